Context: an optimization exercise on an open-source flow, tuned for small area, a short achievable clock period and few clock cycles. The choices shown serve that exercise and are no tape-out recipe.
RTL that was checked went through simulation tests only; none was proved equivalent to the original.
Order is by start time. A run may have started before the one above it ended, and the first run may already hold edits.
Not every run is shown, and edits may drop behaviour that the tests do not exercise.
No functional check of the RTL was part of runs 2 to 9 and 13 to 20.

--- design/flow/run.sh ---
#!/bin/bash
# synth_recipe.tcl (not shown) runs the flow's synth.tcl, then flattens the netlist and writes it again
# the make line also repeats each setting of config.mk as NAME=value (left out here)
make -C /OpenROAD-flow-scripts/flow DESIGN_CONFIG=/design/flow/config.mk WORK_HOME=/design/flow/orfs CLKGATE_MAP_FILE= SYNTH_SCRIPT=/design/flow/synth_recipe.tcl finish
--- design/flow/config.mk ---
export PLATFORM = sky130hd
export DESIGN_NAME = cordic
export DESIGN_NICKNAME = cordic
export VERILOG_FILES = /design/flow/design.v
export SDC_FILE = /design/flow/constraint.sdc
export NUM_CORES = 4
export LEC_CHECK = 0
export CAP_MARGIN = 20
export CORE_MARGIN = 2
export CORE_UTILIZATION = 40
export SLEW_MARGIN = 20
--- design/flow/constraint.sdc ---
create_clock -name core_clock -period 10.0 [get_ports {i_clk}]
set_input_delay 2.0000 -clock core_clock [delete_from_list [all_inputs] [get_ports {i_clk}]]
set_output_delay 2.0000 -clock core_clock [all_outputs]
set_load 0.01 [all_outputs]
--- design/flow/design.v ---
module fxp_smul
#( parameter QINT=8,
    parameter QFRAC=16)
(out, a, b);
    localparam BIT_WIDTH = QINT + QFRAC; 
    output signed [BIT_WIDTH-1:0] out;
    input signed [BIT_WIDTH-1:0] a;
    input signed [BIT_WIDTH-1:0] b;
    wire [BIT_WIDTH*2-1:0] mul_out;
    assign mul_out = a * b;
    assign out = {mul_out[BIT_WIDTH*2-1],mul_out[BIT_WIDTH*2-QINT-2:QFRAC]};
endmodule
module cordic(i_clk, i_rst, i_en, o_vld, o_cosine, o_sine, i_theta);
    localparam ITER = 16;
    localparam ITER_BITS = $clog2(ITER);
    localparam QFRAC = 16;
    localparam QINT = 8;
    localparam QBITS = QFRAC + QINT;
    localparam width = 16;
    localparam STEPS = 2*(ITER-1);
    input i_clk;
    input i_rst;
    input i_en;
    input signed [QBITS-1:0] i_theta;
    output signed [QBITS-1:0] o_cosine;
    output signed [QBITS-1:0] o_sine;
    output o_vld;
    wire signed [QBITS-1:0] cordic_angles [0:ITER-1];
    assign cordic_angles[00] = 'h00c90f;
    assign cordic_angles[01] = 'h0076b1;
    assign cordic_angles[02] = 'h003eb6;
    assign cordic_angles[03] = 'h001fd5;
    assign cordic_angles[04] = 'h000ffa;
    assign cordic_angles[05] = 'h0007ff;
    assign cordic_angles[06] = 'h0003ff;
    assign cordic_angles[07] = 'h0001ff;
    assign cordic_angles[08] = 'h0000ff;
    assign cordic_angles[09] = 'h00007f;
    assign cordic_angles[10] = 'h00003f;
    assign cordic_angles[11] = 'h00001f;
    assign cordic_angles[12] = 'h000010;
    assign cordic_angles[13] = 'h000008;
    assign cordic_angles[14] = 'h000004;
    assign cordic_angles[15] = 'h000002;
    wire signed [QBITS-1:0] cos_prod2;
    assign cos_prod2 = 'h5E66;
    reg signed [QBITS-1:0] x   [0:STEPS];
    reg signed [QBITS-1:0] y   [0:STEPS];
    reg signed [QBITS-1:0] phi [0:STEPS];
    reg           [STEPS:0] vld;   
    assign o_vld = vld[STEPS];
    always @(posedge i_clk) 
    begin 
        if (i_rst) begin
            vld <= 0;
        end
        else begin
            vld <= {vld[STEPS-1:0], i_en};
        end
        if (i_en == 1) begin
            x[0] <= 'h10000;
            y[0] <= 0;
            phi[0] <= i_theta;
        end
    end
    genvar i,k;
    generate 
    for (i = 0; i < ITER; i=i+1)
    begin: outer
        for(k = 0; k < 2; k=k+1)
        begin: corder_iter
            if (2*i + k + 1 <= STEPS) begin: step
            wire phi_cmp;
            wire signed [QBITS-1:0] x_shr, y_shr;
            assign x_shr = x[2*i + k] >>> i;
            assign y_shr = y[2*i + k] >>> i;
            assign phi_cmp = phi[2*i + k][23];
            always @(posedge i_clk)
            begin 
                  x[2*i + k + 1]  <= phi_cmp ?   x[2*i+k] + y_shr : x[2*i+k] - y_shr;
                  y[2*i + k + 1]  <= phi_cmp ?   y[2*i+k] - x_shr : y[2*i+k] + x_shr;
                phi[2*i + k + 1]  <= phi_cmp ? phi[2*i+k] + cordic_angles[i] : phi[2*i+k] - cordic_angles[i];
            end
            end
        end
    end
    endgenerate
    fxp_smul #(QINT, QFRAC) cosine_mul (.out(o_cosine), .a(x[STEPS]), .b(cos_prod2));
    fxp_smul #(QINT, QFRAC) sine_mul   (.out(o_sine),   .a(y[STEPS]), .b(cos_prod2));
endmodule
==> results of run 1 <==
-- cell usage after synthesis, types with 81 or more instances --
| cell type | n | area (sq um) |
|---|---|---|
| a21oi_1 | 1616 | 8090 |
| nor2b_1 | 253 | 1580 |
| a211oi_1 | 120 | 901 |
| nor3_1 | 434 | 2170 |
| mux2i_1 | 115 | 1150 |
| a31oi_1 | 175 | 1090 |
| nand2b_1 | 198 | 1240 |
| and3_1 | 115 | 719 |
| nor2_1 | 1313 | 4930 |
| nor4_1 | 81 | 507 |
| o21ai_0 | 602 | 3010 |
| dfxtp_1 | 1901 | 38100 |
| o21a_1 | 203 | 1520 |
| nand3_1 | 268 | 1340 |
| ha_1 | 2069 | 25900 |
| o21bai_1 | 248 | 1860 |
| clkbuf_1 | 154 | 578 |
| nand2_1 | 623 | 2340 |
| xnor2_1 | 1503 | 13200 |
| a21o_1 | 595 | 4470 |
| inv_1 | 1258 | 4720 |
| xor2_1 | 722 | 6320 |
| fa_1 | 405 | 8110 |
-- registers in the layout, indices dropped and copies added (netlist names) --
name	cells
phi	687
vld	31
x	602
y	605
-- per-layer routing --
metal | up-vias | share of wire (%)
li1 | 57400 | -
met1 | 51500 | 45
met2 | 1431 | 49
met3 | 491 | 2.8
met4 | 2 | 3.1
met5 | - | 0.0051
-- critical path, stage by stage, from the launching register on --
cell and delay [ns]:
dfxtp_2 0.46, ha_1 0.29, inv_1 0.08, fa_1 0.50, inv_1 0.05, fa_1 0.51, fa_1 0.45, fa_1 0.56
inv_1 0.06, fa_1 0.53, inv_1 0.04, ha_1 0.33, a21o_1 0.19, a21oi_1 0.13, nor2b_1 0.09, nor4_4 0.24
nand3_2 0.19, a31o_2 0.31, and3_1 0.19, o21a_1 0.20, o21a_1 0.21, or4b_1 0.46, o2111ai_1 0.12, clkdlybuf4s50_1 0.57
-- stage by stage --
| stage | hold slack (ns) | cells | cell area, sq um |
|---|---|---|---|
| 2_1_floorplan | 0.310 | 16200 | 144000 |
| 3_3_place_gp | 0.311 | 20900 | 151000 |
| 3_5_place_dp | 0.312 | 20900 | 151000 |
| 4_1_cts | 0.325 | 21300 | 158000 |
| 5_1_grt | 0.337 | 21300 | 158000 |
| 6_report | 0.325 | 21300 | 158000 |
-- final timing paths --
| kind | cells past startpoint | slack (ns) | endpoint |
|---|---|---|---|
| hold / removal | 0 | 0.33 | phi[10][0] |
| setup / recovery | 23 | 0.36 | o_sine[22] |
| hold reg to reg | 0 | 0.33 | phi[10][0] |
| setup reg to reg | 14 | 4.89 | x[20][18] |
-- final cells by class --
type / instances / area (sq um)
diodes: 2 / 5.00
inverters: 1261 / 4730
fillers: 35200 / 201000
clock inverters: 114 / 1580
repair buffers: 124 / 1110
multi-input cells: 12800 / 100000
clock buffers: 281 / 6030
flip-flops and latches: 1925 / 38800
well taps: 4773 / 5970
-- cell families after synthesis --
family | count (synthesis) | synth area share (%)
AO/OA/AOI/OAI | 4236 | 18.6
AND/OR/NAND/NOR | 3710 | 12.3
adder cells (fa/ha/maj) | 2474 | 23.6
XOR/XNOR | 2225 | 13.5
flip-flops | 1925 | 26.9
buffers and inverters | 1459 | 3.80
multiplexers | 185 | 1.34
-- repair_timing --
item / in CTS / in global routing
endpoints found under the setup margin: 1 / 1
hold buffers: 0 / 0
gates resized for setup: 6 / 16
setup buffers: 0 / 1
gates cloned: 0 / 0
==> metrics.yaml, run 1 <==
pre_cts_slack_ns: 0.847
hold_viol: 0
post-dp-hpwl_um: 273000
synth_seq_cells: 1925
grt_max_degree: 57
ys_warn_count: 7
slew_violations: 0
via_per_inst: 5.20
cp.required_ns: 8.00
cts_sinks: 1925
grt_pass1_vias: 108000
cts_root_buf: "clkbuf_16"
dr.pass1.iters: 7
synthFlopType: "dfxtp_1"
io_pins: 76
critPathLaunchType: "register"
drv_cap: 0
drive_above_1_share_pct: 3.94
grt.total_usage_pct: 18.0
drc: 0
worstMarginPinSlew_ns: 1.14
die_area_sq_mm: 0.366
start_util_pct: 40.2
core_area_sq_mm: 0.359
syn_inst: 16200
top_usage_layer: "met2"
cts_made_buffers: 215
grt_antenna_before_repair: 3
avgSynthCellArea_sq_um: 8.90
period_share_pct: 96.4
routed_wl_um: 335000
min_from: "phi[9][0]"
postRouteAntennaNets: 0
clkTransAtPathRegs_ns: 0.06
cp-startpoint: "y[30][13]"
slew_headroom_pct: 23.3
gp_congestion: 0.861
crit_arrival_ns: 7.64
final_util_pct: 44.1
fmax_ghz: 0.104
grt_remaining_overflow: 0
clock_path_buffers: 4
final_cell_mix: "ha_1, dfxtp_1, a21oi_1, xnor2_1, nor2_1"
skew_ns: 0.0756
drt_iter0_drc: 5410
wl_per_cell_um: 15.7
synth-async-reset-ratio_pct: 0
path_class: "register to output port"
synthToLayoutAreaGrowth_pct: 9.71
grt.met2_usage_pct: 33.0
setup_ws_ns: 0.359
grt_pass1_wl_um: 550000
setup_viol: 0
synth-edff-count: 24
setup_tns_ns: 0
die_h_um: 605
nNetsFinal: 18900
r2r-start: "y[19][15]"
final_common_cell: "ha_1"
finalWorstPathRequiredPeriod_ns: 9.64
via_count: 111000
port_buffers: 75
met3_usage_pct: 1.57
grtUsageMet1_pct: 22.1
cts-htree-levels: 4
tritoncts: "yes"
synth_area_sq_mm: 0.144
clk_latency_ns: 0.91
yosysSeqAreaShare_pct: 26.9
rows: 220
outcome: "complete, no violations"
hp-class: "register to register"
synth_cell_type_count: 95
cp_max_fo: 7
dieWidth_um: 605
cp-end-kind: "output port"
Testbench counts, summed over its fixed seeds: cycles 8,440.
Power of run 1 is not shown: default switching activity piles up to over one toggle a cycle in this logic, so the estimate is an artifact.
==> run 2: changes to the inputs <==
==> design/flow/design.v (replaced) <==
module fxp_smul
#( parameter QINT=8,
    parameter QFRAC=16)
(out, a, b);
    localparam BIT_WIDTH = QINT + QFRAC; 
    output signed [BIT_WIDTH-1:0] out;
    input signed [BIT_WIDTH-1:0] a;
    input signed [BIT_WIDTH-1:0] b;
    wire [BIT_WIDTH*2-1:0] mul_out;
    assign mul_out = a * b;
    assign out = {mul_out[BIT_WIDTH*2-1],mul_out[BIT_WIDTH*2-QINT-2:QFRAC]};
endmodule
module cordic(i_clk, i_rst, i_en, o_vld, o_cosine, o_sine, i_theta);
    input i_clk;
    input i_rst;
    input i_en;
    input signed [23:0] i_theta;
    output signed [23:0] o_cosine;
    output signed [23:0] o_sine;
    output o_vld;
    reg [29:0] vld;    
    assign o_vld = vld[29];
    always @(posedge i_clk)
        if (i_rst) vld <= 0;
        else vld <= {vld[28:0], i_en};
    wire signed [23:0] th;
    wire signed [18:0] phi0;
    wire sat0;
    wire sgn0;
    reg signed [18:0] phi0_q1;
    reg sat0_q1;
    reg sgn0_q1;
    wire n0;
    wire ltp0;
    wire ltn0;
    wire n1;
    wire signed [18:0] pn0;
    wire signed [17:0] phi1;
    wire sat1;
    wire sgn1;
    reg signed [17:0] phi1_q2;
    reg sat1_q2;
    reg sgn1_q2;
    wire n2;
    wire ltp1;
    wire ltn1;
    wire n3;
    wire signed [17:0] pn1;
    wire signed [16:0] phi2;
    wire sat2;
    wire sgn2;
    reg signed [16:0] phi2_q3;
    reg sat2_q3;
    reg sgn2_q3;
    wire n4;
    wire ltp2;
    wire ltn2;
    wire n5;
    wire signed [16:0] pn2;
    wire signed [15:0] phi3;
    wire sat3;
    wire sgn3;
    reg signed [15:0] phi3_q4;
    reg sat3_q4;
    reg sgn3_q4;
    wire n6;
    wire ltp3;
    wire ltn3;
    wire n7;
    wire signed [15:0] pn3;
    wire signed [14:0] phi4;
    wire sat4;
    wire sgn4;
    reg signed [14:0] phi4_q5;
    reg sat4_q5;
    reg sgn4_q5;
    wire n8;
    wire ltp4;
    wire ltn4;
    wire n9;
    wire signed [14:0] pn4;
    wire signed [13:0] phi5;
    wire sat5;
    wire sgn5;
    reg signed [13:0] phi5_q6;
    reg sat5_q6;
    reg sgn5_q6;
    wire n10;
    wire ltp5;
    wire ltn5;
    wire n11;
    wire signed [13:0] pn5;
    wire signed [12:0] phi6;
    wire sat6;
    wire sgn6;
    reg signed [12:0] phi6_q7;
    reg sat6_q7;
    reg sgn6_q7;
    wire n12;
    wire ltp6;
    wire ltn6;
    wire n13;
    wire signed [12:0] pn6;
    wire signed [11:0] phi7;
    wire sat7;
    wire sgn7;
    reg signed [11:0] phi7_q8;
    reg sat7_q8;
    reg sgn7_q8;
    wire n14;
    wire ltp7;
    wire ltn7;
    wire n15;
    wire signed [11:0] pn7;
    wire signed [10:0] phi8;
    wire sat8;
    wire sgn8;
    reg signed [10:0] phi8_q9;
    reg sat8_q9;
    reg sgn8_q9;
    wire n16;
    wire ltp8;
    wire ltn8;
    wire n17;
    wire signed [10:0] pn8;
    wire signed [9:0] phi9;
    wire sat9;
    wire sgn9;
    reg signed [9:0] phi9_q10;
    reg sat9_q10;
    reg sgn9_q10;
    wire n18;
    wire ltp9;
    wire ltn9;
    wire n19;
    wire signed [9:0] pn9;
    wire signed [8:0] phi10;
    wire sat10;
    wire sgn10;
    reg signed [8:0] phi10_q11;
    reg sat10_q11;
    reg sgn10_q11;
    wire n20;
    wire ltp10;
    wire ltn10;
    wire n21;
    wire signed [8:0] pn10;
    wire signed [7:0] phi11;
    wire sat11;
    wire sgn11;
    reg signed [7:0] phi11_q12;
    reg sat11_q12;
    reg sgn11_q12;
    wire n22;
    wire ltp11;
    wire ltn11;
    wire n23;
    wire signed [7:0] pn11;
    wire signed [6:0] phi12;
    wire sat12;
    wire sgn12;
    reg signed [6:0] phi12_q13;
    reg sat12_q13;
    reg sgn12_q13;
    wire n24;
    wire ltp12;
    wire ltn12;
    wire n25;
    wire signed [6:0] pn12;
    wire signed [5:0] phi13;
    wire sat13;
    wire sgn13;
    reg signed [5:0] phi13_q14;
    reg sat13_q14;
    reg sgn13_q14;
    wire n26;
    wire ltp13;
    wire ltn13;
    wire n27;
    wire signed [5:0] pn13;
    wire signed [3:0] phi14;
    wire sat14;
    wire sgn14;
    reg signed [3:0] phi14_q15;
    reg sat14_q15;
    reg sgn14_q15;
    wire n28;
    wire ltp14;
    wire ltn14;
    wire n29;
    reg n0_q2;
    reg n0_q3;
    reg n0_q4;
    reg n0_q5;
    reg n1_q2;
    reg n1_q3;
    reg n1_q4;
    reg n1_q5;
    reg n2_q3;
    reg n2_q4;
    reg n2_q5;
    reg n3_q3;
    reg n3_q4;
    reg n3_q5;
    reg n4_q4;
    reg n4_q5;
    reg n5_q4;
    reg n5_q5;
    reg n6_q5;
    reg n7_q5;
    wire [7:0] lutidx;
    reg signed [18:0] xl, yl;
    wire signed [18:0] x8;
    wire signed [18:0] y8;
    reg signed [18:0] x8_q6;
    reg signed [18:0] y8_q6;
    reg n8_q6;
    wire signed [18:0] xs8;
    wire signed [18:0] ys8;
    wire [19:0] x9_t;
    wire signed [18:0] x9;
    wire [19:0] y9_t;
    wire signed [18:0] y9;
    reg signed [18:0] x9_q7;
    reg signed [18:0] y9_q7;
    reg n9_q6;
    reg n9_q7;
    wire signed [18:0] xs9;
    wire signed [18:0] ys9;
    wire [19:0] x10_t;
    wire signed [18:0] x10;
    wire [19:0] y10_t;
    wire signed [18:0] y10;
    reg signed [18:0] x10_q8;
    reg signed [18:0] y10_q8;
    reg n10_q7;
    reg n10_q8;
    wire signed [18:0] xs10;
    wire signed [18:0] ys10;
    wire [19:0] x11_t;
    wire signed [18:0] x11;
    wire [19:0] y11_t;
    wire signed [18:0] y11;
    reg signed [18:0] x11_q9;
    reg signed [18:0] y11_q9;
    reg n11_q7;
    reg n11_q8;
    reg n11_q9;
    wire signed [18:0] xs11;
    wire signed [18:0] ys11;
    wire [19:0] x12_t;
    wire signed [18:0] x12;
    wire [19:0] y12_t;
    wire signed [18:0] y12;
    reg signed [18:0] x12_q10;
    reg signed [18:0] y12_q10;
    reg n12_q8;
    reg n12_q9;
    reg n12_q10;
    wire signed [18:0] xs12;
    wire signed [18:0] ys12;
    wire [19:0] x13_t;
    wire signed [18:0] x13;
    wire [19:0] y13_t;
    wire signed [18:0] y13;
    reg signed [18:0] x13_q11;
    reg signed [18:0] y13_q11;
    reg n13_q8;
    reg n13_q9;
    reg n13_q10;
    reg n13_q11;
    wire signed [18:0] xs13;
    wire signed [18:0] ys13;
    wire [19:0] x14_t;
    wire signed [18:0] x14;
    wire [19:0] y14_t;
    wire signed [18:0] y14;
    reg signed [18:0] x14_q12;
    reg signed [18:0] y14_q12;
    reg n14_q9;
    reg n14_q10;
    reg n14_q11;
    reg n14_q12;
    wire signed [18:0] xs14;
    wire signed [18:0] ys14;
    wire [19:0] x15_t;
    wire signed [18:0] x15;
    wire [19:0] y15_t;
    wire signed [18:0] y15;
    reg signed [18:0] x15_q13;
    reg signed [18:0] y15_q13;
    reg n15_q9;
    reg n15_q10;
    reg n15_q11;
    reg n15_q12;
    reg n15_q13;
    wire signed [18:0] xs15;
    wire signed [18:0] ys15;
    wire [19:0] x16_t;
    wire signed [18:0] x16;
    wire [19:0] y16_t;
    wire signed [18:0] y16;
    reg signed [18:0] x16_q14;
    reg signed [18:0] y16_q14;
    reg n16_q10;
    reg n16_q11;
    reg n16_q12;
    reg n16_q13;
    reg n16_q14;
    wire signed [18:0] xs16;
    wire signed [18:0] ys16;
    wire [19:0] x17_t;
    wire signed [18:0] x17;
    wire [19:0] y17_t;
    wire signed [18:0] y17;
    reg signed [18:0] x17_q15;
    reg signed [18:0] y17_q15;
    reg n17_q10;
    reg n17_q11;
    reg n17_q12;
    reg n17_q13;
    reg n17_q14;
    reg n17_q15;
    wire signed [18:0] xs17;
    wire signed [18:0] ys17;
    wire [19:0] x18_t;
    wire signed [18:0] x18;
    wire [19:0] y18_t;
    wire signed [18:0] y18;
    reg signed [18:0] x18_q16;
    reg signed [18:0] y18_q16;
    reg n18_q11;
    reg n18_q12;
    reg n18_q13;
    reg n18_q14;
    reg n18_q15;
    reg n18_q16;
    wire signed [18:0] xs18;
    wire signed [18:0] ys18;
    wire [19:0] x19_t;
    wire signed [18:0] x19;
    wire [19:0] y19_t;
    wire signed [18:0] y19;
    reg signed [18:0] x19_q17;
    reg signed [18:0] y19_q17;
    reg n19_q11;
    reg n19_q12;
    reg n19_q13;
    reg n19_q14;
    reg n19_q15;
    reg n19_q16;
    reg n19_q17;
    wire signed [18:0] xs19;
    wire signed [18:0] ys19;
    wire [19:0] x20_t;
    wire signed [18:0] x20;
    wire [19:0] y20_t;
    wire signed [18:0] y20;
    reg signed [18:0] x20_q18;
    reg signed [18:0] y20_q18;
    reg n20_q12;
    reg n20_q13;
    reg n20_q14;
    reg n20_q15;
    reg n20_q16;
    reg n20_q17;
    reg n20_q18;
    wire signed [18:0] xs20;
    wire signed [18:0] ys20;
    wire [19:0] x21_t;
    wire signed [18:0] x21;
    wire [19:0] y21_t;
    wire signed [18:0] y21;
    reg signed [18:0] x21_q19;
    reg signed [18:0] y21_q19;
    reg n21_q12;
    reg n21_q13;
    reg n21_q14;
    reg n21_q15;
    reg n21_q16;
    reg n21_q17;
    reg n21_q18;
    reg n21_q19;
    wire signed [18:0] xs21;
    wire signed [18:0] ys21;
    wire [19:0] x22_t;
    wire signed [18:0] x22;
    wire [19:0] y22_t;
    wire signed [18:0] y22;
    reg signed [18:0] x22_q20;
    reg signed [18:0] y22_q20;
    reg n22_q13;
    reg n22_q14;
    reg n22_q15;
    reg n22_q16;
    reg n22_q17;
    reg n22_q18;
    reg n22_q19;
    reg n22_q20;
    wire signed [18:0] xs22;
    wire signed [18:0] ys22;
    wire [19:0] x23_t;
    wire signed [18:0] x23;
    wire [19:0] y23_t;
    wire signed [18:0] y23;
    reg signed [18:0] x23_q21;
    reg signed [18:0] y23_q21;
    reg n23_q13;
    reg n23_q14;
    reg n23_q15;
    reg n23_q16;
    reg n23_q17;
    reg n23_q18;
    reg n23_q19;
    reg n23_q20;
    reg n23_q21;
    wire signed [18:0] xs23;
    wire signed [18:0] ys23;
    wire [19:0] x24_t;
    wire signed [18:0] x24;
    wire [19:0] y24_t;
    wire signed [18:0] y24;
    reg signed [18:0] x24_q22;
    reg signed [18:0] y24_q22;
    reg n24_q14;
    reg n24_q15;
    reg n24_q16;
    reg n24_q17;
    reg n24_q18;
    reg n24_q19;
    reg n24_q20;
    reg n24_q21;
    reg n24_q22;
    wire signed [18:0] xs24;
    wire signed [18:0] ys24;
    wire [19:0] x25_t;
    wire signed [18:0] x25;
    wire [19:0] y25_t;
    wire signed [18:0] y25;
    reg signed [18:0] x25_q23;
    reg signed [18:0] y25_q23;
    reg n25_q14;
    reg n25_q15;
    reg n25_q16;
    reg n25_q17;
    reg n25_q18;
    reg n25_q19;
    reg n25_q20;
    reg n25_q21;
    reg n25_q22;
    reg n25_q23;
    wire signed [18:0] xs25;
    wire signed [18:0] ys25;
    wire [19:0] x26_t;
    wire signed [18:0] x26;
    wire [19:0] y26_t;
    wire signed [18:0] y26;
    reg signed [18:0] x26_q24;
    reg signed [18:0] y26_q24;
    reg n26_q15;
    reg n26_q16;
    reg n26_q17;
    reg n26_q18;
    reg n26_q19;
    reg n26_q20;
    reg n26_q21;
    reg n26_q22;
    reg n26_q23;
    reg n26_q24;
    wire signed [18:0] xs26;
    wire signed [18:0] ys26;
    wire [19:0] x27_t;
    wire signed [18:0] x27;
    wire [19:0] y27_t;
    wire signed [18:0] y27;
    reg signed [18:0] x27_q25;
    reg signed [18:0] y27_q25;
    reg n27_q15;
    reg n27_q16;
    reg n27_q17;
    reg n27_q18;
    reg n27_q19;
    reg n27_q20;
    reg n27_q21;
    reg n27_q22;
    reg n27_q23;
    reg n27_q24;
    reg n27_q25;
    wire signed [18:0] xs27;
    wire signed [18:0] ys27;
    wire [19:0] x28_t;
    wire signed [18:0] x28;
    wire [19:0] y28_t;
    wire signed [18:0] y28;
    reg signed [18:0] x28_q26;
    reg signed [18:0] y28_q26;
    reg n28_q16;
    reg n28_q17;
    reg n28_q18;
    reg n28_q19;
    reg n28_q20;
    reg n28_q21;
    reg n28_q22;
    reg n28_q23;
    reg n28_q24;
    reg n28_q25;
    reg n28_q26;
    wire signed [18:0] xs28;
    wire signed [18:0] ys28;
    wire [19:0] x29_t;
    wire signed [18:0] x29;
    wire [19:0] y29_t;
    wire signed [18:0] y29;
    reg signed [18:0] x29_q27;
    reg signed [18:0] y29_q27;
    reg n29_q16;
    reg n29_q17;
    reg n29_q18;
    reg n29_q19;
    reg n29_q20;
    reg n29_q21;
    reg n29_q22;
    reg n29_q23;
    reg n29_q24;
    reg n29_q25;
    reg n29_q26;
    reg n29_q27;
    wire signed [18:0] xs29;
    wire signed [18:0] ys29;
    wire [19:0] x30_t;
    wire signed [18:0] x30;
    wire [19:0] y30_t;
    wire signed [18:0] y30;
    reg signed [18:0] x30_q28;
    wire signed [20:0] tx;
    reg signed [20:0] tx_q29;
    reg signed [18:0] x30_q29;
    wire signed [32:0] qx;
    reg signed [18:0] y30_q28;
    wire signed [20:0] ty;
    reg signed [20:0] ty_q29;
    reg signed [18:0] y30_q29;
    wire signed [32:0] qy;
    reg signed [32:0] qx_q30;
    reg signed [32:0] qy_q30;
    assign th = i_theta;
    assign phi0 = th[18:0];
    assign sat0 = ~((&th[23:18]) | ~(|th[23:18]));
    assign sgn0 = th[23];
    assign n0 = sat0_q1 ? sgn0_q1 : phi0_q1[18];
    assign ltp0 = phi0_q1 < 19'sd51471;
    assign ltn0 = phi0_q1 < -19'sd51471;
    assign n1 = sat0_q1 ? sgn0_q1 : (n0 ? ltn0 : ltp0);
    assign pn0 = (n0 == n1) ? (n0 ? phi0_q1 + 19'sd102942 : phi0_q1 - 19'sd102942) : phi0_q1;
    assign phi1 = pn0[17:0];
    assign sat1 = sat0_q1 | ~((&pn0[18:17]) | ~(|pn0[18:17]));
    assign sgn1 = sat0_q1 ? sgn0_q1 : pn0[18];
    assign n2 = sat1_q2 ? sgn1_q2 : phi1_q2[17];
    assign ltp1 = phi1_q2 < 18'sd30385;
    assign ltn1 = phi1_q2 < -18'sd30385;
    assign n3 = sat1_q2 ? sgn1_q2 : (n2 ? ltn1 : ltp1);
    assign pn1 = (n2 == n3) ? (n2 ? phi1_q2 + 18'sd60770 : phi1_q2 - 18'sd60770) : phi1_q2;
    assign phi2 = pn1[16:0];
    assign sat2 = sat1_q2 | ~((&pn1[17:16]) | ~(|pn1[17:16]));
    assign sgn2 = sat1_q2 ? sgn1_q2 : pn1[17];
    assign n4 = sat2_q3 ? sgn2_q3 : phi2_q3[16];
    assign ltp2 = phi2_q3 < 17'sd16054;
    assign ltn2 = phi2_q3 < -17'sd16054;
    assign n5 = sat2_q3 ? sgn2_q3 : (n4 ? ltn2 : ltp2);
    assign pn2 = (n4 == n5) ? (n4 ? phi2_q3 + 17'sd32108 : phi2_q3 - 17'sd32108) : phi2_q3;
    assign phi3 = pn2[15:0];
    assign sat3 = sat2_q3 | ~((&pn2[16:15]) | ~(|pn2[16:15]));
    assign sgn3 = sat2_q3 ? sgn2_q3 : pn2[16];
    assign n6 = sat3_q4 ? sgn3_q4 : phi3_q4[15];
    assign ltp3 = phi3_q4 < 16'sd8149;
    assign ltn3 = phi3_q4 < -16'sd8149;
    assign n7 = sat3_q4 ? sgn3_q4 : (n6 ? ltn3 : ltp3);
    assign pn3 = (n6 == n7) ? (n6 ? phi3_q4 + 16'sd16298 : phi3_q4 - 16'sd16298) : phi3_q4;
    assign phi4 = pn3[14:0];
    assign sat4 = sat3_q4 | ~((&pn3[15:14]) | ~(|pn3[15:14]));
    assign sgn4 = sat3_q4 ? sgn3_q4 : pn3[15];
    assign n8 = sat4_q5 ? sgn4_q5 : phi4_q5[14];
    assign ltp4 = phi4_q5 < 15'sd4090;
    assign ltn4 = phi4_q5 < -15'sd4090;
    assign n9 = sat4_q5 ? sgn4_q5 : (n8 ? ltn4 : ltp4);
    assign pn4 = (n8 == n9) ? (n8 ? phi4_q5 + 15'sd8180 : phi4_q5 - 15'sd8180) : phi4_q5;
    assign phi5 = pn4[13:0];
    assign sat5 = sat4_q5 | ~((&pn4[14:13]) | ~(|pn4[14:13]));
    assign sgn5 = sat4_q5 ? sgn4_q5 : pn4[14];
    assign n10 = sat5_q6 ? sgn5_q6 : phi5_q6[13];
    assign ltp5 = phi5_q6 < 14'sd2047;
    assign ltn5 = phi5_q6 < -14'sd2047;
    assign n11 = sat5_q6 ? sgn5_q6 : (n10 ? ltn5 : ltp5);
    assign pn5 = (n10 == n11) ? (n10 ? phi5_q6 + 14'sd4094 : phi5_q6 - 14'sd4094) : phi5_q6;
    assign phi6 = pn5[12:0];
    assign sat6 = sat5_q6 | ~((&pn5[13:12]) | ~(|pn5[13:12]));
    assign sgn6 = sat5_q6 ? sgn5_q6 : pn5[13];
    assign n12 = sat6_q7 ? sgn6_q7 : phi6_q7[12];
    assign ltp6 = phi6_q7 < 13'sd1023;
    assign ltn6 = phi6_q7 < -13'sd1023;
    assign n13 = sat6_q7 ? sgn6_q7 : (n12 ? ltn6 : ltp6);
    assign pn6 = (n12 == n13) ? (n12 ? phi6_q7 + 13'sd2046 : phi6_q7 - 13'sd2046) : phi6_q7;
    assign phi7 = pn6[11:0];
    assign sat7 = sat6_q7 | ~((&pn6[12:11]) | ~(|pn6[12:11]));
    assign sgn7 = sat6_q7 ? sgn6_q7 : pn6[12];
    assign n14 = sat7_q8 ? sgn7_q8 : phi7_q8[11];
    assign ltp7 = phi7_q8 < 12'sd511;
    assign ltn7 = phi7_q8 < -12'sd511;
    assign n15 = sat7_q8 ? sgn7_q8 : (n14 ? ltn7 : ltp7);
    assign pn7 = (n14 == n15) ? (n14 ? phi7_q8 + 12'sd1022 : phi7_q8 - 12'sd1022) : phi7_q8;
    assign phi8 = pn7[10:0];
    assign sat8 = sat7_q8 | ~((&pn7[11:10]) | ~(|pn7[11:10]));
    assign sgn8 = sat7_q8 ? sgn7_q8 : pn7[11];
    assign n16 = sat8_q9 ? sgn8_q9 : phi8_q9[10];
    assign ltp8 = phi8_q9 < 11'sd255;
    assign ltn8 = phi8_q9 < -11'sd255;
    assign n17 = sat8_q9 ? sgn8_q9 : (n16 ? ltn8 : ltp8);
    assign pn8 = (n16 == n17) ? (n16 ? phi8_q9 + 11'sd510 : phi8_q9 - 11'sd510) : phi8_q9;
    assign phi9 = pn8[9:0];
    assign sat9 = sat8_q9 | ~((&pn8[10:9]) | ~(|pn8[10:9]));
    assign sgn9 = sat8_q9 ? sgn8_q9 : pn8[10];
    assign n18 = sat9_q10 ? sgn9_q10 : phi9_q10[9];
    assign ltp9 = phi9_q10 < 10'sd127;
    assign ltn9 = phi9_q10 < -10'sd127;
    assign n19 = sat9_q10 ? sgn9_q10 : (n18 ? ltn9 : ltp9);
    assign pn9 = (n18 == n19) ? (n18 ? phi9_q10 + 10'sd254 : phi9_q10 - 10'sd254) : phi9_q10;
    assign phi10 = pn9[8:0];
    assign sat10 = sat9_q10 | ~((&pn9[9:8]) | ~(|pn9[9:8]));
    assign sgn10 = sat9_q10 ? sgn9_q10 : pn9[9];
    assign n20 = sat10_q11 ? sgn10_q11 : phi10_q11[8];
    assign ltp10 = phi10_q11 < 9'sd63;
    assign ltn10 = phi10_q11 < -9'sd63;
    assign n21 = sat10_q11 ? sgn10_q11 : (n20 ? ltn10 : ltp10);
    assign pn10 = (n20 == n21) ? (n20 ? phi10_q11 + 9'sd126 : phi10_q11 - 9'sd126) : phi10_q11;
    assign phi11 = pn10[7:0];
    assign sat11 = sat10_q11 | ~((&pn10[8:7]) | ~(|pn10[8:7]));
    assign sgn11 = sat10_q11 ? sgn10_q11 : pn10[8];
    assign n22 = sat11_q12 ? sgn11_q12 : phi11_q12[7];
    assign ltp11 = phi11_q12 < 8'sd31;
    assign ltn11 = phi11_q12 < -8'sd31;
    assign n23 = sat11_q12 ? sgn11_q12 : (n22 ? ltn11 : ltp11);
    assign pn11 = (n22 == n23) ? (n22 ? phi11_q12 + 8'sd62 : phi11_q12 - 8'sd62) : phi11_q12;
    assign phi12 = pn11[6:0];
    assign sat12 = sat11_q12 | ~((&pn11[7:6]) | ~(|pn11[7:6]));
    assign sgn12 = sat11_q12 ? sgn11_q12 : pn11[7];
    assign n24 = sat12_q13 ? sgn12_q13 : phi12_q13[6];
    assign ltp12 = phi12_q13 < 7'sd16;
    assign ltn12 = phi12_q13 < -7'sd16;
    assign n25 = sat12_q13 ? sgn12_q13 : (n24 ? ltn12 : ltp12);
    assign pn12 = (n24 == n25) ? (n24 ? phi12_q13 + 7'sd32 : phi12_q13 - 7'sd32) : phi12_q13;
    assign phi13 = pn12[5:0];
    assign sat13 = sat12_q13 | ~((&pn12[6:5]) | ~(|pn12[6:5]));
    assign sgn13 = sat12_q13 ? sgn12_q13 : pn12[6];
    assign n26 = sat13_q14 ? sgn13_q14 : phi13_q14[5];
    assign ltp13 = phi13_q14 < 6'sd8;
    assign ltn13 = phi13_q14 < -6'sd8;
    assign n27 = sat13_q14 ? sgn13_q14 : (n26 ? ltn13 : ltp13);
    assign pn13 = (n26 == n27) ? (n26 ? phi13_q14 + 6'sd16 : phi13_q14 - 6'sd16) : phi13_q14;
    assign phi14 = pn13[3:0];
    assign sat14 = sat13_q14 | ~((&pn13[5:3]) | ~(|pn13[5:3]));
    assign sgn14 = sat13_q14 ? sgn13_q14 : pn13[5];
    assign n28 = sat14_q15 ? sgn14_q15 : phi14_q15[3];
    assign ltp14 = phi14_q15 < 4'sd4;
    assign ltn14 = phi14_q15 < -4'sd4;
    assign n29 = sat14_q15 ? sgn14_q15 : (n28 ? ltn14 : ltp14);
    assign lutidx = {n7_q5,n6_q5,n5_q5,n4_q5,n3_q5,n2_q5,n1_q5,n0_q5};
    always @* begin
        case (lutidx)
            8'd0: begin xl = -19'sd176000; yl = -19'sd16800; end
            8'd1: begin xl = -19'sd16800; yl = 19'sd176000; end
            8'd2: begin xl = -19'sd16800; yl = 19'sd176000; end
            8'd3: begin xl = 19'sd176000; yl = 19'sd16800; end
            8'd4: begin xl = -19'sd119040; yl = 19'sd130720; end
            8'd5: begin xl = 19'sd130720; yl = 19'sd119040; end
            8'd6: begin xl = 19'sd130720; yl = 19'sd119040; end
            8'd7: begin xl = 19'sd119040; yl = -19'sd130720; end
            8'd8: begin xl = -19'sd119040; yl = 19'sd130720; end
            8'd9: begin xl = 19'sd130720; yl = 19'sd119040; end
            8'd10: begin xl = 19'sd130720; yl = 19'sd119040; end
            8'd11: begin xl = 19'sd119040; yl = -19'sd130720; end
            8'd12: begin xl = 19'sd33152; yl = 19'sd173664; end
            8'd13: begin xl = 19'sd173664; yl = -19'sd33152; end
            8'd14: begin xl = 19'sd173664; yl = -19'sd33152; end
            8'd15: begin xl = -19'sd33152; yl = -19'sd173664; end
            8'd16: begin xl = -19'sd163200; yl = 19'sd68000; end
            8'd17: begin xl = 19'sd68000; yl = 19'sd163200; end
            8'd18: begin xl = 19'sd68000; yl = 19'sd163200; end
            8'd19: begin xl = 19'sd163200; yl = -19'sd68000; end
            8'd20: begin xl = -19'sd43520; yl = 19'sd171360; end
            8'd21: begin xl = 19'sd171360; yl = 19'sd43520; end
            8'd22: begin xl = 19'sd171360; yl = 19'sd43520; end
            8'd23: begin xl = 19'sd43520; yl = -19'sd171360; end
            8'd24: begin xl = -19'sd43520; yl = 19'sd171360; end
            8'd25: begin xl = 19'sd171360; yl = 19'sd43520; end
            8'd26: begin xl = 19'sd171360; yl = 19'sd43520; end
            8'd27: begin xl = 19'sd43520; yl = -19'sd171360; end
            8'd28: begin xl = 19'sd110976; yl = 19'sd137632; end
            8'd29: begin xl = 19'sd137632; yl = -19'sd110976; end
            8'd30: begin xl = 19'sd137632; yl = -19'sd110976; end
            8'd31: begin xl = -19'sd110976; yl = -19'sd137632; end
            8'd32: begin xl = -19'sd163200; yl = 19'sd68000; end
            8'd33: begin xl = 19'sd68000; yl = 19'sd163200; end
            8'd34: begin xl = 19'sd68000; yl = 19'sd163200; end
            8'd35: begin xl = 19'sd163200; yl = -19'sd68000; end
            8'd36: begin xl = -19'sd43520; yl = 19'sd171360; end
            8'd37: begin xl = 19'sd171360; yl = 19'sd43520; end
            8'd38: begin xl = 19'sd171360; yl = 19'sd43520; end
            8'd39: begin xl = 19'sd43520; yl = -19'sd171360; end
            8'd40: begin xl = -19'sd43520; yl = 19'sd171360; end
            8'd41: begin xl = 19'sd171360; yl = 19'sd43520; end
            8'd42: begin xl = 19'sd171360; yl = 19'sd43520; end
            8'd43: begin xl = 19'sd43520; yl = -19'sd171360; end
            8'd44: begin xl = 19'sd110976; yl = 19'sd137632; end
            8'd45: begin xl = 19'sd137632; yl = -19'sd110976; end
            8'd46: begin xl = 19'sd137632; yl = -19'sd110976; end
            8'd47: begin xl = -19'sd110976; yl = -19'sd137632; end
            8'd48: begin xl = -19'sd112000; yl = 19'sd136800; end
            8'd49: begin xl = 19'sd136800; yl = 19'sd112000; end
            8'd50: begin xl = 19'sd136800; yl = 19'sd112000; end
            8'd51: begin xl = 19'sd112000; yl = -19'sd136800; end
            8'd52: begin xl = 19'sd42240; yl = 19'sd171680; end
            8'd53: begin xl = 19'sd171680; yl = -19'sd42240; end
            8'd54: begin xl = 19'sd171680; yl = -19'sd42240; end
            8'd55: begin xl = -19'sd42240; yl = -19'sd171680; end
            8'd56: begin xl = 19'sd42240; yl = 19'sd171680; end
            8'd57: begin xl = 19'sd171680; yl = -19'sd42240; end
            8'd58: begin xl = 19'sd171680; yl = -19'sd42240; end
            8'd59: begin xl = -19'sd42240; yl = -19'sd171680; end
            8'd60: begin xl = 19'sd162688; yl = 19'sd69216; end
            8'd61: begin xl = 19'sd69216; yl = -19'sd162688; end
            8'd62: begin xl = 19'sd69216; yl = -19'sd162688; end
            8'd63: begin xl = -19'sd162688; yl = -19'sd69216; end
            8'd64: begin xl = -19'sd174720; yl = 19'sd27040; end
            8'd65: begin xl = 19'sd27040; yl = 19'sd174720; end
            8'd66: begin xl = 19'sd27040; yl = 19'sd174720; end
            8'd67: begin xl = 19'sd174720; yl = -19'sd27040; end
            8'd68: begin xl = -19'sd83200; yl = 19'sd156000; end
            8'd69: begin xl = 19'sd156000; yl = 19'sd83200; end
            8'd70: begin xl = 19'sd156000; yl = 19'sd83200; end
            8'd71: begin xl = 19'sd83200; yl = -19'sd156000; end
            8'd72: begin xl = -19'sd83200; yl = 19'sd156000; end
            8'd73: begin xl = 19'sd156000; yl = 19'sd83200; end
            8'd74: begin xl = 19'sd156000; yl = 19'sd83200; end
            8'd75: begin xl = 19'sd83200; yl = -19'sd156000; end
            8'd76: begin xl = 19'sd74880; yl = 19'sd160160; end
            8'd77: begin xl = 19'sd160160; yl = -19'sd74880; end
            8'd78: begin xl = 19'sd160160; yl = -19'sd74880; end
            8'd79: begin xl = -19'sd74880; yl = -19'sd160160; end
            8'd80: begin xl = -19'sd141440; yl = 19'sd106080; end
            8'd81: begin xl = 19'sd106080; yl = 19'sd141440; end
            8'd82: begin xl = 19'sd106080; yl = 19'sd141440; end
            8'd83: begin xl = 19'sd141440; yl = -19'sd106080; end
            8'd84: begin xl = 19'sd0; yl = 19'sd176800; end
            8'd85: begin xl = 19'sd176800; yl = 19'sd0; end
            8'd86: begin xl = 19'sd176800; yl = 19'sd0; end
            8'd87: begin xl = 19'sd0; yl = -19'sd176800; end
            8'd88: begin xl = 19'sd0; yl = 19'sd176800; end
            8'd89: begin xl = 19'sd176800; yl = 19'sd0; end
            8'd90: begin xl = 19'sd176800; yl = 19'sd0; end
            8'd91: begin xl = 19'sd0; yl = -19'sd176800; end
            8'd92: begin xl = 19'sd141440; yl = 19'sd106080; end
            8'd93: begin xl = 19'sd106080; yl = -19'sd141440; end
            8'd94: begin xl = 19'sd106080; yl = -19'sd141440; end
            8'd95: begin xl = -19'sd141440; yl = -19'sd106080; end
            8'd96: begin xl = -19'sd141440; yl = 19'sd106080; end
            8'd97: begin xl = 19'sd106080; yl = 19'sd141440; end
            8'd98: begin xl = 19'sd106080; yl = 19'sd141440; end
            8'd99: begin xl = 19'sd141440; yl = -19'sd106080; end
            8'd100: begin xl = 19'sd0; yl = 19'sd176800; end
            8'd101: begin xl = 19'sd176800; yl = 19'sd0; end
            8'd102: begin xl = 19'sd176800; yl = 19'sd0; end
            8'd103: begin xl = 19'sd0; yl = -19'sd176800; end
            8'd104: begin xl = 19'sd0; yl = 19'sd176800; end
            8'd105: begin xl = 19'sd176800; yl = 19'sd0; end
            8'd106: begin xl = 19'sd176800; yl = 19'sd0; end
            8'd107: begin xl = 19'sd0; yl = -19'sd176800; end
            8'd108: begin xl = 19'sd141440; yl = 19'sd106080; end
            8'd109: begin xl = 19'sd106080; yl = -19'sd141440; end
            8'd110: begin xl = 19'sd106080; yl = -19'sd141440; end
            8'd111: begin xl = -19'sd141440; yl = -19'sd106080; end
            8'd112: begin xl = -19'sd74880; yl = 19'sd160160; end
            8'd113: begin xl = 19'sd160160; yl = 19'sd74880; end
            8'd114: begin xl = 19'sd160160; yl = 19'sd74880; end
            8'd115: begin xl = 19'sd74880; yl = -19'sd160160; end
            8'd116: begin xl = 19'sd83200; yl = 19'sd156000; end
            8'd117: begin xl = 19'sd156000; yl = -19'sd83200; end
            8'd118: begin xl = 19'sd156000; yl = -19'sd83200; end
            8'd119: begin xl = -19'sd83200; yl = -19'sd156000; end
            8'd120: begin xl = 19'sd83200; yl = 19'sd156000; end
            8'd121: begin xl = 19'sd156000; yl = -19'sd83200; end
            8'd122: begin xl = 19'sd156000; yl = -19'sd83200; end
            8'd123: begin xl = -19'sd83200; yl = -19'sd156000; end
            8'd124: begin xl = 19'sd174720; yl = 19'sd27040; end
            8'd125: begin xl = 19'sd27040; yl = -19'sd174720; end
            8'd126: begin xl = 19'sd27040; yl = -19'sd174720; end
            8'd127: begin xl = -19'sd174720; yl = -19'sd27040; end
            8'd128: begin xl = -19'sd174720; yl = 19'sd27040; end
            8'd129: begin xl = 19'sd27040; yl = 19'sd174720; end
            8'd130: begin xl = 19'sd27040; yl = 19'sd174720; end
            8'd131: begin xl = 19'sd174720; yl = -19'sd27040; end
            8'd132: begin xl = -19'sd83200; yl = 19'sd156000; end
            8'd133: begin xl = 19'sd156000; yl = 19'sd83200; end
            8'd134: begin xl = 19'sd156000; yl = 19'sd83200; end
            8'd135: begin xl = 19'sd83200; yl = -19'sd156000; end
            8'd136: begin xl = -19'sd83200; yl = 19'sd156000; end
            8'd137: begin xl = 19'sd156000; yl = 19'sd83200; end
            8'd138: begin xl = 19'sd156000; yl = 19'sd83200; end
            8'd139: begin xl = 19'sd83200; yl = -19'sd156000; end
            8'd140: begin xl = 19'sd74880; yl = 19'sd160160; end
            8'd141: begin xl = 19'sd160160; yl = -19'sd74880; end
            8'd142: begin xl = 19'sd160160; yl = -19'sd74880; end
            8'd143: begin xl = -19'sd74880; yl = -19'sd160160; end
            8'd144: begin xl = -19'sd141440; yl = 19'sd106080; end
            8'd145: begin xl = 19'sd106080; yl = 19'sd141440; end
            8'd146: begin xl = 19'sd106080; yl = 19'sd141440; end
            8'd147: begin xl = 19'sd141440; yl = -19'sd106080; end
            8'd148: begin xl = 19'sd0; yl = 19'sd176800; end
            8'd149: begin xl = 19'sd176800; yl = 19'sd0; end
            8'd150: begin xl = 19'sd176800; yl = 19'sd0; end
            8'd151: begin xl = 19'sd0; yl = -19'sd176800; end
            8'd152: begin xl = 19'sd0; yl = 19'sd176800; end
            8'd153: begin xl = 19'sd176800; yl = 19'sd0; end
            8'd154: begin xl = 19'sd176800; yl = 19'sd0; end
            8'd155: begin xl = 19'sd0; yl = -19'sd176800; end
            8'd156: begin xl = 19'sd141440; yl = 19'sd106080; end
            8'd157: begin xl = 19'sd106080; yl = -19'sd141440; end
            8'd158: begin xl = 19'sd106080; yl = -19'sd141440; end
            8'd159: begin xl = -19'sd141440; yl = -19'sd106080; end
            8'd160: begin xl = -19'sd141440; yl = 19'sd106080; end
            8'd161: begin xl = 19'sd106080; yl = 19'sd141440; end
            8'd162: begin xl = 19'sd106080; yl = 19'sd141440; end
            8'd163: begin xl = 19'sd141440; yl = -19'sd106080; end
            8'd164: begin xl = 19'sd0; yl = 19'sd176800; end
            8'd165: begin xl = 19'sd176800; yl = 19'sd0; end
            8'd166: begin xl = 19'sd176800; yl = 19'sd0; end
            8'd167: begin xl = 19'sd0; yl = -19'sd176800; end
            8'd168: begin xl = 19'sd0; yl = 19'sd176800; end
            8'd169: begin xl = 19'sd176800; yl = 19'sd0; end
            8'd170: begin xl = 19'sd176800; yl = 19'sd0; end
            8'd171: begin xl = 19'sd0; yl = -19'sd176800; end
            8'd172: begin xl = 19'sd141440; yl = 19'sd106080; end
            8'd173: begin xl = 19'sd106080; yl = -19'sd141440; end
            8'd174: begin xl = 19'sd106080; yl = -19'sd141440; end
            8'd175: begin xl = -19'sd141440; yl = -19'sd106080; end
            8'd176: begin xl = -19'sd74880; yl = 19'sd160160; end
            8'd177: begin xl = 19'sd160160; yl = 19'sd74880; end
            8'd178: begin xl = 19'sd160160; yl = 19'sd74880; end
            8'd179: begin xl = 19'sd74880; yl = -19'sd160160; end
            8'd180: begin xl = 19'sd83200; yl = 19'sd156000; end
            8'd181: begin xl = 19'sd156000; yl = -19'sd83200; end
            8'd182: begin xl = 19'sd156000; yl = -19'sd83200; end
            8'd183: begin xl = -19'sd83200; yl = -19'sd156000; end
            8'd184: begin xl = 19'sd83200; yl = 19'sd156000; end
            8'd185: begin xl = 19'sd156000; yl = -19'sd83200; end
            8'd186: begin xl = 19'sd156000; yl = -19'sd83200; end
            8'd187: begin xl = -19'sd83200; yl = -19'sd156000; end
            8'd188: begin xl = 19'sd174720; yl = 19'sd27040; end
            8'd189: begin xl = 19'sd27040; yl = -19'sd174720; end
            8'd190: begin xl = 19'sd27040; yl = -19'sd174720; end
            8'd191: begin xl = -19'sd174720; yl = -19'sd27040; end
            8'd192: begin xl = -19'sd162688; yl = 19'sd69216; end
            8'd193: begin xl = 19'sd69216; yl = 19'sd162688; end
            8'd194: begin xl = 19'sd69216; yl = 19'sd162688; end
            8'd195: begin xl = 19'sd162688; yl = -19'sd69216; end
            8'd196: begin xl = -19'sd42240; yl = 19'sd171680; end
            8'd197: begin xl = 19'sd171680; yl = 19'sd42240; end
            8'd198: begin xl = 19'sd171680; yl = 19'sd42240; end
            8'd199: begin xl = 19'sd42240; yl = -19'sd171680; end
            8'd200: begin xl = -19'sd42240; yl = 19'sd171680; end
            8'd201: begin xl = 19'sd171680; yl = 19'sd42240; end
            8'd202: begin xl = 19'sd171680; yl = 19'sd42240; end
            8'd203: begin xl = 19'sd42240; yl = -19'sd171680; end
            8'd204: begin xl = 19'sd112000; yl = 19'sd136800; end
            8'd205: begin xl = 19'sd136800; yl = -19'sd112000; end
            8'd206: begin xl = 19'sd136800; yl = -19'sd112000; end
            8'd207: begin xl = -19'sd112000; yl = -19'sd136800; end
            8'd208: begin xl = -19'sd110976; yl = 19'sd137632; end
            8'd209: begin xl = 19'sd137632; yl = 19'sd110976; end
            8'd210: begin xl = 19'sd137632; yl = 19'sd110976; end
            8'd211: begin xl = 19'sd110976; yl = -19'sd137632; end
            8'd212: begin xl = 19'sd43520; yl = 19'sd171360; end
            8'd213: begin xl = 19'sd171360; yl = -19'sd43520; end
            8'd214: begin xl = 19'sd171360; yl = -19'sd43520; end
            8'd215: begin xl = -19'sd43520; yl = -19'sd171360; end
            8'd216: begin xl = 19'sd43520; yl = 19'sd171360; end
            8'd217: begin xl = 19'sd171360; yl = -19'sd43520; end
            8'd218: begin xl = 19'sd171360; yl = -19'sd43520; end
            8'd219: begin xl = -19'sd43520; yl = -19'sd171360; end
            8'd220: begin xl = 19'sd163200; yl = 19'sd68000; end
            8'd221: begin xl = 19'sd68000; yl = -19'sd163200; end
            8'd222: begin xl = 19'sd68000; yl = -19'sd163200; end
            8'd223: begin xl = -19'sd163200; yl = -19'sd68000; end
            8'd224: begin xl = -19'sd110976; yl = 19'sd137632; end
            8'd225: begin xl = 19'sd137632; yl = 19'sd110976; end
            8'd226: begin xl = 19'sd137632; yl = 19'sd110976; end
            8'd227: begin xl = 19'sd110976; yl = -19'sd137632; end
            8'd228: begin xl = 19'sd43520; yl = 19'sd171360; end
            8'd229: begin xl = 19'sd171360; yl = -19'sd43520; end
            8'd230: begin xl = 19'sd171360; yl = -19'sd43520; end
            8'd231: begin xl = -19'sd43520; yl = -19'sd171360; end
            8'd232: begin xl = 19'sd43520; yl = 19'sd171360; end
            8'd233: begin xl = 19'sd171360; yl = -19'sd43520; end
            8'd234: begin xl = 19'sd171360; yl = -19'sd43520; end
            8'd235: begin xl = -19'sd43520; yl = -19'sd171360; end
            8'd236: begin xl = 19'sd163200; yl = 19'sd68000; end
            8'd237: begin xl = 19'sd68000; yl = -19'sd163200; end
            8'd238: begin xl = 19'sd68000; yl = -19'sd163200; end
            8'd239: begin xl = -19'sd163200; yl = -19'sd68000; end
            8'd240: begin xl = -19'sd33152; yl = 19'sd173664; end
            8'd241: begin xl = 19'sd173664; yl = 19'sd33152; end
            8'd242: begin xl = 19'sd173664; yl = 19'sd33152; end
            8'd243: begin xl = 19'sd33152; yl = -19'sd173664; end
            8'd244: begin xl = 19'sd119040; yl = 19'sd130720; end
            8'd245: begin xl = 19'sd130720; yl = -19'sd119040; end
            8'd246: begin xl = 19'sd130720; yl = -19'sd119040; end
            8'd247: begin xl = -19'sd119040; yl = -19'sd130720; end
            8'd248: begin xl = 19'sd119040; yl = 19'sd130720; end
            8'd249: begin xl = 19'sd130720; yl = -19'sd119040; end
            8'd250: begin xl = 19'sd130720; yl = -19'sd119040; end
            8'd251: begin xl = -19'sd119040; yl = -19'sd130720; end
            8'd252: begin xl = 19'sd176000; yl = -19'sd16800; end
            8'd253: begin xl = -19'sd16800; yl = -19'sd176000; end
            8'd254: begin xl = -19'sd16800; yl = -19'sd176000; end
            8'd255: begin xl = -19'sd176000; yl = 19'sd16800; end
            default: begin xl = 19'sd0; yl = 19'sd0; end
        endcase
    end
    assign x8 = xl;
    assign y8 = yl;
    assign xs8 = x8_q6 >>> 4;
    assign ys8 = y8_q6 >>> 4;
    assign x9_t = {x8_q6, 1'b1} + {ys8 ^ {19{~n8_q6}}, ~n8_q6};
    assign x9 = x9_t[19:1];
    assign y9_t = {y8_q6, 1'b1} + {xs8 ^ {19{n8_q6}}, n8_q6};
    assign y9 = y9_t[19:1];
    assign xs9 = x9_q7 >>> 4;
    assign ys9 = y9_q7 >>> 4;
    assign x10_t = {x9_q7, 1'b1} + {ys9 ^ {19{~n9_q7}}, ~n9_q7};
    assign x10 = x10_t[19:1];
    assign y10_t = {y9_q7, 1'b1} + {xs9 ^ {19{n9_q7}}, n9_q7};
    assign y10 = y10_t[19:1];
    assign xs10 = x10_q8 >>> 5;
    assign ys10 = y10_q8 >>> 5;
    assign x11_t = {x10_q8, 1'b1} + {ys10 ^ {19{~n10_q8}}, ~n10_q8};
    assign x11 = x11_t[19:1];
    assign y11_t = {y10_q8, 1'b1} + {xs10 ^ {19{n10_q8}}, n10_q8};
    assign y11 = y11_t[19:1];
    assign xs11 = x11_q9 >>> 5;
    assign ys11 = y11_q9 >>> 5;
    assign x12_t = {x11_q9, 1'b1} + {ys11 ^ {19{~n11_q9}}, ~n11_q9};
    assign x12 = x12_t[19:1];
    assign y12_t = {y11_q9, 1'b1} + {xs11 ^ {19{n11_q9}}, n11_q9};
    assign y12 = y12_t[19:1];
    assign xs12 = x12_q10 >>> 6;
    assign ys12 = y12_q10 >>> 6;
    assign x13_t = {x12_q10, 1'b1} + {ys12 ^ {19{~n12_q10}}, ~n12_q10};
    assign x13 = x13_t[19:1];
    assign y13_t = {y12_q10, 1'b1} + {xs12 ^ {19{n12_q10}}, n12_q10};
    assign y13 = y13_t[19:1];
    assign xs13 = x13_q11 >>> 6;
    assign ys13 = y13_q11 >>> 6;
    assign x14_t = {x13_q11, 1'b1} + {ys13 ^ {19{~n13_q11}}, ~n13_q11};
    assign x14 = x14_t[19:1];
    assign y14_t = {y13_q11, 1'b1} + {xs13 ^ {19{n13_q11}}, n13_q11};
    assign y14 = y14_t[19:1];
    assign xs14 = x14_q12 >>> 7;
    assign ys14 = y14_q12 >>> 7;
    assign x15_t = {x14_q12, 1'b1} + {ys14 ^ {19{~n14_q12}}, ~n14_q12};
    assign x15 = x15_t[19:1];
    assign y15_t = {y14_q12, 1'b1} + {xs14 ^ {19{n14_q12}}, n14_q12};
    assign y15 = y15_t[19:1];
    assign xs15 = x15_q13 >>> 7;
    assign ys15 = y15_q13 >>> 7;
    assign x16_t = {x15_q13, 1'b1} + {ys15 ^ {19{~n15_q13}}, ~n15_q13};
    assign x16 = x16_t[19:1];
    assign y16_t = {y15_q13, 1'b1} + {xs15 ^ {19{n15_q13}}, n15_q13};
    assign y16 = y16_t[19:1];
    assign xs16 = x16_q14 >>> 8;
    assign ys16 = y16_q14 >>> 8;
    assign x17_t = {x16_q14, 1'b1} + {ys16 ^ {19{~n16_q14}}, ~n16_q14};
    assign x17 = x17_t[19:1];
    assign y17_t = {y16_q14, 1'b1} + {xs16 ^ {19{n16_q14}}, n16_q14};
    assign y17 = y17_t[19:1];
    assign xs17 = x17_q15 >>> 8;
    assign ys17 = y17_q15 >>> 8;
    assign x18_t = {x17_q15, 1'b1} + {ys17 ^ {19{~n17_q15}}, ~n17_q15};
    assign x18 = x18_t[19:1];
    assign y18_t = {y17_q15, 1'b1} + {xs17 ^ {19{n17_q15}}, n17_q15};
    assign y18 = y18_t[19:1];
    assign xs18 = x18_q16 >>> 9;
    assign ys18 = y18_q16 >>> 9;
    assign x19_t = {x18_q16, 1'b1} + {ys18 ^ {19{~n18_q16}}, ~n18_q16};
    assign x19 = x19_t[19:1];
    assign y19_t = {y18_q16, 1'b1} + {xs18 ^ {19{n18_q16}}, n18_q16};
    assign y19 = y19_t[19:1];
    assign xs19 = x19_q17 >>> 9;
    assign ys19 = y19_q17 >>> 9;
    assign x20_t = {x19_q17, 1'b1} + {ys19 ^ {19{~n19_q17}}, ~n19_q17};
    assign x20 = x20_t[19:1];
    assign y20_t = {y19_q17, 1'b1} + {xs19 ^ {19{n19_q17}}, n19_q17};
    assign y20 = y20_t[19:1];
    assign xs20 = x20_q18 >>> 10;
    assign ys20 = y20_q18 >>> 10;
    assign x21_t = {x20_q18, 1'b1} + {ys20 ^ {19{~n20_q18}}, ~n20_q18};
    assign x21 = x21_t[19:1];
    assign y21_t = {y20_q18, 1'b1} + {xs20 ^ {19{n20_q18}}, n20_q18};
    assign y21 = y21_t[19:1];
    assign xs21 = x21_q19 >>> 10;
    assign ys21 = y21_q19 >>> 10;
    assign x22_t = {x21_q19, 1'b1} + {ys21 ^ {19{~n21_q19}}, ~n21_q19};
    assign x22 = x22_t[19:1];
    assign y22_t = {y21_q19, 1'b1} + {xs21 ^ {19{n21_q19}}, n21_q19};
    assign y22 = y22_t[19:1];
    assign xs22 = x22_q20 >>> 11;
    assign ys22 = y22_q20 >>> 11;
    assign x23_t = {x22_q20, 1'b1} + {ys22 ^ {19{~n22_q20}}, ~n22_q20};
    assign x23 = x23_t[19:1];
    assign y23_t = {y22_q20, 1'b1} + {xs22 ^ {19{n22_q20}}, n22_q20};
    assign y23 = y23_t[19:1];
    assign xs23 = x23_q21 >>> 11;
    assign ys23 = y23_q21 >>> 11;
    assign x24_t = {x23_q21, 1'b1} + {ys23 ^ {19{~n23_q21}}, ~n23_q21};
    assign x24 = x24_t[19:1];
    assign y24_t = {y23_q21, 1'b1} + {xs23 ^ {19{n23_q21}}, n23_q21};
    assign y24 = y24_t[19:1];
    assign xs24 = x24_q22 >>> 12;
    assign ys24 = y24_q22 >>> 12;
    assign x25_t = {x24_q22, 1'b1} + {ys24 ^ {19{~n24_q22}}, ~n24_q22};
    assign x25 = x25_t[19:1];
    assign y25_t = {y24_q22, 1'b1} + {xs24 ^ {19{n24_q22}}, n24_q22};
    assign y25 = y25_t[19:1];
    assign xs25 = x25_q23 >>> 12;
    assign ys25 = y25_q23 >>> 12;
    assign x26_t = {x25_q23, 1'b1} + {ys25 ^ {19{~n25_q23}}, ~n25_q23};
    assign x26 = x26_t[19:1];
    assign y26_t = {y25_q23, 1'b1} + {xs25 ^ {19{n25_q23}}, n25_q23};
    assign y26 = y26_t[19:1];
    assign xs26 = x26_q24 >>> 13;
    assign ys26 = y26_q24 >>> 13;
    assign x27_t = {x26_q24, 1'b1} + {ys26 ^ {19{~n26_q24}}, ~n26_q24};
    assign x27 = x27_t[19:1];
    assign y27_t = {y26_q24, 1'b1} + {xs26 ^ {19{n26_q24}}, n26_q24};
    assign y27 = y27_t[19:1];
    assign xs27 = x27_q25 >>> 13;
    assign ys27 = y27_q25 >>> 13;
    assign x28_t = {x27_q25, 1'b1} + {ys27 ^ {19{~n27_q25}}, ~n27_q25};
    assign x28 = x28_t[19:1];
    assign y28_t = {y27_q25, 1'b1} + {xs27 ^ {19{n27_q25}}, n27_q25};
    assign y28 = y28_t[19:1];
    assign xs28 = x28_q26 >>> 14;
    assign ys28 = y28_q26 >>> 14;
    assign x29_t = {x28_q26, 1'b1} + {ys28 ^ {19{~n28_q26}}, ~n28_q26};
    assign x29 = x29_t[19:1];
    assign y29_t = {y28_q26, 1'b1} + {xs28 ^ {19{n28_q26}}, n28_q26};
    assign y29 = y29_t[19:1];
    assign xs29 = x29_q27 >>> 14;
    assign ys29 = y29_q27 >>> 14;
    assign x30_t = {x29_q27, 1'b1} + {ys29 ^ {19{~n29_q27}}, ~n29_q27};
    assign x30 = x30_t[19:1];
    assign y30_t = {y29_q27, 1'b1} + {xs29 ^ {19{n29_q27}}, n29_q27};
    assign y30 = y30_t[19:1];
    assign tx = {{2{x30_q28[18]}}, x30_q28} + {x30_q28[18], x30_q28, 1'b0};
    assign qx = ({{12{tx_q29[20]}}, tx_q29} <<< 12) + ({{12{tx_q29[20]}}, tx_q29} <<< 4) + {{12{tx_q29[20]}}, tx_q29} - ({{14{x30_q29[18]}}, x30_q29} <<< 8);
    assign ty = {{2{y30_q28[18]}}, y30_q28} + {y30_q28[18], y30_q28, 1'b0};
    assign qy = ({{12{ty_q29[20]}}, ty_q29} <<< 12) + ({{12{ty_q29[20]}}, ty_q29} <<< 4) + {{12{ty_q29[20]}}, ty_q29} - ({{14{y30_q29[18]}}, y30_q29} <<< 8);
    always @(posedge i_clk) begin
        phi0_q1 <= phi0;
        sat0_q1 <= sat0;
        sgn0_q1 <= sgn0;
        phi1_q2 <= phi1;
        sat1_q2 <= sat1;
        sgn1_q2 <= sgn1;
        phi2_q3 <= phi2;
        sat2_q3 <= sat2;
        sgn2_q3 <= sgn2;
        phi3_q4 <= phi3;
        sat3_q4 <= sat3;
        sgn3_q4 <= sgn3;
        phi4_q5 <= phi4;
        sat4_q5 <= sat4;
        sgn4_q5 <= sgn4;
        phi5_q6 <= phi5;
        sat5_q6 <= sat5;
        sgn5_q6 <= sgn5;
        phi6_q7 <= phi6;
        sat6_q7 <= sat6;
        sgn6_q7 <= sgn6;
        phi7_q8 <= phi7;
        sat7_q8 <= sat7;
        sgn7_q8 <= sgn7;
        phi8_q9 <= phi8;
        sat8_q9 <= sat8;
        sgn8_q9 <= sgn8;
        phi9_q10 <= phi9;
        sat9_q10 <= sat9;
        sgn9_q10 <= sgn9;
        phi10_q11 <= phi10;
        sat10_q11 <= sat10;
        sgn10_q11 <= sgn10;
        phi11_q12 <= phi11;
        sat11_q12 <= sat11;
        sgn11_q12 <= sgn11;
        phi12_q13 <= phi12;
        sat12_q13 <= sat12;
        sgn12_q13 <= sgn12;
        phi13_q14 <= phi13;
        sat13_q14 <= sat13;
        sgn13_q14 <= sgn13;
        phi14_q15 <= phi14;
        sat14_q15 <= sat14;
        sgn14_q15 <= sgn14;
        n0_q2 <= n0;
        n0_q3 <= n0_q2;
        n0_q4 <= n0_q3;
        n0_q5 <= n0_q4;
        n1_q2 <= n1;
        n1_q3 <= n1_q2;
        n1_q4 <= n1_q3;
        n1_q5 <= n1_q4;
        n2_q3 <= n2;
        n2_q4 <= n2_q3;
        n2_q5 <= n2_q4;
        n3_q3 <= n3;
        n3_q4 <= n3_q3;
        n3_q5 <= n3_q4;
        n4_q4 <= n4;
        n4_q5 <= n4_q4;
        n5_q4 <= n5;
        n5_q5 <= n5_q4;
        n6_q5 <= n6;
        n7_q5 <= n7;
        x8_q6 <= x8;
        y8_q6 <= y8;
        n8_q6 <= n8;
        x9_q7 <= x9;
        y9_q7 <= y9;
        n9_q6 <= n9;
        n9_q7 <= n9_q6;
        x10_q8 <= x10;
        y10_q8 <= y10;
        n10_q7 <= n10;
        n10_q8 <= n10_q7;
        x11_q9 <= x11;
        y11_q9 <= y11;
        n11_q7 <= n11;
        n11_q8 <= n11_q7;
        n11_q9 <= n11_q8;
        x12_q10 <= x12;
        y12_q10 <= y12;
        n12_q8 <= n12;
        n12_q9 <= n12_q8;
        n12_q10 <= n12_q9;
        x13_q11 <= x13;
        y13_q11 <= y13;
        n13_q8 <= n13;
        n13_q9 <= n13_q8;
        n13_q10 <= n13_q9;
        n13_q11 <= n13_q10;
        x14_q12 <= x14;
        y14_q12 <= y14;
        n14_q9 <= n14;
        n14_q10 <= n14_q9;
        n14_q11 <= n14_q10;
        n14_q12 <= n14_q11;
        x15_q13 <= x15;
        y15_q13 <= y15;
        n15_q9 <= n15;
        n15_q10 <= n15_q9;
        n15_q11 <= n15_q10;
        n15_q12 <= n15_q11;
        n15_q13 <= n15_q12;
        x16_q14 <= x16;
        y16_q14 <= y16;
        n16_q10 <= n16;
        n16_q11 <= n16_q10;
        n16_q12 <= n16_q11;
        n16_q13 <= n16_q12;
        n16_q14 <= n16_q13;
        x17_q15 <= x17;
        y17_q15 <= y17;
        n17_q10 <= n17;
        n17_q11 <= n17_q10;
        n17_q12 <= n17_q11;
        n17_q13 <= n17_q12;
        n17_q14 <= n17_q13;
        n17_q15 <= n17_q14;
        x18_q16 <= x18;
        y18_q16 <= y18;
        n18_q11 <= n18;
        n18_q12 <= n18_q11;
        n18_q13 <= n18_q12;
        n18_q14 <= n18_q13;
        n18_q15 <= n18_q14;
        n18_q16 <= n18_q15;
        x19_q17 <= x19;
        y19_q17 <= y19;
        n19_q11 <= n19;
        n19_q12 <= n19_q11;
        n19_q13 <= n19_q12;
        n19_q14 <= n19_q13;
        n19_q15 <= n19_q14;
        n19_q16 <= n19_q15;
        n19_q17 <= n19_q16;
        x20_q18 <= x20;
        y20_q18 <= y20;
        n20_q12 <= n20;
        n20_q13 <= n20_q12;
        n20_q14 <= n20_q13;
        n20_q15 <= n20_q14;
        n20_q16 <= n20_q15;
        n20_q17 <= n20_q16;
        n20_q18 <= n20_q17;
        x21_q19 <= x21;
        y21_q19 <= y21;
        n21_q12 <= n21;
        n21_q13 <= n21_q12;
        n21_q14 <= n21_q13;
        n21_q15 <= n21_q14;
        n21_q16 <= n21_q15;
        n21_q17 <= n21_q16;
        n21_q18 <= n21_q17;
        n21_q19 <= n21_q18;
        x22_q20 <= x22;
        y22_q20 <= y22;
        n22_q13 <= n22;
        n22_q14 <= n22_q13;
        n22_q15 <= n22_q14;
        n22_q16 <= n22_q15;
        n22_q17 <= n22_q16;
        n22_q18 <= n22_q17;
        n22_q19 <= n22_q18;
        n22_q20 <= n22_q19;
        x23_q21 <= x23;
        y23_q21 <= y23;
        n23_q13 <= n23;
        n23_q14 <= n23_q13;
        n23_q15 <= n23_q14;
        n23_q16 <= n23_q15;
        n23_q17 <= n23_q16;
        n23_q18 <= n23_q17;
        n23_q19 <= n23_q18;
        n23_q20 <= n23_q19;
        n23_q21 <= n23_q20;
        x24_q22 <= x24;
        y24_q22 <= y24;
        n24_q14 <= n24;
        n24_q15 <= n24_q14;
        n24_q16 <= n24_q15;
        n24_q17 <= n24_q16;
        n24_q18 <= n24_q17;
        n24_q19 <= n24_q18;
        n24_q20 <= n24_q19;
        n24_q21 <= n24_q20;
        n24_q22 <= n24_q21;
        x25_q23 <= x25;
        y25_q23 <= y25;
        n25_q14 <= n25;
        n25_q15 <= n25_q14;
        n25_q16 <= n25_q15;
        n25_q17 <= n25_q16;
        n25_q18 <= n25_q17;
        n25_q19 <= n25_q18;
        n25_q20 <= n25_q19;
        n25_q21 <= n25_q20;
        n25_q22 <= n25_q21;
        n25_q23 <= n25_q22;
        x26_q24 <= x26;
        y26_q24 <= y26;
        n26_q15 <= n26;
        n26_q16 <= n26_q15;
        n26_q17 <= n26_q16;
        n26_q18 <= n26_q17;
        n26_q19 <= n26_q18;
        n26_q20 <= n26_q19;
        n26_q21 <= n26_q20;
        n26_q22 <= n26_q21;
        n26_q23 <= n26_q22;
        n26_q24 <= n26_q23;
        x27_q25 <= x27;
        y27_q25 <= y27;
        n27_q15 <= n27;
        n27_q16 <= n27_q15;
        n27_q17 <= n27_q16;
        n27_q18 <= n27_q17;
        n27_q19 <= n27_q18;
        n27_q20 <= n27_q19;
        n27_q21 <= n27_q20;
        n27_q22 <= n27_q21;
        n27_q23 <= n27_q22;
        n27_q24 <= n27_q23;
        n27_q25 <= n27_q24;
        x28_q26 <= x28;
        y28_q26 <= y28;
        n28_q16 <= n28;
        n28_q17 <= n28_q16;
        n28_q18 <= n28_q17;
        n28_q19 <= n28_q18;
        n28_q20 <= n28_q19;
        n28_q21 <= n28_q20;
        n28_q22 <= n28_q21;
        n28_q23 <= n28_q22;
        n28_q24 <= n28_q23;
        n28_q25 <= n28_q24;
        n28_q26 <= n28_q25;
        x29_q27 <= x29;
        y29_q27 <= y29;
        n29_q16 <= n29;
        n29_q17 <= n29_q16;
        n29_q18 <= n29_q17;
        n29_q19 <= n29_q18;
        n29_q20 <= n29_q19;
        n29_q21 <= n29_q20;
        n29_q22 <= n29_q21;
        n29_q23 <= n29_q22;
        n29_q24 <= n29_q23;
        n29_q25 <= n29_q24;
        n29_q26 <= n29_q25;
        n29_q27 <= n29_q26;
        x30_q28 <= x30;
        tx_q29 <= tx;
        x30_q29 <= x30_q28;
        y30_q28 <= y30;
        ty_q29 <= ty;
        y30_q29 <= y30_q28;
        qx_q30 <= qx;
        qy_q30 <= qy;
    end
    assign o_cosine = {{7{qx_q30[32]}}, qx_q30[31:15]};
    assign o_sine   = {{7{qy_q30[32]}}, qy_q30[31:15]};
endmodule
--- a/design/flow/config.mk
+++ b/design/flow/config.mk
@@ -9,3 +9,4 @@
 export CORE_MARGIN = 2
 export CORE_UTILIZATION = 40
 export SLEW_MARGIN = 20
+export SYNTH_MEMORY_MAX_BITS = 16384
==> run 2 against run 1 <==
Critical endpoint is now sat5_q6. Register-to-register slack improved by 1.2 ns. Non-clock buffer count increased by 4. Clock-buffer cell count decreased by 76. Flip-flop and latch count decreased by 555. Critical path depth decreased by 10. First-iteration DRC count decreased by 34%.
==> metrics.yaml, run 2 <==
syn_inst: 9418
rows: 169
avgSynthCellArea_sq_um: 9.03
path_class: "register to register"
skew_ns: 0.0420
grt.total_usage_pct: 17.8
cts-htree-levels: 4
die_area_sq_mm: 0.216
routed_wl_um: 197000
yosysTopAreaCellShare_pct: 32.3
synthMuxAreaShare_pct: 0.918
cpLargestDelayFamily: "compound AO/OA/AOI/OAI gates"
wl_per_cell_um: 15.8
cp-end-kind: "register"
cts_resized: 0
grt.met2_usage_pct: 31.5
crit_slowest_cell: "a21boi_0"
largest_register_ffs: 30
synthTopCellsByArea: "dfxtp_1, ha_1, xnor2_1"
synthMostInstantiatedCell: "dfxtp_1"
synthTopCellsByCount: "dfxtp_1, ha_1, xnor2_1, a21oi_1, nor2_1"
final_cell_mix: "dfxtp_1, ha_1, xnor2_1, a21oi_1, nor2_1"
synth_top_family_by_area: "compound AO/OA/AOI/OAI gates"
grt_antenna_before_repair: 2
grt_pass1_wl_um: 323000
synth_cell_type_count: 97
drt_iter0_drc: 3547
synthFlopType: "dfxtp_1"
top_register: "vld"
reg_top3: "vld x30, tx_q29 x20, ty_q29 x20"
die_h_um: 465
cts_made_buffers: 162
gp_congestion: 0.871
setup_tns_ns: 0
fmax_ghz: 0.257
period_share_pct: 38.9
synthToLayoutAreaGrowth_pct: 11.4
synth_area_sq_mm: 0.0850
synth-async-reset-ratio_pct: 0
met3_usage_pct: 2.37
post-dp-hpwl_um: 154000
clkTransAtPathRegs_ns: 0.06
grt_pass1_vias: 64800
slew_headroom_pct: 30.6
synth_seq_cells: 1370
cpMostUsedCell: "inv_1"
via_count: 65600
cts_sinks: 1370
finalWorstPathRequiredPeriod_ns: 3.89
start_util_pct: 40.2
drive_above_1_share_pct: 5.45
drv_cap: 0
cp.required_ns: 10.69
port_buffers: 75
critPathBufInv: 2
outcome: "complete, no violations"
grtUsageMet1_pct: 22.2
hp-class: "register to register"
synth-edff-count: 0
postRouteAntennaNets: 0
setup_viol: 0
cp_max_fo: 11
via_per_inst: 5.25
ctsHoldBuffers: 0
synth_fa_ha_area_share_pct: 17.4
grt_remaining_overflow: 0
critPathLaunchType: "register"
clk_latency_ns: 0.81
tritoncts: "yes"
clock_path_buffers: 3
grt_max_degree: 72
crit_arrival_ns: 4.58
drc: 0
dr.pass1.iters: 5
crit_chain: "inv_1 -> a21boi_0 -> inv_1 -> ha_1 -> a211oi_1 -> o21bai_1 -> a31oi_1 -> o21ai_0 -> o41ai_1 -> mux2i_1 -> xnor2_1 -> xor2_1 -> nand2_1"
synth_compound_area_share_pct: 19.6
rsz0062_at_grt: "no"
final_common_cell: "dfxtp_1"
slew_violations: 0
ys_warn_count: 1
hold_viol: 0
cts_setup_buffers: 0
top_usage_layer: "met2"
dieWidth_um: 465
synth-simple-area-share_pct: 12.2
worstMarginPinSlew_ns: 1.03
cts_root_buf: "clkbuf_16"
io_pins: 76
max_stage_delay_ns: 0.58
core_area_sq_mm: 0.212
nNetsFinal: 10700
yosysSeqAreaShare_pct: 32.3
yosys.area.top_type: "dfxtp_1"
yosys.area_share.xor_xnor_pct: 14.6
## run 2: cell types whose count changed in the layout (fill, tap and decap cells not counted), sizes merged, moves of 338 or more
cell / previous run / this run
dfxtp: 1901 / 1370
ha: 2069 / 1064
nor2: 1313 / 627
inv: 1268 / 515
xnor2: 1503 / 912
a21oi: 1617 / 785
a21o: 595 / 257
## run 2: cell families (layout without fill, tap and decap cells)
logic type,count (synthesis),after routing
AOI/OAI and AO/OA,2590,2590
xor gates and xnor gates,1413,1413
other,0,4
buffers and inverters,674,926
and+or+nand+nor,2158,2158
adders and majority gates,1142,1142
muxes,71,71
DFF,1370,1370
## run 2: metrics by stage
step | utilization [%] | hold slack, ns | cells | cell area (sq um) | setup WS (ns)
detailed placement | 42.0 | 0.312 | 12200 | 89000 | 6.09
global route | 44.7 | 0.309 | 12500 | 94700 | 5.69
global placement | 42.0 | 0.311 | 12200 | 89000 | 6.23
CTS | 44.7 | 0.300 | 12500 | 94700 | 5.99
finish | 44.7 | 0.302 | 12500 | 94700 | 6.11
floorplan | - | 0.310 | 9418 | 85000 | 6.09
## run 2: layout make-up
class / count / area, sq um
repair buffers: 128 / 1150
diodes: 4 / 10.0
clock buffers: 205 / 4540
flip-flops and latches: 1370 / 27400
inverters: 502 / 1880
well taps: 2821 / 3530
fillers: 20300 / 117000
multi-input cells: 7374 / 55000
clock inverters: 91 / 1120
## run 2: worst register-to-register path: cells and delay by family (launching register included)
kind                     cells  cell delay [ns]
flip-flops                   1             0.36
adder cells (fa/ha/maj)      1             0.45
AND/OR/NAND/NOR              1             0.06
XOR/XNOR                     2             0.35
multiplexers                 1             0.28
AO/OA/AOI/OAI                6             1.79
buffers and inverters        2             0.50
## run 2: final timing paths
path	to	slack, ns	cells after the start	startpoint
setup / recovery	sat5_q6	6.11	13	sat4_q5
hold / removal	n29_q22	0.30	0	n29_q21
setup reg to reg	sat5_q6	6.11	13	sat4_q5
hold reg to reg	n29_q22	0.30	0	n29_q21
## run 2: layer usage
layer  vias up  wire length, um  part of all wire (%)
met5         -               13                0.0066
met4         2             6030                   3.1
met3       328             6890                   3.5
met2      1166            94000                    48
met1     30400            89900                    46
li1      33700                -                     -
Power of run 2 is left out for the same reason.
--- run 3: outline of the changes from run 2 ---
design/flow/design.v: 1330 -> 4234 lines; modules unchanged: 1
  cordic: edited, 1318 -> 4222 lines, shown in part
==> module cordic, changes in run 3, first 70 of 3393 lines <==
@@ -205,9 +205,11 @@
     reg n8_q6;
     wire signed [18:0] xs8;
     wire signed [18:0] ys8;
-    wire [19:0] x9_t;
+    wire [18:0] x9_b;
+    wire [18:0] x9_s;
     wire signed [18:0] x9;
-    wire [19:0] y9_t;
+    wire [18:0] y9_b;
+    wire [18:0] y9_s;
     wire signed [18:0] y9;
     reg signed [18:0] x9_q7;
     reg signed [18:0] y9_q7;
@@ -215,9 +217,11 @@
     reg n9_q7;
     wire signed [18:0] xs9;
     wire signed [18:0] ys9;
-    wire [19:0] x10_t;
+    wire [18:0] x10_b;
+    wire [18:0] x10_s;
     wire signed [18:0] x10;
-    wire [19:0] y10_t;
+    wire [18:0] y10_b;
+    wire [18:0] y10_s;
     wire signed [18:0] y10;
     reg signed [18:0] x10_q8;
     reg signed [18:0] y10_q8;
@@ -225,9 +229,11 @@
     reg n10_q8;
     wire signed [18:0] xs10;
     wire signed [18:0] ys10;
-    wire [19:0] x11_t;
+    wire [18:0] x11_b;
+    wire [18:0] x11_s;
     wire signed [18:0] x11;
-    wire [19:0] y11_t;
+    wire [18:0] y11_b;
+    wire [18:0] y11_s;
     wire signed [18:0] y11;
     reg signed [18:0] x11_q9;
     reg signed [18:0] y11_q9;
@@ -236,9 +242,11 @@
     reg n11_q9;
     wire signed [18:0] xs11;
     wire signed [18:0] ys11;
-    wire [19:0] x12_t;
+    wire [18:0] x12_b;
+    wire [18:0] x12_s;
     wire signed [18:0] x12;
-    wire [19:0] y12_t;
+    wire [18:0] y12_b;
+    wire [18:0] y12_s;
     wire signed [18:0] y12;
     reg signed [18:0] x12_q10;
     reg signed [18:0] y12_q10;
@@ -247,9 +255,11 @@
     reg n12_q10;
     wire signed [18:0] xs12;
     wire signed [18:0] ys12;
-    wire [19:0] x13_t;
+    wire [18:0] x13_b;
+    wire [18:0] x13_s;
     wire signed [18:0] x13;
-    wire [19:0] y13_t;
+    wire [18:0] y13_b;
+    wire [18:0] y13_s;
     wire signed [18:0] y13;
     reg signed [18:0] x13_q11;
     reg signed [18:0] y13_q11;
==> run 3 against run 2 <==
Still clean. Via count fell by 14%. Routed wire length fell by 15%. Utilization rose by 0.31 points. Clock-buffer cell count rose by 9. Synthesized cell count fell by 10%. Cell count fell by 9.3%. Global-route usage fell by 1.2 points. Worst setup slack got worse by 0.49 ns. Critical endpoint is now x23_q21[15].
==> metrics.yaml, run 3 <==
outcome: "complete, no violations"
final_common_cell: "dfxtp_1"
gp_congestion: 0.864
synth-edff-count: 0
clk_latency_ns: 0.78
final_cell_mix: "dfxtp_1, ha_1, inv_1, xnor2_1, nor2_1"
worstMarginPinSlew_ns: 1.05
min_from: "n26_q22"
holdPathStages: 0
cts_setup_buffers: 0
ctsHoldBuffers: 0
yosys.area.top_type: "dfxtp_1"
largest_register_ffs: 30
rows: 163
slew_violations: 0
rsz0062_at_grt: "no"
critPathLaunchType: "register"
synthFlopType: "dfxtp_1"
syn_inst: 8433
postRouteAntennaNets: 0
cp-startpoint: "n22_q20"
tritoncts: "yes"
core_area_sq_mm: 0.198
grt.total_usage_pct: 16.6
ys_warn_count: 1
top_register: "vld"
post-dp-hpwl_um: 132000
synthToLayoutAreaGrowth_pct: 11.6
io_pins: 76
cts_made_buffers: 157
synth-async-reset-ratio_pct: 0
via_per_inst: 4.97
synthTopCellsByCount: "dfxtp_1, ha_1, inv_1, xnor2_1, nor2_1"
r2r-start: "n22_q20"
slew_headroom_pct: 29.5
hold_viol: 0
crit_arrival_ns: 5.10
cts_root_buf: "clkbuf_16"
setup_tns_ns: 0
setup_viol: 0
die_h_um: 451
clkTransAtPathRegs_ns: 0.06
fmax_ghz: 0.228
start_util_pct: 40.4
hp-class: "register to register"
clock_path_buffers: 3
finalWorstPathRequiredPeriod_ns: 4.38
grt_pass1_wl_um: 283000
die_area_sq_mm: 0.203
dieWidth_um: 451
cts_sinks: 1370
via_count: 56300
avgSynthCellArea_sq_um: 9.47
cts_resized: 0
drt_iter0_drc: 2478
wl_per_cell_um: 14.8
r2r_cells: 11
reg_top3: "vld x30, tx_q29 x20, ty_q29 x20"
skew_ns: 0.0237
cp-end-kind: "register"
cp_max_fo: 16
drive_above_1_share_pct: 4.89
synthTopCellsByArea: "dfxtp_1, ha_1, xnor2_1"
port_buffers: 75
drc: 0
yosysTopAreaCellShare_pct: 34.3
synthMostInstantiatedCell: "dfxtp_1"
grt_pass1_vias: 57500
routed_wl_um: 168000
period_share_pct: 43.8
synth_cell_type_count: 88
drv_cap: 0
grt_remaining_overflow: 0
cp.required_ns: 10.71
dr.pass1.iters: 6
synth_area_sq_mm: 0.0798
synth_seq_cells: 1370
grt_antenna_before_repair: 2
yosysSeqAreaShare_pct: 34.3
path_class: "register to register"
cts-htree-levels: 4
nNetsFinal: 9862
grt_max_degree: 89
run 3: cells by family after synthesis:
group | share of synthesized area, %
compound gates | 13.9
xor+xnor | 12.3
fa+ha+maj | 22.3
buf+inv | 4.97
flops | 34.3
mux | 0.804
simple gates | 11.3
run 3: stage by stage:
step,instance area [sq um],std cells,util [%],setup WS [ns],hold WS [ns]
after global placement,83600,11000,42.2,5.37,0.310
after CTS,89100,11300,45.0,5.45,0.312
after global routing,89100,11300,45.1,5.18,0.322
after detailed placement,83600,11000,42.2,5.48,0.312
final,89100,11300,45.1,5.62,0.313
after floorplan,79800,8433,-,5.82,0.310
run 3: layout make-up:
class / count / area [sq um]
well taps: 2640 / 3300
inverters: 887 / 3330
fillers: 18700 / 109000
clock inverters: 71 / 900
clock buffers: 214 / 4600
multi-input cells: 6028 / 48500
flip-flops and latches: 1370 / 27400
diodes: 3 / 7.51
repair buffers: 115 / 1050
run 3: worst paths after layout:
path                               endpoint  slack, ns
worst max-delay path            x23_q21[15]       5.62
worst min-delay path                n26_q23       0.31
worst max register to register  x23_q21[15]       5.62
worst min register to register      n26_q23       0.31
run 3: routing by layer:
layer / share of wire (%) / GRT usage [%] / up-vias
met4: 2.5 / 4.92 / 0
li1: - / - / 29100
met5: 0 / 0 / -
met1: 46 / 21.0 / 26200
met3: 3.2 / 2.37 / 284
met2: 48 / 29.0 / 770
run 3: worst max-delay path, cell delays in order (launching register included):
cell and delay, ns:
dfxtp_1 0.95, xnor2_1 0.54, ha_1 0.38, or4_1 0.53, o221ai_1 0.38, o21ai_1 0.21, o21a_1 0.23, o21a_1 0.18
or2_1 0.23, a21oi_1 0.20, fa_1 0.43, inv_1 0.06
Power of run 3 is left out for the same reason.
==> run 4: changes to the inputs <==
==> design/flow/design.v: back to that of run 2 <==
==> design/flow/flow/run.sh (new file) <==
#!/bin/bash
# Standard layout, with timing repair aiming for extra setup slack.
set -euo pipefail
export SETUP_SLACK_MARGIN=6.5
bash standard.sh > standard.log 2>&1
==> design/flow/standard.sh (new file) <==
#!/bin/bash
# synth_recipe.tcl (not shown) runs the flow's synth.tcl, then flattens the netlist and writes it again
# the make line also repeats each setting of config.mk as NAME=value (left out here)
make -C /OpenROAD-flow-scripts/flow DESIGN_CONFIG=/design/flow/config.mk WORK_HOME=/design/flow/orfs CLKGATE_MAP_FILE= SYNTH_SCRIPT=/design/flow/synth_recipe.tcl "${@:-finish}"
removed: design/flow/run.sh
==> run 4 against run 3 <==
Clock-buffer cell count fell by 10. Worst hold slack got worse by 0.0057 ns. Worst setup slack better by 0.89 ns. Utilization rose by 0.26 points. Critical path depth down 8.
==> metrics.yaml, run 4 <==
synth-edff-count: 0
fmax_ghz: 0.287
final_cell_mix: "dfxtp_1, ha_1, xnor2_1, a21oi_1, nor2_1"
yosysTopAreaCellShare_pct: 32.3
synthMostInstantiatedCell: "dfxtp_1"
start_util_pct: 40.2
nFillCells: 20100
syn_inst: 9418
seq_area_sq_mm: 0.0275
grt_pass1_wl_um: 322000
hold_viol: 0
cts_made_buffers: 160
rrSetupSlack_ns: 6.59
wl_per_cell_um: 15.8
dr.pass1.iters: 6
skew_ns: 0.0396
synthMuxAreaShare_pct: 0.918
synth_compound_area_share_pct: 19.6
synth_seq_cells: 1370
pre_cts_slack_ns: 5.84
drive_above_1_share_pct: 7.15
hold_slack_ns: 0.307
grt_max_degree: 66
clkTransAtPathRegs_ns: 0.06
grt_remaining_overflow: 0
cpMostUsedCell: "buf_6"
post-dp-hpwl_um: 154000
synthFlopType: "dfxtp_1"
final_util_pct: 45.3
rsz0062_at_grt: "yes"
routed_wl_um: 198000
clock_path_buffers: 3
yosys.area_share.xor_xnor_pct: 14.6
rows: 169
synth_top_family_by_area: "compound AO/OA/AOI/OAI gates"
top_register: "vld"
period_share_pct: 34.9
drc: 0
cp.required_ns: 8.00
cts_root_buf: "clkbuf_16"
setup_tns_ns: 0
path_class: "register to output port"
worstMarginPinSlew_ns: 0.973
grt_antenna_before_repair: 1
largest_register_ffs: 30
drv_cap: 0
gp_congestion: 0.901
grt_pass1_vias: 64200
hp-class: "register to register"
max_stage_delay_ns: 0.37
port_buffers: 75
cpLargestDelayFamily: "flip-flops"
slew_headroom_pct: 34.9
tritoncts: "yes"
synthTopCellsByCount: "dfxtp_1, ha_1, xnor2_1, a21oi_1, nor2_1"
multiInputGateArea_sq_mm: 0.0557
dieWidth_um: 465
nNetsFinal: 10700
postRouteAntennaNets: 0
ys_warn_count: 1
reg_top3: "vld x30, tx_q29 x20, ty_q29 x20"
synth-simple-area-share_pct: 12.2
crit_slowest_cell: "dfxtp_4"
cts_sinks: 1370
outcome: "complete, no violations"
core_area_sq_mm: 0.212
via_count: 65800
grt.total_usage_pct: 17.7
via_per_inst: 5.25
io_pins: 76
finalWorstPathRequiredPeriod_ns: 3.49
setup_ws_ns: 6.51
yosys.area.top_type: "dfxtp_1"
drt_iter0_drc: 3445
critPathBufInv: 3
slew_violations: 0
avgSynthCellArea_sq_um: 9.03
setup_viol: 0
synthToLayoutAreaGrowth_pct: 12.8
cts-htree-levels: 4
clk_latency_ns: 0.81
synth_cell_type_count: 97
crit_chain: "buf_6 -> buf_6 -> buf_6"
synth_area_sq_mm: 0.0850
final_common_cell: "dfxtp_1"
crit_arrival_ns: 1.49
cp-end-kind: "output port"
synth-async-reset-ratio_pct: 0
ctsHoldBuffers: 0
die_area_sq_mm: 0.216
cp_max_fo: 6
synthTopCellsByArea: "dfxtp_1, ha_1, xnor2_1"
synth_fa_ha_area_share_pct: 17.4
yosysSeqAreaShare_pct: 32.3
die_h_um: 465
critPathLaunchType: "register"
==> run 4: timing repair <==
item	CTS	global route
gates cloned	0	1
gates resized for setup	159	124
setup buffers	2	43
pin swaps	7	21
setup endpoints to repair	140	91
==> run 4: layer usage <==
metal	global-route usage, %	part of all wire, %	routed length [um]	vias to the layer above
met4	5.49	2.8	5500	0
met5	0	0	0	-
met3	2.32	3.4	6640	329
met1	22.4	46	90900	30500
met2	31.1	48	94500	1108
li1	-	-	-	33800
==> run 4: metrics by stage <==
| stage | area, sq um | cells |
|---|---|---|
| 2_1_floorplan | 85100 | 9418 |
| 3_3_place_gp | 88900 | 12200 |
| 3_5_place_dp | 88900 | 12200 |
| 4_1_cts | 95000 | 12500 |
| 5_1_grt | 95900 | 12500 |
| 6_report | 95900 | 12500 |
==> run 4: cells by family (layout without fill, tap and decap cells) <==
group	after synthesis	after routing
AOI/OAI and AO/OA	2590	2590
and+or+nand+nor	2158	2158
xor gates and xnor gates	1413	1413
DFF	1370	1370
adders and majority gates	1142	1142
buffers and inverters	674	953
muxes	71	71
other	0	1
==> run 4: final cells by class <==
class / instances / area share, %
flip-flops and latches: 1370 / 28.7
clock inverters: 86 / 1.40
clock buffers: 204 / 4.66
well taps: 2821 / 3.68
inverters: 502 / 1.98
repair buffers: 160 / 1.52
repair inverters: 1 / 0.00522
diodes: 1 / 0.00261
multi-input cells: 7374 / 58.1
==> run 4: path summary, 6_finish.rpt <==
check        startpoint          to  cells past startpoint
min reg2reg     n25_q15     n25_q16                      0
min             n25_q15     n25_q16                      0
max reg2reg  y30_q29[0]  qy_q30[29]                     12
max          qy_q30[32]  o_sine[23]                      3
==> run 4: worst register-to-register path: stages, from the launching register on <==
cell     delay (ns)
dfxtp_2        0.33
fa_1           0.55
fa_1           0.45
ha_4           0.27
a21o_1         0.16
a21o_1         0.17
a21o_1         0.16
nor2b_1        0.13
or3_4          0.33
a41o_1         0.24
a41oi_2        0.26
o21ai_2        0.08
xor2_1         0.16
Power of run 4 is left out for the same reason.
==> run 5: changes to the inputs <==
==> design/flow/flow/run.sh (replaced) <==
#!/bin/bash
# Standard layout, with timing repair aiming for extra setup slack.
set -euo pipefail
export SETUP_SLACK_MARGIN=7.0
bash standard.sh > standard.log 2>&1
==> run 5 against run 4 <==
Largest cell class unchanged. Clock-buffer cell count shrank 5. Utilization increased by 2.5 points. Flip-flop and latch count unchanged. Worst setup slack gained 0.12 ns. Cell count grew 2.3%. Routed wire length is 7.3% higher. Still clean. Sequential share of layout area is 1.4 points lower. Critical path type is now register to register. Critical endpoint is now qy_q30[31]. Fmax increased by 3.6%. Synthesized cell count did not move. First-iteration DRC count fell by 2.9%.
==> metrics.yaml, run 5 <==
outcome: "complete, no violations"
grt_antenna_before_repair: 2
core_area_sq_mm: 0.212
synth-async-reset-ratio_pct: 0
yosysSeqAreaShare_pct: 32.3
slew_violations: 0
clkTransAtPathRegs_ns: 0.06
synthFlopType: "dfxtp_1"
final_area_sq_mm: 0.101
yosys.area.top_type: "dfxtp_1"
hp-class: "register to register"
avgSynthCellArea_sq_um: 9.03
tritoncts: "yes"
drv_cap: 0
setup_tns_ns: 0
post-dp-hpwl_um: 156000
cp-end-kind: "register"
cts_root_buf: "clkbuf_16"
syn_inst: 9418
synthTopCellsByArea: "dfxtp_1, ha_1, xnor2_1"
drc: 0
final_cell_mix: "dfxtp_1, ha_1, xnor2_1, a21oi_1, nor2_1"
die_h_um: 465
crit_arrival_ns: 4.09
dieWidth_um: 465
yosysTopAreaCellShare_pct: 32.3
synth_area_sq_mm: 0.0850
cts-htree-levels: 4
synthToLayoutAreaGrowth_pct: 19.1
top_register: "vld"
grt_pass1_vias: 66200
synth-edff-count: 0
path_class: "register to register"
synthTopCellsByCount: "dfxtp_1, ha_1, xnor2_1, a21oi_1, nor2_1"
via_per_inst: 5.30
wl_per_cell_um: 16.6
drive_above_1_share_pct: 14.7
fmax_ghz: 0.297
holdPathStages: 0
synth_seq_cells: 1370
critPathLaunchType: "register"
rows: 169
postRouteAntennaNets: 0
routed_wl_um: 212000
die_area_sq_mm: 0.216
rrSetupSlack_ns: 6.63
final_common_cell: "dfxtp_1"
r2r_cells: 12
clock_path_buffers: 3
period_share_pct: 33.7
cts_sinks: 1370
grt_remaining_overflow: 0
grt_max_degree: 64
drt_iter0_drc: 3345
hold_viol: 0
dpl_cell_area_sq_mm: 0.0893
cp_max_fo: 4
via_count: 67900
clk_latency_ns: 0.83
nNetsFinal: 11000
synth_cell_type_count: 97
slew_headroom_pct: 37.1
grt_pass1_wl_um: 335000
cts_made_buffers: 157
port_buffers: 75
grt.total_usage_pct: 18.5
ys_warn_count: 1
nFillCells: 19600
rsz0062_at_grt: "yes"
setup_viol: 0
worstMarginPinSlew_ns: 0.938
synthMostInstantiatedCell: "dfxtp_1"
io_pins: 76
gp_congestion: 0.908
dr.pass1.iters: 6
skew_ns: 0.0600
finalWorstPathRequiredPeriod_ns: 3.37
reg_top3: "vld x30, tx_q29 x20, ty_q29 x20"
largest_register_ffs: 30
cp.required_ns: 10.72
start_util_pct: 40.2
run 5: cell type report:
type,count,area [sq um],share of cell area [%]
Multi-Input combinational cell,7375,58600,57.9
Sequential cell,1370,27700,27.3
Clock buffer,199,4340,4.28
Timing Repair Buffer,458,4090,4.04
Tap cell,2821,3530,3.48
Inverter,502,1910,1.89
Clock inverter,83,1150,1.14
Antenna cell,3,7.51,0.00741
run 5: per-layer routing:
metal | global-route usage, % | vias to the layer above | wire [um]
met3 | 2.32 | 401 | 7600
met1 | 23.0 | 31800 | 94800
li1 | - | 34400 | -
met5 | 0 | - | 0
met4 | 6.24 | 0 | 6740
met2 | 32.7 | 1277 | 103000
run 5: cells by family (layout without fill, tap and decap cells):
kind of cell,after synthesis,in the layout,share of synthesized area (%)
adders and majority gates,1142,1142,17.4
buffers and inverters,674,1242,3.07
other,0,3,0
xor gates and xnor gates,1413,1414,14.6
and+or+nand+nor,2158,2158,12.2
DFF,1370,1370,32.3
AOI/OAI and AO/OA,2590,2590,19.6
muxes,71,71,0.918
run 5: through the flow:
stage               setup slack [ns]  utilization (%)  hold slack [ns]  cells
floorplan                       6.73                -            0.310   9418
global placement                6.22             42.2            0.310  12200
detailed placement              6.12             42.2            0.312  12200
CTS                             6.59             45.9            0.313  12600
global route                    6.55             47.9            0.322  12800
finish                          6.63             47.9            0.309  12800
run 5: worst paths after layout:
kind / startpoint / endpoint
setup / recovery: ty_q29[8] / qy_q30[31]
hold / removal: n29_q26 / n29_q27
setup reg to reg: ty_q29[8] / qy_q30[31]
hold reg to reg: n29_q26 / n29_q27
run 5: timing repair:
item                                   in CTS  in global routing
buffers inserted                          114                227
endpoints found under the hold margin       0                  0
setup endpoints to repair                 408                248
gates resized for setup                   581                470
pin swaps                                 110                276
hold buffers                                0                  0
cloned                                      1                 12
run 5: critical path, cell delays in order (launching register included):
cell and delay, ns:
dfxtp_4 0.35, fa_1 0.49, fa_1 0.58, ha_4 0.22, a21o_1 0.15, a21o_1 0.15, a21o_1 0.16, nor2b_4 0.12
or3_4 0.34, a41o_4 0.24, and2_4 0.15, o31ai_4 0.19, xnor2_1 0.15
Power of run 5 is left out for the same reason.
--- run 6: outline of the changes from run 5 ---
design/flow/design.v: 1330 -> 4150 lines; modules unchanged: 1
  cordic: edited, 1318 -> 4138 lines, shown in part
==> module cordic, changes in run 6, first 83 of 4202 lines <==
@@ -22,7 +22,8 @@
     wire ltp0;
     wire ltn0;
     wire n1;
-    wire signed [18:0] pn0;
+    wire signed [18:0] cs0;
+    wire signed [18:0] ca0;
     wire signed [17:0] phi1;
     wire sat1;
     wire sgn1;
@@ -33,7 +34,8 @@
     wire ltp1;
     wire ltn1;
     wire n3;
-    wire signed [17:0] pn1;
+    wire signed [17:0] cs1;
+    wire signed [17:0] ca1;
     wire signed [16:0] phi2;
     wire sat2;
     wire sgn2;
@@ -44,7 +46,8 @@
     wire ltp2;
     wire ltn2;
     wire n5;
-    wire signed [16:0] pn2;
+    wire signed [16:0] cs2;
+    wire signed [16:0] ca2;
     wire signed [15:0] phi3;
     wire sat3;
     wire sgn3;
@@ -55,7 +58,8 @@
     wire ltp3;
     wire ltn3;
     wire n7;
-    wire signed [15:0] pn3;
+    wire signed [15:0] cs3;
+    wire signed [15:0] ca3;
     wire signed [14:0] phi4;
     wire sat4;
     wire sgn4;
@@ -66,112 +70,134 @@
     wire ltp4;
     wire ltn4;
     wire n9;
-    wire signed [14:0] pn4;
+    wire signed [14:0] cs4;
+    wire signed [14:0] ca4;
     wire signed [13:0] phi5;
     wire sat5;
     wire sgn5;
     reg signed [13:0] phi5_q6;
+    reg signed [13:0] phi5_q7;
     reg sat5_q6;
+    reg sat5_q7;
     reg sgn5_q6;
+    reg sgn5_q7;
     wire n10;
     wire ltp5;
     wire ltn5;
     wire n11;
-    wire signed [13:0] pn5;
+    wire signed [13:0] cs5;
+    wire signed [13:0] ca5;
     wire signed [12:0] phi6;
     wire sat6;
     wire sgn6;
-    reg signed [12:0] phi6_q7;
-    reg sat6_q7;
-    reg sgn6_q7;
+    reg signed [12:0] phi6_q8;
+    reg signed [12:0] phi6_q9;
+    reg sat6_q8;
+    reg sat6_q9;
+    reg sgn6_q8;
+    reg sgn6_q9;
     wire n12;
     wire ltp6;
     wire ltn6;
     wire n13;
-    wire signed [12:0] pn6;
+    wire signed [12:0] cs6;
+    wire signed [12:0] ca6;
     wire signed [11:0] phi7;
==> design/flow/flow/run.sh (replaced) <==
#!/bin/bash
# The standard layout (standard.sh), with timing repair aiming for extra setup slack.
set -euo pipefail
export SETUP_SLACK_MARGIN=6.6
bash standard.sh > standard.log 2>&1
--- a/design/flow/config.mk
+++ b/design/flow/config.mk
@@ -8,5 +8,7 @@
 export CAP_MARGIN = 20
 export CORE_MARGIN = 2
 export CORE_UTILIZATION = 40
+export CTS_BUF_LIST = sky130_fd_sc_hd__clkbuf_8
+export CTS_CLUSTER_SIZE = 25
 export SLEW_MARGIN = 20
 export SYNTH_MEMORY_MAX_BITS = 16384
==> run 6 against run 5 <==
Cell count decreased by 9.2%. Fmax decreased by 5.0%. Global-route usage decreased by 1.4 points. Still clean. Critical path type unchanged. Flip-flop and latch count decreased by 10. Routed wire length decreased by 17%. Clock-buffer cell count increased by 92.
==> metrics.yaml, run 6 <==
reg_top3: "vld x30, tx_q29 x20, ty_q29 x20"
slew_headroom_pct: 30.0
cts-htree-levels: 4
largest_register_ffs: 30
drc: 0
port_buffers: 75
synth_seq_cells: 1360
synthTopCellsByArea: "dfxtp_1, ha_1, xnor2_1"
drt_iter0_drc: 2858
yosysSeqAreaShare_pct: 34.0
final_common_cell: "dfxtp_1"
clock_path_buffers: 3
crit_arrival_ns: 4.39
cts_sinks: 1360
grt_remaining_overflow: 0
period_share_pct: 35.4
cp_max_fo: 5
synth-async-reset-ratio_pct: 0
synthFlopType: "dfxtp_1"
cts_made_buffers: 231
avgSynthCellArea_sq_um: 9.37
synth-edff-count: 0
fmax_ghz: 0.282
synthToLayoutAreaGrowth_pct: 13.2
yosys.area.top_type: "dfxtp_1"
grt_antenna_before_repair: 3
gp_congestion: 0.868
synth_area_sq_mm: 0.0801
drive_above_1_share_pct: 9.82
synthTopCellsByCount: "dfxtp_1, ha_1, inv_1, xnor2_1, a21oi_1"
r2r-start: "tx_q29[2]"
synth_cell_type_count: 91
die_area_sq_mm: 0.204
r2r_cells: 12
rrSetupSlack_ns: 6.46
clk_latency_ns: 0.95
worstMarginPinSlew_ns: 1.05
syn_inst: 8555
postRouteAntennaNets: 0
hp-class: "register to register"
die_h_um: 452
outcome: "complete, no violations"
holdPathStages: 0
via_per_inst: 5.01
slew_violations: 0
hold_slack_ns: 0.306
grt_pass1_wl_um: 293000
min_from: "phi7_q10[0]"
synthMostInstantiatedCell: "dfxtp_1"
r2r_end: "qx_q30[31]"
ctsHoldBuffers: 0
grt_pass1_vias: 58800
yosysTopAreaCellShare_pct: 34.0
cp.required_ns: 10.85
wl_per_cell_um: 15.1
setup_tns_ns: 0
routed_wl_um: 176000
ys_warn_count: 1
clkTransAtPathRegs_ns: 0.07
rsz0062_at_grt: "yes"
path_class: "register to register"
tritoncts: "yes"
drv_cap: 0
post-dp-hpwl_um: 135000
core_area_sq_mm: 0.199
final_cells: 11600
final_cell_mix: "dfxtp_1, ha_1, inv_1, xnor2_1, a21oi_1"
hold_viol: 0
setup_viol: 0
skew_ns: 0.0448
hold_end: "phi7_q11[0]"
cp-end-kind: "register"
dieWidth_um: 452
top_register: "vld"
grt.total_usage_pct: 17.1
cts_root_buf: "clkbuf_8"
dpl_cell_area_sq_mm: 0.0838
dr.pass1.iters: 8
rows: 164
final_area_sq_mm: 0.0907
finalWorstPathRequiredPeriod_ns: 3.55
nNetsFinal: 9983
grt_max_degree: 86
io_pins: 76
via_count: 58300
critPathLaunchType: "register"
dp.cells: 11100
nFillCells: 19100
start_util_pct: 40.2
[run 6: cell count changes in the layout (fill, tap and decap cells not counted), moves of 70 or more]
cell / before / now
inv_1: 477 / 922
clkbuf_8: 23 / 291
buf_4: 329 / 112
a21oi_1: 694 / 495
clkbuf_16: 169 / 0
fa_1: 67 / 232
xnor2_1: 881 / 742
nor2_1: 616 / 479
o21ai_0: 419 / 293
o21bai_1: 129 / 51
a21oi_2: 84 / 12
nand2_1: 498 / 427
ha_1: 1002 / 932
[run 6: through the flow]
| step | setup WS, ns | util (%) |
|---|---|---|
| CTS | 6.36 | 45.0 |
| floorplan | 6.61 | - |
| detailed placement | 5.72 | 42.0 |
| global route | 6.32 | 45.5 |
| finish | 6.46 | 45.5 |
| global placement | 5.79 | 42.0 |
[run 6: critical path, stage by stage, from the launching register on]
cell and delay, ns:
dfxtp_2 0.35, fa_1 0.56, fa_1 0.46, ha_4 0.28, a21oi_4 0.19, o211ai_1 0.12
buf_4 0.16, nor4b_2 0.35, o21ai_2 0.12, a311oi_2 0.30, o21ai_0 0.15, a31o_2 0.26
xor2_1 0.14
[run 6: cell type report]
| cell class | instances | area [sq um] | area share, % |
|---|---|---|---|
| Inverter | 873 | 3280 | 3.62 |
| Antenna cell | 4 | 10.0 | 0.0110 |
| Timing Repair Buffer | 200 | 1710 | 1.88 |
| Clock buffer | 291 | 4010 | 4.41 |
| Tap cell | 2656 | 3320 | 3.66 |
| Multi-Input combinational cell | 6113 | 49800 | 54.8 |
| Clock inverter | 141 | 1310 | 1.44 |
| Sequential cell | 1360 | 27300 | 30.1 |
[run 6: cell families after synthesis]
group                      share of synthesized area, %
DFF                                                34.0
buffers and inverters                              5.17
adders and majority gates                          20.6
AOI/OAI and AO/OA                                  15.3
muxes                                             0.717
and+or+nand+nor                                    10.8
xor gates and xnor gates                           13.5
[run 6: per-layer routing]
| metal | global-route usage [%] | vias to the layer above | part of all wire [%] |
|---|---|---|---|
| li1 | - | 29800 | - |
| met1 | 22.3 | 27300 | 47 |
| met2 | 29.2 | 883 | 47 |
| met3 | 2.48 | 305 | 3.5 |
| met4 | 5.11 | 0 | 2.3 |
| met5 | 0 | - | 0 |
[run 6: timing repair]
| item | CTS | global route |
|---|---|---|
| pin swaps | 28 | 42 |
| resized for setup | 344 | 135 |
| setup buffers | 21 | 70 |
| endpoints found under the setup margin | 194 | 146 |
[run 6: how the worst max path moves through the flow]
stage               slack (ns)  startpoint           end
finish                    6.46   tx_q29[2]    qx_q30[31]
detailed placement        5.72     n19_q17   y20_q18[15]
CTS                       6.36  qx_q30[32]  o_cosine[21]
global placement          5.79     n19_q17   y20_q18[15]
floorplan                 6.61     n19_q17   y20_q18[15]
global route              6.32  tx_q29[17]    qx_q30[31]
Power of run 6 is left out for the same reason.
==> run 7: changes to the inputs <==
==> design/flow/design.v (replaced) <==
module fxp_smul
#( parameter QINT=8,
    parameter QFRAC=16)
(out, a, b);
    localparam BIT_WIDTH = QINT + QFRAC; 
    output signed [BIT_WIDTH-1:0] out;
    input signed [BIT_WIDTH-1:0] a;
    input signed [BIT_WIDTH-1:0] b;
    wire [BIT_WIDTH*2-1:0] mul_out;
    assign mul_out = a * b;
    assign out = {mul_out[BIT_WIDTH*2-1],mul_out[BIT_WIDTH*2-QINT-2:QFRAC]};
endmodule
module cordic(i_clk, i_rst, i_en, o_vld, o_cosine, o_sine, i_theta);
    input i_clk;
    input i_rst;
    input i_en;
    input signed [23:0] i_theta;
    output signed [23:0] o_cosine;
    output signed [23:0] o_sine;
    output o_vld;
    reg [29:0] vld;    
    assign o_vld = vld[29];
    always @(posedge i_clk)
        if (i_rst) vld <= 0;
        else vld <= {vld[28:0], i_en};
    wire signed [23:0] th;
    wire signed [18:0] phi0;
    wire sat0;
    wire sgn0;
    reg signed [18:0] phi0_q1;
    reg sat0_q1;
    reg sgn0_q1;
    wire n0;
    wire ltp0;
    wire ltn0;
    wire n1;
    wire signed [18:0] cs0;
    wire signed [18:0] ca0;
    wire signed [17:0] phi1;
    wire sat1;
    wire sgn1;
    reg signed [17:0] phi1_q2;
    reg sat1_q2;
    reg sgn1_q2;
    wire n2;
    wire ltp1;
    wire ltn1;
    wire n3;
    wire signed [17:0] cs1;
    wire signed [17:0] ca1;
    wire signed [16:0] phi2;
    wire sat2;
    wire sgn2;
    reg signed [16:0] phi2_q3;
    reg sat2_q3;
    reg sgn2_q3;
    wire n4;
    wire ltp2;
    wire ltn2;
    wire n5;
    wire signed [16:0] cs2;
    wire signed [16:0] ca2;
    wire signed [15:0] phi3;
    wire sat3;
    wire sgn3;
    reg signed [15:0] phi3_q4;
    reg sat3_q4;
    reg sgn3_q4;
    wire n6;
    wire ltp3;
    wire ltn3;
    wire n7;
    wire signed [15:0] cs3;
    wire signed [15:0] ca3;
    wire signed [14:0] phi4;
    wire sat4;
    wire sgn4;
    reg signed [14:0] phi4_q5;
    reg sat4_q5;
    reg sgn4_q5;
    wire n8;
    wire ltp4;
    wire ltn4;
    wire n9;
    wire signed [14:0] cs4;
    wire signed [14:0] ca4;
    wire signed [13:0] phi5;
    wire sat5;
    wire sgn5;
    reg signed [13:0] phi5_q6;
    reg signed [13:0] phi5_q7;
    reg sat5_q6;
    reg sat5_q7;
    reg sgn5_q6;
    reg sgn5_q7;
    wire n10;
    wire ltp5;
    wire ltn5;
    wire n11;
    wire signed [13:0] cs5;
    wire signed [13:0] ca5;
    wire signed [12:0] phi6;
    wire sat6;
    wire sgn6;
    reg signed [12:0] phi6_q8;
    reg signed [12:0] phi6_q9;
    reg sat6_q8;
    reg sat6_q9;
    reg sgn6_q8;
    reg sgn6_q9;
    wire n12;
    wire ltp6;
    wire ltn6;
    wire n13;
    wire signed [12:0] cs6;
    wire signed [12:0] ca6;
    wire signed [11:0] phi7;
    wire sat7;
    wire sgn7;
    reg signed [11:0] phi7_q10;
    reg signed [11:0] phi7_q11;
    reg sat7_q10;
    reg sat7_q11;
    reg sgn7_q10;
    reg sgn7_q11;
    wire n14;
    wire ltp7;
    wire ltn7;
    wire n15;
    wire signed [11:0] cs7;
    wire signed [11:0] ca7;
    wire signed [10:0] phi8;
    wire sat8;
    wire sgn8;
    reg signed [10:0] phi8_q12;
    reg signed [10:0] phi8_q13;
    reg sat8_q12;
    reg sat8_q13;
    reg sgn8_q12;
    reg sgn8_q13;
    wire n16;
    wire ltp8;
    wire ltn8;
    wire n17;
    wire signed [10:0] cs8;
    wire signed [10:0] ca8;
    wire signed [9:0] phi9;
    wire sat9;
    wire sgn9;
    reg signed [9:0] phi9_q14;
    reg sat9_q14;
    reg sgn9_q14;
    wire n18;
    wire ltp9;
    wire ltn9;
    wire n19;
    wire signed [9:0] cs9;
    wire signed [9:0] ca9;
    wire signed [8:0] phi10;
    wire sat10;
    wire sgn10;
    reg signed [8:0] phi10_q15;
    reg sat10_q15;
    reg sgn10_q15;
    wire n20;
    wire ltp10;
    wire ltn10;
    wire n21;
    wire signed [8:0] cs10;
    wire signed [8:0] ca10;
    wire signed [7:0] phi11;
    wire sat11;
    wire sgn11;
    reg signed [7:0] phi11_q16;
    reg sat11_q16;
    reg sgn11_q16;
    wire n22;
    wire ltp11;
    wire ltn11;
    wire n23;
    wire signed [7:0] cs11;
    wire signed [7:0] ca11;
    wire signed [6:0] phi12;
    wire sat12;
    wire sgn12;
    reg signed [6:0] phi12_q17;
    reg sat12_q17;
    reg sgn12_q17;
    wire n24;
    wire ltp12;
    wire ltn12;
    wire n25;
    wire signed [6:0] cs12;
    wire signed [6:0] ca12;
    wire signed [5:0] phi13;
    wire sat13;
    wire sgn13;
    reg signed [5:0] phi13_q18;
    reg sat13_q18;
    reg sgn13_q18;
    wire n26;
    wire ltp13;
    wire ltn13;
    wire n27;
    wire signed [5:0] cs13;
    wire signed [5:0] ca13;
    wire signed [3:0] phi14;
    wire sat14;
    wire sgn14;
    reg signed [3:0] phi14_q19;
    reg sat14_q19;
    reg sgn14_q19;
    wire n28;
    wire ltp14;
    wire ltn14;
    wire n29;
    reg n0_q2;
    reg n0_q3;
    reg n0_q4;
    reg n0_q5;
    reg n1_q2;
    reg n1_q3;
    reg n1_q4;
    reg n1_q5;
    reg n2_q3;
    reg n2_q4;
    reg n2_q5;
    reg n3_q3;
    reg n3_q4;
    reg n3_q5;
    reg n4_q4;
    reg n4_q5;
    reg n5_q4;
    reg n5_q5;
    reg n6_q5;
    reg n7_q5;
    wire [7:0] lutidx;
    reg signed [18:0] xl, yl;
    wire signed [18:0] x8;
    wire signed [18:0] y8;
    reg signed [18:0] x8_q6;
    reg signed [18:0] y8_q6;
    reg n8_q6;
    wire signed [18:0] xs8;
    wire signed [18:0] ys8;
    wire [19:0] x9_t;
    wire signed [18:0] x9;
    wire [19:0] y9_t;
    wire signed [18:0] y9;
    reg signed [18:0] x9_q7;
    reg signed [18:0] y9_q7;
    reg n9_q6;
    reg n9_q7;
    wire signed [18:0] xs9;
    wire signed [18:0] ys9;
    wire [19:0] x10_t;
    wire signed [18:0] x10;
    wire [19:0] y10_t;
    wire signed [18:0] y10;
    reg signed [18:0] x10_q8;
    reg signed [18:0] y10_q8;
    reg n10_q8;
    wire signed [18:0] xs10;
    wire signed [18:0] ys10;
    wire [19:0] x11_t;
    wire signed [18:0] x11;
    wire [19:0] y11_t;
    wire signed [18:0] y11;
    reg signed [18:0] x11_q9;
    reg signed [18:0] y11_q9;
    reg n11_q8;
    reg n11_q9;
    wire signed [18:0] xs11;
    wire signed [18:0] ys11;
    wire [19:0] x12_t;
    wire signed [18:0] x12;
    wire [19:0] y12_t;
    wire signed [18:0] y12;
    reg signed [18:0] x12_q10;
    reg signed [18:0] y12_q10;
    reg n12_q10;
    wire signed [18:0] xs12;
    wire signed [18:0] ys12;
    wire [19:0] x13_t;
    wire signed [18:0] x13;
    wire [19:0] y13_t;
    wire signed [18:0] y13;
    reg signed [18:0] x13_q11;
    reg signed [18:0] y13_q11;
    reg n13_q10;
    reg n13_q11;
    wire signed [18:0] xs13;
    wire signed [18:0] ys13;
    wire [19:0] x14_t;
    wire signed [18:0] x14;
    wire [19:0] y14_t;
    wire signed [18:0] y14;
    reg signed [18:0] x14_q12;
    reg signed [18:0] y14_q12;
    reg n14_q12;
    wire signed [18:0] xs14;
    wire signed [18:0] ys14;
    wire [19:0] x15_t;
    wire signed [18:0] x15;
    wire [19:0] y15_t;
    wire signed [18:0] y15;
    reg signed [18:0] x15_q13;
    reg signed [18:0] y15_q13;
    reg n15_q12;
    reg n15_q13;
    wire signed [18:0] xs15;
    wire signed [18:0] ys15;
    wire [19:0] x16_t;
    wire signed [18:0] x16;
    wire [19:0] y16_t;
    wire signed [18:0] y16;
    reg signed [18:0] x16_q14;
    reg signed [18:0] y16_q14;
    reg n16_q14;
    wire signed [18:0] xs16;
    wire signed [18:0] ys16;
    wire [19:0] x17_t;
    wire signed [18:0] x17;
    wire [19:0] y17_t;
    wire signed [18:0] y17;
    reg signed [18:0] x17_q15;
    reg signed [18:0] y17_q15;
    reg n17_q14;
    reg n17_q15;
    wire signed [18:0] xs17;
    wire signed [18:0] ys17;
    wire [19:0] x18_t;
    wire signed [18:0] x18;
    wire [19:0] y18_t;
    wire signed [18:0] y18;
    reg signed [18:0] x18_q16;
    reg signed [18:0] y18_q16;
    reg n18_q15;
    reg n18_q16;
    wire signed [18:0] xs18;
    wire signed [18:0] ys18;
    wire [19:0] x19_t;
    wire signed [18:0] x19;
    wire [19:0] y19_t;
    wire signed [18:0] y19;
    reg signed [18:0] x19_q17;
    reg signed [18:0] y19_q17;
    reg n19_q15;
    reg n19_q16;
    reg n19_q17;
    wire signed [18:0] xs19;
    wire signed [18:0] ys19;
    wire [19:0] x20_t;
    wire signed [18:0] x20;
    wire [19:0] y20_t;
    wire signed [18:0] y20;
    reg signed [18:0] x20_q18;
    reg signed [18:0] y20_q18;
    reg n20_q16;
    reg n20_q17;
    reg n20_q18;
    wire signed [18:0] xs20;
    wire signed [18:0] ys20;
    wire [19:0] x21_t;
    wire signed [18:0] x21;
    wire [19:0] y21_t;
    wire signed [18:0] y21;
    reg signed [18:0] x21_q19;
    reg signed [18:0] y21_q19;
    reg n21_q16;
    reg n21_q17;
    reg n21_q18;
    reg n21_q19;
    wire signed [18:0] xs21;
    wire signed [18:0] ys21;
    wire [19:0] x22_t;
    wire signed [18:0] x22;
    wire [19:0] y22_t;
    wire signed [18:0] y22;
    reg signed [18:0] x22_q20;
    reg signed [18:0] y22_q20;
    reg n22_q17;
    reg n22_q18;
    reg n22_q19;
    reg n22_q20;
    wire signed [18:0] xs22;
    wire signed [18:0] ys22;
    wire [19:0] x23_t;
    wire signed [18:0] x23;
    wire [19:0] y23_t;
    wire signed [18:0] y23;
    reg signed [18:0] x23_q21;
    reg signed [18:0] y23_q21;
    reg n23_q17;
    reg n23_q18;
    reg n23_q19;
    reg n23_q20;
    reg n23_q21;
    wire signed [18:0] xs23;
    wire signed [18:0] ys23;
    wire [19:0] x24_t;
    wire signed [18:0] x24;
    wire [19:0] y24_t;
    wire signed [18:0] y24;
    reg signed [18:0] x24_q22;
    reg signed [18:0] y24_q22;
    reg n24_q18;
    reg n24_q19;
    reg n24_q20;
    reg n24_q21;
    reg n24_q22;
    wire signed [18:0] xs24;
    wire signed [18:0] ys24;
    wire [19:0] x25_t;
    wire signed [18:0] x25;
    wire [19:0] y25_t;
    wire signed [18:0] y25;
    reg signed [18:0] x25_q23;
    reg signed [18:0] y25_q23;
    reg n25_q18;
    reg n25_q19;
    reg n25_q20;
    reg n25_q21;
    reg n25_q22;
    reg n25_q23;
    wire signed [18:0] xs25;
    wire signed [18:0] ys25;
    wire [19:0] x26_t;
    wire signed [18:0] x26;
    wire [19:0] y26_t;
    wire signed [18:0] y26;
    reg signed [18:0] x26_q24;
    reg signed [18:0] y26_q24;
    reg n26_q19;
    reg n26_q20;
    reg n26_q21;
    reg n26_q22;
    reg n26_q23;
    reg n26_q24;
    wire signed [18:0] xs26;
    wire signed [18:0] ys26;
    wire [19:0] x27_t;
    wire signed [18:0] x27;
    wire [19:0] y27_t;
    wire signed [18:0] y27;
    reg signed [18:0] x27_q25;
    reg signed [18:0] y27_q25;
    reg n27_q19;
    reg n27_q20;
    reg n27_q21;
    reg n27_q22;
    reg n27_q23;
    reg n27_q24;
    reg n27_q25;
    wire signed [18:0] xs27;
    wire signed [18:0] ys27;
    wire [19:0] x28_t;
    wire signed [18:0] x28;
    wire [19:0] y28_t;
    wire signed [18:0] y28;
    reg signed [18:0] x28_q26;
    reg signed [18:0] y28_q26;
    reg n28_q20;
    reg n28_q21;
    reg n28_q22;
    reg n28_q23;
    reg n28_q24;
    reg n28_q25;
    reg n28_q26;
    wire signed [18:0] xs28;
    wire signed [18:0] ys28;
    wire [19:0] x29_t;
    wire signed [18:0] x29;
    wire [19:0] y29_t;
    wire signed [18:0] y29;
    reg signed [18:0] x29_q27;
    reg signed [18:0] y29_q27;
    reg n29_q20;
    reg n29_q21;
    reg n29_q22;
    reg n29_q23;
    reg n29_q24;
    reg n29_q25;
    reg n29_q26;
    reg n29_q27;
    wire signed [18:0] xs29;
    wire signed [18:0] ys29;
    wire [19:0] x30_t;
    wire signed [18:0] x30;
    wire [19:0] y30_t;
    wire signed [18:0] y30;
    reg signed [18:0] x30_q28;
    wire signed [20:0] tx;
    reg signed [20:0] tx_q29;
    reg signed [18:0] x30_q29;
    wire signed [32:0] qx;
    reg signed [18:0] y30_q28;
    wire signed [20:0] ty;
    reg signed [20:0] ty_q29;
    reg signed [18:0] y30_q29;
    wire signed [32:0] qy;
    reg signed [32:0] qx_q30;
    reg signed [32:0] qy_q30;
    assign th = i_theta;
    assign phi0 = th[18:0];
    assign sat0 = ~((&th[23:18]) | ~(|th[23:18]));
    assign sgn0 = th[23];
    assign n0 = sat0_q1 ? sgn0_q1 : phi0_q1[18];
    assign ltp0 = phi0_q1 < 19'sd51471;
    assign ltn0 = phi0_q1 < -19'sd51471;
    assign n1 = sat0_q1 ? sgn0_q1 : (phi0_q1[18] ? ltn0 : ltp0);
    assign cs0 = phi0_q1 - 19'sd102942;
    assign ca0 = phi0_q1 + 19'sd102942;
    assign phi1 = ~ltp0 ? cs0[17:0] : ltn0 ? ca0[17:0] : phi0_q1[17:0];
    assign sat1 = sat0_q1 | (~ltp0 ? ~((&cs0[18:17]) | ~(|cs0[18:17])) : ltn0 ? ~((&ca0[18:17]) | ~(|ca0[18:17])) : 1'b0);
    assign sgn1 = sat0_q1 ? sgn0_q1 : ~ltp0 ? cs0[18] : ltn0 ? ca0[18] : phi0_q1[18];
    assign n2 = sat1_q2 ? sgn1_q2 : phi1_q2[17];
    assign ltp1 = phi1_q2 < 18'sd30385;
    assign ltn1 = phi1_q2 < -18'sd30385;
    assign n3 = sat1_q2 ? sgn1_q2 : (phi1_q2[17] ? ltn1 : ltp1);
    assign cs1 = phi1_q2 - 18'sd60770;
    assign ca1 = phi1_q2 + 18'sd60770;
    assign phi2 = ~ltp1 ? cs1[16:0] : ltn1 ? ca1[16:0] : phi1_q2[16:0];
    assign sat2 = sat1_q2 | (~ltp1 ? ~((&cs1[17:16]) | ~(|cs1[17:16])) : ltn1 ? ~((&ca1[17:16]) | ~(|ca1[17:16])) : 1'b0);
    assign sgn2 = sat1_q2 ? sgn1_q2 : ~ltp1 ? cs1[17] : ltn1 ? ca1[17] : phi1_q2[17];
    assign n4 = sat2_q3 ? sgn2_q3 : phi2_q3[16];
    assign ltp2 = phi2_q3 < 17'sd16054;
    assign ltn2 = phi2_q3 < -17'sd16054;
    assign n5 = sat2_q3 ? sgn2_q3 : (phi2_q3[16] ? ltn2 : ltp2);
    assign cs2 = phi2_q3 - 17'sd32108;
    assign ca2 = phi2_q3 + 17'sd32108;
    assign phi3 = ~ltp2 ? cs2[15:0] : ltn2 ? ca2[15:0] : phi2_q3[15:0];
    assign sat3 = sat2_q3 | (~ltp2 ? ~((&cs2[16:15]) | ~(|cs2[16:15])) : ltn2 ? ~((&ca2[16:15]) | ~(|ca2[16:15])) : 1'b0);
    assign sgn3 = sat2_q3 ? sgn2_q3 : ~ltp2 ? cs2[16] : ltn2 ? ca2[16] : phi2_q3[16];
    assign n6 = sat3_q4 ? sgn3_q4 : phi3_q4[15];
    assign ltp3 = phi3_q4 < 16'sd8149;
    assign ltn3 = phi3_q4 < -16'sd8149;
    assign n7 = sat3_q4 ? sgn3_q4 : (phi3_q4[15] ? ltn3 : ltp3);
    assign cs3 = phi3_q4 - 16'sd16298;
    assign ca3 = phi3_q4 + 16'sd16298;
    assign phi4 = ~ltp3 ? cs3[14:0] : ltn3 ? ca3[14:0] : phi3_q4[14:0];
    assign sat4 = sat3_q4 | (~ltp3 ? ~((&cs3[15:14]) | ~(|cs3[15:14])) : ltn3 ? ~((&ca3[15:14]) | ~(|ca3[15:14])) : 1'b0);
    assign sgn4 = sat3_q4 ? sgn3_q4 : ~ltp3 ? cs3[15] : ltn3 ? ca3[15] : phi3_q4[15];
    assign n8 = sat4_q5 ? sgn4_q5 : phi4_q5[14];
    assign ltp4 = phi4_q5 < 15'sd4090;
    assign ltn4 = phi4_q5 < -15'sd4090;
    assign n9 = sat4_q5 ? sgn4_q5 : (phi4_q5[14] ? ltn4 : ltp4);
    assign cs4 = phi4_q5 - 15'sd8180;
    assign ca4 = phi4_q5 + 15'sd8180;
    assign phi5 = ~ltp4 ? cs4[13:0] : ltn4 ? ca4[13:0] : phi4_q5[13:0];
    assign sat5 = sat4_q5 | (~ltp4 ? ~((&cs4[14:13]) | ~(|cs4[14:13])) : ltn4 ? ~((&ca4[14:13]) | ~(|ca4[14:13])) : 1'b0);
    assign sgn5 = sat4_q5 ? sgn4_q5 : ~ltp4 ? cs4[14] : ltn4 ? ca4[14] : phi4_q5[14];
    assign n10 = sat5_q7 ? sgn5_q7 : phi5_q7[13];
    assign ltp5 = phi5_q7 < 14'sd2047;
    assign ltn5 = phi5_q7 < -14'sd2047;
    assign n11 = sat5_q7 ? sgn5_q7 : (phi5_q7[13] ? ltn5 : ltp5);
    assign cs5 = phi5_q7 - 14'sd4094;
    assign ca5 = phi5_q7 + 14'sd4094;
    assign phi6 = ~ltp5 ? cs5[12:0] : ltn5 ? ca5[12:0] : phi5_q7[12:0];
    assign sat6 = sat5_q7 | (~ltp5 ? ~((&cs5[13:12]) | ~(|cs5[13:12])) : ltn5 ? ~((&ca5[13:12]) | ~(|ca5[13:12])) : 1'b0);
    assign sgn6 = sat5_q7 ? sgn5_q7 : ~ltp5 ? cs5[13] : ltn5 ? ca5[13] : phi5_q7[13];
    assign n12 = sat6_q9 ? sgn6_q9 : phi6_q9[12];
    assign ltp6 = phi6_q9 < 13'sd1023;
    assign ltn6 = phi6_q9 < -13'sd1023;
    assign n13 = sat6_q9 ? sgn6_q9 : (phi6_q9[12] ? ltn6 : ltp6);
    assign cs6 = phi6_q9 - 13'sd2046;
    assign ca6 = phi6_q9 + 13'sd2046;
    assign phi7 = ~ltp6 ? cs6[11:0] : ltn6 ? ca6[11:0] : phi6_q9[11:0];
    assign sat7 = sat6_q9 | (~ltp6 ? ~((&cs6[12:11]) | ~(|cs6[12:11])) : ltn6 ? ~((&ca6[12:11]) | ~(|ca6[12:11])) : 1'b0);
    assign sgn7 = sat6_q9 ? sgn6_q9 : ~ltp6 ? cs6[12] : ltn6 ? ca6[12] : phi6_q9[12];
    assign n14 = sat7_q11 ? sgn7_q11 : phi7_q11[11];
    assign ltp7 = phi7_q11 < 12'sd511;
    assign ltn7 = phi7_q11 < -12'sd511;
    assign n15 = sat7_q11 ? sgn7_q11 : (phi7_q11[11] ? ltn7 : ltp7);
    assign cs7 = phi7_q11 - 12'sd1022;
    assign ca7 = phi7_q11 + 12'sd1022;
    assign phi8 = ~ltp7 ? cs7[10:0] : ltn7 ? ca7[10:0] : phi7_q11[10:0];
    assign sat8 = sat7_q11 | (~ltp7 ? ~((&cs7[11:10]) | ~(|cs7[11:10])) : ltn7 ? ~((&ca7[11:10]) | ~(|ca7[11:10])) : 1'b0);
    assign sgn8 = sat7_q11 ? sgn7_q11 : ~ltp7 ? cs7[11] : ltn7 ? ca7[11] : phi7_q11[11];
    assign n16 = sat8_q13 ? sgn8_q13 : phi8_q13[10];
    assign ltp8 = phi8_q13 < 11'sd255;
    assign ltn8 = phi8_q13 < -11'sd255;
    assign n17 = sat8_q13 ? sgn8_q13 : (phi8_q13[10] ? ltn8 : ltp8);
    assign cs8 = phi8_q13 - 11'sd510;
    assign ca8 = phi8_q13 + 11'sd510;
    assign phi9 = ~ltp8 ? cs8[9:0] : ltn8 ? ca8[9:0] : phi8_q13[9:0];
    assign sat9 = sat8_q13 | (~ltp8 ? ~((&cs8[10:9]) | ~(|cs8[10:9])) : ltn8 ? ~((&ca8[10:9]) | ~(|ca8[10:9])) : 1'b0);
    assign sgn9 = sat8_q13 ? sgn8_q13 : ~ltp8 ? cs8[10] : ltn8 ? ca8[10] : phi8_q13[10];
    assign n18 = sat9_q14 ? sgn9_q14 : phi9_q14[9];
    assign ltp9 = phi9_q14 < 10'sd127;
    assign ltn9 = phi9_q14 < -10'sd127;
    assign n19 = sat9_q14 ? sgn9_q14 : (phi9_q14[9] ? ltn9 : ltp9);
    assign cs9 = phi9_q14 - 10'sd254;
    assign ca9 = phi9_q14 + 10'sd254;
    assign phi10 = ~ltp9 ? cs9[8:0] : ltn9 ? ca9[8:0] : phi9_q14[8:0];
    assign sat10 = sat9_q14 | (~ltp9 ? ~((&cs9[9:8]) | ~(|cs9[9:8])) : ltn9 ? ~((&ca9[9:8]) | ~(|ca9[9:8])) : 1'b0);
    assign sgn10 = sat9_q14 ? sgn9_q14 : ~ltp9 ? cs9[9] : ltn9 ? ca9[9] : phi9_q14[9];
    assign n20 = sat10_q15 ? sgn10_q15 : phi10_q15[8];
    assign ltp10 = phi10_q15 < 9'sd63;
    assign ltn10 = phi10_q15 < -9'sd63;
    assign n21 = sat10_q15 ? sgn10_q15 : (phi10_q15[8] ? ltn10 : ltp10);
    assign cs10 = phi10_q15 - 9'sd126;
    assign ca10 = phi10_q15 + 9'sd126;
    assign phi11 = ~ltp10 ? cs10[7:0] : ltn10 ? ca10[7:0] : phi10_q15[7:0];
    assign sat11 = sat10_q15 | (~ltp10 ? ~((&cs10[8:7]) | ~(|cs10[8:7])) : ltn10 ? ~((&ca10[8:7]) | ~(|ca10[8:7])) : 1'b0);
    assign sgn11 = sat10_q15 ? sgn10_q15 : ~ltp10 ? cs10[8] : ltn10 ? ca10[8] : phi10_q15[8];
    assign n22 = sat11_q16 ? sgn11_q16 : phi11_q16[7];
    assign ltp11 = phi11_q16 < 8'sd31;
    assign ltn11 = phi11_q16 < -8'sd31;
    assign n23 = sat11_q16 ? sgn11_q16 : (phi11_q16[7] ? ltn11 : ltp11);
    assign cs11 = phi11_q16 - 8'sd62;
    assign ca11 = phi11_q16 + 8'sd62;
    assign phi12 = ~ltp11 ? cs11[6:0] : ltn11 ? ca11[6:0] : phi11_q16[6:0];
    assign sat12 = sat11_q16 | (~ltp11 ? ~((&cs11[7:6]) | ~(|cs11[7:6])) : ltn11 ? ~((&ca11[7:6]) | ~(|ca11[7:6])) : 1'b0);
    assign sgn12 = sat11_q16 ? sgn11_q16 : ~ltp11 ? cs11[7] : ltn11 ? ca11[7] : phi11_q16[7];
    assign n24 = sat12_q17 ? sgn12_q17 : phi12_q17[6];
    assign ltp12 = phi12_q17 < 7'sd16;
    assign ltn12 = phi12_q17 < -7'sd16;
    assign n25 = sat12_q17 ? sgn12_q17 : (phi12_q17[6] ? ltn12 : ltp12);
    assign cs12 = phi12_q17 - 7'sd32;
    assign ca12 = phi12_q17 + 7'sd32;
    assign phi13 = ~ltp12 ? cs12[5:0] : ltn12 ? ca12[5:0] : phi12_q17[5:0];
    assign sat13 = sat12_q17 | (~ltp12 ? ~((&cs12[6:5]) | ~(|cs12[6:5])) : ltn12 ? ~((&ca12[6:5]) | ~(|ca12[6:5])) : 1'b0);
    assign sgn13 = sat12_q17 ? sgn12_q17 : ~ltp12 ? cs12[6] : ltn12 ? ca12[6] : phi12_q17[6];
    assign n26 = sat13_q18 ? sgn13_q18 : phi13_q18[5];
    assign ltp13 = phi13_q18 < 6'sd8;
    assign ltn13 = phi13_q18 < -6'sd8;
    assign n27 = sat13_q18 ? sgn13_q18 : (phi13_q18[5] ? ltn13 : ltp13);
    assign cs13 = phi13_q18 - 6'sd16;
    assign ca13 = phi13_q18 + 6'sd16;
    assign phi14 = ~ltp13 ? cs13[3:0] : ltn13 ? ca13[3:0] : phi13_q18[3:0];
    assign sat14 = sat13_q18 | (~ltp13 ? ~((&cs13[5:3]) | ~(|cs13[5:3])) : ltn13 ? ~((&ca13[5:3]) | ~(|ca13[5:3])) : 1'b0);
    assign sgn14 = sat13_q18 ? sgn13_q18 : ~ltp13 ? cs13[5] : ltn13 ? ca13[5] : phi13_q18[5];
    assign n28 = sat14_q19 ? sgn14_q19 : phi14_q19[3];
    assign ltp14 = phi14_q19 < 4'sd4;
    assign ltn14 = phi14_q19 < -4'sd4;
    assign n29 = sat14_q19 ? sgn14_q19 : (phi14_q19[3] ? ltn14 : ltp14);
    assign lutidx = {n7_q5,n6_q5,n5_q5,n4_q5,n3_q5,n2_q5,n1_q5,n0_q5};
    always @* begin
        case (lutidx)
            8'd0: begin xl = -19'sd176000; yl = -19'sd16800; end
            8'd1: begin xl = -19'sd16800; yl = 19'sd176000; end
            8'd2: begin xl = -19'sd16800; yl = 19'sd176000; end
            8'd3: begin xl = 19'sd176000; yl = 19'sd16800; end
            8'd4: begin xl = -19'sd119040; yl = 19'sd130720; end
            8'd5: begin xl = 19'sd130720; yl = 19'sd119040; end
            8'd6: begin xl = 19'sd130720; yl = 19'sd119040; end
            8'd7: begin xl = 19'sd119040; yl = -19'sd130720; end
            8'd8: begin xl = -19'sd119040; yl = 19'sd130720; end
            8'd9: begin xl = 19'sd130720; yl = 19'sd119040; end
            8'd10: begin xl = 19'sd130720; yl = 19'sd119040; end
            8'd11: begin xl = 19'sd119040; yl = -19'sd130720; end
            8'd12: begin xl = 19'sd33152; yl = 19'sd173664; end
            8'd13: begin xl = 19'sd173664; yl = -19'sd33152; end
            8'd14: begin xl = 19'sd173664; yl = -19'sd33152; end
            8'd15: begin xl = -19'sd33152; yl = -19'sd173664; end
            8'd16: begin xl = -19'sd163200; yl = 19'sd68000; end
            8'd17: begin xl = 19'sd68000; yl = 19'sd163200; end
            8'd18: begin xl = 19'sd68000; yl = 19'sd163200; end
            8'd19: begin xl = 19'sd163200; yl = -19'sd68000; end
            8'd20: begin xl = -19'sd43520; yl = 19'sd171360; end
            8'd21: begin xl = 19'sd171360; yl = 19'sd43520; end
            8'd22: begin xl = 19'sd171360; yl = 19'sd43520; end
            8'd23: begin xl = 19'sd43520; yl = -19'sd171360; end
            8'd24: begin xl = -19'sd43520; yl = 19'sd171360; end
            8'd25: begin xl = 19'sd171360; yl = 19'sd43520; end
            8'd26: begin xl = 19'sd171360; yl = 19'sd43520; end
            8'd27: begin xl = 19'sd43520; yl = -19'sd171360; end
            8'd28: begin xl = 19'sd110976; yl = 19'sd137632; end
            8'd29: begin xl = 19'sd137632; yl = -19'sd110976; end
            8'd30: begin xl = 19'sd137632; yl = -19'sd110976; end
            8'd31: begin xl = -19'sd110976; yl = -19'sd137632; end
            8'd32: begin xl = -19'sd163200; yl = 19'sd68000; end
            8'd33: begin xl = 19'sd68000; yl = 19'sd163200; end
            8'd34: begin xl = 19'sd68000; yl = 19'sd163200; end
            8'd35: begin xl = 19'sd163200; yl = -19'sd68000; end
            8'd36: begin xl = -19'sd43520; yl = 19'sd171360; end
            8'd37: begin xl = 19'sd171360; yl = 19'sd43520; end
            8'd38: begin xl = 19'sd171360; yl = 19'sd43520; end
            8'd39: begin xl = 19'sd43520; yl = -19'sd171360; end
            8'd40: begin xl = -19'sd43520; yl = 19'sd171360; end
            8'd41: begin xl = 19'sd171360; yl = 19'sd43520; end
            8'd42: begin xl = 19'sd171360; yl = 19'sd43520; end
            8'd43: begin xl = 19'sd43520; yl = -19'sd171360; end
            8'd44: begin xl = 19'sd110976; yl = 19'sd137632; end
            8'd45: begin xl = 19'sd137632; yl = -19'sd110976; end
            8'd46: begin xl = 19'sd137632; yl = -19'sd110976; end
            8'd47: begin xl = -19'sd110976; yl = -19'sd137632; end
            8'd48: begin xl = -19'sd112000; yl = 19'sd136800; end
            8'd49: begin xl = 19'sd136800; yl = 19'sd112000; end
            8'd50: begin xl = 19'sd136800; yl = 19'sd112000; end
            8'd51: begin xl = 19'sd112000; yl = -19'sd136800; end
            8'd52: begin xl = 19'sd42240; yl = 19'sd171680; end
            8'd53: begin xl = 19'sd171680; yl = -19'sd42240; end
            8'd54: begin xl = 19'sd171680; yl = -19'sd42240; end
            8'd55: begin xl = -19'sd42240; yl = -19'sd171680; end
            8'd56: begin xl = 19'sd42240; yl = 19'sd171680; end
            8'd57: begin xl = 19'sd171680; yl = -19'sd42240; end
            8'd58: begin xl = 19'sd171680; yl = -19'sd42240; end
            8'd59: begin xl = -19'sd42240; yl = -19'sd171680; end
            8'd60: begin xl = 19'sd162688; yl = 19'sd69216; end
            8'd61: begin xl = 19'sd69216; yl = -19'sd162688; end
            8'd62: begin xl = 19'sd69216; yl = -19'sd162688; end
            8'd63: begin xl = -19'sd162688; yl = -19'sd69216; end
            8'd64: begin xl = -19'sd174720; yl = 19'sd27040; end
            8'd65: begin xl = 19'sd27040; yl = 19'sd174720; end
            8'd66: begin xl = 19'sd27040; yl = 19'sd174720; end
            8'd67: begin xl = 19'sd174720; yl = -19'sd27040; end
            8'd68: begin xl = -19'sd83200; yl = 19'sd156000; end
            8'd69: begin xl = 19'sd156000; yl = 19'sd83200; end
            8'd70: begin xl = 19'sd156000; yl = 19'sd83200; end
            8'd71: begin xl = 19'sd83200; yl = -19'sd156000; end
            8'd72: begin xl = -19'sd83200; yl = 19'sd156000; end
            8'd73: begin xl = 19'sd156000; yl = 19'sd83200; end
            8'd74: begin xl = 19'sd156000; yl = 19'sd83200; end
            8'd75: begin xl = 19'sd83200; yl = -19'sd156000; end
            8'd76: begin xl = 19'sd74880; yl = 19'sd160160; end
            8'd77: begin xl = 19'sd160160; yl = -19'sd74880; end
            8'd78: begin xl = 19'sd160160; yl = -19'sd74880; end
            8'd79: begin xl = -19'sd74880; yl = -19'sd160160; end
            8'd80: begin xl = -19'sd141440; yl = 19'sd106080; end
            8'd81: begin xl = 19'sd106080; yl = 19'sd141440; end
            8'd82: begin xl = 19'sd106080; yl = 19'sd141440; end
            8'd83: begin xl = 19'sd141440; yl = -19'sd106080; end
            8'd84: begin xl = 19'sd0; yl = 19'sd176800; end
            8'd85: begin xl = 19'sd176800; yl = 19'sd0; end
            8'd86: begin xl = 19'sd176800; yl = 19'sd0; end
            8'd87: begin xl = 19'sd0; yl = -19'sd176800; end
            8'd88: begin xl = 19'sd0; yl = 19'sd176800; end
            8'd89: begin xl = 19'sd176800; yl = 19'sd0; end
            8'd90: begin xl = 19'sd176800; yl = 19'sd0; end
            8'd91: begin xl = 19'sd0; yl = -19'sd176800; end
            8'd92: begin xl = 19'sd141440; yl = 19'sd106080; end
            8'd93: begin xl = 19'sd106080; yl = -19'sd141440; end
            8'd94: begin xl = 19'sd106080; yl = -19'sd141440; end
            8'd95: begin xl = -19'sd141440; yl = -19'sd106080; end
            8'd96: begin xl = -19'sd141440; yl = 19'sd106080; end
            8'd97: begin xl = 19'sd106080; yl = 19'sd141440; end
            8'd98: begin xl = 19'sd106080; yl = 19'sd141440; end
            8'd99: begin xl = 19'sd141440; yl = -19'sd106080; end
            8'd100: begin xl = 19'sd0; yl = 19'sd176800; end
            8'd101: begin xl = 19'sd176800; yl = 19'sd0; end
            8'd102: begin xl = 19'sd176800; yl = 19'sd0; end
            8'd103: begin xl = 19'sd0; yl = -19'sd176800; end
            8'd104: begin xl = 19'sd0; yl = 19'sd176800; end
            8'd105: begin xl = 19'sd176800; yl = 19'sd0; end
            8'd106: begin xl = 19'sd176800; yl = 19'sd0; end
            8'd107: begin xl = 19'sd0; yl = -19'sd176800; end
            8'd108: begin xl = 19'sd141440; yl = 19'sd106080; end
            8'd109: begin xl = 19'sd106080; yl = -19'sd141440; end
            8'd110: begin xl = 19'sd106080; yl = -19'sd141440; end
            8'd111: begin xl = -19'sd141440; yl = -19'sd106080; end
            8'd112: begin xl = -19'sd74880; yl = 19'sd160160; end
            8'd113: begin xl = 19'sd160160; yl = 19'sd74880; end
            8'd114: begin xl = 19'sd160160; yl = 19'sd74880; end
            8'd115: begin xl = 19'sd74880; yl = -19'sd160160; end
            8'd116: begin xl = 19'sd83200; yl = 19'sd156000; end
            8'd117: begin xl = 19'sd156000; yl = -19'sd83200; end
            8'd118: begin xl = 19'sd156000; yl = -19'sd83200; end
            8'd119: begin xl = -19'sd83200; yl = -19'sd156000; end
            8'd120: begin xl = 19'sd83200; yl = 19'sd156000; end
            8'd121: begin xl = 19'sd156000; yl = -19'sd83200; end
            8'd122: begin xl = 19'sd156000; yl = -19'sd83200; end
            8'd123: begin xl = -19'sd83200; yl = -19'sd156000; end
            8'd124: begin xl = 19'sd174720; yl = 19'sd27040; end
            8'd125: begin xl = 19'sd27040; yl = -19'sd174720; end
            8'd126: begin xl = 19'sd27040; yl = -19'sd174720; end
            8'd127: begin xl = -19'sd174720; yl = -19'sd27040; end
            8'd128: begin xl = -19'sd174720; yl = 19'sd27040; end
            8'd129: begin xl = 19'sd27040; yl = 19'sd174720; end
            8'd130: begin xl = 19'sd27040; yl = 19'sd174720; end
            8'd131: begin xl = 19'sd174720; yl = -19'sd27040; end
            8'd132: begin xl = -19'sd83200; yl = 19'sd156000; end
            8'd133: begin xl = 19'sd156000; yl = 19'sd83200; end
            8'd134: begin xl = 19'sd156000; yl = 19'sd83200; end
            8'd135: begin xl = 19'sd83200; yl = -19'sd156000; end
            8'd136: begin xl = -19'sd83200; yl = 19'sd156000; end
            8'd137: begin xl = 19'sd156000; yl = 19'sd83200; end
            8'd138: begin xl = 19'sd156000; yl = 19'sd83200; end
            8'd139: begin xl = 19'sd83200; yl = -19'sd156000; end
            8'd140: begin xl = 19'sd74880; yl = 19'sd160160; end
            8'd141: begin xl = 19'sd160160; yl = -19'sd74880; end
            8'd142: begin xl = 19'sd160160; yl = -19'sd74880; end
            8'd143: begin xl = -19'sd74880; yl = -19'sd160160; end
            8'd144: begin xl = -19'sd141440; yl = 19'sd106080; end
            8'd145: begin xl = 19'sd106080; yl = 19'sd141440; end
            8'd146: begin xl = 19'sd106080; yl = 19'sd141440; end
            8'd147: begin xl = 19'sd141440; yl = -19'sd106080; end
            8'd148: begin xl = 19'sd0; yl = 19'sd176800; end
            8'd149: begin xl = 19'sd176800; yl = 19'sd0; end
            8'd150: begin xl = 19'sd176800; yl = 19'sd0; end
            8'd151: begin xl = 19'sd0; yl = -19'sd176800; end
            8'd152: begin xl = 19'sd0; yl = 19'sd176800; end
            8'd153: begin xl = 19'sd176800; yl = 19'sd0; end
            8'd154: begin xl = 19'sd176800; yl = 19'sd0; end
            8'd155: begin xl = 19'sd0; yl = -19'sd176800; end
            8'd156: begin xl = 19'sd141440; yl = 19'sd106080; end
            8'd157: begin xl = 19'sd106080; yl = -19'sd141440; end
            8'd158: begin xl = 19'sd106080; yl = -19'sd141440; end
            8'd159: begin xl = -19'sd141440; yl = -19'sd106080; end
            8'd160: begin xl = -19'sd141440; yl = 19'sd106080; end
            8'd161: begin xl = 19'sd106080; yl = 19'sd141440; end
            8'd162: begin xl = 19'sd106080; yl = 19'sd141440; end
            8'd163: begin xl = 19'sd141440; yl = -19'sd106080; end
            8'd164: begin xl = 19'sd0; yl = 19'sd176800; end
            8'd165: begin xl = 19'sd176800; yl = 19'sd0; end
            8'd166: begin xl = 19'sd176800; yl = 19'sd0; end
            8'd167: begin xl = 19'sd0; yl = -19'sd176800; end
            8'd168: begin xl = 19'sd0; yl = 19'sd176800; end
            8'd169: begin xl = 19'sd176800; yl = 19'sd0; end
            8'd170: begin xl = 19'sd176800; yl = 19'sd0; end
            8'd171: begin xl = 19'sd0; yl = -19'sd176800; end
            8'd172: begin xl = 19'sd141440; yl = 19'sd106080; end
            8'd173: begin xl = 19'sd106080; yl = -19'sd141440; end
            8'd174: begin xl = 19'sd106080; yl = -19'sd141440; end
            8'd175: begin xl = -19'sd141440; yl = -19'sd106080; end
            8'd176: begin xl = -19'sd74880; yl = 19'sd160160; end
            8'd177: begin xl = 19'sd160160; yl = 19'sd74880; end
            8'd178: begin xl = 19'sd160160; yl = 19'sd74880; end
            8'd179: begin xl = 19'sd74880; yl = -19'sd160160; end
            8'd180: begin xl = 19'sd83200; yl = 19'sd156000; end
            8'd181: begin xl = 19'sd156000; yl = -19'sd83200; end
            8'd182: begin xl = 19'sd156000; yl = -19'sd83200; end
            8'd183: begin xl = -19'sd83200; yl = -19'sd156000; end
            8'd184: begin xl = 19'sd83200; yl = 19'sd156000; end
            8'd185: begin xl = 19'sd156000; yl = -19'sd83200; end
            8'd186: begin xl = 19'sd156000; yl = -19'sd83200; end
            8'd187: begin xl = -19'sd83200; yl = -19'sd156000; end
            8'd188: begin xl = 19'sd174720; yl = 19'sd27040; end
            8'd189: begin xl = 19'sd27040; yl = -19'sd174720; end
            8'd190: begin xl = 19'sd27040; yl = -19'sd174720; end
            8'd191: begin xl = -19'sd174720; yl = -19'sd27040; end
            8'd192: begin xl = -19'sd162688; yl = 19'sd69216; end
            8'd193: begin xl = 19'sd69216; yl = 19'sd162688; end
            8'd194: begin xl = 19'sd69216; yl = 19'sd162688; end
            8'd195: begin xl = 19'sd162688; yl = -19'sd69216; end
            8'd196: begin xl = -19'sd42240; yl = 19'sd171680; end
            8'd197: begin xl = 19'sd171680; yl = 19'sd42240; end
            8'd198: begin xl = 19'sd171680; yl = 19'sd42240; end
            8'd199: begin xl = 19'sd42240; yl = -19'sd171680; end
            8'd200: begin xl = -19'sd42240; yl = 19'sd171680; end
            8'd201: begin xl = 19'sd171680; yl = 19'sd42240; end
            8'd202: begin xl = 19'sd171680; yl = 19'sd42240; end
            8'd203: begin xl = 19'sd42240; yl = -19'sd171680; end
            8'd204: begin xl = 19'sd112000; yl = 19'sd136800; end
            8'd205: begin xl = 19'sd136800; yl = -19'sd112000; end
            8'd206: begin xl = 19'sd136800; yl = -19'sd112000; end
            8'd207: begin xl = -19'sd112000; yl = -19'sd136800; end
            8'd208: begin xl = -19'sd110976; yl = 19'sd137632; end
            8'd209: begin xl = 19'sd137632; yl = 19'sd110976; end
            8'd210: begin xl = 19'sd137632; yl = 19'sd110976; end
            8'd211: begin xl = 19'sd110976; yl = -19'sd137632; end
            8'd212: begin xl = 19'sd43520; yl = 19'sd171360; end
            8'd213: begin xl = 19'sd171360; yl = -19'sd43520; end
            8'd214: begin xl = 19'sd171360; yl = -19'sd43520; end
            8'd215: begin xl = -19'sd43520; yl = -19'sd171360; end
            8'd216: begin xl = 19'sd43520; yl = 19'sd171360; end
            8'd217: begin xl = 19'sd171360; yl = -19'sd43520; end
            8'd218: begin xl = 19'sd171360; yl = -19'sd43520; end
            8'd219: begin xl = -19'sd43520; yl = -19'sd171360; end
            8'd220: begin xl = 19'sd163200; yl = 19'sd68000; end
            8'd221: begin xl = 19'sd68000; yl = -19'sd163200; end
            8'd222: begin xl = 19'sd68000; yl = -19'sd163200; end
            8'd223: begin xl = -19'sd163200; yl = -19'sd68000; end
            8'd224: begin xl = -19'sd110976; yl = 19'sd137632; end
            8'd225: begin xl = 19'sd137632; yl = 19'sd110976; end
            8'd226: begin xl = 19'sd137632; yl = 19'sd110976; end
            8'd227: begin xl = 19'sd110976; yl = -19'sd137632; end
            8'd228: begin xl = 19'sd43520; yl = 19'sd171360; end
            8'd229: begin xl = 19'sd171360; yl = -19'sd43520; end
            8'd230: begin xl = 19'sd171360; yl = -19'sd43520; end
            8'd231: begin xl = -19'sd43520; yl = -19'sd171360; end
            8'd232: begin xl = 19'sd43520; yl = 19'sd171360; end
            8'd233: begin xl = 19'sd171360; yl = -19'sd43520; end
            8'd234: begin xl = 19'sd171360; yl = -19'sd43520; end
            8'd235: begin xl = -19'sd43520; yl = -19'sd171360; end
            8'd236: begin xl = 19'sd163200; yl = 19'sd68000; end
            8'd237: begin xl = 19'sd68000; yl = -19'sd163200; end
            8'd238: begin xl = 19'sd68000; yl = -19'sd163200; end
            8'd239: begin xl = -19'sd163200; yl = -19'sd68000; end
            8'd240: begin xl = -19'sd33152; yl = 19'sd173664; end
            8'd241: begin xl = 19'sd173664; yl = 19'sd33152; end
            8'd242: begin xl = 19'sd173664; yl = 19'sd33152; end
            8'd243: begin xl = 19'sd33152; yl = -19'sd173664; end
            8'd244: begin xl = 19'sd119040; yl = 19'sd130720; end
            8'd245: begin xl = 19'sd130720; yl = -19'sd119040; end
            8'd246: begin xl = 19'sd130720; yl = -19'sd119040; end
            8'd247: begin xl = -19'sd119040; yl = -19'sd130720; end
            8'd248: begin xl = 19'sd119040; yl = 19'sd130720; end
            8'd249: begin xl = 19'sd130720; yl = -19'sd119040; end
            8'd250: begin xl = 19'sd130720; yl = -19'sd119040; end
            8'd251: begin xl = -19'sd119040; yl = -19'sd130720; end
            8'd252: begin xl = 19'sd176000; yl = -19'sd16800; end
            8'd253: begin xl = -19'sd16800; yl = -19'sd176000; end
            8'd254: begin xl = -19'sd16800; yl = -19'sd176000; end
            8'd255: begin xl = -19'sd176000; yl = 19'sd16800; end
            default: begin xl = 19'sd0; yl = 19'sd0; end
        endcase
    end
    assign x8 = xl;
    assign y8 = yl;
    assign xs8 = x8_q6 >>> 4;
    assign ys8 = y8_q6 >>> 4;
    assign x9_t = {x8_q6, 1'b1} + {ys8 ^ {19{~n8_q6}}, ~n8_q6};
    assign x9 = x9_t[19:1];
    assign y9_t = {y8_q6, 1'b1} + {xs8 ^ {19{n8_q6}}, n8_q6};
    assign y9 = y9_t[19:1];
    assign xs9 = x9_q7 >>> 4;
    assign ys9 = y9_q7 >>> 4;
    assign x10_t = {x9_q7, 1'b1} + {ys9 ^ {19{~n9_q7}}, ~n9_q7};
    assign x10 = x10_t[19:1];
    assign y10_t = {y9_q7, 1'b1} + {xs9 ^ {19{n9_q7}}, n9_q7};
    assign y10 = y10_t[19:1];
    assign xs10 = x10_q8 >>> 5;
    assign ys10 = y10_q8 >>> 5;
    assign x11_t = {x10_q8, 1'b1} + {ys10 ^ {19{~n10_q8}}, ~n10_q8};
    assign x11 = x11_t[19:1];
    assign y11_t = {y10_q8, 1'b1} + {xs10 ^ {19{n10_q8}}, n10_q8};
    assign y11 = y11_t[19:1];
    assign xs11 = x11_q9 >>> 5;
    assign ys11 = y11_q9 >>> 5;
    assign x12_t = {x11_q9, 1'b1} + {ys11 ^ {19{~n11_q9}}, ~n11_q9};
    assign x12 = x12_t[19:1];
    assign y12_t = {y11_q9, 1'b1} + {xs11 ^ {19{n11_q9}}, n11_q9};
    assign y12 = y12_t[19:1];
    assign xs12 = x12_q10 >>> 6;
    assign ys12 = y12_q10 >>> 6;
    assign x13_t = {x12_q10, 1'b1} + {ys12 ^ {19{~n12_q10}}, ~n12_q10};
    assign x13 = x13_t[19:1];
    assign y13_t = {y12_q10, 1'b1} + {xs12 ^ {19{n12_q10}}, n12_q10};
    assign y13 = y13_t[19:1];
    assign xs13 = x13_q11 >>> 6;
    assign ys13 = y13_q11 >>> 6;
    assign x14_t = {x13_q11, 1'b1} + {ys13 ^ {19{~n13_q11}}, ~n13_q11};
    assign x14 = x14_t[19:1];
    assign y14_t = {y13_q11, 1'b1} + {xs13 ^ {19{n13_q11}}, n13_q11};
    assign y14 = y14_t[19:1];
    assign xs14 = x14_q12 >>> 7;
    assign ys14 = y14_q12 >>> 7;
    assign x15_t = {x14_q12, 1'b1} + {ys14 ^ {19{~n14_q12}}, ~n14_q12};
    assign x15 = x15_t[19:1];
    assign y15_t = {y14_q12, 1'b1} + {xs14 ^ {19{n14_q12}}, n14_q12};
    assign y15 = y15_t[19:1];
    assign xs15 = x15_q13 >>> 7;
    assign ys15 = y15_q13 >>> 7;
    assign x16_t = {x15_q13, 1'b1} + {ys15 ^ {19{~n15_q13}}, ~n15_q13};
    assign x16 = x16_t[19:1];
    assign y16_t = {y15_q13, 1'b1} + {xs15 ^ {19{n15_q13}}, n15_q13};
    assign y16 = y16_t[19:1];
    assign xs16 = x16_q14 >>> 8;
    assign ys16 = y16_q14 >>> 8;
    assign x17_t = {x16_q14, 1'b1} + {ys16 ^ {19{~n16_q14}}, ~n16_q14};
    assign x17 = x17_t[19:1];
    assign y17_t = {y16_q14, 1'b1} + {xs16 ^ {19{n16_q14}}, n16_q14};
    assign y17 = y17_t[19:1];
    assign xs17 = x17_q15 >>> 8;
    assign ys17 = y17_q15 >>> 8;
    assign x18_t = {x17_q15, 1'b1} + {ys17 ^ {19{~n17_q15}}, ~n17_q15};
    assign x18 = x18_t[19:1];
    assign y18_t = {y17_q15, 1'b1} + {xs17 ^ {19{n17_q15}}, n17_q15};
    assign y18 = y18_t[19:1];
    assign xs18 = x18_q16 >>> 9;
    assign ys18 = y18_q16 >>> 9;
    assign x19_t = {x18_q16, 1'b1} + {ys18 ^ {19{~n18_q16}}, ~n18_q16};
    assign x19 = x19_t[19:1];
    assign y19_t = {y18_q16, 1'b1} + {xs18 ^ {19{n18_q16}}, n18_q16};
    assign y19 = y19_t[19:1];
    assign xs19 = x19_q17 >>> 9;
    assign ys19 = y19_q17 >>> 9;
    assign x20_t = {x19_q17, 1'b1} + {ys19 ^ {19{~n19_q17}}, ~n19_q17};
    assign x20 = x20_t[19:1];
    assign y20_t = {y19_q17, 1'b1} + {xs19 ^ {19{n19_q17}}, n19_q17};
    assign y20 = y20_t[19:1];
    assign xs20 = x20_q18 >>> 10;
    assign ys20 = y20_q18 >>> 10;
    assign x21_t = {x20_q18, 1'b1} + {ys20 ^ {19{~n20_q18}}, ~n20_q18};
    assign x21 = x21_t[19:1];
    assign y21_t = {y20_q18, 1'b1} + {xs20 ^ {19{n20_q18}}, n20_q18};
    assign y21 = y21_t[19:1];
    assign xs21 = x21_q19 >>> 10;
    assign ys21 = y21_q19 >>> 10;
    assign x22_t = {x21_q19, 1'b1} + {ys21 ^ {19{~n21_q19}}, ~n21_q19};
    assign x22 = x22_t[19:1];
    assign y22_t = {y21_q19, 1'b1} + {xs21 ^ {19{n21_q19}}, n21_q19};
    assign y22 = y22_t[19:1];
    assign xs22 = x22_q20 >>> 11;
    assign ys22 = y22_q20 >>> 11;
    assign x23_t = {x22_q20, 1'b1} + {ys22 ^ {19{~n22_q20}}, ~n22_q20};
    assign x23 = x23_t[19:1];
    assign y23_t = {y22_q20, 1'b1} + {xs22 ^ {19{n22_q20}}, n22_q20};
    assign y23 = y23_t[19:1];
    assign xs23 = x23_q21 >>> 11;
    assign ys23 = y23_q21 >>> 11;
    assign x24_t = {x23_q21, 1'b1} + {ys23 ^ {19{~n23_q21}}, ~n23_q21};
    assign x24 = x24_t[19:1];
    assign y24_t = {y23_q21, 1'b1} + {xs23 ^ {19{n23_q21}}, n23_q21};
    assign y24 = y24_t[19:1];
    assign xs24 = x24_q22 >>> 12;
    assign ys24 = y24_q22 >>> 12;
    assign x25_t = {x24_q22, 1'b1} + {ys24 ^ {19{~n24_q22}}, ~n24_q22};
    assign x25 = x25_t[19:1];
    assign y25_t = {y24_q22, 1'b1} + {xs24 ^ {19{n24_q22}}, n24_q22};
    assign y25 = y25_t[19:1];
    assign xs25 = x25_q23 >>> 12;
    assign ys25 = y25_q23 >>> 12;
    assign x26_t = {x25_q23, 1'b1} + {ys25 ^ {19{~n25_q23}}, ~n25_q23};
    assign x26 = x26_t[19:1];
    assign y26_t = {y25_q23, 1'b1} + {xs25 ^ {19{n25_q23}}, n25_q23};
    assign y26 = y26_t[19:1];
    assign xs26 = x26_q24 >>> 13;
    assign ys26 = y26_q24 >>> 13;
    assign x27_t = {x26_q24, 1'b1} + {ys26 ^ {19{~n26_q24}}, ~n26_q24};
    assign x27 = x27_t[19:1];
    assign y27_t = {y26_q24, 1'b1} + {xs26 ^ {19{n26_q24}}, n26_q24};
    assign y27 = y27_t[19:1];
    assign xs27 = x27_q25 >>> 13;
    assign ys27 = y27_q25 >>> 13;
    assign x28_t = {x27_q25, 1'b1} + {ys27 ^ {19{~n27_q25}}, ~n27_q25};
    assign x28 = x28_t[19:1];
    assign y28_t = {y27_q25, 1'b1} + {xs27 ^ {19{n27_q25}}, n27_q25};
    assign y28 = y28_t[19:1];
    assign xs28 = x28_q26 >>> 14;
    assign ys28 = y28_q26 >>> 14;
    assign x29_t = {x28_q26, 1'b1} + {ys28 ^ {19{~n28_q26}}, ~n28_q26};
    assign x29 = x29_t[19:1];
    assign y29_t = {y28_q26, 1'b1} + {xs28 ^ {19{n28_q26}}, n28_q26};
    assign y29 = y29_t[19:1];
    assign xs29 = x29_q27 >>> 14;
    assign ys29 = y29_q27 >>> 14;
    assign x30_t = {x29_q27, 1'b1} + {ys29 ^ {19{~n29_q27}}, ~n29_q27};
    assign x30 = x30_t[19:1];
    assign y30_t = {y29_q27, 1'b1} + {xs29 ^ {19{n29_q27}}, n29_q27};
    assign y30 = y30_t[19:1];
    assign tx = {{2{x30_q28[18]}}, x30_q28} + {x30_q28[18], x30_q28, 1'b0};
    assign qx = ({{12{tx_q29[20]}}, tx_q29} <<< 12) + ({{12{tx_q29[20]}}, tx_q29} <<< 4) + {{12{tx_q29[20]}}, tx_q29} - ({{14{x30_q29[18]}}, x30_q29} <<< 8);
    assign ty = {{2{y30_q28[18]}}, y30_q28} + {y30_q28[18], y30_q28, 1'b0};
    assign qy = ({{12{ty_q29[20]}}, ty_q29} <<< 12) + ({{12{ty_q29[20]}}, ty_q29} <<< 4) + {{12{ty_q29[20]}}, ty_q29} - ({{14{y30_q29[18]}}, y30_q29} <<< 8);
    always @(posedge i_clk) begin
        phi0_q1 <= phi0;
        sat0_q1 <= sat0;
        sgn0_q1 <= sgn0;
        phi1_q2 <= phi1;
        sat1_q2 <= sat1;
        sgn1_q2 <= sgn1;
        phi2_q3 <= phi2;
        sat2_q3 <= sat2;
        sgn2_q3 <= sgn2;
        phi3_q4 <= phi3;
        sat3_q4 <= sat3;
        sgn3_q4 <= sgn3;
        phi4_q5 <= phi4;
        sat4_q5 <= sat4;
        sgn4_q5 <= sgn4;
        phi5_q6 <= phi5;
        phi5_q7 <= phi5_q6;
        sat5_q6 <= sat5;
        sat5_q7 <= sat5_q6;
        sgn5_q6 <= sgn5;
        sgn5_q7 <= sgn5_q6;
        phi6_q8 <= phi6;
        phi6_q9 <= phi6_q8;
        sat6_q8 <= sat6;
        sat6_q9 <= sat6_q8;
        sgn6_q8 <= sgn6;
        sgn6_q9 <= sgn6_q8;
        phi7_q10 <= phi7;
        phi7_q11 <= phi7_q10;
        sat7_q10 <= sat7;
        sat7_q11 <= sat7_q10;
        sgn7_q10 <= sgn7;
        sgn7_q11 <= sgn7_q10;
        phi8_q12 <= phi8;
        phi8_q13 <= phi8_q12;
        sat8_q12 <= sat8;
        sat8_q13 <= sat8_q12;
        sgn8_q12 <= sgn8;
        sgn8_q13 <= sgn8_q12;
        phi9_q14 <= phi9;
        sat9_q14 <= sat9;
        sgn9_q14 <= sgn9;
        phi10_q15 <= phi10;
        sat10_q15 <= sat10;
        sgn10_q15 <= sgn10;
        phi11_q16 <= phi11;
        sat11_q16 <= sat11;
        sgn11_q16 <= sgn11;
        phi12_q17 <= phi12;
        sat12_q17 <= sat12;
        sgn12_q17 <= sgn12;
        phi13_q18 <= phi13;
        sat13_q18 <= sat13;
        sgn13_q18 <= sgn13;
        phi14_q19 <= phi14;
        sat14_q19 <= sat14;
        sgn14_q19 <= sgn14;
        n0_q2 <= n0;
        n0_q3 <= n0_q2;
        n0_q4 <= n0_q3;
        n0_q5 <= n0_q4;
        n1_q2 <= n1;
        n1_q3 <= n1_q2;
        n1_q4 <= n1_q3;
        n1_q5 <= n1_q4;
        n2_q3 <= n2;
        n2_q4 <= n2_q3;
        n2_q5 <= n2_q4;
        n3_q3 <= n3;
        n3_q4 <= n3_q3;
        n3_q5 <= n3_q4;
        n4_q4 <= n4;
        n4_q5 <= n4_q4;
        n5_q4 <= n5;
        n5_q5 <= n5_q4;
        n6_q5 <= n6;
        n7_q5 <= n7;
        x8_q6 <= x8;
        y8_q6 <= y8;
        n8_q6 <= n8;
        x9_q7 <= x9;
        y9_q7 <= y9;
        n9_q6 <= n9;
        n9_q7 <= n9_q6;
        x10_q8 <= x10;
        y10_q8 <= y10;
        n10_q8 <= n10;
        x11_q9 <= x11;
        y11_q9 <= y11;
        n11_q8 <= n11;
        n11_q9 <= n11_q8;
        x12_q10 <= x12;
        y12_q10 <= y12;
        n12_q10 <= n12;
        x13_q11 <= x13;
        y13_q11 <= y13;
        n13_q10 <= n13;
        n13_q11 <= n13_q10;
        x14_q12 <= x14;
        y14_q12 <= y14;
        n14_q12 <= n14;
        x15_q13 <= x15;
        y15_q13 <= y15;
        n15_q12 <= n15;
        n15_q13 <= n15_q12;
        x16_q14 <= x16;
        y16_q14 <= y16;
        n16_q14 <= n16;
        x17_q15 <= x17;
        y17_q15 <= y17;
        n17_q14 <= n17;
        n17_q15 <= n17_q14;
        x18_q16 <= x18;
        y18_q16 <= y18;
        n18_q15 <= n18;
        n18_q16 <= n18_q15;
        x19_q17 <= x19;
        y19_q17 <= y19;
        n19_q15 <= n19;
        n19_q16 <= n19_q15;
        n19_q17 <= n19_q16;
        x20_q18 <= x20;
        y20_q18 <= y20;
        n20_q16 <= n20;
        n20_q17 <= n20_q16;
        n20_q18 <= n20_q17;
        x21_q19 <= x21;
        y21_q19 <= y21;
        n21_q16 <= n21;
        n21_q17 <= n21_q16;
        n21_q18 <= n21_q17;
        n21_q19 <= n21_q18;
        x22_q20 <= x22;
        y22_q20 <= y22;
        n22_q17 <= n22;
        n22_q18 <= n22_q17;
        n22_q19 <= n22_q18;
        n22_q20 <= n22_q19;
        x23_q21 <= x23;
        y23_q21 <= y23;
        n23_q17 <= n23;
        n23_q18 <= n23_q17;
        n23_q19 <= n23_q18;
        n23_q20 <= n23_q19;
        n23_q21 <= n23_q20;
        x24_q22 <= x24;
        y24_q22 <= y24;
        n24_q18 <= n24;
        n24_q19 <= n24_q18;
        n24_q20 <= n24_q19;
        n24_q21 <= n24_q20;
        n24_q22 <= n24_q21;
        x25_q23 <= x25;
        y25_q23 <= y25;
        n25_q18 <= n25;
        n25_q19 <= n25_q18;
        n25_q20 <= n25_q19;
        n25_q21 <= n25_q20;
        n25_q22 <= n25_q21;
        n25_q23 <= n25_q22;
        x26_q24 <= x26;
        y26_q24 <= y26;
        n26_q19 <= n26;
        n26_q20 <= n26_q19;
        n26_q21 <= n26_q20;
        n26_q22 <= n26_q21;
        n26_q23 <= n26_q22;
        n26_q24 <= n26_q23;
        x27_q25 <= x27;
        y27_q25 <= y27;
        n27_q19 <= n27;
        n27_q20 <= n27_q19;
        n27_q21 <= n27_q20;
        n27_q22 <= n27_q21;
        n27_q23 <= n27_q22;
        n27_q24 <= n27_q23;
        n27_q25 <= n27_q24;
        x28_q26 <= x28;
        y28_q26 <= y28;
        n28_q20 <= n28;
        n28_q21 <= n28_q20;
        n28_q22 <= n28_q21;
        n28_q23 <= n28_q22;
        n28_q24 <= n28_q23;
        n28_q25 <= n28_q24;
        n28_q26 <= n28_q25;
        x29_q27 <= x29;
        y29_q27 <= y29;
        n29_q20 <= n29;
        n29_q21 <= n29_q20;
        n29_q22 <= n29_q21;
        n29_q23 <= n29_q22;
        n29_q24 <= n29_q23;
        n29_q25 <= n29_q24;
        n29_q26 <= n29_q25;
        n29_q27 <= n29_q26;
        x30_q28 <= x30;
        tx_q29 <= tx;
        x30_q29 <= x30_q28;
        y30_q28 <= y30;
        ty_q29 <= ty;
        y30_q29 <= y30_q28;
        qx_q30 <= qx;
        qy_q30 <= qy;
    end
    assign o_cosine = {{7{qx_q30[32]}}, qx_q30[31:15]};
    assign o_sine   = {{7{qy_q30[32]}}, qy_q30[31:15]};
endmodule
==> design/flow/flow/run.sh (replaced) <==
#!/bin/bash
# The standard layout (standard.sh), with timing repair aiming for extra setup slack.
set -euo pipefail
export SETUP_SLACK_MARGIN=6.5
bash standard.sh > standard.log 2>&1
--- a/design/flow/config.mk
+++ b/design/flow/config.mk
@@ -8,7 +8,5 @@
 export CAP_MARGIN = 20
 export CORE_MARGIN = 2
 export CORE_UTILIZATION = 40
-export CTS_BUF_LIST = sky130_fd_sc_hd__clkbuf_8
-export CTS_CLUSTER_SIZE = 25
 export SLEW_MARGIN = 20
 export SYNTH_MEMORY_MAX_BITS = 16384
==> run 7 against run 6 <==
Flip-flop and latch count is the same. Still clean. Worst hold slack gained 0.0019 ns. Sequential share of layout area shrank 1.4 points. Clock-buffer cell count shrank 76. Fmax shrank 0.60%. Critical path depth grew 1. Design area grew 4.8%. Critical path type unchanged. Synthesized cell count grew 12%. Via count grew 16%. Global-route usage grew 0.86 points.
==> metrics.yaml, run 7 <==
synthFlopType: "dfxtp_1"
yosys.area.top_type: "dfxtp_1"
post-dp-hpwl_um: 157000
io_pins: 76
port_buffers: 75
final_util_pct: 44.9
grt.total_usage_pct: 18.0
path_class: "register to register"
routed_wl_um: 201000
via_per_inst: 5.34
finalWorstPathRequiredPeriod_ns: 3.57
cts_root_buf: "clkbuf_16"
avgSynthCellArea_sq_um: 8.86
ctsHoldBuffers: 0
nNetsFinal: 10700
critPathLaunchType: "register"
yosysSeqAreaShare_pct: 31.9
cp-end-kind: "register"
dr.pass1.iters: 6
ys_warn_count: 1
grt_antenna_before_repair: 0
grt_pass1_vias: 65300
die_area_sq_mm: 0.217
setup_viol: 0
dpl_cell_area_sq_mm: 0.0888
synth_top_family_by_area: "compound AO/OA/AOI/OAI gates"
synth_seq_cells: 1360
synth_area_sq_mm: 0.0853
clock_path_buffers: 3
rows: 169
synth-async-reset-ratio_pct: 0
grt_pass1_wl_um: 328000
final_area_sq_mm: 0.0951
top_register: "vld"
synth_cell_type_count: 99
cp_max_fo: 6
synthTopCellsByCount: "dfxtp_1, ha_1, xnor2_1, a21oi_1, nor2_1"
slew_violations: 0
drc: 0
drive_above_1_share_pct: 5.81
clkTransAtPathRegs_ns: 0.06
antenna_cells: 0
setup_tns_ns: 0
clk_latency_ns: 0.81
via_count: 67400
die_h_um: 466
postRouteAntennaNets: 0
outcome: "complete, no violations"
fmax_ghz: 0.280
synth-edff-count: 0
synth_fa_ha_area_share_pct: 15.9
start_util_pct: 40.2
final_common_cell: "dfxtp_1"
skew_ns: 0.0363
yosysTopAreaCellShare_pct: 31.9
synth_compound_area_share_pct: 20.0
synthMuxAreaShare_pct: 0.696
core_area_sq_mm: 0.212
cts_sinks: 1360
period_share_pct: 35.7
hp-class: "register to register"
synthTopCellsByArea: "dfxtp_1, ha_1, xnor2_1"
worstMarginPinSlew_ns: 1.11
cts-htree-levels: 4
final_cell_mix: "dfxtp_1, ha_1, xnor2_1, a21oi_1, nor2_1"
yosys.area_share.xor_xnor_pct: 14.3
gp_congestion: 0.888
slew_headroom_pct: 25.5
drt_iter0_drc: 4029
hold_viol: 0
cp.required_ns: 10.68
tritoncts: "yes"
syn_inst: 9620
synth-simple-area-share_pct: 13.8
largest_register_ffs: 30
drv_cap: 0
synthToLayoutAreaGrowth_pct: 11.5
crit_arrival_ns: 4.25
reg_top3: "vld x30, tx_q29 x20, ty_q29 x20"
hold_slack_ns: 0.308
wl_per_cell_um: 15.9
rsz0062_at_grt: "yes"
cts_made_buffers: 159
grt_remaining_overflow: 0
dieWidth_um: 466
synthMostInstantiatedCell: "dfxtp_1"
grt_max_degree: 94
[run 7: changes by cell type after synthesis, sizes merged, moves of 132 or more]
cell and delta:
a21oi +235, fa -172, inv -368, nand3 +132, nor2 +193, o21ai +170, xnor2 +139
[run 7: repair_timing]
action	CTS	global route
buffers inserted	12	12
gates cloned	0	0
setup endpoints to repair	89	125
gates resized for setup	88	104
pin swaps	12	22
[run 7: cell type report]
type                       instances  area (sq um)
timing repair buffer             131          1140
tap                             2821          3530
clock inverter                    77          1010
clock buffer                     215          4560
multi-input combinational       7518         55700
sequential                      1360         27300
fill                           20400        117000
inverter                         503          1900
[run 7: worst paths after layout]
check / from / to / slack, ns / cells after the start
worst max register to register: ty_q29[9] / qy_q30[32] / 6.43 / 13
worst max-delay path: ty_q29[9] / qy_q30[32] / 6.43 / 13
worst min register to register: phi6_q8[5] / phi6_q9[5] / 0.31 / 0
worst min-delay path: phi6_q8[5] / phi6_q9[5] / 0.31 / 0
[run 7: metal layers]
| metal | global-route usage, % | wire, um |
|---|---|---|
| met5 | 0 | 0 |
| met4 | 5.61 | 5530 |
| met3 | 2.25 | 6830 |
| met2 | 31.5 | 96600 |
| met1 | 22.8 | 92100 |
[run 7: worst max-delay path: stages, from the launching register on]
cell and delay [ns]:
dfxtp_4 0.36, fa_1 0.53, inv_1 0.06, fa_1 0.50, inv_1 0.04, ha_2 0.33
a21oi_2 0.18, nand2_1 0.10, nor4b_4 0.32, a21oi_4 0.12, a21oi_2 0.16, a21oi_2 0.07
or4_1 0.51, and3_1 0.17
[run 7: logic make-up after synthesis]
kind of cell | after synthesis
AO/OA/AOI/OAI | 2592
AND/OR/NAND/NOR | 2432
XOR/XNOR | 1391
flip-flops | 1360
adder cells (fa/ha/maj) | 1047
buffers and inverters | 742
multiplexers | 56
[run 7: metrics by stage]
stage,cells,worst slack (ns)
2_1_floorplan,9620,6.53
3_3_place_gp,12300,5.97
3_5_place_dp,12300,5.88
4_1_cts,12600,6.47
5_1_grt,12600,6.28
6_report,12600,6.43
Power of run 7 is left out for the same reason.
--- run 8: outline of the changes from run 7 ---
design/flow/design.v: 1246 -> 4154 lines; modules unchanged: 1
  cordic: edited, 1234 -> 4142 lines, shown in part
==> module cordic, changes in run 8, first 70 of 3433 lines <==
@@ -231,9 +231,11 @@
     reg n8_q6;
     wire signed [18:0] xs8;
     wire signed [18:0] ys8;
-    wire [19:0] x9_t;
+    wire [18:0] x9_b;
+    wire [18:0] x9_s;
     wire signed [18:0] x9;
-    wire [19:0] y9_t;
+    wire [18:0] y9_b;
+    wire [18:0] y9_s;
     wire signed [18:0] y9;
     reg signed [18:0] x9_q7;
     reg signed [18:0] y9_q7;
@@ -241,18 +243,22 @@
     reg n9_q7;
     wire signed [18:0] xs9;
     wire signed [18:0] ys9;
-    wire [19:0] x10_t;
+    wire [18:0] x10_b;
+    wire [18:0] x10_s;
     wire signed [18:0] x10;
-    wire [19:0] y10_t;
+    wire [18:0] y10_b;
+    wire [18:0] y10_s;
     wire signed [18:0] y10;
     reg signed [18:0] x10_q8;
     reg signed [18:0] y10_q8;
     reg n10_q8;
     wire signed [18:0] xs10;
     wire signed [18:0] ys10;
-    wire [19:0] x11_t;
+    wire [18:0] x11_b;
+    wire [18:0] x11_s;
     wire signed [18:0] x11;
-    wire [19:0] y11_t;
+    wire [18:0] y11_b;
+    wire [18:0] y11_s;
     wire signed [18:0] y11;
     reg signed [18:0] x11_q9;
     reg signed [18:0] y11_q9;
@@ -260,18 +266,22 @@
     reg n11_q9;
     wire signed [18:0] xs11;
     wire signed [18:0] ys11;
-    wire [19:0] x12_t;
+    wire [18:0] x12_b;
+    wire [18:0] x12_s;
     wire signed [18:0] x12;
-    wire [19:0] y12_t;
+    wire [18:0] y12_b;
+    wire [18:0] y12_s;
     wire signed [18:0] y12;
     reg signed [18:0] x12_q10;
     reg signed [18:0] y12_q10;
     reg n12_q10;
     wire signed [18:0] xs12;
     wire signed [18:0] ys12;
-    wire [19:0] x13_t;
+    wire [18:0] x13_b;
+    wire [18:0] x13_s;
     wire signed [18:0] x13;
-    wire [19:0] y13_t;
+    wire [18:0] y13_b;
+    wire [18:0] y13_s;
     wire signed [18:0] y13;
     reg signed [18:0] x13_q11;
     reg signed [18:0] y13_q11;
@@ -279,18 +289,22 @@
     reg n13_q11;
==> design/flow/flow/run.sh (replaced) <==
#!/bin/bash
# The standard layout (standard.sh), with timing repair aiming for extra setup slack.
set -euo pipefail
export SETUP_SLACK_MARGIN=6.6
bash standard.sh > standard.log 2>&1
--- a/design/flow/config.mk
+++ b/design/flow/config.mk
@@ -8,5 +8,8 @@
 export CAP_MARGIN = 20
 export CORE_MARGIN = 2
 export CORE_UTILIZATION = 40
+export CTS_BUF_LIST = sky130_fd_sc_hd__clkbuf_16
+export CTS_CLUSTER_DIAMETER = 100
+export CTS_CLUSTER_SIZE = 25
 export SLEW_MARGIN = 20
 export SYNTH_MEMORY_MAX_BITS = 16384
==> run 8 against run 7 <==
Synthesized cell count down 9.7%. Sequential share of layout area grew 2.5 points. Synthesized area is 3.9% lower. Fmax rose by 7.0%. Register-to-register slack better by 0.28 ns. Critical path depth down 12. Flip-flop and latch count grew 10. Global-route usage is 0.72 points lower. Critical endpoint is now o_sine[23]. Largest cell class unchanged. Highest routed layer unchanged.
==> metrics.yaml, run 8 <==
rows: 166
r2r_end: "x12_q10[15]"
routed_wl_um: 183000
synthFlopType: "dfxtp_1"
drt_iter0_drc: 3097
rrSetupSlack_ns: 6.71
cts_sinks: 1370
synth-edff-count: 0
synth_cell_type_count: 96
final_common_cell: "dfxtp_1"
yosysTopAreaCellShare_pct: 33.5
yosysSeqAreaShare_pct: 33.5
yosys.area.top_type: "dfxtp_1"
finalWorstPathRequiredPeriod_ns: 3.33
dr.pass1.iters: 6
cpLargestDelayFamily: "flip-flops"
setup_viol: 0
grt_pass1_wl_um: 301000
grt_pass1_vias: 59100
period_share_pct: 33.3
pre_cts_slack_ns: 6.18
fmax_ghz: 0.300
dieWidth_um: 457
cp.required_ns: 8.00
clock_path_buffers: 3
holdPathStages: 0
setup_tns_ns: 0
hold_end: "n29_q24"
drc: 0
wl_per_cell_um: 16.1
path_class: "register to output port"
avgSynthCellArea_sq_um: 9.43
largest_register_ffs: 30
ys_warn_count: 1
cts_made_buffers: 71
grt_remaining_overflow: 0
synthTopCellsByArea: "dfxtp_1, ha_1, xnor2_1"
clk_latency_ns: 0.74
tritoncts: "yes"
synth_seq_cells: 1370
crit_chain: "clkdlybuf4s15_2"
dpl_cell_area_sq_mm: 0.0856
synth_area_sq_mm: 0.0820
post-dp-hpwl_um: 147000
hold_slack_ns: 0.297
critPathBufInv: 1
hold_viol: 0
crit_arrival_ns: 1.33
hp-class: "register to register"
syn_inst: 8689
grt_antenna_before_repair: 2
max_stage_delay_ns: 0.39
worstMarginPinSlew_ns: 0.998
core_area_sq_mm: 0.204
synthTopCellsByCount: "dfxtp_1, ha_1, inv_1, xnor2_1, nor2_1"
grt_max_degree: 63
final_area_sq_mm: 0.0881
cts_root_buf: "clkbuf_16"
via_count: 59000
ctsHoldBuffers: 0
crit_slowest_cell: "dfxtp_4"
synthToLayoutAreaGrowth_pct: 7.42
cp-end-kind: "output port"
synthMostInstantiatedCell: "dfxtp_1"
die_area_sq_mm: 0.209
via_per_inst: 5.17
outcome: "complete, no violations"
rsz0062_at_grt: "yes"
gp_congestion: 0.873
nFillCells: 19800
slew_violations: 0
die_h_um: 457
nNetsFinal: 9892
drv_cap: 0
drive_above_1_share_pct: 3.09
r2r_cells: 12
r2r-start: "n11_q9"
io_pins: 76
start_util_pct: 40.1
cts-htree-levels: 3
final_cell_mix: "dfxtp_1, ha_1, inv_1, xnor2_1, nor2_1"
setup_ws_ns: 6.67
skew_ns: 0.0470
slew_headroom_pct: 33.1
reg_top3: "vld x30, bx_q29 x24, by_q29 x24"
critPathLaunchType: "register"
postRouteAntennaNets: 0
clkTransAtPathRegs_ns: 0.09
synth-async-reset-ratio_pct: 0
grt.total_usage_pct: 17.3
min_from: "n29_q23"
port_buffers: 75
top_register: "vld"
cp_max_fo: 5
==> run 8: changes by cell type after synthesis, sizes merged, moves of 48 or more <==
| cell | previous run | this run |
|---|---|---|
| inv | 502 | 777 |
| a21oi | 743 | 503 |
| nand2 | 554 | 337 |
| xnor2 | 891 | 692 |
| fa | 60 | 246 |
| nand3 | 256 | 80 |
| o21ai | 481 | 323 |
| nor2 | 675 | 567 |
| o21a | 101 | 175 |
| and3 | 137 | 65 |
| a211oi | 95 | 41 |
| or3 | 75 | 24 |
| o21bai | 114 | 66 |
==> run 8: metrics by stage <==
step / std cells / utilization, %
final: 11400 / 43.1
after global routing: 11400 / 43.1
after detailed placement: 11300 / 41.9
after floorplan: 8689 / -
after global placement: 11300 / 41.9
after CTS: 11400 / 43.0
==> run 8: final cells by class <==
class                           instances  area, sq um  share of cell area [%]
Antenna cell                            3         7.51                 0.00853
Clock buffer                           72         1800                    2.05
Clock inverter                         29          328                   0.372
Inverter                              779         2920                    3.32
Multi-Input combinational cell       6348        51100                    58.1
Sequential cell                      1370        27500                    31.2
Tap cell                             2688         3360                    3.82
Timing Repair Buffer                  111         1040                    1.18
==> run 8: layer usage <==
metal	global-route usage (%)	vias up	share of wire (%)
li1	-	30200	-
met1	22.1	27700	46
met2	30.8	847	49
met3	1.71	239	2.7
met4	4.46	0	2.5
met5	0	-	0
==> run 8: cells by family (layout without fill, tap and decap cells) <==
kind of cell,count (synthesis),after routing,share of synthesized area [%]
other,0,3,0
multiplexers,70,70,0.917
XOR/XNOR,1217,1217,13.0
AO/OA/AOI/OAI,2045,2045,16.7
adder cells (fa/ha/maj),1185,1185,20.3
flip-flops,1370,1370,33.5
buffers and inverters,971,991,4.52
AND/OR/NAND/NOR,1831,1831,11.1
==> run 8: timing repair <==
item                                    4_1_cts  5_1_grt
gates resized for setup                     114       60
endpoints found under the setup margin       93       84
pin swaps                                     0        2
buffers inserted                              3        0
==> run 8: worst max path at each step <==
stage	cells after the start	slack, ns	end	start
floorplan	11	6.57	x9_q7[18]	n8_q6
global placement	10	6.37	y27_q25[15]	n26_q24
detailed placement	10	6.18	y27_q25[16]	n26_q24
CTS	2	6.57	o_cosine[17]	qx_q30[32]
global route	11	6.58	by_q29[26]	y30_q28[4]
finish	1	6.67	o_sine[23]	qy_q30[32]
==> run 8: worst reg2reg max path: stages (launching register included) <==
cell,delay (ns)
dfxtp_1,0.34
buf_6,0.29
xnor2_1,0.19
ha_1,0.29
a21o_1,0.18
a41oi_1,0.37
a21oi_1,0.17
o21ai_1,0.37
o21ai_1,0.17
a21o_1,0.22
a21oi_1,0.19
fa_1,0.43
inv_1,0.06
Power of run 8 is left out for the same reason.
==> run 9: changes to the inputs <==
==> design/flow/design.v: back to that of run 6 <==
==> run 9 against run 8 <==
Still clean on timing, DRC and antenna. Clock-buffer cell count is 2 higher. Synthesized area is 2.2% lower. Die area is 2.2% lower. Routed wire length is 5.8% lower. Non-clock buffer count is 88 higher. Critical path type is now register to register. Highest routed layer unchanged.
==> metrics.yaml, run 9 <==
cp.required_ns: 10.61
yosysTopAreaCellShare_pct: 34.0
setup_tns_ns: 0
clkTransAtPathRegs_ns: 0.09
start_util_pct: 40.2
cp-end-kind: "register"
pre_cts_slack_ns: 5.72
synth-edff-count: 0
post-dp-hpwl_um: 135000
rsz0062_at_grt: "yes"
die_area_sq_mm: 0.204
dieWidth_um: 452
cp_max_fo: 5
holdPathStages: 0
hp-class: "register to register"
syn_inst: 8555
drv_cap: 0
r2r_cells: 14
path_class: "register to register"
grt_pass1_wl_um: 287000
skew_ns: 0.0357
avgSynthCellArea_sq_um: 9.37
finalWorstPathRequiredPeriod_ns: 3.58
postRouteAntennaNets: 0
final_common_cell: "dfxtp_1"
tritoncts: "yes"
yosysSeqAreaShare_pct: 34.0
reg_top3: "vld x30, tx_q29 x20, ty_q29 x20"
drt_iter0_drc: 2931
top_register: "vld"
ys_warn_count: 1
synthFlopType: "dfxtp_1"
slew_headroom_pct: 31.2
wl_per_cell_um: 15.2
grt_pass1_vias: 57400
final_cell_mix: "dfxtp_1, ha_1, inv_1, xnor2_1, a21oi_1"
gp_congestion: 0.868
crit_arrival_ns: 4.19
cts-htree-levels: 3
synthMostInstantiatedCell: "dfxtp_1"
hold_viol: 0
slew_violations: 0
drive_above_1_share_pct: 6.46
cts_sinks: 1360
cts_root_buf: "clkbuf_16"
synth_cell_type_count: 91
synth_seq_cells: 1360
min_from: "n29_q25"
yosys.area.top_type: "dfxtp_1"
r2r-start: "tx_q29[4]"
core_area_sq_mm: 0.199
die_h_um: 452
ctsHoldBuffers: 0
critPathLaunchType: "register"
cts_made_buffers: 73
io_pins: 76
grt.total_usage_pct: 16.7
synthTopCellsByCount: "dfxtp_1, ha_1, inv_1, xnor2_1, a21oi_1"
synthTopCellsByArea: "dfxtp_1, ha_1, xnor2_1"
grt_remaining_overflow: 0
grt_antenna_before_repair: 2
port_buffers: 75
drc: 0
clk_latency_ns: 0.74
rows: 164
fmax_ghz: 0.279
largest_register_ffs: 30
outcome: "complete, no violations"
period_share_pct: 35.8
nFillCells: 19200
synth-async-reset-ratio_pct: 0
clock_path_buffers: 3
via_count: 57300
synthToLayoutAreaGrowth_pct: 9.38
setup_viol: 0
worstMarginPinSlew_ns: 1.03
routed_wl_um: 172000
dr.pass1.iters: 6
cp-startpoint: "tx_q29[4]"
synth_area_sq_mm: 0.0801
via_per_inst: 5.06
grt_max_degree: 86
setup_ws_ns: 6.42
nNetsFinal: 9825
## run 9: cell count changes in the layout (fill, tap and decap cells not counted), sizes merged, moves of 60 or more
cell | before | now
buf | 45 | 132
nand2 | 337 | 430
inv | 791 | 883
nor2 | 567 | 482
o21a | 175 | 72
xnor2 | 692 | 752
a31o | 5 | 69
nand4 | 90 | 27
and3 | 65 | 136
## run 9: metal layers
metal / routed length (um) / share of wire (%) / GRT usage, % / up-vias
met1: 82100 / 48 / 22.3 / 27000
li1: - / - / - / 29400
met4: 3410 / 2.0 / 4.15 / 0
met3: 4830 / 2.8 / 1.53 / 202
met2: 82100 / 48 / 29.0 / 719
met5: 0 / 0 / 0 / -
## run 9: cell type report
| cell class | instances | area (sq um) | share of cell area [%] |
|---|---|---|---|
| diodes | 2 | 5.00 | 0.00571 |
| multi-input cells | 6114 | 49700 | 56.7 |
| repair buffers | 199 | 1710 | 1.96 |
| clock inverters | 36 | 420 | 0.480 |
| clock buffers | 74 | 1850 | 2.11 |
| well taps | 2656 | 3320 | 3.79 |
| inverters | 873 | 3280 | 3.75 |
| flip-flops and latches | 1360 | 27300 | 31.2 |
## run 9: final timing paths
| kind | endpoint | slack [ns] |
|---|---|---|
| min reg2reg | n29_q26 | 0.31 |
| max reg2reg | qx_q30[31] | 6.42 |
| min | n29_q26 | 0.31 |
| max | qx_q30[31] | 6.42 |
## run 9: critical path: stages (launching register included)
cell and delay [ns]:
dfxtp_2 0.36, fa_1 0.53, inv_1 0.05, fa_1 0.49
inv_1 0.07, ha_4 0.30, nand2_1 0.06, o211ai_1 0.16
buf_4 0.15, o311ai_2 0.12, o21ai_2 0.21, a311oi_2 0.15
or4_1 0.41, a31o_2 0.26, xor2_1 0.14
## run 9: through the flow
step / std cells / hold WS [ns] / utilization (%) / instance area, sq um
finish: 11300 / 0.313 / 43.9 / 87600
detailed placement: 11100 / 0.312 / 42.0 / 83800
floorplan: 8555 / 0.310 / - / 80300
global placement: 11100 / 0.310 / 42.0 / 83800
global route: 11300 / 0.312 / 43.9 / 87600
CTS: 11200 / 0.316 / 43.5 / 86700
## run 9: logic make-up after synthesis
group,count (synthesis),share of synthesized area (%)
compound gates,1865,15.3
simple gates,1780,10.8
flops,1360,34.0
xor+xnor,1239,13.5
fa+ha+maj,1177,20.6
buf+inv,1082,5.17
mux,52,0.717
## run 9: what timing repair did
| item | in CTS | in global routing |
|---|---|---|
| cloned | 0 | 1 |
| setup endpoints to repair | 193 | 98 |
| resized for setup | 216 | 109 |
| setup buffers | 22 | 68 |
| pin swaps | 26 | 26 |
| endpoints found under the hold margin | 0 | 0 |
Power of run 9 is left out for the same reason.
--- run 10: outline of the changes from run 9 ---
design/flow/design.v: 4150 -> 3334 lines; modules unchanged: 1
  cordic: edited, 4138 -> 3322 lines, shown in part
==> module cordic, changes in run 10, first 50 of 5085 lines <==
@@ -522,14 +522,16 @@
     wire [18:0] y30_s;
     wire signed [18:0] y30;
     reg signed [18:0] x30_q28;
-    wire signed [20:0] tx;
-    reg signed [20:0] tx_q29;
-    reg signed [18:0] x30_q29;
+    wire signed [20:0] ax;
+    wire signed [27:0] bx;
+    reg signed [20:0] ax_q29;
+    reg signed [27:0] bx_q29;
     wire signed [32:0] qx;
     reg signed [18:0] y30_q28;
-    wire signed [20:0] ty;
-    reg signed [20:0] ty_q29;
-    reg signed [18:0] y30_q29;
+    wire signed [20:0] ay;
+    wire signed [27:0] by;
+    reg signed [20:0] ay_q29;
+    reg signed [27:0] by_q29;
     wire signed [32:0] qy;
     reg signed [32:0] qx_q30;
     reg signed [32:0] qy_q30;
@@ -934,2999 +936,2181 @@
     assign xs8 = x8_q6 >>> 4;
     assign ys8 = y8_q6 >>> 4;
     assign x9_b = ys8 ^ {19{~n8_q6}};
-wire [18:0] x9_p0 = x8_q6 ^ x9_b;
-wire [18:0] x9_g0 = x8_q6 & x9_b;
-wire x9_G0 = x9_g0[0] | (x9_p0[0] & ~n8_q6);
-wire x9_G1 = x9_g0[2] | (x9_p0[2] & x9_g0[1]);
-wire x9_P1 = x9_p0[2] & x9_p0[1];
-wire x9_G2 = x9_g0[4] | (x9_p0[4] & x9_g0[3]);
-wire x9_P2 = x9_p0[4] & x9_p0[3];
-wire x9_G3 = x9_g0[6] | (x9_p0[6] & x9_g0[5]);
-wire x9_P3 = x9_p0[6] & x9_p0[5];
-wire x9_G4 = x9_g0[8] | (x9_p0[8] & x9_g0[7]);
-wire x9_P4 = x9_p0[8] & x9_p0[7];
-wire x9_G5 = x9_g0[10] | (x9_p0[10] & x9_g0[9]);
-wire x9_P5 = x9_p0[10] & x9_p0[9];
-wire x9_G6 = x9_g0[12] | (x9_p0[12] & x9_g0[11]);
-wire x9_P6 = x9_p0[12] & x9_p0[11];
-wire x9_G7 = x9_g0[14] | (x9_p0[14] & x9_g0[13]);
-wire x9_P7 = x9_p0[14] & x9_p0[13];
-wire x9_G8 = x9_g0[16] | (x9_p0[16] & x9_g0[15]);
-wire x9_P8 = x9_p0[16] & x9_p0[15];
-wire x9_G9 = x9_g0[18] | (x9_p0[18] & x9_g0[17]);
-wire x9_P9 = x9_p0[18] & x9_p0[17];
-wire x9_G10 = x9_g0[1] | (x9_p0[1] & x9_G0);
-wire x9_G11 = x9_G1 | (x9_P1 & x9_G0);
==> run 10 against run 9 <==
Worst hold slack worse by 0.014 ns. Cell count down 8.0%. Utilization about the same. Clock-buffer cell count down 3. Register-to-register slack better by 0.097 ns. Clock skew up 0.0060 ns. Synthesized area down 7.2%. First-iteration DRC count down 6.2%. Global-route usage down 0.30 points. Worst setup slack better by 0.097 ns. Highest routed layer unchanged. Still clean. Design area down 7.3%.
==> metrics.yaml, run 10 <==
nFillCells: 17800
grt_antenna_before_repair: 2
synthFlopType: "dfxtp_1"
nNetsFinal: 8661
start_util_pct: 40.2
skew_ns: 0.0417
synthTopCellsByArea: "dfxtp_1, xnor2_1, ha_1"
cp_max_fo: 6
grt_pass1_vias: 52200
holdPathStages: 0
port_buffers: 75
dpl_cell_area_sq_mm: 0.0775
cpMostUsedCell: "a21o_1"
ctsHoldBuffers: 0
post-dp-hpwl_um: 123000
cts_root_buf: "clkbuf_16"
final_area_sq_mm: 0.0813
synth-async-reset-ratio_pct: 0
dr.pass1.iters: 6
drc: 0
multiInputGateArea_sq_mm: 0.0452
synth_seq_cells: 1370
clkTransAtPathRegs_ns: 0.10
postRouteAntennaNets: 0
crit_chain: "buf_12 -> xor2_4 -> ha_4 -> a21o_1 -> a21oi_2 -> o21bai_1 -> a21oi_2 -> nor2b_2 -> o21a_1 -> nor2_2 -> fa_2 -> nand2_2 -> or3_4 -> nor3_4 -> a31oi_2 -> a21o_1 -> a21o_1 -> nor2_1 -> xor2_1"
cp-startpoint: "n20_q18"
setup_viol: 0
period_share_pct: 34.8
routed_wl_um: 160000
r2r_cells: 19
clock_path_buffers: 3
r2r-start: "n20_q18"
avgSynthCellArea_sq_um: 9.39
clk_latency_ns: 0.72
yosysSeqAreaShare_pct: 36.9
io_pins: 76
die_area_sq_mm: 0.189
synthToLayoutAreaGrowth_pct: 9.30
grt.total_usage_pct: 16.4
cts_sinks: 1370
cp.required_ns: 10.63
largest_register_ffs: 30
seq_area_sq_mm: 0.0275
drt_iter0_drc: 2748
synthMostInstantiatedCell: "dfxtp_1"
yosysTopAreaCellShare_pct: 36.9
outcome: "complete, no violations"
final_cell_mix: "dfxtp_1, xnor2_1, xor2_1, nor2_1, ha_1"
synth-edff-count: 0
dp.cells: 10200
ys_warn_count: 1
max_stage_delay_ns: 0.37
min_from: "n25_q19"
slew_violations: 0
synth_cell_type_count: 104
rsz0062_at_grt: "yes"
grt_max_degree: 74
tritoncts: "yes"
critPathBufInv: 1
critPathLaunchType: "register"
drv_cap: 0
setup_tns_ns: 0
hold_viol: 0
final_common_cell: "dfxtp_1"
rrSetupSlack_ns: 6.52
crit_slowest_cell: "or3_4"
fmax_ghz: 0.287
reg_top3: "vld x30, bx_q29 x24, by_q29 x24"
hp-class: "register to register"
wl_per_cell_um: 15.4
cts-htree-levels: 3
path_class: "register to register"
crit_cells: 19
synthTopCellsByCount: "dfxtp_1, xnor2_1, xor2_1, nor2_1, ha_1"
top_register: "vld"
hold_slack_ns: 0.298
die_h_um: 435
yosys.area.top_type: "dfxtp_1"
gp_congestion: 0.873
core_area_sq_mm: 0.185
antenna_cells: 0
cp-end-kind: "register"
cts_made_buffers: 67
drive_above_1_share_pct: 6.97
via_count: 53100
cpLargestDelayFamily: "compound AO/OA/AOI/OAI gates"
synth_area_sq_mm: 0.0744
final_cells: 10400
crit_arrival_ns: 4.11
dieWidth_um: 435
slew_headroom_pct: 28.4
rows: 158
grt_pass1_wl_um: 262000
via_per_inst: 5.10
finalWorstPathRequiredPeriod_ns: 3.48
syn_inst: 7921
grt_remaining_overflow: 0
worstMarginPinSlew_ns: 1.07
-- run 10: cell types whose count changed in the layout (fill, tap and decap cells not counted), moves of 52 or more --
cell     change
inv_1      -418
ha_1       -409
a21o_1     -158
xor2_1     +154
a21oi_1    -144
nor3_1      +72
nor2_1      +63
xnor2_1     +54
fa_1        -52
-- run 10: layout make-up --
type                    count  area share [%]
clock buffers              71            2.19
clock inverters            16           0.271
inverters                 452            2.09
multi-input cells        5835            55.6
flip-flops and latches   1370            33.8
well taps                2480            3.82
repair buffers            189            2.16
-- run 10: worst reg2reg max path, delay by kind of cell, from the launching register on --
family | cells | cell delay [ns]
flops | 1 | 0.34
compound gates | 8 | 1.30
fa+ha+maj | 2 | 0.45
simple gates | 6 | 0.85
buf+inv | 1 | 0.13
xor+xnor | 2 | 0.35
-- run 10: cell families after synthesis --
logic type      after synthesis  synth area share [%]
fa+ha+maj                   720                  14.0
mux                         135                  1.92
simple gates               2110                  14.1
flops                      1370                  36.9
buf+inv                     716                  3.73
xor+xnor                   1447                  17.0
compound gates             1423                  12.4
-- run 10: path summary, 6_finish.rpt --
kind	endpoint
setup / recovery	y21_q19[17]
hold / removal	n25_q20
setup reg to reg	y21_q19[17]
hold reg to reg	n25_q20
-- run 10: metal layers --
layer | vias to the layer above | share of wire, % | track usage (%)
met1 | 25100 | 46 | 21.0
met5 | - | 0 | 0
li1 | 27000 | - | -
met4 | 0 | 2.6 | 4.44
met2 | 783 | 49 | 29.2
met3 | 191 | 2.8 | 1.72
-- run 10: timing repair --
action / CTS / global route
setup buffers: 35 / 43
setup endpoints to repair: 181 / 193
pin swaps: 16 / 53
gates resized for setup: 182 / 184
gates cloned: 0 / 2
-- run 10: stage by stage --
step	setup WS (ns)	util, %
detailed placement	5.99	41.9
finish	6.52	43.9
CTS	6.44	43.3
global route	6.35	43.9
floorplan	6.48	-
global placement	5.99	41.9
Testbench counts for the RTL of run 10, summed over its fixed seeds: cycles 8,432.
Power of run 10 is left out for the same reason.
==> run 11: changes to the inputs <==
==> design/flow/flow/run.sh (replaced) <==
#!/bin/bash
# The standard layout (standard.sh), with timing repair aiming for extra setup slack.
set -euo pipefail
export SETUP_SLACK_MARGIN=6.8
bash standard.sh > standard.log 2>&1
==> run 11 against run 10 <==
Critical path type unchanged. Flip-flop and latch count unchanged. Synthesized cell count stayed put. Clock skew is essentially flat. Fmax decreased by 2.2%. Highest routed layer unchanged. Via count up 0.69%.
==> metrics.yaml, run 11 <==
outcome: "complete, no violations"
ctsHoldBuffers: 0
drt_iter0_drc: 2586
wl_per_cell_um: 15.5
nNetsFinal: 8766
cp.required_ns: 10.60
synthToLayoutAreaGrowth_pct: 11.6
pre_cts_slack_ns: 5.64
drive_above_1_share_pct: 10.4
path_class: "register to register"
grt_antenna_before_repair: 1
yosysSeqAreaShare_pct: 36.9
crit_chain: "xor2_2 -> ha_1 -> a21o_1 -> a21oi_2 -> o21bai_1 -> a21oi_2 -> nor2b_1 -> buf_4 -> buf_4 -> buf_4 -> buf_6 -> buf_6 -> buf_6 -> buf_4 -> buf_4 -> buf_4 -> buf_6 -> buf_6 -> buf_6 -> buf_6 -> buf_6 -> buf_6 -> nor3_2 -> nor2_1"
dr.pass1.iters: 6
final_cell_mix: "dfxtp_1, xnor2_1, xor2_1, nor2_1, ha_1"
critPathBufInv: 15
grt_pass1_vias: 52400
yosysTopAreaCellShare_pct: 36.9
grt.total_usage_pct: 16.6
reg_top3: "vld x30, bx_q29 x24, by_q29 x24"
slew_violations: 0
r2r-start: "n20_q18"
cts_root_buf: "clkbuf_16"
hold_viol: 0
clkTransAtPathRegs_ns: 0.10
post-dp-hpwl_um: 123000
postRouteAntennaNets: 0
grt_max_degree: 80
avgSynthCellArea_sq_um: 9.39
dieWidth_um: 435
synth_seq_cells: 1370
clock_path_buffers: 3
via_count: 53500
rows: 158
yosys.area.top_type: "dfxtp_1"
cp_max_fo: 2
port_buffers: 75
final_common_cell: "dfxtp_1"
hp-class: "register to register"
via_per_inst: 5.08
cts_sinks: 1370
min_from: "phi7_q10[4]"
cp-end-kind: "register"
core_area_sq_mm: 0.185
setup_tns_ns: 0
rsz0062_at_grt: "yes"
grt_remaining_overflow: 0
largest_register_ffs: 30
gp_congestion: 0.881
crit_slowest_cell: "dfxtp_4"
skew_ns: 0.0416
finalWorstPathRequiredPeriod_ns: 3.56
setup_ws_ns: 6.44
drc: 0
drv_cap: 0
antenna_cells: 0
tritoncts: "yes"
io_pins: 76
synthMostInstantiatedCell: "dfxtp_1"
cpLargestDelayFamily: "buffers and inverters"
worstMarginPinSlew_ns: 1.09
grt_pass1_wl_um: 263000
synth-edff-count: 0
start_util_pct: 40.2
ys_warn_count: 1
cts-htree-levels: 3
fmax_ghz: 0.281
top_register: "vld"
synth-async-reset-ratio_pct: 0
crit_arrival_ns: 4.16
die_h_um: 435
synthTopCellsByArea: "dfxtp_1, xnor2_1, ha_1"
max_stage_delay_ns: 0.37
syn_inst: 7921
critPathLaunchType: "register"
cts_made_buffers: 69
synthTopCellsByCount: "dfxtp_1, xnor2_1, xor2_1, nor2_1, ha_1"
routed_wl_um: 163000
clk_latency_ns: 0.72
die_area_sq_mm: 0.189
setup_viol: 0
synthFlopType: "dfxtp_1"
cp-startpoint: "n20_q18"
slew_headroom_pct: 26.9
synth_area_sq_mm: 0.0744
synth_cell_type_count: 104
cpMostUsedCell: "buf_6"
period_share_pct: 35.6
## run 11: kinds of logic after synthesis
family / after synthesis / synth area share (%)
xor+xnor: 1447 / 17.0
mux: 135 / 1.92
compound gates: 1423 / 12.4
simple gates: 2110 / 14.1
buf+inv: 716 / 3.73
fa+ha+maj: 720 / 14.0
flops: 1370 / 36.9
## run 11: per-layer routing
layer	vias up	routed length, um	part of all wire [%]	track usage, %
met5	-	0	0	0
met4	0	4530	2.8	4.75
met3	212	5060	3.1	1.85
met2	829	79700	49	29.5
met1	25200	73400	45	20.9
li1	27200	-	-	-
## run 11: timing repair
item | 4_1_cts | 5_1_grt
hold endpoints to repair | 0 | 0
endpoints found under the setup margin | 315 | 280
gates cloned | 1 | 3
pin swaps | 61 | 88
buffers inserted | 104 | 76
resized for setup | 444 | 248
## run 11: cell type report
cell class                 instances  area, sq um
fill                           17600       102000
multi-input combinational       5835        46000
sequential                      1370        27600
tap                             2480         3100
timing repair buffer             292         2660
clock buffer                      69         1730
inverter                         452         1700
clock inverter                    19          239
## run 11: per-stage QoR
stage	util (%)	instances	hold slack [ns]	cell area, sq um
floorplan	-	7921	0.310	74600
global placement	41.9	10200	0.311	77600
detailed placement	41.9	10200	0.312	77600
CTS	43.9	10400	0.319	81100
global route	44.8	10500	0.328	83000
finish	44.8	10500	0.315	83000
## run 11: worst paths after layout
kind / end / slack (ns) / depth (start not counted)
setup reg to reg: y21_q19[6] / 6.44 / 24
hold / removal: phi7_q11[4] / 0.32 / 0
hold reg to reg: phi7_q11[4] / 0.32 / 0
setup / recovery: y21_q19[6] / 6.44 / 24
Power of run 11 is left out for the same reason.
==> run 12: changes to the inputs <==
==> design/flow/flow/run.sh (replaced) <==
#!/bin/bash
# The standard layout (standard.sh), with timing repair aiming for extra setup slack.
set -euo pipefail
export SETUP_SLACK_MARGIN=6.6
bash standard.sh > standard.log 2>&1
--- a/design/flow/config.mk
+++ b/design/flow/config.mk
@@ -7,9 +7,10 @@
 export LEC_CHECK = 0
 export CAP_MARGIN = 20
 export CORE_MARGIN = 2
-export CORE_UTILIZATION = 40
+export CORE_UTILIZATION = 60
 export CTS_BUF_LIST = sky130_fd_sc_hd__clkbuf_16
 export CTS_CLUSTER_DIAMETER = 100
 export CTS_CLUSTER_SIZE = 25
+export PLACE_DENSITY = 0.72
 export SLEW_MARGIN = 20
 export SYNTH_MEMORY_MAX_BITS = 16384
==> run 12 against run 11 <==
Still clean on timing, DRC and antenna. Flip-flop and latch count is the same. Global-route usage is 7.6 points higher. Sequential share of layout area increased by 1.3 points. Clock-buffer cell count fell by 8. Synthesized area is the same. Register-to-register slack worse by 0.09 ns. Fmax down 2.4%. Routed wire length shrank 3.6%. Via count down 0.11%. Utilization increased by 20 points. First-iteration DRC count is 19% higher. Synthesized cell count unchanged. Critical endpoint is now y21_q19[15]. Largest cell class unchanged.
==> metrics.yaml, run 12 <==
grt.total_usage_pct: 24.1
synth_cell_type_count: 104
yosysSeqAreaShare_pct: 36.9
avgSynthCellArea_sq_um: 9.39
fmax_ghz: 0.274
drt_iter0_drc: 3090
post-dp-hpwl_um: 120000
cts_made_buffers: 61
yosysTopAreaCellShare_pct: 36.9
slew_violations: 0
synthMostInstantiatedCell: "dfxtp_1"
synthTopCellsByArea: "dfxtp_1, xnor2_1, ha_1"
cts_root_buf: "clkbuf_16"
slew_headroom_pct: 30.5
synthFlopType: "dfxtp_1"
hold_viol: 0
cp.required_ns: 10.63
dpl_cell_area_sq_mm: 0.0764
clk_latency_ns: 0.72
drive_above_1_share_pct: 6.79
critPathLaunchType: "register"
dr.pass1.iters: 7
path_class: "register to register"
drv_cap: 0
start_util_pct: 60.3
largest_register_ffs: 30
setup_tns_ns: 0
postRouteAntennaNets: 0
rsz0062_at_grt: "yes"
hp-class: "register to register"
finalWorstPathRequiredPeriod_ns: 3.65
clock_path_buffers: 3
top_register: "vld"
period_share_pct: 36.5
skew_ns: 0.0253
die_area_sq_mm: 0.127
synth_top_family_by_area: "XOR/XNOR gates"
synth-async-reset-ratio_pct: 0
grt_pass1_vias: 51500
gp_congestion: 0.893
routed_wl_um: 157000
yosys.area.top_type: "dfxtp_1"
synthTopCellsByCount: "dfxtp_1, xnor2_1, xor2_1, nor2_1, ha_1"
synth_fa_ha_area_share_pct: 14.0
yosys.area_share.xor_xnor_pct: 17.0
final_common_cell: "dfxtp_1"
final_area_sq_mm: 0.0798
cp_max_fo: 4
wl_per_cell_um: 16.4
grt_antenna_before_repair: 0
ys_warn_count: 1
antenna_cells: 0
io_pins: 76
drc: 0
cp-end-kind: "register"
grt_pass1_wl_um: 256000
dieWidth_um: 356
cts_sinks: 1370
tritoncts: "yes"
port_buffers: 75
grt_max_degree: 80
syn_inst: 7921
synth_area_sq_mm: 0.0744
rows: 129
outcome: "complete, no violations"
via_per_inst: 5.59
final_cell_mix: "dfxtp_1, xnor2_1, xor2_1, nor2_1, ha_1"
clkTransAtPathRegs_ns: 0.10
worstMarginPinSlew_ns: 1.03
core_area_sq_mm: 0.123
synthToLayoutAreaGrowth_pct: 7.29
die_h_um: 356
final_util_pct: 64.7
grt_remaining_overflow: 0
via_count: 53400
nNetsFinal: 8656
cts-htree-levels: 2
synth-simple-area-share_pct: 14.1
synth-edff-count: 0
synth_seq_cells: 1370
reg_top3: "vld x30, bx_q29 x24, by_q29 x24"
synthMuxAreaShare_pct: 1.92
setup_viol: 0
synth_compound_area_share_pct: 12.4
crit_arrival_ns: 4.28
==> run 12: cell counts after synthesis <==
Identical to the previous run, type by type.
==> run 12: kinds of logic after synthesis <==
logic type / after synthesis
mux: 135
flops: 1370
fa+ha+maj: 720
buf+inv: 716
compound gates: 1423
xor+xnor: 1447
simple gates: 2110
==> run 12: worst max-delay path, stage by stage (launching register included) <==
cell	delay (ns)
dfxtp_4	0.38
buf_6	0.14
xor2_1	0.15
ha_1	0.31
a21oi_2	0.18
o21bai_1	0.12
a21oi_2	0.17
nor2b_2	0.07
o21a_1	0.22
nor2_2	0.14
fa_2	0.26
nand2_2	0.06
or3_4	0.41
nor3_4	0.18
a31oi_2	0.06
a21o_1	0.21
buf_6	0.12
buf_6	0.11
nor2_4	0.08
xor2_1	0.20
==> run 12: area by class of cell <==
cell class,instances,area [sq um]
Multi-Input combinational cell,5835,45200
Sequential cell,1370,27500
Inverter,452,1700
Timing Repair Buffer,190,1720
Clock inverter,11,106
Clock buffer,61,1530
Tap cell,1637,2050
Fill cell,10000,43500
==> run 12: what timing repair did <==
action / CTS / global route
pin swaps: 18 / 59
endpoints found under the setup margin: 189 / 174
gates cloned: 0 / 1
gates resized for setup: 160 / 182
setup buffers: 27 / 56
hold buffers: 0 / 0
==> run 12: final timing paths <==
check / startpoint / to / slack, ns / depth (start not counted)
setup reg to reg: n20_q18 / y21_q19[15] / 6.35 / 19
hold reg to reg: n24_q21 / n24_q22 / 0.32 / 0
hold / removal: n24_q21 / n24_q22 / 0.32 / 0
setup / recovery: n20_q18 / y21_q19[15] / 6.35 / 19
==> run 12: routing by layer <==
layer	vias up	global-route usage (%)	part of all wire, %
li1	26900	-	-
met1	25300	30.4	44
met2	914	43.7	50
met3	269	1.79	2.9
met4	0	7.65	3.2
met5	-	0	0
==> run 12: stage by stage <==
stage | instances | worst slack, ns | hold slack, ns
2_1_floorplan | 7921 | 6.48 | 0.310
3_3_place_gp | 9400 | 5.88 | 0.310
3_5_place_dp | 9400 | 5.77 | 0.312
4_1_cts | 9499 | 6.51 | 0.315
5_1_grt | 9556 | 6.20 | 0.327
6_report | 9556 | 6.35 | 0.316
Power of run 12 is left out for the same reason.
==> run 13: changes to the inputs <==
--- a/design/flow/design.v
+++ b/design/flow/design.v
@@ -1000,10 +1000,9 @@
 wire x9_l_G29 = x9_l_G21 | (x9_l_P21 & x9_l_G19);
 wire x9_l_G30 = x9_l_G22 | (x9_l_P22 & x9_l_G19);
 wire x9_l_G31 = x9_l_G23 | (x9_l_P23 & x9_l_G19);
+wire x9_co = x9_l_G31;
 wire [14:0] x9_l_c = {x9_l_G30,x9_l_G29,x9_l_G28,x9_l_G27,x9_l_G26,x9_l_G25,x9_l_G24,x9_l_G19,x9_l_G18,x9_l_G17,x9_l_G16,x9_l_G9,x9_l_G8,x9_l_G0,~n8_q6};
 assign x9_lo[14:0] = x9_l_p0 ^ x9_l_c;
-wire x9_cl = x9_lo[14] ^ x8_q6[14] ^ x9_b[14];
-wire x9_co = (x8_q6[14] & x9_b[14]) | (x9_cl & (x8_q6[14] ^ x9_b[14]));
 wire x9_en = x9_co ^ x9_b[14];
 wire [3:0] x9_y = x8_q6[18:15] ^ {4{x9_b[14]}};
 wire [3:0] x9_t;
@@ -1066,10 +1065,9 @@
 wire y9_l_G29 = y9_l_G21 | (y9_l_P21 & y9_l_G19);
 wire y9_l_G30 = y9_l_G22 | (y9_l_P22 & y9_l_G19);
 wire y9_l_G31 = y9_l_G23 | (y9_l_P23 & y9_l_G19);
+wire y9_co = y9_l_G31;
 wire [14:0] y9_l_c = {y9_l_G30,y9_l_G29,y9_l_G28,y9_l_G27,y9_l_G26,y9_l_G25,y9_l_G24,y9_l_G19,y9_l_G18,y9_l_G17,y9_l_G16,y9_l_G9,y9_l_G8,y9_l_G0,n8_q6};
 assign y9_lo[14:0] = y9_l_p0 ^ y9_l_c;
-wire y9_cl = y9_lo[14] ^ y8_q6[14] ^ y9_b[14];
-wire y9_co = (y8_q6[14] & y9_b[14]) | (y9_cl & (y8_q6[14] ^ y9_b[14]));
 wire y9_en = y9_co ^ y9_b[14];
 wire [3:0] y9_y = y8_q6[18:15] ^ {4{y9_b[14]}};
 wire [3:0] y9_t;
@@ -1134,10 +1132,9 @@
 wire x10_l_G29 = x10_l_G21 | (x10_l_P21 & x10_l_G19);
 wire x10_l_G30 = x10_l_G22 | (x10_l_P22 & x10_l_G19);
 wire x10_l_G31 = x10_l_G23 | (x10_l_P23 & x10_l_G19);
+wire x10_co = x10_l_G31;
 wire [14:0] x10_l_c = {x10_l_G30,x10_l_G29,x10_l_G28,x10_l_G27,x10_l_G26,x10_l_G25,x10_l_G24,x10_l_G19,x10_l_G18,x10_l_G17,x10_l_G16,x10_l_G9,x10_l_G8,x10_l_G0,~n9_q7};
 assign x10_lo[14:0] = x10_l_p0 ^ x10_l_c;
-wire x10_cl = x10_lo[14] ^ x9_q7[14] ^ x10_b[14];
-wire x10_co = (x9_q7[14] & x10_b[14]) | (x10_cl & (x9_q7[14] ^ x10_b[14]));
 wire x10_en = x10_co ^ x10_b[14];
 wire [3:0] x10_y = x9_q7[18:15] ^ {4{x10_b[14]}};
 wire [3:0] x10_t;
@@ -1200,10 +1197,9 @@
 wire y10_l_G29 = y10_l_G21 | (y10_l_P21 & y10_l_G19);
 wire y10_l_G30 = y10_l_G22 | (y10_l_P22 & y10_l_G19);
 wire y10_l_G31 = y10_l_G23 | (y10_l_P23 & y10_l_G19);
+wire y10_co = y10_l_G31;
 wire [14:0] y10_l_c = {y10_l_G30,y10_l_G29,y10_l_G28,y10_l_G27,y10_l_G26,y10_l_G25,y10_l_G24,y10_l_G19,y10_l_G18,y10_l_G17,y10_l_G16,y10_l_G9,y10_l_G8,y10_l_G0,n9_q7};
 assign y10_lo[14:0] = y10_l_p0 ^ y10_l_c;
-wire y10_cl = y10_lo[14] ^ y9_q7[14] ^ y10_b[14];
-wire y10_co = (y9_q7[14] & y10_b[14]) | (y10_cl & (y9_q7[14] ^ y10_b[14]));
 wire y10_en = y10_co ^ y10_b[14];
 wire [3:0] y10_y = y9_q7[18:15] ^ {4{y10_b[14]}};
 wire [3:0] y10_t;
@@ -1261,10 +1257,9 @@
 wire x11_l_G25 = x11_l_G18 | (x11_l_P18 & x11_l_G17);
 wire x11_l_G26 = x11_l_G19 | (x11_l_P19 & x11_l_G17);
 wire x11_l_G27 = x11_l_G20 | (x11_l_P20 & x11_l_G17);
+wire x11_co = x11_l_G27;
 wire [13:0] x11_l_c = {x11_l_G26,x11_l_G25,x11_l_G24,x11_l_G23,x11_l_G22,x11_l_G21,x11_l_G17,x11_l_G16,x11_l_G15,x11_l_G14,x11_l_G8,x11_l_G7,x11_l_G0,~n10_q8};
 assign x11_lo[13:0] = x11_l_p0 ^ x11_l_c;
-wire x11_cl = x11_lo[13] ^ x10_q8[13] ^ x11_b[13];
-wire x11_co = (x10_q8[13] & x11_b[13]) | (x11_cl & (x10_q8[13] ^ x11_b[13]));
 wire x11_en = x11_co ^ x11_b[13];
 wire [4:0] x11_y = x10_q8[18:14] ^ {5{x11_b[13]}};
 wire [4:0] x11_t;
@@ -1321,10 +1316,9 @@
 wire y11_l_G25 = y11_l_G18 | (y11_l_P18 & y11_l_G17);
 wire y11_l_G26 = y11_l_G19 | (y11_l_P19 & y11_l_G17);
 wire y11_l_G27 = y11_l_G20 | (y11_l_P20 & y11_l_G17);
+wire y11_co = y11_l_G27;
 wire [13:0] y11_l_c = {y11_l_G26,y11_l_G25,y11_l_G24,y11_l_G23,y11_l_G22,y11_l_G21,y11_l_G17,y11_l_G16,y11_l_G15,y11_l_G14,y11_l_G8,y11_l_G7,y11_l_G0,n10_q8};
 assign y11_lo[13:0] = y11_l_p0 ^ y11_l_c;
-wire y11_cl = y11_lo[13] ^ y10_q8[13] ^ y11_b[13];
-wire y11_co = (y10_q8[13] & y11_b[13]) | (y11_cl & (y10_q8[13] ^ y11_b[13]));
 wire y11_en = y11_co ^ y11_b[13];
 wire [4:0] y11_y = y10_q8[18:14] ^ {5{y11_b[13]}};
 wire [4:0] y11_t;
@@ -1383,10 +1377,9 @@
 wire x12_l_G25 = x12_l_G18 | (x12_l_P18 & x12_l_G17);
 wire x12_l_G26 = x12_l_G19 | (x12_l_P19 & x12_l_G17);
 wire x12_l_G27 = x12_l_G20 | (x12_l_P20 & x12_l_G17);
+wire x12_co = x12_l_G27;
 wire [13:0] x12_l_c = {x12_l_G26,x12_l_G25,x12_l_G24,x12_l_G23,x12_l_G22,x12_l_G21,x12_l_G17,x12_l_G16,x12_l_G15,x12_l_G14,x12_l_G8,x12_l_G7,x12_l_G0,~n11_q9};
 assign x12_lo[13:0] = x12_l_p0 ^ x12_l_c;
-wire x12_cl = x12_lo[13] ^ x11_q9[13] ^ x12_b[13];
-wire x12_co = (x11_q9[13] & x12_b[13]) | (x12_cl & (x11_q9[13] ^ x12_b[13]));
 wire x12_en = x12_co ^ x12_b[13];
 wire [4:0] x12_y = x11_q9[18:14] ^ {5{x12_b[13]}};
 wire [4:0] x12_t;
@@ -1443,10 +1436,9 @@
 wire y12_l_G25 = y12_l_G18 | (y12_l_P18 & y12_l_G17);
 wire y12_l_G26 = y12_l_G19 | (y12_l_P19 & y12_l_G17);
 wire y12_l_G27 = y12_l_G20 | (y12_l_P20 & y12_l_G17);
+wire y12_co = y12_l_G27;
 wire [13:0] y12_l_c = {y12_l_G26,y12_l_G25,y12_l_G24,y12_l_G23,y12_l_G22,y12_l_G21,y12_l_G17,y12_l_G16,y12_l_G15,y12_l_G14,y12_l_G8,y12_l_G7,y12_l_G0,n11_q9};
 assign y12_lo[13:0] = y12_l_p0 ^ y12_l_c;
-wire y12_cl = y12_lo[13] ^ y11_q9[13] ^ y12_b[13];
-wire y12_co = (y11_q9[13] & y12_b[13]) | (y12_cl & (y11_q9[13] ^ y12_b[13]));
 wire y12_en = y12_co ^ y12_b[13];
 wire [4:0] y12_y = y11_q9[18:14] ^ {5{y12_b[13]}};
 wire [4:0] y12_t;
@@ -1500,10 +1492,9 @@
 wire x13_l_G22 = x13_l_G12 | (x13_l_P12 & x13_l_G16);
 wire x13_l_G23 = x13_l_G17 | (x13_l_P17 & x13_l_G16);
 wire x13_l_G24 = x13_l_G18 | (x13_l_P18 & x13_l_G16);
+wire x13_co = x13_l_G24;
 wire [12:0] x13_l_c = {x13_l_G23,x13_l_G22,x13_l_G21,x13_l_G20,x13_l_G19,x13_l_G16,x13_l_G15,x13_l_G14,x13_l_G13,x13_l_G8,x13_l_G7,x13_l_G0,~n12_q10};
 assign x13_lo[12:0] = x13_l_p0 ^ x13_l_c;
-wire x13_cl = x13_lo[12] ^ x12_q10[12] ^ x13_b[12];
-wire x13_co = (x12_q10[12] & x13_b[12]) | (x13_cl & (x12_q10[12] ^ x13_b[12]));
 wire x13_en = x13_co ^ x13_b[12];
 wire [5:0] x13_y = x12_q10[18:13] ^ {6{x13_b[12]}};
 wire [5:0] x13_t;
@@ -1556,10 +1547,9 @@
 wire y13_l_G22 = y13_l_G12 | (y13_l_P12 & y13_l_G16);
 wire y13_l_G23 = y13_l_G17 | (y13_l_P17 & y13_l_G16);
 wire y13_l_G24 = y13_l_G18 | (y13_l_P18 & y13_l_G16);
+wire y13_co = y13_l_G24;
 wire [12:0] y13_l_c = {y13_l_G23,y13_l_G22,y13_l_G21,y13_l_G20,y13_l_G19,y13_l_G16,y13_l_G15,y13_l_G14,y13_l_G13,y13_l_G8,y13_l_G7,y13_l_G0,n12_q10};
 assign y13_lo[12:0] = y13_l_p0 ^ y13_l_c;
-wire y13_cl = y13_lo[12] ^ y12_q10[12] ^ y13_b[12];
-wire y13_co = (y12_q10[12] & y13_b[12]) | (y13_cl & (y12_q10[12] ^ y13_b[12]));
 wire y13_en = y13_co ^ y13_b[12];
 wire [5:0] y13_y = y12_q10[18:13] ^ {6{y13_b[12]}};
 wire [5:0] y13_t;
@@ -1614,10 +1604,9 @@
 wire x14_l_G22 = x14_l_G12 | (x14_l_P12 & x14_l_G16);
 wire x14_l_G23 = x14_l_G17 | (x14_l_P17 & x14_l_G16);
 wire x14_l_G24 = x14_l_G18 | (x14_l_P18 & x14_l_G16);
+wire x14_co = x14_l_G24;
 wire [12:0] x14_l_c = {x14_l_G23,x14_l_G22,x14_l_G21,x14_l_G20,x14_l_G19,x14_l_G16,x14_l_G15,x14_l_G14,x14_l_G13,x14_l_G8,x14_l_G7,x14_l_G0,~n13_q11};
 assign x14_lo[12:0] = x14_l_p0 ^ x14_l_c;
-wire x14_cl = x14_lo[12] ^ x13_q11[12] ^ x14_b[12];
-wire x14_co = (x13_q11[12] & x14_b[12]) | (x14_cl & (x13_q11[12] ^ x14_b[12]));
 wire x14_en = x14_co ^ x14_b[12];
 wire [5:0] x14_y = x13_q11[18:13] ^ {6{x14_b[12]}};
 wire [5:0] x14_t;
@@ -1670,10 +1659,9 @@
 wire y14_l_G22 = y14_l_G12 | (y14_l_P12 & y14_l_G16);
 wire y14_l_G23 = y14_l_G17 | (y14_l_P17 & y14_l_G16);
 wire y14_l_G24 = y14_l_G18 | (y14_l_P18 & y14_l_G16);
+wire y14_co = y14_l_G24;
 wire [12:0] y14_l_c = {y14_l_G23,y14_l_G22,y14_l_G21,y14_l_G20,y14_l_G19,y14_l_G16,y14_l_G15,y14_l_G14,y14_l_G13,y14_l_G8,y14_l_G7,y14_l_G0,n13_q11};
 assign y14_lo[12:0] = y14_l_p0 ^ y14_l_c;
-wire y14_cl = y14_lo[12] ^ y13_q11[12] ^ y14_b[12];
-wire y14_co = (y13_q11[12] & y14_b[12]) | (y14_cl & (y13_q11[12] ^ y14_b[12]));
 wire y14_en = y14_co ^ y14_b[12];
 wire [5:0] y14_y = y13_q11[18:13] ^ {6{y14_b[12]}};
 wire [5:0] y14_t;
@@ -1723,10 +1711,9 @@
 wire x15_l_G19 = x15_l_G10 | (x15_l_P10 & x15_l_G15);
 wire x15_l_G20 = x15_l_G11 | (x15_l_P11 & x15_l_G15);
 wire x15_l_G21 = x15_l_G16 | (x15_l_P16 & x15_l_G15);
+wire x15_co = x15_l_G21;
 wire [11:0] x15_l_c = {x15_l_G20,x15_l_G19,x15_l_G18,x15_l_G17,x15_l_G15,x15_l_G14,x15_l_G13,x15_l_G12,x15_l_G7,x15_l_G6,x15_l_G0,~n14_q12};
 assign x15_lo[11:0] = x15_l_p0 ^ x15_l_c;
-wire x15_cl = x15_lo[11] ^ x14_q12[11] ^ x15_b[11];
-wire x15_co = (x14_q12[11] & x15_b[11]) | (x15_cl & (x14_q12[11] ^ x15_b[11]));
 wire x15_en = x15_co ^ x15_b[11];
 wire [6:0] x15_y = x14_q12[18:12] ^ {7{x15_b[11]}};
 wire [6:0] x15_t;
@@ -1775,10 +1762,9 @@
 wire y15_l_G19 = y15_l_G10 | (y15_l_P10 & y15_l_G15);
 wire y15_l_G20 = y15_l_G11 | (y15_l_P11 & y15_l_G15);
 wire y15_l_G21 = y15_l_G16 | (y15_l_P16 & y15_l_G15);
+wire y15_co = y15_l_G21;
 wire [11:0] y15_l_c = {y15_l_G20,y15_l_G19,y15_l_G18,y15_l_G17,y15_l_G15,y15_l_G14,y15_l_G13,y15_l_G12,y15_l_G7,y15_l_G6,y15_l_G0,n14_q12};
 assign y15_lo[11:0] = y15_l_p0 ^ y15_l_c;
-wire y15_cl = y15_lo[11] ^ y14_q12[11] ^ y15_b[11];
-wire y15_co = (y14_q12[11] & y15_b[11]) | (y15_cl & (y14_q12[11] ^ y15_b[11]));
 wire y15_en = y15_co ^ y15_b[11];
 wire [6:0] y15_y = y14_q12[18:12] ^ {7{y15_b[11]}};
 wire [6:0] y15_t;
@@ -1829,10 +1815,9 @@
 wire x16_l_G19 = x16_l_G10 | (x16_l_P10 & x16_l_G15);
 wire x16_l_G20 = x16_l_G11 | (x16_l_P11 & x16_l_G15);
 wire x16_l_G21 = x16_l_G16 | (x16_l_P16 & x16_l_G15);
+wire x16_co = x16_l_G21;
 wire [11:0] x16_l_c = {x16_l_G20,x16_l_G19,x16_l_G18,x16_l_G17,x16_l_G15,x16_l_G14,x16_l_G13,x16_l_G12,x16_l_G7,x16_l_G6,x16_l_G0,~n15_q13};
 assign x16_lo[11:0] = x16_l_p0 ^ x16_l_c;
-wire x16_cl = x16_lo[11] ^ x15_q13[11] ^ x16_b[11];
-wire x16_co = (x15_q13[11] & x16_b[11]) | (x16_cl & (x15_q13[11] ^ x16_b[11]));
 wire x16_en = x16_co ^ x16_b[11];
 wire [6:0] x16_y = x15_q13[18:12] ^ {7{x16_b[11]}};
 wire [6:0] x16_t;
@@ -1881,10 +1866,9 @@
 wire y16_l_G19 = y16_l_G10 | (y16_l_P10 & y16_l_G15);
 wire y16_l_G20 = y16_l_G11 | (y16_l_P11 & y16_l_G15);
 wire y16_l_G21 = y16_l_G16 | (y16_l_P16 & y16_l_G15);
+wire y16_co = y16_l_G21;
 wire [11:0] y16_l_c = {y16_l_G20,y16_l_G19,y16_l_G18,y16_l_G17,y16_l_G15,y16_l_G14,y16_l_G13,y16_l_G12,y16_l_G7,y16_l_G6,y16_l_G0,n15_q13};
 assign y16_lo[11:0] = y16_l_p0 ^ y16_l_c;
-wire y16_cl = y16_lo[11] ^ y15_q13[11] ^ y16_b[11];
-wire y16_co = (y15_q13[11] & y16_b[11]) | (y16_cl & (y15_q13[11] ^ y16_b[11]));
 wire y16_en = y16_co ^ y16_b[11];
 wire [6:0] y16_y = y15_q13[18:12] ^ {7{y16_b[11]}};
 wire [6:0] y16_t;
@@ -1932,10 +1916,9 @@
 wire x17_l_G17 = x17_l_G4 | (x17_l_P4 & x17_l_G15);
 wire x17_l_G18 = x17_l_G10 | (x17_l_P10 & x17_l_G15);
 wire x17_l_G19 = x17_l_G11 | (x17_l_P11 & x17_l_G15);
+wire x17_co = x17_l_G19;
 wire [10:0] x17_l_c = {x17_l_G18,x17_l_G17,x17_l_G16,x17_l_G15,x17_l_G14,x17_l_G13,x17_l_G12,x17_l_G7,x17_l_G6,x17_l_G0,~n16_q14};
 assign x17_lo[10:0] = x17_l_p0 ^ x17_l_c;
-wire x17_cl = x17_lo[10] ^ x16_q14[10] ^ x17_b[10];
-wire x17_co = (x16_q14[10] & x17_b[10]) | (x17_cl & (x16_q14[10] ^ x17_b[10]));
 wire x17_en = x17_co ^ x17_b[10];
 wire [7:0] x17_y = x16_q14[18:11] ^ {8{x17_b[10]}};
 wire [7:0] x17_t;
@@ -1982,10 +1965,9 @@
 wire y17_l_G17 = y17_l_G4 | (y17_l_P4 & y17_l_G15);
 wire y17_l_G18 = y17_l_G10 | (y17_l_P10 & y17_l_G15);
 wire y17_l_G19 = y17_l_G11 | (y17_l_P11 & y17_l_G15);
+wire y17_co = y17_l_G19;
 wire [10:0] y17_l_c = {y17_l_G18,y17_l_G17,y17_l_G16,y17_l_G15,y17_l_G14,y17_l_G13,y17_l_G12,y17_l_G7,y17_l_G6,y17_l_G0,n16_q14};
 assign y17_lo[10:0] = y17_l_p0 ^ y17_l_c;
-wire y17_cl = y17_lo[10] ^ y16_q14[10] ^ y17_b[10];
-wire y17_co = (y16_q14[10] & y17_b[10]) | (y17_cl & (y16_q14[10] ^ y17_b[10]));
 wire y17_en = y17_co ^ y17_b[10];
 wire [7:0] y17_y = y16_q14[18:11] ^ {8{y17_b[10]}};
 wire [7:0] y17_t;
@@ -2034,10 +2016,9 @@
 wire x18_l_G17 = x18_l_G4 | (x18_l_P4 & x18_l_G15);
 wire x18_l_G18 = x18_l_G10 | (x18_l_P10 & x18_l_G15);
 wire x18_l_G19 = x18_l_G11 | (x18_l_P11 & x18_l_G15);
+wire x18_co = x18_l_G19;
 wire [10:0] x18_l_c = {x18_l_G18,x18_l_G17,x18_l_G16,x18_l_G15,x18_l_G14,x18_l_G13,x18_l_G12,x18_l_G7,x18_l_G6,x18_l_G0,~n17_q15};
 assign x18_lo[10:0] = x18_l_p0 ^ x18_l_c;
-wire x18_cl = x18_lo[10] ^ x17_q15[10] ^ x18_b[10];
-wire x18_co = (x17_q15[10] & x18_b[10]) | (x18_cl & (x17_q15[10] ^ x18_b[10]));
 wire x18_en = x18_co ^ x18_b[10];
 wire [7:0] x18_y = x17_q15[18:11] ^ {8{x18_b[10]}};
 wire [7:0] x18_t;
@@ -2084,10 +2065,9 @@
 wire y18_l_G17 = y18_l_G4 | (y18_l_P4 & y18_l_G15);
 wire y18_l_G18 = y18_l_G10 | (y18_l_P10 & y18_l_G15);
 wire y18_l_G19 = y18_l_G11 | (y18_l_P11 & y18_l_G15);
+wire y18_co = y18_l_G19;
 wire [10:0] y18_l_c = {y18_l_G18,y18_l_G17,y18_l_G16,y18_l_G15,y18_l_G14,y18_l_G13,y18_l_G12,y18_l_G7,y18_l_G6,y18_l_G0,n17_q15};
 assign y18_lo[10:0] = y18_l_p0 ^ y18_l_c;
-wire y18_cl = y18_lo[10] ^ y17_q15[10] ^ y18_b[10];
-wire y18_co = (y17_q15[10] & y18_b[10]) | (y18_cl & (y17_q15[10] ^ y18_b[10]));
 wire y18_en = y18_co ^ y18_b[10];
 wire [7:0] y18_y = y17_q15[18:11] ^ {8{y18_b[10]}};
 wire [7:0] y18_t;
@@ -2131,10 +2111,9 @@
 wire x19_l_G14 = x19_l_g0[7] | (x19_l_p0[7] & x19_l_G13);
 wire x19_l_G15 = x19_l_G4 | (x19_l_P4 & x19_l_G13);
 wire x19_l_G16 = x19_l_G9 | (x19_l_P9 & x19_l_G13);
+wire x19_co = x19_l_G16;
 wire [9:0] x19_l_c = {x19_l_G15,x19_l_G14,x19_l_G13,x19_l_G12,x19_l_G11,x19_l_G10,x19_l_G6,x19_l_G5,x19_l_G0,~n18_q16};
 assign x19_lo[9:0] = x19_l_p0 ^ x19_l_c;
-wire x19_cl = x19_lo[9] ^ x18_q16[9] ^ x19_b[9];
-wire x19_co = (x18_q16[9] & x19_b[9]) | (x19_cl & (x18_q16[9] ^ x19_b[9]));
 wire x19_en = x19_co ^ x19_b[9];
 wire [8:0] x19_y = x18_q16[18:10] ^ {9{x19_b[9]}};
 wire [8:0] x19_t;
@@ -2177,10 +2156,9 @@
 wire y19_l_G14 = y19_l_g0[7] | (y19_l_p0[7] & y19_l_G13);
 wire y19_l_G15 = y19_l_G4 | (y19_l_P4 & y19_l_G13);
 wire y19_l_G16 = y19_l_G9 | (y19_l_P9 & y19_l_G13);
+wire y19_co = y19_l_G16;
 wire [9:0] y19_l_c = {y19_l_G15,y19_l_G14,y19_l_G13,y19_l_G12,y19_l_G11,y19_l_G10,y19_l_G6,y19_l_G5,y19_l_G0,n18_q16};
 assign y19_lo[9:0] = y19_l_p0 ^ y19_l_c;
-wire y19_cl = y19_lo[9] ^ y18_q16[9] ^ y19_b[9];
-wire y19_co = (y18_q16[9] & y19_b[9]) | (y19_cl & (y18_q16[9] ^ y19_b[9]));
 wire y19_en = y19_co ^ y19_b[9];
 wire [8:0] y19_y = y18_q16[18:10] ^ {9{y19_b[9]}};
 wire [8:0] y19_t;
@@ -2225,10 +2203,9 @@
 wire x20_l_G14 = x20_l_g0[7] | (x20_l_p0[7] & x20_l_G13);
 wire x20_l_G15 = x20_l_G4 | (x20_l_P4 & x20_l_G13);
 wire x20_l_G16 = x20_l_G9 | (x20_l_P9 & x20_l_G13);
+wire x20_co = x20_l_G16;
 wire [9:0] x20_l_c = {x20_l_G15,x20_l_G14,x20_l_G13,x20_l_G12,x20_l_G11,x20_l_G10,x20_l_G6,x20_l_G5,x20_l_G0,~n19_q17};
 assign x20_lo[9:0] = x20_l_p0 ^ x20_l_c;
-wire x20_cl = x20_lo[9] ^ x19_q17[9] ^ x20_b[9];
-wire x20_co = (x19_q17[9] & x20_b[9]) | (x20_cl & (x19_q17[9] ^ x20_b[9]));
 wire x20_en = x20_co ^ x20_b[9];
 wire [8:0] x20_y = x19_q17[18:10] ^ {9{x20_b[9]}};
 wire [8:0] x20_t;
@@ -2271,10 +2248,9 @@
 wire y20_l_G14 = y20_l_g0[7] | (y20_l_p0[7] & y20_l_G13);
 wire y20_l_G15 = y20_l_G4 | (y20_l_P4 & y20_l_G13);
 wire y20_l_G16 = y20_l_G9 | (y20_l_P9 & y20_l_G13);
+wire y20_co = y20_l_G16;
 wire [9:0] y20_l_c = {y20_l_G15,y20_l_G14,y20_l_G13,y20_l_G12,y20_l_G11,y20_l_G10,y20_l_G6,y20_l_G5,y20_l_G0,n19_q17};
 assign y20_lo[9:0] = y20_l_p0 ^ y20_l_c;
-wire y20_cl = y20_lo[9] ^ y19_q17[9] ^ y20_b[9];
-wire y20_co = (y19_q17[9] & y20_b[9]) | (y20_cl & (y19_q17[9] ^ y20_b[9]));
 wire y20_en = y20_co ^ y20_b[9];
 wire [8:0] y20_y = y19_q17[18:10] ^ {9{y20_b[9]}};
 wire [8:0] y20_t;
@@ -2316,10 +2292,9 @@
 wire x21_l_G12 = x21_l_G8 | (x21_l_P8 & x21_l_G6);
 wire x21_l_G13 = x21_l_g0[7] | (x21_l_p0[7] & x21_l_G12);
 wire x21_l_G14 = x21_l_G4 | (x21_l_P4 & x21_l_G12);
+wire x21_co = x21_l_G14;
 wire [8:0] x21_l_c = {x21_l_G13,x21_l_G12,x21_l_G11,x21_l_G10,x21_l_G9,x21_l_G6,x21_l_G5,x21_l_G0,~n20_q18};
 assign x21_lo[8:0] = x21_l_p0 ^ x21_l_c;
-wire x21_cl = x21_lo[8] ^ x20_q18[8] ^ x21_b[8];
-wire x21_co = (x20_q18[8] & x21_b[8]) | (x21_cl & (x20_q18[8] ^ x21_b[8]));
 wire x21_en = x21_co ^ x21_b[8];
 wire [9:0] x21_y = x20_q18[18:9] ^ {10{x21_b[8]}};
 wire [9:0] x21_t;
@@ -2360,10 +2335,9 @@
 wire y21_l_G12 = y21_l_G8 | (y21_l_P8 & y21_l_G6);
 wire y21_l_G13 = y21_l_g0[7] | (y21_l_p0[7] & y21_l_G12);
 wire y21_l_G14 = y21_l_G4 | (y21_l_P4 & y21_l_G12);
+wire y21_co = y21_l_G14;
 wire [8:0] y21_l_c = {y21_l_G13,y21_l_G12,y21_l_G11,y21_l_G10,y21_l_G9,y21_l_G6,y21_l_G5,y21_l_G0,n20_q18};
 assign y21_lo[8:0] = y21_l_p0 ^ y21_l_c;
-wire y21_cl = y21_lo[8] ^ y20_q18[8] ^ y21_b[8];
-wire y21_co = (y20_q18[8] & y21_b[8]) | (y21_cl & (y20_q18[8] ^ y21_b[8]));
 wire y21_en = y21_co ^ y21_b[8];
 wire [9:0] y21_y = y20_q18[18:9] ^ {10{y21_b[8]}};
 wire [9:0] y21_t;
@@ -2406,10 +2380,9 @@
 wire x22_l_G12 = x22_l_G8 | (x22_l_P8 & x22_l_G6);
 wire x22_l_G13 = x22_l_g0[7] | (x22_l_p0[7] & x22_l_G12);
 wire x22_l_G14 = x22_l_G4 | (x22_l_P4 & x22_l_G12);
+wire x22_co = x22_l_G14;
 wire [8:0] x22_l_c = {x22_l_G13,x22_l_G12,x22_l_G11,x22_l_G10,x22_l_G9,x22_l_G6,x22_l_G5,x22_l_G0,~n21_q19};
 assign x22_lo[8:0] = x22_l_p0 ^ x22_l_c;
-wire x22_cl = x22_lo[8] ^ x21_q19[8] ^ x22_b[8];
-wire x22_co = (x21_q19[8] & x22_b[8]) | (x22_cl & (x21_q19[8] ^ x22_b[8]));
 wire x22_en = x22_co ^ x22_b[8];
 wire [9:0] x22_y = x21_q19[18:9] ^ {10{x22_b[8]}};
 wire [9:0] x22_t;
@@ -2450,10 +2423,9 @@
 wire y22_l_G12 = y22_l_G8 | (y22_l_P8 & y22_l_G6);
 wire y22_l_G13 = y22_l_g0[7] | (y22_l_p0[7] & y22_l_G12);
 wire y22_l_G14 = y22_l_G4 | (y22_l_P4 & y22_l_G12);
+wire y22_co = y22_l_G14;
 wire [8:0] y22_l_c = {y22_l_G13,y22_l_G12,y22_l_G11,y22_l_G10,y22_l_G9,y22_l_G6,y22_l_G5,y22_l_G0,n21_q19};
 assign y22_lo[8:0] = y22_l_p0 ^ y22_l_c;
-wire y22_cl = y22_lo[8] ^ y21_q19[8] ^ y22_b[8];
-wire y22_co = (y21_q19[8] & y22_b[8]) | (y22_cl & (y21_q19[8] ^ y22_b[8]));
 wire y22_en = y22_co ^ y22_b[8];
 wire [9:0] y22_y = y21_q19[18:9] ^ {10{y22_b[8]}};
 wire [9:0] y22_t;
@@ -2493,10 +2465,9 @@
 wire x23_l_G10 = x23_l_G6 | (x23_l_P6 & x23_l_G5);
 wire x23_l_G11 = x23_l_G7 | (x23_l_P7 & x23_l_G5);
 wire x23_l_G12 = x23_l_g0[7] | (x23_l_p0[7] & x23_l_G11);
+wire x23_co = x23_l_G12;
 wire [7:0] x23_l_c = {x23_l_G11,x23_l_G10,x23_l_G9,x23_l_G8,x23_l_G5,x23_l_G4,x23_l_G0,~n22_q20};
 assign x23_lo[7:0] = x23_l_p0 ^ x23_l_c;
-wire x23_cl = x23_lo[7] ^ x22_q20[7] ^ x23_b[7];
-wire x23_co = (x22_q20[7] & x23_b[7]) | (x23_cl & (x22_q20[7] ^ x23_b[7]));
 wire x23_en = x23_co ^ x23_b[7];
 wire [10:0] x23_y = x22_q20[18:8] ^ {11{x23_b[7]}};
 wire [10:0] x23_t;
@@ -2535,10 +2506,9 @@
 wire y23_l_G10 = y23_l_G6 | (y23_l_P6 & y23_l_G5);
 wire y23_l_G11 = y23_l_G7 | (y23_l_P7 & y23_l_G5);
 wire y23_l_G12 = y23_l_g0[7] | (y23_l_p0[7] & y23_l_G11);
+wire y23_co = y23_l_G12;
 wire [7:0] y23_l_c = {y23_l_G11,y23_l_G10,y23_l_G9,y23_l_G8,y23_l_G5,y23_l_G4,y23_l_G0,n22_q20};
 assign y23_lo[7:0] = y23_l_p0 ^ y23_l_c;
-wire y23_cl = y23_lo[7] ^ y22_q20[7] ^ y23_b[7];
-wire y23_co = (y22_q20[7] & y23_b[7]) | (y23_cl & (y22_q20[7] ^ y23_b[7]));
 wire y23_en = y23_co ^ y23_b[7];
 wire [10:0] y23_y = y22_q20[18:8] ^ {11{y23_b[7]}};
 wire [10:0] y23_t;
@@ -2579,10 +2549,9 @@
 wire x24_l_G10 = x24_l_G6 | (x24_l_P6 & x24_l_G5);
 wire x24_l_G11 = x24_l_G7 | (x24_l_P7 & x24_l_G5);
 wire x24_l_G12 = x24_l_g0[7] | (x24_l_p0[7] & x24_l_G11);
+wire x24_co = x24_l_G12;
 wire [7:0] x24_l_c = {x24_l_G11,x24_l_G10,x24_l_G9,x24_l_G8,x24_l_G5,x24_l_G4,x24_l_G0,~n23_q21};
 assign x24_lo[7:0] = x24_l_p0 ^ x24_l_c;
-wire x24_cl = x24_lo[7] ^ x23_q21[7] ^ x24_b[7];
-wire x24_co = (x23_q21[7] & x24_b[7]) | (x24_cl & (x23_q21[7] ^ x24_b[7]));
 wire x24_en = x24_co ^ x24_b[7];
 wire [10:0] x24_y = x23_q21[18:8] ^ {11{x24_b[7]}};
 wire [10:0] x24_t;
@@ -2621,10 +2590,9 @@
 wire y24_l_G10 = y24_l_G6 | (y24_l_P6 & y24_l_G5);
 wire y24_l_G11 = y24_l_G7 | (y24_l_P7 & y24_l_G5);
 wire y24_l_G12 = y24_l_g0[7] | (y24_l_p0[7] & y24_l_G11);
+wire y24_co = y24_l_G12;
 wire [7:0] y24_l_c = {y24_l_G11,y24_l_G10,y24_l_G9,y24_l_G8,y24_l_G5,y24_l_G4,y24_l_G0,n23_q21};
 assign y24_lo[7:0] = y24_l_p0 ^ y24_l_c;
-wire y24_cl = y24_lo[7] ^ y23_q21[7] ^ y24_b[7];
-wire y24_co = (y23_q21[7] & y24_b[7]) | (y24_cl & (y23_q21[7] ^ y24_b[7]));
 wire y24_en = y24_co ^ y24_b[7];
 wire [10:0] y24_y = y23_q21[18:8] ^ {11{y24_b[7]}};
 wire [10:0] y24_t;
@@ -2664,10 +2632,9 @@
 wire x25_l_G9 = x25_l_G2 | (x25_l_P2 & x25_l_G5);
 wire x25_l_G10 = x25_l_G6 | (x25_l_P6 & x25_l_G5);
 wire x25_l_G11 = x25_l_G7 | (x25_l_P7 & x25_l_G5);
+wire x25_co = x25_l_G11;
 wire [6:0] x25_l_c = {x25_l_G10,x25_l_G9,x25_l_G8,x25_l_G5,x25_l_G4,x25_l_G0,~n24_q22};
 assign x25_lo[6:0] = x25_l_p0 ^ x25_l_c;
-wire x25_cl = x25_lo[6] ^ x24_q22[6] ^ x25_b[6];
-wire x25_co = (x24_q22[6] & x25_b[6]) | (x25_cl & (x24_q22[6] ^ x25_b[6]));
 wire x25_en = x25_co ^ x25_b[6];
 wire [11:0] x25_y = x24_q22[18:7] ^ {12{x25_b[6]}};
 wire [11:0] x25_t;
@@ -2706,10 +2673,9 @@
 wire y25_l_G9 = y25_l_G2 | (y25_l_P2 & y25_l_G5);
 wire y25_l_G10 = y25_l_G6 | (y25_l_P6 & y25_l_G5);
 wire y25_l_G11 = y25_l_G7 | (y25_l_P7 & y25_l_G5);
+wire y25_co = y25_l_G11;
 wire [6:0] y25_l_c = {y25_l_G10,y25_l_G9,y25_l_G8,y25_l_G5,y25_l_G4,y25_l_G0,n24_q22};
 assign y25_lo[6:0] = y25_l_p0 ^ y25_l_c;
-wire y25_cl = y25_lo[6] ^ y24_q22[6] ^ y25_b[6];
-wire y25_co = (y24_q22[6] & y25_b[6]) | (y25_cl & (y24_q22[6] ^ y25_b[6]));
 wire y25_en = y25_co ^ y25_b[6];
 wire [11:0] y25_y = y24_q22[18:7] ^ {12{y25_b[6]}};
 wire [11:0] y25_t;
@@ -2750,10 +2716,9 @@
 wire x26_l_G9 = x26_l_G2 | (x26_l_P2 & x26_l_G5);
 wire x26_l_G10 = x26_l_G6 | (x26_l_P6 & x26_l_G5);
 wire x26_l_G11 = x26_l_G7 | (x26_l_P7 & x26_l_G5);
+wire x26_co = x26_l_G11;
 wire [6:0] x26_l_c = {x26_l_G10,x26_l_G9,x26_l_G8,x26_l_G5,x26_l_G4,x26_l_G0,~n25_q23};
 assign x26_lo[6:0] = x26_l_p0 ^ x26_l_c;
-wire x26_cl = x26_lo[6] ^ x25_q23[6] ^ x26_b[6];
-wire x26_co = (x25_q23[6] & x26_b[6]) | (x26_cl & (x25_q23[6] ^ x26_b[6]));
 wire x26_en = x26_co ^ x26_b[6];
 wire [11:0] x26_y = x25_q23[18:7] ^ {12{x26_b[6]}};
 wire [11:0] x26_t;
@@ -2792,10 +2757,9 @@
 wire y26_l_G9 = y26_l_G2 | (y26_l_P2 & y26_l_G5);
 wire y26_l_G10 = y26_l_G6 | (y26_l_P6 & y26_l_G5);
 wire y26_l_G11 = y26_l_G7 | (y26_l_P7 & y26_l_G5);
+wire y26_co = y26_l_G11;
 wire [6:0] y26_l_c = {y26_l_G10,y26_l_G9,y26_l_G8,y26_l_G5,y26_l_G4,y26_l_G0,n25_q23};
 assign y26_lo[6:0] = y26_l_p0 ^ y26_l_c;
-wire y26_cl = y26_lo[6] ^ y25_q23[6] ^ y26_b[6];
-wire y26_co = (y25_q23[6] & y26_b[6]) | (y26_cl & (y25_q23[6] ^ y26_b[6]));
 wire y26_en = y26_co ^ y26_b[6];
 wire [11:0] y26_y = y25_q23[18:7] ^ {12{y26_b[6]}};
 wire [11:0] y26_t;
@@ -2831,10 +2795,9 @@
 wire x27_l_G6 = x27_l_g0[3] | (x27_l_p0[3] & x27_l_G4);
 wire x27_l_G7 = x27_l_G2 | (x27_l_P2 & x27_l_G4);
 wire x27_l_G8 = x27_l_G5 | (x27_l_P5 & x27_l_G4);
+wire x27_co = x27_l_G8;
 wire [5:0] x27_l_c = {x27_l_G7,x27_l_G6,x27_l_G4,x27_l_G3,x27_l_G0,~n26_q24};
 assign x27_lo[5:0] = x27_l_p0 ^ x27_l_c;
-wire x27_cl = x27_lo[5] ^ x26_q24[5] ^ x27_b[5];
-wire x27_co = (x26_q24[5] & x27_b[5]) | (x27_cl & (x26_q24[5] ^ x27_b[5]));
 wire x27_en = x27_co ^ x27_b[5];
 wire [12:0] x27_y = x26_q24[18:6] ^ {13{x27_b[5]}};
 wire [12:0] x27_t;
@@ -2869,10 +2832,9 @@
 wire y27_l_G6 = y27_l_g0[3] | (y27_l_p0[3] & y27_l_G4);
 wire y27_l_G7 = y27_l_G2 | (y27_l_P2 & y27_l_G4);
 wire y27_l_G8 = y27_l_G5 | (y27_l_P5 & y27_l_G4);
+wire y27_co = y27_l_G8;
 wire [5:0] y27_l_c = {y27_l_G7,y27_l_G6,y27_l_G4,y27_l_G3,y27_l_G0,n26_q24};
 assign y27_lo[5:0] = y27_l_p0 ^ y27_l_c;
-wire y27_cl = y27_lo[5] ^ y26_q24[5] ^ y27_b[5];
-wire y27_co = (y26_q24[5] & y27_b[5]) | (y27_cl & (y26_q24[5] ^ y27_b[5]));
 wire y27_en = y27_co ^ y27_b[5];
 wire [12:0] y27_y = y26_q24[18:6] ^ {13{y27_b[5]}};
 wire [12:0] y27_t;
@@ -2909,10 +2871,9 @@
 wire x28_l_G6 = x28_l_g0[3] | (x28_l_p0[3] & x28_l_G4);
 wire x28_l_G7 = x28_l_G2 | (x28_l_P2 & x28_l_G4);
 wire x28_l_G8 = x28_l_G5 | (x28_l_P5 & x28_l_G4);
+wire x28_co = x28_l_G8;
 wire [5:0] x28_l_c = {x28_l_G7,x28_l_G6,x28_l_G4,x28_l_G3,x28_l_G0,~n27_q25};
 assign x28_lo[5:0] = x28_l_p0 ^ x28_l_c;
-wire x28_cl = x28_lo[5] ^ x27_q25[5] ^ x28_b[5];
-wire x28_co = (x27_q25[5] & x28_b[5]) | (x28_cl & (x27_q25[5] ^ x28_b[5]));
 wire x28_en = x28_co ^ x28_b[5];
 wire [12:0] x28_y = x27_q25[18:6] ^ {13{x28_b[5]}};
 wire [12:0] x28_t;
@@ -2947,10 +2908,9 @@
 wire y28_l_G6 = y28_l_g0[3] | (y28_l_p0[3] & y28_l_G4);
 wire y28_l_G7 = y28_l_G2 | (y28_l_P2 & y28_l_G4);
 wire y28_l_G8 = y28_l_G5 | (y28_l_P5 & y28_l_G4);
+wire y28_co = y28_l_G8;
 wire [5:0] y28_l_c = {y28_l_G7,y28_l_G6,y28_l_G4,y28_l_G3,y28_l_G0,n27_q25};
 assign y28_lo[5:0] = y28_l_p0 ^ y28_l_c;
-wire y28_cl = y28_lo[5] ^ y27_q25[5] ^ y28_b[5];
-wire y28_co = (y27_q25[5] & y28_b[5]) | (y28_cl & (y27_q25[5] ^ y28_b[5]));
 wire y28_en = y28_co ^ y28_b[5];
 wire [12:0] y28_y = y27_q25[18:6] ^ {13{y28_b[5]}};
 wire [12:0] y28_t;
@@ -2984,10 +2944,9 @@
 wire x29_l_G4 = x29_l_G1 | (x29_l_P1 & x29_l_G0);
 wire x29_l_G5 = x29_l_g0[3] | (x29_l_p0[3] & x29_l_G4);
 wire x29_l_G6 = x29_l_G2 | (x29_l_P2 & x29_l_G4);
+wire x29_co = x29_l_G6;
 wire [4:0] x29_l_c = {x29_l_G5,x29_l_G4,x29_l_G3,x29_l_G0,~n28_q26};
 assign x29_lo[4:0] = x29_l_p0 ^ x29_l_c;
-wire x29_cl = x29_lo[4] ^ x28_q26[4] ^ x29_b[4];
-wire x29_co = (x28_q26[4] & x29_b[4]) | (x29_cl & (x28_q26[4] ^ x29_b[4]));
 wire x29_en = x29_co ^ x29_b[4];
 wire [13:0] x29_y = x28_q26[18:5] ^ {14{x29_b[4]}};
 wire [13:0] x29_t;
@@ -3020,10 +2979,9 @@
 wire y29_l_G4 = y29_l_G1 | (y29_l_P1 & y29_l_G0);
 wire y29_l_G5 = y29_l_g0[3] | (y29_l_p0[3] & y29_l_G4);
 wire y29_l_G6 = y29_l_G2 | (y29_l_P2 & y29_l_G4);
+wire y29_co = y29_l_G6;
 wire [4:0] y29_l_c = {y29_l_G5,y29_l_G4,y29_l_G3,y29_l_G0,n28_q26};
 assign y29_lo[4:0] = y29_l_p0 ^ y29_l_c;
-wire y29_cl = y29_lo[4] ^ y28_q26[4] ^ y29_b[4];
-wire y29_co = (y28_q26[4] & y29_b[4]) | (y29_cl & (y28_q26[4] ^ y29_b[4]));
 wire y29_en = y29_co ^ y29_b[4];
 wire [13:0] y29_y = y28_q26[18:5] ^ {14{y29_b[4]}};
 wire [13:0] y29_t;
@@ -3058,10 +3016,9 @@
 wire x30_l_G4 = x30_l_G1 | (x30_l_P1 & x30_l_G0);
 wire x30_l_G5 = x30_l_g0[3] | (x30_l_p0[3] & x30_l_G4);
 wire x30_l_G6 = x30_l_G2 | (x30_l_P2 & x30_l_G4);
+wire x30_co = x30_l_G6;
 wire [4:0] x30_l_c = {x30_l_G5,x30_l_G4,x30_l_G3,x30_l_G0,~n29_q27};
 assign x30_lo[4:0] = x30_l_p0 ^ x30_l_c;
-wire x30_cl = x30_lo[4] ^ x29_q27[4] ^ x30_b[4];
-wire x30_co = (x29_q27[4] & x30_b[4]) | (x30_cl & (x29_q27[4] ^ x30_b[4]));
 wire x30_en = x30_co ^ x30_b[4];
 wire [13:0] x30_y = x29_q27[18:5] ^ {14{x30_b[4]}};
 wire [13:0] x30_t;
@@ -3094,10 +3051,9 @@
 wire y30_l_G4 = y30_l_G1 | (y30_l_P1 & y30_l_G0);
 wire y30_l_G5 = y30_l_g0[3] | (y30_l_p0[3] & y30_l_G4);
 wire y30_l_G6 = y30_l_G2 | (y30_l_P2 & y30_l_G4);
+wire y30_co = y30_l_G6;
 wire [4:0] y30_l_c = {y30_l_G5,y30_l_G4,y30_l_G3,y30_l_G0,n29_q27};
 assign y30_lo[4:0] = y30_l_p0 ^ y30_l_c;
-wire y30_cl = y30_lo[4] ^ y29_q27[4] ^ y30_b[4];
-wire y30_co = (y29_q27[4] & y30_b[4]) | (y30_cl & (y29_q27[4] ^ y30_b[4]));
 wire y30_en = y30_co ^ y30_b[4];
 wire [13:0] y30_y = y29_q27[18:5] ^ {14{y30_b[4]}};
 wire [13:0] y30_t;
==> run 13 against run 12 <==
Clock skew increased by 0.00089 ns. Synthesized area increased by 0.91%. Global-route usage increased by 0.26 points. Clock-buffer cell count increased by 10. Cell count increased by 1.7%. Utilization increased by 0.56 points. Flip-flop and latch count unchanged. Via count increased by 2.2%. Register-to-register slack improved by 0.22 ns. Routed wire length increased by 2.0%. Worst setup slack improved by 0.22 ns. Critical path type unchanged.
==> metrics.yaml, run 13 <==
outcome: "complete, no violations"
grt_pass1_vias: 52200
core_area_sq_mm: 0.124
setup_viol: 0
period_share_pct: 34.2
grt_antenna_before_repair: 1
drc: 0
yosys.area.top_type: "dfxtp_1"
grt.total_usage_pct: 24.4
drt_iter0_drc: 3314
rsz0062_at_grt: "yes"
die_h_um: 358
clkTransAtPathRegs_ns: 0.09
cts_made_buffers: 66
wl_per_cell_um: 16.5
synthFlopType: "dfxtp_1"
cp_max_fo: 4
dieWidth_um: 358
synthToLayoutAreaGrowth_pct: 7.80
top_usage_layer: "met2"
drv_cap: 0
ys_warn_count: 1
port_buffers: 75
setup_tns_ns: 0
io_pins: 76
post-dp-hpwl_um: 123000
synth-edff-count: 0
reg_top3: "vld x30, bx_q29 x24, by_q29 x24"
avgSynthCellArea_sq_um: 9.28
nNetsFinal: 8865
synth_seq_cells: 1370
routed_wl_um: 160000
final_cell_mix: "dfxtp_1, xnor2_1, xor2_1, nor2_1, ha_1"
start_util_pct: 60.5
crit_arrival_ns: 3.97
antenna_cells: 0
via_count: 54600
grt_pass1_wl_um: 259000
synthMostInstantiatedCell: "dfxtp_1"
slew_violations: 0
fmax_ghz: 0.292
ctsHoldBuffers: 0
synth-async-reset-ratio_pct: 0
cts_root_buf: "clkbuf_16"
grt_max_degree: 74
tritoncts: "yes"
gp_congestion: 0.915
nFillCells: 10100
met3_usage_pct: 2.30
finalWorstPathRequiredPeriod_ns: 3.42
synthTopCellsByArea: "dfxtp_1, ha_1, xnor2_1"
hold_viol: 0
final_common_cell: "dfxtp_1"
synthTopCellsByCount: "dfxtp_1, xnor2_1, xor2_1, nor2_1, ha_1"
final_cells: 9716
syn_inst: 8086
grt_remaining_overflow: 0
rrSetupSlack_ns: 6.58
path_class: "register to register"
largest_register_ffs: 30
synth_cell_type_count: 88
cts-htree-levels: 3
setup_ws_ns: 6.58
rows: 129
skew_ns: 0.0262
yosysTopAreaCellShare_pct: 36.5
final_util_pct: 65.3
postRouteAntennaNets: 0
worstMarginPinSlew_ns: 1.15
grtUsageMet1_pct: 32.7
pre_cts_slack_ns: 5.92
top_register: "vld"
cp.required_ns: 10.54
yosysSeqAreaShare_pct: 36.5
grt.met2_usage_pct: 41.9
slew_headroom_pct: 23.2
via_per_inst: 5.62
die_area_sq_mm: 0.128
drive_above_1_share_pct: 5.56
cts_sinks: 1370
dp.cells: 9561
synth_area_sq_mm: 0.0750
cp-end-kind: "register"
hp-class: "register to register"
clock_path_buffers: 3
dr.pass1.iters: 5
clk_latency_ns: 0.66
critPathLaunchType: "register"
-- run 13: cell count changes after synthesis, sizes merged, moves of 31 or more --
cell   change
inv       +50
nand2     +37
ha        +47
nor2      +32
a21oi     +38
xor2      -36
o21a      -31
-- run 13: what timing repair did --
action                                 in CTS  in global routing
setup endpoints to repair                 235                210
buffers inserted                           21                 51
resized for setup                         122                180
gates cloned                                1                  3
endpoints found under the hold margin       0                  0
pin swaps                                  12                 73
-- run 13: path summary, 6_finish.rpt --
kind / start / to / cells past startpoint
hold reg to reg: n4_q4 / n4_q5 / 0
setup / recovery: n15_q13 / y16_q14[15] / 12
setup reg to reg: n15_q13 / y16_q14[15] / 12
hold / removal: n4_q4 / n4_q5 / 0
-- run 13: area by class of cell --
class / instances / area [sq um] / area share, %
clock inverters: 8 / 85.1 / 0.105
well taps: 1637 / 2050 / 2.53
clock buffers: 71 / 1780 / 2.20
flip-flops and latches: 1370 / 27500 / 34.0
repair buffers: 182 / 1710 / 2.12
inverters: 503 / 1890 / 2.33
multi-input cells: 5945 / 45900 / 56.7
-- run 13: per-layer routing --
layer / share of wire (%) / wire [um] / up-vias
li1: - / - / 27500
met1: 46 / 73700 / 25800
met2: 48 / 76100 / 1100
met3: 3.7 / 5970 / 236
met4: 2.6 / 4090 / 2
met5: 0.0081 / 13 / -
-- run 13: stage by stage --
step,hold WS [ns],area (sq um)
2_1_floorplan,0.310,75300
3_3_place_gp,0.311,77200
3_5_place_dp,0.312,77200
4_1_cts,0.325,79500
5_1_grt,0.327,80900
6_report,0.327,80900
-- run 13: cell families after synthesis --
| logic type | Yosys count | synth area share [%] |
|---|---|---|
| simple gates | 2151 | 13.9 |
| compound gates | 1489 | 12.6 |
| xor+xnor | 1397 | 16.3 |
| flops | 1370 | 36.5 |
| buf+inv | 771 | 3.94 |
| fa+ha+maj | 771 | 14.8 |
| mux | 137 | 1.89 |
-- run 13: critical path, cell delays in order, from the launching register on --
cell     delay (ns)
dfxtp_4        0.36
buf_12         0.14
xor2_1         0.15
ha_1           0.31
and3_1         0.20
a221o_1        0.35
o311a_1        0.32
o31a_1         0.28
or4_4          0.45
a31oi_4        0.28
nor3b_2        0.22
o21ai_1        0.09
xnor2_1        0.16
Power of run 13 is left out for the same reason.
==> run 14: changes to the inputs <==
--- a/design/flow/config.mk
+++ b/design/flow/config.mk
@@ -7,10 +7,9 @@
 export LEC_CHECK = 0
 export CAP_MARGIN = 20
 export CORE_MARGIN = 2
-export CORE_UTILIZATION = 60
+export CORE_UTILIZATION = 40
 export CTS_BUF_LIST = sky130_fd_sc_hd__clkbuf_16
 export CTS_CLUSTER_DIAMETER = 100
 export CTS_CLUSTER_SIZE = 25
-export PLACE_DENSITY = 0.72
 export SLEW_MARGIN = 20
 export SYNTH_MEMORY_MAX_BITS = 16384
==> run 14 against run 13 <==
Synthesized cell count unchanged. Design area grew 1.6%. Via count fell by 1.1%. Clock-buffer cell count down 2. Flip-flop and latch count stayed put. Die area up 49%. Critical path type unchanged.
==> metrics.yaml, run 14 <==
top_register: "vld"
drt_iter0_drc: 2671
setup_tns_ns: 0
cp-end-kind: "register"
worstMarginPinSlew_ns: 1.13
synthMostInstantiatedCell: "dfxtp_1"
yosysSeqAreaShare_pct: 36.5
core_area_sq_mm: 0.186
crit_arrival_ns: 4.02
yosysTopAreaCellShare_pct: 36.5
gp_congestion: 0.870
port_buffers: 75
cts_made_buffers: 67
rows: 158
avgSynthCellArea_sq_um: 9.28
min_from: "n23_q18"
routed_wl_um: 163000
drive_above_1_share_pct: 6.06
r2r_cells: 12
synthTopCellsByCount: "dfxtp_1, xnor2_1, xor2_1, nor2_1, ha_1"
cp.required_ns: 10.61
ys_warn_count: 1
rsz0062_at_grt: "yes"
grt.met2_usage_pct: 29.4
synth_seq_cells: 1370
io_pins: 76
grtUsageMet1_pct: 21.4
antenna_cells: 0
period_share_pct: 34.1
grt_pass1_wl_um: 266000
top_usage_layer: "met2"
synthTopCellsByArea: "dfxtp_1, ha_1, xnor2_1"
synthFlopType: "dfxtp_1"
grt.total_usage_pct: 16.6
synth-async-reset-ratio_pct: 0
start_util_pct: 40.4
outcome: "complete, no violations"
via_per_inst: 5.10
post-dp-hpwl_um: 125000
grt_max_degree: 74
cp_max_fo: 6
synth_cell_type_count: 88
hold_viol: 0
grt_antenna_before_repair: 3
final_common_cell: "dfxtp_1"
reg_top3: "vld x30, bx_q29 x24, by_q29 x24"
hold_end: "n23_q19"
holdPathStages: 0
setup_viol: 0
clk_latency_ns: 0.71
grt_remaining_overflow: 0
slew_violations: 0
die_area_sq_mm: 0.191
cts-htree-levels: 3
yosys.area.top_type: "dfxtp_1"
tritoncts: "yes"
cts_root_buf: "clkbuf_16"
dr.pass1.iters: 5
via_count: 54000
synthToLayoutAreaGrowth_pct: 9.57
slew_headroom_pct: 24.3
met3_usage_pct: 1.85
drc: 0
synth-edff-count: 0
dieWidth_um: 437
grt_pass1_vias: 52700
clock_path_buffers: 3
finalWorstPathRequiredPeriod_ns: 3.41
largest_register_ffs: 30
drv_cap: 0
wl_per_cell_um: 15.4
final_cell_mix: "dfxtp_1, xnor2_1, xor2_1, nor2_1, ha_1"
nNetsFinal: 8884
die_h_um: 437
postRouteAntennaNets: 0
ctsHoldBuffers: 0
syn_inst: 8086
critPathLaunchType: "register"
clkTransAtPathRegs_ns: 0.10
r2r_end: "y16_q14[14]"
r2r-start: "n15_q13"
hp-class: "register to register"
rrSetupSlack_ns: 6.59
synth_area_sq_mm: 0.0750
skew_ns: 0.0256
fmax_ghz: 0.293
path_class: "register to register"
cts_sinks: 1370
==> run 14: cell count changes in the layout (fill, tap and decap cells not counted), sizes merged <==
cell,previous run,this run
a31oi,83,84
buf,101,120
bufinv,0,1
clkbuf,76,74
clkdlybuf4s15,0,13
clkinv,6,8
dlygate4sd2,49,34
inv,505,511
==> run 14: cell type report <==
cell class | count | area (sq um)
clock buffers | 69 | 1730
clock inverters | 17 | 190
fillers | 17900 | 104000
inverters | 503 | 1890
multi-input cells | 5946 | 45900
flip-flops and latches | 1370 | 27500
well taps | 2480 | 3100
repair buffers | 199 | 1900
==> run 14: metrics by stage <==
stage / hold WS [ns] / cells / setup slack [ns] / util, % / cell area (sq um)
finish: 0.317 / 10600 / 6.59 / 44.2 / 82200
global route: 0.327 / 10600 / 6.41 / 44.2 / 82200
CTS: 0.307 / 10500 / 6.50 / 43.5 / 80800
detailed placement: 0.312 / 10400 / 5.81 / 42.1 / 78200
global placement: 0.310 / 10400 / 5.78 / 42.1 / 78200
floorplan: 0.310 / 8086 / 6.50 / - / 75300
==> run 14: worst max path at each step <==
| stage | to | from | slack [ns] |
|---|---|---|---|
| after floorplan | y16_q14[14] | n15_q13 | 6.50 |
| after global placement | x24_q22[17] | n23_q21 | 5.78 |
| after detailed placement | x24_q22[17] | n23_q21 | 5.81 |
| after CTS | y16_q14[18] | n15_q13 | 6.50 |
| after global routing | x23_q21[15] | n22_q20 | 6.41 |
| final | y16_q14[14] | n15_q13 | 6.59 |
==> run 14: worst max-delay path: stages, from the launching register on <==
cell      delay, ns
dfxtp_4        0.36
buf_12         0.14
xor2_2         0.14
ha_1           0.33
and3_4         0.19
a221o_1        0.36
o311a_4        0.35
o31a_1         0.27
or4_4          0.45
a31oi_4        0.26
xnor2_2        0.14
nand2b_4       0.19
xnor2_2        0.14
==> run 14: logic make-up after synthesis <==
family / Yosys count / share of synthesized area, %
compound gates: 1489 / 12.6
mux: 137 / 1.89
simple gates: 2151 / 13.9
fa+ha+maj: 771 / 14.8
buf+inv: 771 / 3.94
xor+xnor: 1397 / 16.3
flops: 1370 / 36.5
==> run 14: routing by layer <==
metal	vias up	part of all wire [%]
li1	27500	-
met1	25500	46
met2	754	49
met3	203	2.9
met4	0	2.3
met5	-	0
==> run 14: what timing repair did <==
| item | in CTS | in global routing |
|---|---|---|
| gates cloned | 2 | 4 |
| resized for setup | 162 | 171 |
| setup buffers | 24 | 64 |
| endpoints found under the setup margin | 246 | 209 |
| pin swaps | 16 | 70 |
Power of run 14 is left out for the same reason.
==> run 15: changes to the inputs <==
--- a/design/flow/design.v
+++ b/design/flow/design.v
@@ -234,6 +234,14 @@
     reg n5_q5;
     reg n6_q5;
     reg n7_q5;
+    wire le0;
+    wire ls0;
+    wire le1;
+    wire ls1;
+    wire le2;
+    wire ls2;
+    wire le3;
+    wire ls3;
     wire [7:0] lutidx;
     reg signed [18:0] xl, yl;
     wire signed [18:0] x8;
@@ -681,265 +689,273 @@
     assign ltp14 = phi14_q19 < 4'sd4;
     assign ltn14 = phi14_q19 < -4'sd4;
     assign n29 = sat14_q19 ? sgn14_q19 : (phi14_q19[3] ? ltn14 : ltp14);
-    assign lutidx = {n7_q5,n6_q5,n5_q5,n4_q5,n3_q5,n2_q5,n1_q5,n0_q5};
+    assign le0 = n0_q5 ^ n1_q5;
+    assign ls0 = n0_q5 & ~le0;
+    assign le1 = n2_q5 ^ n3_q5;
+    assign ls1 = n2_q5 & ~le1;
+    assign le2 = n4_q5 ^ n5_q5;
+    assign ls2 = n4_q5 & ~le2;
+    assign le3 = n6_q5 ^ n7_q5;
+    assign ls3 = n6_q5 & ~le3;
+    assign lutidx = {ls3,le3,ls2,le2,ls1,le1,ls0,le0};
     always @* begin
         case (lutidx)
             8'd0: begin xl = -19'sd176000; yl = -19'sd16800; end
             8'd1: begin xl = -19'sd16800; yl = 19'sd176000; end
-            8'd2: begin xl = -19'sd16800; yl = 19'sd176000; end
-            8'd3: begin xl = 19'sd176000; yl = 19'sd16800; end
+            8'd2: begin xl = 19'sd176000; yl = 19'sd16800; end
+            8'd3: begin xl = -19'sd16800; yl = 19'sd176000; end
             8'd4: begin xl = -19'sd119040; yl = 19'sd130720; end
             8'd5: begin xl = 19'sd130720; yl = 19'sd119040; end
-            8'd6: begin xl = 19'sd130720; yl = 19'sd119040; end
-            8'd7: begin xl = 19'sd119040; yl = -19'sd130720; end
-            8'd8: begin xl = -19'sd119040; yl = 19'sd130720; end
-            8'd9: begin xl = 19'sd130720; yl = 19'sd119040; end
-            8'd10: begin xl = 19'sd130720; yl = 19'sd119040; end
-            8'd11: begin xl = 19'sd119040; yl = -19'sd130720; end
-            8'd12: begin xl = 19'sd33152; yl = 19'sd173664; end
-            8'd13: begin xl = 19'sd173664; yl = -19'sd33152; end
-            8'd14: begin xl = 19'sd173664; yl = -19'sd33152; end
-            8'd15: begin xl = -19'sd33152; yl = -19'sd173664; end
+            8'd6: begin xl = 19'sd119040; yl = -19'sd130720; end
+            8'd7: begin xl = 19'sd130720; yl = 19'sd119040; end
+            8'd8: begin xl = 19'sd33152; yl = 19'sd173664; end
+            8'd9: begin xl = 19'sd173664; yl = -19'sd33152; end
+            8'd10: begin xl = -19'sd33152; yl = -19'sd173664; end
+            8'd11: begin xl = 19'sd173664; yl = -19'sd33152; end
+            8'd12: begin xl = -19'sd119040; yl = 19'sd130720; end
+            8'd13: begin xl = 19'sd130720; yl = 19'sd119040; end
+            8'd14: begin xl = 19'sd119040; yl = -19'sd130720; end
+            8'd15: begin xl = 19'sd130720; yl = 19'sd119040; end
             8'd16: begin xl = -19'sd163200; yl = 19'sd68000; end
             8'd17: begin xl = 19'sd68000; yl = 19'sd163200; end
-            8'd18: begin xl = 19'sd68000; yl = 19'sd163200; end
-            8'd19: begin xl = 19'sd163200; yl = -19'sd68000; end
+            8'd18: begin xl = 19'sd163200; yl = -19'sd68000; end
+            8'd19: begin xl = 19'sd68000; yl = 19'sd163200; end
             8'd20: begin xl = -19'sd43520; yl = 19'sd171360; end
             8'd21: begin xl = 19'sd171360; yl = 19'sd43520; end
-            8'd22: begin xl = 19'sd171360; yl = 19'sd43520; end
-            8'd23: begin xl = 19'sd43520; yl = -19'sd171360; end
-            8'd24: begin xl = -19'sd43520; yl = 19'sd171360; end
-            8'd25: begin xl = 19'sd171360; yl = 19'sd43520; end
-            8'd26: begin xl = 19'sd171360; yl = 19'sd43520; end
-            8'd27: begin xl = 19'sd43520; yl = -19'sd171360; end
-            8'd28: begin xl = 19'sd110976; yl = 19'sd137632; end
-            8'd29: begin xl = 19'sd137632; yl = -19'sd110976; end
-            8'd30: begin xl = 19'sd137632; yl = -19'sd110976; end
-            8'd31: begin xl = -19'sd110976; yl = -19'sd137632; end
-            8'd32: begin xl = -19'sd163200; yl = 19'sd68000; end
-            8'd33: begin xl = 19'sd68000; yl = 19'sd163200; end
-            8'd34: begin xl = 19'sd68000; yl = 19'sd163200; end
-            8'd35: begin xl = 19'sd163200; yl = -19'sd68000; end
-            8'd36: begin xl = -19'sd43520; yl = 19'sd171360; end
-            8'd37: begin xl = 19'sd171360; yl = 19'sd43520; end
-            8'd38: begin xl = 19'sd171360; yl = 19'sd43520; end
-            8'd39: begin xl = 19'sd43520; yl = -19'sd171360; end
-            8'd40: begin xl = -19'sd43520; yl = 19'sd171360; end
-            8'd41: begin xl = 19'sd171360; yl = 19'sd43520; end
-            8'd42: begin xl = 19'sd171360; yl = 19'sd43520; end
-            8'd43: begin xl = 19'sd43520; yl = -19'sd171360; end
-            8'd44: begin xl = 19'sd110976; yl = 19'sd137632; end
-            8'd45: begin xl = 19'sd137632; yl = -19'sd110976; end
-            8'd46: begin xl = 19'sd137632; yl = -19'sd110976; end
-            8'd47: begin xl = -19'sd110976; yl = -19'sd137632; end
-            8'd48: begin xl = -19'sd112000; yl = 19'sd136800; end
-            8'd49: begin xl = 19'sd136800; yl = 19'sd112000; end
-            8'd50: begin xl = 19'sd136800; yl = 19'sd112000; end
-            8'd51: begin xl = 19'sd112000; yl = -19'sd136800; end
-            8'd52: begin xl = 19'sd42240; yl = 19'sd171680; end
-            8'd53: begin xl = 19'sd171680; yl = -19'sd42240; end
-            8'd54: begin xl = 19'sd171680; yl = -19'sd42240; end
-            8'd55: begin xl = -19'sd42240; yl = -19'sd171680; end
-            8'd56: begin xl = 19'sd42240; yl = 19'sd171680; end
-            8'd57: begin xl = 19'sd171680; yl = -19'sd42240; end
-            8'd58: begin xl = 19'sd171680; yl = -19'sd42240; end
-            8'd59: begin xl = -19'sd42240; yl = -19'sd171680; end
-            8'd60: begin xl = 19'sd162688; yl = 19'sd69216; end
-            8'd61: begin xl = 19'sd69216; yl = -19'sd162688; end
-            8'd62: begin xl = 19'sd69216; yl = -19'sd162688; end
-            8'd63: begin xl = -19'sd162688; yl = -19'sd69216; end
+            8'd22: begin xl = 19'sd43520; yl = -19'sd171360; end
+            8'd23: begin xl = 19'sd171360; yl = 19'sd43520; end
+            8'd24: begin xl = 19'sd110976; yl = 19'sd137632; end
+            8'd25: begin xl = 19'sd137632; yl = -19'sd110976; end
+            8'd26: begin xl = -19'sd110976; yl = -19'sd137632; end
+            8'd27: begin xl = 19'sd137632; yl = -19'sd110976; end
+            8'd28: begin xl = -19'sd43520; yl = 19'sd171360; end
+            8'd29: begin xl = 19'sd171360; yl = 19'sd43520; end
+            8'd30: begin xl = 19'sd43520; yl = -19'sd171360; end
+            8'd31: begin xl = 19'sd171360; yl = 19'sd43520; end
+            8'd32: begin xl = -19'sd112000; yl = 19'sd136800; end
+            8'd33: begin xl = 19'sd136800; yl = 19'sd112000; end
+            8'd34: begin xl = 19'sd112000; yl = -19'sd136800; end
+            8'd35: begin xl = 19'sd136800; yl = 19'sd112000; end
+            8'd36: begin xl = 19'sd42240; yl = 19'sd171680; end
+            8'd37: begin xl = 19'sd171680; yl = -19'sd42240; end
+            8'd38: begin xl = -19'sd42240; yl = -19'sd171680; end
+            8'd39: begin xl = 19'sd171680; yl = -19'sd42240; end
+            8'd40: begin xl = 19'sd162688; yl = 19'sd69216; end
+            8'd41: begin xl = 19'sd69216; yl = -19'sd162688; end
+            8'd42: begin xl = -19'sd162688; yl = -19'sd69216; end
+            8'd43: begin xl = 19'sd69216; yl = -19'sd162688; end
+            8'd44: begin xl = 19'sd42240; yl = 19'sd171680; end
+            8'd45: begin xl = 19'sd171680; yl = -19'sd42240; end
+            8'd46: begin xl = -19'sd42240; yl = -19'sd171680; end
+            8'd47: begin xl = 19'sd171680; yl = -19'sd42240; end
+            8'd48: begin xl = -19'sd163200; yl = 19'sd68000; end
+            8'd49: begin xl = 19'sd68000; yl = 19'sd163200; end
+            8'd50: begin xl = 19'sd163200; yl = -19'sd68000; end
+            8'd51: begin xl = 19'sd68000; yl = 19'sd163200; end
+            8'd52: begin xl = -19'sd43520; yl = 19'sd171360; end
+            8'd53: begin xl = 19'sd171360; yl = 19'sd43520; end
+            8'd54: begin xl = 19'sd43520; yl = -19'sd171360; end
+            8'd55: begin xl = 19'sd171360; yl = 19'sd43520; end
+            8'd56: begin xl = 19'sd110976; yl = 19'sd137632; end
+            8'd57: begin xl = 19'sd137632; yl = -19'sd110976; end
+            8'd58: begin xl = -19'sd110976; yl = -19'sd137632; end
+            8'd59: begin xl = 19'sd137632; yl = -19'sd110976; end
+            8'd60: begin xl = -19'sd43520; yl = 19'sd171360; end
+            8'd61: begin xl = 19'sd171360; yl = 19'sd43520; end
+            8'd62: begin xl = 19'sd43520; yl = -19'sd171360; end
+            8'd63: begin xl = 19'sd171360; yl = 19'sd43520; end
             8'd64: begin xl = -19'sd174720; yl = 19'sd27040; end
             8'd65: begin xl = 19'sd27040; yl = 19'sd174720; end
-            8'd66: begin xl = 19'sd27040; yl = 19'sd174720; end
-            8'd67: begin xl = 19'sd174720; yl = -19'sd27040; end
+            8'd66: begin xl = 19'sd174720; yl = -19'sd27040; end
+            8'd67: begin xl = 19'sd27040; yl = 19'sd174720; end
             8'd68: begin xl = -19'sd83200; yl = 19'sd156000; end
             8'd69: begin xl = 19'sd156000; yl = 19'sd83200; end
-            8'd70: begin xl = 19'sd156000; yl = 19'sd83200; end
-            8'd71: begin xl = 19'sd83200; yl = -19'sd156000; end
-            8'd72: begin xl = -19'sd83200; yl = 19'sd156000; end
-            8'd73: begin xl = 19'sd156000; yl = 19'sd83200; end
-            8'd74: begin xl = 19'sd156000; yl = 19'sd83200; end
-            8'd75: begin xl = 19'sd83200; yl = -19'sd156000; end
-            8'd76: begin xl = 19'sd74880; yl = 19'sd160160; end
-            8'd77: begin xl = 19'sd160160; yl = -19'sd74880; end
-            8'd78: begin xl = 19'sd160160; yl = -19'sd74880; end
-            8'd79: begin xl = -19'sd74880; yl = -19'sd160160; end
+            8'd70: begin xl = 19'sd83200; yl = -19'sd156000; end
+            8'd71: begin xl = 19'sd156000; yl = 19'sd83200; end
+            8'd72: begin xl = 19'sd74880; yl = 19'sd160160; end
+            8'd73: begin xl = 19'sd160160; yl = -19'sd74880; end
+            8'd74: begin xl = -19'sd74880; yl = -19'sd160160; end
+            8'd75: begin xl = 19'sd160160; yl = -19'sd74880; end
+            8'd76: begin xl = -19'sd83200; yl = 19'sd156000; end
+            8'd77: begin xl = 19'sd156000; yl = 19'sd83200; end
+            8'd78: begin xl = 19'sd83200; yl = -19'sd156000; end
+            8'd79: begin xl = 19'sd156000; yl = 19'sd83200; end
             8'd80: begin xl = -19'sd141440; yl = 19'sd106080; end
             8'd81: begin xl = 19'sd106080; yl = 19'sd141440; end
-            8'd82: begin xl = 19'sd106080; yl = 19'sd141440; end
-            8'd83: begin xl = 19'sd141440; yl = -19'sd106080; end
+            8'd82: begin xl = 19'sd141440; yl = -19'sd106080; end
+            8'd83: begin xl = 19'sd106080; yl = 19'sd141440; end
             8'd84: begin xl = 19'sd0; yl = 19'sd176800; end
             8'd85: begin xl = 19'sd176800; yl = 19'sd0; end
-            8'd86: begin xl = 19'sd176800; yl = 19'sd0; end
-            8'd87: begin xl = 19'sd0; yl = -19'sd176800; end
-            8'd88: begin xl = 19'sd0; yl = 19'sd176800; end
-            8'd89: begin xl = 19'sd176800; yl = 19'sd0; end
-            8'd90: begin xl = 19'sd176800; yl = 19'sd0; end
-            8'd91: begin xl = 19'sd0; yl = -19'sd176800; end
-            8'd92: begin xl = 19'sd141440; yl = 19'sd106080; end
-            8'd93: begin xl = 19'sd106080; yl = -19'sd141440; end
-            8'd94: begin xl = 19'sd106080; yl = -19'sd141440; end
-            8'd95: begin xl = -19'sd141440; yl = -19'sd106080; end
-            8'd96: begin xl = -19'sd141440; yl = 19'sd106080; end
-            8'd97: begin xl = 19'sd106080; yl = 19'sd141440; end
-            8'd98: begin xl = 19'sd106080; yl = 19'sd141440; end
-            8'd99: begin xl = 19'sd141440; yl = -19'sd106080; end
-            8'd100: begin xl = 19'sd0; yl = 19'sd176800; end
-            8'd101: begin xl = 19'sd176800; yl = 19'sd0; end
-            8'd102: begin xl = 19'sd176800; yl = 19'sd0; end
-            8'd103: begin xl = 19'sd0; yl = -19'sd176800; end
-            8'd104: begin xl = 19'sd0; yl = 19'sd176800; end
-            8'd105: begin xl = 19'sd176800; yl = 19'sd0; end
-            8'd106: begin xl = 19'sd176800; yl = 19'sd0; end
-            8'd107: begin xl = 19'sd0; yl = -19'sd176800; end
-            8'd108: begin xl = 19'sd141440; yl = 19'sd106080; end
-            8'd109: begin xl = 19'sd106080; yl = -19'sd141440; end
-            8'd110: begin xl = 19'sd106080; yl = -19'sd141440; end
-            8'd111: begin xl = -19'sd141440; yl = -19'sd106080; end
-            8'd112: begin xl = -19'sd74880; yl = 19'sd160160; end
-            8'd113: begin xl = 19'sd160160; yl = 19'sd74880; end
-            8'd114: begin xl = 19'sd160160; yl = 19'sd74880; end
-            8'd115: begin xl = 19'sd74880; yl = -19'sd160160; end
-            8'd116: begin xl = 19'sd83200; yl = 19'sd156000; end
-            8'd117: begin xl = 19'sd156000; yl = -19'sd83200; end
-            8'd118: begin xl = 19'sd156000; yl = -19'sd83200; end
-            8'd119: begin xl = -19'sd83200; yl = -19'sd156000; end
-            8'd120: begin xl = 19'sd83200; yl = 19'sd156000; end
-            8'd121: begin xl = 19'sd156000; yl = -19'sd83200; end
-            8'd122: begin xl = 19'sd156000; yl = -19'sd83200; end
-            8'd123: begin xl = -19'sd83200; yl = -19'sd156000; end
-            8'd124: begin xl = 19'sd174720; yl = 19'sd27040; end
-            8'd125: begin xl = 19'sd27040; yl = -19'sd174720; end
-            8'd126: begin xl = 19'sd27040; yl = -19'sd174720; end
-            8'd127: begin xl = -19'sd174720; yl = -19'sd27040; end
-            8'd128: begin xl = -19'sd174720; yl = 19'sd27040; end
-            8'd129: begin xl = 19'sd27040; yl = 19'sd174720; end
-            8'd130: begin xl = 19'sd27040; yl = 19'sd174720; end
-            8'd131: begin xl = 19'sd174720; yl = -19'sd27040; end
-            8'd132: begin xl = -19'sd83200; yl = 19'sd156000; end
-            8'd133: begin xl = 19'sd156000; yl = 19'sd83200; end
-            8'd134: begin xl = 19'sd156000; yl = 19'sd83200; end
-            8'd135: begin xl = 19'sd83200; yl = -19'sd156000; end
-            8'd136: begin xl = -19'sd83200; yl = 19'sd156000; end
-            8'd137: begin xl = 19'sd156000; yl = 19'sd83200; end
-            8'd138: begin xl = 19'sd156000; yl = 19'sd83200; end
-            8'd139: begin xl = 19'sd83200; yl = -19'sd156000; end
-            8'd140: begin xl = 19'sd74880; yl = 19'sd160160; end
-            8'd141: begin xl = 19'sd160160; yl = -19'sd74880; end
-            8'd142: begin xl = 19'sd160160; yl = -19'sd74880; end
-            8'd143: begin xl = -19'sd74880; yl = -19'sd160160; end
-            8'd144: begin xl = -19'sd141440; yl = 19'sd106080; end
-            8'd145: begin xl = 19'sd106080; yl = 19'sd141440; end
-            8'd146: begin xl = 19'sd106080; yl = 19'sd141440; end
-            8'd147: begin xl = 19'sd141440; yl = -19'sd106080; end
-            8'd148: begin xl = 19'sd0; yl = 19'sd176800; end
-            8'd149: begin xl = 19'sd176800; yl = 19'sd0; end
-            8'd150: begin xl = 19'sd176800; yl = 19'sd0; end
-            8'd151: begin xl = 19'sd0; yl = -19'sd176800; end
-            8'd152: begin xl = 19'sd0; yl = 19'sd176800; end
-            8'd153: begin xl = 19'sd176800; yl = 19'sd0; end
-            8'd154: begin xl = 19'sd176800; yl = 19'sd0; end
-            8'd155: begin xl = 19'sd0; yl = -19'sd176800; end
-            8'd156: begin xl = 19'sd141440; yl = 19'sd106080; end
-            8'd157: begin xl = 19'sd106080; yl = -19'sd141440; end
-            8'd158: begin xl = 19'sd106080; yl = -19'sd141440; end
-            8'd159: begin xl = -19'sd141440; yl = -19'sd106080; end
-            8'd160: begin xl = -19'sd141440; yl = 19'sd106080; end
-            8'd161: begin xl = 19'sd106080; yl = 19'sd141440; end
-            8'd162: begin xl = 19'sd106080; yl = 19'sd141440; end
-            8'd163: begin xl = 19'sd141440; yl = -19'sd106080; end
-            8'd164: begin xl = 19'sd0; yl = 19'sd176800; end
-            8'd165: begin xl = 19'sd176800; yl = 19'sd0; end
-            8'd166: begin xl = 19'sd176800; yl = 19'sd0; end
-            8'd167: begin xl = 19'sd0; yl = -19'sd176800; end
-            8'd168: begin xl = 19'sd0; yl = 19'sd176800; end
-            8'd169: begin xl = 19'sd176800; yl = 19'sd0; end
-            8'd170: begin xl = 19'sd176800; yl = 19'sd0; end
-            8'd171: begin xl = 19'sd0; yl = -19'sd176800; end
-            8'd172: begin xl = 19'sd141440; yl = 19'sd106080; end
-            8'd173: begin xl = 19'sd106080; yl = -19'sd141440; end
-            8'd174: begin xl = 19'sd106080; yl = -19'sd141440; end
-            8'd175: begin xl = -19'sd141440; yl = -19'sd106080; end
-            8'd176: begin xl = -19'sd74880; yl = 19'sd160160; end
-            8'd177: begin xl = 19'sd160160; yl = 19'sd74880; end
-            8'd178: begin xl = 19'sd160160; yl = 19'sd74880; end
-            8'd179: begin xl = 19'sd74880; yl = -19'sd160160; end
-            8'd180: begin xl = 19'sd83200; yl = 19'sd156000; end
-            8'd181: begin xl = 19'sd156000; yl = -19'sd83200; end
-            8'd182: begin xl = 19'sd156000; yl = -19'sd83200; end
-            8'd183: begin xl = -19'sd83200; yl = -19'sd156000; end
-            8'd184: begin xl = 19'sd83200; yl = 19'sd156000; end
-            8'd185: begin xl = 19'sd156000; yl = -19'sd83200; end
-            8'd186: begin xl = 19'sd156000; yl = -19'sd83200; end
-            8'd187: begin xl = -19'sd83200; yl = -19'sd156000; end
-            8'd188: begin xl = 19'sd174720; yl = 19'sd27040; end
-            8'd189: begin xl = 19'sd27040; yl = -19'sd174720; end
-            8'd190: begin xl = 19'sd27040; yl = -19'sd174720; end
-            8'd191: begin xl = -19'sd174720; yl = -19'sd27040; end
-            8'd192: begin xl = -19'sd162688; yl = 19'sd69216; end
-            8'd193: begin xl = 19'sd69216; yl = 19'sd162688; end
-            8'd194: begin xl = 19'sd69216; yl = 19'sd162688; end
-            8'd195: begin xl = 19'sd162688; yl = -19'sd69216; end
-            8'd196: begin xl = -19'sd42240; yl = 19'sd171680; end
-            8'd197: begin xl = 19'sd171680; yl = 19'sd42240; end
-            8'd198: begin xl = 19'sd171680; yl = 19'sd42240; end
-            8'd199: begin xl = 19'sd42240; yl = -19'sd171680; end
-            8'd200: begin xl = -19'sd42240; yl = 19'sd171680; end
-            8'd201: begin xl = 19'sd171680; yl = 19'sd42240; end
-            8'd202: begin xl = 19'sd171680; yl = 19'sd42240; end
-            8'd203: begin xl = 19'sd42240; yl = -19'sd171680; end
-            8'd204: begin xl = 19'sd112000; yl = 19'sd136800; end
-            8'd205: begin xl = 19'sd136800; yl = -19'sd112000; end
-            8'd206: begin xl = 19'sd136800; yl = -19'sd112000; end
-            8'd207: begin xl = -19'sd112000; yl = -19'sd136800; end
-            8'd208: begin xl = -19'sd110976; yl = 19'sd137632; end
-            8'd209: begin xl = 19'sd137632; yl = 19'sd110976; end
-            8'd210: begin xl = 19'sd137632; yl = 19'sd110976; end
-            8'd211: begin xl = 19'sd110976; yl = -19'sd137632; end
-            8'd212: begin xl = 19'sd43520; yl = 19'sd171360; end
-            8'd213: begin xl = 19'sd171360; yl = -19'sd43520; end
-            8'd214: begin xl = 19'sd171360; yl = -19'sd43520; end
-            8'd215: begin xl = -19'sd43520; yl = -19'sd171360; end
-            8'd216: begin xl = 19'sd43520; yl = 19'sd171360; end
-            8'd217: begin xl = 19'sd171360; yl = -19'sd43520; end
-            8'd218: begin xl = 19'sd171360; yl = -19'sd43520; end
-            8'd219: begin xl = -19'sd43520; yl = -19'sd171360; end
-            8'd220: begin xl = 19'sd163200; yl = 19'sd68000; end
-            8'd221: begin xl = 19'sd68000; yl = -19'sd163200; end
-            8'd222: begin xl = 19'sd68000; yl = -19'sd163200; end
-            8'd223: begin xl = -19'sd163200; yl = -19'sd68000; end
-            8'd224: begin xl = -19'sd110976; yl = 19'sd137632; end
-            8'd225: begin xl = 19'sd137632; yl = 19'sd110976; end
-            8'd226: begin xl = 19'sd137632; yl = 19'sd110976; end
-            8'd227: begin xl = 19'sd110976; yl = -19'sd137632; end
-            8'd228: begin xl = 19'sd43520; yl = 19'sd171360; end
-            8'd229: begin xl = 19'sd171360; yl = -19'sd43520; end
-            8'd230: begin xl = 19'sd171360; yl = -19'sd43520; end
-            8'd231: begin xl = -19'sd43520; yl = -19'sd171360; end
-            8'd232: begin xl = 19'sd43520; yl = 19'sd171360; end
-            8'd233: begin xl = 19'sd171360; yl = -19'sd43520; end
-            8'd234: begin xl = 19'sd171360; yl = -19'sd43520; end
-            8'd235: begin xl = -19'sd43520; yl = -19'sd171360; end
-            8'd236: begin xl = 19'sd163200; yl = 19'sd68000; end
-            8'd237: begin xl = 19'sd68000; yl = -19'sd163200; end
-            8'd238: begin xl = 19'sd68000; yl = -19'sd163200; end
-            8'd239: begin xl = -19'sd163200; yl = -19'sd68000; end
-            8'd240: begin xl = -19'sd33152; yl = 19'sd173664; end
-            8'd241: begin xl = 19'sd173664; yl = 19'sd33152; end
-            8'd242: begin xl = 19'sd173664; yl = 19'sd33152; end
-            8'd243: begin xl = 19'sd33152; yl = -19'sd173664; end
-            8'd244: begin xl = 19'sd119040; yl = 19'sd130720; end
-            8'd245: begin xl = 19'sd130720; yl = -19'sd119040; end
-            8'd246: begin xl = 19'sd130720; yl = -19'sd119040; end
-            8'd247: begin xl = -19'sd119040; yl = -19'sd130720; end
-            8'd248: begin xl = 19'sd119040; yl = 19'sd130720; end
-            8'd249: begin xl = 19'sd130720; yl = -19'sd119040; end
-            8'd250: begin xl = 19'sd130720; yl = -19'sd119040; end
-            8'd251: begin xl = -19'sd119040; yl = -19'sd130720; end
-            8'd252: begin xl = 19'sd176000; yl = -19'sd16800; end
-            8'd253: begin xl = -19'sd16800; yl = -19'sd176000; end
-            8'd254: begin xl = -19'sd16800; yl = -19'sd176000; end
-            8'd255: begin xl = -19'sd176000; yl = 19'sd16800; end
+            8'd86: begin xl = 19'sd0; yl = -19'sd176800; end
+            8'd87: begin xl = 19'sd176800; yl = 19'sd0; end
+            8'd88: begin xl = 19'sd141440; yl = 19'sd106080; end
+            8'd89: begin xl = 19'sd106080; yl = -19'sd141440; end
+            8'd90: begin xl = -19'sd141440; yl = -19'sd106080; end
+            8'd91: begin xl = 19'sd106080; yl = -19'sd141440; end
+            8'd92: begin xl = 19'sd0; yl = 19'sd176800; end
+            8'd93: begin xl = 19'sd176800; yl = 19'sd0; end
+            8'd94: begin xl = 19'sd0; yl = -19'sd176800; end
+            8'd95: begin xl = 19'sd176800; yl = 19'sd0; end
+            8'd96: begin xl = -19'sd74880; yl = 19'sd160160; end
+            8'd97: begin xl = 19'sd160160; yl = 19'sd74880; end
+            8'd98: begin xl = 19'sd74880; yl = -19'sd160160; end
+            8'd99: begin xl = 19'sd160160; yl = 19'sd74880; end
+            8'd100: begin xl = 19'sd83200; yl = 19'sd156000; end
+            8'd101: begin xl = 19'sd156000; yl = -19'sd83200; end
+            8'd102: begin xl = -19'sd83200; yl = -19'sd156000; end
+            8'd103: begin xl = 19'sd156000; yl = -19'sd83200; end
+            8'd104: begin xl = 19'sd174720; yl = 19'sd27040; end
+            8'd105: begin xl = 19'sd27040; yl = -19'sd174720; end
+            8'd106: begin xl = -19'sd174720; yl = -19'sd27040; end
+            8'd107: begin xl = 19'sd27040; yl = -19'sd174720; end
+            8'd108: begin xl = 19'sd83200; yl = 19'sd156000; end
+            8'd109: begin xl = 19'sd156000; yl = -19'sd83200; end
+            8'd110: begin xl = -19'sd83200; yl = -19'sd156000; end
+            8'd111: begin xl = 19'sd156000; yl = -19'sd83200; end
+            8'd112: begin xl = -19'sd141440; yl = 19'sd106080; end
+            8'd113: begin xl = 19'sd106080; yl = 19'sd141440; end
+            8'd114: begin xl = 19'sd141440; yl = -19'sd106080; end
+            8'd115: begin xl = 19'sd106080; yl = 19'sd141440; end
+            8'd116: begin xl = 19'sd0; yl = 19'sd176800; end
+            8'd117: begin xl = 19'sd176800; yl = 19'sd0; end
+            8'd118: begin xl = 19'sd0; yl = -19'sd176800; end
+            8'd119: begin xl = 19'sd176800; yl = 19'sd0; end
+            8'd120: begin xl = 19'sd141440; yl = 19'sd106080; end
+            8'd121: begin xl = 19'sd106080; yl = -19'sd141440; end
+            8'd122: begin xl = -19'sd141440; yl = -19'sd106080; end
+            8'd123: begin xl = 19'sd106080; yl = -19'sd141440; end
+            8'd124: begin xl = 19'sd0; yl = 19'sd176800; end
+            8'd125: begin xl = 19'sd176800; yl = 19'sd0; end
+            8'd126: begin xl = 19'sd0; yl = -19'sd176800; end
+            8'd127: begin xl = 19'sd176800; yl = 19'sd0; end
+            8'd128: begin xl = -19'sd162688; yl = 19'sd69216; end
+            8'd129: begin xl = 19'sd69216; yl = 19'sd162688; end
+            8'd130: begin xl = 19'sd162688; yl = -19'sd69216; end
+            8'd131: begin xl = 19'sd69216; yl = 19'sd162688; end
+            8'd132: begin xl = -19'sd42240; yl = 19'sd171680; end
+            8'd133: begin xl = 19'sd171680; yl = 19'sd42240; end
+            8'd134: begin xl = 19'sd42240; yl = -19'sd171680; end
+            8'd135: begin xl = 19'sd171680; yl = 19'sd42240; end
+            8'd136: begin xl = 19'sd112000; yl = 19'sd136800; end
+            8'd137: begin xl = 19'sd136800; yl = -19'sd112000; end
+            8'd138: begin xl = -19'sd112000; yl = -19'sd136800; end
+            8'd139: begin xl = 19'sd136800; yl = -19'sd112000; end
+            8'd140: begin xl = -19'sd42240; yl = 19'sd171680; end
+            8'd141: begin xl = 19'sd171680; yl = 19'sd42240; end
+            8'd142: begin xl = 19'sd42240; yl = -19'sd171680; end
+            8'd143: begin xl = 19'sd171680; yl = 19'sd42240; end
+            8'd144: begin xl = -19'sd110976; yl = 19'sd137632; end
+            8'd145: begin xl = 19'sd137632; yl = 19'sd110976; end
+            8'd146: begin xl = 19'sd110976; yl = -19'sd137632; end
+            8'd147: begin xl = 19'sd137632; yl = 19'sd110976; end
+            8'd148: begin xl = 19'sd43520; yl = 19'sd171360; end
+            8'd149: begin xl = 19'sd171360; yl = -19'sd43520; end
+            8'd150: begin xl = -19'sd43520; yl = -19'sd171360; end
+            8'd151: begin xl = 19'sd171360; yl = -19'sd43520; end
+            8'd152: begin xl = 19'sd163200; yl = 19'sd68000; end
+            8'd153: begin xl = 19'sd68000; yl = -19'sd163200; end
+            8'd154: begin xl = -19'sd163200; yl = -19'sd68000; end
+            8'd155: begin xl = 19'sd68000; yl = -19'sd163200; end
+            8'd156: begin xl = 19'sd43520; yl = 19'sd171360; end
+            8'd157: begin xl = 19'sd171360; yl = -19'sd43520; end
+            8'd158: begin xl = -19'sd43520; yl = -19'sd171360; end
+            8'd159: begin xl = 19'sd171360; yl = -19'sd43520; end
+            8'd160: begin xl = -19'sd33152; yl = 19'sd173664; end
+            8'd161: begin xl = 19'sd173664; yl = 19'sd33152; end
+            8'd162: begin xl = 19'sd33152; yl = -19'sd173664; end
+            8'd163: begin xl = 19'sd173664; yl = 19'sd33152; end
+            8'd164: begin xl = 19'sd119040; yl = 19'sd130720; end
+            8'd165: begin xl = 19'sd130720; yl = -19'sd119040; end
+            8'd166: begin xl = -19'sd119040; yl = -19'sd130720; end
+            8'd167: begin xl = 19'sd130720; yl = -19'sd119040; end
+            8'd168: begin xl = 19'sd176000; yl = -19'sd16800; end
+            8'd169: begin xl = -19'sd16800; yl = -19'sd176000; end
+            8'd170: begin xl = -19'sd176000; yl = 19'sd16800; end
+            8'd171: begin xl = -19'sd16800; yl = -19'sd176000; end
+            8'd172: begin xl = 19'sd119040; yl = 19'sd130720; end
+            8'd173: begin xl = 19'sd130720; yl = -19'sd119040; end
+            8'd174: begin xl = -19'sd119040; yl = -19'sd130720; end
+            8'd175: begin xl = 19'sd130720; yl = -19'sd119040; end
+            8'd176: begin xl = -19'sd110976; yl = 19'sd137632; end
+            8'd177: begin xl = 19'sd137632; yl = 19'sd110976; end
+            8'd178: begin xl = 19'sd110976; yl = -19'sd137632; end
+            8'd179: begin xl = 19'sd137632; yl = 19'sd110976; end
+            8'd180: begin xl = 19'sd43520; yl = 19'sd171360; end
+            8'd181: begin xl = 19'sd171360; yl = -19'sd43520; end
+            8'd182: begin xl = -19'sd43520; yl = -19'sd171360; end
+            8'd183: begin xl = 19'sd171360; yl = -19'sd43520; end
+            8'd184: begin xl = 19'sd163200; yl = 19'sd68000; end
+            8'd185: begin xl = 19'sd68000; yl = -19'sd163200; end
+            8'd186: begin xl = -19'sd163200; yl = -19'sd68000; end
+            8'd187: begin xl = 19'sd68000; yl = -19'sd163200; end
+            8'd188: begin xl = 19'sd43520; yl = 19'sd171360; end
+            8'd189: begin xl = 19'sd171360; yl = -19'sd43520; end
+            8'd190: begin xl = -19'sd43520; yl = -19'sd171360; end
+            8'd191: begin xl = 19'sd171360; yl = -19'sd43520; end
+            8'd192: begin xl = -19'sd174720; yl = 19'sd27040; end
+            8'd193: begin xl = 19'sd27040; yl = 19'sd174720; end
+            8'd194: begin xl = 19'sd174720; yl = -19'sd27040; end
+            8'd195: begin xl = 19'sd27040; yl = 19'sd174720; end
+            8'd196: begin xl = -19'sd83200; yl = 19'sd156000; end
+            8'd197: begin xl = 19'sd156000; yl = 19'sd83200; end
+            8'd198: begin xl = 19'sd83200; yl = -19'sd156000; end
+            8'd199: begin xl = 19'sd156000; yl = 19'sd83200; end
+            8'd200: begin xl = 19'sd74880; yl = 19'sd160160; end
+            8'd201: begin xl = 19'sd160160; yl = -19'sd74880; end
+            8'd202: begin xl = -19'sd74880; yl = -19'sd160160; end
+            8'd203: begin xl = 19'sd160160; yl = -19'sd74880; end
+            8'd204: begin xl = -19'sd83200; yl = 19'sd156000; end
+            8'd205: begin xl = 19'sd156000; yl = 19'sd83200; end
+            8'd206: begin xl = 19'sd83200; yl = -19'sd156000; end
+            8'd207: begin xl = 19'sd156000; yl = 19'sd83200; end
+            8'd208: begin xl = -19'sd141440; yl = 19'sd106080; end
+            8'd209: begin xl = 19'sd106080; yl = 19'sd141440; end
+            8'd210: begin xl = 19'sd141440; yl = -19'sd106080; end
+            8'd211: begin xl = 19'sd106080; yl = 19'sd141440; end
+            8'd212: begin xl = 19'sd0; yl = 19'sd176800; end
+            8'd213: begin xl = 19'sd176800; yl = 19'sd0; end
+            8'd214: begin xl = 19'sd0; yl = -19'sd176800; end
+            8'd215: begin xl = 19'sd176800; yl = 19'sd0; end
+            8'd216: begin xl = 19'sd141440; yl = 19'sd106080; end
+            8'd217: begin xl = 19'sd106080; yl = -19'sd141440; end
+            8'd218: begin xl = -19'sd141440; yl = -19'sd106080; end
+            8'd219: begin xl = 19'sd106080; yl = -19'sd141440; end
+            8'd220: begin xl = 19'sd0; yl = 19'sd176800; end
+            8'd221: begin xl = 19'sd176800; yl = 19'sd0; end
+            8'd222: begin xl = 19'sd0; yl = -19'sd176800; end
+            8'd223: begin xl = 19'sd176800; yl = 19'sd0; end
+            8'd224: begin xl = -19'sd74880; yl = 19'sd160160; end
+            8'd225: begin xl = 19'sd160160; yl = 19'sd74880; end
+            8'd226: begin xl = 19'sd74880; yl = -19'sd160160; end
+            8'd227: begin xl = 19'sd160160; yl = 19'sd74880; end
+            8'd228: begin xl = 19'sd83200; yl = 19'sd156000; end
+            8'd229: begin xl = 19'sd156000; yl = -19'sd83200; end
+            8'd230: begin xl = -19'sd83200; yl = -19'sd156000; end
+            8'd231: begin xl = 19'sd156000; yl = -19'sd83200; end
+            8'd232: begin xl = 19'sd174720; yl = 19'sd27040; end
+            8'd233: begin xl = 19'sd27040; yl = -19'sd174720; end
+            8'd234: begin xl = -19'sd174720; yl = -19'sd27040; end
+            8'd235: begin xl = 19'sd27040; yl = -19'sd174720; end
+            8'd236: begin xl = 19'sd83200; yl = 19'sd156000; end
+            8'd237: begin xl = 19'sd156000; yl = -19'sd83200; end
+            8'd238: begin xl = -19'sd83200; yl = -19'sd156000; end
+            8'd239: begin xl = 19'sd156000; yl = -19'sd83200; end
+            8'd240: begin xl = -19'sd141440; yl = 19'sd106080; end
+            8'd241: begin xl = 19'sd106080; yl = 19'sd141440; end
+            8'd242: begin xl = 19'sd141440; yl = -19'sd106080; end
+            8'd243: begin xl = 19'sd106080; yl = 19'sd141440; end
+            8'd244: begin xl = 19'sd0; yl = 19'sd176800; end
+            8'd245: begin xl = 19'sd176800; yl = 19'sd0; end
+            8'd246: begin xl = 19'sd0; yl = -19'sd176800; end
+            8'd247: begin xl = 19'sd176800; yl = 19'sd0; end
+            8'd248: begin xl = 19'sd141440; yl = 19'sd106080; end
+            8'd249: begin xl = 19'sd106080; yl = -19'sd141440; end
+            8'd250: begin xl = -19'sd141440; yl = -19'sd106080; end
+            8'd251: begin xl = 19'sd106080; yl = -19'sd141440; end
+            8'd252: begin xl = 19'sd0; yl = 19'sd176800; end
+            8'd253: begin xl = 19'sd176800; yl = 19'sd0; end
+            8'd254: begin xl = 19'sd0; yl = -19'sd176800; end
+            8'd255: begin xl = 19'sd176800; yl = 19'sd0; end
             default: begin xl = 19'sd0; yl = 19'sd0; end
         endcase
     end
==> run 15 against run 14 <==
Still clean on timing, DRC and antenna. Sequential share of layout area is 0.087 points lower. Design area increased by 0.30%. Clock-buffer cell count increased by 3. Register-to-register slack worse by 0.05 ns. Clock skew is 0.012 ns higher. Die area decreased by 0.49%. Via count fell by 0.80%. Non-clock buffer count increased by 19. Critical path depth fell by 1. First-iteration DRC count grew 3.7%. Highest routed layer unchanged.
==> metrics.yaml, run 15 <==
start_util_pct: 40.3
ys_warn_count: 1
synth_area_sq_mm: 0.0747
tritoncts: "yes"
grt_pass1_wl_um: 262000
die_h_um: 436
via_count: 53500
grt.total_usage_pct: 16.3
wl_per_cell_um: 15.2
cts-htree-levels: 3
dr.pass1.iters: 5
io_pins: 76
max_stage_delay_ns: 0.53
final_util_pct: 44.5
synth_cell_type_count: 92
drt_iter0_drc: 2771
hp-class: "register to register"
finalWorstPathRequiredPeriod_ns: 3.47
dieWidth_um: 436
yosysTopAreaCellShare_pct: 36.7
final_common_cell: "dfxtp_1"
avgSynthCellArea_sq_um: 9.35
r2r-start: "x14_q12[8]"
die_area_sq_mm: 0.190
cp-startpoint: "x14_q12[8]"
grt_antenna_before_repair: 3
rsz0062_at_grt: "yes"
clock_path_buffers: 3
critPathBufInv: 0
rows: 158
crit_arrival_ns: 4.07
cts_sinks: 1370
worstMarginPinSlew_ns: 0.963
hold_viol: 0
drive_above_1_share_pct: 7.21
cts_root_buf: "clkbuf_16"
outcome: "complete, no violations"
post-dp-hpwl_um: 123000
dp.cells: 10300
via_per_inst: 5.08
clk_latency_ns: 0.72
yosys.area.top_type: "dfxtp_1"
synth-async-reset-ratio_pct: 0
antenna_cells: 0
synthFlopType: "dfxtp_1"
port_buffers: 75
drc: 0
synthMostInstantiatedCell: "dfxtp_1"
setup_ws_ns: 6.53
grt_pass1_vias: 52800
routed_wl_um: 160000
slew_headroom_pct: 35.6
grt_remaining_overflow: 0
cts_made_buffers: 70
ctsHoldBuffers: 0
drv_cap: 0
slew_violations: 0
cpLargestDelayFamily: "compound AO/OA/AOI/OAI gates"
fmax_ghz: 0.289
cp-end-kind: "register"
core_area_sq_mm: 0.185
syn_inst: 7983
synthTopCellsByArea: "dfxtp_1, ha_1, xnor2_1"
final_cells: 10500
clkTransAtPathRegs_ns: 0.09
final_cell_mix: "dfxtp_1, xnor2_1, nor2_1, ha_1, xor2_1"
crit_slowest_cell: "dfxtp_1"
path_class: "register to register"
min_from: "phi7_q10[10]"
yosysSeqAreaShare_pct: 36.7
grt_max_degree: 53
nNetsFinal: 8836
postRouteAntennaNets: 0
skew_ns: 0.0373
gp_congestion: 0.879
synthToLayoutAreaGrowth_pct: 10.4
reg_top3: "vld x30, bx_q29 x24, by_q29 x24"
setup_viol: 0
synth-edff-count: 0
largest_register_ffs: 30
critPathLaunchType: "register"
period_share_pct: 34.7
crit_chain: "xor2_4 -> ha_4 -> and3_4 -> a2111o_1 -> o311a_1 -> o31a_1 -> or4_4 -> a31oi_4 -> xnor2_4 -> o211ai_2 -> xnor2_1"
synth_seq_cells: 1370
cp_max_fo: 5
top_register: "vld"
cp.required_ns: 10.60
setup_tns_ns: 0
pre_cts_slack_ns: 5.84
synthTopCellsByCount: "dfxtp_1, xnor2_1, xor2_1, nor2_1, ha_1"
==> run 15: cell count changes after synthesis, moves of 17 or more <==
cell / before / now
or2_2: 11 / 35
nand2b_1: 111 / 84
o21ai_1: 233 / 2
a21boi_0: 0 / 23
o21ai_0: 119 / 295
o22ai_1: 47 / 29
clkbuf_1: 204 / 182
nor2b_1: 94 / 117
mux2i_1: 102 / 83
a21o_1: 138 / 121
or2_1: 33 / 0
a21oi_1: 419 / 401
==> run 15: kinds of logic after synthesis <==
group           Yosys count  share of synthesized area [%]
flops                  1370                           36.7
xor+xnor               1402                           16.5
fa+ha+maj               776                           14.9
buf+inv                 739                           3.80
compound gates         1422                           12.4
simple gates           2153                           14.0
mux                     121                           1.75
==> run 15: final cells by class <==
| cell class | count | area [sq um] |
|---|---|---|
| multi-input cells | 5875 | 45900 |
| flip-flops and latches | 1370 | 27500 |
| clock inverters | 26 | 270 |
| repair buffers | 218 | 2050 |
| clock buffers | 72 | 1800 |
| well taps | 2480 | 3100 |
| inverters | 498 | 1870 |
| fillers | 17800 | 103000 |
==> run 15: final timing paths <==
check | end | slack, ns | cells past startpoint
max | y15_q13[18] | 6.53 | 11
min | phi7_q11[10] | 0.32 | 0
max reg2reg | y15_q13[18] | 6.53 | 11
min reg2reg | phi7_q11[10] | 0.32 | 0
==> run 15: repair_timing <==
item                       CTS  global route
resized for setup          196           210
cloned                       3             3
setup endpoints to repair  263           208
pin swaps                   18            56
buffers inserted            32            81
==> run 15: layer usage <==
metal / track usage (%) / vias up / part of all wire (%)
li1: - / 27300 / -
met4: 5.23 / 0 / 2.8
met5: 0 / - / 0
met1: 20.5 / 25200 / 45
met2: 29.0 / 788 / 49
met3: 1.75 / 247 / 2.9
==> run 15: through the flow <==
step | hold WS [ns] | area [sq um]
floorplan | 0.310 | 74900
global placement | 0.310 | 77900
detailed placement | 0.312 | 77900
CTS | 0.316 | 80700
global route | 0.321 | 82500
finish | 0.319 | 82500
Power of run 15 is left out for the same reason.
==> run 16: changes to the inputs <==
==> design/flow/flow/run.sh (replaced) <==
#!/bin/bash
# The standard layout (standard.sh), with timing repair aiming for extra setup slack.
set -euo pipefail
export SETUP_SLACK_MARGIN=6.7
bash standard.sh > standard.log 2>&1
==> run 16 against run 15 <==
Still clean. Die area unchanged. Via count is 0.43% higher. Clock skew rose by 0.0087 ns. First-iteration DRC count down 0.43%. Synthesized cell count stayed put. Design area grew 0.81%. Cell count increased by 0.11%. Utilization grew 0.36 points. Non-clock buffer count grew 18. Sequential share of layout area shrank 0.24 points. Highest routed layer unchanged.
==> metrics.yaml, run 16 <==
outcome: "complete, no violations"
rows: 158
largest_register_ffs: 30
synth-edff-count: 0
grt_remaining_overflow: 0
drv_cap: 0
met3_usage_pct: 1.85
hp-class: "register to register"
yosys.area.top_type: "dfxtp_1"
via_per_inst: 5.10
avgSynthCellArea_sq_um: 9.35
slew_violations: 0
crit_arrival_ns: 4.10
crit_chain: "buf_12 -> xor2_2 -> ha_1 -> and3_1 -> a2111o_1 -> o311a_1 -> o31a_1 -> or4_4 -> a31oi_4 -> xnor2_4 -> o211ai_2 -> xnor2_1"
top_usage_layer: "met2"
finalWorstPathRequiredPeriod_ns: 3.49
path_class: "register to register"
final_common_cell: "dfxtp_1"
cts_made_buffers: 70
grt_antenna_before_repair: 1
ys_warn_count: 1
wl_per_cell_um: 15.3
setup_viol: 0
clock_path_buffers: 3
cts-htree-levels: 3
cp_max_fo: 6
worstMarginPinSlew_ns: 0.955
skew_ns: 0.0461
drt_iter0_drc: 2759
slew_headroom_pct: 35.5
synth_seq_cells: 1370
post-dp-hpwl_um: 123000
final_util_pct: 44.8
synth_cell_type_count: 92
grt.met2_usage_pct: 29.3
max_stage_delay_ns: 0.44
yosysTopAreaCellShare_pct: 36.7
drive_above_1_share_pct: 8.77
crit_slowest_cell: "or4_4"
synth-async-reset-ratio_pct: 0
io_pins: 76
tritoncts: "yes"
grtUsageMet1_pct: 20.9
period_share_pct: 34.9
synthToLayoutAreaGrowth_pct: 11.3
gp_congestion: 0.879
top_register: "vld"
dp.cells: 10300
yosysSeqAreaShare_pct: 36.7
nNetsFinal: 8853
cts_sinks: 1370
synthMostInstantiatedCell: "dfxtp_1"
cp-end-kind: "register"
routed_wl_um: 162000
grt_pass1_vias: 52900
fmax_ghz: 0.287
start_util_pct: 40.3
nFillCells: 17700
synth_area_sq_mm: 0.0747
reg_top3: "vld x30, bx_q29 x24, by_q29 x24"
grt_pass1_wl_um: 264000
postRouteAntennaNets: 0
clk_latency_ns: 0.72
core_area_sq_mm: 0.185
synthFlopType: "dfxtp_1"
syn_inst: 7983
die_h_um: 436
port_buffers: 75
final_cell_mix: "dfxtp_1, xnor2_1, nor2_1, xor2_1, ha_1"
die_area_sq_mm: 0.190
dieWidth_um: 436
grt.total_usage_pct: 16.5
drc: 0
clkTransAtPathRegs_ns: 0.10
via_count: 53800
hold_viol: 0
critPathLaunchType: "register"
rsz0062_at_grt: "yes"
grt_max_degree: 53
ctsHoldBuffers: 0
cp.required_ns: 10.62
synthTopCellsByArea: "dfxtp_1, ha_1, xnor2_1"
final_cells: 10600
synthTopCellsByCount: "dfxtp_1, xnor2_1, xor2_1, nor2_1, ha_1"
dr.pass1.iters: 6
cts_root_buf: "clkbuf_16"
setup_tns_ns: 0
-- run 16: cell counts after synthesis --
No cell type changed its count.
-- run 16: critical path, delay by kind of cell, from the launching register on --
| kind | cells | cell delay (ns) |
|---|---|---|
| AO/OA/AOI/OAI | 5 | 1.44 |
| AND/OR/NAND/NOR | 2 | 0.62 |
| XOR/XNOR | 3 | 0.52 |
| flip-flops | 1 | 0.36 |
| adder cells (fa/ha/maj) | 1 | 0.31 |
| buffers and inverters | 1 | 0.14 |
-- run 16: stage by stage --
stage / setup WS [ns] / hold WS (ns) / instance area (sq um)
6_report: 6.51 / 0.305 / 83100
5_1_grt: 6.42 / 0.322 / 83100
4_1_cts: 6.52 / 0.310 / 81200
3_5_place_dp: 5.90 / 0.312 / 78000
3_3_place_gp: 5.95 / 0.310 / 78000
2_1_floorplan: 6.44 / 0.310 / 75100
-- run 16: kinds of logic (layout without fill, tap and decap cells) --
logic type,Yosys count,count (layout),share of synthesized area [%]
adders and majority gates,776,776,14.9
AOI/OAI and AO/OA,1422,1422,12.4
muxes,121,121,1.75
and+or+nand+nor,2153,2153,14.0
other,0,1,0
xor gates and xnor gates,1402,1402,16.5
DFF,1370,1370,36.7
buffers and inverters,739,826,3.80
-- run 16: path summary, 6_finish.rpt --
check | slack (ns) | cells after the start | to | from
worst min register to register | 0.31 | 0 | n23_q20 | n23_q19
worst max-delay path | 6.51 | 12 | y15_q13[18] | n14_q12
worst min-delay path | 0.31 | 0 | n23_q20 | n23_q19
worst max register to register | 6.51 | 12 | y15_q13[18] | n14_q12
-- run 16: area by class of cell --
cell class / instances / area (sq um) / area share (%)
Tap cell: 2480 / 3100 / 3.73
Multi-Input combinational cell: 5874 / 46400 / 55.8
Clock buffer: 71 / 1780 / 2.14
Antenna cell: 1 / 2.50 / 0.00301
Clock inverter: 21 / 315 / 0.379
Sequential cell: 1370 / 27500 / 33.1
Inverter: 498 / 1870 / 2.25
Timing Repair Buffer: 236 / 2170 / 2.61
-- run 16: metal layers --
metal	wire [um]	vias to the layer above	share of wire (%)
met5	0	-	0
met4	4540	0	2.8
met3	5120	251	3.2
met2	79300	841	49
met1	73000	25400	45
li1	-	27300	-
-- run 16: timing repair --
item / in CTS / in global routing
endpoints found under the hold margin: 0 / 0
pin swaps: 43 / 98
resized for setup: 348 / 251
setup buffers: 58 / 69
setup endpoints to repair: 325 / 233
gates cloned: 4 / 3
Power of run 16 is left out for the same reason.
==> run 17: too many edits to list; what changed since run 16 <==
design/flow/design.v: 3306 -> 1831 lines; modules unchanged: 1
  cordic: edited, 3294 -> 1254 lines, shown in part
  cordic_add_s10: new, 47 lines, not shown
  cordic_add_s11: new, 45 lines, not shown
  cordic_add_s12: new, 45 lines, not shown
  cordic_add_s13: new, 41 lines, not shown
  cordic_add_s14: new, 39 lines, not shown
  cordic_add_s4: new, 69 lines, not shown
  cordic_add_s5: new, 63 lines, not shown
  cordic_add_s6: new, 59 lines, not shown
  cordic_add_s7: new, 55 lines, not shown
  cordic_add_s8: new, 53 lines, not shown
  cordic_add_s9: new, 49 lines, not shown
==> module cordic as of run 17, first 84 of 1254 lines <==
module cordic(i_clk, i_rst, i_en, o_vld, o_cosine, o_sine, i_theta);
    input i_clk;
    input i_rst;
    input i_en;
    input signed [23:0] i_theta;
    output signed [23:0] o_cosine;
    output signed [23:0] o_sine;
    output o_vld;
    reg [29:0] vld;    
    assign o_vld = vld[29];
    always @(posedge i_clk)
        if (i_rst) vld <= 0;
        else vld <= {vld[28:0], i_en};
    wire signed [23:0] th;
    wire signed [18:0] phi0;
    wire sat0;
    wire sgn0;
    reg signed [18:0] phi0_q1;
    reg sat0_q1;
    reg sgn0_q1;
    wire n0;
    wire ltp0;
    wire ltn0;
    wire n1;
    wire signed [18:0] cs0;
    wire signed [18:0] ca0;
    wire signed [17:0] phi1;
    wire sat1;
    wire sgn1;
    reg signed [17:0] phi1_q2;
    reg sat1_q2;
    reg sgn1_q2;
    wire n2;
    wire ltp1;
    wire ltn1;
    wire n3;
    wire signed [17:0] cs1;
    wire signed [17:0] ca1;
    wire signed [16:0] phi2;
    wire sat2;
    wire sgn2;
    reg signed [16:0] phi2_q3;
    reg sat2_q3;
    reg sgn2_q3;
    wire n4;
    wire ltp2;
    wire ltn2;
    wire n5;
    wire signed [16:0] cs2;
    wire signed [16:0] ca2;
    wire signed [15:0] phi3;
    wire sat3;
    wire sgn3;
    reg signed [15:0] phi3_q4;
    reg sat3_q4;
    reg sgn3_q4;
    wire n6;
    wire ltp3;
    wire ltn3;
    wire n7;
    wire signed [15:0] cs3;
    wire signed [15:0] ca3;
    wire signed [14:0] phi4;
    wire sat4;
    wire sgn4;
    reg signed [14:0] phi4_q5;
    reg sat4_q5;
    reg sgn4_q5;
    wire n8;
    wire ltp4;
    wire ltn4;
    wire n9;
    wire signed [14:0] cs4;
    wire signed [14:0] ca4;
    wire signed [13:0] phi5;
    wire sat5;
    wire sgn5;
    reg signed [13:0] phi5_q6;
    reg signed [13:0] phi5_q7;
    reg sat5_q6;
    reg sat5_q7;
    reg sgn5_q6;
    reg sgn5_q7;
    wire n10;
==> design/flow/flow/run.sh (replaced) <==
#!/bin/bash
# The standard layout (standard.sh), with timing repair aiming for extra setup slack.
set -euo pipefail
export SETUP_SLACK_MARGIN=6.6
bash standard.sh > standard.log 2>&1
--- a/design/flow/config.mk
+++ b/design/flow/config.mk
@@ -12,4 +12,5 @@
 export CTS_CLUSTER_DIAMETER = 100
 export CTS_CLUSTER_SIZE = 25
 export SLEW_MARGIN = 20
+export SYNTH_HIERARCHICAL = 1
 export SYNTH_MEMORY_MAX_BITS = 16384
==> run 17 against run 16 <==
First-iteration DRC count up 19%. Fmax rose by 4.4%. Flip-flop and latch count increased by 2. Non-clock buffer count is 94 lower. Critical endpoint is now o_cosine[21]. Highest routed layer unchanged.
==> metrics.yaml, run 17 <==
io_pins: 76
synthToLayoutAreaGrowth_pct: 7.52
ys_warn_count: 35
critPathLaunchType: "register"
holdPathStages: 0
postRouteAntennaNets: 0
synth_area_sq_mm: 0.0810
wl_per_cell_um: 16.3
die_area_sq_mm: 0.206
via_per_inst: 5.30
skew_ns: 0.0565
drive_above_1_share_pct: 7.89
path_class: "register to output port"
port_buffers: 75
grt_antenna_before_repair: 2
grt_max_degree: 65
grt.total_usage_pct: 17.4
grt_remaining_overflow: 0
slew_violations: 0
finalWorstPathRequiredPeriod_ns: 3.34
synthMostInstantiatedCell: "dfxtp_1"
drv_cap: 0
cts_root_buf: "clkbuf_16"
synth_seq_cells: 1372
reg_top3: "vld x30, bx_q29 x24, by_q29 x24"
fmax_ghz: 0.299
nNetsFinal: 9334
routed_wl_um: 183000
avgSynthCellArea_sq_um: 9.49
synthTopCellsByArea: "dfxtp_1, ha_1, xor2_1"
cts_sinks: 1372
clkTransAtPathRegs_ns: 0.09
clk_latency_ns: 0.73
gp_congestion: 0.908
cts-htree-levels: 3
ctsHoldBuffers: 0
cp.required_ns: 8.00
final_area_sq_mm: 0.0871
largest_register_ffs: 30
slew_headroom_pct: 32.7
worstMarginPinSlew_ns: 1.01
dieWidth_um: 454
rows: 165
hold_viol: 0
drt_iter0_drc: 3281
dpl_cell_area_sq_mm: 0.0839
hp-class: "register to register"
nFillCells: 19400
synth-edff-count: 0
final_common_cell: "dfxtp_1"
grt_pass1_wl_um: 298000
die_h_um: 454
rsz0062_at_grt: "yes"
drc: 0
cp-end-kind: "output port"
grt_pass1_vias: 57700
top_register: "vld"
dr.pass1.iters: 5
yosysTopAreaCellShare_pct: 33.9
via_count: 59500
cp_max_fo: 6
final_cell_mix: "dfxtp_1, xor2_1, ha_1, xnor2_1, nor2_1"
yosysSeqAreaShare_pct: 33.9
setup_tns_ns: 0
clock_path_buffers: 3
outcome: "complete, no violations"
synth_cell_type_count: 130
synthFlopType: "dfxtp_1"
core_area_sq_mm: 0.202
synthTopCellsByCount: "dfxtp_1, xor2_1, ha_1, xnor2_1, nor2_1"
start_util_pct: 40.2
setup_viol: 0
syn_inst: 8537
cts_made_buffers: 74
period_share_pct: 33.4
post-dp-hpwl_um: 144000
tritoncts: "yes"
r2r_cells: 12
synth-async-reset-ratio_pct: 0
crit_arrival_ns: 1.34
yosys.area.top_type: "dfxtp_1"
run 17: worst paths after layout:
kind	slack (ns)	startpoint	endpoint
worst max-delay path	6.66	qx_q30[32]	o_cosine[21]
worst max register to register	6.70	n22_q20	x23_q21[18]
worst min-delay path	0.31	n29_q23	n29_q24
worst min register to register	0.31	n29_q23	n29_q24
run 17: what timing repair did:
item,4_1_cts,5_1_grt
resized for setup,135,88
pin swaps,3,18
endpoints found under the setup margin,193,156
setup buffers,18,33
run 17: area by class of cell:
class	count	area (sq um)	area share, %
multi-input combinational	6410	50700	58.2
sequential	1372	27500	31.6
tap	2672	3340	3.84
inverter	524	2000	2.30
clock buffer	77	1930	2.21
timing repair buffer	142	1210	1.39
clock inverter	33	418	0.480
antenna	1	2.50	0.00287
run 17: kinds of logic (layout without fill, tap and decap cells):
| logic type | count (synthesis) | after routing | share of synthesized area, % |
|---|---|---|---|
| flops | 1372 | 1372 | 33.9 |
| buf+inv | 774 | 776 | 4.17 |
| fa+ha+maj | 783 | 783 | 13.9 |
| mux | 217 | 217 | 3.15 |
| other cells | 1 | 21 | 0.00463 |
| compound gates | 1858 | 1858 | 16.0 |
| simple gates | 2240 | 2240 | 14.5 |
| xor+xnor | 1292 | 1292 | 14.4 |
run 17: modules after synthesis, one instance, submodules excluded, excerpt:
| module | cells inside | area, sq um | flip-flops and latches |
|---|---|---|---|
| cordic | 3997 | 44800 | 1372 |
| cordic_add_s11 | 87 | 736 | 0 |
| cordic_add_s12 | 94 | 737 | 0 |
| cordic_add_s13 | 95 | 754 | 0 |
| cordic_add_s5 | 124 | 953 | 0 |
| cordic_add_s8 | 99 | 801 | 0 |
| cordic_add_s9 | 100 | 835 | 0 |
run 17: worst max-delay path, stage by stage, from the launching register on:
cell,delay (ns)
dfxtp_4,0.36
buf_6,0.12
buf_2,0.13
run 17: routing by layer:
| metal | vias to the layer above | part of all wire [%] | global-route usage, % | wire length (um) |
|---|---|---|---|---|
| met5 | - | 0 | 0 | 0 |
| met2 | 975 | 50 | 31.6 | 91600 |
| met1 | 28300 | 44 | 21.1 | 80000 |
| li1 | 29900 | - | - | - |
| met3 | 288 | 2.7 | 1.84 | 4900 |
| met4 | 0 | 3.7 | 5.99 | 6710 |
run 17: metrics by stage:
step	setup WS (ns)	hold WS [ns]	instances	utilization, %
after floorplan	6.82	0.310	8556	-
after global placement	6.10	0.310	11100	41.6
after detailed placement	5.97	0.312	11100	41.6
after CTS	6.52	0.314	11200	42.9
after global routing	6.56	0.310	11200	43.2
final	6.66	0.312	11200	43.2
Power of run 17 is left out for the same reason.
==> run 18: changes to the inputs <==
==> design/flow/flow/run.sh (replaced) <==
#!/bin/bash
# The standard layout (standard.sh), with timing repair aiming for extra setup slack.
set -euo pipefail
export SETUP_SLACK_MARGIN=6.8
bash standard.sh > standard.log 2>&1
==> run 18 against run 17 <==
Cell count increased by 0.64%. Clock skew increased by 0.0011 ns. Worst setup slack got worse by 0.0078 ns. Utilization rose by 0.62 points. Flip-flop and latch count unchanged. Synthesized cell count is the same. Routed wire length rose by 0.90%.
==> metrics.yaml, run 18 <==
outcome: "complete, no violations"
cpLargestDelayFamily: "flip-flops"
reg_top3: "vld x30, bx_q29 x24, by_q29 x24"
critPathLaunchType: "register"
hold_end: "n29_q24"
yosysSeqAreaShare_pct: 33.9
slew_headroom_pct: 34.0
grt.met2_usage_pct: 31.8
critPathBufInv: 2
post-dp-hpwl_um: 144000
avgSynthCellArea_sq_um: 9.49
tritoncts: "yes"
path_class: "register to output port"
nNetsFinal: 9407
dieWidth_um: 454
drt_iter0_drc: 3116
ys_warn_count: 35
rrSetupSlack_ns: 6.78
hold_viol: 0
nFillCells: 19300
grt_antenna_before_repair: 1
io_pins: 76
cts_made_buffers: 74
holdPathStages: 0
drc: 0
rows: 165
worstMarginPinSlew_ns: 0.986
dr.pass1.iters: 6
hp-class: "register to register"
drv_cap: 0
routed_wl_um: 185000
cp_max_fo: 6
grt.total_usage_pct: 17.4
min_from: "n29_q23"
met3_usage_pct: 1.82
grt_pass1_vias: 58000
start_util_pct: 40.2
final_common_cell: "dfxtp_1"
die_h_um: 454
largest_register_ffs: 30
r2r_end: "x23_q21[14]"
synth_cell_type_count: 130
r2r_cells: 12
synth_seq_cells: 1372
clkTransAtPathRegs_ns: 0.09
synthTopCellsByArea: "dfxtp_1, ha_1, xor2_1"
crit_chain: "buf_6 -> buf_6"
clk_latency_ns: 0.73
cts_sinks: 1372
syn_inst: 8537
final_util_pct: 43.8
grt_max_degree: 65
final_cells: 11300
dpl_cell_area_sq_mm: 0.0839
r2r-start: "n22_q20"
die_area_sq_mm: 0.206
period_share_pct: 33.5
crit_slowest_cell: "dfxtp_4"
yosys.area.top_type: "dfxtp_1"
final_cell_mix: "dfxtp_1, xor2_1, ha_1, xnor2_1"
cts-htree-levels: 3
antenna_cells: 0
top_register: "vld"
dp.cells: 11100
finalWorstPathRequiredPeriod_ns: 3.35
postRouteAntennaNets: 0
crit_arrival_ns: 1.35
grt_pass1_wl_um: 299000
gp_congestion: 0.908
synthMostInstantiatedCell: "dfxtp_1"
synthFlopType: "dfxtp_1"
wl_per_cell_um: 16.4
cts_root_buf: "clkbuf_16"
synth_area_sq_mm: 0.0810
core_area_sq_mm: 0.202
max_stage_delay_ns: 0.39
rsz0062_at_grt: "yes"
top_usage_layer: "met2"
grtUsageMet1_pct: 21.1
drive_above_1_share_pct: 10.5
skew_ns: 0.0576
synth-async-reset-ratio_pct: 0
final_area_sq_mm: 0.0884
synthToLayoutAreaGrowth_pct: 9.05
grt_remaining_overflow: 0
synthTopCellsByCount: "dfxtp_1, xor2_1, ha_1, xnor2_1, nor2_1"
cp-end-kind: "output port"
cpMostUsedCell: "buf_6"
setup_tns_ns: 0
cp.required_ns: 8.00
fmax_ghz: 0.299
via_per_inst: 5.30
synth-edff-count: 0
via_count: 59900
clock_path_buffers: 3
slew_violations: 0
port_buffers: 75
yosysTopAreaCellShare_pct: 33.9
setup_viol: 0
==> run 18: cell counts after synthesis <==
Identical to the previous run, type by type.
==> run 18: layer usage <==
metal,part of all wire (%),vias to the layer above
li1,-,30100
met1,44,28500
met2,50,994
met3,2.7,283
met4,3.6,0
met5,0,-
==> run 18: what timing repair did <==
action / CTS / global route
setup buffers: 42 / 81
gates resized for setup: 340 / 196
pin swaps: 18 / 64
hold buffers: 0 / 0
endpoints found under the setup margin: 271 / 278
cloned: 0 / 1
==> run 18: kinds of logic (layout without fill, tap and decap cells) <==
group / after synthesis / after routing / synth area share (%)
multiplexers: 217 / 217 / 3.15
adder cells (fa/ha/maj): 783 / 783 / 13.9
AND/OR/NAND/NOR: 2240 / 2240 / 14.5
XOR/XNOR: 1292 / 1292 / 14.4
buffers and inverters: 774 / 849 / 4.17
other: 1 / 20 / 0.00463
AO/OA/AOI/OAI: 1858 / 1858 / 16.0
flip-flops: 1372 / 1372 / 33.9
==> run 18: per-stage QoR <==
step	setup slack [ns]	hold slack, ns
final	6.65	0.313
after global routing	6.58	0.310
after CTS	6.56	0.314
after detailed placement	5.97	0.312
after global placement	6.10	0.310
after floorplan	6.82	0.310
==> run 18: worst register-to-register path, cell delays in order (launching register included) <==
cell        delay [ns]
dfxtp_4           0.43
clkinvlp_4        0.17
xor2_1            0.32
ha_1              0.32
a31oi_4           0.21
o221ai_2          0.15
a21oi_2           0.19
fa_2              0.24
buf_6             0.12
or2b_4            0.28
nor4b_4           0.39
o22ai_1           0.15
xnor2_1           0.14
==> run 18: area by class of cell <==
cell class	count	area (sq um)	share of cell area (%)
timing repair inverter	1	5.00	0.00566
tap	2672	3340	3.78
sequential	1372	27600	31.3
clock inverter	33	418	0.473
multi-input combinational	6410	51200	57.9
inverter	524	2030	2.30
clock buffer	77	1930	2.18
timing repair buffer	214	1820	2.05
==> run 18: worst max-delay path by stage <==
stage                    start      endpoint  slack [ns]  cells after the start
finish              qx_q30[32]  o_cosine[23]        6.65                      2
global route        qx_q30[32]  o_cosine[23]        6.58                      2
CTS                 qx_q30[32]  o_cosine[23]        6.56                      2
detailed placement     n23_q21   x24_q22[18]        5.97                     12
global placement       n23_q21   x24_q22[18]        6.10                     12
floorplan           ax_q29[20]    qx_q30[32]        6.82                     11
==> run 18: modules after synthesis (local to each module, per instance) <==
module	cell area, sq um	copies in the design	flops+latches	cells inside
cordic_add_s7	1030	4	0	141
cordic_add_s4	846	4	0	100
cordic_add_s9	835	4	0	100
cordic_add_s8	801	4	0	99
cordic_add_s6	831	4	0	109
cordic	44800	1	1372	3997
cordic_add_s13	754	4	0	95
cordic_add_s12	737	4	0	94
cordic_add_s5	953	4	0	124
cordic_add_s10	826	4	0	94
cordic_add_s14	713	4	0	92
cordic_add_s11	736	4	0	87
Power of run 18 is left out for the same reason.
==> run 19: too many edits to list; what changed since run 18 <==
design/flow/design.v: 1831 -> 3308 lines; modules unchanged: 1
  cordic: edited, 1254 -> 3296 lines, shown in part
  removed: cordic_add_s10, cordic_add_s11, cordic_add_s12, cordic_add_s13, cordic_add_s14, cordic_add_s4, cordic_add_s5, cordic_add_s6, cordic_add_s7, cordic_add_s8, cordic_add_s9
==> module cordic, changes in run 19, first 69 of 2757 lines <==
@@ -234,243 +234,280 @@
     reg signed [18:0] xl, yl;
     wire signed [18:0] x8;
     wire signed [18:0] y8;
+    wire signed [18:0] yh8;
     reg signed [18:0] x8_q6;
-    reg signed [18:0] y8_q6;
+    reg signed [18:0] yh8_q6;
     reg n8_q6;
     wire signed [18:0] xs8;
     wire signed [18:0] ys8;
     wire [18:0] x9_s;
     wire signed [18:0] x9;
+    reg n9_q6;
+    wire m8;
+    wire [18:0] xn8;
     wire [18:0] y9_s;
-    wire signed [18:0] y9;
+    wire signed [18:0] yh9;
     reg signed [18:0] x9_q7;
-    reg signed [18:0] y9_q7;
-    reg n9_q6;
+    reg signed [18:0] yh9_q7;
     reg n9_q7;
     wire signed [18:0] xs9;
     wire signed [18:0] ys9;
     wire [18:0] x10_s;
     wire signed [18:0] x10;
+    wire m9;
+    wire [18:0] xn9;
     wire [18:0] y10_s;
-    wire signed [18:0] y10;
+    wire signed [18:0] yh10;
     reg signed [18:0] x10_q8;
-    reg signed [18:0] y10_q8;
+    reg signed [18:0] yh10_q8;
     reg n10_q8;
     wire signed [18:0] xs10;
     wire signed [18:0] ys10;
     wire [18:0] x11_s;
     wire signed [18:0] x11;
+    reg n11_q8;
+    wire m10;
+    wire [18:0] xn10;
     wire [18:0] y11_s;
-    wire signed [18:0] y11;
+    wire signed [18:0] yh11;
     reg signed [18:0] x11_q9;
-    reg signed [18:0] y11_q9;
-    reg n11_q8;
+    reg signed [18:0] yh11_q9;
     reg n11_q9;
     wire signed [18:0] xs11;
     wire signed [18:0] ys11;
     wire [18:0] x12_s;
     wire signed [18:0] x12;
+    wire m11;
+    wire [18:0] xn11;
     wire [18:0] y12_s;
-    wire signed [18:0] y12;
+    wire signed [18:0] yh12;
     reg signed [18:0] x12_q10;
-    reg signed [18:0] y12_q10;
+    reg signed [18:0] yh12_q10;
     reg n12_q10;
     wire signed [18:0] xs12;
     wire signed [18:0] ys12;
     wire [18:0] x13_s;
     wire signed [18:0] x13;
==> design/flow/flow/run.sh (replaced) <==
#!/bin/bash
# The standard layout (standard.sh), with timing repair aiming for extra setup slack.
set -euo pipefail
export SETUP_SLACK_MARGIN=6.6
bash standard.sh > standard.log 2>&1
--- a/design/flow/config.mk
+++ b/design/flow/config.mk
@@ -12,5 +12,4 @@
 export CTS_CLUSTER_DIAMETER = 100
 export CTS_CLUSTER_SIZE = 25
 export SLEW_MARGIN = 20
-export SYNTH_HIERARCHICAL = 1
 export SYNTH_MEMORY_MAX_BITS = 16384
==> run 19 against run 18 <==
Via count fell by 12%. Synthesized cell count fell by 6.5%. Critical path depth did not move. Clock-buffer cell count fell by 6. Largest cell class unchanged. Highest routed layer unchanged.
==> metrics.yaml, run 19 <==
cts_root_buf: "clkbuf_16"
rrSetupSlack_ns: 6.74
largest_register_ffs: 30
synthFlopType: "dfxtp_1"
drt_iter0_drc: 2595
setup_tns_ns: 0
synthTopCellsByArea: "dfxtp_1, xnor2_1, ha_1"
drive_above_1_share_pct: 4.03
grt_remaining_overflow: 0
yosysSeqAreaShare_pct: 36.9
hold_slack_ns: 0.319
seq_area_sq_mm: 0.0275
clock_path_buffers: 3
drv_cap: 0
avgSynthCellArea_sq_um: 9.34
slew_headroom_pct: 33.8
path_class: "register to output port"
via_per_inst: 5.05
routed_wl_um: 156000
cpLargestDelayFamily: "flip-flops"
clkTransAtPathRegs_ns: 0.09
cts_made_buffers: 68
max_stage_delay_ns: 0.37
nNetsFinal: 8751
dieWidth_um: 436
cp-end-kind: "output port"
synth-edff-count: 0
synthTopCellsByCount: "dfxtp_1, xnor2_1, ha_1, inv_1, nor2_1"
grt_max_degree: 70
skew_ns: 0.0482
yosys.area.top_type: "dfxtp_1"
grt_antenna_before_repair: 1
outcome: "complete, no violations"
grt.total_usage_pct: 16.1
worstMarginPinSlew_ns: 0.993
final_cell_mix: "dfxtp_1, xnor2_1, ha_1, inv_1, nor2_1"
nFillCells: 18100
rsz0062_at_grt: "yes"
tritoncts: "yes"
dp.cells: 10400
crit_arrival_ns: 1.32
synthToLayoutAreaGrowth_pct: 7.69
via_count: 52800
dpl_cell_area_sq_mm: 0.0779
cpMostUsedCell: "buf_6"
final_common_cell: "dfxtp_1"
synth_area_sq_mm: 0.0746
multiInputGateArea_sq_mm: 0.0446
io_pins: 76
synth_seq_cells: 1373
grt_pass1_vias: 52000
setup_viol: 0
die_area_sq_mm: 0.190
reg_top3: "vld x30, bx_q29 x24, by_q29 x24"
cts_sinks: 1373
core_area_sq_mm: 0.185
syn_inst: 7984
cp_max_fo: 5
finalWorstPathRequiredPeriod_ns: 3.32
critPathLaunchType: "register"
wl_per_cell_um: 14.9
gp_congestion: 0.865
drc: 0
final_area_sq_mm: 0.0803
ys_warn_count: 1
hold_viol: 0
cp.required_ns: 8.00
synth_cell_type_count: 99
rows: 158
postRouteAntennaNets: 0
crit_chain: "buf_6 -> buf_6"
hp-class: "register to register"
die_h_um: 436
fmax_ghz: 0.301
post-dp-hpwl_um: 123000
port_buffers: 75
crit_slowest_cell: "dfxtp_4"
start_util_pct: 40.2
top_register: "vld"
grt_pass1_wl_um: 257000
yosysTopAreaCellShare_pct: 36.9
synth-async-reset-ratio_pct: 0
cts-htree-levels: 3
slew_violations: 0
dr.pass1.iters: 9
final_cells: 10500
period_share_pct: 33.2
critPathBufInv: 2
synthMostInstantiatedCell: "dfxtp_1"
clk_latency_ns: 0.72
==> run 19: cell count changes in the layout (fill, tap and decap cells not counted), sizes merged, moves of 43 or more <==
cell / previous run / this run
a31oi: 119 / 70
a21oi: 454 / 405
inv: 523 / 569
o22ai: 78 / 32
mux2i: 153 / 78
nand2: 526 / 466
buf: 188 / 56
xnor2: 598 / 1093
and2: 91 / 47
xor2: 694 / 394
o21ai: 401 / 353
and4: 60 / 17
nor3: 194 / 238
==> run 19: timing repair <==
action	CTS	global route
setup endpoints to repair	75	88
cloned	0	1
resized for setup	109	72
hold buffers	0	0
hold endpoints to repair	0	0
buffers inserted	5	11
pin swaps	4	13
==> run 19: per-layer routing <==
metal / vias up / GRT usage [%] / share of wire, %
met3: 226 / 1.72 / 3.0
met2: 798 / 29.0 / 49
met1: 24700 / 20.0 / 45
met5: - / 0 / 0
met4: 0 / 4.98 / 2.7
li1: 27100 / - / -
==> run 19: path summary, 6_finish.rpt <==
path / start / endpoint / depth (start not counted)
max: qy_q30[32] / o_sine[23] / 2
min: n29_q22 / n29_q23 / 0
max reg2reg: n22_q20 / x23_q21[17] / 16
min reg2reg: n29_q22 / n29_q23 / 0
==> run 19: area by class of cell <==
class | instances | share of cell area, %
Timing Repair Buffer | 121 | 1.28
Clock buffer | 71 | 2.21
Clock inverter | 21 | 0.235
Tap cell | 2480 | 3.86
Sequential cell | 1373 | 34.3
Timing Repair inverter | 1 | 0.00623
Antenna cell | 1 | 0.00312
Multi-Input combinational cell | 5836 | 55.5
Inverter | 561 | 2.63
==> run 19: cells by family (layout without fill, tap and decap cells) <==
family	count (synthesis)	after routing	synth area share, %
AOI/OAI and AO/OA	1443	1443	12.5
xor gates and xnor gates	1487	1487	17.5
adders and majority gates	762	762	14.3
buffers and inverters	775	775	3.99
DFF	1373	1373	36.9
muxes	99	99	1.39
other	0	1	0
and+or+nand+nor	2045	2045	13.5
==> run 19: metrics by stage <==
stage | setup slack [ns] | util [%]
2_1_floorplan | 6.64 | -
3_5_place_dp | 6.15 | 42.0
3_3_place_gp | 6.22 | 42.0
6_report | 6.68 | 43.3
4_1_cts | 6.54 | 43.1
5_1_grt | 6.55 | 43.3
Power of run 19 is left out for the same reason.
==> run 20: changes to the inputs <==
==> design/flow/flow/run.sh (replaced) <==
#!/bin/bash
# The standard layout (standard.sh), with timing repair aiming for extra setup slack.
set -euo pipefail
export SETUP_SLACK_MARGIN=6.8
bash standard.sh > standard.log 2>&1
==> run 20 against run 19 <==
Still clean on timing, DRC and antenna. Clock skew down 0.012 ns. Worst setup slack lost 0.0061 ns. Cell count is 0.39% higher. Die area is the same.
==> metrics.yaml, run 20 <==
outcome: "complete, no violations"
die_h_um: 436
path_class: "register to output port"
cts_root_buf: "clkbuf_16"
wl_per_cell_um: 15.0
worstMarginPinSlew_ns: 0.937
cp.required_ns: 8.00
grt.total_usage_pct: 16.2
cpLargestDelayFamily: "flip-flops"
nFillCells: 18000
synthToLayoutAreaGrowth_pct: 9.09
grt.met2_usage_pct: 29.5
grt_remaining_overflow: 0
synth-edff-count: 0
synth_seq_cells: 1373
postRouteAntennaNets: 0
drv_cap: 0
avgSynthCellArea_sq_um: 9.34
drive_above_1_share_pct: 6.29
setup_tns_ns: 0
yosysTopAreaCellShare_pct: 36.9
rsz0062_at_grt: "yes"
grt_pass1_wl_um: 260000
crit_chain: "buf_6 -> buf_6"
clock_path_buffers: 3
critPathBufInv: 2
clk_latency_ns: 0.73
drt_iter0_drc: 2646
rows: 158
cts_made_buffers: 69
hp-class: "register to register"
yosys.area.top_type: "dfxtp_1"
rrSetupSlack_ns: 6.76
final_cell_mix: "dfxtp_1, xnor2_1, ha_1, inv_1, nor2_1"
max_stage_delay_ns: 0.39
ctsHoldBuffers: 0
routed_wl_um: 158000
r2r-start: "x22_q20[0]"
hold_end: "n29_q22"
hold_viol: 0
synth_cell_type_count: 99
grt_pass1_vias: 52000
drc: 0
io_pins: 76
r2r_end: "x23_q21[17]"
via_count: 53000
r2r_cells: 14
synth-async-reset-ratio_pct: 0
tritoncts: "yes"
synthFlopType: "dfxtp_1"
core_area_sq_mm: 0.185
synthTopCellsByCount: "dfxtp_1, xnor2_1, ha_1, inv_1, nor2_1"
cp-end-kind: "output port"
largest_register_ffs: 30
final_common_cell: "dfxtp_1"
finalWorstPathRequiredPeriod_ns: 3.33
via_per_inst: 5.04
critPathLaunchType: "register"
reg_top3: "vld x30, bx_q29 x24, by_q29 x24"
nNetsFinal: 8791
holdPathStages: 0
cpMostUsedCell: "buf_6"
crit_slowest_cell: "dfxtp_4"
syn_inst: 7984
clkTransAtPathRegs_ns: 0.09
min_from: "n29_q21"
met3_usage_pct: 1.71
port_buffers: 75
cp_max_fo: 6
fmax_ghz: 0.301
period_share_pct: 33.3
grt_antenna_before_repair: 2
cts-htree-levels: 3
die_area_sq_mm: 0.190
synth_area_sq_mm: 0.0746
start_util_pct: 40.2
ys_warn_count: 1
gp_congestion: 0.854
top_register: "vld"
crit_arrival_ns: 1.33
slew_headroom_pct: 37.3
slew_violations: 0
cts_sinks: 1373
skew_ns: 0.0360
dieWidth_um: 436
top_usage_layer: "met2"
final_util_pct: 43.9
synthTopCellsByArea: "dfxtp_1, xnor2_1, ha_1"
dr.pass1.iters: 5
hold_slack_ns: 0.313
post-dp-hpwl_um: 123000
setup_viol: 0
yosysSeqAreaShare_pct: 36.9
grt_max_degree: 70
synthMostInstantiatedCell: "dfxtp_1"
grtUsageMet1_pct: 20.3
run 20: cell types whose count changed in the layout (fill, tap and decap cells not counted), moves of 5 or more:
| cell | before | now |
|---|---|---|
| buf_6 | 5 | 33 |
| a21oi_1 | 395 | 383 |
| dfxtp_4 | 4 | 12 |
| buf_4 | 44 | 80 |
| ha_1 | 608 | 600 |
| dfxtp_2 | 12 | 48 |
| a21oi_2 | 8 | 16 |
| buf_2 | 7 | 22 |
| o21ai_0 | 338 | 328 |
| o21ai_2 | 1 | 7 |
| dfxtp_1 | 1357 | 1313 |
| ha_4 | 1 | 6 |
| dlygate4sd2_1 | 32 | 0 |
| nor4_1 | 60 | 55 |
run 20: per-layer routing:
layer  part of all wire [%]  up-vias
met3                    2.6      200
li1                       -    27200
met5                      0        -
met4                    2.5        0
met2                     50      727
met1                     45    24900
run 20: how the worst max path moves through the flow:
stage	cells after the start	slack (ns)	end	start
2_1_floorplan	15	6.80	x23_q21[18]	n22_q20
3_5_place_dp	11	6.18	x30_q28[18]	n29_q27
6_report	2	6.67	o_sine[19]	qy_q30[32]
3_3_place_gp	11	6.25	x30_q28[18]	n29_q27
5_1_grt	14	6.55	x23_q21[18]	x22_q20[0]
4_1_cts	1	6.55	o_cosine[22]	qx_q30[32]
run 20: kinds of logic after synthesis:
logic type | Yosys count | synth area share [%]
flip-flops | 1373 | 36.9
XOR/XNOR | 1487 | 17.5
adder cells (fa/ha/maj) | 762 | 14.3
AND/OR/NAND/NOR | 2045 | 13.5
AO/OA/AOI/OAI | 1443 | 12.5
multiplexers | 99 | 1.39
buffers and inverters | 775 | 3.99
run 20: layout make-up:
cell class                      count  area [sq um]  area share, %
Sequential cell                  1373         27600           33.9
Clock inverter                     24           367          0.451
Timing Repair Buffer              161          1340           1.65
Inverter                          561          2110           2.59
Multi-Input combinational cell   5836         45100           55.4
Tap cell                         2480          3100           3.81
Antenna cell                        1          2.50        0.00308
Clock buffer                       70          1750           2.15
run 20: metrics by stage:
stage                     instances  worst slack, ns  area (sq um)
final                         10500             6.67         81400
after CTS                     10500             6.55         80400
after floorplan                7984             6.80         74600
after global routing          10500             6.55         81400
after global placement        10400             6.25         78000
after detailed placement      10400             6.18         78000
run 20: repair_timing:
| item | CTS | global route |
|---|---|---|
| pin swaps | 15 | 44 |
| gates resized for setup | 257 | 200 |
| setup endpoints to repair | 116 | 250 |
| buffers inserted | 25 | 28 |
Power of run 20 is left out for the same reason.
==> run 21: changes to the inputs <==
--- a/design/flow/design.v
+++ b/design/flow/design.v
@@ -556,6 +556,16 @@
     wire signed [32:0] qy;
     reg signed [32:0] qx_q30;
     reg signed [32:0] qy_q30;
+    wire sax;
+    wire sxx;
+    reg sax_q30;
+    reg sxx_q29;
+    reg sxx_q30;
+    wire say;
+    wire sxy;
+    reg say_q30;
+    reg sxy_q29;
+    reg sxy_q30;
     assign th = i_theta;
     assign phi0 = th[18:0];
     assign sat0 = ~((&th[23:18]) | ~(|th[23:18]));
@@ -3097,6 +3107,10 @@
     assign ay = {{2{y30_q28[18]}}, y30_q28} + {y30_q28[18], y30_q28, 1'b0};
     assign by = (({{14{y30_q28[18]}}, y30_q28} <<< 5) + ({{14{y30_q28[18]}}, y30_q28} <<< 4) - ({{14{y30_q28[18]}}, y30_q28} <<< 8));
     assign qy = ({{12{ay_q29[20]}}, ay_q29} <<< 12) + {{12{ay_q29[20]}}, ay_q29} + {{5{by_q29[27]}}, by_q29};
+    assign sax = ax_q29[20];
+    assign sxx = x30_q28[18];
+    assign say = ay_q29[20];
+    assign sxy = y30_q28[18];
     always @(posedge i_clk) begin
         phi0_q1 <= phi0;
         sat0_q1 <= sat0;
@@ -3302,7 +3316,13 @@
         by_q29 <= by;
         qx_q30 <= qx;
         qy_q30 <= qy;
+        sax_q30 <= sax;
+        sxx_q29 <= sxx;
+        sxx_q30 <= sxx_q29;
+        say_q30 <= say;
+        sxy_q29 <= sxy;
+        sxy_q30 <= sxy_q29;
     end
-    assign o_cosine = {{7{qx_q30[32]}}, qx_q30[31:15]};
-    assign o_sine   = {{7{qy_q30[32]}}, qy_q30[31:15]};
+    assign o_cosine = {sxx_q30, sxx_q30, sax_q30, sax_q30, qx_q30[32], qx_q30[32], qx_q30[32], qx_q30[31:15]};
+    assign o_sine = {sxy_q30, sxy_q30, say_q30, say_q30, qy_q30[32], qy_q30[32], qy_q30[32], qy_q30[31:15]};
 endmodule
==> design/flow/flow/run.sh (replaced) <==
#!/bin/bash
# The standard layout (standard.sh), with timing repair aiming for extra setup slack.
# make's full output goes to standard.log; ORFS's own per-step logs are under orfs/logs.
set -euo pipefail
export SETUP_SLACK_MARGIN=6.6
bash standard.sh > standard.log 2>&1
==> run 21 against run 20 <==
Still clean. Utilization is 0.37 points lower. Synthesized cell count increased by 0.11%. Non-clock buffer count decreased by 25. Worst setup slack gained 0.025 ns.
==> metrics.yaml, run 21 <==
drv_cap: 0
synth_cell_type_count: 94
avgSynthCellArea_sq_um: 9.36
ys_warn_count: 1
grt.total_usage_pct: 16.1
die_area_sq_mm: 0.191
post-dp-hpwl_um: 122000
port_buffers: 75
synthTopCellsByArea: "dfxtp_1, xnor2_1, ha_1"
setup_tns_ns: 0
max_stage_delay_ns: 0.35
tritoncts: "yes"
syn_inst: 7993
antenna_cells: 0
reg_top3: "vld x30, bx_q29 x24, by_q29 x24"
worstMarginPinSlew_ns: 0.985
final_common_cell: "dfxtp_1"
outcome: "complete, no violations"
cp_max_fo: 3
ctsHoldBuffers: 0
cp-end-kind: "output port"
cts_made_buffers: 68
slew_violations: 0
grt_antenna_before_repair: 2
critPathBufInv: 1
drc: 0
hp-class: "register to register"
crit_arrival_ns: 1.30
yosysTopAreaCellShare_pct: 36.8
cp-startpoint: "qy_q30[32]"
synth-edff-count: 0
yosys.area.top_type: "dfxtp_1"
nFillCells: 17800
synthToLayoutAreaGrowth_pct: 7.90
grt_pass1_vias: 52500
routed_wl_um: 156000
die_h_um: 437
seq_area_sq_mm: 0.0276
clkTransAtPathRegs_ns: 0.10
grt_max_degree: 82
setup_viol: 0
crit_slowest_cell: "dfxtp_1"
skew_ns: 0.0472
cp.required_ns: 8.00
drt_iter0_drc: 2844
path_class: "register to output port"
via_count: 52800
synthMostInstantiatedCell: "dfxtp_1"
synthFlopType: "dfxtp_1"
io_pins: 76
cpLargestDelayFamily: "flip-flops"
dieWidth_um: 437
rows: 158
via_per_inst: 5.04
start_util_pct: 40.3
finalWorstPathRequiredPeriod_ns: 3.30
cts-htree-levels: 3
cts_root_buf: "clkbuf_16"
crit_chain: "clkdlybuf4s15_1"
critPathLaunchType: "register"
drive_above_1_share_pct: 4.53
largest_register_ffs: 30
core_area_sq_mm: 0.186
final_cell_mix: "dfxtp_1, xnor2_1, inv_1, ha_1, nand2_1"
synth_area_sq_mm: 0.0748
slew_headroom_pct: 34.3
period_share_pct: 33.0
top_register: "vld"
grt_remaining_overflow: 0
synthTopCellsByCount: "dfxtp_1, xnor2_1, ha_1, inv_1, nand2_1"
grt_pass1_wl_um: 259000
rsz0062_at_grt: "yes"
synth_seq_cells: 1375
cts_sinks: 1375
postRouteAntennaNets: 0
yosysSeqAreaShare_pct: 36.8
synth-async-reset-ratio_pct: 0
multiInputGateArea_sq_mm: 0.0447
fmax_ghz: 0.303
r2r-start: "ax_q29[12]"
min_from: "n29_q20"
clk_latency_ns: 0.72
dr.pass1.iters: 6
gp_congestion: 0.866
hold_viol: 0
clock_path_buffers: 3
wl_per_cell_um: 14.8
nNetsFinal: 8778
==> run 21: changes by cell type after synthesis, sizes merged, moves of 15 or more <==
cell,before,now
a21boi,17,34
a21oi,405,355
inv,560,607
nand3,151,168
nor2,525,454
nor3,238,213
o21bai,27,45
or2,30,50
xnor2,1093,1078
==> run 21: worst paths after layout <==
check / slack (ns) / endpoint / depth (start not counted)
worst max register to register: 6.76 / qx_q30[30] / 13
worst min register to register: 0.31 / n29_q21 / 0
worst min-delay path: 0.31 / n29_q21 / 0
worst max-delay path: 6.70 / o_sine[18] / 1
==> run 21: what timing repair did <==
action,CTS,global route
setup buffers,3,24
endpoints found under the setup margin,94,121
pin swaps,6,35
gates resized for setup,97,85
==> run 21: area by class of cell <==
type	instances	share of cell area [%]
clock inverters	18	0.259
clock buffers	70	2.17
repair buffers	136	1.43
multi-input cells	5801	55.3
well taps	2480	3.84
flip-flops and latches	1375	34.1
inverters	607	2.82
==> run 21: per-layer routing <==
layer  track usage [%]  part of all wire, %  vias to the layer above
li1                  -                    -                    27100
met5                 0               0.0084                        -
met4              4.41                  2.7                        2
met3              1.77                  2.7                      205
met2              29.7                   50                      697
met1              19.7                   45                    24800
==> run 21: kinds of logic after synthesis <==
family          after synthesis  share of synthesized area, %
flops                      1375                          36.8
simple gates               1976                          13.0
mux                         110                          1.58
xor+xnor                   1470                          17.2
compound gates             1483                          12.9
fa+ha+maj                   762                          14.3
buf+inv                     817                          4.26
==> run 21: per-stage QoR <==
stage	instance area, sq um	instances	worst slack [ns]	utilization (%)	hold slack (ns)
floorplan	74800	7993	6.65	-	0.310
finish	80800	10500	6.70	43.5	0.314
global placement	78200	10400	6.05	42.1	0.310
global route	80800	10500	6.55	43.5	0.317
CTS	80300	10500	6.53	43.2	0.313
detailed placement	78200	10400	5.99	42.1	0.312
Testbench counts for the RTL of run 21, summed over its fixed seeds: cycles 8,432.
Power of run 21 is left out for the same reason.
==> run 22: changes to the inputs <==
==> design/flow/flow/run.sh (replaced) <==
#!/bin/bash
# The standard layout (standard.sh), with timing repair aiming for extra setup slack.
# make's full output goes to standard.log; ORFS's own per-step logs are under orfs/logs.
set -euo pipefail
export SETUP_SLACK_MARGIN=6.8
bash standard.sh > standard.log 2>&1
==> run 22 against run 21 <==
Critical path depth increased by 1. Worst hold slack lost 0.00076 ns. Sequential share of layout area decreased by 0.45 points.
==> metrics.yaml, run 22 <==
reg_top3: "vld x30, bx_q29 x24, by_q29 x24"
drive_above_1_share_pct: 7.40
cp-end-kind: "output port"
yosysTopAreaCellShare_pct: 36.8
seq_area_sq_mm: 0.0276
synthMostInstantiatedCell: "dfxtp_1"
cp.required_ns: 8.00
routed_wl_um: 157000
dr.pass1.iters: 6
grt_max_degree: 82
hp-class: "register to register"
dieWidth_um: 437
rsz0062_at_grt: "yes"
fmax_ghz: 0.302
met3_usage_pct: 1.78
die_h_um: 437
worstMarginPinSlew_ns: 0.976
cts_made_buffers: 69
final_common_cell: "dfxtp_1"
synthToLayoutAreaGrowth_pct: 9.61
synth-edff-count: 0
start_util_pct: 40.3
synth_seq_cells: 1375
hold_slack_ns: 0.313
synthFlopType: "dfxtp_1"
synth_cell_type_count: 94
drc: 0
cts-htree-levels: 3
slew_violations: 0
antenna_cells: 0
cpLargestDelayFamily: "flip-flops"
finalWorstPathRequiredPeriod_ns: 3.31
crit_arrival_ns: 1.31
hold_viol: 0
synthTopCellsByArea: "dfxtp_1, xnor2_1, ha_1"
clk_latency_ns: 0.73
die_area_sq_mm: 0.191
core_area_sq_mm: 0.186
multiInputGateArea_sq_mm: 0.0455
yosysSeqAreaShare_pct: 36.8
cp_max_fo: 4
grt_pass1_vias: 52500
crit_chain: "buf_4 -> buf_6"
io_pins: 76
setup_tns_ns: 0
nFillCells: 17900
drv_cap: 0
cts_sinks: 1375
critPathBufInv: 2
period_share_pct: 33.1
grt_antenna_before_repair: 1
post-dp-hpwl_um: 122000
holdPathStages: 0
nNetsFinal: 8837
cp-startpoint: "say_q30"
r2r_cells: 11
final_area_sq_mm: 0.0820
via_per_inst: 5.05
path_class: "register to output port"
grt_pass1_wl_um: 260000
slew_headroom_pct: 34.9
top_usage_layer: "met2"
final_util_pct: 44.2
max_stage_delay_ns: 0.35
ys_warn_count: 1
final_cell_mix: "dfxtp_1, xnor2_1, inv_1, ha_1, nand2_1"
outcome: "complete, no violations"
synthTopCellsByCount: "dfxtp_1, xnor2_1, ha_1, inv_1, nand2_1"
crit_slowest_cell: "dfxtp_2"
via_count: 53300
tritoncts: "yes"
min_from: "phi8_q12[2]"
clkTransAtPathRegs_ns: 0.10
clock_path_buffers: 3
skew_ns: 0.0427
wl_per_cell_um: 14.9
setup_viol: 0
r2r_end: "x10_q8[17]"
rrSetupSlack_ns: 6.75
critPathLaunchType: "register"
port_buffers: 75
cts_root_buf: "clkbuf_16"
drt_iter0_drc: 2529
grt.met2_usage_pct: 30.0
syn_inst: 7993
grtUsageMet1_pct: 19.5
dpl_cell_area_sq_mm: 0.0782
synth_area_sq_mm: 0.0748
hold_end: "phi8_q13[2]"
grt.total_usage_pct: 16.2
yosys.area.top_type: "dfxtp_1"
synth-async-reset-ratio_pct: 0
ctsHoldBuffers: 0
avgSynthCellArea_sq_um: 9.36
grt_remaining_overflow: 0
top_register: "vld"
postRouteAntennaNets: 0
rows: 158
gp_congestion: 0.855
r2r-start: "n9_q7"
largest_register_ffs: 30
## run 22: repair_timing
| action | CTS | global route |
|---|---|---|
| gates cloned | 0 | 1 |
| resized for setup | 286 | 232 |
| buffers inserted | 28 | 57 |
| pin swaps | 24 | 80 |
| endpoints found under the setup margin | 183 | 259 |
## run 22: logic make-up after synthesis
| family | count (synthesis) | synth area share (%) |
|---|---|---|
| simple gates | 1976 | 13.0 |
| compound gates | 1483 | 12.9 |
| xor+xnor | 1470 | 17.2 |
| flops | 1375 | 36.8 |
| buf+inv | 817 | 4.26 |
| fa+ha+maj | 762 | 14.3 |
| mux | 110 | 1.58 |
## run 22: worst max-delay path by stage
stage | to | slack [ns] | cells after the start
after global routing | o_sine[21] | 6.60 | 2
after global placement | x30_q28[18] | 6.00 | 11
after floorplan | x23_q21[14] | 6.81 | 14
after detailed placement | x30_q28[18] | 5.98 | 11
after CTS | o_cosine[23] | 6.60 | 1
final | o_sine[20] | 6.69 | 2
## run 22: worst register-to-register path: stages, from the launching register on
cell,delay [ns]
dfxtp_2,0.35
inv_4,0.04
fa_2,0.41
a211o_1,0.32
a2111oi_4,0.42
nor3_4,0.10
o31a_1,0.30
o41a_1,0.43
a211oi_2,0.32
and2_4,0.23
a31oi_1,0.10
xnor2_1,0.15
## run 22: stage by stage
step / worst slack (ns) / cells
2_1_floorplan: 6.81 / 7993
3_3_place_gp: 6.00 / 10400
3_5_place_dp: 5.98 / 10400
4_1_cts: 6.60 / 10500
5_1_grt: 6.60 / 10500
6_report: 6.69 / 10500
## run 22: metal layers
layer  vias to the layer above  wire length (um)
li1                      27300                 -
met1                     25000             69400
met2                       753             79700
met3                       233              3940
met4                         0              4380
met5                         -                 0
## run 22: cell type report
class | instances | area share (%)
Clock buffer | 70 | 2.14
Clock inverter | 22 | 0.313
Inverter | 607 | 2.78
Multi-Input combinational cell | 5801 | 55.4
Sequential cell | 1375 | 33.7
Tap cell | 2480 | 3.78
Timing Repair Buffer | 194 | 1.89
Power of run 22 is left out for the same reason.
==> run 23: changes to the inputs <==
==> design/flow/flow/run.sh (replaced) <==
#!/bin/bash
# The standard layout (standard.sh), with timing repair aiming for extra setup slack.
# make's full output goes to standard.log; ORFS's own per-step logs are under orfs/logs.
set -euo pipefail
export SETUP_SLACK_MARGIN=6.6
bash standard.sh > standard.log 2>&1
--- a/design/flow/config.mk
+++ b/design/flow/config.mk
@@ -7,9 +7,10 @@
 export LEC_CHECK = 0
 export CAP_MARGIN = 20
 export CORE_MARGIN = 2
-export CORE_UTILIZATION = 40
+export CORE_UTILIZATION = 55
 export CTS_BUF_LIST = sky130_fd_sc_hd__clkbuf_16
 export CTS_CLUSTER_DIAMETER = 100
 export CTS_CLUSTER_SIZE = 25
+export PLACE_DENSITY = 0.68
 export SLEW_MARGIN = 20
 export SYNTH_MEMORY_MAX_BITS = 16384
==> run 23 against run 22 <==
Worst hold slack better by 0.0015 ns. Via count about the same. Non-clock buffer count down 55. Critical path type is now register to register.
==> metrics.yaml, run 23 <==
nFillCells: 11600
hold_slack_ns: 0.315
synthFlopType: "dfxtp_1"
final_area_sq_mm: 0.0800
synth_seq_cells: 1375
rows: 135
cpMostUsedCell: "a31oi_2"
largest_register_ffs: 30
ctsHoldBuffers: 0
clkTransAtPathRegs_ns: 0.10
synthTopCellsByArea: "dfxtp_1, xnor2_1, ha_1"
synthTopCellsByCount: "dfxtp_1, xnor2_1, ha_1, inv_1, nand2_1"
synth_area_sq_mm: 0.0748
io_pins: 76
r2r_end: "qy_q30[31]"
drt_iter0_drc: 2846
period_share_pct: 33.5
crit_chain: "fa_1 -> ha_1 -> o21ai_0 -> inv_1 -> a31oi_1 -> a31oi_2 -> o211ai_1 -> a31oi_2 -> a221o_1 -> a21o_1 -> xor2_1"
grt_max_degree: 82
synthMostInstantiatedCell: "dfxtp_1"
final_common_cell: "dfxtp_1"
hp-class: "register to register"
holdPathStages: 0
yosysSeqAreaShare_pct: 36.8
max_stage_delay_ns: 0.47
post-dp-hpwl_um: 120000
via_per_inst: 5.44
wl_per_cell_um: 15.7
cts_root_buf: "clkbuf_16"
yosys.area.top_type: "dfxtp_1"
critPathLaunchType: "register"
ys_warn_count: 1
multiInputGateArea_sq_mm: 0.0447
r2r-start: "ay_q29[17]"
cts-htree-levels: 3
min_from: "n1_q2"
port_buffers: 75
routed_wl_um: 154000
setup_viol: 0
yosysTopAreaCellShare_pct: 36.8
path_class: "register to register"
synth-edff-count: 0
worstMarginPinSlew_ns: 1.02
cpLargestDelayFamily: "compound AO/OA/AOI/OAI gates"
tritoncts: "yes"
synth-async-reset-ratio_pct: 0
nNetsFinal: 8780
clock_path_buffers: 3
grt_antenna_before_repair: 0
rsz0062_at_grt: "yes"
slew_headroom_pct: 31.7
drv_cap: 0
cp-end-kind: "register"
clk_latency_ns: 0.69
r2r_cells: 11
slew_violations: 0
cp.required_ns: 10.58
drc: 0
grt_pass1_vias: 52500
syn_inst: 7993
hold_viol: 0
via_count: 53300
dpl_cell_area_sq_mm: 0.0774
dr.pass1.iters: 5
grt_remaining_overflow: 0
finalWorstPathRequiredPeriod_ns: 3.35
setup_tns_ns: 0
cts_sinks: 1375
drive_above_1_share_pct: 4.48
cts_made_buffers: 67
final_util_pct: 59.1
rrSetupSlack_ns: 6.65
crit_slowest_cell: "dfxtp_1"
reg_top3: "vld x30, bx_q29 x24, by_q29 x24"
grt.total_usage_pct: 21.9
cp_max_fo: 4
avgSynthCellArea_sq_um: 9.36
core_area_sq_mm: 0.135
die_h_um: 373
gp_congestion: 0.896
seq_area_sq_mm: 0.0276
outcome: "complete, no violations"
synth_cell_type_count: 94
skew_ns: 0.0239
dieWidth_um: 373
hold_end: "n1_q3"
grt_pass1_wl_um: 257000
top_register: "vld"
postRouteAntennaNets: 0
synthToLayoutAreaGrowth_pct: 6.87
start_util_pct: 55.3
fmax_ghz: 0.298
critPathBufInv: 1
final_cell_mix: "dfxtp_1, xnor2_1, inv_1, ha_1, nand2_1"
die_area_sq_mm: 0.139
crit_arrival_ns: 3.93
-- run 23: stage by stage --
| stage | setup WS (ns) | std cells |
|---|---|---|
| 2_1_floorplan | 6.65 | 7993 |
| 3_3_place_gp | 6.27 | 9674 |
| 3_5_place_dp | 6.30 | 9674 |
| 4_1_cts | 6.60 | 9763 |
| 5_1_grt | 6.40 | 9786 |
| 6_report | 6.65 | 9787 |
-- run 23: cells by family (layout without fill, tap and decap cells) --
family | Yosys count | after routing | synth area share (%)
compound gates | 1483 | 1483 | 12.9
xor+xnor | 1470 | 1470 | 17.2
fa+ha+maj | 762 | 762 | 14.3
buf+inv | 817 | 829 | 4.26
flops | 1375 | 1375 | 36.8
mux | 110 | 110 | 1.58
other cells | 0 | 1 | 0
simple gates | 1976 | 1976 | 13.0
-- run 23: worst max-delay path by stage --
stage,startpoint,endpoint,cells past startpoint
6_report,ay_q29[17],qy_q30[31],11
5_1_grt,ay_q29[17],qy_q30[31],11
4_1_cts,say_q30,o_sine[22],1
3_5_place_dp,n22_q20,x23_q21[14],13
3_3_place_gp,n22_q20,x23_q21[14],13
2_1_floorplan,n22_q20,x23_q21[14],14
-- run 23: final cells by class --
type,count,share of cell area (%)
Antenna cell,1,0.00313
Clock buffer,73,2.28
Clock inverter,10,0.217
Inverter,607,2.85
Multi-Input combinational cell,5801,55.9
Sequential cell,1375,34.5
Tap cell,1781,2.79
Timing Repair Buffer,139,1.47
-- run 23: timing repair --
item,in CTS,in global routing
setup buffers,6,23
pin swaps,6,34
gates resized for setup,79,91
setup endpoints to repair,88,127
-- run 23: layer usage --
metal | GRT usage [%] | wire length (um)
met1 | 26.4 | 66900
met2 | 40.9 | 78700
met5 | 0 | 0
met3 | 2.33 | 4160
met4 | 6.41 | 4330
Power of run 23 is left out for the same reason.
==> run 24: changes to the inputs <==
==> design/flow/config.mk (replaced) <==
export PLATFORM = sky130hd
export DESIGN_NAME = cordic
export DESIGN_NICKNAME = cordic
export VERILOG_FILES = /design/flow/design.v
export SDC_FILE = /design/flow/constraint.sdc
export NUM_CORES = 4
export LEC_CHECK = 0
export CAP_MARGIN = 20
export CORE_MARGIN = 2
export CORE_UTILIZATION = 40
export CTS_BUF_LIST = sky130_fd_sc_hd__clkbuf_16
export CTS_CLUSTER_DIAMETER = 120
export CTS_CLUSTER_SIZE = 30
export SLEW_MARGIN = 20
export SYNTH_MEMORY_MAX_BITS = 16384
==> run 24 against run 23 <==
First-iteration DRC count decreased by 5.8%. Clock skew increased by 0.025 ns. Critical path depth decreased by 10. Worst setup slack improved by 0.034 ns. Critical path type is now register to output port.
==> metrics.yaml, run 24 <==
drt_iter0_drc: 2682
pre_cts_slack_ns: 5.99
cts_root_buf: "clkbuf_16"
postRouteAntennaNets: 0
fmax_ghz: 0.302
synthTopCellsByCount: "dfxtp_1, xnor2_1, ha_1, inv_1, nand2_1"
period_share_pct: 33.2
via_count: 52600
top_register: "vld"
drc: 0
synth_seq_cells: 1375
slew_violations: 0
largest_register_ffs: 30
synth-edff-count: 0
outcome: "complete, no violations"
critPathBufInv: 1
grt_max_degree: 82
via_per_inst: 5.03
cts-htree-levels: 2
final_cell_mix: "dfxtp_1, xnor2_1, inv_1, ha_1, nand2_1"
cts_sinks: 1375
cp-end-kind: "output port"
setup_viol: 0
multiInputGateArea_sq_mm: 0.0447
slew_headroom_pct: 33.8
start_util_pct: 40.3
grt_antenna_before_repair: 2
die_h_um: 437
yosys.area.top_type: "dfxtp_1"
synth_area_sq_mm: 0.0748
core_area_sq_mm: 0.186
avgSynthCellArea_sq_um: 9.36
crit_arrival_ns: 1.32
grt_remaining_overflow: 0
clkTransAtPathRegs_ns: 0.11
cp_max_fo: 3
crit_chain: "clkdlybuf4s15_1"
setup_ws_ns: 6.68
cpLargestDelayFamily: "flip-flops"
wl_per_cell_um: 14.8
grt_pass1_vias: 52300
io_pins: 76
port_buffers: 75
dr.pass1.iters: 8
synthMostInstantiatedCell: "dfxtp_1"
die_area_sq_mm: 0.191
critPathLaunchType: "register"
cts_made_buffers: 54
max_stage_delay_ns: 0.36
yosysTopAreaCellShare_pct: 36.8
skew_ns: 0.0492
drive_above_1_share_pct: 4.33
drv_cap: 0
rsz0062_at_grt: "yes"
grt_pass1_wl_um: 258000
synth_cell_type_count: 94
gp_congestion: 0.866
seq_area_sq_mm: 0.0276
syn_inst: 7993
nFillCells: 17900
tritoncts: "yes"
cp.required_ns: 8.00
nNetsFinal: 8762
final_common_cell: "dfxtp_1"
ctsHoldBuffers: 0
worstMarginPinSlew_ns: 0.993
path_class: "register to output port"
synth-async-reset-ratio_pct: 0
hold_viol: 0
crit_slowest_cell: "dfxtp_1"
grt.total_usage_pct: 16.0
setup_tns_ns: 0
synthFlopType: "dfxtp_1"
clk_latency_ns: 0.74
clock_path_buffers: 3
synthTopCellsByArea: "dfxtp_1, xnor2_1, ha_1"
finalWorstPathRequiredPeriod_ns: 3.32
dieWidth_um: 437
synthToLayoutAreaGrowth_pct: 7.38
rows: 158
ys_warn_count: 1
reg_top3: "vld x30, bx_q29 x24, by_q29 x24"
hp-class: "register to register"
routed_wl_um: 155000
post-dp-hpwl_um: 122000
yosysSeqAreaShare_pct: 36.8
run 24: changes by cell type in the layout (fill, tap and decap cells not counted), sizes merged:
cell and change:
buf -5, clkbuf -12, clkdlybuf4s15 +9, clkinv +1, dlygate4sd2 -15, inv +3
run 24: cell type report:
cell class	instances	area share, %
clock inverter	14	0.280
tap	2480	3.86
antenna	1	0.00311
sequential	1375	34.3
multi-input combinational	5801	55.6
clock buffer	55	1.71
timing repair buffer	134	1.41
inverter	607	2.83
run 24: routing by layer:
metal | vias to the layer above | GRT usage, % | wire length [um]
li1 | 27100 | - | -
met1 | 24700 | 19.7 | 69500
met2 | 660 | 29.7 | 78000
met3 | 173 | 1.53 | 3770
met4 | 2 | 3.85 | 3780
met5 | - | 0 | 13
run 24: what timing repair did:
item | in CTS | in global routing
pin swaps | 6 | 35
endpoints found under the hold margin | 0 | 0
endpoints found under the setup margin | 97 | 127
buffers inserted | 3 | 22
gates resized for setup | 102 | 90
run 24: stage by stage:
step | instances | util, % | area (sq um) | hold WS [ns]
floorplan | 7993 | - | 74800 | 0.310
detailed placement | 10400 | 42.1 | 78200 | 0.312
global route | 10500 | 43.3 | 80400 | 0.336
global placement | 10400 | 42.1 | 78200 | 0.310
finish | 10500 | 43.3 | 80400 | 0.315
CTS | 10400 | 43.1 | 79900 | 0.324
run 24: cell families after synthesis:
family	share of synthesized area, %
XOR/XNOR	17.2
flip-flops	36.8
adder cells (fa/ha/maj)	14.3
buffers and inverters	4.26
AND/OR/NAND/NOR	13.0
AO/OA/AOI/OAI	12.9
multiplexers	1.58
run 24: worst paths after layout:
path,slack (ns),cells after the start,end,from
worst max-delay path,6.68,1,o_sine[19],qy_q30[32]
worst max register to register,6.73,13,bx_q29[26],x30_q28[4]
worst min-delay path,0.32,0,n24_q20,n24_q19
worst min register to register,0.32,0,n24_q20,n24_q19
Power of run 24 is left out for the same reason.
==> run 25: changes to the inputs <==
--- a/design/flow/design.v
+++ b/design/flow/design.v
@@ -243,7 +243,7 @@
     wire le3;
     wire ls3;
     wire [7:0] lutidx;
-    reg signed [18:0] xl, yl;
+    wire signed [18:0] xl, yl;
     wire signed [18:0] x8;
     wire signed [18:0] y8;
     wire signed [18:0] yh8;
@@ -709,267 +709,355 @@
     assign le3 = n6_q5 ^ n7_q5;
     assign ls3 = n6_q5 & ~le3;
     assign lutidx = {ls3,le3,ls2,le2,ls1,le1,ls0,le0};
-    always @* begin
-        case (lutidx)
-            8'd0: begin xl = -19'sd176000; yl = -19'sd16800; end
-            8'd1: begin xl = -19'sd16800; yl = 19'sd176000; end
-            8'd2: begin xl = 19'sd176000; yl = 19'sd16800; end
-            8'd3: begin xl = -19'sd16800; yl = 19'sd176000; end
-            8'd4: begin xl = -19'sd119040; yl = 19'sd130720; end
-            8'd5: begin xl = 19'sd130720; yl = 19'sd119040; end
-            8'd6: begin xl = 19'sd119040; yl = -19'sd130720; end
-            8'd7: begin xl = 19'sd130720; yl = 19'sd119040; end
-            8'd8: begin xl = 19'sd33152; yl = 19'sd173664; end
-            8'd9: begin xl = 19'sd173664; yl = -19'sd33152; end
-            8'd10: begin xl = -19'sd33152; yl = -19'sd173664; end
-            8'd11: begin xl = 19'sd173664; yl = -19'sd33152; end
-            8'd12: begin xl = -19'sd119040; yl = 19'sd130720; end
-            8'd13: begin xl = 19'sd130720; yl = 19'sd119040; end
-            8'd14: begin xl = 19'sd119040; yl = -19'sd130720; end
-            8'd15: begin xl = 19'sd130720; yl = 19'sd119040; end
-            8'd16: begin xl = -19'sd163200; yl = 19'sd68000; end
-            8'd17: begin xl = 19'sd68000; yl = 19'sd163200; end
-            8'd18: begin xl = 19'sd163200; yl = -19'sd68000; end
-            8'd19: begin xl = 19'sd68000; yl = 19'sd163200; end
-            8'd20: begin xl = -19'sd43520; yl = 19'sd171360; end
-            8'd21: begin xl = 19'sd171360; yl = 19'sd43520; end
-            8'd22: begin xl = 19'sd43520; yl = -19'sd171360; end
-            8'd23: begin xl = 19'sd171360; yl = 19'sd43520; end
-            8'd24: begin xl = 19'sd110976; yl = 19'sd137632; end
-            8'd25: begin xl = 19'sd137632; yl = -19'sd110976; end
-            8'd26: begin xl = -19'sd110976; yl = -19'sd137632; end
-            8'd27: begin xl = 19'sd137632; yl = -19'sd110976; end
-            8'd28: begin xl = -19'sd43520; yl = 19'sd171360; end
-            8'd29: begin xl = 19'sd171360; yl = 19'sd43520; end
-            8'd30: begin xl = 19'sd43520; yl = -19'sd171360; end
-            8'd31: begin xl = 19'sd171360; yl = 19'sd43520; end
-            8'd32: begin xl = -19'sd112000; yl = 19'sd136800; end
-            8'd33: begin xl = 19'sd136800; yl = 19'sd112000; end
-            8'd34: begin xl = 19'sd112000; yl = -19'sd136800; end
-            8'd35: begin xl = 19'sd136800; yl = 19'sd112000; end
-            8'd36: begin xl = 19'sd42240; yl = 19'sd171680; end
-            8'd37: begin xl = 19'sd171680; yl = -19'sd42240; end
-            8'd38: begin xl = -19'sd42240; yl = -19'sd171680; end
-            8'd39: begin xl = 19'sd171680; yl = -19'sd42240; end
-            8'd40: begin xl = 19'sd162688; yl = 19'sd69216; end
-            8'd41: begin xl = 19'sd69216; yl = -19'sd162688; end
-            8'd42: begin xl = -19'sd162688; yl = -19'sd69216; end
-            8'd43: begin xl = 19'sd69216; yl = -19'sd162688; end
-            8'd44: begin xl = 19'sd42240; yl = 19'sd171680; end
-            8'd45: begin xl = 19'sd171680; yl = -19'sd42240; end
-            8'd46: begin xl = -19'sd42240; yl = -19'sd171680; end
-            8'd47: begin xl = 19'sd171680; yl = -19'sd42240; end
-            8'd48: begin xl = -19'sd163200; yl = 19'sd68000; end
-            8'd49: begin xl = 19'sd68000; yl = 19'sd163200; end
-            8'd50: begin xl = 19'sd163200; yl = -19'sd68000; end
-            8'd51: begin xl = 19'sd68000; yl = 19'sd163200; end
-            8'd52: begin xl = -19'sd43520; yl = 19'sd171360; end
-            8'd53: begin xl = 19'sd171360; yl = 19'sd43520; end
-            8'd54: begin xl = 19'sd43520; yl = -19'sd171360; end
-            8'd55: begin xl = 19'sd171360; yl = 19'sd43520; end
-            8'd56: begin xl = 19'sd110976; yl = 19'sd137632; end
-            8'd57: begin xl = 19'sd137632; yl = -19'sd110976; end
-            8'd58: begin xl = -19'sd110976; yl = -19'sd137632; end
-            8'd59: begin xl = 19'sd137632; yl = -19'sd110976; end
-            8'd60: begin xl = -19'sd43520; yl = 19'sd171360; end
-            8'd61: begin xl = 19'sd171360; yl = 19'sd43520; end
-            8'd62: begin xl = 19'sd43520; yl = -19'sd171360; end
-            8'd63: begin xl = 19'sd171360; yl = 19'sd43520; end
-            8'd64: begin xl = -19'sd174720; yl = 19'sd27040; end
-            8'd65: begin xl = 19'sd27040; yl = 19'sd174720; end
-            8'd66: begin xl = 19'sd174720; yl = -19'sd27040; end
-            8'd67: begin xl = 19'sd27040; yl = 19'sd174720; end
-            8'd68: begin xl = -19'sd83200; yl = 19'sd156000; end
-            8'd69: begin xl = 19'sd156000; yl = 19'sd83200; end
-            8'd70: begin xl = 19'sd83200; yl = -19'sd156000; end
-            8'd71: begin xl = 19'sd156000; yl = 19'sd83200; end
-            8'd72: begin xl = 19'sd74880; yl = 19'sd160160; end
-            8'd73: begin xl = 19'sd160160; yl = -19'sd74880; end
-            8'd74: begin xl = -19'sd74880; yl = -19'sd160160; end
-            8'd75: begin xl = 19'sd160160; yl = -19'sd74880; end
-            8'd76: begin xl = -19'sd83200; yl = 19'sd156000; end
-            8'd77: begin xl = 19'sd156000; yl = 19'sd83200; end
-            8'd78: begin xl = 19'sd83200; yl = -19'sd156000; end
-            8'd79: begin xl = 19'sd156000; yl = 19'sd83200; end
-            8'd80: begin xl = -19'sd141440; yl = 19'sd106080; end
-            8'd81: begin xl = 19'sd106080; yl = 19'sd141440; end
-            8'd82: begin xl = 19'sd141440; yl = -19'sd106080; end
-            8'd83: begin xl = 19'sd106080; yl = 19'sd141440; end
-            8'd84: begin xl = 19'sd0; yl = 19'sd176800; end
-            8'd85: begin xl = 19'sd176800; yl = 19'sd0; end
-            8'd86: begin xl = 19'sd0; yl = -19'sd176800; end
-            8'd87: begin xl = 19'sd176800; yl = 19'sd0; end
-            8'd88: begin xl = 19'sd141440; yl = 19'sd106080; end
-            8'd89: begin xl = 19'sd106080; yl = -19'sd141440; end
-            8'd90: begin xl = -19'sd141440; yl = -19'sd106080; end
-            8'd91: begin xl = 19'sd106080; yl = -19'sd141440; end
-            8'd92: begin xl = 19'sd0; yl = 19'sd176800; end
-            8'd93: begin xl = 19'sd176800; yl = 19'sd0; end
-            8'd94: begin xl = 19'sd0; yl = -19'sd176800; end
-            8'd95: begin xl = 19'sd176800; yl = 19'sd0; end
-            8'd96: begin xl = -19'sd74880; yl = 19'sd160160; end
-            8'd97: begin xl = 19'sd160160; yl = 19'sd74880; end
-            8'd98: begin xl = 19'sd74880; yl = -19'sd160160; end
-            8'd99: begin xl = 19'sd160160; yl = 19'sd74880; end
-            8'd100: begin xl = 19'sd83200; yl = 19'sd156000; end
-            8'd101: begin xl = 19'sd156000; yl = -19'sd83200; end
-            8'd102: begin xl = -19'sd83200; yl = -19'sd156000; end
-            8'd103: begin xl = 19'sd156000; yl = -19'sd83200; end
-            8'd104: begin xl = 19'sd174720; yl = 19'sd27040; end
-            8'd105: begin xl = 19'sd27040; yl = -19'sd174720; end
-            8'd106: begin xl = -19'sd174720; yl = -19'sd27040; end
-            8'd107: begin xl = 19'sd27040; yl = -19'sd174720; end
-            8'd108: begin xl = 19'sd83200; yl = 19'sd156000; end
-            8'd109: begin xl = 19'sd156000; yl = -19'sd83200; end
-            8'd110: begin xl = -19'sd83200; yl = -19'sd156000; end
-            8'd111: begin xl = 19'sd156000; yl = -19'sd83200; end
-            8'd112: begin xl = -19'sd141440; yl = 19'sd106080; end
-            8'd113: begin xl = 19'sd106080; yl = 19'sd141440; end
-            8'd114: begin xl = 19'sd141440; yl = -19'sd106080; end
-            8'd115: begin xl = 19'sd106080; yl = 19'sd141440; end
-            8'd116: begin xl = 19'sd0; yl = 19'sd176800; end
-            8'd117: begin xl = 19'sd176800; yl = 19'sd0; end
-            8'd118: begin xl = 19'sd0; yl = -19'sd176800; end
-            8'd119: begin xl = 19'sd176800; yl = 19'sd0; end
-            8'd120: begin xl = 19'sd141440; yl = 19'sd106080; end
-            8'd121: begin xl = 19'sd106080; yl = -19'sd141440; end
-            8'd122: begin xl = -19'sd141440; yl = -19'sd106080; end
-            8'd123: begin xl = 19'sd106080; yl = -19'sd141440; end
-            8'd124: begin xl = 19'sd0; yl = 19'sd176800; end
-            8'd125: begin xl = 19'sd176800; yl = 19'sd0; end
-            8'd126: begin xl = 19'sd0; yl = -19'sd176800; end
-            8'd127: begin xl = 19'sd176800; yl = 19'sd0; end
-            8'd128: begin xl = -19'sd162688; yl = 19'sd69216; end
-            8'd129: begin xl = 19'sd69216; yl = 19'sd162688; end
-            8'd130: begin xl = 19'sd162688; yl = -19'sd69216; end
-            8'd131: begin xl = 19'sd69216; yl = 19'sd162688; end
-            8'd132: begin xl = -19'sd42240; yl = 19'sd171680; end
-            8'd133: begin xl = 19'sd171680; yl = 19'sd42240; end
-            8'd134: begin xl = 19'sd42240; yl = -19'sd171680; end
-            8'd135: begin xl = 19'sd171680; yl = 19'sd42240; end
-            8'd136: begin xl = 19'sd112000; yl = 19'sd136800; end
-            8'd137: begin xl = 19'sd136800; yl = -19'sd112000; end
-            8'd138: begin xl = -19'sd112000; yl = -19'sd136800; end
-            8'd139: begin xl = 19'sd136800; yl = -19'sd112000; end
-            8'd140: begin xl = -19'sd42240; yl = 19'sd171680; end
-            8'd141: begin xl = 19'sd171680; yl = 19'sd42240; end
-            8'd142: begin xl = 19'sd42240; yl = -19'sd171680; end
-            8'd143: begin xl = 19'sd171680; yl = 19'sd42240; end
-            8'd144: begin xl = -19'sd110976; yl = 19'sd137632; end
-            8'd145: begin xl = 19'sd137632; yl = 19'sd110976; end
-            8'd146: begin xl = 19'sd110976; yl = -19'sd137632; end
-            8'd147: begin xl = 19'sd137632; yl = 19'sd110976; end
-            8'd148: begin xl = 19'sd43520; yl = 19'sd171360; end
-            8'd149: begin xl = 19'sd171360; yl = -19'sd43520; end
-            8'd150: begin xl = -19'sd43520; yl = -19'sd171360; end
-            8'd151: begin xl = 19'sd171360; yl = -19'sd43520; end
-            8'd152: begin xl = 19'sd163200; yl = 19'sd68000; end
-            8'd153: begin xl = 19'sd68000; yl = -19'sd163200; end
-            8'd154: begin xl = -19'sd163200; yl = -19'sd68000; end
-            8'd155: begin xl = 19'sd68000; yl = -19'sd163200; end
-            8'd156: begin xl = 19'sd43520; yl = 19'sd171360; end
-            8'd157: begin xl = 19'sd171360; yl = -19'sd43520; end
-            8'd158: begin xl = -19'sd43520; yl = -19'sd171360; end
-            8'd159: begin xl = 19'sd171360; yl = -19'sd43520; end
-            8'd160: begin xl = -19'sd33152; yl = 19'sd173664; end
-            8'd161: begin xl = 19'sd173664; yl = 19'sd33152; end
-            8'd162: begin xl = 19'sd33152; yl = -19'sd173664; end
-            8'd163: begin xl = 19'sd173664; yl = 19'sd33152; end
-            8'd164: begin xl = 19'sd119040; yl = 19'sd130720; end
-            8'd165: begin xl = 19'sd130720; yl = -19'sd119040; end
-            8'd166: begin xl = -19'sd119040; yl = -19'sd130720; end
-            8'd167: begin xl = 19'sd130720; yl = -19'sd119040; end
-            8'd168: begin xl = 19'sd176000; yl = -19'sd16800; end
-            8'd169: begin xl = -19'sd16800; yl = -19'sd176000; end
-            8'd170: begin xl = -19'sd176000; yl = 19'sd16800; end
-            8'd171: begin xl = -19'sd16800; yl = -19'sd176000; end
-            8'd172: begin xl = 19'sd119040; yl = 19'sd130720; end
-            8'd173: begin xl = 19'sd130720; yl = -19'sd119040; end
-            8'd174: begin xl = -19'sd119040; yl = -19'sd130720; end
-            8'd175: begin xl = 19'sd130720; yl = -19'sd119040; end
-            8'd176: begin xl = -19'sd110976; yl = 19'sd137632; end
-            8'd177: begin xl = 19'sd137632; yl = 19'sd110976; end
-            8'd178: begin xl = 19'sd110976; yl = -19'sd137632; end
-            8'd179: begin xl = 19'sd137632; yl = 19'sd110976; end
-            8'd180: begin xl = 19'sd43520; yl = 19'sd171360; end
-            8'd181: begin xl = 19'sd171360; yl = -19'sd43520; end
-            8'd182: begin xl = -19'sd43520; yl = -19'sd171360; end
-            8'd183: begin xl = 19'sd171360; yl = -19'sd43520; end
-            8'd184: begin xl = 19'sd163200; yl = 19'sd68000; end
-            8'd185: begin xl = 19'sd68000; yl = -19'sd163200; end
-            8'd186: begin xl = -19'sd163200; yl = -19'sd68000; end
-            8'd187: begin xl = 19'sd68000; yl = -19'sd163200; end
-            8'd188: begin xl = 19'sd43520; yl = 19'sd171360; end
-            8'd189: begin xl = 19'sd171360; yl = -19'sd43520; end
-            8'd190: begin xl = -19'sd43520; yl = -19'sd171360; end
-            8'd191: begin xl = 19'sd171360; yl = -19'sd43520; end
-            8'd192: begin xl = -19'sd174720; yl = 19'sd27040; end
-            8'd193: begin xl = 19'sd27040; yl = 19'sd174720; end
-            8'd194: begin xl = 19'sd174720; yl = -19'sd27040; end
-            8'd195: begin xl = 19'sd27040; yl = 19'sd174720; end
-            8'd196: begin xl = -19'sd83200; yl = 19'sd156000; end
-            8'd197: begin xl = 19'sd156000; yl = 19'sd83200; end
-            8'd198: begin xl = 19'sd83200; yl = -19'sd156000; end
-            8'd199: begin xl = 19'sd156000; yl = 19'sd83200; end
-            8'd200: begin xl = 19'sd74880; yl = 19'sd160160; end
-            8'd201: begin xl = 19'sd160160; yl = -19'sd74880; end
-            8'd202: begin xl = -19'sd74880; yl = -19'sd160160; end
-            8'd203: begin xl = 19'sd160160; yl = -19'sd74880; end
-            8'd204: begin xl = -19'sd83200; yl = 19'sd156000; end
-            8'd205: begin xl = 19'sd156000; yl = 19'sd83200; end
-            8'd206: begin xl = 19'sd83200; yl = -19'sd156000; end
-            8'd207: begin xl = 19'sd156000; yl = 19'sd83200; end
-            8'd208: begin xl = -19'sd141440; yl = 19'sd106080; end
-            8'd209: begin xl = 19'sd106080; yl = 19'sd141440; end
-            8'd210: begin xl = 19'sd141440; yl = -19'sd106080; end
-            8'd211: begin xl = 19'sd106080; yl = 19'sd141440; end
-            8'd212: begin xl = 19'sd0; yl = 19'sd176800; end
-            8'd213: begin xl = 19'sd176800; yl = 19'sd0; end
-            8'd214: begin xl = 19'sd0; yl = -19'sd176800; end
-            8'd215: begin xl = 19'sd176800; yl = 19'sd0; end
-            8'd216: begin xl = 19'sd141440; yl = 19'sd106080; end
-            8'd217: begin xl = 19'sd106080; yl = -19'sd141440; end
-            8'd218: begin xl = -19'sd141440; yl = -19'sd106080; end
-            8'd219: begin xl = 19'sd106080; yl = -19'sd141440; end
-            8'd220: begin xl = 19'sd0; yl = 19'sd176800; end
-            8'd221: begin xl = 19'sd176800; yl = 19'sd0; end
-            8'd222: begin xl = 19'sd0; yl = -19'sd176800; end
-            8'd223: begin xl = 19'sd176800; yl = 19'sd0; end
-            8'd224: begin xl = -19'sd74880; yl = 19'sd160160; end
-            8'd225: begin xl = 19'sd160160; yl = 19'sd74880; end
-            8'd226: begin xl = 19'sd74880; yl = -19'sd160160; end
-            8'd227: begin xl = 19'sd160160; yl = 19'sd74880; end
-            8'd228: begin xl = 19'sd83200; yl = 19'sd156000; end
-            8'd229: begin xl = 19'sd156000; yl = -19'sd83200; end
-            8'd230: begin xl = -19'sd83200; yl = -19'sd156000; end
-            8'd231: begin xl = 19'sd156000; yl = -19'sd83200; end
-            8'd232: begin xl = 19'sd174720; yl = 19'sd27040; end
-            8'd233: begin xl = 19'sd27040; yl = -19'sd174720; end
-            8'd234: begin xl = -19'sd174720; yl = -19'sd27040; end
-            8'd235: begin xl = 19'sd27040; yl = -19'sd174720; end
-            8'd236: begin xl = 19'sd83200; yl = 19'sd156000; end
-            8'd237: begin xl = 19'sd156000; yl = -19'sd83200; end
-            8'd238: begin xl = -19'sd83200; yl = -19'sd156000; end
-            8'd239: begin xl = 19'sd156000; yl = -19'sd83200; end
-            8'd240: begin xl = -19'sd141440; yl = 19'sd106080; end
-            8'd241: begin xl = 19'sd106080; yl = 19'sd141440; end
-            8'd242: begin xl = 19'sd141440; yl = -19'sd106080; end
-            8'd243: begin xl = 19'sd106080; yl = 19'sd141440; end
-            8'd244: begin xl = 19'sd0; yl = 19'sd176800; end
-            8'd245: begin xl = 19'sd176800; yl = 19'sd0; end
-            8'd246: begin xl = 19'sd0; yl = -19'sd176800; end
-            8'd247: begin xl = 19'sd176800; yl = 19'sd0; end
-            8'd248: begin xl = 19'sd141440; yl = 19'sd106080; end
-            8'd249: begin xl = 19'sd106080; yl = -19'sd141440; end
-            8'd250: begin xl = -19'sd141440; yl = -19'sd106080; end
-            8'd251: begin xl = 19'sd106080; yl = -19'sd141440; end
-            8'd252: begin xl = 19'sd0; yl = 19'sd176800; end
-            8'd253: begin xl = 19'sd176800; yl = 19'sd0; end
-            8'd254: begin xl = 19'sd0; yl = -19'sd176800; end
-            8'd255: begin xl = 19'sd176800; yl = 19'sd0; end
-            default: begin xl = 19'sd0; yl = 19'sd0; end
-        endcase
-    end
+    wire lut_n0 = lutidx[0] ? 1'b1 : 1'b0;
+    wire lut_n1 = lutidx[2] ? 1'b0 : lut_n0;
+    wire lut_n2 = lutidx[2] ? lut_n0 : 1'b0;
+    wire lut_n3 = lutidx[4] ? lut_n2 : lut_n1;
+    wire lut_n4 = lutidx[4] ? lut_n1 : lut_n2;
+    wire lut_n5 = lutidx[6] ? lut_n4 : lut_n3;
+    wire lut_n6 = lutidx[0] ? 1'b0 : 1'b1;
+    wire lut_n7 = lutidx[2] ? lut_n0 : lut_n6;
+    wire lut_n8 = lutidx[2] ? 1'b0 : 1'b1;
+    wire lut_n9 = lutidx[4] ? lut_n8 : lut_n7;
+    wire lut_n10 = lutidx[4] ? lut_n7 : lut_n8;
+    wire lut_n11 = lutidx[6] ? lut_n10 : lut_n9;
+    wire lut_n12 = lutidx[1] ? lut_n6 : 1'b0;
+    wire lut_n13 = lutidx[2] ? lut_n6 : lut_n12;
+    wire lut_n14 = lutidx[1] ? 1'b0 : lut_n6;
+    wire lut_n15 = lutidx[2] ? lut_n6 : lut_n14;
+    wire lut_n16 = lutidx[3] ? lut_n15 : lut_n13;
+    wire lut_n17 = lutidx[1] ? 1'b1 : lut_n0;
+    wire lut_n18 = lutidx[2] ? lut_n0 : lut_n17;
+    wire lut_n19 = lutidx[1] ? lut_n0 : 1'b1;
+    wire lut_n20 = lutidx[2] ? lut_n0 : lut_n19;
+    wire lut_n21 = lutidx[3] ? lut_n20 : lut_n18;
+    wire lut_n22 = lutidx[4] ? lut_n21 : lut_n16;
+    wire lut_n23 = lutidx[2] ? 1'b1 : lut_n19;
+    wire lut_n24 = lutidx[2] ? 1'b1 : lut_n17;
+    wire lut_n25 = lutidx[3] ? lut_n24 : lut_n23;
+    wire lut_n26 = lutidx[2] ? 1'b0 : lut_n14;
+    wire lut_n27 = lutidx[2] ? 1'b0 : lut_n12;
+    wire lut_n28 = lutidx[3] ? lut_n27 : lut_n26;
+    wire lut_n29 = lutidx[4] ? lut_n28 : lut_n25;
+    wire lut_n30 = lutidx[6] ? lut_n29 : lut_n22;
+    wire lut_n31 = lutidx[2] ? lut_n19 : lut_n17;
+    wire lut_n32 = lutidx[3] ? lut_n13 : lut_n15;
+    wire lut_n33 = lutidx[4] ? lut_n32 : lut_n31;
+    wire lut_n34 = lutidx[2] ? lut_n17 : lut_n19;
+    wire lut_n35 = lutidx[4] ? lut_n32 : lut_n34;
+    wire lut_n36 = lutidx[5] ? lut_n35 : lut_n33;
+    wire lut_n37 = lutidx[2] ? lut_n14 : lut_n12;
+    wire lut_n38 = lutidx[3] ? lut_n18 : lut_n20;
+    wire lut_n39 = lutidx[4] ? lut_n38 : lut_n37;
+    wire lut_n40 = lutidx[2] ? lut_n12 : lut_n14;
+    wire lut_n41 = lutidx[4] ? lut_n38 : lut_n40;
+    wire lut_n42 = lutidx[5] ? lut_n41 : lut_n39;
+    wire lut_n43 = lutidx[6] ? lut_n42 : lut_n36;
+    wire lut_n44 = lutidx[2] ? lut_n19 : lut_n12;
+    wire lut_n45 = lutidx[4] ? lut_n44 : lut_n31;
+    wire lut_n46 = lutidx[2] ? 1'b0 : lut_n19;
+    wire lut_n47 = lutidx[2] ? 1'b0 : lut_n17;
+    wire lut_n48 = lutidx[3] ? lut_n47 : lut_n46;
+    wire lut_n49 = lutidx[4] ? lut_n48 : lut_n40;
+    wire lut_n50 = lutidx[4] ? lut_n48 : lut_n37;
+    wire lut_n51 = lutidx[5] ? lut_n50 : lut_n49;
+    wire lut_n52 = lutidx[6] ? lut_n51 : lut_n45;
+    wire lut_n53 = lutidx[2] ? lut_n17 : lut_n14;
+    wire lut_n54 = lutidx[4] ? lut_n53 : lut_n34;
+    wire lut_n55 = lutidx[6] ? lut_n51 : lut_n54;
+    wire lut_n56 = lutidx[7] ? lut_n55 : lut_n52;
+    wire lut_n57 = lutidx[3] ? lut_n44 : lut_n31;
+    wire lut_n58 = lutidx[4] ? lut_n17 : lut_n57;
+    wire lut_n59 = lutidx[3] ? lut_n34 : lut_n53;
+    wire lut_n60 = lutidx[4] ? lut_n17 : lut_n59;
+    wire lut_n61 = lutidx[5] ? lut_n60 : lut_n58;
+    wire lut_n62 = lutidx[2] ? lut_n14 : lut_n17;
+    wire lut_n63 = lutidx[3] ? lut_n37 : lut_n62;
+    wire lut_n64 = lutidx[3] ? lut_n46 : lut_n47;
+    wire lut_n65 = lutidx[4] ? lut_n64 : lut_n63;
+    wire lut_n66 = lutidx[2] ? lut_n12 : lut_n19;
+    wire lut_n67 = lutidx[3] ? lut_n66 : lut_n40;
+    wire lut_n68 = lutidx[4] ? lut_n64 : lut_n67;
+    wire lut_n69 = lutidx[5] ? lut_n68 : lut_n65;
+    wire lut_n70 = lutidx[6] ? lut_n69 : lut_n61;
+    wire lut_n71 = lutidx[4] ? lut_n19 : lut_n57;
+    wire lut_n72 = lutidx[4] ? lut_n19 : lut_n59;
+    wire lut_n73 = lutidx[5] ? lut_n72 : lut_n71;
+    wire lut_n74 = lutidx[6] ? lut_n69 : lut_n73;
+    wire lut_n75 = lutidx[7] ? lut_n74 : lut_n70;
+    wire lut_n76 = lutidx[2] ? lut_n17 : lut_n12;
+    wire lut_n77 = lutidx[3] ? lut_n76 : lut_n34;
+    wire lut_n78 = lutidx[3] ? lut_n19 : lut_n44;
+    wire lut_n79 = lutidx[4] ? lut_n78 : lut_n77;
+    wire lut_n80 = lutidx[3] ? lut_n53 : lut_n17;
+    wire lut_n81 = lutidx[4] ? lut_n78 : lut_n80;
+    wire lut_n82 = lutidx[5] ? lut_n81 : lut_n79;
+    wire lut_n83 = lutidx[3] ? lut_n62 : lut_n14;
+    wire lut_n84 = lutidx[4] ? lut_n38 : lut_n83;
+    wire lut_n85 = lutidx[3] ? lut_n12 : lut_n66;
+    wire lut_n86 = lutidx[4] ? lut_n38 : lut_n85;
+    wire lut_n87 = lutidx[5] ? lut_n86 : lut_n84;
+    wire lut_n88 = lutidx[6] ? lut_n87 : lut_n82;
+    wire lut_n89 = lutidx[4] ? lut_n80 : lut_n78;
+    wire lut_n90 = lutidx[2] ? lut_n19 : lut_n14;
+    wire lut_n91 = lutidx[3] ? lut_n31 : lut_n90;
+    wire lut_n92 = lutidx[4] ? lut_n80 : lut_n91;
+    wire lut_n93 = lutidx[5] ? lut_n92 : lut_n89;
+    wire lut_n94 = lutidx[6] ? lut_n87 : lut_n93;
+    wire lut_n95 = lutidx[7] ? lut_n94 : lut_n88;
+    wire lut_n96 = lutidx[3] ? lut_n40 : lut_n12;
+    wire lut_n97 = lutidx[4] ? lut_n96 : lut_n31;
+    wire lut_n98 = lutidx[3] ? lut_n14 : lut_n37;
+    wire lut_n99 = lutidx[4] ? lut_n96 : lut_n98;
+    wire lut_n100 = lutidx[5] ? lut_n99 : lut_n97;
+    wire lut_n101 = lutidx[3] ? lut_n19 : lut_n31;
+    wire lut_n102 = lutidx[2] ? lut_n0 : lut_n12;
+    wire lut_n103 = lutidx[2] ? lut_n0 : lut_n14;
+    wire lut_n104 = lutidx[3] ? lut_n103 : lut_n102;
+    wire lut_n105 = lutidx[4] ? lut_n104 : lut_n101;
+    wire lut_n106 = lutidx[3] ? lut_n34 : lut_n17;
+    wire lut_n107 = lutidx[4] ? lut_n104 : lut_n106;
+    wire lut_n108 = lutidx[5] ? lut_n107 : lut_n105;
+    wire lut_n109 = lutidx[6] ? lut_n108 : lut_n100;
+    wire lut_n110 = lutidx[4] ? lut_n98 : lut_n96;
+    wire lut_n111 = lutidx[4] ? lut_n98 : lut_n34;
+    wire lut_n112 = lutidx[5] ? lut_n111 : lut_n110;
+    wire lut_n113 = lutidx[6] ? lut_n108 : lut_n112;
+    wire lut_n114 = lutidx[7] ? lut_n113 : lut_n109;
+    wire lut_n115 = lutidx[3] ? lut_n76 : lut_n53;
+    wire lut_n116 = lutidx[4] ? lut_n37 : lut_n115;
+    wire lut_n117 = lutidx[4] ? lut_n37 : lut_n40;
+    wire lut_n118 = lutidx[5] ? lut_n117 : lut_n116;
+    wire lut_n119 = lutidx[3] ? lut_n17 : lut_n34;
+    wire lut_n120 = lutidx[4] ? lut_n28 : lut_n119;
+    wire lut_n121 = lutidx[3] ? lut_n31 : lut_n19;
+    wire lut_n122 = lutidx[4] ? lut_n28 : lut_n121;
+    wire lut_n123 = lutidx[5] ? lut_n122 : lut_n120;
+    wire lut_n124 = lutidx[6] ? lut_n123 : lut_n118;
+    wire lut_n125 = lutidx[4] ? lut_n40 : lut_n37;
+    wire lut_n126 = lutidx[3] ? lut_n44 : lut_n90;
+    wire lut_n127 = lutidx[4] ? lut_n40 : lut_n126;
+    wire lut_n128 = lutidx[5] ? lut_n127 : lut_n125;
+    wire lut_n129 = lutidx[6] ? lut_n123 : lut_n128;
+    wire lut_n130 = lutidx[7] ? lut_n129 : lut_n124;
+    wire lut_n131 = lutidx[4] ? lut_n53 : lut_n106;
+    wire lut_n132 = lutidx[4] ? lut_n53 : lut_n44;
+    wire lut_n133 = lutidx[5] ? lut_n132 : lut_n131;
+    wire lut_n134 = lutidx[6] ? lut_n42 : lut_n133;
+    wire lut_n135 = lutidx[4] ? lut_n44 : lut_n53;
+    wire lut_n136 = lutidx[4] ? lut_n44 : lut_n101;
+    wire lut_n137 = lutidx[5] ? lut_n136 : lut_n135;
+    wire lut_n138 = lutidx[6] ? lut_n42 : lut_n137;
+    wire lut_n139 = lutidx[7] ? lut_n138 : lut_n134;
+    wire lut_n140 = lutidx[2] ? lut_n14 : lut_n19;
+    wire lut_n141 = lutidx[3] ? lut_n14 : lut_n140;
+    wire lut_n142 = lutidx[4] ? lut_n141 : lut_n77;
+    wire lut_n143 = lutidx[2] ? lut_n12 : lut_n17;
+    wire lut_n144 = lutidx[3] ? lut_n143 : lut_n12;
+    wire lut_n145 = lutidx[4] ? lut_n141 : lut_n144;
+    wire lut_n146 = lutidx[5] ? lut_n145 : lut_n142;
+    wire lut_n147 = lutidx[6] ? lut_n51 : lut_n146;
+    wire lut_n148 = lutidx[4] ? lut_n144 : lut_n141;
+    wire lut_n149 = lutidx[4] ? lut_n144 : lut_n91;
+    wire lut_n150 = lutidx[5] ? lut_n149 : lut_n148;
+    wire lut_n151 = lutidx[6] ? lut_n51 : lut_n150;
+    wire lut_n152 = lutidx[7] ? lut_n151 : lut_n147;
+    wire lut_n153 = lutidx[3] ? lut_n31 : lut_n44;
+    wire lut_n154 = lutidx[4] ? lut_n153 : lut_n62;
+    wire lut_n155 = lutidx[3] ? lut_n53 : lut_n34;
+    wire lut_n156 = lutidx[4] ? lut_n153 : lut_n155;
+    wire lut_n157 = lutidx[5] ? lut_n156 : lut_n154;
+    wire lut_n158 = lutidx[4] ? lut_n104 : lut_n153;
+    wire lut_n159 = lutidx[4] ? lut_n104 : lut_n155;
+    wire lut_n160 = lutidx[5] ? lut_n159 : lut_n158;
+    wire lut_n161 = lutidx[6] ? lut_n160 : lut_n157;
+    wire lut_n162 = lutidx[4] ? lut_n155 : lut_n153;
+    wire lut_n163 = lutidx[4] ? lut_n155 : lut_n66;
+    wire lut_n164 = lutidx[5] ? lut_n163 : lut_n162;
+    wire lut_n165 = lutidx[6] ? lut_n160 : lut_n164;
+    wire lut_n166 = lutidx[7] ? lut_n165 : lut_n161;
+    wire lut_n167 = lutidx[3] ? lut_n37 : lut_n140;
+    wire lut_n168 = lutidx[3] ? lut_n37 : lut_n14;
+    wire lut_n169 = lutidx[4] ? lut_n168 : lut_n167;
+    wire lut_n170 = lutidx[3] ? lut_n12 : lut_n40;
+    wire lut_n171 = lutidx[4] ? lut_n168 : lut_n170;
+    wire lut_n172 = lutidx[5] ? lut_n171 : lut_n169;
+    wire lut_n173 = lutidx[4] ? lut_n28 : lut_n168;
+    wire lut_n174 = lutidx[4] ? lut_n28 : lut_n170;
+    wire lut_n175 = lutidx[5] ? lut_n174 : lut_n173;
+    wire lut_n176 = lutidx[6] ? lut_n175 : lut_n172;
+    wire lut_n177 = lutidx[4] ? lut_n170 : lut_n168;
+    wire lut_n178 = lutidx[3] ? lut_n143 : lut_n40;
+    wire lut_n179 = lutidx[4] ? lut_n170 : lut_n178;
+    wire lut_n180 = lutidx[5] ? lut_n179 : lut_n177;
+    wire lut_n181 = lutidx[6] ? lut_n175 : lut_n180;
+    wire lut_n182 = lutidx[7] ? lut_n181 : lut_n176;
+    wire lut_n183 = lutidx[6] ? lut_n125 : lut_n117;
+    wire lut_n184 = lutidx[4] ? lut_n66 : lut_n62;
+    wire lut_n185 = lutidx[4] ? lut_n62 : lut_n66;
+    wire lut_n186 = lutidx[6] ? lut_n185 : lut_n184;
+    wire lut_n187 = lutidx[3] ? lut_n76 : lut_n17;
+    wire lut_n188 = lutidx[4] ? lut_n141 : lut_n187;
+    wire lut_n189 = lutidx[3] ? lut_n19 : lut_n90;
+    wire lut_n190 = lutidx[4] ? lut_n144 : lut_n189;
+    wire lut_n191 = lutidx[6] ? lut_n190 : lut_n188;
+    wire lut_n192 = lutidx[3] ? lut_n17 : lut_n76;
+    wire lut_n193 = lutidx[4] ? lut_n192 : lut_n140;
+    wire lut_n194 = lutidx[4] ? lut_n192 : lut_n90;
+    wire lut_n195 = lutidx[5] ? lut_n194 : lut_n193;
+    wire lut_n196 = lutidx[3] ? lut_n140 : lut_n14;
+    wire lut_n197 = lutidx[4] ? lut_n196 : lut_n143;
+    wire lut_n198 = lutidx[4] ? lut_n196 : lut_n76;
+    wire lut_n199 = lutidx[5] ? lut_n198 : lut_n197;
+    wire lut_n200 = lutidx[6] ? lut_n199 : lut_n195;
+    wire lut_n201 = lutidx[4] ? lut_n62 : lut_n140;
+    wire lut_n202 = lutidx[4] ? lut_n67 : lut_n76;
+    wire lut_n203 = lutidx[4] ? lut_n67 : lut_n143;
+    wire lut_n204 = lutidx[5] ? lut_n203 : lut_n202;
+    wire lut_n205 = lutidx[6] ? lut_n204 : lut_n201;
+    wire lut_n206 = lutidx[4] ? lut_n44 : lut_n90;
+    wire lut_n207 = lutidx[6] ? lut_n204 : lut_n206;
+    wire lut_n208 = lutidx[7] ? lut_n207 : lut_n205;
+    wire lut_n209 = lutidx[3] ? lut_n62 : lut_n140;
+    wire lut_n210 = lutidx[4] ? lut_n19 : lut_n209;
+    wire lut_n211 = lutidx[3] ? lut_n90 : lut_n44;
+    wire lut_n212 = lutidx[4] ? lut_n19 : lut_n211;
+    wire lut_n213 = lutidx[5] ? lut_n212 : lut_n210;
+    wire lut_n214 = lutidx[3] ? lut_n143 : lut_n66;
+    wire lut_n215 = lutidx[3] ? lut_n40 : lut_n66;
+    wire lut_n216 = lutidx[4] ? lut_n215 : lut_n214;
+    wire lut_n217 = lutidx[3] ? lut_n53 : lut_n76;
+    wire lut_n218 = lutidx[4] ? lut_n215 : lut_n217;
+    wire lut_n219 = lutidx[5] ? lut_n218 : lut_n216;
+    wire lut_n220 = lutidx[6] ? lut_n219 : lut_n213;
+    wire lut_n221 = lutidx[4] ? lut_n14 : lut_n209;
+    wire lut_n222 = lutidx[4] ? lut_n14 : lut_n211;
+    wire lut_n223 = lutidx[5] ? lut_n222 : lut_n221;
+    wire lut_n224 = lutidx[6] ? lut_n219 : lut_n223;
+    wire lut_n225 = lutidx[7] ? lut_n224 : lut_n220;
+    wire lut_n226 = lutidx[3] ? lut_n14 : lut_n62;
+    wire lut_n227 = lutidx[4] ? lut_n226 : lut_n91;
+    wire lut_n228 = lutidx[3] ? lut_n44 : lut_n19;
+    wire lut_n229 = lutidx[4] ? lut_n226 : lut_n228;
+    wire lut_n230 = lutidx[5] ? lut_n229 : lut_n227;
+    wire lut_n231 = lutidx[3] ? lut_n66 : lut_n12;
+    wire lut_n232 = lutidx[4] ? lut_n196 : lut_n231;
+    wire lut_n233 = lutidx[3] ? lut_n17 : lut_n53;
+    wire lut_n234 = lutidx[4] ? lut_n196 : lut_n233;
+    wire lut_n235 = lutidx[5] ? lut_n234 : lut_n232;
+    wire lut_n236 = lutidx[6] ? lut_n235 : lut_n230;
+    wire lut_n237 = lutidx[4] ? lut_n228 : lut_n226;
+    wire lut_n238 = lutidx[3] ? lut_n140 : lut_n37;
+    wire lut_n239 = lutidx[4] ? lut_n228 : lut_n238;
+    wire lut_n240 = lutidx[5] ? lut_n239 : lut_n237;
+    wire lut_n241 = lutidx[6] ? lut_n235 : lut_n240;
+    wire lut_n242 = lutidx[7] ? lut_n241 : lut_n236;
+    wire lut_n243 = lutidx[4] ? lut_n187 : lut_n140;
+    wire lut_n244 = lutidx[3] ? lut_n12 : lut_n143;
+    wire lut_n245 = lutidx[4] ? lut_n187 : lut_n244;
+    wire lut_n246 = lutidx[5] ? lut_n245 : lut_n243;
+    wire lut_n247 = lutidx[4] ? lut_n63 : lut_n141;
+    wire lut_n248 = lutidx[3] ? lut_n90 : lut_n19;
+    wire lut_n249 = lutidx[4] ? lut_n63 : lut_n248;
+    wire lut_n250 = lutidx[5] ? lut_n249 : lut_n247;
+    wire lut_n251 = lutidx[6] ? lut_n250 : lut_n246;
+    wire lut_n252 = lutidx[4] ? lut_n244 : lut_n187;
+    wire lut_n253 = lutidx[4] ? lut_n244 : lut_n90;
+    wire lut_n254 = lutidx[5] ? lut_n253 : lut_n252;
+    wire lut_n255 = lutidx[6] ? lut_n250 : lut_n254;
+    wire lut_n256 = lutidx[7] ? lut_n255 : lut_n251;
+    wire lut_n257 = lutidx[4] ? lut_n143 : lut_n153;
+    wire lut_n258 = lutidx[4] ? lut_n143 : lut_n76;
+    wire lut_n259 = lutidx[5] ? lut_n258 : lut_n257;
+    wire lut_n260 = lutidx[4] ? lut_n144 : lut_n196;
+    wire lut_n261 = lutidx[5] ? lut_n260 : lut_n190;
+    wire lut_n262 = lutidx[6] ? lut_n261 : lut_n259;
+    wire lut_n263 = lutidx[4] ? lut_n76 : lut_n143;
+    wire lut_n264 = lutidx[3] ? lut_n62 : lut_n37;
+    wire lut_n265 = lutidx[4] ? lut_n76 : lut_n264;
+    wire lut_n266 = lutidx[5] ? lut_n265 : lut_n263;
+    wire lut_n267 = lutidx[6] ? lut_n261 : lut_n266;
+    wire lut_n268 = lutidx[7] ? lut_n267 : lut_n262;
+    wire lut_n269 = lutidx[4] ? lut_n44 : lut_n248;
+    wire lut_n270 = lutidx[4] ? lut_n44 : lut_n62;
+    wire lut_n271 = lutidx[5] ? lut_n270 : lut_n269;
+    wire lut_n272 = lutidx[6] ? lut_n199 : lut_n271;
+    wire lut_n273 = lutidx[4] ? lut_n62 : lut_n44;
+    wire lut_n274 = lutidx[4] ? lut_n62 : lut_n141;
+    wire lut_n275 = lutidx[5] ? lut_n274 : lut_n273;
+    wire lut_n276 = lutidx[6] ? lut_n199 : lut_n275;
+    wire lut_n277 = lutidx[7] ? lut_n276 : lut_n272;
+    wire lut_n278 = lutidx[4] ? lut_n170 : lut_n91;
+    wire lut_n279 = lutidx[4] ? lut_n170 : lut_n106;
+    wire lut_n280 = lutidx[5] ? lut_n279 : lut_n278;
+    wire lut_n281 = lutidx[6] ? lut_n204 : lut_n280;
+    wire lut_n282 = lutidx[4] ? lut_n106 : lut_n170;
+    wire lut_n283 = lutidx[4] ? lut_n106 : lut_n238;
+    wire lut_n284 = lutidx[5] ? lut_n283 : lut_n282;
+    wire lut_n285 = lutidx[6] ? lut_n204 : lut_n284;
+    wire lut_n286 = lutidx[7] ? lut_n285 : lut_n281;
+    wire lut_n287 = lutidx[3] ? lut_n140 : lut_n62;
+    wire lut_n288 = lutidx[4] ? lut_n287 : lut_n66;
+    wire lut_n289 = lutidx[4] ? lut_n287 : lut_n126;
+    wire lut_n290 = lutidx[5] ? lut_n289 : lut_n288;
+    wire lut_n291 = lutidx[4] ? lut_n63 : lut_n287;
+    wire lut_n292 = lutidx[4] ? lut_n63 : lut_n126;
+    wire lut_n293 = lutidx[5] ? lut_n292 : lut_n291;
+    wire lut_n294 = lutidx[6] ? lut_n293 : lut_n290;
+    wire lut_n295 = lutidx[4] ? lut_n126 : lut_n287;
+    wire lut_n296 = lutidx[4] ? lut_n126 : lut_n53;
+    wire lut_n297 = lutidx[5] ? lut_n296 : lut_n295;
+    wire lut_n298 = lutidx[6] ? lut_n293 : lut_n297;
+    wire lut_n299 = lutidx[7] ? lut_n298 : lut_n294;
+    wire lut_n300 = lutidx[4] ? lut_n144 : lut_n178;
+    wire lut_n301 = lutidx[4] ? lut_n144 : lut_n192;
+    wire lut_n302 = lutidx[5] ? lut_n301 : lut_n300;
+    wire lut_n303 = lutidx[5] ? lut_n301 : lut_n144;
+    wire lut_n304 = lutidx[6] ? lut_n303 : lut_n302;
+    wire lut_n305 = lutidx[4] ? lut_n192 : lut_n144;
+    wire lut_n306 = lutidx[3] ? lut_n34 : lut_n76;
+    wire lut_n307 = lutidx[4] ? lut_n192 : lut_n306;
+    wire lut_n308 = lutidx[5] ? lut_n307 : lut_n305;
+    wire lut_n309 = lutidx[6] ? lut_n303 : lut_n308;
+    wire lut_n310 = lutidx[7] ? lut_n309 : lut_n304;
+    assign xl[0] = 1'b0;
+    assign xl[1] = 1'b0;
+    assign xl[2] = 1'b0;
+    assign xl[3] = 1'b0;
+    assign xl[4] = 1'b0;
+    assign xl[5] = lut_n0;
+    assign xl[6] = lut_n5;
+    assign xl[7] = lut_n11;
+    assign xl[8] = lut_n30;
+    assign xl[9] = lut_n43;
+    assign xl[10] = lut_n56;
+    assign xl[11] = lut_n75;
+    assign xl[12] = lut_n95;
+    assign xl[13] = lut_n114;
+    assign xl[14] = lut_n130;
+    assign xl[15] = lut_n139;
+    assign xl[16] = lut_n152;
+    assign xl[17] = lut_n166;
+    assign xl[18] = lut_n182;
+    assign yl[0] = 1'b0;
+    assign yl[1] = 1'b0;
+    assign yl[2] = 1'b0;
+    assign yl[3] = 1'b0;
+    assign yl[4] = 1'b0;
+    assign yl[5] = lut_n6;
+    assign yl[6] = lut_n183;
+    assign yl[7] = lut_n186;
+    assign yl[8] = lut_n191;
+    assign yl[9] = lut_n200;
+    assign yl[10] = lut_n208;
+    assign yl[11] = lut_n225;
+    assign yl[12] = lut_n242;
+    assign yl[13] = lut_n256;
+    assign yl[14] = lut_n268;
+    assign yl[15] = lut_n277;
+    assign yl[16] = lut_n286;
+    assign yl[17] = lut_n299;
+    assign yl[18] = lut_n310;
     assign x8 = xl;
     assign y8 = yl;
     assign yh8 = y8 ^ {19{~n8}};
--- a/design/flow/config.mk
+++ b/design/flow/config.mk
@@ -9,7 +9,6 @@
 export CORE_MARGIN = 2
 export CORE_UTILIZATION = 40
 export CTS_BUF_LIST = sky130_fd_sc_hd__clkbuf_16
-export CTS_CLUSTER_DIAMETER = 120
-export CTS_CLUSTER_SIZE = 30
+export CTS_CLUSTER_DIAMETER = 100
+export CTS_CLUSTER_SIZE = 25
 export SLEW_MARGIN = 20
-export SYNTH_MEMORY_MAX_BITS = 16384
==> run 25 against run 24 <==
Cell count is 1.0% lower. Highest routed layer is now met4. Synthesized cell count fell by 1.4%. Critical path type unchanged. Clock skew decreased by 0.0015 ns. Synthesized area shrank 1.1%. Flip-flop and latch count unchanged. Fmax is essentially flat. Still clean on timing, DRC and antenna. Register-to-register slack worse by 0.04 ns. Routed wire length is 0.43% lower.
==> metrics.yaml, run 25 <==
grt_remaining_overflow: 0
met2_length_um: 78700
path_class: "register to output port"
final_util_pct: 43.5
dr.pass1.iters: 6
dpl_cell_area_sq_mm: 0.0775
drc: 0
outcome: "complete, no violations"
cp.required_ns: 8.00
drive_above_1_share_pct: 3.81
period_share_pct: 33.2
postRouteAntennaNets: 0
critPathBufInv: 1
ctsHoldBuffers: 0
nNetsFinal: 8665
yosysSeqAreaShare_pct: 37.2
grt_antenna_before_repair: 1
critPathLaunchType: "register"
slew_violations: 0
clkTransAtPathRegs_ns: 0.10
yosys.area.top_type: "dfxtp_1"
setup_tns_ns: 0
cpLargestDelayFamily: "flip-flops"
grt.total_usage_pct: 16.3
port_buffers: 75
fmax_ghz: 0.301
skew_ns: 0.0477
hold_viol: 0
via_per_inst: 5.05
slew_headroom_pct: 34.7
clock_path_buffers: 3
crit_slowest_cell: "dfxtp_1"
ys_warn_count: 1
hp-class: "register to register"
via_count: 52300
rsz0062_at_grt: "yes"
drv_cap: 0
dieWidth_um: 434
synth_area_sq_mm: 0.0740
wl_per_cell_um: 14.9
cts_sinks: 1375
maxUsedRoutingLayer: "met4"
gp_congestion: 0.855
synthTopCellsByArea: "dfxtp_1, xnor2_1, ha_1"
cts_made_buffers: 69
synth-edff-count: 0
clk_latency_ns: 0.72
final_common_cell: "dfxtp_1"
post-dp-hpwl_um: 121000
die_area_sq_mm: 0.189
pre_cts_slack_ns: 6.26
setup_viol: 0
setup_ws_ns: 6.68
rows: 157
avgSynthCellArea_sq_um: 9.39
final_cell_mix: "dfxtp_1, xnor2_1, ha_1, inv_1, nor2_1"
core_area_sq_mm: 0.183
synth_seq_cells: 1375
tritoncts: "yes"
synthMostInstantiatedCell: "dfxtp_1"
start_util_pct: 40.3
cp-end-kind: "output port"
die_h_um: 434
cp_max_fo: 3
yosysTopAreaCellShare_pct: 37.2
grt_pass1_wl_um: 256000
met3_length_um: 4070
synthToLayoutAreaGrowth_pct: 7.88
cts-htree-levels: 3
io_pins: 76
cts_root_buf: "clkbuf_16"
synthTopCellsByCount: "dfxtp_1, xnor2_1, ha_1, inv_1, nor2_1"
final_area_sq_mm: 0.0799
crit_chain: "dlygate4sd2_1"
synthFlopType: "dfxtp_1"
synth_cell_type_count: 94
crit_arrival_ns: 1.32
largest_register_ffs: 30
top_register: "vld"
met1Wirelength_um: 67400
routed_wl_um: 154000
grt_pass1_vias: 52000
max_stage_delay_ns: 0.35
drt_iter0_drc: 2641
reg_top3: "vld x30, bx_q29 x24, by_q29 x24"
syn_inst: 7880
finalWorstPathRequiredPeriod_ns: 3.32
grt_max_degree: 58
worstMarginPinSlew_ns: 0.969
synth-async-reset-ratio_pct: 0
[run 25: cell count changes in the layout (fill, tap and decap cells not counted), sizes merged, moves of 18 or more]
cell,change
o21ai,-34
a21oi,+33
nor2,+30
inv,-29
nor3,-25
or2,-22
nor4,+20
mux2i,-18
nand3,-18
[run 25: final timing paths]
check / startpoint / endpoint / slack, ns / cells past startpoint
setup / recovery: qx_q30[32] / o_cosine[18] / 6.68 / 1
hold / removal: sgn7_q10 / sgn7_q11 / 0.31 / 0
setup reg to reg: n23_q21 / x24_q22[18] / 6.69 / 15
hold reg to reg: sgn7_q10 / sgn7_q11 / 0.31 / 0
[run 25: logic make-up after synthesis]
logic type / after synthesis / share of synthesized area [%]
fa+ha+maj: 766 / 14.5
xor+xnor: 1484 / 17.6
mux: 87 / 1.25
compound gates: 1457 / 12.6
simple gates: 1931 / 12.8
flops: 1375 / 37.2
buf+inv: 780 / 4.04
[run 25: cell type report]
class | instances | area, sq um
sequential | 1375 | 27600
tap | 2464 | 3080
clock buffer | 71 | 1780
inverter | 581 | 2180
timing repair buffer | 120 | 1050
multi-input combinational | 5725 | 44000
antenna | 2 | 5.00
fill | 17800 | 104000
clock inverter | 20 | 215
[run 25: metrics by stage]
step | hold WS [ns] | instances
after floorplan | 0.310 | 7880
after global placement | 0.311 | 10300
after detailed placement | 0.312 | 10300
after CTS | 0.313 | 10300
after global routing | 0.332 | 10400
final | 0.312 | 10400
[run 25: what timing repair did]
action | 4_1_cts | 5_1_grt
setup endpoints to repair | 78 | 93
resized for setup | 90 | 68
buffers inserted | 3 | 9
pin swaps | 5 | 20
[run 25: metal layers]
metal | up-vias | global-route usage (%)
met2 | 716 | 30.4
met4 | 0 | 4.99
met3 | 225 | 1.60
li1 | 26700 | -
met1 | 24700 | 19.5
met5 | - | 0
Testbench counts for the RTL of run 25, summed over its fixed seeds: cycles 8,432.
Power of run 25 is left out for the same reason.
==> run 26: changes to the inputs <==
==> design/flow/run.sh (new file) <==
#!/bin/bash
# synth_recipe.tcl (not shown) runs the flow's synth.tcl, then flattens the netlist and writes it again
# the make line also repeats each setting of config.mk as NAME=value (left out here)
make -C /OpenROAD-flow-scripts/flow DESIGN_CONFIG=/design/flow/config.mk WORK_HOME=/design/flow/orfs CLKGATE_MAP_FILE= SYNTH_SCRIPT=/design/flow/synth_recipe.tcl finish
removed: design/flow/flow/run.sh
removed: design/flow/standard.sh
==> run 26 against run 25 <==
Critical path depth is 14 higher. Via count is 0.63% lower. Die area stayed put. Synthesized cell count stayed put. Highest routed layer unchanged. Design area is 0.49% lower. Largest cell class unchanged. Flip-flop and latch count stayed put. Fmax is 16% lower. Clock-buffer cell count is 3 lower. Clock skew is 0.0048 ns lower. Routed wire length is 1.3% lower. Utilization is 0.21 points lower. Register-to-register slack worse by 0.65 ns.
==> metrics.yaml, run 26 <==
outcome: "complete, no violations"
drt_iter0_drc: 2590
drc: 0
synthTopCellsByCount: "dfxtp_1, xnor2_1, ha_1, inv_1, nor2_1"
via_per_inst: 5.03
cpMostUsedCell: "a21o_1"
die_area_sq_mm: 0.189
crit_cells: 15
grt_remaining_overflow: 0
r2r_cells: 15
dieWidth_um: 434
hp-class: "register to register"
top_register: "vld"
yosysTopAreaCellShare_pct: 37.2
largest_register_ffs: 30
cts_resized: 0
core_area_sq_mm: 0.183
fmax_ghz: 0.252
slew_headroom_pct: 34.4
period_share_pct: 39.6
synth-async-reset-ratio_pct: 0
cts_sinks: 1375
yosysSeqAreaShare_pct: 37.2
holdPathStages: 0
critPathBufInv: 1
routed_wl_um: 152000
synth_area_sq_mm: 0.0740
syn_inst: 7880
postRouteAntennaNets: 0
yosys.area.top_type: "dfxtp_1"
cts_root_buf: "clkbuf_16"
synthToLayoutAreaGrowth_pct: 7.35
final_common_cell: "dfxtp_1"
cts_setup_buffers: 0
synthMostInstantiatedCell: "dfxtp_1"
drv_cap: 0
synthFlopType: "dfxtp_1"
grt_pass1_wl_um: 253000
rsz0062_at_grt: "no"
grt_antenna_before_repair: 1
crit_chain: "inv_1 -> fa_1 -> a21o_1 -> a21o_1 -> a21o_1 -> a21oi_1 -> nor2b_1 -> o21ai_0 -> nand2b_1 -> fa_1 -> nand2b_1 -> or4_1 -> a21oi_1 -> o21ai_0 -> xnor2_1"
critPathLaunchType: "register"
hold_viol: 0
avgSynthCellArea_sq_um: 9.39
wl_per_cell_um: 14.7
synth_seq_cells: 1375
cts-htree-levels: 3
grt_max_degree: 58
clock_path_buffers: 3
gp_congestion: 0.859
drive_above_1_share_pct: 2.75
ctsHoldBuffers: 0
crit_slowest_cell: "fa_1"
path_class: "register to register"
clk_latency_ns: 0.72
tritoncts: "yes"
grt_pass1_vias: 51500
post-dp-hpwl_um: 121000
finalWorstPathRequiredPeriod_ns: 3.96
via_count: 52000
io_pins: 76
cp_max_fo: 6
slew_violations: 0
crit_arrival_ns: 4.53
start_util_pct: 40.3
cpLargestDelayFamily: "compound AO/OA/AOI/OAI gates"
ys_warn_count: 1
cts_made_buffers: 68
cp.required_ns: 10.57
nFillCells: 17800
setup_viol: 0
grt.total_usage_pct: 16.1
worstMarginPinSlew_ns: 0.974
port_buffers: 75
rows: 157
nNetsFinal: 8650
setup_tns_ns: 0
synth-edff-count: 0
dr.pass1.iters: 6
die_h_um: 434
synthTopCellsByArea: "dfxtp_1, xnor2_1, ha_1"
synth_cell_type_count: 94
max_stage_delay_ns: 0.47
final_cell_mix: "dfxtp_1, xnor2_1, ha_1, inv_1, nor2_1"
clkTransAtPathRegs_ns: 0.09
skew_ns: 0.0429
reg_top3: "vld x30, bx_q29 x24, by_q29 x24"
cp-end-kind: "register"
## run 26: cell counts after synthesis
Identical to the previous run, type by type.
## run 26: cell families after synthesis
| family | count (synthesis) | share of synthesized area, % |
|---|---|---|
| fa+ha+maj | 766 | 14.5 |
| xor+xnor | 1484 | 17.6 |
| flops | 1375 | 37.2 |
| simple gates | 1931 | 12.8 |
| compound gates | 1457 | 12.6 |
| mux | 87 | 1.25 |
| buf+inv | 780 | 4.04 |
## run 26: worst paths after layout
path,end,startpoint,slack (ns)
setup / recovery,x24_q22[18],n23_q21,6.04
hold / removal,phi5_q7[11],phi5_q6[11],0.30
setup reg to reg,x24_q22[18],n23_q21,6.04
hold reg to reg,phi5_q7[11],phi5_q6[11],0.30
## run 26: through the flow
stage | utilization (%) | setup slack, ns | cell area, sq um | hold slack [ns] | cells
6_report | 43.3 | 6.04 | 79500 | 0.304 | 10300
5_1_grt | 43.3 | 5.77 | 79500 | 0.315 | 10300
4_1_cts | 43.3 | 5.98 | 79400 | 0.306 | 10300
3_5_place_dp | 42.2 | 6.08 | 77500 | 0.312 | 10300
3_3_place_gp | 42.2 | 6.06 | 77500 | 0.311 | 10300
2_1_floorplan | - | 6.57 | 74000 | 0.310 | 7880
## run 26: cell type report
class	count	area, sq um	share of cell area [%]
Multi-Input combinational cell	5725	43700	55.0
Sequential cell	1375	27500	34.6
Tap cell	2464	3080	3.88
Inverter	581	2180	2.74
Clock buffer	68	1700	2.14
Timing Repair Buffer	106	983	1.24
Clock inverter	22	292	0.367
Antenna cell	1	2.50	0.00315
## run 26: worst register-to-register path: stages, from the launching register on
cell and delay [ns]:
dfxtp_1 0.38, inv_1 0.07, fa_1 0.41, a21o_1 0.18, a21o_1 0.21, a21o_1 0.19, a21oi_1 0.23, nor2b_1 0.10
o21ai_0 0.18, nand2b_1 0.11, fa_1 0.47, nand2b_1 0.21, or4_1 0.42, a21oi_1 0.32, o21ai_0 0.19, xnor2_1 0.15
## run 26: routing by layer
metal  track usage [%]  up-vias  routed length, um
met1              19.3    24300              66900
met5                 0        -                  0
met4              5.80        0               5530
li1                  -    26700                  -
met2              29.6      689              76500
met3              1.68      253               3430
Power of run 26 is left out for the same reason.
==> run 27: changes to the inputs <==
==> design/flow/flow/run.sh (new file) <==
#!/bin/bash
# The standard layout (standard.sh), with timing repair aiming for extra setup slack.
# make's full output goes to standard.log; ORFS's own per-step logs are under orfs/logs.
set -euo pipefail
export SETUP_SLACK_MARGIN=6.6
bash standard.sh > standard.log 2>&1
==> design/flow/standard.sh (new file) <==
#!/bin/bash
# synth_recipe.tcl (not shown) runs the flow's synth.tcl, then flattens the netlist and writes it again
# the make line also repeats each setting of config.mk as NAME=value (left out here)
make -C /OpenROAD-flow-scripts/flow DESIGN_CONFIG=/design/flow/config.mk WORK_HOME=/design/flow/orfs CLKGATE_MAP_FILE= SYNTH_SCRIPT=/design/flow/synth_recipe.tcl "${@:-finish}"
--- a/design/flow/config.mk
+++ b/design/flow/config.mk
@@ -9,6 +9,6 @@
 export CORE_MARGIN = 2
 export CORE_UTILIZATION = 40
 export CTS_BUF_LIST = sky130_fd_sc_hd__clkbuf_16
-export CTS_CLUSTER_DIAMETER = 100
-export CTS_CLUSTER_SIZE = 25
+export CTS_CLUSTER_DIAMETER = 80
+export CTS_CLUSTER_SIZE = 20
 export SLEW_MARGIN = 20
removed: design/flow/run.sh
==> run 27 against run 26 <==
Worst setup slack improved by 0.64 ns. Synthesized area is the same. Clock-buffer cell count up 26. Routed wire length grew 1.7%. Fmax rose by 19%. Critical path depth decreased by 14. Clock skew is 0.011 ns lower. Design area increased by 1.8%. Sequential share of layout area fell by 0.58 points. Worst hold slack improved by 0.0092 ns. Die area unchanged.
==> metrics.yaml, run 27 <==
post-dp-hpwl_um: 121000
wl_per_cell_um: 14.9
setup_viol: 0
dpl_cell_area_sq_mm: 0.0775
postRouteAntennaNets: 0
drc: 0
grt.total_usage_pct: 16.4
clock_path_buffers: 3
drive_above_1_share_pct: 4.70
drv_cap: 0
synthMostInstantiatedCell: "dfxtp_1"
final_cells: 10400
finalWorstPathRequiredPeriod_ns: 3.32
grt_remaining_overflow: 0
setup_ws_ns: 6.68
hold_viol: 0
top_register: "vld"
synth_cell_type_count: 94
grt_pass1_vias: 52200
synth_seq_cells: 1375
synthMuxAreaShare_pct: 1.25
yosys.area.top_type: "dfxtp_1"
largest_register_ffs: 30
routed_wl_um: 155000
via_count: 52500
die_area_sq_mm: 0.189
cp.required_ns: 8.00
slew_headroom_pct: 34.0
core_area_sq_mm: 0.183
synthFlopType: "dfxtp_1"
skew_ns: 0.0318
crit_slowest_cell: "dfxtp_2"
start_util_pct: 40.3
worstMarginPinSlew_ns: 0.979
reg_top3: "vld x30, bx_q29 x24, by_q29 x24"
pre_cts_slack_ns: 6.26
setup_tns_ns: 0
seq_area_sq_mm: 0.0276
gp_congestion: 0.855
avgSynthCellArea_sq_um: 9.39
drt_iter0_drc: 2705
cts_made_buffers: 93
dp.cells: 10300
die_h_um: 434
cp_max_fo: 4
outcome: "complete, no violations"
synth-edff-count: 0
yosysSeqAreaShare_pct: 37.2
grt_pass1_wl_um: 258000
rows: 157
synth_fa_ha_area_share_pct: 14.5
cts-htree-levels: 3
synth_top_family_by_area: "XOR/XNOR gates"
cp-end-kind: "output port"
crit_arrival_ns: 1.32
port_buffers: 75
crit_chain: "clkdlybuf4s15_1"
dr.pass1.iters: 5
critPathBufInv: 1
synth_compound_area_share_pct: 12.6
period_share_pct: 33.2
cts_root_buf: "clkbuf_16"
yosys.area_share.xor_xnor_pct: 17.6
critPathLaunchType: "register"
multiInputGateArea_sq_mm: 0.0440
synth-async-reset-ratio_pct: 0
fmax_ghz: 0.301
final_common_cell: "dfxtp_1"
clkTransAtPathRegs_ns: 0.08
clk_latency_ns: 0.74
via_per_inst: 5.04
grt_antenna_before_repair: 1
dieWidth_um: 434
synth-simple-area-share_pct: 12.8
synth_area_sq_mm: 0.0740
max_stage_delay_ns: 0.35
final_cell_mix: "dfxtp_1, xnor2_1, ha_1, inv_1, nor2_1"
slew_violations: 0
yosysTopAreaCellShare_pct: 37.2
synthTopCellsByCount: "dfxtp_1, xnor2_1, ha_1, inv_1, nor2_1"
tritoncts: "yes"
synthToLayoutAreaGrowth_pct: 9.32
cpLargestDelayFamily: "flip-flops"
cts_sinks: 1375
final_area_sq_mm: 0.0809
grt_max_degree: 58
ys_warn_count: 1
nFillCells: 17800
path_class: "register to output port"
rsz0062_at_grt: "yes"
syn_inst: 7880
hp-class: "register to register"
synthTopCellsByArea: "dfxtp_1, xnor2_1, ha_1"
io_pins: 76
nNetsFinal: 8689
[run 27: stage by stage]
step                utilization [%]  hold slack, ns
detailed placement             42.2           0.312
floorplan                         -           0.310
global route                   44.1           0.312
finish                         44.1           0.313
global placement               42.2           0.311
CTS                            43.9           0.301
[run 27: what timing repair did]
item                       4_1_cts  5_1_grt
setup endpoints to repair       79       94
setup buffers                    3        9
gates resized for setup        107       79
hold buffers                     0        0
pin swaps                        5       22
gates cloned                     0        0
[run 27: cell type report]
| type | instances | share of cell area [%] |
|---|---|---|
| inverters | 581 | 2.69 |
| multi-input cells | 5725 | 54.4 |
| repair buffers | 120 | 1.33 |
| clock buffers | 94 | 2.91 |
| clock inverters | 58 | 0.787 |
| diodes | 1 | 0.00309 |
| flip-flops and latches | 1375 | 34.1 |
| well taps | 2464 | 3.81 |
[run 27: path summary, 6_finish.rpt]
kind	start	end	slack, ns	cells past startpoint
setup reg to reg	n23_q21	x24_q22[18]	6.71	15
hold / removal	n24_q19	n24_q20	0.31	0
hold reg to reg	n24_q19	n24_q20	0.31	0
setup / recovery	say_q30	o_sine[23]	6.68	1
[run 27: metal layers]
metal / GRT usage (%) / wire length, um
met1: 19.5 / 67400
met2: 30.4 / 78800
met3: 1.67 / 4430
met4: 5.29 / 4360
met5: 0 / 0
[run 27: logic make-up (layout without fill, tap and decap cells)]
family | after synthesis | after routing
compound gates | 1457 | 1457
xor+xnor | 1484 | 1484
fa+ha+maj | 766 | 766
buf+inv | 780 | 853
flops | 1375 | 1375
mux | 87 | 87
other cells | 0 | 1
simple gates | 1931 | 1931
Power of run 27 is left out for the same reason.
==> run 28: changes to the inputs <==
--- a/design/flow/config.mk
+++ b/design/flow/config.mk
@@ -9,6 +9,7 @@
 export CORE_MARGIN = 2
 export CORE_UTILIZATION = 40
 export CTS_BUF_LIST = sky130_fd_sc_hd__clkbuf_16
-export CTS_CLUSTER_DIAMETER = 80
-export CTS_CLUSTER_SIZE = 20
+export CTS_CLUSTER_DIAMETER = 100
+export CTS_CLUSTER_SIZE = 25
+export PLACE_DENSITY = 0.75
 export SLEW_MARGIN = 20
==> run 28 against run 27 <==
Register-to-register slack barely moved. Still clean. Clock-buffer cell count fell by 23. Critical endpoint is now o_sine[21]. Largest cell class unchanged. Via count rose by 1.3%. Cell count fell by 0.50%. Sequential share of layout area rose by 0.40 points. Highest routed layer unchanged. Flip-flop and latch count did not move. Synthesized area did not move.
==> metrics.yaml, run 28 <==
gp_congestion: 0.899
clkTransAtPathRegs_ns: 0.09
period_share_pct: 33.3
synthTopCellsByCount: "dfxtp_1, xnor2_1, ha_1, inv_1, nor2_1"
grt_max_degree: 58
drc: 0
die_area_sq_mm: 0.189
via_per_inst: 5.13
drive_above_1_share_pct: 4.00
clk_latency_ns: 0.72
r2r-start: "yh19_q17[13]"
yosysSeqAreaShare_pct: 37.2
cp-end-kind: "output port"
rows: 157
die_h_um: 434
grt_pass1_wl_um: 252000
via_count: 53200
r2r_end: "x20_q18[18]"
start_util_pct: 40.3
synth-edff-count: 0
largest_register_ffs: 30
max_stage_delay_ns: 0.38
cts-htree-levels: 3
ctsHoldBuffers: 0
synth_area_sq_mm: 0.0740
synthTopCellsByArea: "dfxtp_1, xnor2_1, ha_1"
dieWidth_um: 434
synth_top_family_by_area: "XOR/XNOR gates"
grt_antenna_before_repair: 0
rsz0062_at_grt: "yes"
reg_top3: "vld x30, bx_q29 x24, by_q29 x24"
grt.total_usage_pct: 15.8
rrSetupSlack_ns: 6.71
hold_viol: 0
synthMostInstantiatedCell: "dfxtp_1"
slew_headroom_pct: 38.0
grt_remaining_overflow: 0
antenna_cells: 0
clock_path_buffers: 3
tritoncts: "yes"
synth_compound_area_share_pct: 12.6
yosys.area.top_type: "dfxtp_1"
avgSynthCellArea_sq_um: 9.39
crit_arrival_ns: 1.33
top_register: "vld"
ys_warn_count: 1
synth-async-reset-ratio_pct: 0
crit_chain: "clkdlybuf4s15_2"
worstMarginPinSlew_ns: 0.927
dr.pass1.iters: 6
io_pins: 76
critPathLaunchType: "register"
port_buffers: 75
r2r_cells: 9
cp.required_ns: 8.00
synth_cell_type_count: 94
crit_slowest_cell: "dfxtp_1"
routed_wl_um: 152000
cts_made_buffers: 70
nNetsFinal: 8676
path_class: "register to output port"
holdPathStages: 0
final_cell_mix: "dfxtp_1, xnor2_1, ha_1, inv_1, nor2_1"
cts_root_buf: "clkbuf_16"
slew_violations: 0
synthFlopType: "dfxtp_1"
synth_fa_ha_area_share_pct: 14.5
hp-class: "register to register"
critPathBufInv: 1
drv_cap: 0
setup_viol: 0
synth-simple-area-share_pct: 12.8
cts_sinks: 1375
cp_max_fo: 4
setup_tns_ns: 0
fmax_ghz: 0.301
final_common_cell: "dfxtp_1"
postRouteAntennaNets: 0
cpLargestDelayFamily: "flip-flops"
min_from: "n29_q21"
post-dp-hpwl_um: 118000
skew_ns: 0.0481
core_area_sq_mm: 0.183
yosysTopAreaCellShare_pct: 37.2
yosys.area_share.xor_xnor_pct: 17.6
wl_per_cell_um: 14.6
outcome: "complete, no violations"
syn_inst: 7880
hold_end: "n29_q22"
synthMuxAreaShare_pct: 1.25
drt_iter0_drc: 2772
synthToLayoutAreaGrowth_pct: 8.05
synth_seq_cells: 1375
grt_pass1_vias: 53200
finalWorstPathRequiredPeriod_ns: 3.33
## run 28: cell type report
class	count	area, sq um
well taps	2464	3080
flip-flops and latches	1375	27600
multi-input cells	5725	44000
inverters	581	2180
clock inverters	20	305
clock buffers	71	1780
repair buffers	130	1090
fillers	17300	103000
## run 28: worst max-delay path by stage
| stage | endpoint | from | cells after the start |
|---|---|---|---|
| finish | o_sine[21] | say_q30 | 1 |
| global route | qx_q30[31] | ax_q29[20] | 10 |
| CTS | yh20_q18[18] | x19_q17[10] | 11 |
| detailed placement | yh20_q18[18] | x19_q17[10] | 11 |
| global placement | x18_q16[13] | n17_q15 | 11 |
| floorplan | x24_q22[18] | n23_q21 | 15 |
## run 28: cells by family (layout without fill, tap and decap cells)
| kind of cell | Yosys count | count (layout) |
|---|---|---|
| compound gates | 1457 | 1457 |
| mux | 87 | 87 |
| flops | 1375 | 1375 |
| simple gates | 1931 | 1931 |
| fa+ha+maj | 766 | 766 |
| buf+inv | 780 | 802 |
| xor+xnor | 1484 | 1484 |
## run 28: timing repair
| item | 4_1_cts | 5_1_grt |
|---|---|---|
| pin swaps | 3 | 22 |
| gates resized for setup | 99 | 64 |
| endpoints found under the setup margin | 109 | 79 |
| setup buffers | 2 | 22 |
## run 28: per-layer routing
layer	track usage [%]	vias up	share of wire [%]
met5	0	-	0
met4	6.54	0	4.1
met3	1.81	350	3.0
met2	29.4	1009	51
met1	18.2	25100	42
li1	-	26800	-
## run 28: through the flow
stage                     util (%)  hold WS [ns]  worst slack, ns  instance area, sq um  std cells
after CTS                     43.4         0.324             6.47                 79600      10300
after global placement        42.2         0.310             6.17                 77400      10300
after detailed placement      42.2         0.312             6.02                 77400      10300
after global routing          43.6         0.337             6.52                 80000      10400
final                         43.6         0.323             6.67                 80000      10400
after floorplan                  -         0.310             6.64                 74000       7880
Power of run 28 is left out for the same reason.

==> static timing again, ports no longer ideal <==
No port has a modelled driver above. Below, the same layouts with a new extraction and two added sets of constraints. Step 1, drivers: a clkbuf_16 drives i_clk and a buf_2 each remaining input, both assumed. Step 2 adds t to the input delays and takes it off the output delays; t is the mean of the earliest and latest rising clock arrival at the registers after step 1. Input paths then give back, and output paths get back, about the clock's delay inside the block. a / b / c = ideal ports / drivers / drivers and shift; a / b = the first two.
run	shift t [ns]	slack for setup (ns)	hold slack, ns	worst slew at a driven data input, ns
run 1	0.973	0.359 / 0.263 / 1.235	0.325 / 0.325 / 0.325	0.04
run 2	0.871	6.105 / 6.048 / 6.105	0.302 / 0.302 / 0.302	0.04
run 3	0.857	5.618 / 5.618 / 5.618	0.313 / 0.313 / 0.313	0.04
run 4	0.874	6.510 / 6.427 / 6.563	0.307 / 0.307 / 0.307	0.05
run 5	0.883	6.631 / 6.583 / 6.603	0.309 / 0.309 / 0.309	0.04
run 6	1.019	6.455 / 6.444 / 6.455	0.306 / 0.306 / 0.306	0.06
run 7	0.869	6.434 / 6.434 / 6.434	0.308 / 0.308 / 0.308	0.04
run 8	0.793	6.668 / 6.582 / 6.573	0.297 / 0.297 / 0.297	0.04
run 9	0.800	6.422 / 6.422 / 6.422	0.313 / 0.313 / 0.313	0.06
run 10	0.774	6.519 / 6.519 / 6.519	0.298 / 0.298 / 0.298	0.05
run 11	0.781	6.441 / 6.441 / 6.441	0.315 / 0.315 / 0.315	0.06
run 12	0.786	6.352 / 6.352 / 6.352	0.316 / 0.316 / 0.316	0.04
run 13	0.722	6.575 / 6.575 / 6.575	0.327 / 0.327 / 0.327	0.04
run 14	0.782	6.586 / 6.586 / 6.517	0.317 / 0.317 / 0.317	0.06
run 15	0.791	6.534 / 6.534 / 6.534	0.319 / 0.319 / 0.319	0.04
run 16	0.775	6.514 / 6.514 / 6.514	0.305 / 0.305 / 0.305	0.04
run 17	0.786	6.661 / 6.576 / 6.617	0.312 / 0.312 / 0.312	0.04
run 18	0.788	6.653 / 6.567 / 6.613	0.313 / 0.313 / 0.313	0.04
run 19	0.777	6.678 / 6.599 / 6.650	0.319 / 0.319 / 0.319	0.03
run 20	0.795	6.672 / 6.595 / 6.617	0.313 / 0.313 / 0.313	0.05
run 21	0.778	6.697 / 6.618 / 6.580	0.314 / 0.314 / 0.314	0.04
run 22	0.786	6.688 / 6.613 / 6.616	0.313 / 0.313 / 0.313	0.04
run 23	0.752	6.650 / 6.605 / 6.602	0.315 / 0.315 / 0.315	0.05
run 24	0.792	6.684 / 6.605 / 6.556	0.315 / 0.315 / 0.315	0.04
run 25	0.776	6.682 / 6.606 / 6.631	0.312 / 0.312 / 0.312	0.05
run 26	0.789	6.038 / 6.038 / 6.038	0.304 / 0.304 / 0.304	0.05
run 27	0.802	6.677 / 6.601 / 6.617	0.313 / 0.313 / 0.313	0.05
run 28	0.774	6.672 / 6.598 / 6.626	0.323 / 0.323 / 0.323	0.05
After both steps every run listed still meets setup and hold. The setup slack of run 24, which loses most, moves by -0.079 ns with the drivers and by -0.128 ns with both steps.
